Context: an optimization exercise on an open-source flow, tuned for small area. The choices shown serve that exercise and are no tape-out recipe. Where RTL was checked, it was by simulation tests only, not by an equivalence proof against the original. Order is by start time. A run may have started before the one above it ended, and the first run may already hold edits. Not every run is shown, and edits may drop behaviour that the tests do not exercise. The RTL of runs 4 to 10 and 18 was laid out without a check of its function. The flow treats the clock pin as an ideal source, which a real chip does not have. Power is estimated from default activity; no workload was simulated.

File: flow/config.mk
export PLATFORM = sky130hd
export DESIGN_NAME = top_multi_sensor_lcd_uart
export DESIGN_NICKNAME = top_multi_sensor_lcd_uart
export VERILOG_FILES = /design/flow/design.v
export SDC_FILE = /design/flow/constraint.sdc
export NUM_CORES = 4
export LEC_CHECK = 0
export CAP_MARGIN = 20
export CORE_MARGIN = 2
export CORE_UTILIZATION = 40
export SLEW_MARGIN = 20
File: flow/constraint.sdc
create_clock -name core_clock -period 20.0 [get_ports {clk}]
set_input_delay 4.0000 -clock core_clock [delete_from_list [all_inputs] [get_ports {clk}]]
set_output_delay 4.0000 -clock core_clock [all_outputs]
set_load 0.01 [all_outputs]
File: flow/design.v
module uart_tx #(
    parameter CLKS_PER_BIT = 5208  
)(
    input wire       clk,
    input wire       rst_n,
    input wire       tx_start,
    input wire [7:0] tx_data,
    output reg       tx_serial,
    output reg       busy
);
    localparam IDLE  = 2'b00;
    localparam START = 2'b01;
    localparam DATA  = 2'b10;
    localparam STOP  = 2'b11;
    reg [1:0]  state;
    reg [15:0] clk_count;  
    reg [2:0]  bit_index;
    reg [7:0]  data_temp;
    always @(posedge clk or negedge rst_n) begin
        if (!rst_n) begin
            state     <= IDLE;
            tx_serial <= 1'b1;
            busy      <= 1'b0;
            clk_count <= 0;
            bit_index <= 0;
            data_temp <= 8'd0;
        end else begin
            case (state)
                IDLE: begin
                    tx_serial <= 1'b1;
                    busy      <= 1'b0;
                    clk_count <= 0;
                    bit_index <= 0;
                    if (tx_start) begin
                        data_temp <= tx_data;
                        busy      <= 1'b1;
                        state     <= START;
                    end
                end
                START: begin
                    tx_serial <= 1'b0;
                    if (clk_count < CLKS_PER_BIT - 1) begin
                        clk_count <= clk_count + 1;
                    end else begin
                        clk_count <= 0;
                        state     <= DATA;
                    end
                end
                DATA: begin
                    tx_serial <= data_temp[bit_index];
                    if (clk_count < CLKS_PER_BIT - 1) begin
                        clk_count <= clk_count + 1;
                    end else begin
                        clk_count <= 0;
                        if (bit_index < 7)
                            bit_index <= bit_index + 1;
                        else begin
                            bit_index <= 0;
                            state     <= STOP;
                        end
                    end
                end
                STOP: begin
                    tx_serial <= 1'b1;
                    if (clk_count < CLKS_PER_BIT - 1) begin
                        clk_count <= clk_count + 1;
                    end else begin
                        clk_count <= 0;
                        busy      <= 1'b0;
                        state     <= IDLE;
                    end
                end
                default: state <= IDLE;
            endcase
        end
    end
endmodule
module I2C_ADS1115 #(
    parameter [31:0] CONVERSION_DELAY = 32'd9000,
    parameter [31:0] READ_WAIT        = 32'd20000
)(
    input   system_clock,
    input   rst_n,           
    input   reset_n,         
    output  I2C_SCLK,
    input   sda_in,
    output  sda_out,
    output  sda_oe,
    output reg [15:0] adc_value,
    output reg        adc_valid
);
localparam RESET                     = 6'd0;
localparam WAIT_START                = 6'd1;
localparam START_WR_CONFIG           = 6'd2;
localparam START_WR_CONFIG_RDY       = 6'd3;
localparam START_WR_CONFIG_STB       = 6'd4;
localparam WRITE_CONFIG              = 6'd5;
localparam STOP_WR_CONFIG            = 6'd6;
localparam STOP_WR_CONFIG_RDY        = 6'd7;
localparam STOP_WR_CONFIG_STB        = 6'd8;
localparam WAIT_CONVERSION           = 6'd9;
localparam START_WR_PTR              = 6'd10;
localparam START_WR_PTR_RDY          = 6'd11;
localparam START_WR_PTR_STB          = 6'd12;
localparam WRITE_PTR                 = 6'd13;
localparam STOP_WR_PTR               = 6'd14;  
localparam STOP_WR_PTR_RDY           = 6'd15;  
localparam STOP_WR_PTR_STB           = 6'd16;  
localparam START_READ                = 6'd17;  
localparam START_READ_READY          = 6'd18;  
localparam START_READ_STABLE         = 6'd19;  
localparam READ_DATA                 = 6'd20;
localparam STOP_READ                 = 6'd21;
localparam STOP_READ_READY           = 6'd22;
localparam STOP_READ_STABLE          = 6'd23;
reg [5:0]   presentState;
reg [5:0]   nextState;
reg [31:0]  count_2;
reg         i2c_sclk_local_200khz;
reg         i2c_sclk_local_output;
reg         sda_out_en;
reg [7:0]   i2c_clock_cycles;
reg         i2c_sda_state;
reg [31:0]  counter_last;
reg [7:0]   adc_byte_high;
reg [7:0]   adc_byte_low;
localparam [7:0] cmd_write      = {7'b100_1000, 1'b0};  
localparam [7:0] cmd_read       = {7'b100_1000, 1'b1};  
localparam [7:0] ptr_convert    = 8'h00;
localparam [7:0] ptr_config     = 8'h01;
localparam [7:0] config_msb     = 8'hC3;  
localparam [7:0] config_lsb     = 8'h83;  
always @ (posedge system_clock or negedge rst_n) begin
    if (!rst_n) begin
        count_2 <= 32'd0;
        i2c_sclk_local_200khz <= 1'b1;
    end else if(count_2 == 25) begin
         i2c_sclk_local_200khz <= ~i2c_sclk_local_200khz;
         count_2 <= 32'd1;
    end else count_2 <= count_2 + 32'd1;
end
wire step = (count_2 == 25) && !i2c_sclk_local_200khz;
always @ (posedge system_clock or negedge rst_n) begin
    if (!rst_n) presentState <= RESET;
    else if (step) begin
        if(!reset_n) presentState <= RESET;
        else presentState <= nextState;
    end
end
always @ (*) begin
    case(presentState)
        WRITE_CONFIG: begin
            if( (i2c_clock_cycles >= 16 && i2c_clock_cycles <= 17) ||
                (i2c_clock_cycles >= 34 && i2c_clock_cycles <= 35) ||
                (i2c_clock_cycles >= 52 && i2c_clock_cycles <= 53) ||
                (i2c_clock_cycles >= 70 && i2c_clock_cycles <= 71) )
                sda_out_en = 1'b0;  
            else sda_out_en = 1'b1;
        end
        WRITE_PTR: begin
            if( (i2c_clock_cycles >= 16 && i2c_clock_cycles <= 17) ||
                (i2c_clock_cycles >= 34 && i2c_clock_cycles <= 35) )
                sda_out_en = 1'b0;  
            else sda_out_en = 1'b1;
        end
        READ_DATA: begin
            if( i2c_clock_cycles <= 15 ) sda_out_en = 1'b1;
            else if (i2c_clock_cycles >= 34 && i2c_clock_cycles <= 35) sda_out_en = 1'b1;
            else if (i2c_clock_cycles >= 52 && i2c_clock_cycles <= 53) sda_out_en = 1'b1;
            else sda_out_en = 1'b0;
        end
        default: sda_out_en = 1'b1;
    endcase
end
always @ (posedge system_clock or negedge rst_n) begin
    if (!rst_n) begin
        adc_byte_high <= 8'd0;
        adc_byte_low  <= 8'd0;
    end else if(step && presentState == READ_DATA && i2c_sclk_local_output == 1'b1 && sda_out_en == 1'b0) begin
        case(i2c_clock_cycles)
            19: adc_byte_high[7] <= sda_in; 21: adc_byte_high[6] <= sda_in;
            23: adc_byte_high[5] <= sda_in; 25: adc_byte_high[4] <= sda_in;
            27: adc_byte_high[3] <= sda_in; 29: adc_byte_high[2] <= sda_in;
            31: adc_byte_high[1] <= sda_in; 33: adc_byte_high[0] <= sda_in;
            37: adc_byte_low[7] <= sda_in;  39: adc_byte_low[6] <= sda_in;
            41: adc_byte_low[5] <= sda_in;  43: adc_byte_low[4] <= sda_in;
            45: adc_byte_low[3] <= sda_in;  47: adc_byte_low[2] <= sda_in;
            49: adc_byte_low[1] <= sda_in;  51: adc_byte_low[0] <= sda_in;
            default: ;
        endcase
    end
end
always @ (posedge system_clock or negedge rst_n) begin
    if (!rst_n) begin
        adc_value <= 16'd0;
        adc_valid <= 1'b0;
    end else if (step) begin
        if(!reset_n) begin
            adc_value <= 16'd0;
            adc_valid <= 1'b0;
        end
        else if(presentState == STOP_READ && nextState == STOP_READ_READY) begin
            adc_value <= {adc_byte_high, adc_byte_low};
            adc_valid <= 1'b1;
        end
        else if(presentState == STOP_READ_STABLE) begin
            adc_valid <= 1'b0;
        end
    end
end
always @ (*) begin
    i2c_sda_state = 1'b1;
    case(presentState)
        RESET, WAIT_START, WAIT_CONVERSION: i2c_sda_state = 1'b1;
        START_WR_CONFIG: i2c_sda_state = 1'b1;
        START_WR_CONFIG_RDY, START_WR_CONFIG_STB: i2c_sda_state = 1'b0;
        STOP_WR_CONFIG, STOP_WR_CONFIG_RDY: i2c_sda_state = 1'b0;
        STOP_WR_CONFIG_STB: i2c_sda_state = 1'b1;
        START_WR_PTR: i2c_sda_state = 1'b1;
        START_WR_PTR_RDY, START_WR_PTR_STB: i2c_sda_state = 1'b0;
        STOP_WR_PTR:         i2c_sda_state = 1'b0;
        STOP_WR_PTR_RDY:     i2c_sda_state = 1'b0;
        STOP_WR_PTR_STB:     i2c_sda_state = 1'b1;
        START_READ:          i2c_sda_state = 1'b1;
        START_READ_READY:    i2c_sda_state = 1'b0;
        START_READ_STABLE:   i2c_sda_state = 1'b0;
        STOP_READ, STOP_READ_READY: i2c_sda_state = 1'b0;
        STOP_READ_STABLE: i2c_sda_state = 1'b1;
        WRITE_CONFIG: begin
             case(i2c_clock_cycles)
                0,1: i2c_sda_state = cmd_write[7];   2,3: i2c_sda_state = cmd_write[6];
                4,5: i2c_sda_state = cmd_write[5];   6,7: i2c_sda_state = cmd_write[4];
                8,9: i2c_sda_state = cmd_write[3];   10,11: i2c_sda_state = cmd_write[2];
                12,13: i2c_sda_state = cmd_write[1]; 14,15: i2c_sda_state = cmd_write[0];
                18,19: i2c_sda_state = ptr_config[7]; 20,21: i2c_sda_state = ptr_config[6];
                22,23: i2c_sda_state = ptr_config[5]; 24,25: i2c_sda_state = ptr_config[4];
                26,27: i2c_sda_state = ptr_config[3]; 28,29: i2c_sda_state = ptr_config[2];
                30,31: i2c_sda_state = ptr_config[1]; 32,33: i2c_sda_state = ptr_config[0];
                36,37: i2c_sda_state = config_msb[7]; 38,39: i2c_sda_state = config_msb[6];
                40,41: i2c_sda_state = config_msb[5]; 42,43: i2c_sda_state = config_msb[4];
                44,45: i2c_sda_state = config_msb[3]; 46,47: i2c_sda_state = config_msb[2];
                48,49: i2c_sda_state = config_msb[1]; 50,51: i2c_sda_state = config_msb[0];
                54,55: i2c_sda_state = config_lsb[7]; 56,57: i2c_sda_state = config_lsb[6];
                58,59: i2c_sda_state = config_lsb[5]; 60,61: i2c_sda_state = config_lsb[4];
                62,63: i2c_sda_state = config_lsb[3]; 64,65: i2c_sda_state = config_lsb[2];
                66,67: i2c_sda_state = config_lsb[1]; 68,69: i2c_sda_state = config_lsb[0];
                default: i2c_sda_state = 1'b1;
            endcase
        end
        WRITE_PTR: begin
            case(i2c_clock_cycles)
                0,1: i2c_sda_state = cmd_write[7];   2,3: i2c_sda_state = cmd_write[6];
                4,5: i2c_sda_state = cmd_write[5];   6,7: i2c_sda_state = cmd_write[4];
                8,9: i2c_sda_state = cmd_write[3];   10,11: i2c_sda_state = cmd_write[2];
                12,13: i2c_sda_state = cmd_write[1]; 14,15: i2c_sda_state = cmd_write[0];
                18,19: i2c_sda_state = ptr_convert[7]; 20,21: i2c_sda_state = ptr_convert[6];
                22,23: i2c_sda_state = ptr_convert[5]; 24,25: i2c_sda_state = ptr_convert[4];
                26,27: i2c_sda_state = ptr_convert[3]; 28,29: i2c_sda_state = ptr_convert[2];
                30,31: i2c_sda_state = ptr_convert[1]; 32,33: i2c_sda_state = ptr_convert[0];
                default: i2c_sda_state = 1'b1;
            endcase
        end
        READ_DATA: begin
             case(i2c_clock_cycles)
                0,1: i2c_sda_state = cmd_read[7];   2,3: i2c_sda_state = cmd_read[6];
                4,5: i2c_sda_state = cmd_read[5];   6,7: i2c_sda_state = cmd_read[4];
                8,9: i2c_sda_state = cmd_read[3];   10,11: i2c_sda_state = cmd_read[2];
                12,13: i2c_sda_state = cmd_read[1]; 14,15: i2c_sda_state = cmd_read[0];
                34,35: i2c_sda_state = 1'b0;  
                52,53: i2c_sda_state = 1'b1;  
                default: i2c_sda_state = 1'b1;
            endcase
        end
        default: i2c_sda_state = 1'b1;
    endcase
end
always @ (posedge system_clock or negedge rst_n) begin
    if (!rst_n) begin
        counter_last     <= 32'd0;
        i2c_clock_cycles <= 8'd0;
    end else if (step) begin
        if(presentState == WAIT_CONVERSION || presentState == STOP_READ_STABLE) begin
             if(presentState == WAIT_CONVERSION && counter_last < CONVERSION_DELAY)
                 counter_last <= counter_last + 1;
             else if (presentState == STOP_READ_STABLE && counter_last < READ_WAIT)
                 counter_last <= counter_last + 1;
             else
                 counter_last <= 0;
        end else begin
             counter_last <= 0;
        end
        case(presentState)
            WRITE_CONFIG: i2c_clock_cycles <= (i2c_clock_cycles + 1) % 72;
            WRITE_PTR:    i2c_clock_cycles <= (i2c_clock_cycles + 1) % 36;
            READ_DATA:    i2c_clock_cycles <= (i2c_clock_cycles + 1) % 54;
            default:      i2c_clock_cycles <= 0;
        endcase
    end
end
always @ (*) begin
    case(presentState)
        RESET, WAIT_START, WAIT_CONVERSION: i2c_sclk_local_output = 1'b1;
        START_WR_CONFIG:        i2c_sclk_local_output = 1'b1;
        START_WR_CONFIG_RDY:    i2c_sclk_local_output = 1'b1;
        START_WR_CONFIG_STB:    i2c_sclk_local_output = 1'b0;
        WRITE_CONFIG:           i2c_sclk_local_output = i2c_clock_cycles[0];
        STOP_WR_CONFIG:         i2c_sclk_local_output = 1'b0;
        STOP_WR_CONFIG_RDY:     i2c_sclk_local_output = 1'b1;
        STOP_WR_CONFIG_STB:     i2c_sclk_local_output = 1'b1;
        START_WR_PTR:           i2c_sclk_local_output = 1'b1;
        START_WR_PTR_RDY:       i2c_sclk_local_output = 1'b1;
        START_WR_PTR_STB:       i2c_sclk_local_output = 1'b0;
        WRITE_PTR:              i2c_sclk_local_output = i2c_clock_cycles[0];
        STOP_WR_PTR:            i2c_sclk_local_output = 1'b0;
        STOP_WR_PTR_RDY:        i2c_sclk_local_output = 1'b1;
        STOP_WR_PTR_STB:        i2c_sclk_local_output = 1'b1;
        START_READ:             i2c_sclk_local_output = 1'b1;
        START_READ_READY:       i2c_sclk_local_output = 1'b1;
        START_READ_STABLE:      i2c_sclk_local_output = 1'b0;
        READ_DATA:              i2c_sclk_local_output = i2c_clock_cycles[0];
        STOP_READ:              i2c_sclk_local_output = 1'b0;
        STOP_READ_READY:        i2c_sclk_local_output = 1'b1;
        STOP_READ_STABLE:       i2c_sclk_local_output = 1'b1;
        default: i2c_sclk_local_output = 1'b1;
    endcase
end
always @ (*) begin
    case(presentState)
        RESET: nextState = WAIT_START;
        WAIT_START: nextState = START_WR_CONFIG;
        START_WR_CONFIG:        nextState = START_WR_CONFIG_RDY;
        START_WR_CONFIG_RDY:    nextState = START_WR_CONFIG_STB;
        START_WR_CONFIG_STB:    nextState = WRITE_CONFIG;
        WRITE_CONFIG:           if(i2c_clock_cycles == 71) nextState = STOP_WR_CONFIG;
                                else nextState = WRITE_CONFIG;
        STOP_WR_CONFIG:         nextState = STOP_WR_CONFIG_RDY;
        STOP_WR_CONFIG_RDY:     nextState = STOP_WR_CONFIG_STB;
        STOP_WR_CONFIG_STB:     nextState = WAIT_CONVERSION;
        WAIT_CONVERSION:        if(counter_last >= CONVERSION_DELAY) nextState = START_WR_PTR;
                                else nextState = WAIT_CONVERSION;
        START_WR_PTR:           nextState = START_WR_PTR_RDY;
        START_WR_PTR_RDY:       nextState = START_WR_PTR_STB;
        START_WR_PTR_STB:       nextState = WRITE_PTR;
        WRITE_PTR:              if(i2c_clock_cycles == 35) nextState = STOP_WR_PTR;
                                else nextState = WRITE_PTR;
        STOP_WR_PTR:            nextState = STOP_WR_PTR_RDY;
        STOP_WR_PTR_RDY:        nextState = STOP_WR_PTR_STB;
        STOP_WR_PTR_STB:        nextState = START_READ;
        START_READ:             nextState = START_READ_READY;
        START_READ_READY:       nextState = START_READ_STABLE;
        START_READ_STABLE:      nextState = READ_DATA;
        READ_DATA:              if(i2c_clock_cycles == 53) nextState = STOP_READ;
                                else nextState = READ_DATA;
        STOP_READ:              nextState = STOP_READ_READY;
        STOP_READ_READY:        nextState = STOP_READ_STABLE;
        STOP_READ_STABLE:       if(counter_last == 0) nextState = WAIT_START;
                                else nextState = STOP_READ_STABLE;
        default: nextState = RESET;
    endcase
end
assign I2C_SCLK = i2c_sclk_local_output;
assign sda_out  = i2c_sda_state;
assign sda_oe   = sda_out_en;
endmodule
module I2C_BH1750 #(
    parameter [31:0] READ_WAIT = 32'd18000
)(
    input   system_clock,
    input   rst_n,           
    input   reset_n,         
    output  I2C_SCLK,
    input   sda_in,
    output  sda_out,
    output  sda_oe,
    output reg [15:0] lux_value,
    output reg lux_valid
);
localparam RESET                        = 5'd0;
localparam WAIT_RDWR                    = 5'd1;
localparam START_WR                     = 5'd2;
localparam START_WR_READY               = 5'd3;
localparam START_WR_STABLE              = 5'd4;
localparam WRITE                        = 5'd5;
localparam STOP_WR                      = 5'd6;
localparam STOP_WR_READY                = 5'd7;
localparam STOP_WR_STABLE               = 5'd8;
localparam START_READ                   = 5'd9;
localparam START_READ_READY             = 5'd10;
localparam START_READ_STABLE            = 5'd11;
localparam READ                         = 5'd12;
localparam STOP_READ                    = 5'd13;
localparam STOP_READ_READY              = 5'd14;
localparam STOP_READ_STABLE             = 5'd15;
reg [3:0]   presentState;
reg [3:0]   nextState;
reg [31:0]  count_2;
reg         i2c_sclk_local_200khz;
reg         i2c_sclk_local_output;
reg         sda_out_en;
reg [7:0]   i2c_clock_cycles;
reg         i2c_sda_state;
reg         i2c_sda_hold;        
reg [31:0]  counter_last;
reg [7:0] lux_byte_high;
reg [7:0] lux_byte_low;
localparam [7:0] write_command = {7'b0100_011, 1'b0};   
localparam [7:0] read_command  = {7'b0100_011, 1'b1};   
localparam [7:0] write_configuration = 8'h11;
always @ (posedge system_clock or negedge rst_n)
begin
    if (!rst_n)
    begin
        count_2 <= 32'd0;
        i2c_sclk_local_200khz <= 1'b1;
    end
    else if(count_2 == 25)
    begin
         i2c_sclk_local_200khz <= ~i2c_sclk_local_200khz;
         count_2 <= 32'd1;
    end
    else
        count_2 <= count_2 + 32'd1;
end
wire step = (count_2 == 25) && !i2c_sclk_local_200khz;
always @ (posedge system_clock or negedge rst_n)
begin
    if (!rst_n)
        presentState <= RESET;
    else if (step)
    begin
        if(!reset_n)
            presentState <= RESET;
        else
            presentState <= nextState;
    end
end
always @ (*)
begin
	if(presentState == WRITE)
		begin
			if(i2c_clock_cycles <= 15)
				sda_out_en = 1'b1;
			else if (i2c_clock_cycles > 17 && i2c_clock_cycles <= 33)
				sda_out_en = 1'b1;
			else
				sda_out_en = 1'b0;
		end
	else if (presentState == READ)
		if(i2c_clock_cycles <= 15)
			sda_out_en = 1'b1;
		else if(i2c_clock_cycles == 34 || i2c_clock_cycles == 35 || i2c_clock_cycles == 52 ||i2c_clock_cycles == 53)
			sda_out_en = 1'b1;
		else
			sda_out_en = 1'b0;
	else
		sda_out_en = 1'b1;
end
always @ (posedge system_clock or negedge rst_n)
begin
    if (!rst_n)
    begin
        lux_byte_high <= 8'd0;
        lux_byte_low  <= 8'd0;
    end
    else if(step && presentState == READ && i2c_sclk_local_output == 1'b1 && sda_out_en == 1'b0)
    begin
        case(i2c_clock_cycles)
            19: lux_byte_high[7] <= sda_in;
            21: lux_byte_high[6] <= sda_in;
            23: lux_byte_high[5] <= sda_in;
            25: lux_byte_high[4] <= sda_in;
            27: lux_byte_high[3] <= sda_in;
            29: lux_byte_high[2] <= sda_in;
            31: lux_byte_high[1] <= sda_in;
            33: lux_byte_high[0] <= sda_in;
            37: lux_byte_low[7] <= sda_in;
            39: lux_byte_low[6] <= sda_in;
            41: lux_byte_low[5] <= sda_in;
            43: lux_byte_low[4] <= sda_in;
            45: lux_byte_low[3] <= sda_in;
            47: lux_byte_low[2] <= sda_in;
            49: lux_byte_low[1] <= sda_in;
            51: lux_byte_low[0] <= sda_in;
            default: begin end
        endcase
    end
end
always @ (posedge system_clock or negedge rst_n)
begin
    if (!rst_n)
    begin
        lux_value <= 16'd0;
        lux_valid <= 1'b0;
    end
    else if (step)
    begin
        if(!reset_n)
        begin
            lux_value <= 16'd0;
            lux_valid <= 1'b0;
        end
        else if(presentState == STOP_READ && nextState == STOP_READ_READY)
        begin
            lux_value <= {lux_byte_high, lux_byte_low};
            lux_valid <= 1'b1;
        end
        else if(presentState == STOP_READ_STABLE && counter_last == 32'd0)
        begin
            lux_valid <= 1'b0;   
        end
    end
end
always @ (posedge system_clock or negedge rst_n)
begin
    if (!rst_n)
        i2c_sda_hold <= 1'b0;
    else if (step)
        i2c_sda_hold <= i2c_sda_state;
end
always @ (*)
begin
    i2c_sda_state = i2c_sda_hold;
    case(presentState)
        RESET:
            i2c_sda_state = 1'b1;
        START_WR:
            i2c_sda_state = 1'b0;
        WRITE: begin
            case(i2c_clock_cycles)
                0: i2c_sda_state = write_command[7];
                1: i2c_sda_state = write_command[7];
                2: i2c_sda_state = write_command[6];
                3: i2c_sda_state = write_command[6];
                4: i2c_sda_state = write_command[5];
                5: i2c_sda_state = write_command[5];
                6: i2c_sda_state = write_command[4];
                7: i2c_sda_state = write_command[4];
                8: i2c_sda_state = write_command[3];
                9: i2c_sda_state = write_command[3];
                10: i2c_sda_state = write_command[2];
                11: i2c_sda_state = write_command[2];
                12: i2c_sda_state = write_command[1];
                13: i2c_sda_state = write_command[1];
                14: i2c_sda_state = write_command[0];
                15: i2c_sda_state = write_command[0];
                18: i2c_sda_state = write_configuration[7];
                19: i2c_sda_state = write_configuration[7];
                20: i2c_sda_state = write_configuration[6];
                21: i2c_sda_state = write_configuration[6];
                22: i2c_sda_state = write_configuration[5];
                23: i2c_sda_state = write_configuration[5];
                24: i2c_sda_state = write_configuration[4];
                25: i2c_sda_state = write_configuration[4];
                26: i2c_sda_state = write_configuration[3];
                27: i2c_sda_state = write_configuration[3];
                28: i2c_sda_state = write_configuration[2];
                29: i2c_sda_state = write_configuration[2];
                30: i2c_sda_state = write_configuration[1];
                31: i2c_sda_state = write_configuration[1];
                32: i2c_sda_state = write_configuration[0];
                33: i2c_sda_state = write_configuration[0];
                default: begin end
            endcase
        end
        STOP_WR:
            i2c_sda_state = 1'b0;
        STOP_WR_READY:
            i2c_sda_state = 1'b0;
        STOP_WR_STABLE:
            i2c_sda_state = 1'b1;
        START_READ:
            i2c_sda_state = 1'b0;
        READ:
        begin
            case(i2c_clock_cycles)
                0: i2c_sda_state = read_command[7];
                1: i2c_sda_state = read_command[7];
                2: i2c_sda_state = read_command[6];
                3: i2c_sda_state = read_command[6];
                4: i2c_sda_state = read_command[5];
                5: i2c_sda_state = read_command[5];
                6: i2c_sda_state = read_command[4];
                7: i2c_sda_state = read_command[4];
                8: i2c_sda_state = read_command[3];
                9: i2c_sda_state = read_command[3];
                10: i2c_sda_state = read_command[2];
                11: i2c_sda_state = read_command[2];
                12: i2c_sda_state = read_command[1];
                13: i2c_sda_state = read_command[1];
                14: i2c_sda_state = read_command[0];
                15: i2c_sda_state = read_command[0];
                34: i2c_sda_state = 1'b0;    
                35: i2c_sda_state = 1'b0;
                52: i2c_sda_state = 1'b1;    
                53: i2c_sda_state = 1'b1;
                default: begin end
            endcase
        end
        STOP_READ:
            i2c_sda_state = 1'b0;
        STOP_READ_READY:
            i2c_sda_state = 1'b0;
        STOP_READ_STABLE:
            i2c_sda_state = 1'b1;
        default: begin end   
    endcase
end
always @ (posedge system_clock or negedge rst_n)
begin
    if (!rst_n)
    begin
        i2c_sclk_local_output <= 1'b1;
        i2c_clock_cycles      <= 8'd0;
        counter_last          <= 32'd0;
    end
    else if (step)
    begin
    case(presentState)
        RESET:
            i2c_sclk_local_output   <= 1'd1;
        WAIT_RDWR:
            i2c_sclk_local_output   <= 1'd1;
        START_WR:
            i2c_sclk_local_output   <= 1'd1;
        START_WR_READY:
            i2c_sclk_local_output   <= 1'd0;
        START_WR_STABLE:
            i2c_sclk_local_output   <= i2c_sclk_local_output;
        WRITE:
            begin
                i2c_clock_cycles        <= (i2c_clock_cycles + 'd1) % 36;
                i2c_sclk_local_output   <= ~i2c_sclk_local_output;
            end
        STOP_WR:
            i2c_sclk_local_output   <= 1'd1;
        STOP_WR_READY:
            i2c_sclk_local_output   <= 1'd1;
        STOP_WR_STABLE:
            i2c_sclk_local_output   <= i2c_sclk_local_output;
        START_READ:
            i2c_sclk_local_output   <= 1'd1;
        START_READ_READY:
            i2c_sclk_local_output   <= 1'd0;
        START_READ_STABLE:
            i2c_sclk_local_output   <= i2c_sclk_local_output;
        READ:
            begin
                i2c_clock_cycles        <= (i2c_clock_cycles + 'd1) % 54;
                i2c_sclk_local_output   <= ~i2c_sclk_local_output;
            end
        STOP_READ:
            i2c_sclk_local_output   <= 1'd1;
        STOP_READ_READY:
            i2c_sclk_local_output   <= 1'd1;
        STOP_READ_STABLE:
            begin
                if(counter_last >= READ_WAIT) begin counter_last <= 0; end
                else begin counter_last <= counter_last + 32'd1; end
                i2c_sclk_local_output   <= i2c_sclk_local_output;
            end
        default:
            begin
                i2c_sclk_local_output   <= 1'd1;
            end
    endcase
    end
end
always @ (*)
begin
    case(presentState)
        RESET:              nextState = WAIT_RDWR;
        WAIT_RDWR:          nextState = START_WR;
        START_WR:           nextState = START_WR_READY;
        START_WR_READY:     nextState = START_WR_STABLE;
        START_WR_STABLE:    nextState = WRITE;
        WRITE:
            if(i2c_clock_cycles == 35)
                nextState = STOP_WR;
            else
                nextState = WRITE;
        STOP_WR:            nextState = STOP_WR_READY;
        STOP_WR_READY:      nextState = STOP_WR_STABLE;
        STOP_WR_STABLE:     nextState = START_READ;
        START_READ:         nextState = START_READ_READY;
        START_READ_READY:   nextState = START_READ_STABLE;
        START_READ_STABLE:  nextState = READ;
        READ:
            if(i2c_clock_cycles == 53)
                nextState = STOP_READ;
            else
                nextState = READ;
        STOP_READ:          nextState = STOP_READ_READY;
        STOP_READ_READY:    nextState = STOP_READ_STABLE;
        STOP_READ_STABLE:
            if(counter_last == READ_WAIT)
                nextState = START_READ;
            else
                nextState = STOP_READ_STABLE;
        default:
            nextState = RESET;
    endcase
end
assign I2C_SCLK = i2c_sclk_local_output;
assign sda_out  = i2c_sda_state;
assign sda_oe   = sda_out_en;
endmodule
module LCD1602_controller #(
    parameter NUM_COMMANDS = 4,
    parameter NUM_DATA_ALL = 32,
    parameter NUM_DATA_PERLINE = 16,
    parameter DATA_BITS = 8,
    parameter COUNT_MAX = 800000
)(
    input clk,
    input rst_n,                 
    input reset,                 
    input ready_i,
    input [15:0] number1,
    input [15:0] number2,
    output reg rs,
    output rw,
    output enable,
    output reg [DATA_BITS-1:0] data
);
    localparam IDLE                = 3'b000;
    localparam CONFIG_CMD1         = 3'b001;
    localparam WR_STATIC_TEXT_1L   = 3'b010;
    localparam CONFIG_CMD2         = 3'b011;
    localparam WR_STATIC_TEXT_2L   = 3'b100;
    localparam WR_DYN_MAIN         = 3'b101;
    localparam DYN_CURSOR_1 = 2'b00;
    localparam DYN_WR_1     = 2'b01;
    localparam DYN_CURSOR_2 = 2'b10;
    localparam DYN_WR_2     = 2'b11;
    localparam CLEAR_DISPLAY = 8'h01;
    localparam SHIFT_CURSOR_RIGHT = 8'h06;
    localparam DISPON_CURSOROFF = 8'h0C;
    localparam LINES2_MATRIX5x8_MODE8bit = 8'h38;
    localparam START_2LINE = 8'hC0;
    localparam START_AFTER_STATIC_1 = 8'h8B;
    localparam START_AFTER_STATIC_2 = 8'hCB;
    localparam NUM_DATA_DYN_1 = 5;
    localparam NUM_DATA_DYN_2 = 5;
    reg [2:0] fsm_state, next_state;
    reg [1:0] dyn_state, next_dyn_state;
    reg clk_16ms;
    reg [$clog2(COUNT_MAX)-1:0] clk_counter;
    reg [$clog2(NUM_COMMANDS)-1:0] command_counter;
    reg [$clog2(NUM_DATA_PERLINE)-1:0] data_counter;
    reg [DATA_BITS-1:0] dynamic_data_mem1 [0: NUM_DATA_DYN_1-1];
    reg [DATA_BITS-1:0] dynamic_data_mem2 [0: NUM_DATA_DYN_2-1];
    function [7:0] static_data_mem;
        input [4:0] addr;
        begin
            case (addr)
                5'd0:  static_data_mem = 8'h48;
                5'd1:  static_data_mem = 8'h75;
                5'd2:  static_data_mem = 8'h6D;
                5'd3:  static_data_mem = 8'h65;
                5'd4:  static_data_mem = 8'h64;
                5'd5:  static_data_mem = 8'h61;
                5'd6:  static_data_mem = 8'h64;
                5'd7:  static_data_mem = 8'h28;
                5'd8:  static_data_mem = 8'h25;
                5'd9:  static_data_mem = 8'h29;
                5'd16: static_data_mem = 8'h56;
                5'd17: static_data_mem = 8'h61;
                5'd18: static_data_mem = 8'h6C;
                5'd19: static_data_mem = 8'h6F;
                5'd20: static_data_mem = 8'h72;
                5'd21: static_data_mem = 8'h5F;
                5'd22: static_data_mem = 8'h4C;
                5'd23: static_data_mem = 8'h75;
                5'd24: static_data_mem = 8'h78;
                default: static_data_mem = 8'h20;
            endcase
        end
    endfunction
    function [7:0] config_mem;
        input [1:0] addr;
        begin
            case (addr)
                2'd0: config_mem = LINES2_MATRIX5x8_MODE8bit;
                2'd1: config_mem = SHIFT_CURSOR_RIGHT;
                2'd2: config_mem = DISPON_CURSOROFF;
                default: config_mem = CLEAR_DISPLAY;
            endcase
        end
    endfunction
    always @(posedge clk or negedge rst_n) begin
        if (!rst_n) begin
            clk_16ms <= 1'b0;
            clk_counter <= 'b0;
        end else if (clk_counter == COUNT_MAX-1) begin
            clk_16ms <= ~clk_16ms;
            clk_counter <= 'b0;
        end else begin
            clk_counter <= clk_counter + 1;
        end
    end
    wire step = (clk_counter == COUNT_MAX-1) && !clk_16ms;
    always @(posedge clk or negedge rst_n) begin
        if (!rst_n) begin
            fsm_state <= IDLE;
            dyn_state <= DYN_CURSOR_1;
        end else if (reset == 1'b0) begin
            fsm_state <= IDLE;
            dyn_state <= DYN_CURSOR_1;
        end else if (step) begin
            fsm_state <= next_state;
            dyn_state <= next_dyn_state;
        end
    end
    always @(*) begin
        next_state = fsm_state;
        next_dyn_state = dyn_state;
        case (fsm_state)
            IDLE: next_state = (ready_i) ? CONFIG_CMD1 : IDLE;
            CONFIG_CMD1: next_state = (command_counter == (NUM_COMMANDS-1)) ? WR_STATIC_TEXT_1L : CONFIG_CMD1;
            WR_STATIC_TEXT_1L: next_state = (data_counter == (NUM_DATA_PERLINE-1)) ? CONFIG_CMD2 : WR_STATIC_TEXT_1L;
            CONFIG_CMD2: next_state = WR_STATIC_TEXT_2L;
            WR_STATIC_TEXT_2L: next_state = (data_counter == (NUM_DATA_PERLINE-1)) ? WR_DYN_MAIN : WR_STATIC_TEXT_2L;
            WR_DYN_MAIN: begin
                next_state = WR_DYN_MAIN;
                case (dyn_state)
                    DYN_CURSOR_1: next_dyn_state = DYN_WR_1;
                    DYN_WR_1: next_dyn_state = (data_counter == (NUM_DATA_DYN_1-1)) ? DYN_CURSOR_2 : DYN_WR_1;
                    DYN_CURSOR_2: next_dyn_state = DYN_WR_2;
                    DYN_WR_2: next_dyn_state = (data_counter == (NUM_DATA_DYN_2-1)) ? DYN_CURSOR_1 : DYN_WR_2;
                    default: next_dyn_state = DYN_CURSOR_1;
                endcase
            end
            default: next_state = IDLE;
        endcase
    end
    reg [2:0] bcd_state;
    reg [4:0] bcd_counter;
    reg [35:0] shift_reg;  
    reg [15:0] bin_in;
    reg [19:0] bcd_out_1;
    reg [19:0] bcd_out_2;
    reg current_input_sel;  
    localparam BCD_IDLE  = 3'd0;
    localparam BCD_LOAD  = 3'd1;
    localparam BCD_CHECK = 3'd2;
    localparam BCD_SHIFT = 3'd3;
    localparam BCD_DONE  = 3'd4;
    function [3:0] corr;
        input [3:0] val;
        begin
            corr = (val >= 4'd5) ? (val + 4'd3) : val;
        end
    endfunction
    always @(posedge clk or negedge rst_n) begin
        if (!rst_n) begin
            bcd_state <= BCD_IDLE;
            bcd_counter <= 0;
            shift_reg <= 0;
            bin_in <= 0;
            bcd_out_1 <= 0;
            bcd_out_2 <= 0;
            current_input_sel <= 0;
        end else if (!reset) begin
            bcd_state <= BCD_IDLE;
            bcd_counter <= 0;
            shift_reg <= 0;
            bin_in <= 0;
            bcd_out_1 <= 0;
            bcd_out_2 <= 0;
            current_input_sel <= 0;
        end else begin
            case (bcd_state)
                BCD_IDLE: begin
                    if (current_input_sel == 0) begin
                        bin_in <= number1;
                    end else begin
                        bin_in <= number2;
                    end
                    bcd_state <= BCD_LOAD;
                end
                BCD_LOAD: begin
                    shift_reg <= {20'd0, bin_in};
                    bcd_counter <= 0;
                    bcd_state <= BCD_CHECK;
                end
                BCD_CHECK: begin
                    if (bcd_counter == 16) begin
                        bcd_state <= BCD_DONE;
                    end else begin
                        shift_reg[35:32] <= corr(shift_reg[35:32]);  
                        shift_reg[31:28] <= corr(shift_reg[31:28]);  
                        shift_reg[27:24] <= corr(shift_reg[27:24]);  
                        shift_reg[23:20] <= corr(shift_reg[23:20]);  
                        shift_reg[19:16] <= corr(shift_reg[19:16]);  
                        bcd_state <= BCD_SHIFT;
                    end
                end
                BCD_SHIFT: begin
                    shift_reg <= shift_reg << 1;
                    bcd_counter <= bcd_counter + 1;
                    bcd_state <= BCD_CHECK;
                end
                BCD_DONE: begin
                    if (current_input_sel == 0)
                        bcd_out_1 <= shift_reg[35:16];
                    else
                        bcd_out_2 <= shift_reg[35:16];
                    current_input_sel <= ~current_input_sel;
                    bcd_state <= BCD_IDLE;
                end
                default: bcd_state <= bcd_state;
            endcase
        end
    end
    reg [7:0] num1_t5, num1_t4, num1_t3, num1_t2, num1_t1;
    reg [7:0] num2_t5, num2_t4, num2_t3, num2_t2, num2_t1;
    reg [3:0] d4_1, d3_1, d2_1, d1_1, d0_1;
    reg [3:0] d4_2, d3_2, d2_2, d1_2, d0_2;
    always @(*) begin
        d4_1 = bcd_out_1[19:16];
        d3_1 = bcd_out_1[15:12];
        d2_1 = bcd_out_1[11:8];
        d1_1 = bcd_out_1[7:4];
        d0_1 = bcd_out_1[3:0];
        num1_t5 = (d4_1 == 0) ? 8'h20 : ("0" + d4_1);
        num1_t4 = ((d3_1 == 0) && (num1_t5 == 8'h20)) ? 8'h20 : ("0" + d3_1);
        num1_t3 = ((d2_1 == 0) && (num1_t5 == 8'h20) && (num1_t4 == 8'h20)) ? 8'h20 : ("0" + d2_1);
        num1_t2 = ((d1_1 == 0) && (num1_t5 == 8'h20) && (num1_t4 == 8'h20) && (num1_t3 == 8'h20)) ? 8'h20 : ("0" + d1_1);
        num1_t1 = "0" + d0_1;
        d4_2 = bcd_out_2[19:16];
        d3_2 = bcd_out_2[15:12];
        d2_2 = bcd_out_2[11:8];
        d1_2 = bcd_out_2[7:4];
        d0_2 = bcd_out_2[3:0];
        num2_t5 = (d4_2 == 0) ? 8'h20 : ("0" + d4_2);
        num2_t4 = ((d3_2 == 0) && (num2_t5 == 8'h20)) ? 8'h20 : ("0" + d3_2);
        num2_t3 = ((d2_2 == 0) && (num2_t5 == 8'h20) && (num2_t4 == 8'h20)) ? 8'h20 : ("0" + d2_2);
        num2_t2 = ((d1_2 == 0) && (num2_t5 == 8'h20) && (num2_t4 == 8'h20) && (num2_t3 == 8'h20)) ? 8'h20 : ("0" + d1_2);
        num2_t1 = "0" + d0_2;
        dynamic_data_mem1[0] = num1_t5;
        dynamic_data_mem1[1] = num1_t4;
        dynamic_data_mem1[2] = num1_t3;
        dynamic_data_mem1[3] = num1_t2;
        dynamic_data_mem1[4] = num1_t1;
        dynamic_data_mem2[0] = num2_t5;
        dynamic_data_mem2[1] = num2_t4;
        dynamic_data_mem2[2] = num2_t3;
        dynamic_data_mem2[3] = num2_t2;
        dynamic_data_mem2[4] = num2_t1;
    end
    always @(posedge clk or negedge rst_n) begin
        if (!rst_n) begin
            command_counter <= 0;
            data_counter <= 0;
            data <= 8'b0;
            rs <= 1'b0;
        end else if (step) begin
            if (reset == 1'b0) begin
                command_counter <= 0;
                data_counter <= 0;
                data <= 8'b0;
            end else begin
                case (fsm_state)
                    IDLE: begin
                        command_counter <= 0;
                        data_counter <= 0;
                        rs <= 1'b0;
                        data <= 8'b0;
                    end
                    CONFIG_CMD1: begin
                        rs <= 1'b0;
                        data <= config_mem(command_counter);
                        command_counter <= command_counter + 1;
                    end
                    WR_STATIC_TEXT_1L: begin
                        rs <= 1'b1;
                        data <= static_data_mem({1'b0, data_counter});
                        data_counter <= data_counter + 1;
                    end
                    CONFIG_CMD2: begin
                        rs <= 1'b0;
                        data <= START_2LINE;
                        data_counter <= 0;
                    end
                    WR_STATIC_TEXT_2L: begin
                        rs <= 1'b1;
                        data <= static_data_mem({1'b1, data_counter});
                        data_counter <= data_counter + 1;
                    end
                    WR_DYN_MAIN: begin
                        case (dyn_state)
                            DYN_CURSOR_1: begin
                                rs <= 1'b0;
                                data <= START_AFTER_STATIC_1;
                                data_counter <= 0;
                            end
                            DYN_WR_1: begin
                                rs <= 1'b1;
                                data <= dynamic_data_mem1[data_counter];
                                data_counter <= data_counter + 1;
                            end
                            DYN_CURSOR_2: begin
                                rs <= 1'b0;
                                data <= START_AFTER_STATIC_2;
                                data_counter <= 0;
                            end
                            DYN_WR_2: begin
                                rs <= 1'b1;
                                data <= dynamic_data_mem2[data_counter];
                                data_counter <= data_counter + 1;
                            end
                            default: begin
                                rs <= 1'b0;
                                data <= 8'b0;
                            end
                        endcase
                    end
                    default: begin
                        rs <= 1'b0;
                        data <= 8'b0;
                    end
                endcase
            end
        end
    end
    assign enable = clk_16ms;
    assign rw = 1'b0;
endmodule
module top_multi_sensor_lcd_uart (
    input  wire        clk,         
    input  wire        reset,       
    output wire        I2C_SCLK,
    input  wire        i2c_sda_in,
    output wire        i2c_sda_out,
    output wire        i2c_sda_oe,
    output wire        rs,
    output wire        rw,
    output wire        enable,
    output wire [7:0]  data,
    output wire        uart_tx_pin
);
parameter integer UART_CLKS_PER_BIT = 16;
parameter integer SWITCH_CYCLES     = 50_000;    
parameter integer LCD_STARTUP       = 1_000;     
parameter integer LCD_COUNT_MAX     = 16;        
parameter integer UART_GAP          = 100;       
parameter integer ADS_CONV_DELAY    = 30;        
parameter integer ADS_READ_WAIT     = 60;        
parameter integer BH_READ_WAIT      = 60;        
reg [31:0] timer_cnt;
reg        active_sensor;  
always @(posedge clk or negedge reset) begin
    if (!reset) begin
        timer_cnt     <= 0;
        active_sensor <= 0;
    end else begin
        if (timer_cnt < SWITCH_CYCLES) begin
            timer_cnt <= timer_cnt + 1;
        end else begin
            timer_cnt     <= 0;
            active_sensor <= ~active_sensor;
        end
    end
end
wire reset_ads = reset & (active_sensor == 1'b0);
wire reset_bh  = reset & (active_sensor == 1'b1);
wire        sclk_ads, sclk_bh;
wire        sda_out_ads, sda_out_bh, sda_oe_ads, sda_oe_bh;
wire [15:0] ads_raw_value, lux_raw_value;
wire        ads_valid, lux_valid;
reg  [15:0] latched_humidity, latched_lux;
assign I2C_SCLK    = (active_sensor == 1'b0) ? sclk_ads    : sclk_bh;
assign i2c_sda_out = (active_sensor == 1'b0) ? sda_out_ads : sda_out_bh;
assign i2c_sda_oe  = (active_sensor == 1'b0) ? sda_oe_ads  : sda_oe_bh;
reg [15:0] humidity_pct;
reg [15:0] ads_unsigned;
localparam [15:0] VALOR_SECO   = 16'd24000;
localparam [15:0] VALOR_HUMEDO = 16'd7500;
always @(*) begin
    if (ads_raw_value[15] == 1'b1) ads_unsigned = 16'd0;
    else ads_unsigned = ads_raw_value;
    if (ads_unsigned >= VALOR_SECO)        humidity_pct = 16'd0;
    else if (ads_unsigned <= VALOR_HUMEDO) humidity_pct = 16'd100;
    else humidity_pct = ((VALOR_SECO - ads_unsigned) * 32'd1589) >> 18;  
end
always @(posedge clk or negedge reset) begin
    if (!reset) begin
        latched_humidity <= 0;
        latched_lux      <= 0;
    end else begin
        if (ads_valid) latched_humidity <= humidity_pct;
        if (lux_valid) latched_lux      <= lux_raw_value;
    end
end
reg [15:0] uart_tx_buffer;
reg        uart_start_signal;
reg [7:0]  uart_byte_to_send;
wire       uart_busy;
reg [7:0]  sensor_id;
reg [15:0] gap_counter;
reg [3:0]  tx_state;
reg [3:0]  return_state;
localparam S_IDLE       = 4'd0;
localparam S_LOAD_ID    = 4'd1;
localparam S_LOAD_HIGH  = 4'd2;
localparam S_LOAD_LOW   = 4'd3;
localparam S_LOAD_NL    = 4'd4;
localparam S_TRIGGER_TX = 4'd5;
localparam S_WAIT_BUSY  = 4'd6;
localparam S_WAIT_DONE  = 4'd7;
localparam S_GAP        = 4'd8;
uart_tx #(.CLKS_PER_BIT(UART_CLKS_PER_BIT)) uart_inst (
    .clk       (clk),
    .rst_n     (reset),
    .tx_start  (uart_start_signal),
    .tx_data   (uart_byte_to_send),
    .tx_serial (uart_tx_pin),
    .busy      (uart_busy)
);
always @(posedge clk or negedge reset) begin
    if (!reset) begin
        tx_state          <= S_IDLE;
        uart_start_signal <= 0;
        uart_byte_to_send <= 0;
        uart_tx_buffer    <= 0;
        sensor_id         <= 0;
        gap_counter       <= 0;
        return_state      <= S_IDLE;
    end else begin
        case (tx_state)
            S_IDLE: begin
                uart_start_signal <= 0;
                if (lux_valid) begin
                    uart_tx_buffer <= lux_raw_value;
                    sensor_id      <= 8'hAA;
                    tx_state       <= S_LOAD_ID;
                end
                else if (ads_valid) begin
                    uart_tx_buffer <= humidity_pct;
                    sensor_id      <= 8'hBB;
                    tx_state       <= S_LOAD_ID;
                end
            end
            S_LOAD_ID: begin
                uart_byte_to_send <= sensor_id;
                return_state      <= S_LOAD_HIGH;
                tx_state          <= S_TRIGGER_TX;
            end
            S_LOAD_HIGH: begin
                uart_byte_to_send <= uart_tx_buffer[15:8];
                return_state      <= S_LOAD_LOW;
                tx_state          <= S_TRIGGER_TX;
            end
            S_LOAD_LOW: begin
                uart_byte_to_send <= uart_tx_buffer[7:0];
                return_state      <= S_LOAD_NL;
                tx_state          <= S_TRIGGER_TX;
            end
            S_LOAD_NL: begin
                uart_byte_to_send <= 8'h0A;
                return_state      <= S_IDLE;
                tx_state          <= S_TRIGGER_TX;
            end
            S_TRIGGER_TX: begin
                uart_start_signal <= 1;
                if (uart_busy == 1) begin
                    tx_state <= S_WAIT_DONE;
                end
            end
            S_WAIT_DONE: begin
                uart_start_signal <= 0;
                if (uart_busy == 0) begin
                    tx_state <= S_GAP;
                end
            end
            S_GAP: begin
                if (gap_counter < UART_GAP) begin
                    gap_counter <= gap_counter + 1;
                end else begin
                    gap_counter <= 0;
                    tx_state    <= return_state;
                end
            end
            default: tx_state <= S_IDLE;
        endcase
    end
end
I2C_ADS1115 #(.CONVERSION_DELAY(ADS_CONV_DELAY), .READ_WAIT(ADS_READ_WAIT)) i2c_ads (
    .system_clock(clk), .rst_n(reset), .reset_n(reset_ads),
    .I2C_SCLK(sclk_ads), .sda_in(i2c_sda_in), .sda_out(sda_out_ads), .sda_oe(sda_oe_ads),
    .adc_value(ads_raw_value), .adc_valid(ads_valid)
);
I2C_BH1750 #(.READ_WAIT(BH_READ_WAIT)) i2c_bh (
    .system_clock(clk), .rst_n(reset), .reset_n(reset_bh),
    .I2C_SCLK(sclk_bh), .sda_in(i2c_sda_in), .sda_out(sda_out_bh), .sda_oe(sda_oe_bh),
    .lux_value(lux_raw_value), .lux_valid(lux_valid)
);
reg [31:0] lcd_startup_cnt;
reg        lcd_reset_n;
always @(posedge clk or negedge reset) begin
    if (!reset) begin
        lcd_startup_cnt <= 0;
        lcd_reset_n     <= 0;
    end else if (lcd_startup_cnt < LCD_STARTUP) begin
        lcd_startup_cnt <= lcd_startup_cnt + 1;
        lcd_reset_n     <= 0;
    end else begin
        lcd_reset_n     <= 1;
    end
end
LCD1602_controller #(
    .NUM_COMMANDS(4), .NUM_DATA_ALL(32), .NUM_DATA_PERLINE(16), .DATA_BITS(8), .COUNT_MAX(LCD_COUNT_MAX)
) lcd_inst (
    .clk(clk), .rst_n(reset), .reset(lcd_reset_n), .ready_i(1'b1),
    .number1(latched_humidity), .number2(latched_lux),
    .rs(rs), .rw(rw), .enable(enable), .data(data)
);
endmodule
File: flow/run.sh
#!/bin/bash
# synth_recipe.tcl (not shown) runs the flow's synth.tcl, then flattens the netlist and writes it again
# the make line also repeats each setting of config.mk as NAME=value (left out here)
make -C /OpenROAD-flow-scripts/flow DESIGN_CONFIG=/design/flow/config.mk WORK_HOME=/design/flow/orfs CLKGATE_MAP_FILE= SYNTH_SCRIPT=/design/flow/synth_recipe.tcl finish
==> results of run 1 <==
[area by class of cell]
class	count	share of cell area
Multi-Input combinational cell	2463	0.490
Sequential cell	522	0.382
Clock buffer	80	0.0490
Tap cell	1030	0.0377
Inverter	153	0.0168
Clock inverter	27	0.0123
Timing Repair Buffer	46	0.0116
[placed cells by master, fill, tap and decap left out, drive strengths merged, types with 54 or more instances in the layout]
cell type  instances
a21oi            153
clkbuf            80
dfrtp            518
ha               194
inv              152
mux2              60
mux2i             60
nand2            328
nand3             99
nor2             314
nor3              86
o21ai            259
xnor2            104
xor2              54
[through the flow]
stage / utilization / hold slack (ps)
6_report: 0.449 / 370
5_1_grt: 0.449 / 385
4_1_cts: 0.449 / 374
3_5_place_dp: 0.422 / 361
3_3_place_gp: 0.422 / 359
2_1_floorplan: - / 421
[critical path, delay by kind of cell (launching register included)]
family,cells,cell delay [ps]
AOI/OAI and AO/OA,25,5070
and+or+nand+nor,19,5060
adders and majority gates,6,1840
muxes,4,1210
buffers and inverters,3,740
DFF,1,490
[layer usage]
layer	wire length, um	vias to the layer above
met5	0	-
met4	1230	0
met1	33400	11000
li1	-	11500
met2	29000	335
met3	2080	83
[logic make-up (layout without fill, tap and decap cells)]
logic type	Yosys count	count (layout)
compound gates	753	753
xor+xnor	158	158
fa+ha+maj	246	246
buf+inv	302	306
flops	522	522
mux	122	122
other cells	2	33
simple gates	1151	1151
[worst max-delay path by stage]
stage	from	end	slack, ps	cells after the start
floorplan	i2c_ads.presentState[3]	i2c_ads.i2c_clock_cycles[1]	7400	61
global route	i2c_ads.presentState[3]	i2c_ads.i2c_clock_cycles[1]	4130	58
CTS	i2c_ads.presentState[3]	i2c_ads.i2c_clock_cycles[1]	5430	55
global placement	i2c_ads.presentState[3]	i2c_ads.i2c_clock_cycles[1]	5660	55
finish	i2c_ads.presentState[3]	i2c_ads.i2c_clock_cycles[1]	5460	57
detailed placement	i2c_ads.presentState[3]	i2c_ads.i2c_clock_cycles[1]	5480	55
[where the power goes]
| group | switching [uW] | leakage (uW) | internal, uW |
|---|---|---|---|
| clock network | 434 | 0.00103 | 713 |
| registers | 45.8 | 0.00706 | 1100 |
| logic | 189 | 0.00742 | 143 |
==> flow_summary.yaml, run 1 <==
critical_path:
  critical_path_class: "flip-flop to flip-flop"
  cp.required_ps: 20510
  r2r_start: "i2c_ads.presentState[3]"
  crit_fanout: 16
  setup.reg_to_reg.worst_slack_ps: 5460
  critical_path_cell_with_the_highest_stage_delay: "sky130_fd_sc_hd__or3_1"
  crit-reg2reg-capture: "i2c_ads.i2c_clock_cycles[1]"
  setup.worst_path.end_class: "flip-flop"
  rr_worst_depth: 57
  worst-endpoint-arrival_ps: 15050
  slowest_delay_ps: 670
  cpMostUsedCell: "sky130_fd_sc_hd__o21a_1"
  timing.critical_path.from_type: "flip-flop"
yosys:
  postSynthAreaPerCell_um2: 9.47
  synth_area_leaders: "sky130_fd_sc_hd__dfrtp_1, sky130_fd_sc_hd__ha_1, sky130_fd_sc_hd__nand2_1"
  synth_top_cells_by_count: "sky130_fd_sc_hd__dfrtp_1, sky130_fd_sc_hd__nand2_1, sky130_fd_sc_hd__nor2_1"
  synth_warnings: 7
  synth_compound_gate_area_share: 0.157
  synth_cell_type_count: 102
  main_flop_type_after_synthesis: "sky130_fd_sc_hd__dfrtp_1"
  synth_edf_count: 0
  yosys.area.top_type_share: 0.421
  synth_cells: 3256
  dominant_combinational_cell_family_by_area_after_synthesis: "simple AND/OR/NAND/NOR gates"
  synth_sequential_area_ratio: 0.424
  synth-simple-area-share: 0.180
  synth_seq_cells: 522
  synth.most_common_cell: "sky130_fd_sc_hd__dfrtp_1"
  postSynth.asyncResetShare: 1.00
  syn-cell-area_um2: 30800
  yosys.area_share.adder: 0.113
  synth-xor-area-share: 0.0449
  post_synth_mux_area_share: 0.0443
  synthDominantAreaCellType: "sky130_fd_sc_hd__dfrtp_1"
detailed_routing:
  drt_iter0_drc: 1559
  drt_first_pass_iters: 6
  final_antenna_net_count: 0
  avgViaCountPerCell: 5.32
  final_wirelength_um: 65700
  drt-wirelength-per-cell_um: 15.2
  drt_drc_violations_left: 0
  via_count: 23000
worst_hold_path:
  hold_path_end: "lcd_startup_cnt[24]"
  hold_path_startpoint: "lcd_startup_cnt[24]"
  timing.hold.worst.class: "flip-flop to flip-flop"
  min_delay_path_depth: 0
final_layout:
  nets: 3492
  area_occupied_by_registers_um2: 13100
  layout.cell_area.non_filler_um2: 34200
  p_r_area_growth_vs_syn_pct: 10.9
  filler_cell_count: 7345
  final_cells: 4321
  multiInputGateArea_um2: 16800
  largest_register_ff_count: 36
  proportion_of_layout_cells_with_a_drive_suffix_above_1: 0.0751
  antenna-diode-count: 0
global_route:
  busiest_layer_in_global_routing: "met2"
  grtUsageMet2: 0.262
  grt_first_pass_wirelength_um: 113000
  global_route.usage.met1: 0.249
  grt_overflow_total: 0
  grt_pass1_vias: 22100
  grt_usage: 0.169
  met3_usage: 0.0205
  grt_max_degree: 170
  grt_antenna_before_repair: 0
power:
  power-per-cell-area_nw_per_um2: 76.9
  fin_total_pwr_uw: 2630
  vdd.ir_drop.worst_v: 0.0000598
  p_leak_uw: 0.0155
outcome:
  run_status: "complete, no violations"
place:
  gp_congestion: 0.860
  dpl_worst_slack_ps: 5480
  io_buffers: 16
  number_of_placed_instances_taps_included: 4214
  placed_cell_area_um2: 32100
  dp_hpwl_um: 46400
floorplanning:
  floorplan.rows: 101
  fp.coreArea_um2: 76100
  die_y_um: 282
  initial_utilization: 0.405
  io_pins: 18
  chipWidth_um: 282
  design.die.area_um2: 79300
sta:
  timing.slew.headroom: 0.320
  fmaxAchievable_ghz: 0.0688
  min_period_over_period: 0.727
  fin_clk_skew_ps: 22.4
  timing.setup.tns_ps: 0
  timing.final.crit_period_ps: 14540
  finalHoldViolCount: 0
  setup_ws_ps: 5460
  setup_viol: 0
  rsz0062_at_grt: "no"
  timing.final.max_slew_violations: 0
  worst_pin_slew_ps: 1020
clock_tree:
  worst_skew_pair.late_latency_ps: 620
  cts_tree: "built"
  cts.repair_timing.setup_buffer_count: 0
  ctsRootBufferMaster: "sky130_fd_sc_hd__clkbuf_16"
  ctsHoldBuffers: 0
  numClockSinks: 522
  clkSlewWorstSetupHoldPaths_ps: 60
  cts_made_buffers: 57
  clk_buf_depth: 3
  h_tree_depth: 2
  post_cts_resized: 0
job:
  maxCapViolCount: 0
==> run 2, diff against run 1 <==
==> flow/design.v (replaced) <==
module top_multi_sensor_lcd_uart (
    input  wire        clk,
    input  wire        reset,        
    output wire        I2C_SCLK,
    input  wire        i2c_sda_in,
    output wire        i2c_sda_out,
    output wire        i2c_sda_oe,
    output reg         rs,
    output wire        rw,
    output wire        enable,
    output reg  [7:0]  data,
    output wire        uart_tx_pin
);
reg [15:0] timer_cnt;
reg        active_sensor;            
wire timer_end = &{timer_cnt[15], timer_cnt[14], timer_cnt[9], timer_cnt[8], timer_cnt[6], timer_cnt[4]};
always @(posedge clk or negedge reset) begin
    if (!reset) begin
        timer_cnt     <= 16'd0;
        active_sensor <= 1'b0;
    end else if (timer_end) begin
        timer_cnt     <= 16'd0;
        active_sensor <= ~active_sensor;
    end else begin
        timer_cnt     <= timer_cnt + 16'd1;
    end
end
reg lcd_run;
always @(posedge clk or negedge reset) begin
    if (!reset) lcd_run <= 1'b0;
    else if (&{timer_cnt[9], timer_cnt[8], timer_cnt[7], timer_cnt[6], timer_cnt[5], timer_cnt[3]})
        lcd_run <= 1'b1;
end
reg [5:0] div50;
wire i2c_step = div50[5] & div50[4] & ~div50[1] & div50[0];      
always @(posedge clk or negedge reset) begin
    if (!reset)        div50 <= 6'd63;
    else if (i2c_step) div50 <= 6'd0;
    else               div50 <= div50 + 6'd1;
end
reg  [7:0] i2c_pos;
wire       is_bh = &i2c_pos[7:4];
wire [3:0] bh_s  = is_bh ? i2c_pos[3:0] : 4'd0;
reg  [5:0] bh_c;         
reg  [5:0] bh_w;         
reg        bh_sclk;
reg        lux_valid;
localparam B_WRITE = 4'd5, B_READ = 4'd12, B_SPR = 4'd13, B_SPRR = 4'd14, B_SPRS = 4'd15;
reg       ads_sclk, ads_oe, ads_sda, ads_cap;
reg [6:0] ac;
always @(*) begin
    ads_sclk = 1'b1; ads_oe = 1'b1; ads_sda = 1'b1; ads_cap = 1'b0; ac = 7'd0;
    if (i2c_pos >= 8'd5 && i2c_pos <= 8'd76) begin               
        ac = i2c_pos - 8'd5;
        ads_sclk = ac[0];
        ads_oe = !(ac[6:1] == 6'd8 || ac[6:1] == 6'd17 || ac[6:1] == 6'd26 || ac[6:1] == 6'd35);
        case (ac[6:1])
            6'd0: ads_sda = 1'b1; 6'd1: ads_sda = 1'b0; 6'd2: ads_sda = 1'b0; 6'd3: ads_sda = 1'b1;
            6'd4: ads_sda = 1'b0; 6'd5: ads_sda = 1'b0; 6'd6: ads_sda = 1'b0; 6'd7: ads_sda = 1'b0;
            6'd9:  ads_sda = 1'b0; 6'd10: ads_sda = 1'b0; 6'd11: ads_sda = 1'b0; 6'd12: ads_sda = 1'b0;
            6'd13: ads_sda = 1'b0; 6'd14: ads_sda = 1'b0; 6'd15: ads_sda = 1'b0; 6'd16: ads_sda = 1'b1;
            6'd18: ads_sda = 1'b1; 6'd19: ads_sda = 1'b1; 6'd20: ads_sda = 1'b0; 6'd21: ads_sda = 1'b0;
            6'd22: ads_sda = 1'b0; 6'd23: ads_sda = 1'b0; 6'd24: ads_sda = 1'b1; 6'd25: ads_sda = 1'b1;
            6'd27: ads_sda = 1'b1; 6'd28: ads_sda = 1'b0; 6'd29: ads_sda = 1'b0; 6'd30: ads_sda = 1'b0;
            6'd31: ads_sda = 1'b0; 6'd32: ads_sda = 1'b0; 6'd33: ads_sda = 1'b1; 6'd34: ads_sda = 1'b1;
            default: ads_sda = 1'b1;
        endcase
    end else if (i2c_pos >= 8'd114 && i2c_pos <= 8'd149) begin   
        ac = i2c_pos - 8'd114;
        ads_sclk = ac[0];
        ads_oe = !(ac[6:1] == 6'd8 || ac[6:1] == 6'd17);
        case (ac[6:1])
            6'd0: ads_sda = 1'b1; 6'd1: ads_sda = 1'b0; 6'd2: ads_sda = 1'b0; 6'd3: ads_sda = 1'b1;
            6'd4: ads_sda = 1'b0; 6'd5: ads_sda = 1'b0; 6'd6: ads_sda = 1'b0; 6'd7: ads_sda = 1'b0;
            6'd9:  ads_sda = 1'b0; 6'd10: ads_sda = 1'b0; 6'd11: ads_sda = 1'b0; 6'd12: ads_sda = 1'b0;
            6'd13: ads_sda = 1'b0; 6'd14: ads_sda = 1'b0; 6'd15: ads_sda = 1'b0; 6'd16: ads_sda = 1'b0;
            default: ads_sda = 1'b1;
        endcase
    end else if (i2c_pos >= 8'd156 && i2c_pos <= 8'd209) begin   
        ac = i2c_pos - 8'd156;
        ads_sclk = ac[0];
        ads_oe = (ac <= 7'd15) || ac[6:1] == 6'd17 || ac[6:1] == 6'd26;
        case (ac[6:1])
            6'd0: ads_sda = 1'b1; 6'd1: ads_sda = 1'b0; 6'd2: ads_sda = 1'b0; 6'd3: ads_sda = 1'b1;
            6'd4: ads_sda = 1'b0; 6'd5: ads_sda = 1'b0; 6'd6: ads_sda = 1'b0; 6'd7: ads_sda = 1'b1;
            6'd17: ads_sda = 1'b0;
            default: ads_sda = 1'b1;
        endcase
        ads_cap = ac[0] && ((ac >= 7'd19 && ac <= 7'd33) || (ac >= 7'd37 && ac <= 7'd51));
    end else begin
        case (i2c_pos)
            8'd4, 8'd113, 8'd155, 8'd77, 8'd150, 8'd210: ads_sclk = 1'b0;
            default: ads_sclk = 1'b1;
        endcase
        case (i2c_pos)
            8'd3, 8'd4, 8'd77, 8'd78, 8'd112, 8'd113, 8'd150, 8'd151,
            8'd154, 8'd155, 8'd210, 8'd211: ads_sda = 1'b0;
            default: ads_sda = 1'b1;
        endcase
    end
end
wire ads_valid = (i2c_pos == 8'd211) || (i2c_pos == 8'd212);
reg bh_oe, bh_sda, bh_cap;
always @(*) begin
    bh_oe = 1'b1; bh_sda = 1'b1; bh_cap = 1'b0;
    case (bh_s)
        4'd1: bh_sda = 1'b1;                        
        4'd2, 4'd3, 4'd4: bh_sda = 1'b0;            
        B_WRITE: begin
            bh_oe = (bh_c <= 6'd15) || (bh_c >= 6'd18 && bh_c <= 6'd33);
            case (bh_c[5:1])
                5'd0: bh_sda = 1'b0; 5'd1: bh_sda = 1'b1; 5'd2: bh_sda = 1'b0; 5'd3: bh_sda = 1'b0;
                5'd4: bh_sda = 1'b0; 5'd5: bh_sda = 1'b1; 5'd6: bh_sda = 1'b1; 5'd7: bh_sda = 1'b0;
                5'd9: bh_sda = 1'b0; 5'd10: bh_sda = 1'b0; 5'd11: bh_sda = 1'b0; 5'd12: bh_sda = 1'b1;
                5'd13: bh_sda = 1'b0; 5'd14: bh_sda = 1'b0; 5'd15: bh_sda = 1'b0; 5'd16: bh_sda = 1'b1;
                default: bh_sda = 1'b1;
            endcase
        end
        4'd6, 4'd7: bh_sda = 1'b0;                  
        4'd8: bh_sda = 1'b1;                        
        4'd9, 4'd10, 4'd11: bh_sda = 1'b0;          
        B_READ: begin
            bh_oe = (bh_c <= 6'd15) || bh_c[5:1] == 5'd17 || bh_c[5:1] == 5'd26;
            case (bh_c[5:1])
                5'd0: bh_sda = 1'b0; 5'd1: bh_sda = 1'b1; 5'd2: bh_sda = 1'b0; 5'd3: bh_sda = 1'b0;
                5'd4: bh_sda = 1'b0; 5'd5: bh_sda = 1'b1; 5'd6: bh_sda = 1'b1; 5'd7: bh_sda = 1'b1;
                5'd17: bh_sda = 1'b0;
                default: bh_sda = 1'b1;
            endcase
            bh_cap = bh_c[0] && ((bh_c >= 6'd19 && bh_c <= 6'd33) || (bh_c >= 6'd37 && bh_c <= 6'd51));
        end
        B_SPR, B_SPRR: bh_sda = 1'b0;
        default: bh_sda = 1'b1;
    endcase
end
assign I2C_SCLK    = active_sensor ? bh_sclk : ads_sclk;
assign i2c_sda_out = active_sensor ? bh_sda  : ads_sda;
assign i2c_sda_oe  = active_sensor ? bh_oe   : ads_oe;
always @(posedge clk or negedge reset) begin
    if (!reset) begin
        i2c_pos <= 8'd0;
    end else if (i2c_step) begin
        if (!active_sensor) begin
            if (is_bh || i2c_pos == 8'd212) i2c_pos <= 8'd1;
            else                            i2c_pos <= i2c_pos + 8'd1;
        end else if (!is_bh) begin
            i2c_pos <= 8'hF1;
        end else begin
            case (bh_s)
                B_WRITE: if (bh_c == 6'd35) i2c_pos <= 8'hF6;
                B_READ:  if (bh_c == 6'd53) i2c_pos <= 8'hFD;
                B_SPRS:  if (bh_w[5] & bh_w[4] & bh_w[3] & bh_w[2]) i2c_pos <= 8'hF9;
                default: i2c_pos <= i2c_pos + 8'd1;
            endcase
        end
    end
end
always @(posedge clk or negedge reset) begin
    if (!reset) begin
        bh_c <= 6'd0; bh_w <= 6'd0; bh_sclk <= 1'b1; lux_valid <= 1'b0;
    end else if (i2c_step) begin
        case (bh_s)
            4'd3, 4'd10: bh_sclk <= 1'b0;
            4'd4, 4'd8, 4'd11: ;
            B_WRITE: begin
                bh_sclk <= ~bh_sclk;
                bh_c    <= (bh_c >= 6'd35) ? bh_c - 6'd35 : bh_c + 6'd1;
            end
            B_READ: begin
                bh_sclk <= ~bh_sclk;
                bh_c    <= (bh_c == 6'd53) ? 6'd0 : bh_c + 6'd1;
            end
            B_SPRS: bh_w <= (bh_w[5] & bh_w[4] & bh_w[3] & bh_w[2]) ? 6'd0 : bh_w + 6'd1;
            default: bh_sclk <= 1'b1;
        endcase
        if (!active_sensor)                   lux_valid <= 1'b0;
        else if (bh_s == B_SPR)               lux_valid <= 1'b1;
        else if (bh_s == B_SPRS && bh_w == 0) lux_valid <= 1'b0;
    end
end
reg  [15:0] rx;
reg  [10:0] hacc;        
reg         hbr;         
reg         hneg;        
wire        hcalc = (i2c_pos == 8'd208) && (div50 <= 6'd25);
wire        hsub  = !div50[5] && !div50[4];                  
wire        kbit  = (16'h5DC0 >> div50[3:0]) & 1'b1;         
wire        bin   = (div50 == 6'd0) ? 1'b0 : hbr;
wire        dbit  = kbit ^ rx[0] ^ bin;
wire        bout  = (!kbit & (rx[0] | bin)) | (rx[0] & bin);
wire [11:0] hsum  = {1'b0, hacc} + ((hsub & dbit) ? 12'd1589 : 12'd0);
always @(posedge clk) begin
    if (i2c_step && (ads_cap || bh_cap))
        rx <= {rx[14:0], i2c_sda_in};
    else if (hcalc)
        rx <= {hsum[0], rx[15:1]};
end
always @(posedge clk) begin
    hacc <= hcalc ? hsum[11:1] : 11'd0;
    if (hcalc && hsub) hbr <= bout;
    if (hcalc && div50 == 6'd15) hneg <= rx[0];
end
reg [6:0] humidity;
always @(*) begin
    if (hneg)                humidity = 7'd100;
    else if (hbr)            humidity = 7'd0;
    else if (rx[15:8] > 8'd100) humidity = 7'd100;
    else                     humidity = rx[14:8];
end
reg  [15:0] latched_lux;
reg  [6:0]  latched_hum;
wire [15:0] lux_value = (i2c_pos == 8'hFE) ? rx : latched_lux;
always @(posedge clk or negedge reset) begin
    if (!reset) begin
        latched_lux <= 16'd0;
        latched_hum <= 7'd0;
    end else begin
        if (ads_valid) latched_hum <= humidity;
        if (lux_valid) latched_lux <= lux_value;
    end
end
reg [8:0]  u_cnt;        
reg [1:0]  u_byte;
reg [15:0] u_buf;
reg        u_lux;
always @(posedge clk or negedge reset) begin
    if (!reset) begin
        u_cnt <= 9'd0; u_byte <= 2'd0;
    end else if (u_cnt == 9'd0) begin
        if (lux_valid || ads_valid) begin
            u_cnt <= 9'd108; u_byte <= 2'd0;
        end
    end else if (u_cnt == 9'd372) begin
        u_cnt  <= (u_byte == 2'd3) ? 9'd0 : 9'd108;
        u_byte <= u_byte + 2'd1;
    end else begin
        u_cnt <= u_cnt + 9'd1;
    end
end
always @(posedge clk) begin
    if (u_cnt == 9'd0) begin
        u_lux <= lux_valid;
        u_buf <= lux_valid ? lux_value : {9'd0, humidity};
    end
end
reg [7:0] u_data;
always @(*) begin
    case (u_byte)
        2'd0: u_data = u_lux ? 8'hAA : 8'hBB;
        2'd1: u_data = u_buf[15:8];
        2'd2: u_data = u_buf[7:0];
        default: u_data = 8'h0A;
    endcase
end
assign uart_tx_pin = (u_cnt[8:4] == 5'b00111) ? 1'b0 :
                     (u_cnt[8:7] == 2'b01)    ? u_data[u_cnt[6:4]] : 1'b1;
reg [4:0] lcd_div;
wire lcd_step = (lcd_div == 5'd15);
assign enable = lcd_div[4];
assign rw = 1'b0;
always @(posedge clk or negedge reset) begin
    if (!reset) lcd_div <= 5'd0;
    else        lcd_div <= lcd_div + 5'd1;
end
reg        bcd_sel;
reg [5:0]  bcd_t;
reg [19:0] dd;           
reg [8:0]  bcd1;
reg [18:0] bcd2;
always @(posedge clk or negedge reset) begin
    if (!reset) begin
        bcd_sel <= 1'b0; bcd_t <= 6'd0;
    end else if (!lcd_run) begin
        bcd_sel <= 1'b0; bcd_t <= 6'd0;
    end else if (bcd_t == 6'd35) begin
        bcd_sel <= ~bcd_sel; bcd_t <= 6'd0;
    end else begin
        bcd_t <= bcd_t + 6'd1;
    end
end
function [3:0] corr;
    input [3:0] v;
    corr = (v >= 4'd5) ? v + 4'd3 : v;
endfunction
reg [19:0] ddc;
always @(*) begin
    ddc = dd;
    ddc[3:0] = corr(dd[3:0]);
    if (bcd_t[3:2] != 2'b00) ddc[7:4]   = corr(dd[7:4]);
    if (bcd_t[3])            ddc[11:8]  = corr(dd[11:8]);
    if (bcd_t[3:2] == 2'b11) ddc[15:12] = corr(dd[15:12]);
end
always @(posedge clk) begin
    if (bcd_t == 6'd0)
        dd <= {bcd_sel ? latched_lux : {9'd0, latched_hum}, 4'd0};
    else if (bcd_t[5:4] == 2'b01)
        dd <= {ddc[18:0], ddc[19]};
    if (bcd_t == 6'd35) begin
        if (bcd_sel) bcd2 <= dd[18:0];
        else         bcd1 <= dd[8:0];
    end
end
reg [5:0] lcd_pos;
always @(posedge clk or negedge reset) begin
    if (!reset)         lcd_pos <= 6'd0;
    else if (!lcd_run)  lcd_pos <= 6'd0;
    else if (lcd_step)  lcd_pos <= (lcd_pos == 6'd49) ? 6'd38 : lcd_pos + 6'd1;
end
function [7:0] static_text;
    input [4:0] a;
    case (a)
        5'd0:  static_text = 8'h48; 5'd1:  static_text = 8'h75; 5'd2:  static_text = 8'h6D;
        5'd3:  static_text = 8'h65; 5'd4:  static_text = 8'h64; 5'd5:  static_text = 8'h61;
        5'd6:  static_text = 8'h64; 5'd7:  static_text = 8'h28; 5'd8:  static_text = 8'h25;
        5'd9:  static_text = 8'h29;
        5'd16: static_text = 8'h56; 5'd17: static_text = 8'h61; 5'd18: static_text = 8'h6C;
        5'd19: static_text = 8'h6F; 5'd20: static_text = 8'h72; 5'd21: static_text = 8'h5F;
        5'd22: static_text = 8'h4C; 5'd23: static_text = 8'h75; 5'd24: static_text = 8'h78;
        default: static_text = 8'h20;
    endcase
endfunction
function [7:0] digit_char;
    input [18:0] b;
    input [2:0]  j;
    reg z4, z3, z2, z1;
    begin
        z4 = (b[18:16] == 3'd0);
        z3 = z4 && (b[15:12] == 4'd0);
        z2 = z3 && (b[11:8] == 4'd0);
        z1 = z2 && (b[7:4] == 4'd0);
        case (j)
            3'd0: digit_char = z4 ? 8'h20 : {5'b00110, b[18:16]};
            3'd1: digit_char = z3 ? 8'h20 : {4'h3, b[15:12]};
            3'd2: digit_char = z2 ? 8'h20 : {4'h3, b[11:8]};
            3'd3: digit_char = z1 ? 8'h20 : {4'h3, b[7:4]};
            default: digit_char = {4'h3, b[3:0]};
        endcase
    end
endfunction
reg       nrs;
reg [7:0] ndata;
always @(*) begin
    nrs = 1'b1; ndata = 8'h00;
    if (lcd_pos == 6'd0) begin
        nrs = 1'b0; ndata = 8'h00;
    end else if (lcd_pos <= 6'd4) begin
        nrs = 1'b0;
        case (lcd_pos[2:0])
            3'd1: ndata = 8'h38; 3'd2: ndata = 8'h06; 3'd3: ndata = 8'h0C; default: ndata = 8'h01;
        endcase
    end else if (lcd_pos <= 6'd20) begin
        ndata = static_text({1'b0, lcd_pos[3:0] - 4'd5});
    end else if (lcd_pos == 6'd21) begin
        nrs = 1'b0; ndata = 8'hC0;
    end else if (lcd_pos <= 6'd37) begin
        ndata = static_text({1'b1, lcd_pos[3:0] - 4'd6});
    end else if (lcd_pos == 6'd38) begin
        nrs = 1'b0; ndata = 8'h8B;
    end else if (lcd_pos <= 6'd43) begin
        ndata = digit_char({10'd0, bcd1}, lcd_pos[2:0] - 3'd7);
    end else if (lcd_pos == 6'd44) begin
        nrs = 1'b0; ndata = 8'hCB;
    end else begin
        ndata = digit_char(bcd2, lcd_pos[2:0] - 3'd5);
    end
end
always @(posedge clk or negedge reset) begin
    if (!reset) begin
        rs <= 1'b0; data <= 8'h00;
    end else if (lcd_step) begin
        if (!lcd_run) begin
            data <= 8'h00;
        end else begin
            rs <= nrs; data <= ndata;
        end
    end
end
endmodule
==> run 2 against run 1 <==
  * Non-clock buffer count fell by 23
  * Via count decreased by 57%
  * Synthesized cell count decreased by 59%
  * Utilization is 0.61 points lower
  * Still clean
  * Clock skew fell by 11 ps
  * Sequential share of layout area grew 1.2 points
  * Wire length shrank 56%
  * Largest cell class unchanged
==> flow_summary.yaml, run 2 <==
final_layout:
  proportion_of_layout_cells_with_a_drive_suffix_above_1: 0.0730
  filler_cell_count: 2979
  layout.cell_area.non_filler_um2: 13600
  largest_register_ff_count: 20
  most-common-layout-cells: "sky130_fd_sc_hd__nand2_1, sky130_fd_sc_hd__nor2_1, sky130_fd_sc_hd__dfrtp_1"
  final_cells: 1724
  p_r_area_growth_vs_syn_pct: 8.90
  multiInputGateArea_um2: 6590
  area_occupied_by_registers_um2: 5360
  reg.largest.list: "dd: 20 flops, bcd2: 19 flops"
  antenna-diode-count: 0
  final_common_cell: "sky130_fd_sc_hd__nand2_1"
  nets: 1388
detailed_routing:
  avgViaCountPerCell: 5.68
  final_wirelength_um: 29100
  final_antenna_net_count: 0
  drt_drc_violations_left: 0
  drt_iter0_drc: 848
  drt_first_pass_iters: 6
  drt-wirelength-per-cell_um: 16.9
  via_count: 9790
floorplanning:
  die_y_um: 181
  design.die.area_um2: 32600
  initial_utilization: 0.407
  io_pins: 18
  chipWidth_um: 181
  floorplan.rows: 64
  fp.coreArea_um2: 30700
critical_path:
  critical_path_class: "flip-flop to primary output"
  setup.worst_path.end_class: "primary output"
  crit_fanout: 26
  slowest_delay_ps: 960
  rr_worst_depth: 9
  critical_path_cell_with_the_highest_stage_delay: "sky130_fd_sc_hd__dfrtp_1"
  cp.required_ps: 16000
  timing.critical_path.from_type: "flip-flop"
  cpMostUsedCell: "sky130_fd_sc_hd__nand3_1"
  crit_path_cell_trace: "clkinv_1 > ha_1 > nor2b_1 > or3_1 > nand3_1 > nor3_1 > and2_0 > or4_1 > nand3_1 > clkdlybuf4s50_1"
  worst-endpoint-arrival_ps: 4620
yosys:
  synth_cells: 1334
  syn-cell-area_um2: 12500
  synth_top_cells_by_count: "sky130_fd_sc_hd__nand2_1, sky130_fd_sc_hd__nor2_1, sky130_fd_sc_hd__dfrtp_1"
  synthDominantAreaCellType: "sky130_fd_sc_hd__dfrtp_1"
  main_flop_type_after_synthesis: "sky130_fd_sc_hd__dfrtp_1"
  synth_cell_type_count: 82
  synth_sequential_area_ratio: 0.429
  synth_area_leaders: "sky130_fd_sc_hd__dfrtp_1, sky130_fd_sc_hd__edfxtp_1, sky130_fd_sc_hd__ha_1"
  postSynthAreaPerCell_um2: 9.36
  synth_seq_cells: 201
  synth.most_common_cell: "sky130_fd_sc_hd__nand2_1"
  synth_edf_count: 79
  synth_warnings: 1
  postSynth.asyncResetShare: 0.532
  yosys.area.top_type_share: 0.200
clock_tree:
  clkSlewWorstSetupHoldPaths_ps: 70
  cts.repair_timing.setup_buffer_count: 0
  post_cts_resized: 0
  cts_made_buffers: 23
  ctsHoldBuffers: 0
  numClockSinks: 201
  cts_tree: "built"
  h_tree_depth: 1
  ctsRootBufferMaster: "sky130_fd_sc_hd__clkbuf_16"
  worst_skew_pair.late_latency_ps: 500
  clk_buf_depth: 3
sta:
  worst_pin_slew_ps: 978
  min_period_over_period: 0.431
  timing.setup.tns_ps: 0
  setup_viol: 0
  timing.final.crit_period_ps: 8620
  fmaxAchievable_ghz: 0.116
  rsz0062_at_grt: "no"
  fin_clk_skew_ps: 11.1
  timing.final.max_slew_violations: 0
  setup_ws_ps: 11380
  finalHoldViolCount: 0
  timing.slew.headroom: 0.348
place:
  number_of_placed_instances_taps_included: 1683
  placed_cell_area_um2: 12900
  io_buffers: 16
  dpl_worst_slack_ps: 12030
  dp_hpwl_um: 20200
  gp_congestion: 0.864
global_route:
  grt_pass1_vias: 9414
  grt_antenna_before_repair: 0
  grt_first_pass_wirelength_um: 48400
  grt_overflow_total: 0
  grt_usage: 0.176
  grt_max_degree: 57
worst_hold_path:
  timing.hold.worst.class: "flip-flop to flip-flop"
  min_delay_path_depth: 1
outcome:
  run_status: "complete, no violations"
job:
  maxCapViolCount: 0
==> run 2: changes by cell type after synthesis, moves of 51 or more <==
cell,change
sky130_fd_sc_hd__xnor2_1,-75
sky130_fd_sc_hd__edfxtp_1,+79
sky130_fd_sc_hd__fa_1,-51
sky130_fd_sc_hd__nor2_1,-198
sky130_fd_sc_hd__o21ai_0,-146
sky130_fd_sc_hd__clkbuf_1,-88
sky130_fd_sc_hd__inv_1,-96
sky130_fd_sc_hd__dfrtp_1,-418
sky130_fd_sc_hd__nand2_1,-179
sky130_fd_sc_hd__ha_1,-122
sky130_fd_sc_hd__a21oi_1,-81
sky130_fd_sc_hd__nor3_1,-53
==> run 2: kinds of logic (layout without fill, tap and decap cells) <==
group / count (synthesis) / after routing / share of synthesized area
other: 1 / 1 / 0.000300
buffers and inverters: 126 / 120 / 0.0429
and+or+nand+nor: 489 / 489 / 0.190
DFF: 201 / 201 / 0.429
xor gates and xnor gates: 56 / 56 / 0.0393
muxes: 52 / 52 / 0.0480
AOI/OAI and AO/OA: 336 / 336 / 0.177
adders and majority gates: 73 / 73 / 0.0738
==> run 2: metrics by stage <==
stage                     hold slack (ps)  utilization
final                                 453        0.443
after global routing                  478        0.443
after CTS                             459        0.443
after detailed placement              451        0.420
after global placement                450        0.419
after floorplan                       408            -
==> run 2: final cells by class <==
class | count | area share
repair buffers | 23 | 0.0157
flip-flops and latches | 201 | 0.394
multi-input cells | 1007 | 0.485
inverters | 56 | 0.0155
clock buffers | 29 | 0.0440
well taps | 396 | 0.0364
clock inverters | 12 | 0.00948
==> run 2: critical path: cells and delay by family (launching register included) <==
| family | cells | cell delay, ps |
|---|---|---|
| AND/OR/NAND/NOR | 7 | 1580 |
| buffers and inverters | 2 | 1120 |
| flip-flops | 1 | 960 |
| adder cells (fa/ha/maj) | 1 | 450 |
==> run 2: final timing paths <==
| kind | from | endpoint | slack, ps |
|---|---|---|---|
| worst max-delay path | i2c_pos[3] | i2c_sda_oe | 11380 |
| min in group asynchronous | reset | data[7] | 3560 |
| worst max register to register | i2c_pos[3] | rx[9] | 14920 |
| worst min register to register | lcd_div[0] | lcd_div[0] | 450 |
| worst min-delay path | lcd_div[0] | lcd_div[0] | 450 |
| max in group asynchronous | reset | bcd_t[1] | 15210 |
==> run 2: routing by layer <==
layer / up-vias / track usage / routed length (um)
met5: - / 0 / 0
met4: 0 / 0.0432 / 534
met3: 39 / 0.0182 / 1290
met2: 238 / 0.290 / 13500
met1: 4696 / 0.248 / 13800
li1: 4817 / - / -
Power of run 2 is not shown: the default activity estimate is doubtful for this run.
==> run 3, diff against run 2 <==
--- a/flow/config.mk
+++ b/flow/config.mk
@@ -5,7 +5,10 @@
 export SDC_FILE = /design/flow/constraint.sdc
 export NUM_CORES = 4
 export LEC_CHECK = 0
+export ABC_AREA = 1
 export CAP_MARGIN = 20
 export CORE_MARGIN = 2
 export CORE_UTILIZATION = 40
+export CTS_BUF_LIST = sky130_fd_sc_hd__clkbuf_4
+export HOLD_SLACK_MARGIN = 0
 export SLEW_MARGIN = 20
==> run 3 against run 2 <==
  * Non-clock buffer count decreased by 3
  * Hold slack improved by 2.3 ps
  * Sequential share of layout area decreased by 0.43 points
  * Setup slack improved by 920 ps
  * Critical endpoint is now i2c_sda_out
  * Wire length increased by 4.2%
  * Via count increased by 11%
  * Synthesized area decreased by 0.50%
  * Global-route usage increased by 1.3 points
  * Clock-buffer cell count increased by 55
==> flow_summary.yaml, run 3 <==
outcome:
  run_status: "complete, no violations"
yosys:
  synth_cells: 1616
  postSynthAreaPerCell_um2: 7.69
  synth_top_cells_by_count: "sky130_fd_sc_hd__nand2_1, sky130_fd_sc_hd__inv_1, sky130_fd_sc_hd__nor2_1"
  synth_seq_cells: 201
  synth_edf_count: 79
  post_synth_mux_area_share: 0
  synth.most_common_cell: "sky130_fd_sc_hd__nand2_1"
  synth-xor-area-share: 0.0219
  yosys.area.top_type_share: 0.201
  postSynth.asyncResetShare: 0.532
  dominant_combinational_cell_family_by_area_after_synthesis: "simple AND/OR/NAND/NOR gates"
  syn-cell-area_um2: 12400
  synth_cell_type_count: 56
  yosys.area_share.adder: 0.0741
  synth_compound_gate_area_share: 0.138
  synth_warnings: 1
  main_flop_type_after_synthesis: "sky130_fd_sc_hd__dfrtp_1"
  synth_sequential_area_ratio: 0.431
  synth_area_leaders: "sky130_fd_sc_hd__dfrtp_1, sky130_fd_sc_hd__edfxtp_1, sky130_fd_sc_hd__nand2_1"
  synthDominantAreaCellType: "sky130_fd_sc_hd__dfrtp_1"
  synth-simple-area-share: 0.256
clock_tree:
  clk_buf_depth: 3
  numClockSinks: 201
  cts_tree: "built"
  ctsRootBufferMaster: "sky130_fd_sc_hd__clkbuf_4"
  post_cts_resized: 0
  worst_skew_pair.late_latency_ps: 710
  h_tree_depth: 2
  cts_made_buffers: 57
  ctsHoldBuffers: 0
  cts.repair_timing.setup_buffer_count: 0
  clkSlewWorstSetupHoldPaths_ps: 70
detailed_routing:
  via_count: 10900
  drt_first_pass_iters: 5
  drt-wirelength-per-cell_um: 14.4
  avgViaCountPerCell: 5.15
  final_wirelength_um: 30400
  drt_iter0_drc: 693
  drt_drc_violations_left: 0
  final_antenna_net_count: 0
global_route:
  grt_antenna_before_repair: 1
  grt_usage: 0.189
  grt_pass1_vias: 10600
  grt_overflow_total: 0
  grt_first_pass_wirelength_um: 51600
  grt_max_degree: 66
critical_path:
  crit_fanout: 16
  rr_worst_depth: 15
  timing.critical_path.from_type: "flip-flop"
  crit_path_start: "i2c_pos[2]"
  setup.reg_to_reg.worst_slack_ps: 16210
  crit-reg2reg-capture: "rx[2]"
  worst-endpoint-arrival_ps: 3700
  setup.worst_path.end_class: "primary output"
  cp-endpoint: "i2c_sda_out"
  cp.required_ps: 16000
  critical_path_class: "flip-flop to primary output"
  r2r_start: "i2c_pos[0]"
sta:
  min_period_over_period: 0.385
  timing.setup.tns_ps: 0
  worst_pin_slew_ps: 895
  fin_clk_skew_ps: 85.6
  timing.slew.headroom: 0.403
  timing.final.crit_period_ps: 7700
  fmaxAchievable_ghz: 0.130
  setup_viol: 0
  timing.final.max_slew_violations: 0
  finalHoldViolCount: 0
  hold_slack_ps: 455
  rsz0062_at_grt: "no"
final_layout:
  reg.largest.list: "dd: 20 flops, bcd2: 19 flops"
  p_r_area_growth_vs_syn_pct: 10.7
  nets: 1741
  filler_cell_count: 3130
  final_cells: 2110
  largest_register_ff_count: 20
  proportion_of_layout_cells_with_a_drive_suffix_above_1: 0.0747
  most-common-layout-cells: "sky130_fd_sc_hd__nand2_1, sky130_fd_sc_hd__inv_1, sky130_fd_sc_hd__nor2_1"
  final_common_cell: "sky130_fd_sc_hd__nand2_1"
floorplanning:
  die_y_um: 180
  floorplan.rows: 64
  design.die.area_um2: 32500
  fp.coreArea_um2: 30600
  io_pins: 18
  chipWidth_um: 180
  initial_utilization: 0.406
place:
  io_buffers: 16
  number_of_placed_instances_taps_included: 2002
  gp_congestion: 0.945
  dp_hpwl_um: 22100
job:
  maxCapViolCount: 0
worst_hold_path:
  timing.hold.worst.class: "flip-flop to flip-flop"
## run 3: cell count changes in the layout (fill, tap and decap cells not counted), sizes merged, moves of 20 or more
cell / previous run / this run
inv: 55 / 215
nor2: 113 / 171
nor2b: 21 / 1
nand2b: 20 / 0
xnor2: 29 / 3
nand3: 61 / 116
clkbuf: 29 / 84
o21ai: 99 / 142
nand2: 150 / 405
mux2: 36 / 0
## run 3: worst max-delay path: stages, from the launching register on
cell	delay (ps)
sky130_fd_sc_hd__dfrtp_1	720
sky130_fd_sc_hd__inv_1	290
sky130_fd_sc_hd__ha_1	350
sky130_fd_sc_hd__nand2_1	120
sky130_fd_sc_hd__inv_1	50
sky130_fd_sc_hd__o21ai_0	250
sky130_fd_sc_hd__nand2_1	80
sky130_fd_sc_hd__nand3_1	100
sky130_fd_sc_hd__nand2_1	100
sky130_fd_sc_hd__inv_1	60
sky130_fd_sc_hd__nand2_1	40
sky130_fd_sc_hd__nand3_1	80
sky130_fd_sc_hd__nand2_1	60
sky130_fd_sc_hd__a21oi_1	170
sky130_fd_sc_hd__clkdlybuf4s50_1	560
## run 3: cells by family (layout without fill, tap and decap cells)
family / after synthesis / after routing
xor gates and xnor gates: 31 / 31
DFF: 201 / 201
other: 1 / 2
buffers and inverters: 247 / 344
and+or+nand+nor: 760 / 760
adders and majority gates: 73 / 73
AOI/OAI and AO/OA: 303 / 303
## run 3: cell type report
class,instances,area [um2],area share
multi-input combinational,1168,6100,0.444
inverter,217,815,0.0593
tap,396,495,0.0360
clock buffer,84,631,0.0459
sequential,201,5360,0.390
clock inverter,23,155,0.0113
antenna,1,2.50,0.000182
timing repair buffer,20,188,0.0137
## run 3: how the worst min path moves through the flow
stage          slack [ps]       start         end  cells past startpoint
6_report              460  lcd_div[0]  lcd_div[0]                      1
5_1_grt               470      dd[18]    bcd2[18]                      0
4_1_cts               460      dd[11]    bcd2[11]                      0
3_5_place_dp          440      dd[11]    bcd2[11]                      0
3_3_place_gp          440      dd[11]    bcd2[11]                      0
2_1_floorplan         420  lcd_div[0]  lcd_div[0]                      1
## run 3: metal layers
layer  global-route usage  wire length, um  share of wire
met1                0.249            13900           0.46
met2                0.312            13900           0.46
met3               0.0317             1540          0.051
met4               0.0713              966          0.032
met5                    0                0              0
## run 3: metrics by stage
| step | area, um2 | setup slack, ps | util |
|---|---|---|---|
| floorplan | 12400 | 13950 | - |
| global placement | 13000 | 13040 | 0.424 |
| detailed placement | 13000 | 13020 | 0.424 |
| CTS | 13700 | 12300 | 0.449 |
| global route | 13700 | 11990 | 0.449 |
| finish | 13700 | 12300 | 0.449 |
Power of run 3 is not shown: the default activity estimate is doubtful for this run.
==> run 4, diff against run 3 <==
--- a/flow/design.v
+++ b/flow/design.v
@@ -1,50 +1,70 @@
-module top_multi_sensor_lcd_uart (
+module uart_logger (
     input  wire        clk,
-    input  wire        reset,        
-    output wire        I2C_SCLK,
-    input  wire        i2c_sda_in,
-    output wire        i2c_sda_out,
-    output wire        i2c_sda_oe,
-    output reg         rs,
-    output wire        rw,
-    output wire        enable,
-    output reg  [7:0]  data,
-    output wire        uart_tx_pin
+    input  wire        reset,
+    input  wire        lux_valid,
+    input  wire [15:0] lux_value,
+    input  wire        ads_valid,
+    input  wire [6:0]  humidity,
+    output wire        tx
 );
-reg [15:0] timer_cnt;
-reg        active_sensor;            
-wire timer_end = &{timer_cnt[15], timer_cnt[14], timer_cnt[9], timer_cnt[8], timer_cnt[6], timer_cnt[4]};
+reg [8:0]  u_cnt;        
+reg [1:0]  u_byte;
+reg [15:0] u_buf;
+reg        u_lux;
 always @(posedge clk or negedge reset) begin
     if (!reset) begin
-        timer_cnt     <= 16'd0;
-        active_sensor <= 1'b0;
-    end else if (timer_end) begin
-        timer_cnt     <= 16'd0;
-        active_sensor <= ~active_sensor;
+        u_cnt <= 9'd0; u_byte <= 2'd0;
+    end else if (u_cnt == 9'd0) begin
+        if (lux_valid || ads_valid) begin
+            u_cnt <= 9'd108; u_byte <= 2'd0;
+        end
+    end else if (u_cnt == 9'd372) begin
+        u_cnt  <= (u_byte == 2'd3) ? 9'd0 : 9'd108;
+        u_byte <= u_byte + 2'd1;
     end else begin
-        timer_cnt     <= timer_cnt + 16'd1;
+        u_cnt <= u_cnt + 9'd1;
     end
 end
-reg lcd_run;
-always @(posedge clk or negedge reset) begin
-    if (!reset) lcd_run <= 1'b0;
-    else if (&{timer_cnt[9], timer_cnt[8], timer_cnt[7], timer_cnt[6], timer_cnt[5], timer_cnt[3]})
-        lcd_run <= 1'b1;
+always @(posedge clk) begin
+    if (u_cnt == 9'd0) begin
+        u_lux <= lux_valid;
+        u_buf <= lux_valid ? lux_value : {9'd0, humidity};
+    end
 end
-reg [5:0] div50;
-wire i2c_step = div50[5] & div50[4] & ~div50[1] & div50[0];      
-always @(posedge clk or negedge reset) begin
-    if (!reset)        div50 <= 6'd63;
-    else if (i2c_step) div50 <= 6'd0;
-    else               div50 <= div50 + 6'd1;
+reg [7:0] u_data;
+always @(*) begin
+    case (u_byte)
+        2'd0: u_data = u_lux ? 8'hAA : 8'hBB;
+        2'd1: u_data = u_buf[15:8];
+        2'd2: u_data = u_buf[7:0];
+        default: u_data = 8'h0A;
+    endcase
 end
+assign tx = (u_cnt[8:4] == 5'b00111) ? 1'b0 :
+            (u_cnt[8:7] == 2'b01)    ? u_data[u_cnt[6:4]] : 1'b1;
+endmodule
+module i2c_sensors (
+    input  wire        clk,
+    input  wire        reset,
+    input  wire        active_sensor,
+    input  wire [5:0]  div50,
+    input  wire        i2c_step,
+    input  wire        sda_in,
+    output wire        sclk,
+    output wire        sda_out,
+    output wire        sda_oe,
+    input  wire [15:0] latched_lux,
+    output wire        ads_valid,
+    output reg  [6:0]  humidity,
+    output reg         lux_valid,
+    output wire [15:0] lux_value
+);
 reg  [7:0] i2c_pos;
 wire       is_bh = &i2c_pos[7:4];
 wire [3:0] bh_s  = is_bh ? i2c_pos[3:0] : 4'd0;
 reg  [5:0] bh_c;         
 reg  [5:0] bh_w;         
 reg        bh_sclk;
-reg        lux_valid;
 localparam B_WRITE = 4'd5, B_READ = 4'd12, B_SPR = 4'd13, B_SPRR = 4'd14, B_SPRS = 4'd15;
 reg       ads_sclk, ads_oe, ads_sda, ads_cap;
 reg [6:0] ac;
@@ -99,7 +119,7 @@
         endcase
     end
 end
-wire ads_valid = (i2c_pos == 8'd211) || (i2c_pos == 8'd212);
+assign ads_valid = (i2c_pos == 8'd211) || (i2c_pos == 8'd212);
 reg bh_oe, bh_sda, bh_cap;
 always @(*) begin
     bh_oe = 1'b1; bh_sda = 1'b1; bh_cap = 1'b0;
@@ -133,9 +153,9 @@
         default: bh_sda = 1'b1;
     endcase
 end
-assign I2C_SCLK    = active_sensor ? bh_sclk : ads_sclk;
-assign i2c_sda_out = active_sensor ? bh_sda  : ads_sda;
-assign i2c_sda_oe  = active_sensor ? bh_oe   : ads_oe;
+assign sclk    = active_sensor ? bh_sclk : ads_sclk;
+assign sda_out = active_sensor ? bh_sda  : ads_sda;
+assign sda_oe  = active_sensor ? bh_oe   : ads_oe;
 always @(posedge clk or negedge reset) begin
     if (!reset) begin
         i2c_pos <= 8'd0;
@@ -184,87 +204,51 @@
 reg         hneg;        
 wire        hcalc = (i2c_pos == 8'd208) && (div50 <= 6'd25);
 wire        hsub  = !div50[5] && !div50[4];                  
+wire        hkeep = hcalc && div50 >= 6'd18;                 
 wire        kbit  = (16'h5DC0 >> div50[3:0]) & 1'b1;         
+wire        xbit  = rx[div50[3:0]];
 wire        bin   = (div50 == 6'd0) ? 1'b0 : hbr;
-wire        dbit  = kbit ^ rx[0] ^ bin;
-wire        bout  = (!kbit & (rx[0] | bin)) | (rx[0] & bin);
+wire        dbit  = kbit ^ xbit ^ bin;
+wire        bout  = (!kbit & (xbit | bin)) | (xbit & bin);
 wire [11:0] hsum  = {1'b0, hacc} + ((hsub & dbit) ? 12'd1589 : 12'd0);
 always @(posedge clk) begin
-    if (i2c_step && (ads_cap || bh_cap))
-        rx <= {rx[14:0], i2c_sda_in};
-    else if (hcalc)
-        rx <= {hsum[0], rx[15:1]};
+    if (i2c_step && (ads_cap || bh_cap) || hkeep)
+        rx <= {rx[14:0], hcalc ? hsum[0] : sda_in};
 end
 always @(posedge clk) begin
     hacc <= hcalc ? hsum[11:1] : 11'd0;
     if (hcalc && hsub) hbr <= bout;
-    if (hcalc && div50 == 6'd15) hneg <= rx[0];
+    if (hcalc && div50 == 6'd15) hneg <= xbit;
 end
-reg [6:0] humidity;
+wire [7:0] hraw = {rx[0], rx[1], rx[2], rx[3], rx[4], rx[5], rx[6], rx[7]};
 always @(*) begin
-    if (hneg)                humidity = 7'd100;
-    else if (hbr)            humidity = 7'd0;
-    else if (rx[15:8] > 8'd100) humidity = 7'd100;
-    else                     humidity = rx[14:8];
+    if (hneg)               humidity = 7'd100;
+    else if (hbr)           humidity = 7'd0;
+    else if (hraw > 8'd100) humidity = 7'd100;
+    else                    humidity = hraw[6:0];
 end
-reg  [15:0] latched_lux;
-reg  [6:0]  latched_hum;
-wire [15:0] lux_value = (i2c_pos == 8'hFE) ? rx : latched_lux;
-always @(posedge clk or negedge reset) begin
-    if (!reset) begin
-        latched_lux <= 16'd0;
-        latched_hum <= 7'd0;
-    end else begin
-        if (ads_valid) latched_hum <= humidity;
-        if (lux_valid) latched_lux <= lux_value;
-    end
-end
-reg [8:0]  u_cnt;        
-reg [1:0]  u_byte;
-reg [15:0] u_buf;
-reg        u_lux;
-always @(posedge clk or negedge reset) begin
-    if (!reset) begin
-        u_cnt <= 9'd0; u_byte <= 2'd0;
-    end else if (u_cnt == 9'd0) begin
-        if (lux_valid || ads_valid) begin
-            u_cnt <= 9'd108; u_byte <= 2'd0;
-        end
-    end else if (u_cnt == 9'd372) begin
-        u_cnt  <= (u_byte == 2'd3) ? 9'd0 : 9'd108;
-        u_byte <= u_byte + 2'd1;
-    end else begin
-        u_cnt <= u_cnt + 9'd1;
-    end
-end
-always @(posedge clk) begin
-    if (u_cnt == 9'd0) begin
-        u_lux <= lux_valid;
-        u_buf <= lux_valid ? lux_value : {9'd0, humidity};
-    end
-end
-reg [7:0] u_data;
-always @(*) begin
-    case (u_byte)
-        2'd0: u_data = u_lux ? 8'hAA : 8'hBB;
-        2'd1: u_data = u_buf[15:8];
-        2'd2: u_data = u_buf[7:0];
-        default: u_data = 8'h0A;
-    endcase
-end
-assign uart_tx_pin = (u_cnt[8:4] == 5'b00111) ? 1'b0 :
-                     (u_cnt[8:7] == 2'b01)    ? u_data[u_cnt[6:4]] : 1'b1;
+assign lux_value = (i2c_pos == 8'hFE) ? rx : latched_lux;
+endmodule
+module lcd_display (
+    input  wire        clk,
+    input  wire        reset,
+    input  wire        lcd_run,      
+    input  wire [6:0]  number1,
+    input  wire [15:0] number2,
+    output reg         rs,
+    output wire        enable,
+    output reg  [7:0]  data
+);
 reg [4:0] lcd_div;
 wire lcd_step = (lcd_div == 5'd15);
 assign enable = lcd_div[4];
-assign rw = 1'b0;
 always @(posedge clk or negedge reset) begin
     if (!reset) lcd_div <= 5'd0;
     else        lcd_div <= lcd_div + 5'd1;
 end
 reg        bcd_sel;
 reg [5:0]  bcd_t;
-reg [19:0] dd;           
+reg [19:0] dd;
 reg [8:0]  bcd1;
 reg [18:0] bcd2;
 always @(posedge clk or negedge reset) begin
@@ -282,22 +266,22 @@
     input [3:0] v;
     corr = (v >= 4'd5) ? v + 4'd3 : v;
 endfunction
-reg [19:0] ddc;
+wire        dd_it = (bcd_t[5:4] == 2'b01);
+wire [15:0] dd_in = bcd_sel ? number2 : {9'd0, number1};
+reg  [19:0] ddc;
 always @(*) begin
     ddc = dd;
-    ddc[3:0] = corr(dd[3:0]);
-    if (bcd_t[3:2] != 2'b00) ddc[7:4]   = corr(dd[7:4]);
-    if (bcd_t[3])            ddc[11:8]  = corr(dd[11:8]);
-    if (bcd_t[3:2] == 2'b11) ddc[15:12] = corr(dd[15:12]);
+    if (dd_it)                           ddc[3:0]   = corr(dd[3:0]);
+    if (dd_it && bcd_t[3:2] != 2'b00)    ddc[7:4]   = corr(dd[7:4]);
+    if (dd_it && bcd_t[3])               ddc[11:8]  = corr(dd[11:8]);
+    if (dd_it && bcd_t[3:2] == 2'b11)    ddc[15:12] = corr(dd[15:12]);
 end
 always @(posedge clk) begin
-    if (bcd_t == 6'd0)
-        dd <= {bcd_sel ? latched_lux : {9'd0, latched_hum}, 4'd0};
-    else if (bcd_t[5:4] == 2'b01)
-        dd <= {ddc[18:0], ddc[19]};
+    if (bcd_t == 6'd0) dd <= {dd_in[10:0], 4'd0, dd_in[15:11]};
+    else               dd <= {ddc[18:0], ddc[19]};
     if (bcd_t == 6'd35) begin
-        if (bcd_sel) bcd2 <= dd[18:0];
-        else         bcd1 <= dd[8:0];
+        if (bcd_sel) bcd2 <= {dd[1:0], dd[19:3]};
+        else         bcd1 <= dd[11:3];
     end
 end
 reg [5:0] lcd_pos;
@@ -319,7 +303,7 @@
         default: static_text = 8'h20;
     endcase
 endfunction
-function [7:0] digit_char;
+function [4:0] digit_of;
     input [18:0] b;
     input [2:0]  j;
     reg z4, z3, z2, z1;
@@ -329,50 +313,120 @@
         z2 = z3 && (b[11:8] == 4'd0);
         z1 = z2 && (b[7:4] == 4'd0);
         case (j)
-            3'd0: digit_char = z4 ? 8'h20 : {5'b00110, b[18:16]};
-            3'd1: digit_char = z3 ? 8'h20 : {4'h3, b[15:12]};
-            3'd2: digit_char = z2 ? 8'h20 : {4'h3, b[11:8]};
-            3'd3: digit_char = z1 ? 8'h20 : {4'h3, b[7:4]};
-            default: digit_char = {4'h3, b[3:0]};
+            3'd0: digit_of = {z4, 1'b0, b[18:16]};
+            3'd1: digit_of = {z3, b[15:12]};
+            3'd2: digit_of = {z2, b[11:8]};
+            3'd3: digit_of = {z1, b[7:4]};
+            default: digit_of = {1'b0, b[3:0]};
         endcase
     end
 endfunction
-reg       nrs;
-reg [7:0] ndata;
+reg [4:0] lcd_dig;       
+always @(posedge clk) begin
+    if (lcd_step) begin
+        if (lcd_pos >= 6'd39 && lcd_pos <= 6'd43)
+            lcd_dig <= digit_of({10'd0, bcd1}, lcd_pos[2:0] - 3'd7);
+        else if (lcd_pos >= 6'd45)
+            lcd_dig <= digit_of(bcd2, lcd_pos[2:0] - 3'd5);
+        else
+            lcd_dig <= 5'b10000;     
+    end
+end
+wire lcd_dyn = (lcd_pos == 6'd38) || (lcd_pos >= 6'd40 && lcd_pos <= 6'd44) || (lcd_pos >= 6'd46);
 always @(*) begin
-    nrs = 1'b1; ndata = 8'h00;
-    if (lcd_pos == 6'd0) begin
-        nrs = 1'b0; ndata = 8'h00;
-    end else if (lcd_pos <= 6'd4) begin
-        nrs = 1'b0;
+    rs = 1'b1; data = 8'h00;
+    if (lcd_pos <= 6'd5) begin
+        rs = 1'b0;
         case (lcd_pos[2:0])
-            3'd1: ndata = 8'h38; 3'd2: ndata = 8'h06; 3'd3: ndata = 8'h0C; default: ndata = 8'h01;
+            3'd2: data = 8'h38; 3'd3: data = 8'h06; 3'd4: data = 8'h0C; 3'd5: data = 8'h01;
+            default: data = 8'h00;
         endcase
-    end else if (lcd_pos <= 6'd20) begin
-        ndata = static_text({1'b0, lcd_pos[3:0] - 4'd5});
-    end else if (lcd_pos == 6'd21) begin
-        nrs = 1'b0; ndata = 8'hC0;
+    end else if (lcd_pos <= 6'd21) begin
+        data = static_text({1'b0, lcd_pos[3:0] - 4'd6});
+    end else if (lcd_pos == 6'd22) begin
+        rs = 1'b0; data = 8'hC0;
     end else if (lcd_pos <= 6'd37) begin
-        ndata = static_text({1'b1, lcd_pos[3:0] - 4'd6});
-    end else if (lcd_pos == 6'd38) begin
-        nrs = 1'b0; ndata = 8'h8B;
-    end else if (lcd_pos <= 6'd43) begin
-        ndata = digit_char({10'd0, bcd1}, lcd_pos[2:0] - 3'd7);
-    end else if (lcd_pos == 6'd44) begin
-        nrs = 1'b0; ndata = 8'hCB;
+        data = static_text({1'b1, lcd_pos[3:0] - 4'd7});
+    end else if (lcd_pos == 6'd39) begin
+        rs = 1'b0; data = 8'h8B;
+    end else if (lcd_pos == 6'd45) begin
+        rs = 1'b0; data = 8'hCB;
+    end
+    if (lcd_dyn)
+        data = lcd_dig[4] ? 8'h20 : {4'h3, lcd_dig[3:0]};
+end
+endmodule
+module top_multi_sensor_lcd_uart (
+    input  wire        clk,
+    input  wire        reset,        
+    output wire        I2C_SCLK,
+    input  wire        i2c_sda_in,
+    output wire        i2c_sda_out,
+    output wire        i2c_sda_oe,
+    output wire        rs,
+    output wire        rw,
+    output wire        enable,
+    output wire [7:0]  data,
+    output wire        uart_tx_pin
+);
+reg [15:0] tmr;
+reg        active_sensor;            
+wire       tmr_end = (tmr == 16'hBFE3);
+wire       tmr_fb  = ~(tmr[15] ^ tmr[14] ^ tmr[12] ^ tmr[3]) ^ tmr_end;
+always @(posedge clk or negedge reset) begin
+    if (!reset) begin
+        tmr           <= 16'h7FC6;
+        active_sensor <= 1'b0;
     end else begin
-        ndata = digit_char(bcd2, lcd_pos[2:0] - 3'd5);
+        tmr           <= {tmr[14:0], tmr_fb};
+        if (tmr_end) active_sensor <= ~active_sensor;
     end
 end
+reg lcd_run;
+always @(posedge clk or negedge reset) begin
+    if (!reset) lcd_run <= 1'b0;
+    else if (tmr[13] & tmr[12] & tmr[10] & tmr[5] & ~tmr[9] & ~tmr[2] & ~tmr[1] & ~tmr[0])
+        lcd_run <= 1'b1;
+end
+reg [5:0] div50;
+wire i2c_step = div50[5] & div50[4] & ~div50[1] & div50[0];      
+always @(posedge clk or negedge reset) begin
+    if (!reset)        div50 <= 6'd63;
+    else if (i2c_step) div50 <= 6'd0;
+    else               div50 <= div50 + 6'd1;
+end
+wire        ads_valid, lux_valid;
+wire [6:0]  humidity;
+wire [15:0] lux_value;
+reg  [15:0] latched_lux;
+reg  [6:0]  latched_hum;
+i2c_sensors u_i2c (
+    .clk(clk), .reset(reset), .active_sensor(active_sensor),
+    .div50(div50), .i2c_step(i2c_step),
+    .sda_in(i2c_sda_in), .sclk(I2C_SCLK), .sda_out(i2c_sda_out), .sda_oe(i2c_sda_oe),
+    .latched_lux(latched_lux),
+    .ads_valid(ads_valid), .humidity(humidity),
+    .lux_valid(lux_valid), .lux_value(lux_value)
+);
 always @(posedge clk or negedge reset) begin
     if (!reset) begin
-        rs <= 1'b0; data <= 8'h00;
-    end else if (lcd_step) begin
-        if (!lcd_run) begin
-            data <= 8'h00;
-        end else begin
-            rs <= nrs; data <= ndata;
-        end
+        latched_lux <= 16'd0;
+        latched_hum <= 7'd0;
+    end else begin
+        if (ads_valid) latched_hum <= humidity;
+        if (lux_valid) latched_lux <= lux_value;
     end
 end
+uart_logger u_uart (
+    .clk(clk), .reset(reset),
+    .lux_valid(lux_valid), .lux_value(lux_value),
+    .ads_valid(ads_valid), .humidity(humidity),
+    .tx(uart_tx_pin)
+);
+lcd_display u_lcd (
+    .clk(clk), .reset(reset), .lcd_run(lcd_run),
+    .number1(latched_hum), .number2(latched_lux),
+    .rs(rs), .enable(enable), .data(data)
+);
+assign rw = 1'b0;
 endmodule
--- a/flow/config.mk
+++ b/flow/config.mk
@@ -5,10 +5,11 @@
 export SDC_FILE = /design/flow/constraint.sdc
 export NUM_CORES = 4
 export LEC_CHECK = 0
-export ABC_AREA = 1
 export CAP_MARGIN = 20
 export CORE_MARGIN = 2
 export CORE_UTILIZATION = 40
-export CTS_BUF_LIST = sky130_fd_sc_hd__clkbuf_4
+export CTS_BUF_LIST = sky130_fd_sc_hd__clkbuf_4 sky130_fd_sc_hd__clkbuf_8
+export CTS_CLUSTER_DIAMETER = 60
+export CTS_CLUSTER_SIZE = 20
 export HOLD_SLACK_MARGIN = 0
 export SLEW_MARGIN = 20
==> run 4 against run 3 <==
  * Hold slack got worse by 110 ps
  * Sequential cell count fell by 4
  * Global-route usage fell by 0.82 points
  * Final cell count shrank 21%
==> flow_summary.yaml, run 4 <==
sta:
  min_period_over_period: 0.402
  fmaxAchievable_ghz: 0.124
  timing.final.crit_period_ps: 8050
  rsz0062_at_grt: "no"
  timing.setup.tns_ps: 0
  fin_clk_skew_ps: 22.4
  timing.slew.headroom: 0.316
  timing.final.max_slew_violations: 0
  finalHoldViolCount: 0
  setup_viol: 0
  worst_pin_slew_ps: 1030
clock_tree:
  h_tree_depth: 4
  cts_tree: "built"
  clkSlewWorstSetupHoldPaths_ps: 120
  cts_made_buffers: 17
  numClockSinks: 197
  clk_buf_depth: 2
  worst_skew_pair.late_latency_ps: 480
  cts.repair_timing.setup_buffer_count: 0
  ctsRootBufferMaster: "sky130_fd_sc_hd__clkbuf_8"
  post_cts_resized: 0
  ctsHoldBuffers: 0
critical_path:
  cp.required_ps: 16000
  cp.buffers_inverters: 3
  timing.critical_path.from_type: "flip-flop"
  critical-path-top-delay-family: "compound AO/OA/AOI/OAI gates"
  crit_path_cell_trace: "inv_1 > ha_1 > xnor2_1 > inv_1 > ha_1 > a211o_1 > a31oi_1 > o21ai_0 > o22ai_1 > a31oi_1 > clkdlybuf4s50_1"
  rr_worst_depth: 14
  worst-endpoint-arrival_ps: 4050
  crit-reg2reg-capture: "u_i2c.hacc[10]"
  r2r_start: "div50[0]"
  slowest_delay_ps: 760
  setup.worst_path.end_class: "primary output"
  critical_path_class: "flip-flop to primary output"
  setup.reg_to_reg.worst_slack_ps: 15660
  critical_path_cell_with_the_highest_stage_delay: "sky130_fd_sc_hd__dfrtp_1"
  crit_fanout: 17
global_route:
  grtUsageMet2: 0.271
  busiest_layer_in_global_routing: "met2"
  grt_overflow_total: 0
  global_route.usage.met1: 0.270
  grt_usage: 0.181
  met3_usage: 0.0297
  grt_antenna_before_repair: 0
  grt_pass1_vias: 8801
  grt_max_degree: 56
  grt_first_pass_wirelength_um: 46300
floorplanning:
  chipWidth_um: 179
  io_pins: 18
  die_y_um: 179
  design.die.area_um2: 31900
  floorplan.rows: 63
  initial_utilization: 0.409
  fp.coreArea_um2: 29900
final_layout:
  largest_register_ff_count: 20
  final_common_cell: "sky130_fd_sc_hd__nand2_1"
  p_r_area_growth_vs_syn_pct: 5.88
  reg.largest.list: "u_lcd.dd: 20 flops, u_lcd.bcd2: 19 flops"
  final_cells: 1675
  most-common-layout-cells: "sky130_fd_sc_hd__nand2_1, sky130_fd_sc_hd__a21oi_1, sky130_fd_sc_hd__nor2_1"
  fin_util: 0.433
  antenna-diode-count: 0
  proportion_of_layout_cells_with_a_drive_suffix_above_1: 0.0794
  nets: 1350
yosys:
  synthDominantAreaCellType: "sky130_fd_sc_hd__edfxtp_1"
  postSynthAreaPerCell_um2: 9.33
  synth_warnings: 4
  synth_seq_cells: 197
  synth_sequential_area_ratio: 0.421
  postSynth.asyncResetShare: 0.497
  synth_edf_count: 68
  synth_cell_type_count: 99
  synth_top_cells_by_count: "sky130_fd_sc_hd__nand2_1, sky130_fd_sc_hd__a21oi_1, sky130_fd_sc_hd__nor2_1"
  synth.most_common_cell: "sky130_fd_sc_hd__nand2_1"
  synth_cells: 1308
  main_flop_type_after_synthesis: "sky130_fd_sc_hd__dfrtp_1"
  syn-cell-area_um2: 12200
  synth_area_leaders: "sky130_fd_sc_hd__edfxtp_1, sky130_fd_sc_hd__dfrtp_1, sky130_fd_sc_hd__ha_1"
  yosys.area.top_type_share: 0.167
place:
  dp_hpwl_um: 19800
  number_of_placed_instances_taps_included: 1643
  gp_congestion: 0.899
  io_buffers: 16
detailed_routing:
  via_count: 9425
  drt_drc_violations_left: 0
  drt_iter0_drc: 818
  drt-wirelength-per-cell_um: 16.8
  final_antenna_net_count: 0
  final_wirelength_um: 28100
  avgViaCountPerCell: 5.63
  drt_first_pass_iters: 5
worst_hold_path:
  timing.hold.worst.class: "flip-flop to flip-flop"
  hold_path_startpoint: "tmr[8]"
  hold_path_end: "tmr[9]"
  min_delay_path_depth: 0
outcome:
  run_status: "complete, no violations"
job:
  maxCapViolCount: 0
==> run 4: cell count changes after synthesis, moves of 17 or more <==
cell | before | now
sky130_fd_sc_hd__nand2_1 | 402 | 138
sky130_fd_sc_hd__inv_1 | 209 | 63
sky130_fd_sc_hd__nor2_1 | 166 | 89
sky130_fd_sc_hd__nand3_1 | 115 | 41
sky130_fd_sc_hd__o21ai_0 | 140 | 81
sky130_fd_sc_hd__xnor2_1 | 3 | 33
sky130_fd_sc_hd__clkbuf_1 | 17 | 40
sky130_fd_sc_hd__dfrtp_1 | 100 | 80
sky130_fd_sc_hd__buf_2 | 5 | 22
sky130_fd_sc_hd__nor2b_1 | 1 | 18
==> run 4: metal layers <==
layer  wire length, um  part of all wire
met3              1010             0.036
met5                 0                 0
met4               499             0.018
met1             14400              0.51
met2             12100              0.43
==> run 4: cell families after synthesis <==
logic type / synth area share
fa+ha+maj: 0.0775
compound gates: 0.196
flops: 0.421
simple gates: 0.181
mux: 0.0408
buf+inv: 0.0493
xor+xnor: 0.0344
other cells: 0.000307
==> run 4: worst max-delay path by stage <==
stage / endpoint / cells after the start / slack (ps) / from
detailed placement: i2c_sda_oe / 8 / 12580 / u_i2c.i2c_pos[2]
floorplan: i2c_sda_oe / 10 / 13510 / u_i2c.i2c_pos[3]
finish: i2c_sda_out / 11 / 11950 / u_i2c.i2c_pos[1]
CTS: i2c_sda_oe / 8 / 12010 / u_i2c.i2c_pos[2]
global route: I2C_SCLK / 9 / 11720 / u_i2c.i2c_pos[1]
global placement: i2c_sda_out / 9 / 12640 / u_i2c.i2c_pos[1]
==> run 4: layout make-up <==
cell class,instances,area [um2]
clock buffer,19,249
multi-input combinational,968,6470
fill,2884,17000
sequential,197,5140
clock inverter,13,133
tap,390,488
inverter,66,248
timing repair buffer,22,203
==> run 4: metrics by stage <==
step / setup slack [ps] / area (um2) / hold slack, ps
finish: 11950 / 12900 / 349
CTS: 12010 / 12900 / 351
global route: 11720 / 12900 / 348
detailed placement: 12580 / 12500 / 357
floorplan: 13510 / 12200 / 354
global placement: 12640 / 12500 / 356
Power of run 4 is not shown: the default activity estimate is doubtful for this run.
==> run 5, diff against run 4 <==
--- a/flow/config.mk
+++ b/flow/config.mk
@@ -5,6 +5,7 @@
 export SDC_FILE = /design/flow/constraint.sdc
 export NUM_CORES = 4
 export LEC_CHECK = 0
+export ABC_AREA = 1
 export CAP_MARGIN = 20
 export CORE_MARGIN = 2
 export CORE_UTILIZATION = 40
==> run 5 against run 4 <==
  * Hold slack better by 23 ps
  * Sequential cell count stayed put
  * Register-to-register slack better by 440 ps
  * Utilization is 0.59 points higher
  * Synthesized area is 0.28% lower
  * Clock-buffer cell count is 1 lower
  * Non-clock buffer count is 3 lower
  * Critical endpoint unchanged
  * Highest routed layer unchanged
==> flow_summary.yaml, run 5 <==
floorplanning:
  die_y_um: 178
  floorplan.rows: 63
  chipWidth_um: 178
  io_pins: 18
  initial_utilization: 0.409
  design.die.area_um2: 31800
  fp.coreArea_um2: 29800
critical_path:
  cp.buffers_inverters: 2
  crit_fanout: 16
  worst-endpoint-arrival_ps: 3680
  slowest_delay_ps: 710
  critical_path_cell_with_the_highest_stage_delay: "sky130_fd_sc_hd__dfrtp_1"
  critical_path_class: "flip-flop to primary output"
  critical-path-top-delay-family: "buffers and inverters"
  cpMostUsedCell: "sky130_fd_sc_hd__nand2_1"
  cp.required_ps: 16000
  setup.worst_path.end_class: "primary output"
  crit_path_cell_trace: "clkinv_1 > ha_1 > nand2_1 > nand2_1 > nand2_1 > nand2_1 > nor2_1 > nand2_1 > nand2_1 > nor2_1 > nor2_1 > nor2_1 > a21oi_1 > clkdlybuf4s50_1"
  timing.critical_path.from_type: "flip-flop"
yosys:
  yosys.area_share.adder: 0.0777
  synth_edf_count: 68
  syn-cell-area_um2: 12200
  synthDominantAreaCellType: "sky130_fd_sc_hd__edfxtp_1"
  postSynth.asyncResetShare: 0.497
  synth_top_cells_by_count: "sky130_fd_sc_hd__nand2_1, sky130_fd_sc_hd__inv_1, sky130_fd_sc_hd__nor2_1"
  synth-xor-area-share: 0.0209
  main_flop_type_after_synthesis: "sky130_fd_sc_hd__dfrtp_1"
  post_synth_mux_area_share: 0
  synth_warnings: 4
  synth_cell_type_count: 58
  synth_seq_cells: 197
  synth.most_common_cell: "sky130_fd_sc_hd__nand2_1"
  synth_compound_gate_area_share: 0.130
  synth_cells: 1586
  synth_sequential_area_ratio: 0.422
  postSynthAreaPerCell_um2: 7.68
  dominant_combinational_cell_family_by_area_after_synthesis: "simple AND/OR/NAND/NOR gates"
  synth_area_leaders: "sky130_fd_sc_hd__edfxtp_1, sky130_fd_sc_hd__dfrtp_1, sky130_fd_sc_hd__nand2_1"
  synth-simple-area-share: 0.267
  yosys.area.top_type_share: 0.168
detailed_routing:
  drt-wirelength-per-cell_um: 14.3
  drt_drc_violations_left: 0
  final_wirelength_um: 28500
  avgViaCountPerCell: 5.14
  via_count: 10300
  drt_first_pass_iters: 7
  final_antenna_net_count: 0
  drt_iter0_drc: 731
final_layout:
  antenna-diode-count: 0
  layout.cell_area.non_filler_um2: 13100
  reg.largest.list: "u_lcd.dd: 20 flops, u_lcd.bcd2: 19 flops"
  largest_register_ff_count: 20
  final_common_cell: "sky130_fd_sc_hd__nand2_1"
  most-common-layout-cells: "sky130_fd_sc_hd__nand2_1, sky130_fd_sc_hd__inv_1, sky130_fd_sc_hd__nor2_1"
  p_r_area_growth_vs_syn_pct: 7.34
  proportion_of_layout_cells_with_a_drive_suffix_above_1: 0.0616
  filler_cell_count: 3000
  nets: 1671
sta:
  rsz0062_at_grt: "no"
  worst_pin_slew_ps: 761
  timing.final.max_slew_violations: 0
  setup_viol: 0
  fin_clk_skew_ps: 19.7
  finalHoldViolCount: 0
  fmaxAchievable_ghz: 0.130
  timing.setup.tns_ps: 0
  min_period_over_period: 0.384
  timing.final.crit_period_ps: 7680
  timing.slew.headroom: 0.491
clock_tree:
  clk_buf_depth: 2
  cts_made_buffers: 17
  ctsRootBufferMaster: "sky130_fd_sc_hd__clkbuf_8"
  ctsHoldBuffers: 0
  cts.repair_timing.setup_buffer_count: 0
  numClockSinks: 197
  h_tree_depth: 4
  clkSlewWorstSetupHoldPaths_ps: 110
  post_cts_resized: 0
  worst_skew_pair.late_latency_ps: 480
  cts_tree: "built"
global_route:
  grt_max_degree: 53
  grt_overflow_total: 0
  grt_usage: 0.189
  grt_pass1_vias: 9791
  grt_antenna_before_repair: 0
  grt_first_pass_wirelength_um: 48400
outcome:
  run_status: "complete, no violations"
job:
  maxCapViolCount: 0
worst_hold_path:
  timing.hold.worst.class: "flip-flop to flip-flop"
place:
  io_buffers: 16
  dp_hpwl_um: 21500
  placed_cell_area_um2: 12700
  gp_congestion: 0.911
run 5: cell count changes after synthesis, moves of 25 or more:
cell,before,now
sky130_fd_sc_hd__o21ai_0,81,123
sky130_fd_sc_hd__xnor2_1,33,3
sky130_fd_sc_hd__clkbuf_1,40,15
sky130_fd_sc_hd__nand3_1,41,113
sky130_fd_sc_hd__nand2_1,138,385
sky130_fd_sc_hd__inv_1,63,213
sky130_fd_sc_hd__nor2_1,89,156
run 5: logic make-up after synthesis:
| kind of cell | after synthesis |
|---|---|
| AND/OR/NAND/NOR | 748 |
| buffers and inverters | 255 |
| other | 1 |
| XOR/XNOR | 29 |
| flip-flops | 197 |
| adder cells (fa/ha/maj) | 75 |
| AO/OA/AOI/OAI | 281 |
run 5: area by class of cell:
type / instances / area, um2 / share of cell area
tap: 390 / 488 / 0.0373
inverter: 224 / 843 / 0.0645
clock buffer: 18 / 248 / 0.0190
multi-input combinational: 1134 / 6040 / 0.462
clock inverter: 14 / 129 / 0.00986
timing repair buffer: 19 / 180 / 0.0138
sequential: 197 / 5140 / 0.393
run 5: path summary, 6_finish.rpt:
kind / startpoint / endpoint / slack (ps) / cells after the start
max: u_i2c.i2c_pos[3] / i2c_sda_out / 12320 / 14
min: tmr[7] / tmr[8] / 370 / 0
max reg2reg: div50[0] / u_i2c.hacc[9] / 16100 / 16
min reg2reg: tmr[7] / tmr[8] / 370 / 0
max in group asynchronous: reset / u_lcd.lcd_pos[1] / 15340 / 2
min in group asynchronous: reset / u_lcd.lcd_div[4] / 3520 / 1
run 5: routing by layer:
layer	global-route usage	wire (um)
met5	0	0
met4	0.0512	372
met3	0.0264	772
met2	0.317	13400
met1	0.255	13900
run 5: worst register-to-register path, stage by stage (launching register included):
cell	delay [ps]
sky130_fd_sc_hd__dfstp_2	730
sky130_fd_sc_hd__clkinv_1	280
sky130_fd_sc_hd__o21ai_0	220
sky130_fd_sc_hd__o22ai_1	100
sky130_fd_sc_hd__nand2_1	60
sky130_fd_sc_hd__nand4_1	160
sky130_fd_sc_hd__fa_1	470
sky130_fd_sc_hd__nor2_1	450
sky130_fd_sc_hd__ha_1	280
sky130_fd_sc_hd__ha_1	170
sky130_fd_sc_hd__nand2_1	90
sky130_fd_sc_hd__a21oi_1	180
sky130_fd_sc_hd__a21oi_1	160
sky130_fd_sc_hd__o31ai_1	290
sky130_fd_sc_hd__nand2_1	90
sky130_fd_sc_hd__nand2_1	60
sky130_fd_sc_hd__nor2_1	40
run 5: metrics by stage:
step | instances | hold WS, ps | utilization | setup slack (ps)
2_1_floorplan | 1586 | 354 | - | 13720
4_1_cts | 1996 | 373 | 0.439 | 12310
3_3_place_gp | 1964 | 357 | 0.426 | 12930
3_5_place_dp | 1964 | 359 | 0.426 | 12870
5_1_grt | 1996 | 376 | 0.439 | 12030
6_report | 1996 | 372 | 0.439 | 12320
Power of run 5 is not shown: the default activity estimate is doubtful for this run.
==> run 6, diff against run 5 <==
==> flow/design.v (replaced) <==
module uart_logger (
    input  wire        clk,
    input  wire        reset,
    input  wire        lux_valid,
    input  wire [15:0] latched_lux,
    input  wire        ads_valid,
    input  wire [6:0]  latched_hum,
    output wire        tx
);
reg [8:0]  u_cnt;        
reg [1:0]  u_byte;
reg [15:0] u_buf;
reg        u_lux;
always @(posedge clk or negedge reset) begin
    if (!reset) begin
        u_cnt <= 9'd0; u_byte <= 2'd0;
    end else if (u_cnt == 9'd0) begin
        if (lux_valid || ads_valid) begin
            u_cnt <= 9'd108; u_byte <= 2'd0;
        end
    end else if (u_cnt == 9'd372) begin
        u_cnt  <= (u_byte == 2'd3) ? 9'd0 : 9'd108;
        u_byte <= u_byte + 2'd1;
    end else begin
        u_cnt <= u_cnt + 9'd1;
    end
end
always @(posedge clk) begin
    if (u_cnt == 9'd0) u_lux <= lux_valid;
    if (u_cnt == 9'd108 && u_byte == 2'd0) u_buf <= latched_lux;
end
reg [7:0] u_data;
always @(*) begin
    case (u_byte)
        2'd0: u_data = u_lux ? 8'hAA : 8'hBB;
        2'd1: u_data = u_lux ? u_buf[15:8] : 8'h00;
        2'd2: u_data = u_lux ? u_buf[7:0] : {1'b0, latched_hum};
        default: u_data = 8'h0A;
    endcase
end
assign tx = (u_cnt[8:4] == 5'b00111) ? 1'b0 :
            (u_cnt[8:7] == 2'b01)    ? u_data[u_cnt[6:4]] : 1'b1;
endmodule
module i2c_sensors (
    input  wire        clk,
    input  wire        reset,
    input  wire        active_sensor,
    input  wire [5:0]  div50,
    input  wire        i2c_step,
    input  wire        sda_in,
    output wire        sclk,
    output wire        sda_out,
    output wire        sda_oe,
    output wire        ads_valid,
    output reg  [6:0]  humidity,
    output reg         lux_valid,
    output wire        lux_load,     
    output reg  [15:0] rx
);
reg  [7:0] i2c_pos;
wire       is_bh = &i2c_pos[7:4];
wire [3:0] bh_s  = is_bh ? i2c_pos[3:0] : 4'd0;
reg  [5:0] bh_c;         
reg  [5:0] bh_w;         
reg        bh_sclk;
localparam B_WRITE = 4'd5, B_READ = 4'd12, B_SPR = 4'd13, B_SPRS = 4'd15;
wire ads_sclk, ads_oe, ads_sda, ads_cap, ads_calc, ads_last;
ads_dec u_ads (.pos(i2c_pos), .sclk(ads_sclk), .oe(ads_oe), .sda(ads_sda), .cap(ads_cap),
               .valid(ads_valid), .calc(ads_calc), .last(ads_last));
wire bh_oe, bh_sda, bh_cap;
bh_dec u_bh (.s(bh_s), .c(bh_c), .oe(bh_oe), .sda(bh_sda), .cap(bh_cap));
assign sclk    = active_sensor ? bh_sclk : ads_sclk;
assign sda_out = active_sensor ? bh_sda  : ads_sda;
assign sda_oe  = active_sensor ? bh_oe   : ads_oe;
wire bh_w60 = bh_w[5] & bh_w[4] & bh_w[3] & bh_w[2];     
always @(posedge clk or negedge reset) begin
    if (!reset) begin
        i2c_pos <= 8'd0;
    end else if (i2c_step) begin
        if (!active_sensor) begin
            if (is_bh || ads_last) i2c_pos <= 8'd1;
            else                   i2c_pos <= i2c_pos + 8'd1;
        end else if (!is_bh) begin
            i2c_pos <= 8'hF1;
        end else begin
            case (bh_s)
                B_WRITE: if (bh_c == 6'd35) i2c_pos <= 8'hF6;
                B_READ:  if (bh_c == 6'd53) i2c_pos <= 8'hFD;
                B_SPRS:  if (bh_w60)        i2c_pos <= 8'hF9;
                default: i2c_pos <= i2c_pos + 8'd1;
            endcase
        end
    end
end
always @(posedge clk or negedge reset) begin
    if (!reset) begin
        bh_c <= 6'd0; bh_w <= 6'd0; bh_sclk <= 1'b1; lux_valid <= 1'b0;
    end else if (i2c_step) begin
        case (bh_s)
            4'd3, 4'd10: bh_sclk <= 1'b0;
            4'd4, 4'd8, 4'd11: ;
            B_WRITE: begin
                bh_sclk <= ~bh_sclk;
                bh_c    <= (bh_c >= 6'd35) ? bh_c - 6'd35 : bh_c + 6'd1;
            end
            B_READ: begin
                bh_sclk <= ~bh_sclk;
                bh_c    <= (bh_c == 6'd53) ? 6'd0 : bh_c + 6'd1;
            end
            B_SPRS: bh_w <= bh_w60 ? 6'd0 : bh_w + 6'd1;
            default: bh_sclk <= 1'b1;
        endcase
        if (!active_sensor)                   lux_valid <= 1'b0;
        else if (bh_s == B_SPR)               lux_valid <= 1'b1;
        else if (bh_s == B_SPRS && bh_w == 0) lux_valid <= 1'b0;
    end
end
assign lux_load = (i2c_pos == 8'hFE);
reg  [10:0] hacc;        
reg         hbr;         
reg         hneg;        
wire        hcalc = ads_calc && (div50 <= 6'd25);
wire        hsub  = !div50[5] && !div50[4];                  
wire        hkeep = hcalc && div50 >= 6'd18;                 
wire        kbit  = (16'h5DC0 >> div50[3:0]) & 1'b1;         
wire        xbit  = rx[div50[3:0]];
wire        bin   = (div50 == 6'd0) ? 1'b0 : hbr;
wire        dbit  = kbit ^ xbit ^ bin;
wire        bout  = (!kbit & (xbit | bin)) | (xbit & bin);
wire [11:0] hsum  = {1'b0, hacc} + ((hsub & dbit) ? 12'd1589 : 12'd0);
always @(posedge clk) begin
    if (i2c_step && (ads_cap || bh_cap) || hkeep)
        rx <= {rx[14:0], hcalc ? hsum[0] : sda_in};
end
always @(posedge clk) begin
    hacc <= hcalc ? hsum[11:1] : 11'd0;
    if (hcalc && hsub) hbr <= bout;
    if (hcalc && div50 == 6'd15) hneg <= xbit;
end
wire [7:0] hraw = {rx[0], rx[1], rx[2], rx[3], rx[4], rx[5], rx[6], rx[7]};
always @(*) begin
    if (hneg)               humidity = 7'd100;
    else if (hbr)           humidity = 7'd0;
    else if (hraw > 8'd100) humidity = 7'd100;
    else                    humidity = hraw[6:0];
end
endmodule
module ads_dec (
    input wire [7:0] pos,
    output reg sclk,
    output reg oe,
    output reg sda,
    output reg cap,
    output reg valid,
    output reg calc,
    output reg last
);
always @(*) begin
    case ({pos})
        8'd0: {sclk, oe, sda, cap, valid, calc, last} = 7'b1110000;
        8'd1: {sclk, oe, sda, cap, valid, calc, last} = 7'b1110000;
        8'd2: {sclk, oe, sda, cap, valid, calc, last} = 7'b1110000;
        8'd3: {sclk, oe, sda, cap, valid, calc, last} = 7'b1100000;
        8'd4: {sclk, oe, sda, cap, valid, calc, last} = 7'b0100000;
        8'd5: {sclk, oe, sda, cap, valid, calc, last} = 7'b0110000;
        8'd6: {sclk, oe, sda, cap, valid, calc, last} = 7'b1110000;
        8'd7: {sclk, oe, sda, cap, valid, calc, last} = 7'b0100000;
        8'd8: {sclk, oe, sda, cap, valid, calc, last} = 7'b1100000;
        8'd9: {sclk, oe, sda, cap, valid, calc, last} = 7'b0100000;
        8'd10: {sclk, oe, sda, cap, valid, calc, last} = 7'b1100000;
        8'd11: {sclk, oe, sda, cap, valid, calc, last} = 7'b0110000;
        8'd12: {sclk, oe, sda, cap, valid, calc, last} = 7'b1110000;
        8'd13: {sclk, oe, sda, cap, valid, calc, last} = 7'b0100000;
        8'd14: {sclk, oe, sda, cap, valid, calc, last} = 7'b1100000;
        8'd15: {sclk, oe, sda, cap, valid, calc, last} = 7'b0100000;
        8'd16: {sclk, oe, sda, cap, valid, calc, last} = 7'b1100000;
        8'd17: {sclk, oe, sda, cap, valid, calc, last} = 7'b0100000;
        8'd18: {sclk, oe, sda, cap, valid, calc, last} = 7'b1100000;
        8'd19: {sclk, oe, sda, cap, valid, calc, last} = 7'b0100000;
        8'd20: {sclk, oe, sda, cap, valid, calc, last} = 7'b1100000;
        8'd21: {sclk, oe, sda, cap, valid, calc, last} = 7'b0000000;
        8'd22: {sclk, oe, sda, cap, valid, calc, last} = 7'b1000000;
        8'd23: {sclk, oe, sda, cap, valid, calc, last} = 7'b0100000;
        8'd24: {sclk, oe, sda, cap, valid, calc, last} = 7'b1100000;
        8'd25: {sclk, oe, sda, cap, valid, calc, last} = 7'b0100000;
        8'd26: {sclk, oe, sda, cap, valid, calc, last} = 7'b1100000;
        8'd27: {sclk, oe, sda, cap, valid, calc, last} = 7'b0100000;
        8'd28: {sclk, oe, sda, cap, valid, calc, last} = 7'b1100000;
        8'd29: {sclk, oe, sda, cap, valid, calc, last} = 7'b0100000;
        8'd30: {sclk, oe, sda, cap, valid, calc, last} = 7'b1100000;
        8'd31: {sclk, oe, sda, cap, valid, calc, last} = 7'b0100000;
        8'd32: {sclk, oe, sda, cap, valid, calc, last} = 7'b1100000;
        8'd33: {sclk, oe, sda, cap, valid, calc, last} = 7'b0100000;
        8'd34: {sclk, oe, sda, cap, valid, calc, last} = 7'b1100000;
        8'd35: {sclk, oe, sda, cap, valid, calc, last} = 7'b0100000;
        8'd36: {sclk, oe, sda, cap, valid, calc, last} = 7'b1100000;
        8'd37: {sclk, oe, sda, cap, valid, calc, last} = 7'b0110000;
        8'd38: {sclk, oe, sda, cap, valid, calc, last} = 7'b1110000;
        8'd39: {sclk, oe, sda, cap, valid, calc, last} = 7'b0000000;
        8'd40: {sclk, oe, sda, cap, valid, calc, last} = 7'b1000000;
        8'd41: {sclk, oe, sda, cap, valid, calc, last} = 7'b0110000;
        8'd42: {sclk, oe, sda, cap, valid, calc, last} = 7'b1110000;
        8'd43: {sclk, oe, sda, cap, valid, calc, last} = 7'b0110000;
        8'd44: {sclk, oe, sda, cap, valid, calc, last} = 7'b1110000;
        8'd45: {sclk, oe, sda, cap, valid, calc, last} = 7'b0100000;
        8'd46: {sclk, oe, sda, cap, valid, calc, last} = 7'b1100000;
        8'd47: {sclk, oe, sda, cap, valid, calc, last} = 7'b0100000;
        8'd48: {sclk, oe, sda, cap, valid, calc, last} = 7'b1100000;
        8'd49: {sclk, oe, sda, cap, valid, calc, last} = 7'b0100000;
        8'd50: {sclk, oe, sda, cap, valid, calc, last} = 7'b1100000;
        8'd51: {sclk, oe, sda, cap, valid, calc, last} = 7'b0100000;
        8'd52: {sclk, oe, sda, cap, valid, calc, last} = 7'b1100000;
        8'd53: {sclk, oe, sda, cap, valid, calc, last} = 7'b0110000;
        8'd54: {sclk, oe, sda, cap, valid, calc, last} = 7'b1110000;
        8'd55: {sclk, oe, sda, cap, valid, calc, last} = 7'b0110000;
        8'd56: {sclk, oe, sda, cap, valid, calc, last} = 7'b1110000;
        8'd57: {sclk, oe, sda, cap, valid, calc, last} = 7'b0000000;
        8'd58: {sclk, oe, sda, cap, valid, calc, last} = 7'b1000000;
        8'd59: {sclk, oe, sda, cap, valid, calc, last} = 7'b0110000;
        8'd60: {sclk, oe, sda, cap, valid, calc, last} = 7'b1110000;
        8'd61: {sclk, oe, sda, cap, valid, calc, last} = 7'b0100000;
        8'd62: {sclk, oe, sda, cap, valid, calc, last} = 7'b1100000;
        8'd63: {sclk, oe, sda, cap, valid, calc, last} = 7'b0100000;
        8'd64: {sclk, oe, sda, cap, valid, calc, last} = 7'b1100000;
        8'd65: {sclk, oe, sda, cap, valid, calc, last} = 7'b0100000;
        8'd66: {sclk, oe, sda, cap, valid, calc, last} = 7'b1100000;
        8'd67: {sclk, oe, sda, cap, valid, calc, last} = 7'b0100000;
        8'd68: {sclk, oe, sda, cap, valid, calc, last} = 7'b1100000;
        8'd69: {sclk, oe, sda, cap, valid, calc, last} = 7'b0100000;
        8'd70: {sclk, oe, sda, cap, valid, calc, last} = 7'b1100000;
        8'd71: {sclk, oe, sda, cap, valid, calc, last} = 7'b0110000;
        8'd72: {sclk, oe, sda, cap, valid, calc, last} = 7'b1110000;
        8'd73: {sclk, oe, sda, cap, valid, calc, last} = 7'b0110000;
        8'd74: {sclk, oe, sda, cap, valid, calc, last} = 7'b1110000;
        8'd75: {sclk, oe, sda, cap, valid, calc, last} = 7'b0000000;
        8'd76: {sclk, oe, sda, cap, valid, calc, last} = 7'b1000000;
        8'd77: {sclk, oe, sda, cap, valid, calc, last} = 7'b0100000;
        8'd78: {sclk, oe, sda, cap, valid, calc, last} = 7'b1100000;
        8'd79: {sclk, oe, sda, cap, valid, calc, last} = 7'b1110000;
        8'd80: {sclk, oe, sda, cap, valid, calc, last} = 7'b1110000;
        8'd81: {sclk, oe, sda, cap, valid, calc, last} = 7'b1110000;
        8'd82: {sclk, oe, sda, cap, valid, calc, last} = 7'b1110000;
        8'd83: {sclk, oe, sda, cap, valid, calc, last} = 7'b1110000;
        8'd84: {sclk, oe, sda, cap, valid, calc, last} = 7'b1110000;
        8'd85: {sclk, oe, sda, cap, valid, calc, last} = 7'b1110000;
        8'd86: {sclk, oe, sda, cap, valid, calc, last} = 7'b1110000;
        8'd87: {sclk, oe, sda, cap, valid, calc, last} = 7'b1110000;
        8'd88: {sclk, oe, sda, cap, valid, calc, last} = 7'b1110000;
        8'd89: {sclk, oe, sda, cap, valid, calc, last} = 7'b1110000;
        8'd90: {sclk, oe, sda, cap, valid, calc, last} = 7'b1110000;
        8'd91: {sclk, oe, sda, cap, valid, calc, last} = 7'b1110000;
        8'd92: {sclk, oe, sda, cap, valid, calc, last} = 7'b1110000;
        8'd93: {sclk, oe, sda, cap, valid, calc, last} = 7'b1110000;
        8'd94: {sclk, oe, sda, cap, valid, calc, last} = 7'b1110000;
        8'd95: {sclk, oe, sda, cap, valid, calc, last} = 7'b1110000;
        8'd96: {sclk, oe, sda, cap, valid, calc, last} = 7'b1110000;
        8'd97: {sclk, oe, sda, cap, valid, calc, last} = 7'b1110000;
        8'd98: {sclk, oe, sda, cap, valid, calc, last} = 7'b1110000;
        8'd99: {sclk, oe, sda, cap, valid, calc, last} = 7'b1110000;
        8'd100: {sclk, oe, sda, cap, valid, calc, last} = 7'b1110000;
        8'd101: {sclk, oe, sda, cap, valid, calc, last} = 7'b1110000;
        8'd102: {sclk, oe, sda, cap, valid, calc, last} = 7'b1110000;
        8'd103: {sclk, oe, sda, cap, valid, calc, last} = 7'b1110000;
        8'd104: {sclk, oe, sda, cap, valid, calc, last} = 7'b1110000;
        8'd105: {sclk, oe, sda, cap, valid, calc, last} = 7'b1110000;
        8'd106: {sclk, oe, sda, cap, valid, calc, last} = 7'b1110000;
        8'd107: {sclk, oe, sda, cap, valid, calc, last} = 7'b1110000;
        8'd108: {sclk, oe, sda, cap, valid, calc, last} = 7'b1110000;
        8'd109: {sclk, oe, sda, cap, valid, calc, last} = 7'b1110000;
        8'd110: {sclk, oe, sda, cap, valid, calc, last} = 7'b1110000;
        8'd111: {sclk, oe, sda, cap, valid, calc, last} = 7'b1110000;
        8'd112: {sclk, oe, sda, cap, valid, calc, last} = 7'b1100000;
        8'd113: {sclk, oe, sda, cap, valid, calc, last} = 7'b0100000;
        8'd114: {sclk, oe, sda, cap, valid, calc, last} = 7'b0110000;
        8'd115: {sclk, oe, sda, cap, valid, calc, last} = 7'b1110000;
        8'd116: {sclk, oe, sda, cap, valid, calc, last} = 7'b0100000;
        8'd117: {sclk, oe, sda, cap, valid, calc, last} = 7'b1100000;
        8'd118: {sclk, oe, sda, cap, valid, calc, last} = 7'b0100000;
        8'd119: {sclk, oe, sda, cap, valid, calc, last} = 7'b1100000;
        8'd120: {sclk, oe, sda, cap, valid, calc, last} = 7'b0110000;
        8'd121: {sclk, oe, sda, cap, valid, calc, last} = 7'b1110000;
        8'd122: {sclk, oe, sda, cap, valid, calc, last} = 7'b0100000;
        8'd123: {sclk, oe, sda, cap, valid, calc, last} = 7'b1100000;
        8'd124: {sclk, oe, sda, cap, valid, calc, last} = 7'b0100000;
        8'd125: {sclk, oe, sda, cap, valid, calc, last} = 7'b1100000;
        8'd126: {sclk, oe, sda, cap, valid, calc, last} = 7'b0100000;
        8'd127: {sclk, oe, sda, cap, valid, calc, last} = 7'b1100000;
        8'd128: {sclk, oe, sda, cap, valid, calc, last} = 7'b0100000;
        8'd129: {sclk, oe, sda, cap, valid, calc, last} = 7'b1100000;
        8'd130: {sclk, oe, sda, cap, valid, calc, last} = 7'b0000000;
        8'd131: {sclk, oe, sda, cap, valid, calc, last} = 7'b1000000;
        8'd132: {sclk, oe, sda, cap, valid, calc, last} = 7'b0100000;
        8'd133: {sclk, oe, sda, cap, valid, calc, last} = 7'b1100000;
        8'd134: {sclk, oe, sda, cap, valid, calc, last} = 7'b0100000;
        8'd135: {sclk, oe, sda, cap, valid, calc, last} = 7'b1100000;
        8'd136: {sclk, oe, sda, cap, valid, calc, last} = 7'b0100000;
        8'd137: {sclk, oe, sda, cap, valid, calc, last} = 7'b1100000;
        8'd138: {sclk, oe, sda, cap, valid, calc, last} = 7'b0100000;
        8'd139: {sclk, oe, sda, cap, valid, calc, last} = 7'b1100000;
        8'd140: {sclk, oe, sda, cap, valid, calc, last} = 7'b0100000;
        8'd141: {sclk, oe, sda, cap, valid, calc, last} = 7'b1100000;
        8'd142: {sclk, oe, sda, cap, valid, calc, last} = 7'b0100000;
        8'd143: {sclk, oe, sda, cap, valid, calc, last} = 7'b1100000;
        8'd144: {sclk, oe, sda, cap, valid, calc, last} = 7'b0100000;
        8'd145: {sclk, oe, sda, cap, valid, calc, last} = 7'b1100000;
        8'd146: {sclk, oe, sda, cap, valid, calc, last} = 7'b0100000;
        8'd147: {sclk, oe, sda, cap, valid, calc, last} = 7'b1100000;
        8'd148: {sclk, oe, sda, cap, valid, calc, last} = 7'b0000000;
        8'd149: {sclk, oe, sda, cap, valid, calc, last} = 7'b1000000;
        8'd150: {sclk, oe, sda, cap, valid, calc, last} = 7'b0100000;
        8'd151: {sclk, oe, sda, cap, valid, calc, last} = 7'b1100000;
        8'd152: {sclk, oe, sda, cap, valid, calc, last} = 7'b1110000;
        8'd153: {sclk, oe, sda, cap, valid, calc, last} = 7'b1110000;
        8'd154: {sclk, oe, sda, cap, valid, calc, last} = 7'b1100000;
        8'd155: {sclk, oe, sda, cap, valid, calc, last} = 7'b0100000;
        8'd156: {sclk, oe, sda, cap, valid, calc, last} = 7'b0110000;
        8'd157: {sclk, oe, sda, cap, valid, calc, last} = 7'b1110000;
        8'd158: {sclk, oe, sda, cap, valid, calc, last} = 7'b0100000;
        8'd159: {sclk, oe, sda, cap, valid, calc, last} = 7'b1100000;
        8'd160: {sclk, oe, sda, cap, valid, calc, last} = 7'b0100000;
        8'd161: {sclk, oe, sda, cap, valid, calc, last} = 7'b1100000;
        8'd162: {sclk, oe, sda, cap, valid, calc, last} = 7'b0110000;
        8'd163: {sclk, oe, sda, cap, valid, calc, last} = 7'b1110000;
        8'd164: {sclk, oe, sda, cap, valid, calc, last} = 7'b0100000;
        8'd165: {sclk, oe, sda, cap, valid, calc, last} = 7'b1100000;
        8'd166: {sclk, oe, sda, cap, valid, calc, last} = 7'b0100000;
        8'd167: {sclk, oe, sda, cap, valid, calc, last} = 7'b1100000;
        8'd168: {sclk, oe, sda, cap, valid, calc, last} = 7'b0100000;
        8'd169: {sclk, oe, sda, cap, valid, calc, last} = 7'b1100000;
        8'd170: {sclk, oe, sda, cap, valid, calc, last} = 7'b0110000;
        8'd171: {sclk, oe, sda, cap, valid, calc, last} = 7'b1110000;
        8'd172: {sclk, oe, sda, cap, valid, calc, last} = 7'b0000000;
        8'd173: {sclk, oe, sda, cap, valid, calc, last} = 7'b1000000;
        8'd174: {sclk, oe, sda, cap, valid, calc, last} = 7'b0000000;
        8'd175: {sclk, oe, sda, cap, valid, calc, last} = 7'b1001000;
        8'd176: {sclk, oe, sda, cap, valid, calc, last} = 7'b0000000;
        8'd177: {sclk, oe, sda, cap, valid, calc, last} = 7'b1001000;
        8'd178: {sclk, oe, sda, cap, valid, calc, last} = 7'b0000000;
        8'd179: {sclk, oe, sda, cap, valid, calc, last} = 7'b1001000;
        8'd180: {sclk, oe, sda, cap, valid, calc, last} = 7'b0000000;
        8'd181: {sclk, oe, sda, cap, valid, calc, last} = 7'b1001000;
        8'd182: {sclk, oe, sda, cap, valid, calc, last} = 7'b0000000;
        8'd183: {sclk, oe, sda, cap, valid, calc, last} = 7'b1001000;
        8'd184: {sclk, oe, sda, cap, valid, calc, last} = 7'b0000000;
        8'd185: {sclk, oe, sda, cap, valid, calc, last} = 7'b1001000;
        8'd186: {sclk, oe, sda, cap, valid, calc, last} = 7'b0000000;
        8'd187: {sclk, oe, sda, cap, valid, calc, last} = 7'b1001000;
        8'd188: {sclk, oe, sda, cap, valid, calc, last} = 7'b0000000;
        8'd189: {sclk, oe, sda, cap, valid, calc, last} = 7'b1001000;
        8'd190: {sclk, oe, sda, cap, valid, calc, last} = 7'b0100000;
        8'd191: {sclk, oe, sda, cap, valid, calc, last} = 7'b1100000;
        8'd192: {sclk, oe, sda, cap, valid, calc, last} = 7'b0000000;
        8'd193: {sclk, oe, sda, cap, valid, calc, last} = 7'b1001000;
        8'd194: {sclk, oe, sda, cap, valid, calc, last} = 7'b0000000;
        8'd195: {sclk, oe, sda, cap, valid, calc, last} = 7'b1001000;
        8'd196: {sclk, oe, sda, cap, valid, calc, last} = 7'b0000000;
        8'd197: {sclk, oe, sda, cap, valid, calc, last} = 7'b1001000;
        8'd198: {sclk, oe, sda, cap, valid, calc, last} = 7'b0000000;
        8'd199: {sclk, oe, sda, cap, valid, calc, last} = 7'b1001000;
        8'd200: {sclk, oe, sda, cap, valid, calc, last} = 7'b0000000;
        8'd201: {sclk, oe, sda, cap, valid, calc, last} = 7'b1001000;
        8'd202: {sclk, oe, sda, cap, valid, calc, last} = 7'b0000000;
        8'd203: {sclk, oe, sda, cap, valid, calc, last} = 7'b1001000;
        8'd204: {sclk, oe, sda, cap, valid, calc, last} = 7'b0000000;
        8'd205: {sclk, oe, sda, cap, valid, calc, last} = 7'b1001000;
        8'd206: {sclk, oe, sda, cap, valid, calc, last} = 7'b0000000;
        8'd207: {sclk, oe, sda, cap, valid, calc, last} = 7'b1001000;
        8'd208: {sclk, oe, sda, cap, valid, calc, last} = 7'b0110010;
        8'd209: {sclk, oe, sda, cap, valid, calc, last} = 7'b1110000;
        8'd210: {sclk, oe, sda, cap, valid, calc, last} = 7'b0100000;
        8'd211: {sclk, oe, sda, cap, valid, calc, last} = 7'b1100100;
        8'd212: {sclk, oe, sda, cap, valid, calc, last} = 7'b1110101;
        8'd213: {sclk, oe, sda, cap, valid, calc, last} = 7'b1110101;
        8'd214: {sclk, oe, sda, cap, valid, calc, last} = 7'b1110101;
        8'd215: {sclk, oe, sda, cap, valid, calc, last} = 7'b1110101;
        8'd216: {sclk, oe, sda, cap, valid, calc, last} = 7'b0110010;
        8'd217: {sclk, oe, sda, cap, valid, calc, last} = 7'b1110000;
        8'd218: {sclk, oe, sda, cap, valid, calc, last} = 7'b0100000;
        8'd219: {sclk, oe, sda, cap, valid, calc, last} = 7'b1100100;
        8'd220: {sclk, oe, sda, cap, valid, calc, last} = 7'b1110101;
        8'd221: {sclk, oe, sda, cap, valid, calc, last} = 7'b1110101;
        8'd222: {sclk, oe, sda, cap, valid, calc, last} = 7'b1110101;
        8'd223: {sclk, oe, sda, cap, valid, calc, last} = 7'b1110101;
        8'd224: {sclk, oe, sda, cap, valid, calc, last} = 7'b1110000;
        8'd225: {sclk, oe, sda, cap, valid, calc, last} = 7'b1110000;
        8'd226: {sclk, oe, sda, cap, valid, calc, last} = 7'b1110000;
        8'd227: {sclk, oe, sda, cap, valid, calc, last} = 7'b1110000;
        8'd228: {sclk, oe, sda, cap, valid, calc, last} = 7'b1110000;
        8'd229: {sclk, oe, sda, cap, valid, calc, last} = 7'b1110000;
        8'd230: {sclk, oe, sda, cap, valid, calc, last} = 7'b1110000;
        8'd231: {sclk, oe, sda, cap, valid, calc, last} = 7'b1110000;
        8'd232: {sclk, oe, sda, cap, valid, calc, last} = 7'b1110000;
        8'd233: {sclk, oe, sda, cap, valid, calc, last} = 7'b1110000;
        8'd234: {sclk, oe, sda, cap, valid, calc, last} = 7'b1110000;
        8'd235: {sclk, oe, sda, cap, valid, calc, last} = 7'b1110000;
        8'd236: {sclk, oe, sda, cap, valid, calc, last} = 7'b1110000;
        8'd237: {sclk, oe, sda, cap, valid, calc, last} = 7'b1110000;
        8'd238: {sclk, oe, sda, cap, valid, calc, last} = 7'b1110000;
        8'd239: {sclk, oe, sda, cap, valid, calc, last} = 7'b1110000;
        8'd240: {sclk, oe, sda, cap, valid, calc, last} = 7'b1110000;
        8'd241: {sclk, oe, sda, cap, valid, calc, last} = 7'b1110000;
        8'd242: {sclk, oe, sda, cap, valid, calc, last} = 7'b1110000;
        8'd243: {sclk, oe, sda, cap, valid, calc, last} = 7'b1110000;
        8'd244: {sclk, oe, sda, cap, valid, calc, last} = 7'b1110000;
        8'd245: {sclk, oe, sda, cap, valid, calc, last} = 7'b1110000;
        8'd246: {sclk, oe, sda, cap, valid, calc, last} = 7'b1110000;
        8'd247: {sclk, oe, sda, cap, valid, calc, last} = 7'b1110000;
        8'd248: {sclk, oe, sda, cap, valid, calc, last} = 7'b1110000;
        8'd249: {sclk, oe, sda, cap, valid, calc, last} = 7'b1110000;
        8'd250: {sclk, oe, sda, cap, valid, calc, last} = 7'b1110000;
        8'd251: {sclk, oe, sda, cap, valid, calc, last} = 7'b1110000;
        8'd252: {sclk, oe, sda, cap, valid, calc, last} = 7'b1110000;
        8'd253: {sclk, oe, sda, cap, valid, calc, last} = 7'b1110000;
        8'd254: {sclk, oe, sda, cap, valid, calc, last} = 7'b1110000;
        8'd255: {sclk, oe, sda, cap, valid, calc, last} = 7'b1110000;
        default: {sclk, oe, sda, cap, valid, calc, last} = 7'b0000000;
    endcase
end
endmodule
module bh_dec (
    input wire [3:0] s,
    input wire [5:0] c,
    output reg oe,
    output reg sda,
    output reg cap
);
always @(*) begin
    case ({s, c})
        10'd0: {oe, sda, cap} = 3'b110;
        10'd1: {oe, sda, cap} = 3'b110;
        10'd2: {oe, sda, cap} = 3'b110;
        10'd3: {oe, sda, cap} = 3'b110;
        10'd4: {oe, sda, cap} = 3'b110;
        10'd5: {oe, sda, cap} = 3'b110;
        10'd6: {oe, sda, cap} = 3'b110;
        10'd7: {oe, sda, cap} = 3'b110;
        10'd8: {oe, sda, cap} = 3'b110;
        10'd9: {oe, sda, cap} = 3'b110;
        10'd10: {oe, sda, cap} = 3'b110;
        10'd11: {oe, sda, cap} = 3'b110;
        10'd12: {oe, sda, cap} = 3'b110;
        10'd13: {oe, sda, cap} = 3'b110;
        10'd14: {oe, sda, cap} = 3'b110;
        10'd15: {oe, sda, cap} = 3'b110;
        10'd16: {oe, sda, cap} = 3'b110;
        10'd17: {oe, sda, cap} = 3'b110;
        10'd18: {oe, sda, cap} = 3'b110;
        10'd19: {oe, sda, cap} = 3'b110;
        10'd20: {oe, sda, cap} = 3'b110;
        10'd21: {oe, sda, cap} = 3'b110;
        10'd22: {oe, sda, cap} = 3'b110;
        10'd23: {oe, sda, cap} = 3'b110;
        10'd24: {oe, sda, cap} = 3'b110;
        10'd25: {oe, sda, cap} = 3'b110;
        10'd26: {oe, sda, cap} = 3'b110;
        10'd27: {oe, sda, cap} = 3'b110;
        10'd28: {oe, sda, cap} = 3'b110;
        10'd29: {oe, sda, cap} = 3'b110;
        10'd30: {oe, sda, cap} = 3'b110;
        10'd31: {oe, sda, cap} = 3'b110;
        10'd32: {oe, sda, cap} = 3'b110;
        10'd33: {oe, sda, cap} = 3'b110;
        10'd34: {oe, sda, cap} = 3'b110;
        10'd35: {oe, sda, cap} = 3'b110;
        10'd36: {oe, sda, cap} = 3'b110;
        10'd37: {oe, sda, cap} = 3'b110;
        10'd38: {oe, sda, cap} = 3'b110;
        10'd39: {oe, sda, cap} = 3'b110;
        10'd40: {oe, sda, cap} = 3'b110;
        10'd41: {oe, sda, cap} = 3'b110;
        10'd42: {oe, sda, cap} = 3'b110;
        10'd43: {oe, sda, cap} = 3'b110;
        10'd44: {oe, sda, cap} = 3'b110;
        10'd45: {oe, sda, cap} = 3'b110;
        10'd46: {oe, sda, cap} = 3'b110;
        10'd47: {oe, sda, cap} = 3'b110;
        10'd48: {oe, sda, cap} = 3'b110;
        10'd49: {oe, sda, cap} = 3'b110;
        10'd50: {oe, sda, cap} = 3'b110;
        10'd51: {oe, sda, cap} = 3'b110;
        10'd52: {oe, sda, cap} = 3'b110;
        10'd53: {oe, sda, cap} = 3'b110;
        10'd54: {oe, sda, cap} = 3'b110;
        10'd55: {oe, sda, cap} = 3'b110;
        10'd56: {oe, sda, cap} = 3'b110;
        10'd57: {oe, sda, cap} = 3'b110;
        10'd58: {oe, sda, cap} = 3'b110;
        10'd59: {oe, sda, cap} = 3'b110;
        10'd60: {oe, sda, cap} = 3'b110;
        10'd61: {oe, sda, cap} = 3'b110;
        10'd62: {oe, sda, cap} = 3'b110;
        10'd63: {oe, sda, cap} = 3'b110;
        10'd64: {oe, sda, cap} = 3'b110;
        10'd65: {oe, sda, cap} = 3'b110;
        10'd66: {oe, sda, cap} = 3'b110;
        10'd67: {oe, sda, cap} = 3'b110;
        10'd68: {oe, sda, cap} = 3'b110;
        10'd69: {oe, sda, cap} = 3'b110;
        10'd70: {oe, sda, cap} = 3'b110;
        10'd71: {oe, sda, cap} = 3'b110;
        10'd72: {oe, sda, cap} = 3'b110;
        10'd73: {oe, sda, cap} = 3'b110;
        10'd74: {oe, sda, cap} = 3'b110;
        10'd75: {oe, sda, cap} = 3'b110;
        10'd76: {oe, sda, cap} = 3'b110;
        10'd77: {oe, sda, cap} = 3'b110;
        10'd78: {oe, sda, cap} = 3'b110;
        10'd79: {oe, sda, cap} = 3'b110;
        10'd80: {oe, sda, cap} = 3'b110;
        10'd81: {oe, sda, cap} = 3'b110;
        10'd82: {oe, sda, cap} = 3'b110;
        10'd83: {oe, sda, cap} = 3'b110;
        10'd84: {oe, sda, cap} = 3'b110;
        10'd85: {oe, sda, cap} = 3'b110;
        10'd86: {oe, sda, cap} = 3'b110;
        10'd87: {oe, sda, cap} = 3'b110;
        10'd88: {oe, sda, cap} = 3'b110;
        10'd89: {oe, sda, cap} = 3'b110;
        10'd90: {oe, sda, cap} = 3'b110;
        10'd91: {oe, sda, cap} = 3'b110;
        10'd92: {oe, sda, cap} = 3'b110;
        10'd93: {oe, sda, cap} = 3'b110;
        10'd94: {oe, sda, cap} = 3'b110;
        10'd95: {oe, sda, cap} = 3'b110;
        10'd96: {oe, sda, cap} = 3'b110;
        10'd97: {oe, sda, cap} = 3'b110;
        10'd98: {oe, sda, cap} = 3'b110;
        10'd99: {oe, sda, cap} = 3'b110;
        10'd100: {oe, sda, cap} = 3'b110;
        10'd101: {oe, sda, cap} = 3'b110;
        10'd102: {oe, sda, cap} = 3'b110;
        10'd103: {oe, sda, cap} = 3'b110;
        10'd104: {oe, sda, cap} = 3'b110;
        10'd105: {oe, sda, cap} = 3'b110;
        10'd106: {oe, sda, cap} = 3'b110;
        10'd107: {oe, sda, cap} = 3'b110;
        10'd108: {oe, sda, cap} = 3'b110;
        10'd109: {oe, sda, cap} = 3'b110;
        10'd110: {oe, sda, cap} = 3'b110;
        10'd111: {oe, sda, cap} = 3'b110;
        10'd112: {oe, sda, cap} = 3'b110;
        10'd113: {oe, sda, cap} = 3'b110;
        10'd114: {oe, sda, cap} = 3'b110;
        10'd115: {oe, sda, cap} = 3'b110;
        10'd116: {oe, sda, cap} = 3'b110;
        10'd117: {oe, sda, cap} = 3'b110;
        10'd118: {oe, sda, cap} = 3'b110;
        10'd119: {oe, sda, cap} = 3'b110;
        10'd120: {oe, sda, cap} = 3'b110;
        10'd121: {oe, sda, cap} = 3'b110;
        10'd122: {oe, sda, cap} = 3'b110;
        10'd123: {oe, sda, cap} = 3'b110;
        10'd124: {oe, sda, cap} = 3'b110;
        10'd125: {oe, sda, cap} = 3'b110;
        10'd126: {oe, sda, cap} = 3'b110;
        10'd127: {oe, sda, cap} = 3'b110;
        10'd128: {oe, sda, cap} = 3'b100;
        10'd129: {oe, sda, cap} = 3'b100;
        10'd130: {oe, sda, cap} = 3'b100;
        10'd131: {oe, sda, cap} = 3'b100;
        10'd132: {oe, sda, cap} = 3'b100;
        10'd133: {oe, sda, cap} = 3'b100;
        10'd134: {oe, sda, cap} = 3'b100;
        10'd135: {oe, sda, cap} = 3'b100;
        10'd136: {oe, sda, cap} = 3'b100;
        10'd137: {oe, sda, cap} = 3'b100;
        10'd138: {oe, sda, cap} = 3'b100;
        10'd139: {oe, sda, cap} = 3'b100;
        10'd140: {oe, sda, cap} = 3'b100;
        10'd141: {oe, sda, cap} = 3'b100;
        10'd142: {oe, sda, cap} = 3'b100;
        10'd143: {oe, sda, cap} = 3'b100;
        10'd144: {oe, sda, cap} = 3'b100;
        10'd145: {oe, sda, cap} = 3'b100;
        10'd146: {oe, sda, cap} = 3'b100;
        10'd147: {oe, sda, cap} = 3'b100;
        10'd148: {oe, sda, cap} = 3'b100;
        10'd149: {oe, sda, cap} = 3'b100;
        10'd150: {oe, sda, cap} = 3'b100;
        10'd151: {oe, sda, cap} = 3'b100;
        10'd152: {oe, sda, cap} = 3'b100;
        10'd153: {oe, sda, cap} = 3'b100;
        10'd154: {oe, sda, cap} = 3'b100;
        10'd155: {oe, sda, cap} = 3'b100;
        10'd156: {oe, sda, cap} = 3'b100;
        10'd157: {oe, sda, cap} = 3'b100;
        10'd158: {oe, sda, cap} = 3'b100;
        10'd159: {oe, sda, cap} = 3'b100;
        10'd160: {oe, sda, cap} = 3'b100;
        10'd161: {oe, sda, cap} = 3'b100;
        10'd162: {oe, sda, cap} = 3'b100;
        10'd163: {oe, sda, cap} = 3'b100;
        10'd164: {oe, sda, cap} = 3'b100;
        10'd165: {oe, sda, cap} = 3'b100;
        10'd166: {oe, sda, cap} = 3'b100;
        10'd167: {oe, sda, cap} = 3'b100;
        10'd168: {oe, sda, cap} = 3'b100;
        10'd169: {oe, sda, cap} = 3'b100;
        10'd170: {oe, sda, cap} = 3'b100;
        10'd171: {oe, sda, cap} = 3'b100;
        10'd172: {oe, sda, cap} = 3'b100;
        10'd173: {oe, sda, cap} = 3'b100;
        10'd174: {oe, sda, cap} = 3'b100;
        10'd175: {oe, sda, cap} = 3'b100;
        10'd176: {oe, sda, cap} = 3'b100;
        10'd177: {oe, sda, cap} = 3'b100;
        10'd178: {oe, sda, cap} = 3'b100;
        10'd179: {oe, sda, cap} = 3'b100;
        10'd180: {oe, sda, cap} = 3'b100;
        10'd181: {oe, sda, cap} = 3'b100;
        10'd182: {oe, sda, cap} = 3'b100;
        10'd183: {oe, sda, cap} = 3'b100;
        10'd184: {oe, sda, cap} = 3'b100;
        10'd185: {oe, sda, cap} = 3'b100;
        10'd186: {oe, sda, cap} = 3'b100;
        10'd187: {oe, sda, cap} = 3'b100;
        10'd188: {oe, sda, cap} = 3'b100;
        10'd189: {oe, sda, cap} = 3'b100;
        10'd190: {oe, sda, cap} = 3'b100;
        10'd191: {oe, sda, cap} = 3'b100;
        10'd192: {oe, sda, cap} = 3'b100;
        10'd193: {oe, sda, cap} = 3'b100;
        10'd194: {oe, sda, cap} = 3'b100;
        10'd195: {oe, sda, cap} = 3'b100;
        10'd196: {oe, sda, cap} = 3'b100;
        10'd197: {oe, sda, cap} = 3'b100;
        10'd198: {oe, sda, cap} = 3'b100;
        10'd199: {oe, sda, cap} = 3'b100;
        10'd200: {oe, sda, cap} = 3'b100;
        10'd201: {oe, sda, cap} = 3'b100;
        10'd202: {oe, sda, cap} = 3'b100;
        10'd203: {oe, sda, cap} = 3'b100;
        10'd204: {oe, sda, cap} = 3'b100;
        10'd205: {oe, sda, cap} = 3'b100;
        10'd206: {oe, sda, cap} = 3'b100;
        10'd207: {oe, sda, cap} = 3'b100;
        10'd208: {oe, sda, cap} = 3'b100;
        10'd209: {oe, sda, cap} = 3'b100;
        10'd210: {oe, sda, cap} = 3'b100;
        10'd211: {oe, sda, cap} = 3'b100;
        10'd212: {oe, sda, cap} = 3'b100;
        10'd213: {oe, sda, cap} = 3'b100;
        10'd214: {oe, sda, cap} = 3'b100;
        10'd215: {oe, sda, cap} = 3'b100;
        10'd216: {oe, sda, cap} = 3'b100;
        10'd217: {oe, sda, cap} = 3'b100;
        10'd218: {oe, sda, cap} = 3'b100;
        10'd219: {oe, sda, cap} = 3'b100;
        10'd220: {oe, sda, cap} = 3'b100;
        10'd221: {oe, sda, cap} = 3'b100;
        10'd222: {oe, sda, cap} = 3'b100;
        10'd223: {oe, sda, cap} = 3'b100;
        10'd224: {oe, sda, cap} = 3'b100;
        10'd225: {oe, sda, cap} = 3'b100;
        10'd226: {oe, sda, cap} = 3'b100;
        10'd227: {oe, sda, cap} = 3'b100;
        10'd228: {oe, sda, cap} = 3'b100;
        10'd229: {oe, sda, cap} = 3'b100;
        10'd230: {oe, sda, cap} = 3'b100;
        10'd231: {oe, sda, cap} = 3'b100;
        10'd232: {oe, sda, cap} = 3'b100;
        10'd233: {oe, sda, cap} = 3'b100;
        10'd234: {oe, sda, cap} = 3'b100;
        10'd235: {oe, sda, cap} = 3'b100;
        10'd236: {oe, sda, cap} = 3'b100;
        10'd237: {oe, sda, cap} = 3'b100;
        10'd238: {oe, sda, cap} = 3'b100;
        10'd239: {oe, sda, cap} = 3'b100;
        10'd240: {oe, sda, cap} = 3'b100;
        10'd241: {oe, sda, cap} = 3'b100;
        10'd242: {oe, sda, cap} = 3'b100;
        10'd243: {oe, sda, cap} = 3'b100;
        10'd244: {oe, sda, cap} = 3'b100;
        10'd245: {oe, sda, cap} = 3'b100;
        10'd246: {oe, sda, cap} = 3'b100;
        10'd247: {oe, sda, cap} = 3'b100;
        10'd248: {oe, sda, cap} = 3'b100;
        10'd249: {oe, sda, cap} = 3'b100;
        10'd250: {oe, sda, cap} = 3'b100;
        10'd251: {oe, sda, cap} = 3'b100;
        10'd252: {oe, sda, cap} = 3'b100;
        10'd253: {oe, sda, cap} = 3'b100;
        10'd254: {oe, sda, cap} = 3'b100;
        10'd255: {oe, sda, cap} = 3'b100;
        10'd256: {oe, sda, cap} = 3'b100;
        10'd257: {oe, sda, cap} = 3'b100;
        10'd258: {oe, sda, cap} = 3'b100;
        10'd259: {oe, sda, cap} = 3'b100;
        10'd260: {oe, sda, cap} = 3'b100;
        10'd261: {oe, sda, cap} = 3'b100;
        10'd262: {oe, sda, cap} = 3'b100;
        10'd263: {oe, sda, cap} = 3'b100;
        10'd264: {oe, sda, cap} = 3'b100;
        10'd265: {oe, sda, cap} = 3'b100;
        10'd266: {oe, sda, cap} = 3'b100;
        10'd267: {oe, sda, cap} = 3'b100;
        10'd268: {oe, sda, cap} = 3'b100;
        10'd269: {oe, sda, cap} = 3'b100;
        10'd270: {oe, sda, cap} = 3'b100;
        10'd271: {oe, sda, cap} = 3'b100;
        10'd272: {oe, sda, cap} = 3'b100;
        10'd273: {oe, sda, cap} = 3'b100;
        10'd274: {oe, sda, cap} = 3'b100;
        10'd275: {oe, sda, cap} = 3'b100;
        10'd276: {oe, sda, cap} = 3'b100;
        10'd277: {oe, sda, cap} = 3'b100;
        10'd278: {oe, sda, cap} = 3'b100;
        10'd279: {oe, sda, cap} = 3'b100;
        10'd280: {oe, sda, cap} = 3'b100;
        10'd281: {oe, sda, cap} = 3'b100;
        10'd282: {oe, sda, cap} = 3'b100;
        10'd283: {oe, sda, cap} = 3'b100;
        10'd284: {oe, sda, cap} = 3'b100;
        10'd285: {oe, sda, cap} = 3'b100;
        10'd286: {oe, sda, cap} = 3'b100;
        10'd287: {oe, sda, cap} = 3'b100;
        10'd288: {oe, sda, cap} = 3'b100;
        10'd289: {oe, sda, cap} = 3'b100;
        10'd290: {oe, sda, cap} = 3'b100;
        10'd291: {oe, sda, cap} = 3'b100;
        10'd292: {oe, sda, cap} = 3'b100;
        10'd293: {oe, sda, cap} = 3'b100;
        10'd294: {oe, sda, cap} = 3'b100;
        10'd295: {oe, sda, cap} = 3'b100;
        10'd296: {oe, sda, cap} = 3'b100;
        10'd297: {oe, sda, cap} = 3'b100;
        10'd298: {oe, sda, cap} = 3'b100;
        10'd299: {oe, sda, cap} = 3'b100;
        10'd300: {oe, sda, cap} = 3'b100;
        10'd301: {oe, sda, cap} = 3'b100;
        10'd302: {oe, sda, cap} = 3'b100;
        10'd303: {oe, sda, cap} = 3'b100;
        10'd304: {oe, sda, cap} = 3'b100;
        10'd305: {oe, sda, cap} = 3'b100;
        10'd306: {oe, sda, cap} = 3'b100;
        10'd307: {oe, sda, cap} = 3'b100;
        10'd308: {oe, sda, cap} = 3'b100;
        10'd309: {oe, sda, cap} = 3'b100;
        10'd310: {oe, sda, cap} = 3'b100;
        10'd311: {oe, sda, cap} = 3'b100;
        10'd312: {oe, sda, cap} = 3'b100;
        10'd313: {oe, sda, cap} = 3'b100;
        10'd314: {oe, sda, cap} = 3'b100;
        10'd315: {oe, sda, cap} = 3'b100;
        10'd316: {oe, sda, cap} = 3'b100;
        10'd317: {oe, sda, cap} = 3'b100;
        10'd318: {oe, sda, cap} = 3'b100;
        10'd319: {oe, sda, cap} = 3'b100;
        10'd320: {oe, sda, cap} = 3'b100;
        10'd321: {oe, sda, cap} = 3'b100;
        10'd322: {oe, sda, cap} = 3'b110;
        10'd323: {oe, sda, cap} = 3'b110;
        10'd324: {oe, sda, cap} = 3'b100;
        10'd325: {oe, sda, cap} = 3'b100;
        10'd326: {oe, sda, cap} = 3'b100;
        10'd327: {oe, sda, cap} = 3'b100;
        10'd328: {oe, sda, cap} = 3'b100;
        10'd329: {oe, sda, cap} = 3'b100;
        10'd330: {oe, sda, cap} = 3'b110;
        10'd331: {oe, sda, cap} = 3'b110;
        10'd332: {oe, sda, cap} = 3'b110;
        10'd333: {oe, sda, cap} = 3'b110;
        10'd334: {oe, sda, cap} = 3'b100;
        10'd335: {oe, sda, cap} = 3'b100;
        10'd336: {oe, sda, cap} = 3'b000;
        10'd337: {oe, sda, cap} = 3'b000;
        10'd338: {oe, sda, cap} = 3'b100;
        10'd339: {oe, sda, cap} = 3'b100;
        10'd340: {oe, sda, cap} = 3'b100;
        10'd341: {oe, sda, cap} = 3'b100;
        10'd342: {oe, sda, cap} = 3'b100;
        10'd343: {oe, sda, cap} = 3'b100;
        10'd344: {oe, sda, cap} = 3'b110;
        10'd345: {oe, sda, cap} = 3'b110;
        10'd346: {oe, sda, cap} = 3'b100;
        10'd347: {oe, sda, cap} = 3'b100;
        10'd348: {oe, sda, cap} = 3'b100;
        10'd349: {oe, sda, cap} = 3'b100;
        10'd350: {oe, sda, cap} = 3'b100;
        10'd351: {oe, sda, cap} = 3'b100;
        10'd352: {oe, sda, cap} = 3'b110;
        10'd353: {oe, sda, cap} = 3'b110;
        10'd354: {oe, sda, cap} = 3'b000;
        10'd355: {oe, sda, cap} = 3'b000;
        10'd356: {oe, sda, cap} = 3'b000;
        10'd357: {oe, sda, cap} = 3'b000;
        10'd358: {oe, sda, cap} = 3'b000;
        10'd359: {oe, sda, cap} = 3'b000;
        10'd360: {oe, sda, cap} = 3'b000;
        10'd361: {oe, sda, cap} = 3'b000;
        10'd362: {oe, sda, cap} = 3'b000;
        10'd363: {oe, sda, cap} = 3'b000;
        10'd364: {oe, sda, cap} = 3'b000;
        10'd365: {oe, sda, cap} = 3'b000;
        10'd366: {oe, sda, cap} = 3'b000;
        10'd367: {oe, sda, cap} = 3'b000;
        10'd368: {oe, sda, cap} = 3'b000;
        10'd369: {oe, sda, cap} = 3'b000;
        10'd370: {oe, sda, cap} = 3'b000;
        10'd371: {oe, sda, cap} = 3'b000;
        10'd372: {oe, sda, cap} = 3'b000;
        10'd373: {oe, sda, cap} = 3'b000;
        10'd374: {oe, sda, cap} = 3'b000;
        10'd375: {oe, sda, cap} = 3'b000;
        10'd376: {oe, sda, cap} = 3'b000;
        10'd377: {oe, sda, cap} = 3'b000;
        10'd378: {oe, sda, cap} = 3'b000;
        10'd379: {oe, sda, cap} = 3'b000;
        10'd380: {oe, sda, cap} = 3'b000;
        10'd381: {oe, sda, cap} = 3'b000;
        10'd382: {oe, sda, cap} = 3'b000;
        10'd383: {oe, sda, cap} = 3'b000;
        10'd384: {oe, sda, cap} = 3'b100;
        10'd385: {oe, sda, cap} = 3'b100;
        10'd386: {oe, sda, cap} = 3'b100;
        10'd387: {oe, sda, cap} = 3'b100;
        10'd388: {oe, sda, cap} = 3'b100;
        10'd389: {oe, sda, cap} = 3'b100;
        10'd390: {oe, sda, cap} = 3'b100;
        10'd391: {oe, sda, cap} = 3'b100;
        10'd392: {oe, sda, cap} = 3'b100;
        10'd393: {oe, sda, cap} = 3'b100;
        10'd394: {oe, sda, cap} = 3'b100;
        10'd395: {oe, sda, cap} = 3'b100;
        10'd396: {oe, sda, cap} = 3'b100;
        10'd397: {oe, sda, cap} = 3'b100;
        10'd398: {oe, sda, cap} = 3'b100;
        10'd399: {oe, sda, cap} = 3'b100;
        10'd400: {oe, sda, cap} = 3'b100;
        10'd401: {oe, sda, cap} = 3'b100;
        10'd402: {oe, sda, cap} = 3'b100;
        10'd403: {oe, sda, cap} = 3'b100;
        10'd404: {oe, sda, cap} = 3'b100;
        10'd405: {oe, sda, cap} = 3'b100;
        10'd406: {oe, sda, cap} = 3'b100;
        10'd407: {oe, sda, cap} = 3'b100;
        10'd408: {oe, sda, cap} = 3'b100;
        10'd409: {oe, sda, cap} = 3'b100;
        10'd410: {oe, sda, cap} = 3'b100;
        10'd411: {oe, sda, cap} = 3'b100;
        10'd412: {oe, sda, cap} = 3'b100;
        10'd413: {oe, sda, cap} = 3'b100;
        10'd414: {oe, sda, cap} = 3'b100;
        10'd415: {oe, sda, cap} = 3'b100;
        10'd416: {oe, sda, cap} = 3'b100;
        10'd417: {oe, sda, cap} = 3'b100;
        10'd418: {oe, sda, cap} = 3'b100;
        10'd419: {oe, sda, cap} = 3'b100;
        10'd420: {oe, sda, cap} = 3'b100;
        10'd421: {oe, sda, cap} = 3'b100;
        10'd422: {oe, sda, cap} = 3'b100;
        10'd423: {oe, sda, cap} = 3'b100;
        10'd424: {oe, sda, cap} = 3'b100;
        10'd425: {oe, sda, cap} = 3'b100;
        10'd426: {oe, sda, cap} = 3'b100;
        10'd427: {oe, sda, cap} = 3'b100;
        10'd428: {oe, sda, cap} = 3'b100;
        10'd429: {oe, sda, cap} = 3'b100;
        10'd430: {oe, sda, cap} = 3'b100;
        10'd431: {oe, sda, cap} = 3'b100;
        10'd432: {oe, sda, cap} = 3'b100;
        10'd433: {oe, sda, cap} = 3'b100;
        10'd434: {oe, sda, cap} = 3'b100;
        10'd435: {oe, sda, cap} = 3'b100;
        10'd436: {oe, sda, cap} = 3'b100;
        10'd437: {oe, sda, cap} = 3'b100;
        10'd438: {oe, sda, cap} = 3'b100;
        10'd439: {oe, sda, cap} = 3'b100;
        10'd440: {oe, sda, cap} = 3'b100;
        10'd441: {oe, sda, cap} = 3'b100;
        10'd442: {oe, sda, cap} = 3'b100;
        10'd443: {oe, sda, cap} = 3'b100;
        10'd444: {oe, sda, cap} = 3'b100;
        10'd445: {oe, sda, cap} = 3'b100;
        10'd446: {oe, sda, cap} = 3'b100;
        10'd447: {oe, sda, cap} = 3'b100;
        10'd448: {oe, sda, cap} = 3'b100;
        10'd449: {oe, sda, cap} = 3'b100;
        10'd450: {oe, sda, cap} = 3'b100;
        10'd451: {oe, sda, cap} = 3'b100;
        10'd452: {oe, sda, cap} = 3'b100;
        10'd453: {oe, sda, cap} = 3'b100;
        10'd454: {oe, sda, cap} = 3'b100;
        10'd455: {oe, sda, cap} = 3'b100;
        10'd456: {oe, sda, cap} = 3'b100;
        10'd457: {oe, sda, cap} = 3'b100;
        10'd458: {oe, sda, cap} = 3'b100;
        10'd459: {oe, sda, cap} = 3'b100;
        10'd460: {oe, sda, cap} = 3'b100;
        10'd461: {oe, sda, cap} = 3'b100;
        10'd462: {oe, sda, cap} = 3'b100;
        10'd463: {oe, sda, cap} = 3'b100;
        10'd464: {oe, sda, cap} = 3'b100;
        10'd465: {oe, sda, cap} = 3'b100;
        10'd466: {oe, sda, cap} = 3'b100;
        10'd467: {oe, sda, cap} = 3'b100;
        10'd468: {oe, sda, cap} = 3'b100;
        10'd469: {oe, sda, cap} = 3'b100;
        10'd470: {oe, sda, cap} = 3'b100;
        10'd471: {oe, sda, cap} = 3'b100;
        10'd472: {oe, sda, cap} = 3'b100;
        10'd473: {oe, sda, cap} = 3'b100;
        10'd474: {oe, sda, cap} = 3'b100;
        10'd475: {oe, sda, cap} = 3'b100;
        10'd476: {oe, sda, cap} = 3'b100;
        10'd477: {oe, sda, cap} = 3'b100;
        10'd478: {oe, sda, cap} = 3'b100;
        10'd479: {oe, sda, cap} = 3'b100;
        10'd480: {oe, sda, cap} = 3'b100;
        10'd481: {oe, sda, cap} = 3'b100;
        10'd482: {oe, sda, cap} = 3'b100;
        10'd483: {oe, sda, cap} = 3'b100;
        10'd484: {oe, sda, cap} = 3'b100;
        10'd485: {oe, sda, cap} = 3'b100;
        10'd486: {oe, sda, cap} = 3'b100;
        10'd487: {oe, sda, cap} = 3'b100;
        10'd488: {oe, sda, cap} = 3'b100;
        10'd489: {oe, sda, cap} = 3'b100;
        10'd490: {oe, sda, cap} = 3'b100;
        10'd491: {oe, sda, cap} = 3'b100;
        10'd492: {oe, sda, cap} = 3'b100;
        10'd493: {oe, sda, cap} = 3'b100;
        10'd494: {oe, sda, cap} = 3'b100;
        10'd495: {oe, sda, cap} = 3'b100;
        10'd496: {oe, sda, cap} = 3'b100;
        10'd497: {oe, sda, cap} = 3'b100;
        10'd498: {oe, sda, cap} = 3'b100;
        10'd499: {oe, sda, cap} = 3'b100;
        10'd500: {oe, sda, cap} = 3'b100;
        10'd501: {oe, sda, cap} = 3'b100;
        10'd502: {oe, sda, cap} = 3'b100;
        10'd503: {oe, sda, cap} = 3'b100;
        10'd504: {oe, sda, cap} = 3'b100;
        10'd505: {oe, sda, cap} = 3'b100;
        10'd506: {oe, sda, cap} = 3'b100;
        10'd507: {oe, sda, cap} = 3'b100;
        10'd508: {oe, sda, cap} = 3'b100;
        10'd509: {oe, sda, cap} = 3'b100;
        10'd510: {oe, sda, cap} = 3'b100;
        10'd511: {oe, sda, cap} = 3'b100;
        10'd512: {oe, sda, cap} = 3'b110;
        10'd513: {oe, sda, cap} = 3'b110;
        10'd514: {oe, sda, cap} = 3'b110;
        10'd515: {oe, sda, cap} = 3'b110;
        10'd516: {oe, sda, cap} = 3'b110;
        10'd517: {oe, sda, cap} = 3'b110;
        10'd518: {oe, sda, cap} = 3'b110;
        10'd519: {oe, sda, cap} = 3'b110;
        10'd520: {oe, sda, cap} = 3'b110;
        10'd521: {oe, sda, cap} = 3'b110;
        10'd522: {oe, sda, cap} = 3'b110;
        10'd523: {oe, sda, cap} = 3'b110;
        10'd524: {oe, sda, cap} = 3'b110;
        10'd525: {oe, sda, cap} = 3'b110;
        10'd526: {oe, sda, cap} = 3'b110;
        10'd527: {oe, sda, cap} = 3'b110;
        10'd528: {oe, sda, cap} = 3'b110;
        10'd529: {oe, sda, cap} = 3'b110;
        10'd530: {oe, sda, cap} = 3'b110;
        10'd531: {oe, sda, cap} = 3'b110;
        10'd532: {oe, sda, cap} = 3'b110;
        10'd533: {oe, sda, cap} = 3'b110;
        10'd534: {oe, sda, cap} = 3'b110;
        10'd535: {oe, sda, cap} = 3'b110;
        10'd536: {oe, sda, cap} = 3'b110;
        10'd537: {oe, sda, cap} = 3'b110;
        10'd538: {oe, sda, cap} = 3'b110;
        10'd539: {oe, sda, cap} = 3'b110;
        10'd540: {oe, sda, cap} = 3'b110;
        10'd541: {oe, sda, cap} = 3'b110;
        10'd542: {oe, sda, cap} = 3'b110;
        10'd543: {oe, sda, cap} = 3'b110;
        10'd544: {oe, sda, cap} = 3'b110;
        10'd545: {oe, sda, cap} = 3'b110;
        10'd546: {oe, sda, cap} = 3'b110;
        10'd547: {oe, sda, cap} = 3'b110;
        10'd548: {oe, sda, cap} = 3'b110;
        10'd549: {oe, sda, cap} = 3'b110;
        10'd550: {oe, sda, cap} = 3'b110;
        10'd551: {oe, sda, cap} = 3'b110;
        10'd552: {oe, sda, cap} = 3'b110;
        10'd553: {oe, sda, cap} = 3'b110;
        10'd554: {oe, sda, cap} = 3'b110;
        10'd555: {oe, sda, cap} = 3'b110;
        10'd556: {oe, sda, cap} = 3'b110;
        10'd557: {oe, sda, cap} = 3'b110;
        10'd558: {oe, sda, cap} = 3'b110;
        10'd559: {oe, sda, cap} = 3'b110;
        10'd560: {oe, sda, cap} = 3'b110;
        10'd561: {oe, sda, cap} = 3'b110;
        10'd562: {oe, sda, cap} = 3'b110;
        10'd563: {oe, sda, cap} = 3'b110;
        10'd564: {oe, sda, cap} = 3'b110;
        10'd565: {oe, sda, cap} = 3'b110;
        10'd566: {oe, sda, cap} = 3'b110;
        10'd567: {oe, sda, cap} = 3'b110;
        10'd568: {oe, sda, cap} = 3'b110;
        10'd569: {oe, sda, cap} = 3'b110;
        10'd570: {oe, sda, cap} = 3'b110;
        10'd571: {oe, sda, cap} = 3'b110;
        10'd572: {oe, sda, cap} = 3'b110;
        10'd573: {oe, sda, cap} = 3'b110;
        10'd574: {oe, sda, cap} = 3'b110;
        10'd575: {oe, sda, cap} = 3'b110;
        10'd576: {oe, sda, cap} = 3'b100;
        10'd577: {oe, sda, cap} = 3'b100;
        10'd578: {oe, sda, cap} = 3'b100;
        10'd579: {oe, sda, cap} = 3'b100;
        10'd580: {oe, sda, cap} = 3'b100;
        10'd581: {oe, sda, cap} = 3'b100;
        10'd582: {oe, sda, cap} = 3'b100;
        10'd583: {oe, sda, cap} = 3'b100;
        10'd584: {oe, sda, cap} = 3'b100;
        10'd585: {oe, sda, cap} = 3'b100;
        10'd586: {oe, sda, cap} = 3'b100;
        10'd587: {oe, sda, cap} = 3'b100;
        10'd588: {oe, sda, cap} = 3'b100;
        10'd589: {oe, sda, cap} = 3'b100;
        10'd590: {oe, sda, cap} = 3'b100;
        10'd591: {oe, sda, cap} = 3'b100;
        10'd592: {oe, sda, cap} = 3'b100;
        10'd593: {oe, sda, cap} = 3'b100;
        10'd594: {oe, sda, cap} = 3'b100;
        10'd595: {oe, sda, cap} = 3'b100;
        10'd596: {oe, sda, cap} = 3'b100;
        10'd597: {oe, sda, cap} = 3'b100;
        10'd598: {oe, sda, cap} = 3'b100;
        10'd599: {oe, sda, cap} = 3'b100;
        10'd600: {oe, sda, cap} = 3'b100;
        10'd601: {oe, sda, cap} = 3'b100;
        10'd602: {oe, sda, cap} = 3'b100;
        10'd603: {oe, sda, cap} = 3'b100;
        10'd604: {oe, sda, cap} = 3'b100;
        10'd605: {oe, sda, cap} = 3'b100;
        10'd606: {oe, sda, cap} = 3'b100;
        10'd607: {oe, sda, cap} = 3'b100;
        10'd608: {oe, sda, cap} = 3'b100;
        10'd609: {oe, sda, cap} = 3'b100;
        10'd610: {oe, sda, cap} = 3'b100;
        10'd611: {oe, sda, cap} = 3'b100;
        10'd612: {oe, sda, cap} = 3'b100;
        10'd613: {oe, sda, cap} = 3'b100;
        10'd614: {oe, sda, cap} = 3'b100;
        10'd615: {oe, sda, cap} = 3'b100;
        10'd616: {oe, sda, cap} = 3'b100;
        10'd617: {oe, sda, cap} = 3'b100;
        10'd618: {oe, sda, cap} = 3'b100;
        10'd619: {oe, sda, cap} = 3'b100;
        10'd620: {oe, sda, cap} = 3'b100;
        10'd621: {oe, sda, cap} = 3'b100;
        10'd622: {oe, sda, cap} = 3'b100;
        10'd623: {oe, sda, cap} = 3'b100;
        10'd624: {oe, sda, cap} = 3'b100;
        10'd625: {oe, sda, cap} = 3'b100;
        10'd626: {oe, sda, cap} = 3'b100;
        10'd627: {oe, sda, cap} = 3'b100;
        10'd628: {oe, sda, cap} = 3'b100;
        10'd629: {oe, sda, cap} = 3'b100;
        10'd630: {oe, sda, cap} = 3'b100;
        10'd631: {oe, sda, cap} = 3'b100;
        10'd632: {oe, sda, cap} = 3'b100;
        10'd633: {oe, sda, cap} = 3'b100;
        10'd634: {oe, sda, cap} = 3'b100;
        10'd635: {oe, sda, cap} = 3'b100;
        10'd636: {oe, sda, cap} = 3'b100;
        10'd637: {oe, sda, cap} = 3'b100;
        10'd638: {oe, sda, cap} = 3'b100;
        10'd639: {oe, sda, cap} = 3'b100;
        10'd640: {oe, sda, cap} = 3'b100;
        10'd641: {oe, sda, cap} = 3'b100;
        10'd642: {oe, sda, cap} = 3'b100;
        10'd643: {oe, sda, cap} = 3'b100;
        10'd644: {oe, sda, cap} = 3'b100;
        10'd645: {oe, sda, cap} = 3'b100;
        10'd646: {oe, sda, cap} = 3'b100;
        10'd647: {oe, sda, cap} = 3'b100;
        10'd648: {oe, sda, cap} = 3'b100;
        10'd649: {oe, sda, cap} = 3'b100;
        10'd650: {oe, sda, cap} = 3'b100;
        10'd651: {oe, sda, cap} = 3'b100;
        10'd652: {oe, sda, cap} = 3'b100;
        10'd653: {oe, sda, cap} = 3'b100;
        10'd654: {oe, sda, cap} = 3'b100;
        10'd655: {oe, sda, cap} = 3'b100;
        10'd656: {oe, sda, cap} = 3'b100;
        10'd657: {oe, sda, cap} = 3'b100;
        10'd658: {oe, sda, cap} = 3'b100;
        10'd659: {oe, sda, cap} = 3'b100;
        10'd660: {oe, sda, cap} = 3'b100;
        10'd661: {oe, sda, cap} = 3'b100;
        10'd662: {oe, sda, cap} = 3'b100;
        10'd663: {oe, sda, cap} = 3'b100;
        10'd664: {oe, sda, cap} = 3'b100;
        10'd665: {oe, sda, cap} = 3'b100;
        10'd666: {oe, sda, cap} = 3'b100;
        10'd667: {oe, sda, cap} = 3'b100;
        10'd668: {oe, sda, cap} = 3'b100;
        10'd669: {oe, sda, cap} = 3'b100;
        10'd670: {oe, sda, cap} = 3'b100;
        10'd671: {oe, sda, cap} = 3'b100;
        10'd672: {oe, sda, cap} = 3'b100;
        10'd673: {oe, sda, cap} = 3'b100;
        10'd674: {oe, sda, cap} = 3'b100;
        10'd675: {oe, sda, cap} = 3'b100;
        10'd676: {oe, sda, cap} = 3'b100;
        10'd677: {oe, sda, cap} = 3'b100;
        10'd678: {oe, sda, cap} = 3'b100;
        10'd679: {oe, sda, cap} = 3'b100;
        10'd680: {oe, sda, cap} = 3'b100;
        10'd681: {oe, sda, cap} = 3'b100;
        10'd682: {oe, sda, cap} = 3'b100;
        10'd683: {oe, sda, cap} = 3'b100;
        10'd684: {oe, sda, cap} = 3'b100;
        10'd685: {oe, sda, cap} = 3'b100;
        10'd686: {oe, sda, cap} = 3'b100;
        10'd687: {oe, sda, cap} = 3'b100;
        10'd688: {oe, sda, cap} = 3'b100;
        10'd689: {oe, sda, cap} = 3'b100;
        10'd690: {oe, sda, cap} = 3'b100;
        10'd691: {oe, sda, cap} = 3'b100;
        10'd692: {oe, sda, cap} = 3'b100;
        10'd693: {oe, sda, cap} = 3'b100;
        10'd694: {oe, sda, cap} = 3'b100;
        10'd695: {oe, sda, cap} = 3'b100;
        10'd696: {oe, sda, cap} = 3'b100;
        10'd697: {oe, sda, cap} = 3'b100;
        10'd698: {oe, sda, cap} = 3'b100;
        10'd699: {oe, sda, cap} = 3'b100;
        10'd700: {oe, sda, cap} = 3'b100;
        10'd701: {oe, sda, cap} = 3'b100;
        10'd702: {oe, sda, cap} = 3'b100;
        10'd703: {oe, sda, cap} = 3'b100;
        10'd704: {oe, sda, cap} = 3'b100;
        10'd705: {oe, sda, cap} = 3'b100;
        10'd706: {oe, sda, cap} = 3'b100;
        10'd707: {oe, sda, cap} = 3'b100;
        10'd708: {oe, sda, cap} = 3'b100;
        10'd709: {oe, sda, cap} = 3'b100;
        10'd710: {oe, sda, cap} = 3'b100;
        10'd711: {oe, sda, cap} = 3'b100;
        10'd712: {oe, sda, cap} = 3'b100;
        10'd713: {oe, sda, cap} = 3'b100;
        10'd714: {oe, sda, cap} = 3'b100;
        10'd715: {oe, sda, cap} = 3'b100;
        10'd716: {oe, sda, cap} = 3'b100;
        10'd717: {oe, sda, cap} = 3'b100;
        10'd718: {oe, sda, cap} = 3'b100;
        10'd719: {oe, sda, cap} = 3'b100;
        10'd720: {oe, sda, cap} = 3'b100;
        10'd721: {oe, sda, cap} = 3'b100;
        10'd722: {oe, sda, cap} = 3'b100;
        10'd723: {oe, sda, cap} = 3'b100;
        10'd724: {oe, sda, cap} = 3'b100;
        10'd725: {oe, sda, cap} = 3'b100;
        10'd726: {oe, sda, cap} = 3'b100;
        10'd727: {oe, sda, cap} = 3'b100;
        10'd728: {oe, sda, cap} = 3'b100;
        10'd729: {oe, sda, cap} = 3'b100;
        10'd730: {oe, sda, cap} = 3'b100;
        10'd731: {oe, sda, cap} = 3'b100;
        10'd732: {oe, sda, cap} = 3'b100;
        10'd733: {oe, sda, cap} = 3'b100;
        10'd734: {oe, sda, cap} = 3'b100;
        10'd735: {oe, sda, cap} = 3'b100;
        10'd736: {oe, sda, cap} = 3'b100;
        10'd737: {oe, sda, cap} = 3'b100;
        10'd738: {oe, sda, cap} = 3'b100;
        10'd739: {oe, sda, cap} = 3'b100;
        10'd740: {oe, sda, cap} = 3'b100;
        10'd741: {oe, sda, cap} = 3'b100;
        10'd742: {oe, sda, cap} = 3'b100;
        10'd743: {oe, sda, cap} = 3'b100;
        10'd744: {oe, sda, cap} = 3'b100;
        10'd745: {oe, sda, cap} = 3'b100;
        10'd746: {oe, sda, cap} = 3'b100;
        10'd747: {oe, sda, cap} = 3'b100;
        10'd748: {oe, sda, cap} = 3'b100;
        10'd749: {oe, sda, cap} = 3'b100;
        10'd750: {oe, sda, cap} = 3'b100;
        10'd751: {oe, sda, cap} = 3'b100;
        10'd752: {oe, sda, cap} = 3'b100;
        10'd753: {oe, sda, cap} = 3'b100;
        10'd754: {oe, sda, cap} = 3'b100;
        10'd755: {oe, sda, cap} = 3'b100;
        10'd756: {oe, sda, cap} = 3'b100;
        10'd757: {oe, sda, cap} = 3'b100;
        10'd758: {oe, sda, cap} = 3'b100;
        10'd759: {oe, sda, cap} = 3'b100;
        10'd760: {oe, sda, cap} = 3'b100;
        10'd761: {oe, sda, cap} = 3'b100;
        10'd762: {oe, sda, cap} = 3'b100;
        10'd763: {oe, sda, cap} = 3'b100;
        10'd764: {oe, sda, cap} = 3'b100;
        10'd765: {oe, sda, cap} = 3'b100;
        10'd766: {oe, sda, cap} = 3'b100;
        10'd767: {oe, sda, cap} = 3'b100;
        10'd768: {oe, sda, cap} = 3'b100;
        10'd769: {oe, sda, cap} = 3'b100;
        10'd770: {oe, sda, cap} = 3'b110;
        10'd771: {oe, sda, cap} = 3'b110;
        10'd772: {oe, sda, cap} = 3'b100;
        10'd773: {oe, sda, cap} = 3'b100;
        10'd774: {oe, sda, cap} = 3'b100;
        10'd775: {oe, sda, cap} = 3'b100;
        10'd776: {oe, sda, cap} = 3'b100;
        10'd777: {oe, sda, cap} = 3'b100;
        10'd778: {oe, sda, cap} = 3'b110;
        10'd779: {oe, sda, cap} = 3'b110;
        10'd780: {oe, sda, cap} = 3'b110;
        10'd781: {oe, sda, cap} = 3'b110;
        10'd782: {oe, sda, cap} = 3'b110;
        10'd783: {oe, sda, cap} = 3'b110;
        10'd784: {oe, sda, cap} = 3'b000;
        10'd785: {oe, sda, cap} = 3'b000;
        10'd786: {oe, sda, cap} = 3'b000;
        10'd787: {oe, sda, cap} = 3'b001;
        10'd788: {oe, sda, cap} = 3'b000;
        10'd789: {oe, sda, cap} = 3'b001;
        10'd790: {oe, sda, cap} = 3'b000;
        10'd791: {oe, sda, cap} = 3'b001;
        10'd792: {oe, sda, cap} = 3'b000;
        10'd793: {oe, sda, cap} = 3'b001;
        10'd794: {oe, sda, cap} = 3'b000;
        10'd795: {oe, sda, cap} = 3'b001;
        10'd796: {oe, sda, cap} = 3'b000;
        10'd797: {oe, sda, cap} = 3'b001;
        10'd798: {oe, sda, cap} = 3'b000;
        10'd799: {oe, sda, cap} = 3'b001;
        10'd800: {oe, sda, cap} = 3'b000;
        10'd801: {oe, sda, cap} = 3'b001;
        10'd802: {oe, sda, cap} = 3'b100;
        10'd803: {oe, sda, cap} = 3'b100;
        10'd804: {oe, sda, cap} = 3'b000;
        10'd805: {oe, sda, cap} = 3'b001;
        10'd806: {oe, sda, cap} = 3'b000;
        10'd807: {oe, sda, cap} = 3'b001;
        10'd808: {oe, sda, cap} = 3'b000;
        10'd809: {oe, sda, cap} = 3'b001;
        10'd810: {oe, sda, cap} = 3'b000;
        10'd811: {oe, sda, cap} = 3'b001;
        10'd812: {oe, sda, cap} = 3'b000;
        10'd813: {oe, sda, cap} = 3'b001;
        10'd814: {oe, sda, cap} = 3'b000;
        10'd815: {oe, sda, cap} = 3'b001;
        10'd816: {oe, sda, cap} = 3'b000;
        10'd817: {oe, sda, cap} = 3'b001;
        10'd818: {oe, sda, cap} = 3'b000;
        10'd819: {oe, sda, cap} = 3'b001;
        10'd820: {oe, sda, cap} = 3'b110;
        10'd821: {oe, sda, cap} = 3'b110;
        10'd822: {oe, sda, cap} = 3'b110;
        10'd823: {oe, sda, cap} = 3'b110;
        10'd824: {oe, sda, cap} = 3'b000;
        10'd825: {oe, sda, cap} = 3'b001;
        10'd826: {oe, sda, cap} = 3'b000;
        10'd827: {oe, sda, cap} = 3'b001;
        10'd828: {oe, sda, cap} = 3'b110;
        10'd829: {oe, sda, cap} = 3'b110;
        10'd830: {oe, sda, cap} = 3'b110;
        10'd831: {oe, sda, cap} = 3'b110;
        10'd832: {oe, sda, cap} = 3'b100;
        10'd833: {oe, sda, cap} = 3'b100;
        10'd834: {oe, sda, cap} = 3'b100;
        10'd835: {oe, sda, cap} = 3'b100;
        10'd836: {oe, sda, cap} = 3'b100;
        10'd837: {oe, sda, cap} = 3'b100;
        10'd838: {oe, sda, cap} = 3'b100;
        10'd839: {oe, sda, cap} = 3'b100;
        10'd840: {oe, sda, cap} = 3'b100;
        10'd841: {oe, sda, cap} = 3'b100;
        10'd842: {oe, sda, cap} = 3'b100;
        10'd843: {oe, sda, cap} = 3'b100;
        10'd844: {oe, sda, cap} = 3'b100;
        10'd845: {oe, sda, cap} = 3'b100;
        10'd846: {oe, sda, cap} = 3'b100;
        10'd847: {oe, sda, cap} = 3'b100;
        10'd848: {oe, sda, cap} = 3'b100;
        10'd849: {oe, sda, cap} = 3'b100;
        10'd850: {oe, sda, cap} = 3'b100;
        10'd851: {oe, sda, cap} = 3'b100;
        10'd852: {oe, sda, cap} = 3'b100;
        10'd853: {oe, sda, cap} = 3'b100;
        10'd854: {oe, sda, cap} = 3'b100;
        10'd855: {oe, sda, cap} = 3'b100;
        10'd856: {oe, sda, cap} = 3'b100;
        10'd857: {oe, sda, cap} = 3'b100;
        10'd858: {oe, sda, cap} = 3'b100;
        10'd859: {oe, sda, cap} = 3'b100;
        10'd860: {oe, sda, cap} = 3'b100;
        10'd861: {oe, sda, cap} = 3'b100;
        10'd862: {oe, sda, cap} = 3'b100;
        10'd863: {oe, sda, cap} = 3'b100;
        10'd864: {oe, sda, cap} = 3'b100;
        10'd865: {oe, sda, cap} = 3'b100;
        10'd866: {oe, sda, cap} = 3'b100;
        10'd867: {oe, sda, cap} = 3'b100;
        10'd868: {oe, sda, cap} = 3'b100;
        10'd869: {oe, sda, cap} = 3'b100;
        10'd870: {oe, sda, cap} = 3'b100;
        10'd871: {oe, sda, cap} = 3'b100;
        10'd872: {oe, sda, cap} = 3'b100;
        10'd873: {oe, sda, cap} = 3'b100;
        10'd874: {oe, sda, cap} = 3'b100;
        10'd875: {oe, sda, cap} = 3'b100;
        10'd876: {oe, sda, cap} = 3'b100;
        10'd877: {oe, sda, cap} = 3'b100;
        10'd878: {oe, sda, cap} = 3'b100;
        10'd879: {oe, sda, cap} = 3'b100;
        10'd880: {oe, sda, cap} = 3'b100;
        10'd881: {oe, sda, cap} = 3'b100;
        10'd882: {oe, sda, cap} = 3'b100;
        10'd883: {oe, sda, cap} = 3'b100;
        10'd884: {oe, sda, cap} = 3'b100;
        10'd885: {oe, sda, cap} = 3'b100;
        10'd886: {oe, sda, cap} = 3'b100;
        10'd887: {oe, sda, cap} = 3'b100;
        10'd888: {oe, sda, cap} = 3'b100;
        10'd889: {oe, sda, cap} = 3'b100;
        10'd890: {oe, sda, cap} = 3'b100;
        10'd891: {oe, sda, cap} = 3'b100;
        10'd892: {oe, sda, cap} = 3'b100;
        10'd893: {oe, sda, cap} = 3'b100;
        10'd894: {oe, sda, cap} = 3'b100;
        10'd895: {oe, sda, cap} = 3'b100;
        10'd896: {oe, sda, cap} = 3'b100;
        10'd897: {oe, sda, cap} = 3'b100;
        10'd898: {oe, sda, cap} = 3'b100;
        10'd899: {oe, sda, cap} = 3'b100;
        10'd900: {oe, sda, cap} = 3'b100;
        10'd901: {oe, sda, cap} = 3'b100;
        10'd902: {oe, sda, cap} = 3'b100;
        10'd903: {oe, sda, cap} = 3'b100;
        10'd904: {oe, sda, cap} = 3'b100;
        10'd905: {oe, sda, cap} = 3'b100;
        10'd906: {oe, sda, cap} = 3'b100;
        10'd907: {oe, sda, cap} = 3'b100;
        10'd908: {oe, sda, cap} = 3'b100;
        10'd909: {oe, sda, cap} = 3'b100;
        10'd910: {oe, sda, cap} = 3'b100;
        10'd911: {oe, sda, cap} = 3'b100;
        10'd912: {oe, sda, cap} = 3'b100;
        10'd913: {oe, sda, cap} = 3'b100;
        10'd914: {oe, sda, cap} = 3'b100;
        10'd915: {oe, sda, cap} = 3'b100;
        10'd916: {oe, sda, cap} = 3'b100;
        10'd917: {oe, sda, cap} = 3'b100;
        10'd918: {oe, sda, cap} = 3'b100;
        10'd919: {oe, sda, cap} = 3'b100;
        10'd920: {oe, sda, cap} = 3'b100;
        10'd921: {oe, sda, cap} = 3'b100;
        10'd922: {oe, sda, cap} = 3'b100;
        10'd923: {oe, sda, cap} = 3'b100;
        10'd924: {oe, sda, cap} = 3'b100;
        10'd925: {oe, sda, cap} = 3'b100;
        10'd926: {oe, sda, cap} = 3'b100;
        10'd927: {oe, sda, cap} = 3'b100;
        10'd928: {oe, sda, cap} = 3'b100;
        10'd929: {oe, sda, cap} = 3'b100;
        10'd930: {oe, sda, cap} = 3'b100;
        10'd931: {oe, sda, cap} = 3'b100;
        10'd932: {oe, sda, cap} = 3'b100;
        10'd933: {oe, sda, cap} = 3'b100;
        10'd934: {oe, sda, cap} = 3'b100;
        10'd935: {oe, sda, cap} = 3'b100;
        10'd936: {oe, sda, cap} = 3'b100;
        10'd937: {oe, sda, cap} = 3'b100;
        10'd938: {oe, sda, cap} = 3'b100;
        10'd939: {oe, sda, cap} = 3'b100;
        10'd940: {oe, sda, cap} = 3'b100;
        10'd941: {oe, sda, cap} = 3'b100;
        10'd942: {oe, sda, cap} = 3'b100;
        10'd943: {oe, sda, cap} = 3'b100;
        10'd944: {oe, sda, cap} = 3'b100;
        10'd945: {oe, sda, cap} = 3'b100;
        10'd946: {oe, sda, cap} = 3'b100;
        10'd947: {oe, sda, cap} = 3'b100;
        10'd948: {oe, sda, cap} = 3'b100;
        10'd949: {oe, sda, cap} = 3'b100;
        10'd950: {oe, sda, cap} = 3'b100;
        10'd951: {oe, sda, cap} = 3'b100;
        10'd952: {oe, sda, cap} = 3'b100;
        10'd953: {oe, sda, cap} = 3'b100;
        10'd954: {oe, sda, cap} = 3'b100;
        10'd955: {oe, sda, cap} = 3'b100;
        10'd956: {oe, sda, cap} = 3'b100;
        10'd957: {oe, sda, cap} = 3'b100;
        10'd958: {oe, sda, cap} = 3'b100;
        10'd959: {oe, sda, cap} = 3'b100;
        10'd960: {oe, sda, cap} = 3'b110;
        10'd961: {oe, sda, cap} = 3'b110;
        10'd962: {oe, sda, cap} = 3'b110;
        10'd963: {oe, sda, cap} = 3'b110;
        10'd964: {oe, sda, cap} = 3'b110;
        10'd965: {oe, sda, cap} = 3'b110;
        10'd966: {oe, sda, cap} = 3'b110;
        10'd967: {oe, sda, cap} = 3'b110;
        10'd968: {oe, sda, cap} = 3'b110;
        10'd969: {oe, sda, cap} = 3'b110;
        10'd970: {oe, sda, cap} = 3'b110;
        10'd971: {oe, sda, cap} = 3'b110;
        10'd972: {oe, sda, cap} = 3'b110;
        10'd973: {oe, sda, cap} = 3'b110;
        10'd974: {oe, sda, cap} = 3'b110;
        10'd975: {oe, sda, cap} = 3'b110;
        10'd976: {oe, sda, cap} = 3'b110;
        10'd977: {oe, sda, cap} = 3'b110;
        10'd978: {oe, sda, cap} = 3'b110;
        10'd979: {oe, sda, cap} = 3'b110;
        10'd980: {oe, sda, cap} = 3'b110;
        10'd981: {oe, sda, cap} = 3'b110;
        10'd982: {oe, sda, cap} = 3'b110;
        10'd983: {oe, sda, cap} = 3'b110;
        10'd984: {oe, sda, cap} = 3'b110;
        10'd985: {oe, sda, cap} = 3'b110;
        10'd986: {oe, sda, cap} = 3'b110;
        10'd987: {oe, sda, cap} = 3'b110;
        10'd988: {oe, sda, cap} = 3'b110;
        10'd989: {oe, sda, cap} = 3'b110;
        10'd990: {oe, sda, cap} = 3'b110;
        10'd991: {oe, sda, cap} = 3'b110;
        10'd992: {oe, sda, cap} = 3'b110;
        10'd993: {oe, sda, cap} = 3'b110;
        10'd994: {oe, sda, cap} = 3'b110;
        10'd995: {oe, sda, cap} = 3'b110;
        10'd996: {oe, sda, cap} = 3'b110;
        10'd997: {oe, sda, cap} = 3'b110;
        10'd998: {oe, sda, cap} = 3'b110;
        10'd999: {oe, sda, cap} = 3'b110;
        10'd1000: {oe, sda, cap} = 3'b110;
        10'd1001: {oe, sda, cap} = 3'b110;
        10'd1002: {oe, sda, cap} = 3'b110;
        10'd1003: {oe, sda, cap} = 3'b110;
        10'd1004: {oe, sda, cap} = 3'b110;
        10'd1005: {oe, sda, cap} = 3'b110;
        10'd1006: {oe, sda, cap} = 3'b110;
        10'd1007: {oe, sda, cap} = 3'b110;
        10'd1008: {oe, sda, cap} = 3'b110;
        10'd1009: {oe, sda, cap} = 3'b110;
        10'd1010: {oe, sda, cap} = 3'b110;
        10'd1011: {oe, sda, cap} = 3'b110;
        10'd1012: {oe, sda, cap} = 3'b110;
        10'd1013: {oe, sda, cap} = 3'b110;
        10'd1014: {oe, sda, cap} = 3'b110;
        10'd1015: {oe, sda, cap} = 3'b110;
        10'd1016: {oe, sda, cap} = 3'b110;
        10'd1017: {oe, sda, cap} = 3'b110;
        10'd1018: {oe, sda, cap} = 3'b110;
        10'd1019: {oe, sda, cap} = 3'b110;
        10'd1020: {oe, sda, cap} = 3'b110;
        10'd1021: {oe, sda, cap} = 3'b110;
        10'd1022: {oe, sda, cap} = 3'b110;
        10'd1023: {oe, sda, cap} = 3'b110;
        default: {oe, sda, cap} = 3'b000;
    endcase
end
endmodule
module lcd_rom (
    input wire [5:0] pos,
    output reg rs,
    output reg d7,
    output reg d6,
    output reg d5,
    output reg d4,
    output reg d3,
    output reg d2,
    output reg d1,
    output reg d0,
    output reg dyn
);
always @(*) begin
    case ({pos})
        6'd0: {rs, d7, d6, d5, d4, d3, d2, d1, d0, dyn} = 10'b0000000000;
        6'd1: {rs, d7, d6, d5, d4, d3, d2, d1, d0, dyn} = 10'b0000000000;
        6'd2: {rs, d7, d6, d5, d4, d3, d2, d1, d0, dyn} = 10'b0001110000;
        6'd3: {rs, d7, d6, d5, d4, d3, d2, d1, d0, dyn} = 10'b0000001100;
        6'd4: {rs, d7, d6, d5, d4, d3, d2, d1, d0, dyn} = 10'b0000011000;
        6'd5: {rs, d7, d6, d5, d4, d3, d2, d1, d0, dyn} = 10'b0000000010;
        6'd6: {rs, d7, d6, d5, d4, d3, d2, d1, d0, dyn} = 10'b1010010000;
        6'd7: {rs, d7, d6, d5, d4, d3, d2, d1, d0, dyn} = 10'b1011101010;
        6'd8: {rs, d7, d6, d5, d4, d3, d2, d1, d0, dyn} = 10'b1011011010;
        6'd9: {rs, d7, d6, d5, d4, d3, d2, d1, d0, dyn} = 10'b1011001010;
        6'd10: {rs, d7, d6, d5, d4, d3, d2, d1, d0, dyn} = 10'b1011001000;
        6'd11: {rs, d7, d6, d5, d4, d3, d2, d1, d0, dyn} = 10'b1011000010;
        6'd12: {rs, d7, d6, d5, d4, d3, d2, d1, d0, dyn} = 10'b1011001000;
        6'd13: {rs, d7, d6, d5, d4, d3, d2, d1, d0, dyn} = 10'b1001010000;
        6'd14: {rs, d7, d6, d5, d4, d3, d2, d1, d0, dyn} = 10'b1001001010;
        6'd15: {rs, d7, d6, d5, d4, d3, d2, d1, d0, dyn} = 10'b1001010010;
        6'd16: {rs, d7, d6, d5, d4, d3, d2, d1, d0, dyn} = 10'b1001000000;
        6'd17: {rs, d7, d6, d5, d4, d3, d2, d1, d0, dyn} = 10'b1001000000;
        6'd18: {rs, d7, d6, d5, d4, d3, d2, d1, d0, dyn} = 10'b1001000000;
        6'd19: {rs, d7, d6, d5, d4, d3, d2, d1, d0, dyn} = 10'b1001000000;
        6'd20: {rs, d7, d6, d5, d4, d3, d2, d1, d0, dyn} = 10'b1001000000;
        6'd21: {rs, d7, d6, d5, d4, d3, d2, d1, d0, dyn} = 10'b1001000000;
        6'd22: {rs, d7, d6, d5, d4, d3, d2, d1, d0, dyn} = 10'b0110000000;
        6'd23: {rs, d7, d6, d5, d4, d3, d2, d1, d0, dyn} = 10'b1010101100;
        6'd24: {rs, d7, d6, d5, d4, d3, d2, d1, d0, dyn} = 10'b1011000010;
        6'd25: {rs, d7, d6, d5, d4, d3, d2, d1, d0, dyn} = 10'b1011011000;
        6'd26: {rs, d7, d6, d5, d4, d3, d2, d1, d0, dyn} = 10'b1011011110;
        6'd27: {rs, d7, d6, d5, d4, d3, d2, d1, d0, dyn} = 10'b1011100100;
        6'd28: {rs, d7, d6, d5, d4, d3, d2, d1, d0, dyn} = 10'b1010111110;
        6'd29: {rs, d7, d6, d5, d4, d3, d2, d1, d0, dyn} = 10'b1010011000;
        6'd30: {rs, d7, d6, d5, d4, d3, d2, d1, d0, dyn} = 10'b1011101010;
        6'd31: {rs, d7, d6, d5, d4, d3, d2, d1, d0, dyn} = 10'b1011110000;
        6'd32: {rs, d7, d6, d5, d4, d3, d2, d1, d0, dyn} = 10'b1001000000;
        6'd33: {rs, d7, d6, d5, d4, d3, d2, d1, d0, dyn} = 10'b1001000000;
        6'd34: {rs, d7, d6, d5, d4, d3, d2, d1, d0, dyn} = 10'b1001000000;
        6'd35: {rs, d7, d6, d5, d4, d3, d2, d1, d0, dyn} = 10'b1001000000;
        6'd36: {rs, d7, d6, d5, d4, d3, d2, d1, d0, dyn} = 10'b1001000000;
        6'd37: {rs, d7, d6, d5, d4, d3, d2, d1, d0, dyn} = 10'b1001000000;
        6'd38: {rs, d7, d6, d5, d4, d3, d2, d1, d0, dyn} = 10'b1000000001;
        6'd39: {rs, d7, d6, d5, d4, d3, d2, d1, d0, dyn} = 10'b0100010110;
        6'd40: {rs, d7, d6, d5, d4, d3, d2, d1, d0, dyn} = 10'b1000000001;
        6'd41: {rs, d7, d6, d5, d4, d3, d2, d1, d0, dyn} = 10'b1000000001;
        6'd42: {rs, d7, d6, d5, d4, d3, d2, d1, d0, dyn} = 10'b1000000001;
        6'd43: {rs, d7, d6, d5, d4, d3, d2, d1, d0, dyn} = 10'b1000000001;
        6'd44: {rs, d7, d6, d5, d4, d3, d2, d1, d0, dyn} = 10'b1000000001;
        6'd45: {rs, d7, d6, d5, d4, d3, d2, d1, d0, dyn} = 10'b0110010110;
        6'd46: {rs, d7, d6, d5, d4, d3, d2, d1, d0, dyn} = 10'b1000000001;
        6'd47: {rs, d7, d6, d5, d4, d3, d2, d1, d0, dyn} = 10'b1000000001;
        6'd48: {rs, d7, d6, d5, d4, d3, d2, d1, d0, dyn} = 10'b1000000001;
        6'd49: {rs, d7, d6, d5, d4, d3, d2, d1, d0, dyn} = 10'b1000000001;
        6'd50: {rs, d7, d6, d5, d4, d3, d2, d1, d0, dyn} = 10'b1000000001;
        6'd51: {rs, d7, d6, d5, d4, d3, d2, d1, d0, dyn} = 10'b1000000001;
        6'd52: {rs, d7, d6, d5, d4, d3, d2, d1, d0, dyn} = 10'b1000000001;
        6'd53: {rs, d7, d6, d5, d4, d3, d2, d1, d0, dyn} = 10'b1000000001;
        6'd54: {rs, d7, d6, d5, d4, d3, d2, d1, d0, dyn} = 10'b1000000001;
        6'd55: {rs, d7, d6, d5, d4, d3, d2, d1, d0, dyn} = 10'b1000000001;
        6'd56: {rs, d7, d6, d5, d4, d3, d2, d1, d0, dyn} = 10'b1000000001;
        6'd57: {rs, d7, d6, d5, d4, d3, d2, d1, d0, dyn} = 10'b1000000001;
        6'd58: {rs, d7, d6, d5, d4, d3, d2, d1, d0, dyn} = 10'b1000000001;
        6'd59: {rs, d7, d6, d5, d4, d3, d2, d1, d0, dyn} = 10'b1000000001;
        6'd60: {rs, d7, d6, d5, d4, d3, d2, d1, d0, dyn} = 10'b1000000001;
        6'd61: {rs, d7, d6, d5, d4, d3, d2, d1, d0, dyn} = 10'b1000000001;
        6'd62: {rs, d7, d6, d5, d4, d3, d2, d1, d0, dyn} = 10'b1000000001;
        6'd63: {rs, d7, d6, d5, d4, d3, d2, d1, d0, dyn} = 10'b1000000001;
        default: {rs, d7, d6, d5, d4, d3, d2, d1, d0, dyn} = 10'b0000000000;
    endcase
end
endmodule
module lcd_display (
    input  wire        clk,
    input  wire        reset,
    input  wire        lcd_run,      
    input  wire [6:0]  number1,
    input  wire [15:0] number2,
    output wire        rs,
    output wire        enable,
    output wire [7:0]  data
);
reg [4:0] lcd_div;
wire lcd_step = (lcd_div == 5'd15);
assign enable = lcd_div[4];
always @(posedge clk or negedge reset) begin
    if (!reset) lcd_div <= 5'd0;
    else        lcd_div <= lcd_div + 5'd1;
end
reg        bcd_sel;
reg [5:0]  bcd_t;
reg [19:0] dd;
reg [8:0]  bcd1;
reg [18:0] bcd2;
always @(posedge clk or negedge reset) begin
    if (!reset) begin
        bcd_sel <= 1'b0; bcd_t <= 6'd0;
    end else if (!lcd_run) begin
        bcd_sel <= 1'b0; bcd_t <= 6'd0;
    end else if (bcd_t == 6'd35) begin
        bcd_sel <= ~bcd_sel; bcd_t <= 6'd0;
    end else begin
        bcd_t <= bcd_t + 6'd1;
    end
end
function [3:0] corr;
    input [3:0] v;
    corr = (v >= 4'd5) ? v + 4'd3 : v;
endfunction
wire        dd_it = (bcd_t[5:4] == 2'b01);
wire [15:0] dd_in = bcd_sel ? number2 : {9'd0, number1};
reg  [19:0] ddc;
always @(*) begin
    ddc = dd;
    if (dd_it)                           ddc[3:0]   = corr(dd[3:0]);
    if (dd_it && bcd_t[3:2] != 2'b00)    ddc[7:4]   = corr(dd[7:4]);
    if (dd_it && bcd_t[3])               ddc[11:8]  = corr(dd[11:8]);
    if (dd_it && bcd_t[3:2] == 2'b11)    ddc[15:12] = corr(dd[15:12]);
end
always @(posedge clk) begin
    if (bcd_t == 6'd0) dd <= {dd_in[10:0], 4'd0, dd_in[15:11]};
    else               dd <= {ddc[18:0], ddc[19]};
    if (bcd_t == 6'd35) begin
        if (bcd_sel) bcd2 <= {dd[1:0], dd[19:3]};
        else         bcd1 <= dd[11:3];
    end
end
reg [5:0] lcd_pos;
always @(posedge clk or negedge reset) begin
    if (!reset)         lcd_pos <= 6'd0;
    else if (!lcd_run)  lcd_pos <= 6'd0;
    else if (lcd_step)  lcd_pos <= (lcd_pos == 6'd49) ? 6'd38 : lcd_pos + 6'd1;
end
function [4:0] digit_of;
    input [18:0] b;
    input [2:0]  j;
    reg z4, z3, z2, z1;
    begin
        z4 = (b[18:16] == 3'd0);
        z3 = z4 && (b[15:12] == 4'd0);
        z2 = z3 && (b[11:8] == 4'd0);
        z1 = z2 && (b[7:4] == 4'd0);
        case (j)
            3'd0: digit_of = {z4, 1'b0, b[18:16]};
            3'd1: digit_of = {z3, b[15:12]};
            3'd2: digit_of = {z2, b[11:8]};
            3'd3: digit_of = {z1, b[7:4]};
            default: digit_of = {1'b0, b[3:0]};
        endcase
    end
endfunction
reg [4:0] lcd_dig;       
always @(posedge clk) begin
    if (lcd_step) begin
        if (lcd_pos >= 6'd39 && lcd_pos <= 6'd43)
            lcd_dig <= digit_of({10'd0, bcd1}, lcd_pos[2:0] - 3'd7);
        else if (lcd_pos >= 6'd45)
            lcd_dig <= digit_of(bcd2, lcd_pos[2:0] - 3'd5);
        else
            lcd_dig <= 5'b10000;     
    end
end
wire       lcd_dyn;
wire [7:0] lcd_const;
lcd_rom u_rom (.pos(lcd_pos), .rs(rs), .d7(lcd_const[7]), .d6(lcd_const[6]), .d5(lcd_const[5]),
               .d4(lcd_const[4]), .d3(lcd_const[3]), .d2(lcd_const[2]), .d1(lcd_const[1]),
               .d0(lcd_const[0]), .dyn(lcd_dyn));
assign data = !lcd_dyn ? lcd_const : lcd_dig[4] ? 8'h20 : {4'h3, lcd_dig[3:0]};
endmodule
module top_multi_sensor_lcd_uart (
    input  wire        clk,
    input  wire        reset,        
    output wire        I2C_SCLK,
    input  wire        i2c_sda_in,
    output wire        i2c_sda_out,
    output wire        i2c_sda_oe,
    output wire        rs,
    output wire        rw,
    output wire        enable,
    output wire [7:0]  data,
    output wire        uart_tx_pin
);
reg [15:0] tmr;
reg        active_sensor;            
wire       tmr_end = (tmr == 16'hBFE3);
wire       tmr_fb  = ~(tmr[15] ^ tmr[14] ^ tmr[12] ^ tmr[3]) ^ tmr_end;
always @(posedge clk or negedge reset) begin
    if (!reset) begin
        tmr           <= 16'h7FC6;
        active_sensor <= 1'b0;
    end else begin
        tmr           <= {tmr[14:0], tmr_fb};
        if (tmr_end) active_sensor <= ~active_sensor;
    end
end
reg lcd_run;
always @(posedge clk or negedge reset) begin
    if (!reset) lcd_run <= 1'b0;
    else if (tmr[13] & tmr[12] & tmr[10] & tmr[5] & ~tmr[9] & ~tmr[2] & ~tmr[1] & ~tmr[0])
        lcd_run <= 1'b1;
end
reg [5:0] div50;
wire i2c_step = div50[5] & div50[4] & ~div50[1] & div50[0];      
always @(posedge clk or negedge reset) begin
    if (!reset)        div50 <= 6'd63;
    else if (i2c_step) div50 <= 6'd0;
    else               div50 <= div50 + 6'd1;
end
wire        ads_valid, lux_valid, lux_load;
wire [6:0]  humidity;
wire [15:0] rx;
reg  [15:0] latched_lux;
reg  [6:0]  latched_hum;
i2c_sensors u_i2c (
    .clk(clk), .reset(reset), .active_sensor(active_sensor),
    .div50(div50), .i2c_step(i2c_step),
    .sda_in(i2c_sda_in), .sclk(I2C_SCLK), .sda_out(i2c_sda_out), .sda_oe(i2c_sda_oe),
    .ads_valid(ads_valid), .humidity(humidity),
    .lux_valid(lux_valid), .lux_load(lux_load), .rx(rx)
);
always @(posedge clk or negedge reset) begin
    if (!reset) begin
        latched_lux <= 16'd0;
        latched_hum <= 7'd0;
    end else begin
        if (ads_valid) latched_hum <= humidity;
        if (lux_load)  latched_lux <= rx;
    end
end
uart_logger u_uart (
    .clk(clk), .reset(reset),
    .lux_valid(lux_valid), .latched_lux(latched_lux),
    .ads_valid(ads_valid), .latched_hum(latched_hum),
    .tx(uart_tx_pin)
);
lcd_display u_lcd (
    .clk(clk), .reset(reset), .lcd_run(lcd_run),
    .number1(latched_hum), .number2(latched_lux),
    .rs(rs), .enable(enable), .data(data)
);
assign rw = 1'b0;
endmodule
--- a/flow/config.mk
+++ b/flow/config.mk
@@ -5,7 +5,6 @@
 export SDC_FILE = /design/flow/constraint.sdc
 export NUM_CORES = 4
 export LEC_CHECK = 0
-export ABC_AREA = 1
 export CAP_MARGIN = 20
 export CORE_MARGIN = 2
 export CORE_UTILIZATION = 40
==> run 6 against run 5 <==
  * Via count shrank 20%
  * Still clean
  * Synthesized area shrank 8.9%
  * Sequential cell count is the same
  * Critical path depth shrank 6
  * Register-to-register slack got worse by 530 ps
  * Non-clock buffer count rose by 4
  * Wire length decreased by 16%
  * Synthesized cell count decreased by 31%
  * Critical endpoint unchanged
  * Clock skew grew 6.6 ps
==> flow_summary.yaml, run 6 <==
yosys:
  synth_cell_type_count: 91
  synth_sequential_area_ratio: 0.463
  synth_seq_cells: 197
  synth_warnings: 7
  postSynth.asyncResetShare: 0.497
  yosys.area.top_type_share: 0.184
  syn-cell-area_um2: 11100
  synth.most_common_cell: "sky130_fd_sc_hd__nor2_1"
  main_flop_type_after_synthesis: "sky130_fd_sc_hd__dfrtp_1"
  synth_edf_count: 68
  synth_area_leaders: "sky130_fd_sc_hd__edfxtp_1, sky130_fd_sc_hd__dfrtp_1, sky130_fd_sc_hd__ha_1"
  postSynthAreaPerCell_um2: 10.1
  synthDominantAreaCellType: "sky130_fd_sc_hd__edfxtp_1"
  synth_top_cells_by_count: "sky130_fd_sc_hd__nor2_1, sky130_fd_sc_hd__dfrtp_1, sky130_fd_sc_hd__nand2_1"
  synth_cells: 1100
floorplanning:
  floorplan.rows: 60
  io_pins: 18
  initial_utilization: 0.409
  design.die.area_um2: 29100
  fp.coreArea_um2: 27100
  die_y_um: 171
  chipWidth_um: 171
final_layout:
  reg.largest.list: "u_lcd.dd: 20 flops, u_lcd.bcd2: 19 flops"
  p_r_area_growth_vs_syn_pct: 7.08
  antenna-diode-count: 0
  filler_cell_count: 2596
  largest_register_ff_count: 20
  final_common_cell: "sky130_fd_sc_hd__nor2_1"
  proportion_of_layout_cells_with_a_drive_suffix_above_1: 0.0971
  area_occupied_by_registers_um2: 5140
  nets: 1143
  multiInputGateArea_um2: 5430
  most-common-layout-cells: "sky130_fd_sc_hd__nor2_1, sky130_fd_sc_hd__dfrtp_1, sky130_fd_sc_hd__nand2_1"
clock_tree:
  worst_skew_pair.late_latency_ps: 470
  cts.repair_timing.setup_buffer_count: 0
  post_cts_resized: 0
  ctsRootBufferMaster: "sky130_fd_sc_hd__clkbuf_8"
  ctsHoldBuffers: 0
  cts_tree: "built"
  clk_buf_depth: 2
  numClockSinks: 197
  cts_made_buffers: 17
  clkSlewWorstSetupHoldPaths_ps: 120
  h_tree_depth: 4
critical_path:
  timing.critical_path.from_type: "flip-flop"
  setup.reg_to_reg.worst_slack_ps: 15570
  crit-reg2reg-capture: "u_i2c.hacc[8]"
  cp-endpoint: "i2c_sda_out"
  cpMostUsedCell: "sky130_fd_sc_hd__inv_1"
  setup.worst_path.end_class: "primary output"
  critical_path_cell_with_the_highest_stage_delay: "sky130_fd_sc_hd__dfrtp_1"
  r2r_start: "div50[0]"
  crit_fanout: 21
  crit_path_cell_trace: "inv_1 > ha_1 > inv_1 > a2111oi_0 > a311oi_1 > a221oi_1 > o211a_1 > clkdlybuf4s50_1"
  slowest_delay_ps: 800
  cp.required_ps: 16000
  rr_worst_depth: 12
  crit_path_start: "u_i2c.i2c_pos[1]"
  critical_path_class: "flip-flop to primary output"
  worst-endpoint-arrival_ps: 3600
sta:
  timing.final.crit_period_ps: 7600
  worst_pin_slew_ps: 962
  finalHoldViolCount: 0
  timing.setup.tns_ps: 0
  timing.slew.headroom: 0.358
  rsz0062_at_grt: "no"
  min_period_over_period: 0.380
  setup_viol: 0
  timing.final.max_slew_violations: 0
  fin_clk_skew_ps: 26.3
  fmaxAchievable_ghz: 0.132
place:
  gp_congestion: 0.878
  dp_hpwl_um: 16800
  io_buffers: 16
detailed_routing:
  final_antenna_net_count: 0
  drt_iter0_drc: 701
  via_count: 8248
  drt-wirelength-per-cell_um: 16.3
  final_wirelength_um: 23900
  drt_first_pass_iters: 8
  drt_drc_violations_left: 0
  avgViaCountPerCell: 5.63
job:
  maxCapViolCount: 0
global_route:
  grt_pass1_vias: 7654
  grt_overflow_total: 0
  grt_first_pass_wirelength_um: 39800
  grt_max_degree: 74
  grt_usage: 0.170
  grt_antenna_before_repair: 0
worst_hold_path:
  timing.hold.worst.class: "flip-flop to flip-flop"
outcome:
  run_status: "complete, no violations"
## run 6: changes by cell type in the layout (fill, tap and decap cells not counted), sizes merged, moves of 28 or more
| cell | change |
|---|---|
| nor2 | -82 |
| inv | -164 |
| nand3 | -75 |
| mux2i | +28 |
| nand2 | -316 |
| o21ai | -85 |
## run 6: area by class of cell
cell class,count,share of cell area
Sequential cell,197,0.432
Inverter,62,0.0196
Tap cell,372,0.0392
Timing Repair Buffer,23,0.0177
Clock inverter,14,0.0132
Multi-Input combinational cell,778,0.457
Clock buffer,18,0.0209
## run 6: through the flow
step | std cells | cell area [um2] | util | worst slack, ps | hold WS [ps]
global route | 1464 | 11900 | 0.438 | 12210 | 363
floorplan | 1100 | 11100 | - | 13890 | 354
finish | 1464 | 11900 | 0.438 | 12400 | 364
global placement | 1432 | 11500 | 0.423 | 13070 | 355
detailed placement | 1432 | 11500 | 0.423 | 12960 | 358
CTS | 1464 | 11900 | 0.438 | 12430 | 364
## run 6: routing by layer
metal  up-vias  part of all wire  global-route usage
li1       3996                 -                   -
met1      3963              0.48               0.244
met2       259              0.46               0.269
met3        30             0.046              0.0241
met4         0             0.015              0.0479
met5         -                 0                   0
## run 6: critical path, delay by kind of cell (launching register included)
kind,cells,cell delay (ps)
buf+inv,3,850
flops,1,800
compound gates,4,1010
fa+ha+maj,1,450
## run 6: cell families (layout without fill, tap and decap cells)
group,Yosys count,after routing,synth area share
buffers and inverters,125,117,0.0487
other,1,1,0.000338
adders and majority gates,61,61,0.0695
AOI/OAI and AO/OA,291,291,0.179
and+or+nand+nor,333,333,0.153
muxes,55,55,0.0567
xor gates and xnor gates,37,37,0.0292
DFF,197,197,0.463
## run 6: how the worst min path moves through the flow
stage / start / endpoint / cells past startpoint
5_1_grt: tmr[7] / tmr[8] / 0
3_3_place_gp: tmr[6] / tmr[7] / 0
6_report: tmr[7] / tmr[8] / 0
2_1_floorplan: tmr[11] / tmr[12] / 0
4_1_cts: tmr[7] / tmr[8] / 0
3_5_place_dp: tmr[7] / tmr[8] / 0
Power of run 6 is not shown: the default activity estimate is doubtful for this run.
==> run 7, diff against run 6 <==
==> flow/flow/run.sh (new file) <==
#!/bin/bash
# Own flow: the standard synthesis, then the combinational logic between
# the registers is mapped again by ABC with an area-oriented script (every
# register instance, its name and its cell type are kept), then the standard flow's
# standard layout steps from the synthesized netlist on.
set -euo pipefail
W=$PWD
R=$W/orfs/results/$FLOW_PLATFORM/top_multi_sensor_lcd_uart/base
LIB=$FLOW_HOME/platforms/$FLOW_PLATFORM/lib/sky130_fd_sc_hd__tt_025C_1v80.lib
YOSYS=$FLOW_HOME/../tools/install/yosys/bin/yosys
[ -x "$YOSYS" ] || YOSYS=yosys

bash standard.sh synth > log_synth_standard.txt 2>&1
cp "$R/1_2_yosys.v" netlist_standard.v

python3 flow/split_lib.py "$LIB" lib_seq.lib lib_comb.lib > log_split_lib.txt 2>&1

cat > resynth.ys <<YS
read_liberty -lib lib_seq.lib
read_liberty -ignore_miss_func lib_comb.lib
read_verilog netlist_standard.v
hierarchy -top $FLOW_TOP
flatten
opt -purge
abc -liberty $LIB -script $W/flow/resynth.abc -dont_use sky130_fd_sc_hd__lpflow_* -dont_use sky130_fd_sc_hd__probe*
opt_clean -purge
splitnets
opt_clean -purge
hilomap -singleton -hicell sky130_fd_sc_hd__conb_1 HI -locell sky130_fd_sc_hd__conb_1 LO
insbuf -buf sky130_fd_sc_hd__buf_4 A X
opt_clean -purge
tee -o resynth_stat.txt stat -liberty $LIB
write_verilog -noattr -noexpr -nohex -nodec netlist_resynth.v
YS
"$YOSYS" -q resynth.ys > log_resynth.txt 2>&1

cp netlist_resynth.v "$R/1_2_yosys.v"
rm -f "$R/1_synth.odb" "$R/1_synth.sdc"
bash standard.sh finish > log_finish.txt 2>&1
==> flow/flow/resynth.abc (new file) <==
strash
dch
balance
rewrite
refactor
balance
rewrite
rewrite -z
balance
refactor -z
rewrite -z
balance
dch
amap
==> flow/flow/split_lib.py (new file) <==
#!/usr/bin/env python3
"""Split a Liberty file into its sequential cells and its combinational cells."""
import re, sys
lib = open(sys.argv[1]).read()
idx = [m.start() for m in re.finditer(r'\n\s*cell\s*\(', lib)]
head = lib[:idx[0]]
cells = [lib[s:(idx[i + 1] if i + 1 < len(idx) else len(lib))] for i, s in enumerate(idx)]
last = cells[-1]
cells[-1] = last[:last.rstrip().rfind('}')]
seq = [c for c in cells if re.search(r'\n\s*(ff|latch|statetable)\s*\(', c)]
comb = [c for c in cells if not re.search(r'\n\s*(ff|latch|statetable)\s*\(', c)]
open(sys.argv[2], 'w').write(head + ''.join(seq) + '\n}\n')
open(sys.argv[3], 'w').write(head + ''.join(comb) + '\n}\n')
print(len(seq), 'sequential,', len(comb), 'combinational cells')
==> flow/standard.sh (new file) <==
#!/bin/bash
# synth_recipe.tcl (not shown) runs the flow's synth.tcl, then flattens the netlist and writes it again
# the make line also repeats each setting of config.mk as NAME=value (left out here)
make -C /OpenROAD-flow-scripts/flow DESIGN_CONFIG=/design/flow/config.mk WORK_HOME=/design/flow/orfs CLKGATE_MAP_FILE= SYNTH_SCRIPT=/design/flow/synth_recipe.tcl "${@:-finish}"
removed: flow/run.sh
==> run 7 against run 6 <==
  * Largest cell class is now sequential cells
  * Synthesized cell count decreased by 9.0%
  * Clock skew decreased by 6.4 ps
  * Critical endpoint unchanged
  * Register-to-register slack got worse by 230 ps
==> flow_summary.yaml, run 7 <==
detailed_routing:
  via_count: 7642
  drt_iter0_drc: 655
  drt_drc_violations_left: 0
  wirelength_met1_um: 10300
  final_antenna_net_count: 0
  drt_first_pass_iters: 5
  final_wirelength_um: 22300
  avgViaCountPerCell: 5.70
  highest_metal_layer_with_signal_wires: "met4"
  drt-wirelength-per-cell_um: 16.6
  route.met2.wl_um: 10500
  met3WireLength_um: 1040
final_layout:
  nets: 1045
  reg.largest.list: "u_lcd.dd: 20 flops, u_lcd.bcd2: 19 flops"
  multiInputGateArea_um2: 3670
  largest_register_ff_count: 20
  filler_cell_count: 2157
  proportion_of_layout_cells_with_a_drive_suffix_above_1: 0.0569
  most-common-layout-cells: "sky130_fd_sc_hd__nor2_1, sky130_fd_sc_hd__clkinv_1, sky130_fd_sc_hd__o21ai_0, sky130_fd_sc_hd__dfrtp_1, sky130_fd_sc_hd__nand2_1"
  p_r_area_growth_vs_syn_pct: 11.1
  antenna-diode-count: 0
  final_common_cell: "sky130_fd_sc_hd__nor2_1"
  area_occupied_by_registers_um2: 5140
clock_tree:
  clkSlewWorstSetupHoldPaths_ps: 120
  worst_skew_pair.late_latency_ps: 480
  clk_buf_depth: 2
  h_tree_depth: 4
  post_cts_resized: 0
  numClockSinks: 197
  cts_tree: "built"
  ctsHoldBuffers: 0
  ctsRootBufferMaster: "sky130_fd_sc_hd__clkbuf_8"
  cts_made_buffers: 17
  cts.repair_timing.setup_buffer_count: 0
global_route:
  grt_antenna_before_repair: 0
  grt_usage: 0.191
  grt_max_degree: 78
  grt_first_pass_wirelength_um: 37100
  grt_pass1_vias: 7260
  grt_overflow_total: 0
sta:
  timing.setup.tns_ps: 0
  min_period_over_period: 0.371
  timing.slew.headroom: 0.273
  timing.final.crit_period_ps: 7410
  setup_viol: 0
  fin_clk_skew_ps: 19.9
  finalHoldViolCount: 0
  hold_slack_ps: 374
  fmaxAchievable_ghz: 0.135
  worst_pin_slew_ps: 1080
  timing.final.max_slew_violations: 0
  rsz0062_at_grt: "no"
yosys:
  syn-cell-area_um2: 9230
  synth_cells: 1001
  synth_warnings: 7
  postSynthAreaPerCell_um2: 9.22
floorplanning:
  io_pins: 18
  design.die.area_um2: 24300
  floorplan.rows: 55
  die_y_um: 156
  fp.coreArea_um2: 22600
  initial_utilization: 0.408
  chipWidth_um: 156
place:
  gp_congestion: 0.943
  dp_hpwl_um: 16200
  io_buffers: 16
critical_path:
  setup.worst_path.end_class: "primary output"
  crit_path_cell_trace: "clkinv_1 > nor2_1 > clkinv_1 > nor2_1 > nor2_1 > o21ai_0 > nor3_1 > a311oi_1 > clkdlybuf4s50_1"
  timing.critical_path.from_type: "flip-flop"
  crit_fanout: 14
  slowest_delay_ps: 630
  critical_path_cell_with_the_highest_stage_delay: "sky130_fd_sc_hd__dfrtp_1"
  cpMostUsedCell: "sky130_fd_sc_hd__nor2_1"
  worst-endpoint-arrival_ps: 3420
  critical_path_class: "flip-flop to primary output"
  cp.required_ps: 16000
worst_hold_path:
  timing.hold.worst.class: "flip-flop to flip-flop"
outcome:
  run_status: "complete, no violations"
job:
  maxCapViolCount: 0
==> run 7: final timing paths <==
kind	from	end	slack (ps)	cells past startpoint
worst min-delay path	tmr[6]	tmr[7]	370	0
worst max-delay path	u_i2c.i2c_pos[0]	i2c_sda_out	12590	9
worst min register to register	tmr[6]	tmr[7]	370	0
worst max register to register	div50[0]	u_i2c.hacc[9]	15340	20
min in group asynchronous	reset	u_lcd.lcd_pos[1]	3430	1
max in group asynchronous	reset	latched_lux[11]	15310	2
==> run 7: per-layer routing <==
layer,GRT usage,up-vias
li1,-,3762
met1,0.261,3626
met2,0.308,216
met3,0.0422,38
met4,0.0537,0
met5,0,-
==> run 7: area by class of cell <==
type,instances,share of cell area
sequential,197,0.501
clock buffer,17,0.0228
inverter,115,0.0421
timing repair buffer,23,0.0210
tap,285,0.0348
clock inverter,15,0.0198
multi-input combinational,688,0.358
==> run 7: per-stage QoR <==
step	utilization	area [um2]	instances	setup WS (ps)
floorplan	-	9230	1001	13950
global route	0.453	10300	1340	12160
detailed placement	0.433	9800	1307	13150
finish	0.453	10300	1340	12590
global placement	0.433	9800	1307	13170
CTS	0.452	10200	1339	12600
==> run 7: critical path: cells and delay by family (launching register included) <==
kind,cells,cell delay [ps]
DFF,1,630
AOI/OAI and AO/OA,2,310
and+or+nand+nor,4,960
buffers and inverters,3,1040
Power of run 7 is not shown: the default activity estimate is doubtful for this run.
==> run 8, diff against run 7 <==
--- a/flow/flow/run.sh
+++ b/flow/flow/run.sh
@@ -36,4 +36,7 @@
 
 cp netlist_resynth.v "$R/1_2_yosys.v"
 rm -f "$R/1_synth.odb" "$R/1_synth.sdc"
+# port buffers: the smallest buffer cell; clock tree without dummy loads
+export BUFFER_PORTS_ARGS="-buffer_cell sky130_fd_sc_hd__buf_1"
+export CTS_ARGS="-sink_clustering_enable -repair_clock_nets -sink_clustering_size 20 -sink_clustering_max_diameter 60 -buf_list {sky130_fd_sc_hd__clkbuf_4 sky130_fd_sc_hd__clkbuf_8} -dont_use_dummy_load"
 bash standard.sh finish > log_finish.txt 2>&1
==> run 8 against run 7 <==
  * Still clean on timing, DRC and antenna
  * Utilization shrank 1.3 points
  * Clock skew grew 24 ps
  * Register-to-register slack gained 150 ps
  * Non-clock buffer count is the same
  * Critical path depth grew 1
  * Final cell count shrank 1.1%
  * First-iteration DRC count grew 14%
  * Die area is the same
  * Critical endpoint unchanged
==> flow_summary.yaml, run 8 <==
clock_tree:
  ctsHoldBuffers: 0
  clkSlewWorstSetupHoldPaths_ps: 120
  ctsRootBufferMaster: "sky130_fd_sc_hd__clkbuf_8"
  clk_buf_depth: 2
  post_cts_resized: 0
  cts_made_buffers: 17
  numClockSinks: 197
  worst_skew_pair.late_latency_ps: 470
  cts_tree: "built"
  cts.repair_timing.setup_buffer_count: 0
  h_tree_depth: 4
critical_path:
  critical_path_cell_with_the_highest_stage_delay: "sky130_fd_sc_hd__dfrtp_1"
  cp-endpoint: "i2c_sda_out"
  cp.buffers_inverters: 4
  cp.required_ps: 16000
  crit_path_start: "u_i2c.i2c_pos[5]"
  worst-endpoint-arrival_ps: 3060
  crit_fanout: 10
  setup.worst_path.end_class: "primary output"
  setup.reg_to_reg.worst_slack_ps: 15490
  critical_path_class: "flip-flop to primary output"
  worst-path-stages: 10
  r2r_start: "div50[0]"
  rr_worst_depth: 20
  crit-reg2reg-capture: "u_i2c.hacc[10]"
  timing.critical_path.from_type: "flip-flop"
  critical-path-top-delay-family: "simple AND/OR/NAND/NOR gates"
  crit_path_cell_trace: "clkinv_1 > nor2_1 > clkinv_1 > nor2_1 > clkinv_1 > nor2_1 > o21ai_0 > nor3_1 > a311oi_1 > buf_1"
  slowest_delay_ps: 470
place:
  dp_hpwl_um: 16200
  io_buffers: 16
  dpl_worst_slack_ps: 13540
  gp_congestion: 0.970
global_route:
  grt_antenna_before_repair: 0
  grt_usage: 0.187
  grt_pass1_vias: 7260
  grt_overflow_total: 0
  grt_first_pass_wirelength_um: 36700
  grt_max_degree: 52
detailed_routing:
  highest_metal_layer_with_signal_wires: "met4"
  via_count: 7650
  drt_first_pass_iters: 6
  final_wirelength_um: 22200
  route.met2.wl_um: 10200
  drt-wirelength-per-cell_um: 16.7
  met3WireLength_um: 1120
  final_antenna_net_count: 0
  drt_iter0_drc: 745
  wirelength_met1_um: 10400
  avgViaCountPerCell: 5.77
  drt_drc_violations_left: 0
yosys:
  synth_cells: 1001
  synth_warnings: 7
  syn-cell-area_um2: 9230
  postSynthAreaPerCell_um2: 9.22
sta:
  worst_pin_slew_ps: 1010
  setup_viol: 0
  rsz0062_at_grt: "no"
  fin_clk_skew_ps: 44.4
  min_period_over_period: 0.353
  timing.final.max_slew_violations: 0
  setup_ws_ps: 12940
  timing.slew.headroom: 0.319
  timing.setup.tns_ps: 0
  fmaxAchievable_ghz: 0.142
  finalHoldViolCount: 0
  timing.final.crit_period_ps: 7060
final_layout:
  final_common_cell: "sky130_fd_sc_hd__nor2_1"
  largest_register_ff_count: 20
  p_r_area_growth_vs_syn_pct: 7.79
  most-common-layout-cells: "sky130_fd_sc_hd__nor2_1, sky130_fd_sc_hd__clkinv_1, sky130_fd_sc_hd__o21ai_0, sky130_fd_sc_hd__dfrtp_1, sky130_fd_sc_hd__nand2_1"
  antenna-diode-count: 0
  nets: 1045
  proportion_of_layout_cells_with_a_drive_suffix_above_1: 0.0442
  reg.largest.list: "u_lcd.dd: 20 flops, u_lcd.bcd2: 19 flops"
floorplanning:
  chipWidth_um: 156
  initial_utilization: 0.408
  fp.coreArea_um2: 22600
  die_y_um: 156
  design.die.area_um2: 24300
  io_pins: 18
  floorplan.rows: 55
worst_hold_path:
  timing.hold.worst.class: "flip-flop to flip-flop"
  min_delay_path_depth: 0
outcome:
  run_status: "complete, no violations"
job:
  maxCapViolCount: 0
## run 8: worst min path at each step
stage / startpoint / endpoint / slack (ps)
floorplan: tmr[13] / tmr[14] / 350
global placement: tmr[6] / tmr[7] / 360
detailed placement: tmr[13] / tmr[14] / 360
CTS: tmr[8] / tmr[9] / 350
global route: tmr[8] / tmr[9] / 350
finish: tmr[8] / tmr[9] / 350
## run 8: stage by stage
stage                     hold slack [ps]  cells  utilization  cell area, um2
after floorplan                       354   1001            -            9230
after global placement                356   1308        0.429            9720
after detailed placement              357   1308        0.429            9720
after CTS                             352   1325        0.439            9950
after global routing                  349   1325        0.439            9950
final                                 353   1325        0.439            9950
## run 8: per-layer routing
layer  up-vias  track usage
li1       3755            -
met2       217        0.305
met5         -            0
met3        33       0.0378
met1      3645        0.257
met4         0       0.0498
## run 8: area by class of cell
| class | count | area, um2 |
|---|---|---|
| clock buffer | 17 | 234 |
| fill | 2183 | 12700 |
| inverter | 115 | 432 |
| multi-input combinational | 688 | 3670 |
| sequential | 197 | 5140 |
| tap | 285 | 357 |
| timing repair buffer | 23 | 116 |
Power of run 8 is not shown: the default activity estimate is doubtful for this run.
==> run 9, diff against run 8 <==
--- a/flow/flow/run.sh
+++ b/flow/flow/run.sh
@@ -38,5 +38,5 @@
 rm -f "$R/1_synth.odb" "$R/1_synth.sdc"
 # port buffers: the smallest buffer cell; clock tree without dummy loads
 export BUFFER_PORTS_ARGS="-buffer_cell sky130_fd_sc_hd__buf_1"
-export CTS_ARGS="-sink_clustering_enable -repair_clock_nets -sink_clustering_size 20 -sink_clustering_max_diameter 60 -buf_list {sky130_fd_sc_hd__clkbuf_4 sky130_fd_sc_hd__clkbuf_8} -dont_use_dummy_load"
+export CTS_ARGS="-sink_clustering_enable -repair_clock_nets -sink_clustering_size 30 -sink_clustering_max_diameter 80 -buf_list {sky130_fd_sc_hd__clkbuf_8 sky130_fd_sc_hd__clkbuf_16} -dont_use_dummy_load"
 bash standard.sh finish > log_finish.txt 2>&1
==> run 9 against run 8 <==
  * Die area is the same
  * Sequential share of layout area fell by 0.97 points
  * Synthesized area unchanged
  * Via count is 0.95% higher
  * Utilization up 0.85 points
  * Highest routed layer unchanged
==> flow_summary.yaml, run 9 <==
detailed_routing:
  via_count: 7723
  drt_first_pass_iters: 6
  drt-wirelength-per-cell_um: 16.8
  final_wirelength_um: 22300
  drt_drc_violations_left: 0
  final_antenna_net_count: 0
  drt_iter0_drc: 780
  avgViaCountPerCell: 5.83
final_layout:
  proportion_of_layout_cells_with_a_drive_suffix_above_1: 0.0442
  nets: 1045
  reg.largest.list: "u_lcd.dd: 20 flops, u_lcd.bcd2: 19 flops"
  antenna-diode-count: 0
  most-common-layout-cells: "sky130_fd_sc_hd__nor2_1, sky130_fd_sc_hd__clkinv_1, sky130_fd_sc_hd__o21ai_0, sky130_fd_sc_hd__dfrtp_1, sky130_fd_sc_hd__nand2_1"
  largest_register_ff_count: 20
  p_r_area_growth_vs_syn_pct: 9.87
  final_common_cell: "sky130_fd_sc_hd__nor2_1"
job:
  maxCapViolCount: 0
sta:
  timing.slew.headroom: 0.331
  min_period_over_period: 0.351
  rsz0062_at_grt: "no"
  fmaxAchievable_ghz: 0.142
  timing.setup.tns_ps: 0
  timing.final.max_slew_violations: 0
  worst_pin_slew_ps: 995
  finalHoldViolCount: 0
  setup_viol: 0
  fin_clk_skew_ps: 30.6
  timing.final.crit_period_ps: 7020
clock_tree:
  post_cts_resized: 0
  clkSlewWorstSetupHoldPaths_ps: 80
  cts.repair_timing.setup_buffer_count: 0
  clk_buf_depth: 2
  ctsHoldBuffers: 0
  worst_skew_pair.late_latency_ps: 440
  cts_made_buffers: 17
  cts_tree: "built"
  numClockSinks: 197
  ctsRootBufferMaster: "sky130_fd_sc_hd__clkbuf_16"
  h_tree_depth: 4
critical_path:
  cp.required_ps: 16000
  timing.critical_path.from_type: "flip-flop"
  setup.reg_to_reg.worst_slack_ps: 15480
  critical_path_class: "flip-flop to primary output"
  worst-endpoint-arrival_ps: 3020
  setup.worst_path.end_class: "primary output"
  crit_fanout: 10
yosys:
  postSynthAreaPerCell_um2: 9.22
  syn-cell-area_um2: 9230
  synth_warnings: 7
  synth_cells: 1001
global_route:
  grt_overflow_total: 0
  grt_antenna_before_repair: 0
  grt_first_pass_wirelength_um: 36800
  grt_usage: 0.188
  grt_pass1_vias: 7262
  grt_max_degree: 52
place:
  gp_congestion: 0.970
  io_buffers: 16
  dp_hpwl_um: 16200
floorplanning:
  design.die.area_um2: 24300
  initial_utilization: 0.408
  fp.coreArea_um2: 22600
  die_y_um: 156
  floorplan.rows: 55
  io_pins: 18
  chipWidth_um: 156
outcome:
  run_status: "complete, no violations"
worst_hold_path:
  timing.hold.worst.class: "flip-flop to flip-flop"
==> run 9: area by class of cell <==
type                    count  area (um2)
fillers                  2157       12500
flip-flops and latches    197        5140
multi-input cells         688        3670
inverters                 115         432
clock buffers              17         425
well taps                 285         357
repair buffers             23         116
==> run 9: worst paths after layout <==
path	endpoint	cells past startpoint	startpoint
setup / recovery	i2c_sda_out	10	u_i2c.i2c_pos[5]
hold / removal	tmr[9]	0	tmr[8]
setup reg to reg	u_i2c.hacc[10]	20	div50[0]
hold reg to reg	tmr[9]	0	tmr[8]
max in group asynchronous	u_i2c.i2c_pos[2]	2	reset
min in group asynchronous	tmr[15]	1	reset
==> run 9: critical path, stage by stage, from the launching register on <==
cell and delay [ps]:
sky130_fd_sc_hd__dfrtp_1 460, sky130_fd_sc_hd__clkinv_1 310, sky130_fd_sc_hd__nor2_1 380, sky130_fd_sc_hd__clkinv_1 230
sky130_fd_sc_hd__nor2_1 260, sky130_fd_sc_hd__clkinv_1 140, sky130_fd_sc_hd__nor2_1 140, sky130_fd_sc_hd__o21ai_0 100
sky130_fd_sc_hd__nor3_1 350, sky130_fd_sc_hd__a311oi_1 80, sky130_fd_sc_hd__buf_1 150
==> run 9: stage by stage <==
stage / hold WS [ps] / setup slack (ps) / cell area, um2 / util / instances
floorplan: 354 / 13950 / 9230 / - / 1001
global placement: 356 / 13560 / 9720 / 0.429 / 1308
detailed placement: 357 / 13540 / 9720 / 0.429 / 1308
CTS: 359 / 13070 / 10100 / 0.448 / 1325
global route: 357 / 12670 / 10100 / 0.448 / 1325
finish: 357 / 12980 / 10100 / 0.448 / 1325
==> run 9: routing by layer <==
metal / vias up / routed length (um) / track usage
met3: 36 / 1110 / 0.0378
met2: 237 / 10300 / 0.304
met1: 3690 / 10400 / 0.257
met5: - / 0 / 0
li1: 3760 / - / -
met4: 0 / 410 / 0.0559
Power of run 9 is not shown: the default activity estimate is doubtful for this run.
==> run 10, diff against run 9 <==
--- a/flow/flow/run.sh
+++ b/flow/flow/run.sh
@@ -38,5 +38,5 @@
 rm -f "$R/1_synth.odb" "$R/1_synth.sdc"
 # port buffers: the smallest buffer cell; clock tree without dummy loads
 export BUFFER_PORTS_ARGS="-buffer_cell sky130_fd_sc_hd__buf_1"
-export CTS_ARGS="-sink_clustering_enable -repair_clock_nets -sink_clustering_size 30 -sink_clustering_max_diameter 80 -buf_list {sky130_fd_sc_hd__clkbuf_8 sky130_fd_sc_hd__clkbuf_16} -dont_use_dummy_load"
+export CTS_ARGS="-sink_clustering_enable -repair_clock_nets -sink_clustering_size 20 -sink_clustering_max_diameter 60 -buf_list {sky130_fd_sc_hd__clkbuf_4 sky130_fd_sc_hd__clkbuf_8} -dont_use_dummy_load"
 bash standard.sh finish > log_finish.txt 2>&1
--- a/flow/config.mk
+++ b/flow/config.mk
@@ -7,9 +7,10 @@
 export LEC_CHECK = 0
 export CAP_MARGIN = 20
 export CORE_MARGIN = 2
-export CORE_UTILIZATION = 40
+export CORE_UTILIZATION = 65
 export CTS_BUF_LIST = sky130_fd_sc_hd__clkbuf_4 sky130_fd_sc_hd__clkbuf_8
 export CTS_CLUSTER_DIAMETER = 60
 export CTS_CLUSTER_SIZE = 20
 export HOLD_SLACK_MARGIN = 0
+export PLACE_DENSITY = 0.8
 export SLEW_MARGIN = 20
==> run 10 against run 9 <==
  * Via count up 2.8%
  * Critical path depth fell by 1
  * Synthesized area stayed put
  * Final cell count down 8.0%
  * Setup slack worse by 58 ps
==> flow_summary.yaml, run 10 <==
detailed_routing:
  via_count: 7937
  drt_first_pass_iters: 5
  final_antenna_net_count: 0
  drt-wirelength-per-cell_um: 18.8
  avgViaCountPerCell: 6.51
  drt_iter0_drc: 727
  drt_drc_violations_left: 0
  final_wirelength_um: 23000
yosys:
  syn-cell-area_um2: 9230
  synth_cells: 1001
  synth_warnings: 7
  postSynthAreaPerCell_um2: 9.22
sta:
  worst_pin_slew_ps: 1030
  timing.setup.tns_ps: 0
  rsz0062_at_grt: "no"
  timing.final.crit_period_ps: 7080
  setup_viol: 0
  timing.slew.headroom: 0.295
  fin_clk_skew_ps: 46.1
  finalHoldViolCount: 0
  fmaxAchievable_ghz: 0.141
  min_period_over_period: 0.354
  timing.final.max_slew_violations: 0
clock_tree:
  h_tree_depth: 4
  cts_tree: "built"
  clk_buf_depth: 2
  ctsRootBufferMaster: "sky130_fd_sc_hd__clkbuf_8"
  cts_made_buffers: 17
  clkSlewWorstSetupHoldPaths_ps: 80
  worst_skew_pair.late_latency_ps: 480
  cts.repair_timing.setup_buffer_count: 0
  ctsHoldBuffers: 0
  numClockSinks: 197
  post_cts_resized: 0
final_layout:
  antenna-diode-count: 0
  final_common_cell: "sky130_fd_sc_hd__nor2_1"
  largest_register_ff_count: 20
  nets: 1044
  reg.largest.list: "u_lcd.dd: 20 flops, u_lcd.bcd2: 19 flops"
  filler_cell_count: 1043
  proportion_of_layout_cells_with_a_drive_suffix_above_1: 0.0433
  fin_util: 0.707
  p_r_area_growth_vs_syn_pct: 6.29
  most-common-layout-cells: "sky130_fd_sc_hd__nor2_1, sky130_fd_sc_hd__clkinv_1, sky130_fd_sc_hd__o21ai_0, sky130_fd_sc_hd__dfrtp_1, sky130_fd_sc_hd__nand2_1"
  layout.cell_area.non_filler_um2: 9810
critical_path:
  cpMostUsedCell: "sky130_fd_sc_hd__nor2_1"
  slowest_delay_ps: 620
  cp.buffers_inverters: 3
  r2r_start: "div50[0]"
  critical-path-top-delay-family: "simple AND/OR/NAND/NOR gates"
  rr_worst_depth: 19
  cp.required_ps: 16000
  critical_path_class: "flip-flop to primary output"
  setup.worst_path.end_class: "primary output"
  critical_path_cell_with_the_highest_stage_delay: "sky130_fd_sc_hd__dfrtp_1"
  timing.critical_path.from_type: "flip-flop"
  crit_fanout: 14
  crit-reg2reg-capture: "u_i2c.hacc[9]"
  setup.reg_to_reg.worst_slack_ps: 14980
  worst-endpoint-arrival_ps: 3080
  worst-path-stages: 9
  crit_path_cell_trace: "clkinv_1 > nor2_1 > clkinv_1 > nor2_1 > nor2_1 > o21ai_0 > nor3_1 > a311oi_1 > buf_1"
global_route:
  grt_antenna_before_repair: 0
  grt_first_pass_wirelength_um: 37400
  grt_max_degree: 54
  grt_pass1_vias: 7442
  grt_overflow_total: 0
  grt_usage: 0.322
place:
  placed_cell_area_um2: 9580
  dp_hpwl_um: 17000
  gp_congestion: 0.970
  io_buffers: 16
floorplanning:
  fp.coreArea_um2: 13900
  design.die.area_um2: 15200
  floorplan.rows: 43
  die_y_um: 123
  chipWidth_um: 123
  io_pins: 18
  initial_utilization: 0.665
outcome:
  run_status: "complete, no violations"
worst_hold_path:
  hold_path_startpoint: "tmr[11]"
  timing.hold.worst.class: "flip-flop to flip-flop"
  hold_path_end: "tmr[12]"
  min_delay_path_depth: 0
job:
  maxCapViolCount: 0
-- run 10: cell count changes in the layout (fill, tap and decap cells not counted) --
cell                        before  now
sky130_fd_sc_hd__buf_4           7    6
sky130_fd_sc_hd__clkbuf_16      17    0
sky130_fd_sc_hd__clkbuf_8        0   17
-- run 10: worst max-delay path by stage --
stage                                 from     endpoint  slack [ps]
after CTS                 u_i2c.i2c_pos[0]  i2c_sda_out       13000
after global routing      u_i2c.i2c_pos[0]  i2c_sda_out       12630
after detailed placement  u_i2c.i2c_pos[0]  i2c_sda_out       13500
final                     u_i2c.i2c_pos[0]  i2c_sda_out       12920
after floorplan           u_i2c.i2c_pos[0]  i2c_sda_out       13950
after global placement    u_i2c.i2c_pos[0]   i2c_sda_oe       13540
-- run 10: layer usage --
| layer | vias to the layer above | wire (um) | global-route usage |
|---|---|---|---|
| li1 | 3750 | - | - |
| met5 | - | 0 | 0 |
| met1 | 3776 | 9610 | 0.407 |
| met4 | 0 | 818 | 0.138 |
| met3 | 77 | 1260 | 0.0581 |
| met2 | 334 | 11300 | 0.544 |
-- run 10: layout make-up --
cell class	instances	area, um2	share of cell area
sequential	197	5140	0.524
multi-input combinational	688	3670	0.374
inverter	115	432	0.0440
clock buffer	17	234	0.0238
tap	180	225	0.0230
timing repair buffer	22	109	0.0111
-- run 10: through the flow --
step / hold slack, ps / worst slack (ps) / cells
2_1_floorplan: 354 / 13950 / 1001
3_3_place_gp: 356 / 13540 / 1202
3_5_place_dp: 358 / 13500 / 1202
4_1_cts: 363 / 13000 / 1219
5_1_grt: 365 / 12630 / 1219
6_report: 366 / 12920 / 1219
-- run 10: worst register-to-register path: cells and delay by family (launching register included) --
kind | cells | cell delay [ps]
compound gates | 10 | 2590
simple gates | 7 | 1390
flops | 1 | 610
buf+inv | 2 | 370
Power of run 10 is not shown: the default activity estimate is doubtful for this run.
==> run 11, diff against run 10 <==
--- a/flow/design.v
+++ b/flow/design.v
@@ -2,14 +2,14 @@
     input  wire        clk,
     input  wire        reset,
     input  wire        lux_valid,
-    input  wire [15:0] latched_lux,
+    input  wire [15:0] sbuf,         
+    output wire        sbuf_load,
     input  wire        ads_valid,
     input  wire [6:0]  latched_hum,
     output wire        tx
 );
 reg [8:0]  u_cnt;        
 reg [1:0]  u_byte;
-reg [15:0] u_buf;
 reg        u_lux;
 always @(posedge clk or negedge reset) begin
     if (!reset) begin
@@ -27,14 +27,14 @@
 end
 always @(posedge clk) begin
     if (u_cnt == 9'd0) u_lux <= lux_valid;
-    if (u_cnt == 9'd108 && u_byte == 2'd0) u_buf <= latched_lux;
 end
+assign sbuf_load = u_lux && u_cnt == 9'd108 && u_byte == 2'd0;
 reg [7:0] u_data;
 always @(*) begin
     case (u_byte)
         2'd0: u_data = u_lux ? 8'hAA : 8'hBB;
-        2'd1: u_data = u_lux ? u_buf[15:8] : 8'h00;
-        2'd2: u_data = u_lux ? u_buf[7:0] : {1'b0, latched_hum};
+        2'd1: u_data = u_lux ? sbuf[15:8] : 8'h00;
+        2'd2: u_data = u_lux ? sbuf[7:0] : {1'b0, latched_hum};
         default: u_data = 8'h0A;
     endcase
 end
@@ -55,7 +55,10 @@
     output reg  [6:0]  humidity,
     output reg         lux_valid,
     output wire        lux_load,     
-    output reg  [15:0] rx
+    output reg  [15:0] rx,
+    input  wire [15:0] latched_lux,
+    input  wire        sbuf_load,
+    output reg  [15:0] sbuf          
 );
 reg  [7:0] i2c_pos;
 wire       is_bh = &i2c_pos[7:4];
@@ -116,15 +119,14 @@
     end
 end
 assign lux_load = (i2c_pos == 8'hFE);
-reg  [10:0] hacc;        
-reg         hbr;         
-reg         hneg;        
-wire        hcalc = ads_calc && (div50 <= 6'd25);
-wire        hsub  = !div50[5] && !div50[4];                  
-wire        hkeep = hcalc && div50 >= 6'd18;                 
+wire        hcalc = ads_calc && (div50 >= 6'd16) && (div50 <= 6'd41);
+wire        hsub  = (div50[5:4] == 2'b01);                   
+wire        hfirst= (div50 == 6'd16);
+wire        hkeep = hcalc && div50 >= 6'd34;                 
 wire        kbit  = (16'h5DC0 >> div50[3:0]) & 1'b1;         
 wire        xbit  = rx[div50[3:0]];
-wire        bin   = (div50 == 6'd0) ? 1'b0 : hbr;
+wire [10:0] hacc  = hfirst ? 11'd0 : sbuf[10:0];
+wire        bin   = hfirst ? 1'b0 : sbuf[11];
 wire        dbit  = kbit ^ xbit ^ bin;
 wire        bout  = (!kbit & (xbit | bin)) | (xbit & bin);
 wire [11:0] hsum  = {1'b0, hacc} + ((hsub & dbit) ? 12'd1589 : 12'd0);
@@ -133,14 +135,18 @@
         rx <= {rx[14:0], hcalc ? hsum[0] : sda_in};
 end
 always @(posedge clk) begin
-    hacc <= hcalc ? hsum[11:1] : 11'd0;
-    if (hcalc && hsub) hbr <= bout;
-    if (hcalc && div50 == 6'd15) hneg <= xbit;
+    if (hcalc) begin
+        sbuf[10:0] <= hsum[11:1];
+        if (hsub) sbuf[11] <= bout;
+        if (div50 == 6'd31) sbuf[12] <= xbit;
+    end else if (sbuf_load) begin
+        sbuf <= latched_lux;
+    end
 end
 wire [7:0] hraw = {rx[0], rx[1], rx[2], rx[3], rx[4], rx[5], rx[6], rx[7]};
 always @(*) begin
-    if (hneg)               humidity = 7'd100;
-    else if (hbr)           humidity = 7'd0;
+    if (sbuf[12])           humidity = 7'd100;
+    else if (sbuf[11])      humidity = 7'd0;
     else if (hraw > 8'd100) humidity = 7'd100;
     else                    humidity = hraw[6:0];
 end
@@ -1556,7 +1562,7 @@
 end
 reg        bcd_sel;
 reg [5:0]  bcd_t;
-reg [19:0] dd;
+reg [18:0] dd;
 reg [8:0]  bcd1;
 reg [18:0] bcd2;
 always @(posedge clk or negedge reset) begin
@@ -1575,20 +1581,21 @@
     corr = (v >= 4'd5) ? v + 4'd3 : v;
 endfunction
 wire        dd_it = (bcd_t[5:4] == 2'b01);
+wire [3:0]  dd_k  = bcd_t[3:0];
 wire [15:0] dd_in = bcd_sel ? number2 : {9'd0, number1};
-reg  [19:0] ddc;
+reg  [18:0] ddc;
 always @(*) begin
     ddc = dd;
-    if (dd_it)                           ddc[3:0]   = corr(dd[3:0]);
-    if (dd_it && bcd_t[3:2] != 2'b00)    ddc[7:4]   = corr(dd[7:4]);
-    if (dd_it && bcd_t[3])               ddc[11:8]  = corr(dd[11:8]);
-    if (dd_it && bcd_t[3:2] == 2'b11)    ddc[15:12] = corr(dd[15:12]);
+    if (dd_it && dd_k != 4'd0) ddc[3:0]   = corr(dd[3:0]);
+    if (dd_it && dd_k >= 4'd5)  ddc[7:4]   = corr(dd[7:4]);
+    if (dd_it && dd_k >= 4'd9)  ddc[11:8]  = corr(dd[11:8]);
+    if (dd_it && dd_k >= 4'd13) ddc[15:12] = corr(dd[15:12]);
 end
 always @(posedge clk) begin
-    if (bcd_t == 6'd0) dd <= {dd_in[10:0], 4'd0, dd_in[15:11]};
-    else               dd <= {ddc[18:0], ddc[19]};
+    if (bcd_t == 6'd0) dd <= {dd_in[11:0], 3'd0, dd_in[15:12]};
+    else               dd <= {ddc[17:0], ddc[18]};
     if (bcd_t == 6'd35) begin
-        if (bcd_sel) bcd2 <= {dd[1:0], dd[19:3]};
+        if (bcd_sel) bcd2 <= {dd[2:0], dd[18:3]};
         else         bcd1 <= dd[11:3];
     end
 end
@@ -1667,15 +1674,17 @@
         lcd_run <= 1'b1;
 end
 reg [5:0] div50;
-wire i2c_step = div50[5] & div50[4] & ~div50[1] & div50[0];      
+wire i2c_step = div50[5] & div50[4] & div50[1];      
 always @(posedge clk or negedge reset) begin
-    if (!reset)        div50 <= 6'd63;
-    else if (i2c_step) div50 <= 6'd0;
+    if (!reset)        div50 <= 6'd0;
+    else if (i2c_step) div50 <= 6'd1;
     else               div50 <= div50 + 6'd1;
 end
 wire        ads_valid, lux_valid, lux_load;
 wire [6:0]  humidity;
 wire [15:0] rx;
+wire [15:0] sbuf;
+wire        sbuf_load;
 reg  [15:0] latched_lux;
 reg  [6:0]  latched_hum;
 i2c_sensors u_i2c (
@@ -1683,7 +1692,8 @@
     .div50(div50), .i2c_step(i2c_step),
     .sda_in(i2c_sda_in), .sclk(I2C_SCLK), .sda_out(i2c_sda_out), .sda_oe(i2c_sda_oe),
     .ads_valid(ads_valid), .humidity(humidity),
-    .lux_valid(lux_valid), .lux_load(lux_load), .rx(rx)
+    .lux_valid(lux_valid), .lux_load(lux_load), .rx(rx),
+    .latched_lux(latched_lux), .sbuf_load(sbuf_load), .sbuf(sbuf)
 );
 always @(posedge clk or negedge reset) begin
     if (!reset) begin
@@ -1696,7 +1706,7 @@
 end
 uart_logger u_uart (
     .clk(clk), .reset(reset),
-    .lux_valid(lux_valid), .latched_lux(latched_lux),
+    .lux_valid(lux_valid), .sbuf(sbuf), .sbuf_load(sbuf_load),
     .ads_valid(ads_valid), .latched_hum(latched_hum),
     .tx(uart_tx_pin)
 );
--- a/flow/config.mk
+++ b/flow/config.mk
@@ -7,10 +7,9 @@
 export LEC_CHECK = 0
 export CAP_MARGIN = 20
 export CORE_MARGIN = 2
-export CORE_UTILIZATION = 65
+export CORE_UTILIZATION = 40
 export CTS_BUF_LIST = sky130_fd_sc_hd__clkbuf_4 sky130_fd_sc_hd__clkbuf_8
 export CTS_CLUSTER_DIAMETER = 60
 export CTS_CLUSTER_SIZE = 20
 export HOLD_SLACK_MARGIN = 0
-export PLACE_DENSITY = 0.8
 export SLEW_MARGIN = 20
==> run 11 against run 10 <==
  * Utilization fell by 27 points
  * Non-clock buffer count unchanged
  * First-iteration DRC count shrank 14%
  * Clock-buffer cell count did not move
  * Critical endpoint unchanged
  * Highest routed layer unchanged
==> flow_summary.yaml, run 11 <==
detailed_routing:
  via_count: 7784
  final_antenna_net_count: 0
  drt_iter0_drc: 624
  drt-wirelength-per-cell_um: 17.0
  final_wirelength_um: 23200
  avgViaCountPerCell: 5.69
  drt_first_pass_iters: 5
  drt_drc_violations_left: 0
final_layout:
  nets: 1087
  proportion_of_layout_cells_with_a_drive_suffix_above_1: 0.0333
  final_common_cell: "sky130_fd_sc_hd__nor2_1"
  most-common-layout-cells: "sky130_fd_sc_hd__nor2_1, sky130_fd_sc_hd__clkinv_1, sky130_fd_sc_hd__nand2_1"
  p_r_area_growth_vs_syn_pct: 7.57
  reg.largest.list: "u_lcd.bcd2: 19 flops, u_lcd.dd: 19 flops"
  antenna-diode-count: 0
floorplanning:
  chipWidth_um: 155
  fp.coreArea_um2: 22500
  io_pins: 18
  initial_utilization: 0.406
  design.die.area_um2: 24100
  die_y_um: 155
  floorplan.rows: 55
sta:
  hold_slack_ps: 348
  fmaxAchievable_ghz: 0.135
  worst_pin_slew_ps: 787
  setup_viol: 0
  fin_clk_skew_ps: 45.3
  rsz0062_at_grt: "no"
  min_period_over_period: 0.369
  finalHoldViolCount: 0
  timing.final.max_slew_violations: 0
  timing.final.crit_period_ps: 7390
  timing.setup.tns_ps: 0
  timing.slew.headroom: 0.473
critical_path:
  cp.required_ps: 16000
  timing.critical_path.from_type: "flip-flop"
  critical_path_class: "flip-flop to primary output"
  worst-endpoint-arrival_ps: 3390
  crit_fanout: 10
  setup.worst_path.end_class: "primary output"
clock_tree:
  clkSlewWorstSetupHoldPaths_ps: 110
  ctsRootBufferMaster: "sky130_fd_sc_hd__clkbuf_8"
  ctsHoldBuffers: 0
  h_tree_depth: 4
  worst_skew_pair.late_latency_ps: 470
  post_cts_resized: 0
  clk_buf_depth: 2
  cts_made_buffers: 17
  cts.repair_timing.setup_buffer_count: 0
  numClockSinks: 183
  cts_tree: "built"
yosys:
  syn-cell-area_um2: 9140
  postSynthAreaPerCell_um2: 8.75
  synth_warnings: 7
  synth_cells: 1044
global_route:
  grt_max_degree: 51
  grt_pass1_vias: 7506
  grt_first_pass_wirelength_um: 38400
  grt_antenna_before_repair: 0
  grt_usage: 0.200
  grt_overflow_total: 0
job:
  maxCapViolCount: 0
worst_hold_path:
  timing.hold.worst.class: "flip-flop to flip-flop"
outcome:
  run_status: "complete, no violations"
place:
  dp_hpwl_um: 17600
  gp_congestion: 0.921
  io_buffers: 16
-- run 11: cell count changes in the layout (fill, tap and decap cells not counted), moves of 7 or more --
cell / before / now
sky130_fd_sc_hd__a21oi_1: 50 / 37
sky130_fd_sc_hd__a221oi_1: 17 / 7
sky130_fd_sc_hd__clkinv_1: 115 / 144
sky130_fd_sc_hd__dfxtp_1: 31 / 19
sky130_fd_sc_hd__nand2_1: 79 / 87
sky130_fd_sc_hd__nand3_1: 19 / 26
sky130_fd_sc_hd__nand4_1: 3 / 12
sky130_fd_sc_hd__nor2_1: 194 / 238
sky130_fd_sc_hd__nor3_1: 41 / 27
sky130_fd_sc_hd__o21ai_0: 80 / 60
sky130_fd_sc_hd__o32ai_1: 6 / 20
-- run 11: final timing paths --
path,start,end,slack [ps],cells past startpoint
worst max-delay path,u_i2c.i2c_pos[0],i2c_sda_out,12610,9
worst min-delay path,tmr[10],tmr[11],350,0
worst max register to register,div50[0],u_i2c.sbuf[9],14910,25
worst min register to register,tmr[10],tmr[11],350,0
max in group asynchronous,reset,u_i2c.bh_w[0],15280,2
min in group asynchronous,reset,tmr[15],3570,1
-- run 11: final cells by class --
| class | count | area, um2 |
|---|---|---|
| sequential | 183 | 4830 |
| clock buffer | 17 | 234 |
| fill | 2269 | 12700 |
| tap | 285 | 357 |
| inverter | 144 | 541 |
| timing repair buffer | 22 | 109 |
| multi-input combinational | 716 | 3760 |
-- run 11: layer usage --
metal | GRT usage | vias up | part of all wire
met5 | 0 | - | 0
met4 | 0.0692 | 0 | 0.026
met3 | 0.0409 | 40 | 0.046
met2 | 0.324 | 210 | 0.46
met1 | 0.268 | 3687 | 0.47
li1 | - | 3847 | -
-- run 11: critical path, cell delays in order, from the launching register on --
cell                       delay (ps)
sky130_fd_sc_hd__dfrtp_1          460
sky130_fd_sc_hd__clkinv_1         320
sky130_fd_sc_hd__nor2_1           440
sky130_fd_sc_hd__clkinv_1         260
sky130_fd_sc_hd__nor2_1           230
sky130_fd_sc_hd__clkinv_1         110
sky130_fd_sc_hd__nor2_1           470
sky130_fd_sc_hd__clkinv_1         280
sky130_fd_sc_hd__a31oi_1          200
sky130_fd_sc_hd__buf_1            170
-- run 11: stage by stage --
| step | cells | util | area [um2] | setup slack, ps |
|---|---|---|---|---|
| CTS | 1367 | 0.437 | 9830 | 12690 |
| detailed placement | 1350 | 0.426 | 9600 | 13180 |
| finish | 1367 | 0.437 | 9830 | 12610 |
| global placement | 1350 | 0.426 | 9600 | 13230 |
| global route | 1367 | 0.437 | 9830 | 12210 |
| floorplan | 1044 | - | 9140 | 13780 |
Power of run 11 is not shown: the default activity estimate is doubtful for this run.
==> run 12, diff against run 11 <==
==> flow/flow/run.sh (replaced) <==
#!/bin/bash
# Own flow: the standard synthesis; then the combinational logic between
# the registers is mapped again by ABC with area-oriented scripts (every
# register instance keeps its name and cell type) and the smallest result is
# kept; then the standard layout steps from the synthesized netlist on,
# with the smallest buffer cell on the ports and a clock tree without dummy
# loads.
set -euo pipefail
W=$PWD
R=$W/orfs/results/$FLOW_PLATFORM/top_multi_sensor_lcd_uart/base
LIB=$FLOW_HOME/platforms/$FLOW_PLATFORM/lib/sky130_fd_sc_hd__tt_025C_1v80.lib
YOSYS=$FLOW_HOME/../tools/install/yosys/bin/yosys
[ -x "$YOSYS" ] || YOSYS=yosys

bash standard.sh synth > log_synth_standard.txt 2>&1
cp "$R/1_2_yosys.v" netlist_standard.v

python3 flow/split_lib.py "$LIB" lib_seq.lib lib_comb.lib > log_split_lib.txt 2>&1

for v in a b c d; do
  cat > resynth_$v.ys <<YS
read_liberty -lib lib_seq.lib
read_liberty -ignore_miss_func lib_comb.lib
read_verilog netlist_standard.v
hierarchy -top $FLOW_TOP
flatten
opt -purge
abc -liberty $LIB -script $W/flow/abc_$v.script -dont_use sky130_fd_sc_hd__lpflow_* -dont_use sky130_fd_sc_hd__probe*
opt_clean -purge
splitnets
opt_clean -purge
hilomap -singleton -hicell sky130_fd_sc_hd__conb_1 HI -locell sky130_fd_sc_hd__conb_1 LO
insbuf -buf sky130_fd_sc_hd__buf_4 A X
opt_clean -purge
tee -o resynth_stat_$v.txt stat -liberty $LIB
write_verilog -noattr -noexpr -nohex -nodec netlist_resynth_$v.v
YS
  ( "$YOSYS" -q resynth_$v.ys > log_resynth_$v.txt 2>&1 || true ) &
done
wait

best=""; best_area=""
for v in a b c d; do
  [ -s netlist_resynth_$v.v ] || continue
  a=$(awk '/Chip area for module/ {print $NF}' resynth_stat_$v.txt)
  [ -n "$a" ] || continue
  if [ -z "$best" ] || awk -v x="$a" -v y="$best_area" 'BEGIN{exit !(x<y)}'; then best=$v; best_area=$a; fi
done
echo "resynthesis variant $best, area $best_area" > log_resynth_choice.txt
[ -n "$best" ]

cp netlist_resynth_$best.v "$R/1_2_yosys.v"
rm -f "$R/1_synth.odb" "$R/1_synth.sdc"
export BUFFER_PORTS_ARGS="-buffer_cell sky130_fd_sc_hd__buf_1"
export CTS_ARGS="-sink_clustering_enable -repair_clock_nets -sink_clustering_size 20 -sink_clustering_max_diameter 60 -buf_list {sky130_fd_sc_hd__clkbuf_4 sky130_fd_sc_hd__clkbuf_8} -dont_use_dummy_load"
bash standard.sh finish > log_finish.txt 2>&1
==> flow/flow/abc_a.script (new file) <==
strash
&get -n
&deepsyn -T 60
&put
dch
amap
==> flow/flow/abc_b.script (new file) <==
strash
&get -n
&deepsyn -T 60
&dch -f
&nf -R 1000
&put
==> flow/flow/abc_c.script (new file) <==
strash
&get -n
&deepsyn -T 60 -S 3
&put
dch
amap
==> flow/flow/abc_d.script (new file) <==
strash
dch
balance
rewrite
refactor
balance
rewrite
rewrite -z
balance
refactor -z
rewrite -z
balance
dch
amap
removed: flow/flow/resynth.abc
==> run 12 against run 11 <==
  * Fmax grew 1.9%
  * Die area decreased by 5.3%
  * Global-route usage rose by 0.28 points
  * Non-clock buffer count grew 1
  * Setup slack better by 140 ps
  * Via count fell by 8.5%
  * Largest cell class unchanged
  * Register-to-register slack better by 1100 ps
  * Hold slack lost 1.7 ps
  * Sequential share of layout area increased by 2.7 points
  * Critical path depth grew 2
==> flow_summary.yaml, run 12 <==
outcome:
  run_status: "complete, no violations"
place:
  placed_cell_area_um2: 9090
  io_buffers: 16
  dp_hpwl_um: 16400
  dpl_worst_slack_ps: 13300
  gp_congestion: 0.884
sta:
  timing.slew.headroom: 0.415
  timing.setup.tns_ps: 0
  rsz0062_at_grt: "no"
  fin_clk_skew_ps: 42.0
  timing.final.crit_period_ps: 7250
  timing.final.max_slew_violations: 0
  worst_pin_slew_ps: 871
  setup_viol: 0
  finalHoldViolCount: 0
  fmaxAchievable_ghz: 0.138
  setup_ws_ps: 12750
  min_period_over_period: 0.362
clock_tree:
  cts_made_buffers: 17
  post_cts_resized: 0
  cts_tree: "built"
  worst_skew_pair.late_latency_ps: 470
  cts.repair_timing.setup_buffer_count: 0
  clk_buf_depth: 2
  h_tree_depth: 4
  ctsRootBufferMaster: "sky130_fd_sc_hd__clkbuf_8"
  numClockSinks: 183
  ctsHoldBuffers: 0
  clkSlewWorstSetupHoldPaths_ps: 110
final_layout:
  nets: 987
  p_r_area_growth_vs_syn_pct: 7.95
  final_common_cell: "sky130_fd_sc_hd__nor2_1"
  layout.cell_area.non_filler_um2: 9330
  reg.largest.list: "u_lcd.bcd2: 19 flops, u_lcd.dd: 19 flops"
  proportion_of_layout_cells_with_a_drive_suffix_above_1: 0.0377
  most-common-layout-cells: "sky130_fd_sc_hd__nor2_1, sky130_fd_sc_hd__clkinv_1, sky130_fd_sc_hd__nand2_1"
  area_occupied_by_registers_um2: 4830
  antenna-diode-count: 0
  multiInputGateArea_um2: 3340
  filler_cell_count: 2038
critical_path:
  timing.critical_path.from_type: "flip-flop"
  critical_path_class: "flip-flop to primary output"
  worst-endpoint-arrival_ps: 3250
  setup.reg_to_reg.worst_slack_ps: 15970
  crit_path_start: "u_i2c.i2c_pos[3]"
  r2r_start: "div50[2]"
  crit_fanout: 11
  crit-reg2reg-capture: "u_i2c.sbuf[9]"
  rr_worst_depth: 15
  setup.worst_path.end_class: "primary output"
  cp.required_ps: 16000
  cp-endpoint: "i2c_sda_oe"
detailed_routing:
  avgViaCountPerCell: 5.67
  drt_drc_violations_left: 0
  drt-wirelength-per-cell_um: 17.3
  drt_first_pass_iters: 5
  final_antenna_net_count: 0
  final_wirelength_um: 21700
  via_count: 7123
  drt_iter0_drc: 714
floorplanning:
  io_pins: 18
  fp.coreArea_um2: 21100
  chipWidth_um: 151
  floorplan.rows: 53
  initial_utilization: 0.410
  die_y_um: 151
  design.die.area_um2: 22800
worst_hold_path:
  hold_path_startpoint: "tmr[10]"
  min_delay_path_depth: 0
  timing.hold.worst.class: "flip-flop to flip-flop"
yosys:
  syn-cell-area_um2: 8640
  synth_warnings: 7
  synth_cells: 943
  postSynthAreaPerCell_um2: 9.16
global_route:
  grt_first_pass_wirelength_um: 35900
  grt_usage: 0.203
  grt_antenna_before_repair: 0
  grt_overflow_total: 0
  grt_pass1_vias: 6829
  grt_max_degree: 52
job:
  maxCapViolCount: 0
-- run 12: changes by cell type in the layout (fill, tap and decap cells not counted), moves of 5 or more --
| cell | before | now |
|---|---|---|
| sky130_fd_sc_hd__nand4_1 | 12 | 4 |
| sky130_fd_sc_hd__clkinv_1 | 144 | 122 |
| sky130_fd_sc_hd__a31oi_1 | 22 | 15 |
| sky130_fd_sc_hd__nor2_1 | 238 | 179 |
| sky130_fd_sc_hd__nor2b_1 | 10 | 4 |
| sky130_fd_sc_hd__o21ai_0 | 60 | 65 |
| sky130_fd_sc_hd__o32ai_1 | 20 | 3 |
| sky130_fd_sc_hd__nor3_1 | 27 | 36 |
-- run 12: worst max-delay path, cell delays in order, from the launching register on --
cell,delay (ps)
sky130_fd_sc_hd__dfrtp_1,520
sky130_fd_sc_hd__clkinv_1,350
sky130_fd_sc_hd__nor2_1,250
sky130_fd_sc_hd__clkinv_1,140
sky130_fd_sc_hd__nor2_1,270
sky130_fd_sc_hd__clkinv_1,150
sky130_fd_sc_hd__nand2_1,80
sky130_fd_sc_hd__a32oi_1,120
sky130_fd_sc_hd__a2111oi_0,450
sky130_fd_sc_hd__a211oi_1,130
sky130_fd_sc_hd__a21oi_1,170
sky130_fd_sc_hd__buf_1,160
-- run 12: layer usage --
| layer | routed length (um) | vias up | share of wire | track usage |
|---|---|---|---|---|
| met3 | 785 | 37 | 0.036 | 0.0410 |
| met5 | 0 | - | 0 | 0 |
| met2 | 10500 | 167 | 0.48 | 0.329 |
| met4 | 437 | 0 | 0.020 | 0.0640 |
| li1 | - | 3484 | - | - |
| met1 | 10100 | 3435 | 0.46 | 0.274 |
-- run 12: layout make-up --
type	count	area share
clock buffer	17	0.0251
inverter	122	0.0491
multi-input combinational	637	0.359
sequential	183	0.518
tap	275	0.0369
timing repair buffer	23	0.0125
-- run 12: worst min-delay path by stage --
stage,slack [ps],endpoint
finish,350,tmr[11]
global route,340,tmr[11]
CTS,350,tmr[11]
detailed placement,360,tmr[11]
global placement,360,tmr[11]
floorplan,350,tmr[11]
-- run 12: stage by stage --
| step | cells | hold WS, ps | utilization |
|---|---|---|---|
| after floorplan | 943 | 354 | - |
| after global placement | 1240 | 357 | 0.431 |
| after detailed placement | 1240 | 358 | 0.431 |
| after CTS | 1257 | 346 | 0.442 |
| after global routing | 1257 | 338 | 0.442 |
| final | 1257 | 347 | 0.442 |
Power of run 12 is not shown: the default activity estimate is doubtful for this run.
==> run 13, diff against run 12 <==
--- a/flow/design.v
+++ b/flow/design.v
@@ -1565,10 +1565,8 @@
 reg [18:0] dd;
 reg [8:0]  bcd1;
 reg [18:0] bcd2;
-always @(posedge clk or negedge reset) begin
-    if (!reset) begin
-        bcd_sel <= 1'b0; bcd_t <= 6'd0;
-    end else if (!lcd_run) begin
+always @(posedge clk) begin
+    if (!lcd_run) begin
         bcd_sel <= 1'b0; bcd_t <= 6'd0;
     end else if (bcd_t == 6'd35) begin
         bcd_sel <= ~bcd_sel; bcd_t <= 6'd0;
--- a/flow/flow/run.sh
+++ b/flow/flow/run.sh
@@ -17,7 +17,7 @@
 
 python3 flow/split_lib.py "$LIB" lib_seq.lib lib_comb.lib > log_split_lib.txt 2>&1
 
-for v in a b c d; do
+for v in a b c d e; do
   cat > resynth_$v.ys <<YS
 read_liberty -lib lib_seq.lib
 read_liberty -ignore_miss_func lib_comb.lib
@@ -40,7 +40,7 @@
 wait
 
 best=""; best_area=""
-for v in a b c d; do
+for v in a b c d e; do
   [ -s netlist_resynth_$v.v ] || continue
   a=$(awk '/Chip area for module/ {print $NF}' resynth_stat_$v.txt)
   [ -n "$a" ] || continue
==> flow/flow/abc_c.script (replaced) <==
strash
&get -n
&deepsyn -T 60 -S 4
&put
dch
amap
==> flow/flow/abc_e.script (new file) <==
strash
&get -n
&deepsyn -T 60 -S 5
&put
dch
amap
==> run 13 against run 12 <==
  * Register-to-register slack worse by 310 ps
  * Clock skew down 21 ps
  * Highest routed layer unchanged
  * Die area hardly changed
  * Fmax decreased by 3.2%
  * Synthesized area barely moved
  * Non-clock buffer count stayed put
  * Hold slack got worse by 7.0 ps
  * Critical path depth unchanged
  * Design area is essentially flat
  * Final cell count barely moved
  * Wire length fell by 1.0%
  * Utilization is essentially flat
==> flow_summary.yaml, run 13 <==
critical_path:
  critical-path-top-delay-family: "simple AND/OR/NAND/NOR gates"
  cp.required_ps: 16000
  slowest_delay_ps: 610
  setup.worst_path.end_class: "primary output"
  setup.reg_to_reg.worst_slack_ps: 15660
  crit-reg2reg-capture: "u_i2c.sbuf[9]"
  crit_path_cell_trace: "clkinv_1 > nor3_1 > clkinv_1 > nor2_1 > nor2_1 > a221oi_1 > nor3_1 > a211oi_1 > a311oi_1 > a21oi_1 > buf_1"
  timing.critical_path.from_type: "flip-flop"
  critical_path_class: "flip-flop to primary output"
  worst-endpoint-arrival_ps: 3490
  cp.buffers_inverters: 3
  critical_path_cell_with_the_highest_stage_delay: "sky130_fd_sc_hd__nor3_1"
  r2r_start: "div50[1]"
  crit_fanout: 9
  rr_worst_depth: 19
floorplanning:
  chipWidth_um: 151
  io_pins: 18
  floorplan.rows: 53
  design.die.area_um2: 22800
  die_y_um: 151
  fp.coreArea_um2: 21100
  initial_utilization: 0.410
sta:
  timing.final.crit_period_ps: 7490
  min_period_over_period: 0.374
  fmaxAchievable_ghz: 0.134
  worst_pin_slew_ps: 895
  setup_viol: 0
  finalHoldViolCount: 0
  rsz0062_at_grt: "no"
  timing.setup.tns_ps: 0
  timing.slew.headroom: 0.398
  timing.final.max_slew_violations: 0
  fin_clk_skew_ps: 21.2
yosys:
  synth_cells: 942
  syn-cell-area_um2: 8650
  synth_warnings: 7
  postSynthAreaPerCell_um2: 9.18
global_route:
  grt_first_pass_wirelength_um: 35600
  grt_overflow_total: 0
  grt_pass1_vias: 6804
  grt_usage: 0.200
  grt_antenna_before_repair: 0
  grt_max_degree: 66
clock_tree:
  h_tree_depth: 4
  worst_skew_pair.late_latency_ps: 460
  numClockSinks: 183
  clkSlewWorstSetupHoldPaths_ps: 90
  ctsRootBufferMaster: "sky130_fd_sc_hd__clkbuf_8"
  ctsHoldBuffers: 0
  clk_buf_depth: 2
  cts_tree: "built"
  cts.repair_timing.setup_buffer_count: 0
  post_cts_resized: 0
  cts_made_buffers: 17
place:
  io_buffers: 16
  dp_hpwl_um: 16000
  gp_congestion: 0.915
final_layout:
  nets: 986
  reg.largest.list: "u_lcd.bcd2: 19 flops, u_lcd.dd: 19 flops"
  filler_cell_count: 2094
  p_r_area_growth_vs_syn_pct: 7.94
  proportion_of_layout_cells_with_a_drive_suffix_above_1: 0.0377
  final_common_cell: "sky130_fd_sc_hd__nor2_1"
  most-common-layout-cells: "sky130_fd_sc_hd__nor2_1, sky130_fd_sc_hd__clkinv_1, sky130_fd_sc_hd__dfrtp_1"
  antenna-diode-count: 0
worst_hold_path:
  timing.hold.worst.class: "flip-flop to flip-flop"
  min_delay_path_depth: 0
  hold_path_end: "tmr[12]"
  hold_path_startpoint: "tmr[11]"
detailed_routing:
  via_count: 7224
  final_wirelength_um: 21500
  drt-wirelength-per-cell_um: 17.1
  avgViaCountPerCell: 5.75
  drt_first_pass_iters: 5
  drt_drc_violations_left: 0
  drt_iter0_drc: 505
  final_antenna_net_count: 0
outcome:
  run_status: "complete, no violations"
job:
  maxCapViolCount: 0
==> run 13: cell count changes in the layout (fill, tap and decap cells not counted), moves of 5 or more <==
cell,previous run,this run
sky130_fd_sc_hd__nand3_1,28,34
sky130_fd_sc_hd__dfxtp_1,19,26
sky130_fd_sc_hd__dfrtp_1,86,79
sky130_fd_sc_hd__a211oi_1,20,25
sky130_fd_sc_hd__nand2_1,87,68
sky130_fd_sc_hd__o21ai_0,65,59
sky130_fd_sc_hd__a32oi_1,1,7
sky130_fd_sc_hd__o221ai_1,10,4
sky130_fd_sc_hd__and3_1,7,2
sky130_fd_sc_hd__and2_0,6,0
sky130_fd_sc_hd__a221oi_1,9,2
==> run 13: worst reg2reg max path: stages, from the launching register on <==
cell and delay, ps:
sky130_fd_sc_hd__dfrtp_1 390, sky130_fd_sc_hd__clkinv_1 140, sky130_fd_sc_hd__nor2_1 360, sky130_fd_sc_hd__a2111oi_0 190, sky130_fd_sc_hd__o21ai_0 120, sky130_fd_sc_hd__o21ai_0 110
sky130_fd_sc_hd__a22oi_1 290, sky130_fd_sc_hd__clkinv_1 180, sky130_fd_sc_hd__o211ai_1 560, sky130_fd_sc_hd__clkinv_1 250, sky130_fd_sc_hd__o21ai_0 150, sky130_fd_sc_hd__or2_0 200
sky130_fd_sc_hd__nor2_1 80, sky130_fd_sc_hd__nor2_1 160, sky130_fd_sc_hd__nand3_1 150, sky130_fd_sc_hd__nor2_1 170, sky130_fd_sc_hd__or2_0 170, sky130_fd_sc_hd__or2_0 200
sky130_fd_sc_hd__a21o_1 110, sky130_fd_sc_hd__a32oi_1 80
==> run 13: area by class of cell <==
type | count | area (um2) | area share
Clock buffer | 17 | 234 | 0.0251
Inverter | 126 | 473 | 0.0507
Multi-Input combinational cell | 632 | 3370 | 0.361
Sequential cell | 183 | 4790 | 0.514
Tap cell | 275 | 344 | 0.0369
Timing Repair Buffer | 23 | 116 | 0.0125
==> run 13: metal layers <==
metal,global-route usage,share of wire,wire length (um)
met5,0,0,0
met1,0.276,0.46,9820
met2,0.320,0.47,10200
met4,0.0682,0.020,429
met3,0.0370,0.049,1050
==> run 13: how the worst max path moves through the flow <==
| stage | start | endpoint | slack [ps] | cells after the start |
|---|---|---|---|---|
| CTS | u_i2c.i2c_pos[6] | I2C_SCLK | 12550 | 11 |
| floorplan | u_i2c.i2c_pos[6] | I2C_SCLK | 13700 | 10 |
| detailed placement | u_i2c.i2c_pos[6] | I2C_SCLK | 13070 | 11 |
| finish | u_i2c.i2c_pos[6] | I2C_SCLK | 12510 | 11 |
| global placement | u_i2c.i2c_pos[6] | I2C_SCLK | 13180 | 11 |
| global route | u_i2c.i2c_pos[6] | I2C_SCLK | 12190 | 11 |
==> run 13: stage by stage <==
stage	setup WS, ps	instances	utilization	hold WS (ps)	cell area (um2)
finish	12510	1256	0.443	340	9330
global route	12190	1256	0.443	344	9330
floorplan	13700	942	-	345	8650
CTS	12550	1256	0.443	344	9330
detailed placement	13070	1239	0.432	359	9100
global placement	13180	1239	0.432	356	9100
Power of run 13 is not shown: the default activity estimate is doubtful for this run.
==> run 14, diff against run 13 <==
--- a/flow/flow/run.sh
+++ b/flow/flow/run.sh
@@ -3,8 +3,8 @@
 # the registers is mapped again by ABC with area-oriented scripts (every
 # register instance keeps its name and cell type) and the smallest result is
 # kept; then the standard layout steps from the synthesized netlist on,
-# with the smallest buffer cell on the ports and a clock tree without dummy
-# loads.
+# with the smallest buffer cell on the ports, a clock tree without dummy loads
+# and clock leaf buffers downsized where the clock slew allows.
 set -euo pipefail
 W=$PWD
 R=$W/orfs/results/$FLOW_PLATFORM/top_multi_sensor_lcd_uart/base
@@ -17,7 +17,8 @@
 
 python3 flow/split_lib.py "$LIB" lib_seq.lib lib_comb.lib > log_split_lib.txt 2>&1
 
-for v in a b c d e; do
+resynth() {
+  local v=$1
   cat > resynth_$v.ys <<YS
 read_liberty -lib lib_seq.lib
 read_liberty -ignore_miss_func lib_comb.lib
@@ -35,14 +36,17 @@
 tee -o resynth_stat_$v.txt stat -liberty $LIB
 write_verilog -noattr -noexpr -nohex -nodec netlist_resynth_$v.v
 YS
-  ( "$YOSYS" -q resynth_$v.ys > log_resynth_$v.txt 2>&1 || true ) &
-done
-wait
+  "$YOSYS" -q resynth_$v.ys > log_resynth_$v.txt 2>&1 || true
+}
+
+VARIANTS="base s1 s2 s3 s4 s5 s6 s7 s8"
+for v in base s1 s2 s3 s4; do resynth $v & done; wait
+for v in s5 s6 s7 s8; do resynth $v & done; wait
 
 best=""; best_area=""
-for v in a b c d e; do
+for v in $VARIANTS; do
   [ -s netlist_resynth_$v.v ] || continue
-  a=$(awk '/Chip area for module/ {print $NF}' resynth_stat_$v.txt)
+  a=$(awk '/Chip area for module/ {print $NF}' resynth_stat_$v.txt 2>/dev/null || true)
   [ -n "$a" ] || continue
   if [ -z "$best" ] || awk -v x="$a" -v y="$best_area" 'BEGIN{exit !(x<y)}'; then best=$v; best_area=$a; fi
 done
@@ -53,4 +57,5 @@
 rm -f "$R/1_synth.odb" "$R/1_synth.sdc"
 export BUFFER_PORTS_ARGS="-buffer_cell sky130_fd_sc_hd__buf_1"
 export CTS_ARGS="-sink_clustering_enable -repair_clock_nets -sink_clustering_size 20 -sink_clustering_max_diameter 60 -buf_list {sky130_fd_sc_hd__clkbuf_4 sky130_fd_sc_hd__clkbuf_8} -dont_use_dummy_load"
+export POST_CTS_TCL=$W/flow/downsize.tcl
 bash standard.sh finish > log_finish.txt 2>&1
==> flow/flow/abc_base.script (new file) <==
strash
dch
balance
rewrite
refactor
balance
rewrite
rewrite -z
balance
refactor -z
rewrite -z
balance
dch
amap
==> flow/flow/abc_s1.script (new file) <==
strash
&get -n
&deepsyn -T 90 -S 1
&put
dch
amap
==> flow/flow/abc_s2.script (new file) <==
strash
&get -n
&deepsyn -T 90 -S 2
&put
dch
amap
==> flow/flow/abc_s3.script (new file) <==
strash
&get -n
&deepsyn -T 90 -S 3
&put
dch
amap
==> flow/flow/abc_s4.script (new file) <==
strash
&get -n
&deepsyn -T 90 -S 4
&put
dch
amap
==> flow/flow/abc_s5.script (new file) <==
strash
&get -n
&deepsyn -T 90 -S 5
&put
dch
amap
==> flow/flow/abc_s6.script (new file) <==
strash
&get -n
&deepsyn -T 90 -S 6
&put
dch
amap
==> flow/flow/abc_s7.script (new file) <==
strash
&get -n
&deepsyn -T 90 -S 7
&put
dch
amap
==> flow/flow/abc_s8.script (new file) <==
strash
&get -n
&deepsyn -T 90 -S 8
&put
dch
amap
==> flow/flow/downsize.tcl (new file) <==
proc clk_pins_worst_slew { inst } {
  set w 0
  set onet [get_nets -of_objects [get_pins [get_full_name $inst]/X]]
  foreach p [get_pins -of_objects $onet -filter "direction == input"] {
    set s [get_property $p slew_max]
    if {$s > $w} { set w $s }
  }
  return $w
}
proc downsize_clock_leaves { from to limit } {
  estimate_parasitics -placement
  set n 0
  foreach inst [get_cells *] {
    if {[get_property $inst ref_name] != $from} continue
    set before [clk_pins_worst_slew $inst]
    replace_cell $inst $to
    estimate_parasitics -placement
    set after [clk_pins_worst_slew $inst]
    # the buffer feeding this one must stay fine too
    if {$after > $limit} {
      replace_cell $inst $from
      estimate_parasitics -placement
    } else {
      incr n
    }
  }
  puts "downsize_clock_leaves: $n buffers $from -> $to"
}

downsize_clock_leaves sky130_fd_sc_hd__clkbuf_8 sky130_fd_sc_hd__clkbuf_4 0.115
removed: flow/flow/abc_a.script
removed: flow/flow/abc_b.script
removed: flow/flow/abc_c.script
removed: flow/flow/abc_d.script
removed: flow/flow/abc_e.script
==> run 14 against run 13 <==
  * Final cell count unchanged
  * Wire length rose by 1.7%
  * Via count decreased by 0.22%
  * Clock skew up 12 ps
  * Design area down 0.59%
  * Utilization is 0.26 points lower
  * Clock-buffer cell count is the same
  * Register-to-register slack got worse by 460 ps
  * Non-clock buffer count down 1
  * Synthesized area is 0.17% lower
  * Sequential cell count unchanged
  * Critical endpoint is now i2c_sda_oe
  * Largest cell class unchanged
==> flow_summary.yaml, run 14 <==
critical_path:
  slowest_delay_ps: 570
  critical-path-top-delay-family: "compound AO/OA/AOI/OAI gates"
  setup.reg_to_reg.worst_slack_ps: 15200
  crit-reg2reg-capture: "u_i2c.sbuf[9]"
  setup.worst_path.end_class: "primary output"
  cpMostUsedCell: "sky130_fd_sc_hd__clkinv_1"
  crit_path_cell_trace: "clkinv_1 > nor2_1 > clkinv_1 > nand2_1 > o22ai_1 > a2111oi_0 > nand3_1 > a31oi_1 > clkinv_1 > o32ai_1 > buf_1"
  rr_worst_depth: 26
  r2r_start: "div50[1]"
  critical_path_cell_with_the_highest_stage_delay: "sky130_fd_sc_hd__a2111oi_0"
  cp.buffers_inverters: 4
  crit_fanout: 8
  critical_path_class: "flip-flop to primary output"
  timing.critical_path.from_type: "flip-flop"
  worst-endpoint-arrival_ps: 3370
  cp.required_ps: 16000
sta:
  finalHoldViolCount: 0
  min_period_over_period: 0.369
  timing.setup.tns_ps: 0
  timing.final.crit_period_ps: 7370
  setup_viol: 0
  worst_pin_slew_ps: 954
  fmaxAchievable_ghz: 0.136
  rsz0062_at_grt: "no"
  hold_slack_ps: 370
  fin_clk_skew_ps: 33.4
  timing.slew.headroom: 0.359
  timing.final.max_slew_violations: 0
clock_tree:
  cts_tree: "built"
  clkSlewWorstSetupHoldPaths_ps: 100
  numClockSinks: 183
  worst_skew_pair.late_latency_ps: 460
detailed_routing:
  final_antenna_net_count: 0
  final_wirelength_um: 21900
  drt_drc_violations_left: 0
  drt_iter0_drc: 505
  drt_first_pass_iters: 5
  drt-wirelength-per-cell_um: 17.4
  via_count: 7208
  avgViaCountPerCell: 5.74
global_route:
  grt_usage: 0.205
  grt_max_degree: 49
  grt_overflow_total: 0
  grt_pass1_vias: 6857
  grt_antenna_before_repair: 0
  grt_first_pass_wirelength_um: 36200
place:
  gp_congestion: 0.927
  io_buffers: 16
  dp_hpwl_um: 16500
floorplanning:
  fp.coreArea_um2: 21100
  io_pins: 18
  design.die.area_um2: 22800
  floorplan.rows: 53
  chipWidth_um: 151
  die_y_um: 151
  initial_utilization: 0.409
final_layout:
  fin_util: 0.440
  reg.largest.list: "u_lcd.bcd2: 19 flops, u_lcd.dd: 19 flops"
  most-common-layout-cells: "sky130_fd_sc_hd__nor2_1, sky130_fd_sc_hd__clkinv_1, sky130_fd_sc_hd__nand2_1"
  nets: 986
  p_r_area_growth_vs_syn_pct: 7.49
  final_common_cell: "sky130_fd_sc_hd__nor2_1"
  antenna-diode-count: 0
  proportion_of_layout_cells_with_a_drive_suffix_above_1: 0.0377
job:
  maxCapViolCount: 0
yosys:
  syn-cell-area_um2: 8630
  synth_warnings: 7
  postSynthAreaPerCell_um2: 9.15
  synth_cells: 943
worst_hold_path:
  min_delay_path_depth: 0
  hold_path_startpoint: "tmr[6]"
  timing.hold.worst.class: "flip-flop to flip-flop"
  hold_path_end: "tmr[7]"
outcome:
  run_status: "complete, no violations"
## run 14: per-layer routing
layer  wire, um  up-vias  track usage
met5          0        -            0
met2       9960      222        0.312
met1      10400     3440        0.293
li1           -     3508            -
met4        493        0       0.0692
met3       1030       38       0.0404
## run 14: per-stage QoR
step	instances	instance area (um2)	setup slack, ps
6_report	1256	9280	12630
5_1_grt	1256	9280	12210
2_1_floorplan	943	8630	13620
3_3_place_gp	1239	9080	13150
3_5_place_dp	1239	9080	13140
## run 14: how the worst max path moves through the flow
stage | start | to | slack [ps] | depth (start not counted)
floorplan | u_i2c.i2c_pos[0] | i2c_sda_oe | 13620 | 10
global placement | u_i2c.i2c_pos[0] | i2c_sda_oe | 13150 | 11
detailed placement | u_i2c.i2c_pos[0] | i2c_sda_oe | 13140 | 11
global route | u_i2c.i2c_pos[0] | i2c_sda_oe | 12210 | 11
finish | u_i2c.i2c_pos[0] | i2c_sda_oe | 12630 | 11
## run 14: cell type report
cell class	instances	area, um2
multi-input cells	624	3330
well taps	275	344
fillers	2111	11800
clock buffers	17	196
flip-flops and latches	183	4790
inverters	135	507
repair buffers	22	109
Power of run 14 is not shown: the default activity estimate is doubtful for this run.
==> run 15, diff against run 14 <==
--- a/flow/config.mk
+++ b/flow/config.mk
@@ -5,11 +5,11 @@
 export SDC_FILE = /design/flow/constraint.sdc
 export NUM_CORES = 4
 export LEC_CHECK = 0
-export CAP_MARGIN = 20
+export CAP_MARGIN = 0
 export CORE_MARGIN = 2
 export CORE_UTILIZATION = 40
 export CTS_BUF_LIST = sky130_fd_sc_hd__clkbuf_4 sky130_fd_sc_hd__clkbuf_8
 export CTS_CLUSTER_DIAMETER = 60
 export CTS_CLUSTER_SIZE = 20
 export HOLD_SLACK_MARGIN = 0
-export SLEW_MARGIN = 20
+export SLEW_MARGIN = 0
==> run 15 against run 14 <==
  * Sequential share of layout area stayed put
  * Critical path depth stayed put
  * Utilization stayed put
  * Die area stayed put
  * Setup slack stayed put
  * Register-to-register slack hardly changed
  * Wire length stayed put
  * First-iteration DRC count stayed put
  * Sequential cell count stayed put
  * Via count stayed put
  * Critical path type unchanged
  * Largest cell class unchanged
  * Highest routed layer unchanged
==> flow_summary.yaml, run 15 <==
outcome:
  run_status: "complete, no violations"
sta:
  setup_viol: 0
  setup_ws_ps: 12630
  min_period_over_period: 0.369
  fmaxAchievable_ghz: 0.136
  timing.final.max_slew_violations: 0
  finalHoldViolCount: 0
  rsz0062_at_grt: "no"
  fin_clk_skew_ps: 33.4
  timing.setup.tns_ps: 0
  timing.slew.headroom: 0.359
  worst_pin_slew_ps: 954
  timing.final.crit_period_ps: 7370
final_layout:
  final_common_cell: "sky130_fd_sc_hd__nor2_1"
  reg.largest.list: "u_lcd.bcd2: 19 flops, u_lcd.dd: 19 flops"
  antenna-diode-count: 0
  p_r_area_growth_vs_syn_pct: 7.49
  nets: 986
  most-common-layout-cells: "sky130_fd_sc_hd__nor2_1, sky130_fd_sc_hd__clkinv_1, sky130_fd_sc_hd__nand2_1"
  layout.cell_area.non_filler_um2: 9280
  proportion_of_layout_cells_with_a_drive_suffix_above_1: 0.0377
global_route:
  grt_overflow_total: 0
  grt_max_degree: 49
  grt_usage: 0.205
  grt_pass1_vias: 6857
  grt_antenna_before_repair: 0
  grt_first_pass_wirelength_um: 36200
worst_hold_path:
  hold_path_end: "tmr[7]"
  min_delay_path_depth: 0
  hold_path_startpoint: "tmr[6]"
  timing.hold.worst.class: "flip-flop to flip-flop"
place:
  gp_congestion: 0.927
  io_buffers: 16
  placed_cell_area_um2: 9080
  dpl_worst_slack_ps: 13140
  dp_hpwl_um: 16500
clock_tree:
  numClockSinks: 183
  cts_tree: "built"
  worst_skew_pair.late_latency_ps: 460
  clkSlewWorstSetupHoldPaths_ps: 100
floorplanning:
  floorplan.rows: 53
  chipWidth_um: 151
  die_y_um: 151
  io_pins: 18
  fp.coreArea_um2: 21100
  design.die.area_um2: 22800
  initial_utilization: 0.409
yosys:
  synth_warnings: 7
  synth_cells: 943
  syn-cell-area_um2: 8630
  postSynthAreaPerCell_um2: 9.15
critical_path:
  crit_path_cell_trace: "clkinv_1 > nor2_1 > clkinv_1 > nand2_1 > o22ai_1 > a2111oi_0 > nand3_1 > a31oi_1 > clkinv_1 > o32ai_1 > buf_1"
  crit_fanout: 8
  crit_path_start: "u_i2c.i2c_pos[0]"
  timing.critical_path.from_type: "flip-flop"
  cp.required_ps: 16000
  critical_path_cell_with_the_highest_stage_delay: "sky130_fd_sc_hd__a2111oi_0"
  rr_worst_depth: 26
  setup.worst_path.end_class: "primary output"
  critical_path_class: "flip-flop to primary output"
  crit-reg2reg-capture: "u_i2c.sbuf[9]"
  setup.reg_to_reg.worst_slack_ps: 15200
  slowest_delay_ps: 570
  r2r_start: "div50[1]"
  cpMostUsedCell: "sky130_fd_sc_hd__clkinv_1"
  worst-endpoint-arrival_ps: 3370
detailed_routing:
  drt-wirelength-per-cell_um: 17.4
  final_antenna_net_count: 0
  via_count: 7208
  drt_iter0_drc: 505
  avgViaCountPerCell: 5.74
  final_wirelength_um: 21900
  drt_drc_violations_left: 0
  drt_first_pass_iters: 5
job:
  maxCapViolCount: 0
## run 15: cell counts in the layout (fill, tap and decap cells not counted)
No cell type changed its count.
## run 15: layer usage
layer  track usage  vias to the layer above  share of wire
met2         0.312                      222           0.45
met4        0.0692                        0          0.023
met1         0.293                     3440           0.48
li1              -                     3508              -
met3        0.0404                       38          0.047
met5             0                        -              0
## run 15: how the worst max path moves through the flow
stage / to / cells past startpoint
floorplan: i2c_sda_oe / 10
global placement: i2c_sda_oe / 11
detailed placement: i2c_sda_oe / 11
global route: i2c_sda_oe / 11
finish: i2c_sda_oe / 11
## run 15: worst max-delay path, delay by kind of cell (launching register included)
| kind | cells | cell delay (ps) |
|---|---|---|
| compound gates | 4 | 1120 |
| buf+inv | 4 | 730 |
| simple gates | 3 | 580 |
| flops | 1 | 520 |
## run 15: layout make-up
class                           count  area, um2
Multi-Input combinational cell    624       3330
Inverter                          135        507
Fill cell                        2111      11800
Sequential cell                   183       4790
Timing Repair Buffer               22        109
Clock buffer                       17        196
Tap cell                          275        344
## run 15: per-stage QoR
step	util	hold WS, ps	cells
6_report	0.440	370	1256
3_5_place_dp	0.431	357	1239
3_3_place_gp	0.431	355	1239
5_1_grt	0.440	376	1256
2_1_floorplan	-	345	943
Power of run 15 is not shown: the default activity estimate is doubtful for this run.
==> run 16, diff against run 15 <==
--- a/flow/design.v
+++ b/flow/design.v
@@ -18,7 +18,7 @@
         if (lux_valid || ads_valid) begin
             u_cnt <= 9'd108; u_byte <= 2'd0;
         end
-    end else if (u_cnt == 9'd372) begin
+    end else if (u_cnt[8] & u_cnt[6] & u_cnt[5] & u_cnt[4] & u_cnt[2]) begin    
         u_cnt  <= (u_byte == 2'd3) ? 9'd0 : 9'd108;
         u_byte <= u_byte + 2'd1;
     end else begin
@@ -87,8 +87,8 @@
             i2c_pos <= 8'hF1;
         end else begin
             case (bh_s)
-                B_WRITE: if (bh_c == 6'd35) i2c_pos <= 8'hF6;
-                B_READ:  if (bh_c == 6'd53) i2c_pos <= 8'hFD;
+                B_WRITE: if (bh_c[5] & ~bh_c[4] & ~bh_c[3] & ~bh_c[2] & bh_c[1] & bh_c[0]) i2c_pos <= 8'hF6;    
+                B_READ:  if (bh_c[5] & bh_c[4] & bh_c[2] & bh_c[0]) i2c_pos <= 8'hFD;    
                 B_SPRS:  if (bh_w60)        i2c_pos <= 8'hF9;
                 default: i2c_pos <= i2c_pos + 8'd1;
             endcase
@@ -108,7 +108,7 @@
             end
             B_READ: begin
                 bh_sclk <= ~bh_sclk;
-                bh_c    <= (bh_c == 6'd53) ? 6'd0 : bh_c + 6'd1;
+                bh_c    <= (bh_c[5] & bh_c[4] & bh_c[2] & bh_c[0]) ? 6'd0 : bh_c + 6'd1;
             end
             B_SPRS: bh_w <= bh_w60 ? 6'd0 : bh_w + 6'd1;
             default: bh_sclk <= 1'b1;
@@ -1568,7 +1568,7 @@
 always @(posedge clk) begin
     if (!lcd_run) begin
         bcd_sel <= 1'b0; bcd_t <= 6'd0;
-    end else if (bcd_t == 6'd35) begin
+    end else if (bcd_t[5] & bcd_t[1] & bcd_t[0]) begin      
         bcd_sel <= ~bcd_sel; bcd_t <= 6'd0;
     end else begin
         bcd_t <= bcd_t + 6'd1;
@@ -1601,7 +1601,7 @@
 always @(posedge clk or negedge reset) begin
     if (!reset)         lcd_pos <= 6'd0;
     else if (!lcd_run)  lcd_pos <= 6'd0;
-    else if (lcd_step)  lcd_pos <= (lcd_pos == 6'd49) ? 6'd38 : lcd_pos + 6'd1;
+    else if (lcd_step)  lcd_pos <= (lcd_pos[5] & lcd_pos[4] & lcd_pos[0]) ? 6'd38 : lcd_pos + 6'd1;    
 end
 function [4:0] digit_of;
     input [18:0] b;
@@ -1621,15 +1621,17 @@
         endcase
     end
 endfunction
-reg [4:0] lcd_dig;       
+reg  [3:0] lcd_dig;
+wire [4:0] dig1 = digit_of({10'd0, bcd1}, lcd_pos[2:0] - 3'd7);
+wire [4:0] dig2 = digit_of(bcd2, lcd_pos[2:0] - 3'd5);
 always @(posedge clk) begin
     if (lcd_step) begin
         if (lcd_pos >= 6'd39 && lcd_pos <= 6'd43)
-            lcd_dig <= digit_of({10'd0, bcd1}, lcd_pos[2:0] - 3'd7);
+            lcd_dig <= dig1[4] ? 4'hF : dig1[3:0];
         else if (lcd_pos >= 6'd45)
-            lcd_dig <= digit_of(bcd2, lcd_pos[2:0] - 3'd5);
+            lcd_dig <= dig2[4] ? 4'hF : dig2[3:0];
         else
-            lcd_dig <= 5'b10000;     
+            lcd_dig <= 4'hF;         
     end
 end
 wire       lcd_dyn;
@@ -1637,7 +1639,7 @@
 lcd_rom u_rom (.pos(lcd_pos), .rs(rs), .d7(lcd_const[7]), .d6(lcd_const[6]), .d5(lcd_const[5]),
                .d4(lcd_const[4]), .d3(lcd_const[3]), .d2(lcd_const[2]), .d1(lcd_const[1]),
                .d0(lcd_const[0]), .dyn(lcd_dyn));
-assign data = !lcd_dyn ? lcd_const : lcd_dig[4] ? 8'h20 : {4'h3, lcd_dig[3:0]};
+assign data = !lcd_dyn ? lcd_const : (&lcd_dig) ? 8'h20 : {4'h3, lcd_dig};
 endmodule
 module top_multi_sensor_lcd_uart (
     input  wire        clk,
@@ -1654,7 +1656,7 @@
 );
 reg [15:0] tmr;
 reg        active_sensor;            
-wire       tmr_end = (tmr == 16'hBFE3);
+wire       tmr_end = ({tmr[15], tmr[12:0]} == 14'h3FE3);
 wire       tmr_fb  = ~(tmr[15] ^ tmr[14] ^ tmr[12] ^ tmr[3]) ^ tmr_end;
 always @(posedge clk or negedge reset) begin
     if (!reset) begin
--- a/flow/config.mk
+++ b/flow/config.mk
@@ -5,11 +5,11 @@
 export SDC_FILE = /design/flow/constraint.sdc
 export NUM_CORES = 4
 export LEC_CHECK = 0
-export CAP_MARGIN = 0
+export CAP_MARGIN = 20
 export CORE_MARGIN = 2
 export CORE_UTILIZATION = 40
 export CTS_BUF_LIST = sky130_fd_sc_hd__clkbuf_4 sky130_fd_sc_hd__clkbuf_8
 export CTS_CLUSTER_DIAMETER = 60
 export CTS_CLUSTER_SIZE = 20
 export HOLD_SLACK_MARGIN = 0
-export SLEW_MARGIN = 0
+export SLEW_MARGIN = 20
==> run 16 against run 15 <==
  * Still clean
  * Sequential share of layout area down 0.52 points
  * Sequential cell count decreased by 1
  * Via count is 0.75% higher
  * First-iteration DRC count rose by 28%
  * Synthesized area is 0.12% higher
  * Setup slack got worse by 290 ps
  * Clock-buffer cell count unchanged
==> flow_summary.yaml, run 16 <==
outcome:
  run_status: "complete, no violations"
critical_path:
  slowest_delay_ps: 750
  cpMostUsedCell: "sky130_fd_sc_hd__nor2_1"
  critical_path_cell_with_the_highest_stage_delay: "sky130_fd_sc_hd__a2111oi_0"
  timing.critical_path.from_type: "flip-flop"
  cp.required_ps: 16000
  crit_fanout: 12
  critical_path_class: "flip-flop to primary output"
  setup.worst_path.end_class: "primary output"
  crit_path_cell_trace: "clkinv_1 > nor2_1 > clkinv_1 > nor3_1 > a31oi_1 > nor4b_1 > a2111oi_0 > nor2_1 > nor2_1 > nor2_1 > a21oi_1 > buf_1"
  worst-endpoint-arrival_ps: 3660
floorplanning:
  fp.coreArea_um2: 21100
  design.die.area_um2: 22800
  floorplan.rows: 53
  die_y_um: 151
  initial_utilization: 0.410
  chipWidth_um: 151
  io_pins: 18
job:
  maxCapViolCount: 0
sta:
  timing.slew.headroom: 0.360
  worst_pin_slew_ps: 960
  setup_viol: 0
  fin_clk_skew_ps: 38.2
  timing.final.max_slew_violations: 0
  rsz0062_at_grt: "no"
  finalHoldViolCount: 0
  hold_slack_ps: 365
  timing.setup.tns_ps: 0
  min_period_over_period: 0.383
  fmaxAchievable_ghz: 0.130
  timing.final.crit_period_ps: 7660
yosys:
  syn-cell-area_um2: 8640
  postSynthAreaPerCell_um2: 9.05
  synth_cells: 955
  synth_warnings: 7
global_route:
  grt_max_degree: 56
  grt_usage: 0.205
  grt_overflow_total: 0
  grt_first_pass_wirelength_um: 36400
  grt_pass1_vias: 6930
  grt_antenna_before_repair: 0
final_layout:
  antenna-diode-count: 0
  reg.largest.list: "u_lcd.bcd2: 19 flops, u_lcd.dd: 19 flops"
  proportion_of_layout_cells_with_a_drive_suffix_above_1: 0.0402
  final_common_cell: "sky130_fd_sc_hd__nor2_1"
  most-common-layout-cells: "sky130_fd_sc_hd__nor2_1, sky130_fd_sc_hd__clkinv_1, sky130_fd_sc_hd__dfrtp_1"
  nets: 1000
  p_r_area_growth_vs_syn_pct: 7.79
  multiInputGateArea_um2: 3370
  area_occupied_by_registers_um2: 4760
  filler_cell_count: 2118
detailed_routing:
  avgViaCountPerCell: 5.72
  route.met2.wl_um: 10200
  wirelength_met1_um: 9890
  drt_first_pass_iters: 6
  highest_metal_layer_with_signal_wires: "met4"
  met3WireLength_um: 1080
  drt_iter0_drc: 646
  drt-wirelength-per-cell_um: 17.1
  via_count: 7262
  drt_drc_violations_left: 0
  final_antenna_net_count: 0
  final_wirelength_um: 21700
worst_hold_path:
  timing.hold.worst.class: "flip-flop to flip-flop"
place:
  gp_congestion: 0.930
  io_buffers: 16
  dp_hpwl_um: 16300
clock_tree:
  clkSlewWorstSetupHoldPaths_ps: 90
  worst_skew_pair.late_latency_ps: 450
  cts_tree: "built"
  numClockSinks: 182
## run 16: cell count changes in the layout (fill, tap and decap cells not counted), moves of 5 or more
cell and change:
sky130_fd_sc_hd__nor3_1 +19, sky130_fd_sc_hd__nor2_1 +11, sky130_fd_sc_hd__nand3_1 -10, sky130_fd_sc_hd__o221ai_1 -8, sky130_fd_sc_hd__o22ai_1 -8, sky130_fd_sc_hd__o32ai_1 +8, sky130_fd_sc_hd__a31oi_1 +7, sky130_fd_sc_hd__a32oi_1 -6
sky130_fd_sc_hd__nand2_1 -6, sky130_fd_sc_hd__a211oi_1 +5, sky130_fd_sc_hd__nand4_1 +5
## run 16: per-layer routing
metal / GRT usage / vias up
met1: 0.282 / 3451
met2: 0.325 / 223
met5: 0 / -
met3: 0.0407 / 45
li1: - / 3543
met4: 0.0678 / 0
## run 16: path summary, 6_finish.rpt
path                                       start               end  slack, ps  depth (start not counted)
worst max-delay path            u_lcd.lcd_pos[1]                rs      12340                         12
worst min-delay path                     tmr[10]           tmr[11]        360                          0
worst max register to register          div50[1]    u_i2c.sbuf[10]      15380                         22
worst min register to register           tmr[10]           tmr[11]        360                          0
max in group asynchronous                  reset   u_uart.u_cnt[2]      15300                          2
min in group asynchronous                  reset  u_lcd.lcd_pos[1]       3560                          1
## run 16: final cells by class
cell class,count,area share
Tap cell,275,0.0369
Sequential cell,182,0.511
Inverter,137,0.0552
Multi-Input combinational cell,635,0.361
Timing Repair Buffer,24,0.0133
Clock buffer,17,0.0218
## run 16: metrics by stage
stage	setup slack, ps	std cells	utilization	area (um2)
2_1_floorplan	13520	955	-	8640
3_3_place_gp	13020	1253	0.432	9110
3_5_place_dp	12910	1253	0.432	9110
5_1_grt	11910	1270	0.442	9320
6_report	12340	1270	0.442	9320
## run 16: critical path: cells and delay by family, from the launching register on
family                 cells  cell delay, ps
AND/OR/NAND/NOR            6            1090
AO/OA/AOI/OAI              3             990
buffers and inverters      3             660
flip-flops                 1             480
Power of run 16 is not shown: the default activity estimate is doubtful for this run.
==> run 17, diff against run 16 <==
--- a/flow/flow/run.sh
+++ b/flow/flow/run.sh
@@ -39,9 +39,10 @@
   "$YOSYS" -q resynth_$v.ys > log_resynth_$v.txt 2>&1 || true
 }
 
-VARIANTS="base s1 s2 s3 s4 s5 s6 s7 s8"
+VARIANTS="base s1 s2 s3 s4 s5 s6 s7 s8 s9 s10 s11 s12"
 for v in base s1 s2 s3 s4; do resynth $v & done; wait
 for v in s5 s6 s7 s8; do resynth $v & done; wait
+for v in s9 s10 s11 s12; do resynth $v & done; wait
 
 best=""; best_area=""
 for v in $VARIANTS; do
==> flow/flow/abc_s1.script (replaced) <==
strash
&get -n
&deepsyn -T 75 -S 1
&put
dch
amap
==> flow/flow/abc_s10.script (new file) <==
strash
&get -n
&deepsyn -T 75 -S 10
&put
dch
amap
==> flow/flow/abc_s11.script (new file) <==
strash
&get -n
&deepsyn -T 75 -S 11
&put
dch
amap
==> flow/flow/abc_s12.script (new file) <==
strash
&get -n
&deepsyn -T 75 -S 12
&put
dch
amap
==> flow/flow/abc_s2.script (replaced) <==
strash
&get -n
&deepsyn -T 75 -S 2
&put
dch
amap
==> flow/flow/abc_s3.script (replaced) <==
strash
&get -n
&deepsyn -T 75 -S 3
&put
dch
amap
==> flow/flow/abc_s4.script (replaced) <==
strash
&get -n
&deepsyn -T 75 -S 4
&put
dch
amap
==> flow/flow/abc_s5.script (replaced) <==
strash
&get -n
&deepsyn -T 75 -S 5
&put
dch
amap
==> flow/flow/abc_s6.script (replaced) <==
strash
&get -n
&deepsyn -T 75 -S 6
&put
dch
amap
==> flow/flow/abc_s7.script (replaced) <==
strash
&get -n
&deepsyn -T 75 -S 7
&put
dch
amap
==> flow/flow/abc_s8.script (replaced) <==
strash
&get -n
&deepsyn -T 75 -S 8
&put
dch
amap
==> flow/flow/abc_s9.script (new file) <==
strash
&get -n
&deepsyn -T 75 -S 9
&put
dch
amap
==> run 17 against run 16 <==
  * Non-clock buffer count up 1
  * Utilization is 0.16 points lower
  * Fmax is 6.4% higher
  * Final cell count decreased by 1.3%
  * Global-route usage shrank 0.82 points
  * Clock-buffer cell count is the same
  * Die area fell by 0.71%
  * Critical path depth fell by 2
  * Critical endpoint is now data[5]
  * Highest routed layer unchanged
==> flow_summary.yaml, run 17 <==
outcome:
  run_status: "complete, no violations"
clock_tree:
  clkSlewWorstSetupHoldPaths_ps: 100
  worst_skew_pair.late_latency_ps: 450
  numClockSinks: 182
  cts_tree: "built"
critical_path:
  critical_path_cell_with_the_highest_stage_delay: "sky130_fd_sc_hd__nor2_1"
  critical_path_class: "flip-flop to primary output"
  slowest_delay_ps: 630
  cpMostUsedCell: "sky130_fd_sc_hd__nor2_1"
  crit_path_cell_trace: "clkinv_1 > nor2_1 > clkinv_1 > o21ai_0 > o21ai_0 > and2_0 > nor2_1 > nor2_1 > a211oi_1 > buf_1"
  rr_worst_depth: 18
  cp.required_ps: 16000
  crit_fanout: 11
  setup.worst_path.end_class: "primary output"
  r2r_start: "div50[1]"
  worst-endpoint-arrival_ps: 3200
  crit-reg2reg-capture: "u_i2c.sbuf[9]"
  timing.critical_path.from_type: "flip-flop"
  setup.reg_to_reg.worst_slack_ps: 16340
yosys:
  syn-cell-area_um2: 8580
  synth_warnings: 7
  synth_cells: 938
  postSynthAreaPerCell_um2: 9.15
final_layout:
  filler_cell_count: 2036
  most-common-layout-cells: "sky130_fd_sc_hd__nor2_1, sky130_fd_sc_hd__clkinv_1, sky130_fd_sc_hd__dfrtp_1"
  antenna-diode-count: 0
  nets: 984
  final_common_cell: "sky130_fd_sc_hd__nor2_1"
  reg.largest.list: "u_lcd.bcd2: 19 flops, u_lcd.dd: 19 flops"
  p_r_area_growth_vs_syn_pct: 7.86
  final_cells: 1254
  layout.cell_area.non_filler_um2: 9250
  proportion_of_layout_cells_with_a_drive_suffix_above_1: 0.0419
floorplanning:
  die_y_um: 150
  fp.coreArea_um2: 21000
  initial_utilization: 0.408
  chipWidth_um: 150
  design.die.area_um2: 22600
  floorplan.rows: 53
  io_pins: 18
detailed_routing:
  drt-wirelength-per-cell_um: 16.8
  drt_first_pass_iters: 5
  drt_drc_violations_left: 0
  drt_iter0_drc: 571
  via_count: 7118
  final_wirelength_um: 21100
  final_antenna_net_count: 0
  avgViaCountPerCell: 5.68
sta:
  timing.final.max_slew_violations: 0
  rsz0062_at_grt: "no"
  min_period_over_period: 0.360
  finalHoldViolCount: 0
  fmaxAchievable_ghz: 0.139
  fin_clk_skew_ps: 39.4
  setup_viol: 0
  worst_pin_slew_ps: 805
  timing.setup.tns_ps: 0
  timing.slew.headroom: 0.463
  timing.final.crit_period_ps: 7200
job:
  maxCapViolCount: 0
worst_hold_path:
  hold_path_end: "tmr[12]"
  min_delay_path_depth: 0
  timing.hold.worst.class: "flip-flop to flip-flop"
  hold_path_startpoint: "tmr[11]"
global_route:
  grt_first_pass_wirelength_um: 34900
  grt_overflow_total: 0
  grt_max_degree: 62
  grt_antenna_before_repair: 0
  grt_pass1_vias: 6630
  grt_usage: 0.196
place:
  gp_congestion: 0.957
  placed_cell_area_um2: 9060
  dp_hpwl_um: 15900
  io_buffers: 16
  number_of_placed_instances_taps_included: 1237
run 17: area by class of cell:
class | instances | area, um2 | share of cell area
Multi-Input combinational cell | 615 | 3290 | 0.356
Clock buffer | 17 | 196 | 0.0212
Tap cell | 275 | 344 | 0.0372
Inverter | 140 | 526 | 0.0568
Sequential cell | 182 | 4760 | 0.515
Timing Repair Buffer | 25 | 131 | 0.0142
run 17: metrics by stage:
| step | setup slack (ps) | hold slack [ps] | utilization |
|---|---|---|---|
| 6_report | 12800 | 367 | 0.440 |
| 5_1_grt | 12570 | 375 | 0.440 |
| 3_5_place_dp | 13340 | 359 | 0.431 |
| 3_3_place_gp | 13480 | 357 | 0.431 |
| 2_1_floorplan | 13680 | 346 | - |
run 17: routing by layer:
metal | GRT usage | vias to the layer above | routed length [um]
li1 | - | 3475 | -
met1 | 0.285 | 3394 | 10200
met2 | 0.301 | 217 | 9530
met3 | 0.0376 | 32 | 1010
met4 | 0.0557 | 0 | 299
met5 | 0 | - | 0
run 17: worst max-delay path by stage:
stage,startpoint,to,slack [ps]
final,u_lcd.lcd_pos[0],data[5],12800
after global routing,u_lcd.lcd_pos[0],data[5],12570
after floorplan,u_lcd.lcd_pos[0],data[5],13680
after detailed placement,u_lcd.lcd_pos[0],data[5],13340
after global placement,u_lcd.lcd_pos[0],data[5],13480
run 17: critical path, delay by kind of cell (launching register included):
| kind | cells | cell delay, ps |
|---|---|---|
| and+or+nand+nor | 4 | 1030 |
| AOI/OAI and AO/OA | 3 | 510 |
| DFF | 1 | 450 |
| buffers and inverters | 3 | 770 |
Power of run 17 is not shown: the default activity estimate is doubtful for this run.
==> run 18, diff against run 17 <==
--- a/flow/design.v
+++ b/flow/design.v
@@ -1695,15 +1695,20 @@
     .lux_valid(lux_valid), .lux_load(lux_load), .rx(rx),
     .latched_lux(latched_lux), .sbuf_load(sbuf_load), .sbuf(sbuf)
 );
+reg lux_seen, hum_seen;
 always @(posedge clk or negedge reset) begin
     if (!reset) begin
-        latched_lux <= 16'd0;
-        latched_hum <= 7'd0;
+        lux_seen <= 1'b0;
+        hum_seen <= 1'b0;
     end else begin
-        if (ads_valid) latched_hum <= humidity;
-        if (lux_load)  latched_lux <= rx;
+        if (lux_load)  lux_seen <= 1'b1;
+        if (ads_valid) hum_seen <= 1'b1;
     end
 end
+always @(posedge clk) begin
+    if (ads_valid) latched_hum <= humidity;
+    if (lux_load)  latched_lux <= rx;
+end
 uart_logger u_uart (
     .clk(clk), .reset(reset),
     .lux_valid(lux_valid), .sbuf(sbuf), .sbuf_load(sbuf_load),
@@ -1712,7 +1717,7 @@
 );
 lcd_display u_lcd (
     .clk(clk), .reset(reset), .lcd_run(lcd_run),
-    .number1(latched_hum), .number2(latched_lux),
+    .number1(hum_seen ? latched_hum : 7'd0), .number2(lux_seen ? latched_lux : 16'd0),
     .rs(rs), .enable(enable), .data(data)
 );
 assign rw = 1'b0;
==> run 18 against run 17 <==
  * Critical path type unchanged
  * Clock-buffer cell count unchanged
  * Register-to-register slack got worse by 380 ps
  * Synthesized cell count is 2.3% lower
  * Still clean on timing, DRC and antenna
  * Setup slack better by 270 ps
  * Clock skew increased by 5.6 ps
  * Via count down 2.3%
  * First-iteration DRC count fell by 13%
  * Sequential cell count increased by 2
  * Hold slack worse by 21 ps
  * Non-clock buffer count grew 1
==> flow_summary.yaml, run 18 <==
critical_path:
  rr_worst_depth: 15
  critical-path-top-delay-family: "simple AND/OR/NAND/NOR gates"
  crit-reg2reg-capture: "u_i2c.bh_c[2]"
  crit_path_cell_trace: "clkinv_1 > nor2_1 > clkinv_1 > nor2_1 > nand2_1 > clkinv_1 > nor2_1 > o21ai_0 > a311oi_1 > nor3_1 > buf_1"
  worst-endpoint-arrival_ps: 2940
  cp.required_ps: 16000
  slowest_delay_ps: 540
  cp.buffers_inverters: 4
  worst-path-stages: 11
  critical_path_cell_with_the_highest_stage_delay: "sky130_fd_sc_hd__dfrtp_1"
  r2r_start: "div50[1]"
  crit_fanout: 11
  critical_path_class: "flip-flop to primary output"
  setup.reg_to_reg.worst_slack_ps: 15960
  timing.critical_path.from_type: "flip-flop"
  setup.worst_path.end_class: "primary output"
final_layout:
  filler_cell_count: 2037
  nets: 963
  final_common_cell: "sky130_fd_sc_hd__nor2_1"
  antenna-diode-count: 0
  most-common-layout-cells: "sky130_fd_sc_hd__nor2_1, sky130_fd_sc_hd__clkinv_1, sky130_fd_sc_hd__edfxtp_1"
  proportion_of_layout_cells_with_a_drive_suffix_above_1: 0.0428
  p_r_area_growth_vs_syn_pct: 7.91
  reg.largest.list: "u_lcd.bcd2: 19 flops, u_lcd.dd: 19 flops"
floorplanning:
  design.die.area_um2: 22800
  die_y_um: 151
  floorplan.rows: 53
  io_pins: 18
  initial_utilization: 0.410
  fp.coreArea_um2: 21100
  chipWidth_um: 151
global_route:
  grt_max_degree: 71
  grt_first_pass_wirelength_um: 34300
  grt_antenna_before_repair: 0
  grt_pass1_vias: 6553
  grt_usage: 0.194
  grt_overflow_total: 0
yosys:
  postSynthAreaPerCell_um2: 9.43
  synth_warnings: 7
  synth_cells: 916
  syn-cell-area_um2: 8640
sta:
  fmaxAchievable_ghz: 0.144
  finalHoldViolCount: 0
  timing.slew.headroom: 0.380
  timing.setup.tns_ps: 0
  worst_pin_slew_ps: 930
  setup_viol: 0
  timing.final.crit_period_ps: 6940
  fin_clk_skew_ps: 45.0
  min_period_over_period: 0.347
  rsz0062_at_grt: "no"
  timing.final.max_slew_violations: 0
worst_hold_path:
  min_delay_path_depth: 0
  hold_path_startpoint: "tmr[11]"
  timing.hold.worst.class: "flip-flop to flip-flop"
  hold_path_end: "tmr[12]"
job:
  maxCapViolCount: 0
detailed_routing:
  drt_iter0_drc: 495
  avgViaCountPerCell: 5.64
  highest_metal_layer_with_signal_wires: "met4"
  met3WireLength_um: 1080
  route.met2.wl_um: 9470
  drt_first_pass_iters: 7
  via_count: 6954
  final_wirelength_um: 20900
  wirelength_met1_um: 9850
  drt_drc_violations_left: 0
  final_antenna_net_count: 0
  drt-wirelength-per-cell_um: 16.9
place:
  dp_hpwl_um: 15600
  io_buffers: 16
  gp_congestion: 0.952
clock_tree:
  worst_skew_pair.late_latency_ps: 470
  numClockSinks: 184
  cts_tree: "built"
  clkSlewWorstSetupHoldPaths_ps: 110
outcome:
  run_status: "complete, no violations"
[run 18: area by class of cell]
type,count,area (um2),area share
Sequential cell,184,4930,0.529
Clock buffer,17,203,0.0217
Timing Repair Buffer,26,139,0.0149
Multi-Input combinational cell,610,3250,0.349
Tap cell,275,344,0.0369
Inverter,121,454,0.0487
[run 18: worst register-to-register path, stage by stage, from the launching register on]
cell and delay, ps:
sky130_fd_sc_hd__dfrtp_1 440, sky130_fd_sc_hd__clkinv_1 230, sky130_fd_sc_hd__nor3_1 230, sky130_fd_sc_hd__buf_4 190, sky130_fd_sc_hd__clkinv_1 340, sky130_fd_sc_hd__or3_1 490, sky130_fd_sc_hd__nor3_1 390, sky130_fd_sc_hd__clkinv_1 200
sky130_fd_sc_hd__nor3_1 300, sky130_fd_sc_hd__nand2_1 90, sky130_fd_sc_hd__a32o_1 250, sky130_fd_sc_hd__o21ai_0 110, sky130_fd_sc_hd__nor3_1 100, sky130_fd_sc_hd__nor4_1 340, sky130_fd_sc_hd__nor2_1 100, sky130_fd_sc_hd__a21oi_1 170
[run 18: per-layer routing]
| layer | vias up | global-route usage |
|---|---|---|
| met5 | - | 0 |
| met4 | 0 | 0.0668 |
| met3 | 41 | 0.0334 |
| met2 | 241 | 0.305 |
| met1 | 3264 | 0.272 |
| li1 | 3408 | - |
[run 18: per-stage QoR]
| step | worst slack, ps | hold slack [ps] | area, um2 | utilization | std cells |
|---|---|---|---|---|---|
| global route | 12630 | 348 | 9320 | 0.442 | 1233 |
| global placement | 13660 | 355 | 9120 | 0.432 | 1216 |
| finish | 13060 | 346 | 9320 | 0.442 | 1233 |
| floorplan | 14020 | 345 | 8640 | - | 916 |
| detailed placement | 13580 | 355 | 9120 | 0.432 | 1216 |
[run 18: worst max path at each step]
stage | start | endpoint | slack [ps]
2_1_floorplan | u_i2c.i2c_pos[0] | I2C_SCLK | 14020
3_3_place_gp | u_i2c.i2c_pos[0] | I2C_SCLK | 13660
3_5_place_dp | u_i2c.i2c_pos[0] | I2C_SCLK | 13580
5_1_grt | u_i2c.i2c_pos[0] | I2C_SCLK | 12630
6_report | u_i2c.i2c_pos[0] | I2C_SCLK | 13060
Power of run 18 is not shown: the default activity estimate is doubtful for this run.
==> run 19, diff against run 18 <==
--- a/flow/design.v
+++ b/flow/design.v
@@ -1695,20 +1695,15 @@
     .lux_valid(lux_valid), .lux_load(lux_load), .rx(rx),
     .latched_lux(latched_lux), .sbuf_load(sbuf_load), .sbuf(sbuf)
 );
-reg lux_seen, hum_seen;
 always @(posedge clk or negedge reset) begin
     if (!reset) begin
-        lux_seen <= 1'b0;
-        hum_seen <= 1'b0;
+        latched_lux <= 16'd0;
+        latched_hum <= 7'd0;
     end else begin
-        if (lux_load)  lux_seen <= 1'b1;
-        if (ads_valid) hum_seen <= 1'b1;
+        if (ads_valid) latched_hum <= humidity;
+        if (lux_load)  latched_lux <= rx;
     end
 end
-always @(posedge clk) begin
-    if (ads_valid) latched_hum <= humidity;
-    if (lux_load)  latched_lux <= rx;
-end
 uart_logger u_uart (
     .clk(clk), .reset(reset),
     .lux_valid(lux_valid), .sbuf(sbuf), .sbuf_load(sbuf_load),
@@ -1717,7 +1712,7 @@
 );
 lcd_display u_lcd (
     .clk(clk), .reset(reset), .lcd_run(lcd_run),
-    .number1(hum_seen ? latched_hum : 7'd0), .number2(lux_seen ? latched_lux : 16'd0),
+    .number1(latched_hum), .number2(latched_lux),
     .rs(rs), .enable(enable), .data(data)
 );
 assign rw = 1'b0;
--- a/flow/flow/downsize.tcl
+++ b/flow/flow/downsize.tcl
@@ -27,4 +27,4 @@
   puts "downsize_clock_leaves: $n buffers $from -> $to"
 }
 
-downsize_clock_leaves sky130_fd_sc_hd__clkbuf_8 sky130_fd_sc_hd__clkbuf_4 0.115
+downsize_clock_leaves sky130_fd_sc_hd__clkbuf_8 sky130_fd_sc_hd__clkbuf_4 0.122
==> run 19 against run 18 <==
  * Still clean
  * Via count up 2.2%
  * Final cell count up 1.7%
  * Non-clock buffer count down 1
  * Synthesized cell count up 2.4%
  * Critical path type unchanged
==> flow_summary.yaml, run 19 <==
clock_tree:
  clkSlewWorstSetupHoldPaths_ps: 110
  numClockSinks: 182
  cts_tree: "built"
  worst_skew_pair.late_latency_ps: 440
floorplanning:
  die_y_um: 150
  design.die.area_um2: 22600
  chipWidth_um: 150
  fp.coreArea_um2: 21000
  floorplan.rows: 53
  io_pins: 18
  initial_utilization: 0.408
place:
  gp_congestion: 0.957
  io_buffers: 16
  dp_hpwl_um: 15900
yosys:
  synth_cells: 938
  postSynthAreaPerCell_um2: 9.15
  synth_warnings: 7
  syn-cell-area_um2: 8580
sta:
  timing.setup.tns_ps: 0
  min_period_over_period: 0.359
  rsz0062_at_grt: "no"
  timing.final.crit_period_ps: 7190
  finalHoldViolCount: 0
  setup_viol: 0
  fin_clk_skew_ps: 33.5
  timing.slew.headroom: 0.464
  worst_pin_slew_ps: 804
  fmaxAchievable_ghz: 0.139
  timing.final.max_slew_violations: 0
worst_hold_path:
  hold_path_end: "tmr[7]"
  hold_path_startpoint: "tmr[6]"
  min_delay_path_depth: 0
  timing.hold.worst.class: "flip-flop to flip-flop"
final_layout:
  proportion_of_layout_cells_with_a_drive_suffix_above_1: 0.0419
  final_common_cell: "sky130_fd_sc_hd__nor2_1"
  most-common-layout-cells: "sky130_fd_sc_hd__nor2_1, sky130_fd_sc_hd__clkinv_1, sky130_fd_sc_hd__dfrtp_1"
  nets: 984
  reg.largest.list: "u_lcd.bcd2: 19 flops, u_lcd.dd: 19 flops"
  p_r_area_growth_vs_syn_pct: 7.72
  antenna-diode-count: 0
global_route:
  grt_first_pass_wirelength_um: 34900
  grt_overflow_total: 0
  grt_antenna_before_repair: 0
  grt_usage: 0.196
  grt_max_degree: 62
  grt_pass1_vias: 6630
critical_path:
  critical_path_cell_with_the_highest_stage_delay: "sky130_fd_sc_hd__nor2_1"
  setup.worst_path.end_class: "primary output"
  crit_fanout: 11
  r2r_start: "div50[1]"
  rr_worst_depth: 18
  timing.critical_path.from_type: "flip-flop"
  crit_path_cell_trace: "clkinv_1 > nor2_1 > clkinv_1 > o21ai_0 > o21ai_0 > and2_0 > nor2_1 > nor2_1 > a211oi_1 > buf_1"
  worst-endpoint-arrival_ps: 3190
  critical_path_class: "flip-flop to primary output"
  slowest_delay_ps: 630
  cp.required_ps: 16000
  crit-reg2reg-capture: "u_i2c.sbuf[9]"
  setup.reg_to_reg.worst_slack_ps: 16320
  cpMostUsedCell: "sky130_fd_sc_hd__nor2_1"
detailed_routing:
  final_wirelength_um: 21000
  drt_drc_violations_left: 0
  final_antenna_net_count: 0
  drt_first_pass_iters: 5
  drt-wirelength-per-cell_um: 16.8
  via_count: 7105
  drt_iter0_drc: 564
  avgViaCountPerCell: 5.67
job:
  maxCapViolCount: 0
outcome:
  run_status: "complete, no violations"
[run 19: through the flow]
| step | area (um2) | hold WS [ps] | worst slack [ps] | instances | utilization |
|---|---|---|---|---|---|
| 6_report | 9240 | 362 | 12810 | 1254 | 0.440 |
| 5_1_grt | 9240 | 375 | 12580 | 1254 | 0.440 |
| 3_5_place_dp | 9060 | 359 | 13340 | 1237 | 0.431 |
| 3_3_place_gp | 9060 | 357 | 13480 | 1237 | 0.431 |
| 2_1_floorplan | 8580 | 346 | 13680 | 938 | - |
[run 19: worst max-delay path by stage]
stage,to,slack (ps),start,cells past startpoint
2_1_floorplan,data[5],13680,u_lcd.lcd_pos[0],9
3_3_place_gp,data[5],13480,u_lcd.lcd_pos[0],10
6_report,data[5],12810,u_lcd.lcd_pos[0],10
5_1_grt,data[5],12580,u_lcd.lcd_pos[0],10
3_5_place_dp,data[5],13340,u_lcd.lcd_pos[0],10
[run 19: area by class of cell]
cell class	count	area (um2)
clock buffer	17	184
fill	2037	11800
inverter	140	526
multi-input combinational	615	3290
sequential	182	4760
tap	275	344
timing repair buffer	25	131
[run 19: metal layers]
layer	vias to the layer above	global-route usage	share of wire
met5	-	0	0
met4	0	0.0557	0.014
met3	26	0.0367	0.051
met2	230	0.301	0.45
met1	3369	0.285	0.48
li1	3480	-	-
[run 19: critical path, delay by kind of cell, from the launching register on]
family                 cells  cell delay (ps)
and+or+nand+nor            4             1030
DFF                        1              450
AOI/OAI and AO/OA          3              510
buffers and inverters      3              770
Power of run 19 is not shown: the default activity estimate is doubtful for this run.

-- what the ideal ports hide --
The results above use ideal ports. As a check the final layouts listed here were re-extracted and re-timed, cells and wires unchanged. Step 1 sets driving cells, clkbuf_16 on the clock port and buf_2 on the other inputs (assumed; they add their load-dependent delay and slew). Step 2 moves the port delays by t, midway between the first and last clock arrival at a register: inputs arrive t later, outputs are due t later. That takes back most of the time a late clock gives input paths. Slacks: ideal / step 1 / step 2; pairs: ideal / step 1.
run | t (ns) | setup slack, ns | worst setup path at the end | clock arrival spread, ns | slew at the worst register clock pin (ns)
run 1 | 0.671 | 5.465 / 5.465 / 5.465 | register to register | 0.023 / 0.023 | 0.06 / 0.06
run 2 | 0.546 | 11.380 / 11.333 / 11.878 | register to output | 0.013 / 0.013 | 0.07 / 0.07
run 3 | 0.717 | 12.299 / 12.256 / 12.973 | register to output | 0.089 / 0.089 | 0.07 / 0.07
run 4 | 0.512 | 11.951 / 11.904 / 12.416 | register to output | 0.023 / 0.023 | 0.12 / 0.12
run 5 | 0.518 | 12.323 / 12.276 / 12.795 | register to output | 0.022 / 0.021 | 0.12 / 0.12
run 6 | 0.502 | 12.399 / 12.355 / 12.857 | register to output | 0.027 / 0.026 | 0.12 / 0.12
run 7 | 0.508 | 12.585 / 12.543 / 13.051 | register to output | 0.020 / 0.021 | 0.12 / 0.12
run 8 | 0.494 | 12.936 / 12.892 / 13.386 | register to output | 0.047 / 0.048 | 0.12 / 0.12
run 9 | 0.474 | 12.976 / 12.926 / 13.399 | register to output | 0.035 / 0.035 | 0.08 / 0.08
run 10 | 0.499 | 12.918 / 12.878 / 13.377 | register to output | 0.046 / 0.046 | 0.11 / 0.11
run 11 | 0.491 | 12.613 / 12.570 / 13.060 | register to output | 0.048 / 0.049 | 0.11 / 0.11
run 12 | 0.490 | 12.751 / 12.709 / 13.199 | register to output | 0.044 / 0.044 | 0.11 / 0.11
run 13 | 0.494 | 12.510 / 12.467 / 12.961 | register to output | 0.024 / 0.024 | 0.09 / 0.09
run 14 | 0.483 | 12.628 / 12.589 / 13.072 | register to output | 0.033 / 0.034 | 0.11 / 0.11
run 15 | 0.483 | 12.628 / 12.589 / 13.072 | register to output | 0.033 / 0.034 | 0.11 / 0.11
run 16 | 0.483 | 12.336 / 12.289 / 12.772 | register to output | 0.038 / 0.038 | 0.11 / 0.11
run 17 | 0.475 | 12.799 / 12.758 / 13.233 | register to output | 0.040 / 0.041 | 0.11 / 0.11
run 18 | 0.491 | 13.064 / 13.023 / 13.514 | register to output | 0.045 / 0.045 | 0.12 / 0.12
run 19 | 0.467 | 12.811 / 12.771 / 13.237 | register to output | 0.037 / 0.037 | 0.11 / 0.11
After both steps setup and hold are still met in every run listed.
